What follows belongs to an exercise in optimizing a design on an open flow for small area and a short achievable clock period; a production flow would make more cautious choices.
At most, simulation tests tie the RTL to the original design; equivalence was not proved.
The runs stand in the order in which they began. Some may have run side by side, so a run need not build on the results above it, and the first need not be the original design.
The series may have gaps, and a smaller design here may also do less where the tests do not look.
Only the layout flow was run in runs 1 to 4, 8, 11, 13, 15, 19, 20, 22, 27 and 28; the RTL was not checked for function there.

==> flow/design.v <==
module fft_complex_compute #(
  parameter DATA_WIDTH = 32
) (
  input  logic clk,
  input  logic [DATA_WIDTH-1:0] x_N,
  input  logic [DATA_WIDTH-1:0] x_M,
  input  logic [DATA_WIDTH-1:0] w_N,
  output logic [DATA_WIDTH-1:0] y_N,
  output logic [DATA_WIDTH-1:0] y_M
);
  localparam H = DATA_WIDTH/2;
  logic signed [H-1:0] reg_x_N_r, reg_x_N_i;
  logic signed [H-1:0] dly_x_N_r, dly_x_N_i;
  logic signed [H-1:0] reg_x_M_r, reg_x_M_i;
  logic signed [H-1:0] reg_w_N_r, reg_w_N_i;
  logic signed [H-1:0] add_y_N_r, add_y_N_i;
  logic signed [H-1:0] add_y_M_r, add_y_M_i;
  logic signed [DATA_WIDTH-1:0] mul_y_N_r, mul_y_N_i;
  logic signed [DATA_WIDTH-1:0] mul_y_M_r, mul_y_M_i;
  always_ff @(posedge clk) begin
    reg_x_N_r <= x_N[DATA_WIDTH-1:H];
    reg_x_N_i <= x_N[H-1:0];
    reg_x_M_r <= x_M[DATA_WIDTH-1:H];
    reg_x_M_i <= x_M[H-1:0];
    reg_w_N_r <= w_N[DATA_WIDTH-1:H];
    reg_w_N_i <= w_N[H-1:0];
  end
  always_ff @(posedge clk) begin
    dly_x_N_r <= reg_x_N_r;
    dly_x_N_i <= reg_x_N_i;
  end
  always_ff @(posedge clk) begin
    mul_y_N_r <= reg_w_N_r*reg_x_M_r;
    mul_y_M_r <= reg_w_N_i*reg_x_M_i;
    mul_y_N_i <= reg_w_N_r*reg_x_M_i;
    mul_y_M_i <= reg_w_N_i*reg_x_M_r;
  end
  always_ff @(posedge clk) begin
    add_y_N_r <= dly_x_N_r + mul_y_N_r[DATA_WIDTH-3:H-2] - mul_y_M_r[DATA_WIDTH-3:H-2];
    add_y_M_r <= dly_x_N_r - mul_y_N_r[DATA_WIDTH-3:H-2] + mul_y_M_r[DATA_WIDTH-3:H-2];
    add_y_N_i <= dly_x_N_i + mul_y_N_i[DATA_WIDTH-3:H-2] + mul_y_M_i[DATA_WIDTH-3:H-2];
    add_y_M_i <= dly_x_N_i - mul_y_N_i[DATA_WIDTH-3:H-2] - mul_y_M_i[DATA_WIDTH-3:H-2];
  end
  assign y_N = {add_y_N_r,add_y_N_i};
  assign y_M = {add_y_M_r,add_y_M_i};
endmodule
==> flow/run.sh <==
#!/bin/bash
# synth_recipe.tcl (not shown) runs the flow's synth.tcl, then flattens the netlist and writes it again
# the make line also repeats each setting of config.mk as NAME=value (left out here)
make -C /OpenROAD-flow-scripts/flow DESIGN_CONFIG=/design/flow/config.mk WORK_HOME=/design/flow/orfs CLKGATE_MAP_FILE= SYNTH_SCRIPT=/design/flow/synth_recipe.tcl finish
==> flow/config.mk <==
export PLATFORM = sky130hd
export DESIGN_NAME = fft_complex_compute
export DESIGN_NICKNAME = fft_complex_compute
export VERILOG_FILES = /design/flow/design.v
export SDC_FILE = /design/flow/constraint.sdc
export NUM_CORES = 4
export LEC_CHECK = 0
export CAP_MARGIN = 20
export CORE_MARGIN = 2
export CORE_UTILIZATION = 40
export SLEW_MARGIN = 20
==> flow/constraint.sdc <==
create_clock -name core_clock -period 8.0 [get_ports {clk}]
set_input_delay 1.6000 -clock core_clock [delete_from_list [all_inputs] [get_ports {clk}]]
set_output_delay 1.6000 -clock core_clock [all_outputs]
set_load 0.01 [all_outputs]
==> results of run 1 <==
[cell usage in the layout (no fill, tap or decap), drive strengths merged, types with 5 or more instances in the layout]
cell and instances:
a2111oi 10, a211oi 5, a21boi 11, a21o 21, a21oi 66, and2 487
and3 16, and4 6, buf 84, clkbuf 46, clkdlybuf4s50 160, dfxtp 255
fa 1049, ha 366, inv 1288, nand2 512, nand2b 35, nand3 17
nand4 12, nor2 125, nor2b 14, nor3 22, o2111ai 8, o211ai 10
o21a 13, o21ai 51, o21bai 5, or3 5, xnor2 135, xor2 30
[final timing paths]
kind | startpoint | end | slack, ns | cells after the start
setup / recovery | reg_x_M_i[1]$_DFF_P_ | mul_y_M_r[29]$_DFF_P_ | 1.0 | 21
hold / removal | reg_x_N_r[14]$_DFF_P_ | dly_x_N_r[14]$_DFF_P_ | 0.32 | 0
setup reg to reg | reg_x_M_i[1]$_DFF_P_ | mul_y_M_r[29]$_DFF_P_ | 1.0 | 21
hold reg to reg | reg_x_N_r[14]$_DFF_P_ | dly_x_N_r[14]$_DFF_P_ | 0.32 | 0
[cell families after synthesis]
| group | share of synthesized area |
|---|---|
| adders and majority gates | 0.562 |
| DFF | 0.112 |
| AOI/OAI and AO/OA | 0.0340 |
| and+or+nand+nor | 0.139 |
| buffers and inverters | 0.122 |
| xor gates and xnor gates | 0.0317 |
| muxes | 0.000220 |
[routing by layer]
layer / up-vias / part of all wire
li1: 14000 / -
met1: 15900 / 0.43
met2: 677 / 0.50
met3: 163 / 0.045
met4: 2 / 0.029
met5: - / 0.00011
[registers in the layout (all words and copies together), names as in the netlist]
register   count
add_y_N_i     16
add_y_N_r     15
mul_y_M_r     16
dly_x_N_i     16
mul_y_N_r     16
reg_w_N_i     16
mul_y_N_i     16
reg_x_N_i     16
add_y_M_r     16
dly_x_N_r     16
mul_y_M_i     16
reg_w_N_r     16
reg_x_M_i     16
reg_x_N_r     16
reg_x_M_r     16
add_y_M_i     16
[critical path, cell delays in order (launching register included)]
cell and delay [ns]:
dfxtp_1 1.02, buf_4 0.38, nand2_1 0.11, fa_1 0.52, fa_1 0.53, fa_1 0.52, inv_1 0.06, fa_1 0.48
fa_1 0.51, inv_1 0.05, fa_1 0.49, inv_1 0.05, ha_1 0.30, and4_1 0.23, a21oi_1 0.18, o211ai_1 0.11
a31o_2 0.30, a21oi_1 0.19, o22ai_1 0.14, o41ai_1 0.41, o21bai_1 0.13, xnor2_1 0.14
[layout make-up]
type                       instances  area (sq um)
clock buffer                      46           990
clock inverter                    17           221
sequential                       255          5110
timing repair buffer             244          2260
inverter                        1283          4820
antenna                            2          5.00
tap                             1500          1880
fill                           10900         62500
multi-input combinational       3078         34900
[per-stage QoR]
stage | instance area, sq um | instances | worst slack, ns | hold WS [ns] | util
floorplan | 45500 | 4809 | 1.94 | 0.310 | -
global placement | 49000 | 6360 | 1.10 | 0.311 | 0.435
detailed placement | 49000 | 6360 | 1.01 | 0.312 | 0.435
CTS | 50200 | 6423 | 0.982 | 0.321 | 0.445
global route | 50200 | 6424 | 0.628 | 0.327 | 0.445
finish | 50200 | 6425 | 0.998 | 0.319 | 0.445
==> impl_metrics.toml, run 1 <==
[logic_synthesis]
ys_ff_latch = 255
yosys_warnings = 1
synth-edff-count = 0
netlist_instances = 4809
syn_area_per_cell_sq_um = 9.47
yosysTopAreaCellShare = 0.461
synth.most_common_cell = "inv_1"
seq_area_frac_synth = 0.112
yosys-top-cells-area = "fa_1 (46%), dfxtp_1 (11%), inv_1 (11%), ha_1 (10%), and2_1 (6.7%)"
synthDistinctLibCells = 64
synth_top_cell_by_area = "fa_1"
ys_async_sr_fraction = 0
synth_ff_type = "dfxtp_1"
syn_area_sq_um = 45500
synth_commonest_cells = "inv_1 (1282), fa_1 (1049), nand2_1 (512)"

[hold_path]
hold_class = "reg2reg"

[cts]
ctsResizeCount = 0
path_clk_slew_ns = 0.05
cts.sink_count = 255
cts_hold_buffers = 0
clkLatencyLatePin_ns = 0.60
root_buffer = "clkbuf_16"
cts_tree = "built"
postCtsSetupRepairBufs = 0
clk_path_buf_depth = 3
cts_max_level = 2
cts_made_buffers = 36

[die]
coreArea_sq_um = 113000
start_util = 0.404
fp.dieW_microns = 341
ios = 161
dieArea_sq_um = 117000
die_h_microns = 341
rows = 123

[status]
status = "finished clean"

[routing]
wl_microns = 114000
drc = 0
viasPerCell = 4.78
drtIter0Drc = 1505
dr.pass1.iters = 5
num_vias = 30700
ant_nets = 0
wire_per_inst_microns = 17.8

[sta]
rsz0062_at_grt = "false"
tns_ns = 0
setup-violations-final = 0
slew_violations = 0
fin_crit_sh = 0.875
hold_violations = 0
worstMarginPinSlew_ns = 1.07
clock.fmax_mhz = 143
period_needed_ns = 7.00
fin_skew_ns = 0.0469
max_slew_margin = 0.285

[global_routing]
grt_max_degree = 33
antenna_found_initial = 7
grt_pass1_vias = 34000
track_usage = 0.206
use_met1 = 0.265
grt_pass1_wl_microns = 187000
use_met2 = 0.363
grt_overflow = 0
grt.busiest_layer = "met2"
gr-usage-met3 = 0.0268

[placement]
hpwl_microns = 93600
gp_congestion = 0.883
portBuffers = 160

[run]
maxCapViolCount = 0

[layout]
area_growth_pct = 10.2
fin_nets = 6410
drive_gt1_frac = 0.0325

[setup_path]
worstPathMaxFanout = 17
cp.required_ns = 8.44
start_kind = "flop"
end_kind = "flop"
path_class = "reg2reg"
arrival_ns = 7.45
Power of run 1 is not shown: default switching activity piles up to over one toggle a cycle in this logic, so the estimate is an artifact.
==> run 2: too many edits to list; what changed since run 1 <==
flow/design.v: 46 -> 2611 lines; modules unchanged: 0
  fft_complex_compute: edited, 46 -> 2603 lines, shown in part
  cbfly_fa: new, 4 lines
  cbfly_ha: new, 4 lines
==> module fft_complex_compute, changes in run 2, first 95 of 2622 lines <==
@@ -10,37 +10,2594 @@
 );
-  localparam H = DATA_WIDTH/2;
-  logic signed [H-1:0] reg_x_N_r, reg_x_N_i;
-  logic signed [H-1:0] dly_x_N_r, dly_x_N_i;
-  logic signed [H-1:0] reg_x_M_r, reg_x_M_i;
-  logic signed [H-1:0] reg_w_N_r, reg_w_N_i;
-  logic signed [H-1:0] add_y_N_r, add_y_N_i;
-  logic signed [H-1:0] add_y_M_r, add_y_M_i;
-  logic signed [DATA_WIDTH-1:0] mul_y_N_r, mul_y_N_i;
-  logic signed [DATA_WIDTH-1:0] mul_y_M_r, mul_y_M_i;
+  logic [15:0] ar, ai, wr, wi;
+  logic [15:0] ar2, ai2;
+  logic [15:0] ynr, yni, ymr, ymi;
+  logic [7:0] br_neg, br_one, br_two;
+  logic [7:0] bi_neg, bi_one, bi_two;
+  logic pp1;
+  logic pp2;
+  logic pp3;
+  logic pp4;
+  logic pp5;
+  logic pp6;
+  logic pp7;
+  logic pp8;
+  logic pp9;
+  logic pp10;
+  logic pp11;
+  logic pp12;
+  logic pp13;
+  logic pp14;
+  logic pp15;
+  logic pp16;
+  logic pp17;
+  logic pp18;
+  logic pp19;
+  logic pp20;
+  logic pp21;
+  logic pp22;
+  logic pp23;
+  logic pp24;
+  logic pp25;
+  logic pp26;
+  logic pp27;
+  logic pp28;
+  logic pp29;
+  logic pp30;
+  logic pp31;
+  logic pp32;
+  logic pp33;
+  logic pp34;
+  logic pp35;
+  logic pp36;
+  logic pp37;
+  logic pp38;
+  logic pp39;
+  logic pp40;
+  logic pp41;
+  logic pp42;
+  logic pp43;
+  logic pp44;
+  logic pp45;
+  logic pp46;
+  logic pp47;
+  logic pp48;
+  logic pp49;
+  logic pp50;
+  logic pp51;
+  logic pp52;
+  logic pp53;
+  logic pp54;
+  logic pp55;
+  logic pp56;
+  logic pp57;
+  logic pp58;
+  logic pp59;
+  logic pp60;
+  logic pp61;
+  logic pp62;
+  logic pp63;
+  logic pp64;
+  logic pp65;
+  logic pp66;
+  logic pp67;
+  logic pp68;
+  logic pp69;
+  logic pp70;
+  logic pp71;
+  logic pp72;
+  logic pp73;
+  logic pp74;
+  logic pp75;
+  logic pp76;
+  logic pp77;
+  logic pp78;
+  logic pp79;
==> module cbfly_fa as of run 2 <==
module cbfly_fa (input logic a, b, c, output logic s, co);
  assign s = a ^ b ^ c;
  assign co = (a & b) | (a & c) | (b & c);
endmodule
==> module cbfly_ha as of run 2 <==
module cbfly_ha (input logic a, b, output logic s, co);
  assign s = a ^ b;
  assign co = a & b;
endmodule
--- a/flow/config.mk
+++ b/flow/config.mk
@@ -7,2 +7,3 @@
 export LEC_CHECK = 0
+export ABC_AREA = 1
 export CAP_MARGIN = 20
@@ -11 +12,3 @@
 export SLEW_MARGIN = 20
+export SYNTH_HIERARCHICAL = 1
+export SYNTH_MINIMUM_KEEP_SIZE = 0
==> run 2 against run 1 <==
  * Still clean
  * Area after synthesis down 33%
  * Via count down 21%
  * Maximum frequency up 30%
  * Die area down 32%
  * Cell count down 33%
  * Wire length down 12%
  * Global-route usage up 5.1 points
  * Clock skew down 0.015 ns
  * Sequential share of layout area up 5.9 points
  * Utilization up 0.48 points
  * Critical path depth down 11
==> impl_metrics.toml, run 2 <==
[logic_synthesis]
synth_top_cell_by_area = "fa_1"
ys_async_sr_fraction = 0
syn_area_sq_um = 30600
ys_ff_latch = 274
netlist_instances = 3250
yosys-top-cells-area = "fa_1 (32%), dfxtp_1 (18%), xor2_1 (16%), o22ai_1 (9.3%), ha_1 (5.2%)"
synth_ff_type = "dfxtp_1"
synth-edff-count = 0
synthDistinctLibCells = 24
seq_area_frac_synth = 0.179
syn_area_per_cell_sq_um = 9.41
synth_commonest_cells = "xor2_1 (549), fa_1 (496), o22ai_1 (457)"
yosysTopAreaCellShare = 0.325
yosys_warnings = 7
synth.most_common_cell = "xor2_1"

[setup_path]
cpMostUsedCell = "fa_1"
slowest_delay_ns = 0.91
cp.required_ns = 8.43
crit_chain = "inv_1 -> o22ai_1 -> xor2_1 -> fa_1 -> fa_1 -> fa_1 -> fa_1 -> fa_1 -> fa_1 -> fa_1"
reg2reg_depth = 10
end_kind = "flop"
path_class = "reg2reg"
slowest_stage = "dfxtp_1"
start_kind = "flop"
worstPathMaxFanout = 18
arrival_ns = 5.81

[die]
ios = 161
rows = 101
die_h_microns = 281
fp.dieW_microns = 281
dieArea_sq_um = 78700
coreArea_sq_um = 75800
start_util = 0.404

[cts]
clkLatencyLatePin_ns = 0.58
cts_hold_buffers = 0
ctsResizeCount = 0
cts_max_level = 2
clk_path_buf_depth = 3
cts_tree = "built"
cts.sink_count = 274
root_buffer = "clkbuf_16"
cts_made_buffers = 35
postCtsSetupRepairBufs = 0
path_clk_slew_ns = 0.06

[routing]
drtIter0Drc = 2385
num_vias = 24200
wl_microns = 101000
wire_per_inst_microns = 23.4
wl_met1_microns = 39800
drc = 0
top_layer = "met4"
ant_nets = 0
dr.pass1.iters = 7
met3WireLength_microns = 11400
route.met2.wl_microns = 44500
viasPerCell = 5.64

[sta]
slew_violations = 0
worstMarginPinSlew_ns = 1.01
clock.fmax_mhz = 186
fin_crit_sh = 0.672
setup-violations-final = 0
tns_ns = 0
rsz0062_at_grt = "false"
max_slew_margin = 0.326
period_needed_ns = 5.38
hold_violations = 0
fin_skew_ns = 0.0314

[global_routing]
grt_max_degree = 36
grt_pass1_vias = 24800
track_usage = 0.257
antenna_found_initial = 1
grt_pass1_wl_microns = 152000
grt_overflow = 0

[layout]
final_common_cell = "xor2_1"
area_growth_pct = 11.6
fin_nets = 4010
layout_common_cells = "xor2_1 (549), fa_1 (496), o22ai_1 (457), nand2_1 (419), inv_1 (363)"
drive_gt1_frac = 0.0567

[hold_path]
holdPathStages = 0
hold_class = "reg2reg"

[placement]
gp_congestion = 0.940
hpwl_microns = 71000
portBuffers = 160

[status]
status = "finished clean"

[run]
maxCapViolCount = 0
[run 2: cell count changes in the layout (fill, tap and decap cells not counted), moves of 21 or more]
cell / previous run / this run
o22ai_1: 1 / 457
xor2_1: 30 / 549
ha_1: 366 / 128
nor2_1: 125 / 76
inv_1: 1282 / 363
xnor2_1: 135 / 11
fa_1: 1049 / 496
nand2_1: 512 / 419
a21o_1: 21 / 0
nand3_1: 17 / 71
nand2b_1: 35 / 0
and2_1: 487 / 0
[run 2: per-module statistics from Yosys, one instance, submodules excluded]
module | cells inside | cell area (sq um) | flops+latches | times used
fft_complex_compute | 2778 | 21400 | 274 | 1
cbfly_fa | 1 | 20.0 | 0 | 432
cbfly_ha | 1 | 12.5 | 0 | 40
[run 2: worst paths after layout]
path | slack, ns | from | end
setup / recovery | 2.62 | wr[0]$_DFF_P_ | dsi[4]$_DFF_P_
hold / removal | 0.32 | ar[1]$_DFF_P_ | ar2[1]$_DFF_P_
setup reg to reg | 2.62 | wr[0]$_DFF_P_ | dsi[4]$_DFF_P_
hold reg to reg | 0.32 | ar[1]$_DFF_P_ | ar2[1]$_DFF_P_
[run 2: kinds of logic after synthesis]
logic type | share of synthesized area
buf+inv | 0.0848
fa+ha+maj | 0.377
xor+xnor | 0.160
simple gates | 0.0790
other cells | 0.000123
compound gates | 0.114
flops | 0.179
mux | 0.00515
[run 2: worst max-delay path: cells and delay by family, from the launching register on]
kind,cells,cell delay (ns)
compound gates,1,0.31
xor+xnor,1,0.24
fa+ha+maj,7,3.18
buf+inv,1,0.58
flops,1,0.91
[run 2: stage by stage]
| step | hold slack [ns] | area [sq um] | setup slack (ns) | instances | utilization |
|---|---|---|---|---|---|
| after floorplan | 0.310 | 30600 | 3.75 | 3263 | - |
| after global placement | 0.311 | 32900 | 2.81 | 4230 | 0.433 |
| after detailed placement | 0.313 | 32900 | 2.71 | 4230 | 0.433 |
| after CTS | 0.323 | 34100 | 2.67 | 4294 | 0.450 |
| after global routing | 0.330 | 34100 | 2.45 | 4295 | 0.450 |
| final | 0.322 | 34100 | 2.62 | 4295 | 0.450 |
[run 2: layer usage]
layer  GRT usage  vias to the layer above
met5           0                        -
met4       0.108                        0
met3      0.0724                      333
met2       0.404                     1535
met1       0.331                    11800
li1            -                    10600
[run 2: area by class of cell]
cell class                 instances  area, sq um
sequential                       274         5500
clock buffer                      46          977
antenna                            1         2.50
clock inverter                    18          300
timing repair buffer             236         2170
inverter                         372         1400
fill                            7312        41700
tap                              978         1220
multi-input combinational       2370        22600
Power of run 2 is not shown: the default activity estimate is doubtful for this run.
==> run 3: changes to the inputs <==
--- a/flow/config.mk
+++ b/flow/config.mk
@@ -11,2 +11,3 @@
 export CORE_UTILIZATION = 40
+export SETUP_SLACK_MARGIN = 3.5
 export SLEW_MARGIN = 20
==> run 3 against run 2 <==
  * Synthesized cell count unchanged
  * Critical path depth is 1 higher
  * Via count grew 0.92%
  * Still clean
  * Highest routed layer unchanged
  * First-iteration DRC count grew 5.9%
  * Hold slack is essentially flat
  * Area after synthesis stayed put
  * Non-clock buffer count rose by 57
  * Maximum frequency up 20%
  * Wire length grew 1.9%
==> impl_metrics.toml, run 3 <==
[sta]
rsz0062_at_grt = "true"
worstMarginPinSlew_ns = 0.784
tns_ns = 0
setup-violations-final = 0
hold_violations = 0
fin_skew_ns = 0.0343
max_slew_margin = 0.472
fin_crit_sh = 0.561
clock.fmax_mhz = 223
period_needed_ns = 4.49
slew_violations = 0

[setup_path]
cp.required_ns = 8.45
path_delay_family = "adder cells"
crit_chain = "inv_1 -> buf_6 -> o22ai_1 -> xor2_1 -> fa_1 -> fa_1 -> fa_1 -> fa_1 -> fa_1 -> fa_1 -> fa_1"
cpMostUsedCell = "fa_1"
slowest_delay_ns = 0.55
path_class = "reg2reg"
r2r_setup_slack_ns = 3.51
slowest_stage = "fa_1"
cp_num_buf_inv = 2
arrival_ns = 4.94
end_kind = "flop"
worstPathMaxFanout = 30
r2r_end = "dsr[4]$_DFF_P_"
reg2reg_depth = 11
start_kind = "flop"
r2r-start = "br_two[3]$_DFF_P_"

[global_routing]
grt_pass1_wl_microns = 155000
grt_max_degree = 36
track_usage = 0.261
grt_overflow = 0
grt_pass1_vias = 25100
antenna_found_initial = 1

[status]
status = "finished clean"

[logic_synthesis]
yosys-top-cells-area = "fa_1 (32%), dfxtp_1 (18%), xor2_1 (16%), o22ai_1 (9.3%), ha_1 (5.2%)"
ys_async_sr_fraction = 0
yosys_warnings = 7
ys_ff_latch = 274
synth-edff-count = 0
syn_area_per_cell_sq_um = 9.41
synth_commonest_cells = "xor2_1 (549), fa_1 (496), o22ai_1 (457)"
synthDistinctLibCells = 24
seq_area_frac_synth = 0.179
syn_area_sq_um = 30600
synth_ff_type = "dfxtp_1"
synth.most_common_cell = "xor2_1"
synth_top_cell_by_area = "fa_1"
yosysTopAreaCellShare = 0.325
netlist_instances = 3250

[routing]
wire_per_inst_microns = 23.6
num_vias = 24400
ant_nets = 0
drc = 0
drtIter0Drc = 2526
viasPerCell = 5.62
wl_microns = 103000
dr.pass1.iters = 6

[cts]
cts_made_buffers = 35
cts_tree = "built"
clkLatencyLatePin_ns = 0.59
clk_path_buf_depth = 3
root_buffer = "clkbuf_16"
cts.sink_count = 274
path_clk_slew_ns = 0.06
cts_max_level = 2

[hold_path]
hp-start = "ar[1]$_DFF_P_"
hold_class = "reg2reg"
holdPathStages = 0
holdPathEnd = "ar2[1]$_DFF_P_"

[run]
maxCapViolCount = 0

[die]
fp.dieW_microns = 281
dieArea_sq_um = 78700
start_util = 0.404
rows = 101
ios = 161
die_h_microns = 281
coreArea_sq_um = 75800

[layout]
final_cell_area_sq_um = 35100
nFillCells = 7221
multiInputGateArea_sq_um = 22600
regArea_sq_um = 5540
final_common_cell = "xor2_1"
fin_nets = 4067
drive_gt1_frac = 0.0907
layout_common_cells = "xor2_1 (548), fa_1 (486), o22ai_1 (450), nand2_1 (419), inv_1 (339)"
area_growth_pct = 14.6

[placement]
gp_congestion = 0.940
placed_area_sq_um = 32900
portBuffers = 160
hpwl_microns = 71000
[run 3: per-module statistics from Yosys (local to each module, per instance)]
module,copies in the design,flip-flops and latches,cells,area [sq um]
cbfly_ha,40,0,1,12.5
cbfly_fa,432,0,1,20.0
fft_complex_compute,1,274,2778,21400
[run 3: how the worst max path moves through the flow]
| stage | cells past startpoint | slack (ns) | to | startpoint |
|---|---|---|---|---|
| after floorplan | 11 | 3.75 | dsr[4]$_DFF_P_ | bi_neg[6]$_DFF_P_ |
| after global placement | 10 | 2.81 | dsi[4]$_DFF_P_ | wr[0]$_DFF_P_ |
| after detailed placement | 10 | 2.71 | dsi[4]$_DFF_P_ | wr[0]$_DFF_P_ |
| after CTS | 11 | 3.50 | dsr[4]$_DFF_P_ | br_two[7]$_DFF_P_ |
| after global routing | 13 | 3.43 | dei[0]$_DFF_P_ | wr[1]$_DFF_P_ |
| final | 11 | 3.51 | dsr[4]$_DFF_P_ | br_two[3]$_DFF_P_ |
[run 3: cell type report]
cell class	count	share of cell area
Multi-Input combinational cell	2370	0.646
Sequential cell	274	0.158
Timing Repair Buffer	293	0.0818
Inverter	372	0.0429
Tap cell	978	0.0349
Clock buffer	46	0.0279
Clock inverter	18	0.00857
Antenna cell	1	0.0000714
[run 3: per-layer routing]
layer,GRT usage,share of wire
met5,0,0
met4,0.128,0.055
met3,0.0828,0.11
met2,0.404,0.44
met1,0.330,0.39
[run 3: per-stage QoR]
step           setup WS (ns)   util  instances  hold WS (ns)
2_1_floorplan           3.75      -       3263         0.310
3_3_place_gp            2.81  0.433       4230         0.311
3_5_place_dp            2.71  0.433       4230         0.313
4_1_cts                 3.50  0.459       4346         0.323
5_1_grt                 3.43  0.462       4352         0.330
6_report                3.51  0.462       4352         0.322
[run 3: cells by family (layout without fill, tap and decap cells)]
family,count (synthesis),count (layout),share of synthesized area
AOI/OAI and AO/OA,557,557,0.114
buffers and inverters,619,729,0.0848
muxes,14,14,0.00515
and+or+nand+nor,601,601,0.0790
xor gates and xnor gates,560,560,0.160
DFF,274,274,0.179
other,1,15,0.000123
adders and majority gates,624,624,0.377
[run 3: repair_timing]
action                     in CTS  in global routing
pin swaps                       0                 10
hold buffers                    0                  0
setup endpoints to repair      37                 14
gates resized for setup        71                 60
setup buffers                  52                  5
[run 3: worst reg2reg max path: cells and delay by family (launching register included)]
family | cells | cell delay (ns)
compound gates | 1 | 0.20
buf+inv | 2 | 0.42
xor+xnor | 1 | 0.19
flops | 1 | 0.33
fa+ha+maj | 7 | 3.21
Power of run 3 is not shown: the default activity estimate is doubtful for this run.
==> run 4: changes to the inputs <==
--- a/flow/config.mk
+++ b/flow/config.mk
@@ -11,3 +11,3 @@
 export CORE_UTILIZATION = 40
-export SETUP_SLACK_MARGIN = 3.5
+export SETUP_SLACK_MARGIN = 4.2
 export SLEW_MARGIN = 20
==> run 4 against run 3 <==
  * Hold slack got worse by 0.0061 ns
  * Utilization rose by 3.9 points
  * Via count rose by 4.3%
  * Sequential share of layout area fell by 1.1 points
  * Sequential cell count did not move
  * Design area rose by 8.4%
  * Global-route usage rose by 1.3 points
  * Die area did not move
  * Clock skew fell by 0.0077 ns
  * Largest cell class unchanged
  * Register-to-register slack improved by 0.13 ns
==> impl_metrics.toml, run 4 <==
[logic_synthesis]
netlist_instances = 3250
synth-edff-count = 0
yosys-top-cells-area = "fa_1 (32%), dfxtp_1 (18%), xor2_1 (16%), o22ai_1 (9.3%), ha_1 (5.2%)"
yosysTopAreaCellShare = 0.325
seq_area_frac_synth = 0.179
yosys_warnings = 7
ys_async_sr_fraction = 0
synth_commonest_cells = "xor2_1 (549), fa_1 (496), o22ai_1 (457)"
syn_area_sq_um = 30600
ys_ff_latch = 274
synthDistinctLibCells = 24
synth.most_common_cell = "xor2_1"
synth_ff_type = "dfxtp_1"
synth_top_cell_by_area = "fa_1"
syn_area_per_cell_sq_um = 9.41

[sta]
worst_slack_ns = 3.64
tns_ns = 0
fin_crit_sh = 0.545
worstMarginPinSlew_ns = 1.25
setup-violations-final = 0
rsz0062_at_grt = "true"
max_slew_margin = 0.158
worst_hold_slack_ns = 0.316
period_needed_ns = 4.36
hold_violations = 0
slew_violations = 0
clock.fmax_mhz = 229
fin_skew_ns = 0.0266

[placement]
portBuffers = 160
gp_congestion = 0.945
hpwl_microns = 69200
detailedPlace.worstSlack_ns = 2.91
dp.cells = 4228

[layout]
stdcell_count = 4398
fin_nets = 4114
drive_gt1_frac = 0.184
layout_common_cells = "xor2_1 (502), nand2_1 (417), o22ai_1 (374), fa_1 (373), inv_1 (321)"
n_antenna_cell = 0
area_growth_pct = 24.2
final_common_cell = "xor2_1"

[die]
fp.dieW_microns = 281
coreArea_sq_um = 75800
ios = 161
dieArea_sq_um = 78700
start_util = 0.404
rows = 101
die_h_microns = 281

[global_routing]
grt_pass1_wl_microns = 161000
grt_max_degree = 36
antenna_found_initial = 1
grt_pass1_vias = 26100
grt_overflow = 0
track_usage = 0.274

[setup_path]
end_kind = "flop"
path_class = "reg2reg"
slowest_stage = "fa_2"
cp_num_buf_inv = 1
cpMostUsedCell = "fa_1"
start_kind = "flop"
crit_chain = "buf_4 -> o21ai_0 -> xor2_1 -> fa_1 -> fa_1 -> fa_2 -> fa_1 -> fa_1 -> fa_2"
slowest_delay_ns = 0.58
cp.required_ns = 8.44
worstPathMaxFanout = 6
path_delay_family = "adder cells"
arrival_ns = 4.80

[routing]
ant_nets = 0
wire_per_inst_microns = 24.8
dr.pass1.iters = 9
viasPerCell = 5.80
num_vias = 25500
drc = 0
drtIter0Drc = 3010
wl_microns = 109000

[cts]
cts_max_level = 2
clk_path_buf_depth = 3
path_clk_slew_ns = 0.06
cts_hold_buffers = 0
cts.sink_count = 274
cts_made_buffers = 35
cts_tree = "built"
root_buffer = "clkbuf_16"
clkLatencyLatePin_ns = 0.59

[hold_path]
hold_class = "reg2reg"

[status]
status = "finished clean"

[run]
maxCapViolCount = 0
==> run 4: cell counts after synthesis <==
Identical to the previous run, type by type.
==> run 4: final timing paths <==
kind / endpoint / slack, ns / start / cells past startpoint
max reg2reg: dsi[4]$_DFF_P_ / 3.64 / wr[15]$_DFF_P_ / 9
min: ai2[11]$_DFF_P_ / 0.32 / ai[11]$_DFF_P_ / 0
max: dsi[4]$_DFF_P_ / 3.64 / wr[15]$_DFF_P_ / 9
min reg2reg: ai2[11]$_DFF_P_ / 0.32 / ai[11]$_DFF_P_ / 0
==> run 4: repair_timing <==
item | CTS | global route
gates cloned | 23 | 5
endpoints found under the setup margin | 58 | 51
resized for setup | 426 | 146
buffers inserted | 65 | 13
pin swaps | 93 | 78
==> run 4: final cells by class <==
type / instances / area [sq um]
fillers: 6843 / 37800
repair buffers: 339 / 4540
clock inverters: 15 / 144
flip-flops and latches: 274 / 5580
repair inverters: 1 / 6.26
multi-input cells: 2370 / 24000
clock buffers: 49 / 1030
inverters: 372 / 1530
well taps: 978 / 1220
==> run 4: cells by family after synthesis <==
kind of cell | share of synthesized area
compound gates | 0.114
simple gates | 0.0790
xor+xnor | 0.160
fa+ha+maj | 0.377
buf+inv | 0.0848
flops | 0.179
mux | 0.00515
other cells | 0.000123
==> run 4: per-module statistics from Yosys, one instance, submodules excluded <==
module,times used,cell area (sq um),flip-flops and latches,cells
cbfly_fa,432,20.0,0,1
cbfly_ha,40,12.5,0,1
fft_complex_compute,1,21400,274,2778
==> run 4: routing by layer <==
| metal | part of all wire | up-vias | global-route usage |
|---|---|---|---|
| met3 | 0.13 | 497 | 0.0938 |
| li1 | - | 10800 | - |
| met4 | 0.070 | 0 | 0.169 |
| met5 | 0 | - | 0 |
| met2 | 0.43 | 1833 | 0.414 |
| met1 | 0.37 | 12400 | 0.337 |
==> run 4: stage by stage <==
step,cell area (sq um),utilization
detailed placement,33100,0.436
floorplan,31100,-
global route,38000,0.501
CTS,37100,0.489
global placement,33100,0.436
finish,38000,0.501
Power of run 4 is not shown: the default activity estimate is doubtful for this run.
## Run 5: large edit since run 4, in outline
flow/design.v: 2611 -> 3423 lines; modules unchanged: 2
  fft_complex_compute: edited, 2603 -> 3415 lines, shown in part
==> module fft_complex_compute, changes in run 5, first 113 of 3974 lines <==
@@ -370,36 +370,36 @@
   logic c355;
-  logic [13:0] rA_ls356;
-  logic [13:0] rA_lc357;
-  logic [14:0] rA_sum358;
-  logic rA_cy359;
-  logic s360;
-  logic c361;
-  logic s362;
-  logic c363;
-  logic s364;
-  logic c365;
-  logic s366;
-  logic c367;
-  logic s368;
-  logic c369;
-  logic s370;
-  logic c371;
-  logic s372;
-  logic c373;
-  logic s374;
-  logic c375;
-  logic s376;
-  logic c377;
-  logic s378;
-  logic c379;
-  logic s380;
-  logic c381;
-  logic s382;
-  logic c383;
-  logic s384;
-  logic c385;
-  logic s386;
-  logic c387;
-  logic s388;
-  logic c389;
+  logic g356;
+  logic p357;
+  logic g358;
+  logic p359;
+  logic g360;
+  logic p361;
+  logic g362;
+  logic p363;
+  logic g364;
+  logic p365;
+  logic g366;
+  logic p367;
+  logic g368;
+  logic p369;
+  logic g370;
+  logic p371;
+  logic g372;
+  logic p373;
+  logic g374;
+  logic g375;
+  logic g376;
+  logic p377;
+  logic g378;
+  logic g379;
+  logic g380;
+  logic g381;
+  logic p382;
+  logic g383;
+  logic g384;
+  logic g385;
+  logic p386;
+  logic g387;
+  logic p388;
+  logic g389;
   logic s390;
@@ -458,318 +458,318 @@
   logic c443;
-  logic [13:0] rB_ls444;
-  logic [13:0] rB_lc445;
-  logic [14:0] rB_sum446;
-  logic rB_cy447;
-  logic ci448;
-  logic ci449;
-  logic ci450;
-  logic ci451;
-  logic ci452;
-  logic ci453;
-  logic ci454;
-  logic s455;
-  logic c456;
-  logic s457;
-  logic c458;
-  logic s459;
-  logic c460;
-  logic s461;
-  logic c462;
-  logic s463;
-  logic c464;
-  logic s465;
-  logic c466;
-  logic s467;
-  logic c468;
-  logic s469;
-  logic c470;
-  logic s471;
-  logic c472;
-  logic s473;
-  logic c474;
-  logic s475;
-  logic c476;
-  logic s477;
-  logic c478;
-  logic s479;
-  logic c480;
-  logic s481;
-  logic c482;
-  logic s483;
--- a/flow/config.mk
+++ b/flow/config.mk
@@ -11,3 +11,3 @@
 export CORE_UTILIZATION = 40
-export SETUP_SLACK_MARGIN = 4.2
+export SETUP_SLACK_MARGIN = 4.0
 export SLEW_MARGIN = 20
==> run 5 against run 4 <==
  * Critical endpoint is now qi_l0g1$_DFF_P_
  * Utilization down 5.4 points
  * Highest routed layer unchanged
  * Critical path depth up 1
  * Cell count up 0.25%
  * Sequential share of layout area up 4.9 points
  * Non-clock buffer count down 106
==> impl_metrics.toml, run 5 <==
[status]
status = "finished clean"

[sta]
rsz0062_at_grt = "true"
fin_crit_sh = 0.492
clock.fmax_mhz = 254
worst_hold_slack_ns = 0.319
slew_violations = 0
fin_skew_ns = 0.0236
hold_violations = 0
setup-violations-final = 0
tns_ns = 0
period_needed_ns = 3.93
max_slew_margin = 0.309
worstMarginPinSlew_ns = 1.03

[logic_synthesis]
synthDistinctLibCells = 31
synth_ff_type = "dfxtp_1"
synth.most_common_cell = "xor2_1"
yosys_warnings = 7
syn_area_sq_um = 31900
syn_area_per_cell_sq_um = 9.69
yosys-top-cells-area = "fa_1 (30%), dfxtp_1 (22%), xor2_1 (15%), o22ai_1 (9.3%), nand2_1 (5.0%)"
ys_ff_latch = 344
yosysTopAreaCellShare = 0.301
synth-edff-count = 0
netlist_instances = 3293
seq_area_frac_synth = 0.216
ys_async_sr_fraction = 0
synth_top_cell_by_area = "fa_1"
synth_commonest_cells = "xor2_1 (544), fa_1 (480), o22ai_1 (476)"

[global_routing]
antenna_found_initial = 2
grt_max_degree = 34
track_usage = 0.249
grt_pass1_wl_microns = 155000
grt_overflow = 0
grt_pass1_vias = 25000

[setup_path]
crit_chain = "clkinvlp_4 -> o22ai_1 -> xor2_1 -> fa_1 -> fa_1 -> fa_1 -> ha_1 -> ha_1 -> nor2_1 -> o21ai_0"
worstPathMaxFanout = 30
r2r-start = "bi_one[3]$_DFF_P_"
r2r_setup_slack_ns = 4.07
start_kind = "flop"
startpoint = "bi_one[3]$_DFF_P_"
cp_num_buf_inv = 1
path_delay_family = "adder cells"
cp.required_ns = 8.46
slowest_stage = "clkinvlp_4"
end_kind = "flop"
path_class = "reg2reg"
arrival_ns = 4.39
slowest_delay_ns = 0.61
cpMostUsedCell = "fa_1"

[die]
start_util = 0.404
rows = 103
die_h_microns = 286
coreArea_sq_um = 79000
fp.dieW_microns = 286
dieArea_sq_um = 82100
ios = 161

[layout]
layout_common_cells = "xor2_1 (544), fa_1 (480), o22ai_1 (476), nand2_1 (422), dfxtp_1 (336)"
drive_gt1_frac = 0.0566
final_common_cell = "xor2_1"
area_growth_pct = 10.6
fin_nets = 4031

[placement]
hpwl_microns = 71900
gp_congestion = 0.954
portBuffers = 160

[hold_path]
hold_class = "reg2reg"
hp-start = "ai[12]$_DFF_P_"

[routing]
viasPerCell = 5.64
wl_microns = 103000
dr.pass1.iters = 6
ant_nets = 0
drc = 0
wire_per_inst_microns = 23.3
drtIter0Drc = 2630
num_vias = 24900

[cts]
cts.sink_count = 344
cts_hold_buffers = 0
cts_max_level = 2
root_buffer = "clkbuf_16"
path_clk_slew_ns = 0.06
clk_path_buf_depth = 3
cts_made_buffers = 42
cts_tree = "built"
clkLatencyLatePin_ns = 0.59

[run]
maxCapViolCount = 0
-- run 5: cell types whose count changed after synthesis, sizes merged, moves of 11 or more --
cell / delta
buf: +58
a21oi: -12
nand3: -11
fa: -16
clkbuf: -62
dfxtp: +70
inv: -45
nor2: +38
-- run 5: cell type report --
cell class | instances | area [sq um]
Antenna cell | 1 | 2.50
Fill cell | 7638 | 43700
Sequential cell | 344 | 6900
Timing Repair inverter | 1 | 7.51
Tap cell | 1050 | 1310
Multi-Input combinational cell | 2378 | 22300
Timing Repair Buffer | 233 | 2160
Clock buffer | 53 | 1120
Clock inverter | 21 | 249
Inverter | 328 | 1260
-- run 5: worst paths after layout --
kind,endpoint,cells past startpoint
max,qi_l0g1$_DFF_P_,10
min,ai2[12]$_DFF_P_,0
max reg2reg,qi_l0g1$_DFF_P_,10
min reg2reg,ai2[12]$_DFF_P_,0
-- run 5: cells by family (layout without fill, tap and decap cells) --
| family | Yosys count | after routing | synth area share |
|---|---|---|---|
| AO/OA/AOI/OAI | 564 | 564 | 0.109 |
| AND/OR/NAND/NOR | 630 | 630 | 0.0791 |
| XOR/XNOR | 564 | 564 | 0.155 |
| multiplexers | 14 | 14 | 0.00494 |
| buffers and inverters | 571 | 636 | 0.0864 |
| flip-flops | 344 | 344 | 0.216 |
| other | 0 | 1 | 0 |
| adder cells (fa/ha/maj) | 606 | 606 | 0.350 |
-- run 5: Yosys stat by module (local to each module, per instance) --
module               flops+latches  cells  area (sq um)  copies in the design
fft_complex_compute            344   2765         21700                     1
cbfly_fa                         0      1          20.0                   476
cbfly_ha                         0      1          12.5                    52
-- run 5: stage by stage --
stage / area (sq um) / worst slack [ns] / instances / util
after detailed placement: 33800 / 3.99 / 4326 / 0.428
after global routing: 35300 / 3.93 / 4408 / 0.447
after global placement: 33800 / 4.03 / 4326 / 0.428
after CTS: 35200 / 4.02 / 4400 / 0.445
final: 35300 / 4.07 / 4409 / 0.447
after floorplan: 31900 / 4.73 / 3293 / -
-- run 5: what timing repair did --
action                                  4_1_cts  5_1_grt
resized for setup                             1        8
endpoints found under the hold margin         0        0
pin swaps                                     0        0
endpoints found under the setup margin        1       58
buffers inserted                              0        5
cloned                                        0        1
-- run 5: routing by layer --
metal | up-vias | GRT usage | routed length (microns)
met1 | 12100 | 0.332 | 41100
met4 | 0 | 0.111 | 5270
met5 | - | 0 | 0
li1 | 10800 | - | -
met3 | 319 | 0.0675 | 12100
met2 | 1624 | 0.377 | 44200
Power of run 5 is left out: the tool's default activity adds up to more than one toggle a clock period on the data nets, which glitch-free logic cannot reach.
==> run 6: changes to the inputs <==
--- a/flow/config.mk
+++ b/flow/config.mk
@@ -11,3 +11,3 @@
 export CORE_UTILIZATION = 40
-export SETUP_SLACK_MARGIN = 4.0
+export SETUP_SLACK_MARGIN = 5.0
 export SLEW_MARGIN = 20
==> run 6 against run 5 <==
  * Still clean
  * Critical path depth rose by 1
  * Synthesized cell count unchanged
  * Area after synthesis did not move
  * Design area rose by 20%
  * Sequential share of layout area decreased by 2.9 points
  * Via count is 12% higher
  * Cell count rose by 4.8%
  * Sequential cell count is the same
  * Maximum frequency up 18%
  * First-iteration DRC count up 54%
  * Count of clock-buffer cells in the layout up 9
  * Clock skew is 0.0029 ns higher
==> impl_metrics.toml, run 6 <==
[status]
status = "finished clean"

[sta]
hold_violations = 0
slew_violations = 0
worst_hold_slack_ns = 0.314
max_slew_margin = 0.207
rsz0062_at_grt = "true"
clock.fmax_mhz = 300
tns_ns = 0
fin_skew_ns = 0.0265
fin_crit_sh = 0.417
setup-violations-final = 0
period_needed_ns = 3.34
worstMarginPinSlew_ns = 1.18

[setup_path]
path_delay_family = "adder cells"
slowest_delay_ns = 0.55
end_kind = "flop"
crit_chain = "inv_6 -> buf_12 -> o22ai_2 -> xor2_1 -> fa_1 -> fa_1 -> fa_1 -> fa_2 -> o221a_2 -> nand2_1 -> nand2_1"
worstPathMaxFanout = 7
start_kind = "flop"
cpMostUsedCell = "fa_1"
path_class = "reg2reg"
slowest_stage = "fa_1"
cp.required_ns = 8.54
arrival_ns = 3.88
cp_num_buf_inv = 2

[logic_synthesis]
yosys-top-cells-area = "fa_1 (30%), dfxtp_1 (22%), xor2_1 (15%), o22ai_1 (9.3%), nand2_1 (5.0%)"
netlist_instances = 3293
synth_top_family_by_area = "adder cells"
synth.most_common_cell = "xor2_1"
syn_area_per_cell_sq_um = 9.69
synth_commonest_cells = "xor2_1 (544), fa_1 (480), o22ai_1 (476)"
ys_async_sr_fraction = 0
yosys_warnings = 7
synth-edff-count = 0
synth-simple-area-share = 0.0791
seq_area_frac_synth = 0.216
synthDistinctLibCells = 31
synth_mux_area_frac = 0.00494
synth_top_cell_by_area = "fa_1"
ys_ff_latch = 344
synthXorXnorAreaFrac = 0.155
synth_compound_area_frac = 0.109
yosysTopAreaCellShare = 0.301
synth_fa_ha_area_frac = 0.350
synth_ff_type = "dfxtp_1"
syn_area_sq_um = 31900

[global_routing]
grt_max_degree = 34
antenna_found_initial = 0
grt_overflow = 0
grt_pass1_wl_microns = 173000
grt_pass1_vias = 27300
track_usage = 0.284

[cts]
cts_tree = "built"
clkLatencyLatePin_ns = 0.60
path_clk_slew_ns = 0.07
clk_path_buf_depth = 3
cts.sink_count = 344
root_buffer = "clkbuf_16"
cts_made_buffers = 42
cts_max_level = 2

[die]
rows = 103
fp.dieW_microns = 286
coreArea_sq_um = 79000
start_util = 0.404
die_h_microns = 286
ios = 161
dieArea_sq_um = 82100

[routing]
drtIter0Drc = 4038
dr.pass1.iters = 13
wire_per_inst_microns = 27.3
num_vias = 27800
ant_nets = 0
wl_microns = 126000
drc = 0
viasPerCell = 6.01

[layout]
n_antenna_cell = 0
final_util = 0.535
fin_nets = 4238
regArea_sq_um = 7040
drive_gt1_frac = 0.297
final_common_cell = "xor2_1"
layout_common_cells = "xor2_1 (486), o22ai_1 (350), fa_1 (336), nand2_1 (332), dfxtp_1 (277)"
area_growth_pct = 32.4
nFillCells = 6619
multiInputGateArea_sq_um = 25400

[placement]
hpwl_microns = 71300
portBuffers = 160
gp_congestion = 0.934

[hold_path]
hold_class = "reg2reg"

[run]
maxCapViolCount = 0
[run 6: cell counts after synthesis]
Identical to the previous run, type by type.
[run 6: layout make-up]
cell class              count  area share
flip-flops and latches    344       0.167
multi-input cells        2378       0.602
clock inverters            16     0.00320
inverters                 328      0.0360
well taps                1050      0.0311
repair inverters            6     0.00116
repair buffers            435       0.130
clock buffers              62      0.0298
[run 6: repair_timing]
item / CTS / global route
hold buffers: 0 / 0
setup buffers: 112 / 53
gates resized for setup: 631 / 496
cloned: 37 / 15
endpoints found under the hold margin: 0 / 0
pin swaps: 127 / 246
endpoints found under the setup margin: 181 / 111
[run 6: logic make-up (layout without fill, tap and decap cells)]
group / Yosys count / after routing
AOI/OAI and AO/OA: 564 / 564
muxes: 14 / 14
DFF: 344 / 344
xor gates and xnor gates: 564 / 564
buffers and inverters: 571 / 847
and+or+nand+nor: 630 / 630
adders and majority gates: 606 / 606
[run 6: modules after synthesis (local to each module, per instance)]
module / times used / flip-flops and latches
cbfly_fa: 476 / 0
cbfly_ha: 52 / 0
fft_complex_compute: 1 / 344
[run 6: worst paths after layout]
path	end	depth (start not counted)	startpoint	slack, ns
setup / recovery	qr_l1g0$_DFF_P_	11	wi[8]$_DFF_P_	4.66
hold / removal	ai2[13]$_DFF_P_	0	ai[13]$_DFF_P_	0.31
setup reg to reg	qr_l1g0$_DFF_P_	11	wi[8]$_DFF_P_	4.66
hold reg to reg	ai2[13]$_DFF_P_	0	ai[13]$_DFF_P_	0.31
[run 6: per-stage QoR]
step	instance area, sq um	setup WS, ns	cells
final	42200	4.66	4619
after global routing	42200	4.63	4619
after CTS	39300	4.77	4551
after detailed placement	34000	4.11	4324
after global placement	34000	4.11	4324
after floorplan	32300	4.94	3293
[run 6: routing by layer]
layer  wire length, microns  up-vias  track usage
met1                  44500    13400        0.345
li1                       -    11200            -
met2                  51400     2385        0.408
met3                  19600      786        0.128
met5                    195        -      0.00698
met4                  10500        6        0.178
Power of run 6 is left out for the same reason.
==> run 7: changes to the inputs <==
--- a/flow/config.mk
+++ b/flow/config.mk
@@ -10,4 +10,5 @@
 export CORE_MARGIN = 2
-export CORE_UTILIZATION = 40
-export SETUP_SLACK_MARGIN = 5.0
+export CORE_UTILIZATION = 60
+export PLACE_DENSITY = 0.7
+export SETUP_SLACK_MARGIN = 4.5
 export SLEW_MARGIN = 20
==> run 7 against run 6 <==
  * Wire length shrank 18%
  * Utilization grew 14 points
  * Register-to-register slack lost 0.19 ns
  * Highest routed layer is now met4
==> impl_metrics.toml, run 7 <==
[status]
status = "finished clean"

[cts]
cts_made_buffers = 38
cts_max_level = 2
path_clk_slew_ns = 0.06
root_buffer = "clkbuf_16"
cts_tree = "built"
cts_hold_buffers = 0
cts.sink_count = 344
clkLatencyLatePin_ns = 0.59
clk_path_buf_depth = 3

[die]
ios = 161
coreArea_sq_um = 52600
die_h_microns = 235
rows = 84
fp.dieW_microns = 235
dieArea_sq_um = 55100
start_util = 0.607

[global_routing]
grt_max_degree = 34
track_usage = 0.369
grt_pass1_wl_microns = 155000
grt_overflow = 0
antenna_found_initial = 0
grt_pass1_vias = 26100

[sta]
clock.fmax_mhz = 283
max_slew_margin = 0.284
hold_violations = 0
setup-violations-final = 0
rsz0062_at_grt = "true"
fin_crit_sh = 0.442
worst_hold_slack_ns = 0.325
fin_skew_ns = 0.0370
worst_slack_ns = 4.47
worstMarginPinSlew_ns = 1.06
slew_violations = 0
tns_ns = 0
period_needed_ns = 3.53

[logic_synthesis]
yosysTopAreaCellShare = 0.301
synth-edff-count = 0
synth_top_family_by_area = "adder cells"
synth-simple-area-share = 0.0791
synthXorXnorAreaFrac = 0.155
synth_commonest_cells = "xor2_1 (544), fa_1 (480), o22ai_1 (476)"
seq_area_frac_synth = 0.216
synthDistinctLibCells = 31
yosys-top-cells-area = "fa_1 (30%), dfxtp_1 (22%), xor2_1 (15%), o22ai_1 (9.3%), nand2_1 (5.0%)"
synth_top_cell_by_area = "fa_1"
ys_ff_latch = 344
syn_area_sq_um = 31900
ys_async_sr_fraction = 0
synth_ff_type = "dfxtp_1"
synth.most_common_cell = "xor2_1"
synth_compound_area_frac = 0.109
synth_fa_ha_area_frac = 0.350
yosys_warnings = 7
netlist_instances = 3293
syn_area_per_cell_sq_um = 9.69
synth_mux_area_frac = 0.00494

[routing]
viasPerCell = 6.25
wl_microns = 103000
wire_per_inst_microns = 25.3
dr.pass1.iters = 6
num_vias = 25400
drtIter0Drc = 2709
drc = 0
ant_nets = 0

[setup_path]
worstPathMaxFanout = 33
r2r-start = "br_neg[5]$_DFF_P_"
slowest_delay_ns = 0.61
slowest_stage = "buf_4"
cp.required_ns = 8.49
arrival_ns = 4.02
path_class = "reg2reg"
cpMostUsedCell = "fa_1"
start_kind = "flop"
crit_chain = "buf_4 -> inv_1 -> xor2_1 -> fa_1 -> fa_1 -> fa_1 -> o221a_2 -> nand2_1 -> nand2_1"
startpoint = "br_neg[5]$_DFF_P_"
end_kind = "flop"

[hold_path]
hold_class = "reg2reg"
hp-start = "ar[4]$_DFF_P_"

[layout]
nFillCells = 4153
multiInputGateArea_sq_um = 22400
regArea_sq_um = 6930
layout_common_cells = "xor2_1 (537), fa_1 (476), o22ai_1 (469), nand2_1 (422), dfxtp_1 (322)"
fin_nets = 4052
drive_gt1_frac = 0.0726
final_common_cell = "xor2_1"
area_growth_pct = 10.8

[placement]
gp_congestion = 1.02
detailedPlace.worstSlack_ns = 3.92
portBuffers = 160
hpwl_microns = 70800

[run]
maxCapViolCount = 0
[run 7: cell counts after synthesis]
No cell type changed its count.
[run 7: path summary, 6_finish.rpt]
kind	depth (start not counted)	end	slack, ns
hold / removal	0	ar2[4]$_DFF_P_	0.32
hold reg to reg	0	ar2[4]$_DFF_P_	0.32
setup reg to reg	9	qr_l0g0$_DFF_P_	4.47
setup / recovery	9	qr_l0g0$_DFF_P_	4.47
[run 7: layer usage]
metal / vias to the layer above / track usage / part of all wire
li1: 10800 / - / -
met2: 1795 / 0.549 / 0.43
met5: - / 0 / 0
met4: 0 / 0.206 / 0.062
met3: 451 / 0.114 / 0.12
met1: 12300 / 0.480 / 0.38
[run 7: per-stage QoR]
stage	util	std cells	area, sq um
4_1_cts	0.667	4060	35100
6_report	0.673	4063	35400
3_5_place_dp	0.635	3967	33400
5_1_grt	0.673	4062	35400
2_1_floorplan	-	3293	31900
3_3_place_gp	0.635	3967	33400
[run 7: modules after synthesis (local to each module, per instance)]
| module | flops+latches | times used | cells inside |
|---|---|---|---|
| cbfly_fa | 0 | 476 | 1 |
| cbfly_ha | 0 | 52 | 1 |
| fft_complex_compute | 344 | 1 | 2765 |
[run 7: cells by family (layout without fill, tap and decap cells)]
| group | count (synthesis) | in the layout |
|---|---|---|
| DFF | 344 | 344 |
| adders and majority gates | 606 | 606 |
| xor gates and xnor gates | 564 | 564 |
| AOI/OAI and AO/OA | 564 | 564 |
| other | 0 | 1 |
| muxes | 14 | 14 |
| and+or+nand+nor | 630 | 630 |
| buffers and inverters | 571 | 652 |
[run 7: worst max-delay path, delay by kind of cell (launching register included)]
family | cells | cell delay, ns
AO/OA/AOI/OAI | 1 | 0.27
flip-flops | 1 | 0.31
XOR/XNOR | 1 | 0.47
adder cells (fa/ha/maj) | 3 | 1.36
AND/OR/NAND/NOR | 2 | 0.10
buffers and inverters | 2 | 0.93
[run 7: final cells by class]
| cell class | count | share of cell area |
|---|---|---|
| inverters | 328 | 0.0366 |
| diodes | 1 | 0.0000707 |
| repair buffers | 257 | 0.0735 |
| well taps | 688 | 0.0243 |
| clock inverters | 16 | 0.00630 |
| flip-flops and latches | 344 | 0.196 |
| clock buffers | 49 | 0.0303 |
| multi-input cells | 2378 | 0.633 |
| repair inverters | 2 | 0.000424 |
[run 7: what timing repair did]
action                                  4_1_cts  5_1_grt
endpoints found under the setup margin       71       40
pin swaps                                     0        8
gates cloned                                  2        0
gates resized for setup                      47       83
buffers inserted                             26        2
Power of run 7 is left out for the same reason.
==> run 8: changes to the inputs <==
--- a/flow/design.v
+++ b/flow/design.v
@@ -13,2 +13,3 @@
   logic [15:0] ynr, yni, ymr, ymi;
+  logic [15:0] ar3, ai3, dr3, di3;
   logic [7:0] br_neg, br_one, br_two;
@@ -1593,6 +1594,6 @@
   logic c1578;
-  logic s1579;
-  logic c1580;
-  logic s1581;
-  logic c1582;
+  logic [15:0] dr_x1579;
+  logic [15:0] dr_y1580;
+  logic lc1581;
+  logic lc1582;
   logic s1583;
@@ -1625,20 +1626,20 @@
   logic c1610;
-  logic [15:0] ynr_x1611;
-  logic [15:0] ynr_y1612;
-  logic na1613;
-  logic na1614;
-  logic na1615;
-  logic na1616;
-  logic na1617;
-  logic na1618;
-  logic na1619;
-  logic na1620;
-  logic na1621;
-  logic na1622;
-  logic na1623;
-  logic na1624;
-  logic na1625;
-  logic na1626;
-  logic na1627;
-  logic na1628;
+  logic s1611;
+  logic c1612;
+  logic s1613;
+  logic c1614;
+  logic s1615;
+  logic c1616;
+  logic s1617;
+  logic c1618;
+  logic s1619;
+  logic c1620;
+  logic s1621;
+  logic c1622;
+  logic s1623;
+  logic c1624;
+  logic s1625;
+  logic c1626;
+  logic s1627;
+  logic c1628;
   logic s1629;
@@ -1661,168 +1662,4 @@
   logic c1646;
-  logic s1647;
-  logic c1648;
-  logic s1649;
-  logic c1650;
-  logic s1651;
-  logic c1652;
-  logic s1653;
-  logic c1654;
-  logic s1655;
-  logic c1656;
-  logic s1657;
-  logic c1658;
-  logic s1659;
-  logic c1660;
-  logic [15:0] ymr_x1661;
-  logic [15:0] ymr_y1662;
-  logic lc1663;
-  logic lc1664;
-  logic s1665;
-  logic c1666;
-  logic s1667;
-  logic c1668;
-  logic s1669;
-  logic c1670;
-  logic s1671;
-  logic c1672;
-  logic s1673;
-  logic c1674;
-  logic s1675;
-  logic c1676;
-  logic s1677;
-  logic c1678;
-  logic s1679;
-  logic c1680;
-  logic s1681;
-  logic c1682;
-  logic s1683;
-  logic c1684;
-  logic s1685;
-  logic c1686;
-  logic s1687;
-  logic c1688;
-  logic s1689;
-  logic c1690;
-  logic s1691;
-  logic c1692;
-  logic s1693;
-  logic c1694;
-  logic s1695;
-  logic c1696;
-  logic s1697;
-  logic c1698;
-  logic s1699;
-  logic c1700;
-  logic s1701;
-  logic c1702;
-  logic s1703;
-  logic c1704;
-  logic s1705;
-  logic c1706;
-  logic s1707;
-  logic c1708;
-  logic s1709;
-  logic c1710;
-  logic s1711;
-  logic c1712;
-  logic s1713;
-  logic c1714;
-  logic s1715;
-  logic c1716;
-  logic s1717;
-  logic c1718;
-  logic s1719;
-  logic c1720;
-  logic s1721;
-  logic c1722;
-  logic s1723;
-  logic c1724;
-  logic s1725;
-  logic c1726;
-  logic s1727;
-  logic c1728;
-  logic s1729;
-  logic c1730;
-  logic s1731;
-  logic c1732;
-  logic s1733;
-  logic c1734;
-  logic s1735;
-  logic c1736;
-  logic s1737;
-  logic c1738;
-  logic s1739;
-  logic c1740;
-  logic s1741;
-  logic c1742;
-  logic s1743;
-  logic c1744;
-  logic s1745;
-  logic c1746;
-  logic s1747;
-  logic c1748;
-  logic s1749;
-  logic c1750;
-  logic s1751;
-  logic c1752;
-  logic s1753;
-  logic c1754;
-  logic s1755;
-  logic c1756;
-  logic s1757;
-  logic c1758;
-  logic s1759;
-  logic c1760;
-  logic [15:0] yni_x1761;
-  logic [15:0] yni_y1762;
-  logic na1763;
-  logic na1764;
-  logic na1765;
-  logic na1766;
-  logic na1767;
-  logic na1768;
-  logic na1769;
-  logic na1770;
-  logic na1771;
-  logic na1772;
-  logic na1773;
-  logic na1774;
-  logic na1775;
-  logic na1776;
-  logic na1777;
-  logic na1778;
-  logic s1779;
-  logic c1780;
-  logic s1781;
-  logic c1782;
-  logic s1783;
-  logic c1784;
-  logic s1785;
-  logic c1786;
-  logic s1787;
-  logic c1788;
-  logic s1789;
-  logic c1790;
-  logic s1791;
-  logic c1792;
-  logic s1793;
-  logic c1794;
-  logic s1795;
-  logic c1796;
-  logic s1797;
-  logic c1798;
-  logic s1799;
-  logic c1800;
-  logic s1801;
-  logic c1802;
-  logic s1803;
-  logic c1804;
-  logic s1805;
-  logic c1806;
-  logic s1807;
-  logic c1808;
-  logic s1809;
-  logic c1810;
-  logic [15:0] ymi_x1811;
-  logic [15:0] ymi_y1812;
+  logic [15:0] di_x1647;
+  logic [15:0] di_y1648;
   wire [16:0] br_x = {x_M[31:16], 1'b0};
@@ -3270,146 +3107,50 @@
   cbfly_fa u_s1577 (.a(qr_h15_3), .b(c1572), .c(s1575), .s(s1577), .co(c1578));
-  cbfly_ha u_s1579 (.a(ar2[0]), .b(s1515), .s(s1579), .co(c1580));
-  cbfly_fa u_s1581 (.a(ar2[1]), .b(c1518), .c(c1580), .s(s1581), .co(c1582));
-  cbfly_fa u_s1583 (.a(ar2[2]), .b(c1522), .c(s1525), .s(s1583), .co(c1584));
-  cbfly_fa u_s1585 (.a(ar2[3]), .b(c1526), .c(s1529), .s(s1585), .co(c1586));
-  cbfly_fa u_s1587 (.a(ar2[4]), .b(c1530), .c(s1533), .s(s1587), .co(c1588));
-  cbfly_fa u_s1589 (.a(ar2[5]), .b(c1534), .c(s1537), .s(s1589), .co(c1590));
-  cbfly_fa u_s1591 (.a(ar2[6]), .b(s1541), .c(c1538), .s(s1591), .co(c1592));
-  cbfly_fa u_s1593 (.a(ar2[7]), .b(c1542), .c(s1545), .s(s1593), .co(c1594));
-  cbfly_fa u_s1595 (.a(ar2[8]), .b(s1549), .c(c1546), .s(s1595), .co(c1596));
-  cbfly_fa u_s1597 (.a(ar2[9]), .b(c1550), .c(s1553), .s(s1597), .co(c1598));
-  cbfly_fa u_s1599 (.a(ar2[10]), .b(c1554), .c(s1557), .s(s1599), .co(c1600));
-  cbfly_fa u_s1601 (.a(ar2[11]), .b(c1558), .c(s1561), .s(s1601), .co(c1602));
-  cbfly_fa u_s1603 (.a(ar2[12]), .b(c1562), .c(s1565), .s(s1603), .co(c1604));
-  cbfly_fa u_s1605 (.a(ar2[13]), .b(c1566), .c(s1569), .s(s1605), .co(c1606));
-  cbfly_fa u_s1607 (.a(ar2[14]), .b(c1570), .c(s1573), .s(s1607), .co(c1608));
-  cbfly_fa u_s1609 (.a(ar2[15]), .b(c1574), .c(s1577), .s(s1609), .co(c1610));
-  assign ynr_x1611 = {c1608, c1606, c1604, c1602, c1600, c1598, c1596, c1594, c1592, c1590, c1588, c1586, c1584, c1582, s1521, s1517};
-  assign ynr_y1612 = {s1609, s1607, s1605, s1603, s1601, s1599, s1597, s1595, s1593, s1591, s1589, s1587, s1585, s1583, s1581, s1579};
-  always_ff @(posedge clk) ynr <= ynr_x1611 + ynr_y1612;
-  assign na1613 = ~ar2[0];
-  assign na1614 = ~ar2[1];
-  assign na1615 = ~ar2[2];
-  assign na1616 = ~ar2[3];
-  assign na1617 = ~ar2[4];
-  assign na1618 = ~ar2[5];
-  assign na1619 = ~ar2[6];
-  assign na1620 = ~ar2[7];
-  assign na1621 = ~ar2[8];
-  assign na1622 = ~ar2[9];
-  assign na1623 = ~ar2[10];
-  assign na1624 = ~ar2[11];
-  assign na1625 = ~ar2[12];
-  assign na1626 = ~ar2[13];
-  assign na1627 = ~ar2[14];
-  assign na1628 = ~ar2[15];
-  cbfly_ha u_s1629 (.a(na1613), .b(s1515), .s(s1629), .co(c1630));
-  cbfly_fa u_s1631 (.a(na1614), .b(c1518), .c(c1630), .s(s1631), .co(c1632));
-  cbfly_fa u_s1633 (.a(na1615), .b(c1522), .c(s1525), .s(s1633), .co(c1634));
-  cbfly_fa u_s1635 (.a(na1616), .b(c1526), .c(s1529), .s(s1635), .co(c1636));
-  cbfly_fa u_s1637 (.a(na1617), .b(c1530), .c(s1533), .s(s1637), .co(c1638));
-  cbfly_fa u_s1639 (.a(na1618), .b(c1534), .c(s1537), .s(s1639), .co(c1640));
-  cbfly_fa u_s1641 (.a(na1619), .b(s1541), .c(c1538), .s(s1641), .co(c1642));
-  cbfly_fa u_s1643 (.a(na1620), .b(c1542), .c(s1545), .s(s1643), .co(c1644));
-  cbfly_fa u_s1645 (.a(na1621), .b(s1549), .c(c1546), .s(s1645), .co(c1646));
-  cbfly_fa u_s1647 (.a(na1622), .b(c1550), .c(s1553), .s(s1647), .co(c1648));
-  cbfly_fa u_s1649 (.a(na1623), .b(c1554), .c(s1557), .s(s1649), .co(c1650));
-  cbfly_fa u_s1651 (.a(na1624), .b(c1558), .c(s1561), .s(s1651), .co(c1652));
-  cbfly_fa u_s1653 (.a(na1625), .b(c1562), .c(s1565), .s(s1653), .co(c1654));
-  cbfly_fa u_s1655 (.a(na1626), .b(c1566), .c(s1569), .s(s1655), .co(c1656));
-  cbfly_fa u_s1657 (.a(na1627), .b(c1570), .c(s1573), .s(s1657), .co(c1658));
-  cbfly_fa u_s1659 (.a(na1628), .b(c1574), .c(s1577), .s(s1659), .co(c1660));
-  assign ymr_x1661 = {c1658, c1656, c1654, c1652, c1650, c1648, c1646, c1644, c1642, c1640, c1638, c1636, c1634, c1632, s1521, s1517};
-  assign ymr_y1662 = {s1659, s1657, s1655, s1653, s1651, s1649, s1647, s1645, s1643, s1641, s1639, s1637, s1635, s1633, s1631, s1629};
-  always_ff @(posedge clk) ymr <= ~(ymr_x1661 + ymr_y1662);
-  assign lc1663 = qi_l0g1 | (qi_l0p1 & qi_l0g0);
-  assign lc1664 = qi_l1g1 | (qi_l1p1 & qi_l1g0);
-  cbfly_fa u_s1665 (.a(qi_h0_0), .b(qi_h0_1), .c(qi_h0_2), .s(s1665), .co(c1666));
-  cbfly_fa u_s1667 (.a(qi_h0_3), .b(lc1663), .c(lc1664), .s(s1667), .co(c1668));
-  cbfly_fa u_s1669 (.a(qi_h1_0), .b(qi_h1_1), .c(qi_h1_2), .s(s1669), .co(c1670));
-  cbfly_fa u_s1671 (.a(qi_h1_3), .b(c1666), .c(s1669), .s(s1671), .co(c1672));
-  cbfly_fa u_s1673 (.a(qi_h2_0), .b(qi_h2_1), .c(qi_h2_2), .s(s1673), .co(c1674));
-  cbfly_fa u_s1675 (.a(qi_h2_3), .b(c1670), .c(s1673), .s(s1675), .co(c1676));
-  cbfly_fa u_s1677 (.a(qi_h3_0), .b(qi_h3_1), .c(qi_h3_2), .s(s1677), .co(c1678));
-  cbfly_fa u_s1679 (.a(qi_h3_3), .b(c1674), .c(s1677), .s(s1679), .co(c1680));
-  cbfly_fa u_s1681 (.a(qi_h4_0), .b(qi_h4_1), .c(qi_h4_2), .s(s1681), .co(c1682));
-  cbfly_fa u_s1683 (.a(qi_h4_3), .b(c1678), .c(s1681), .s(s1683), .co(c1684));
-  cbfly_fa u_s1685 (.a(qi_h5_0), .b(qi_h5_1), .c(qi_h5_2), .s(s1685), .co(c1686));
-  cbfly_fa u_s1687 (.a(qi_h5_3), .b(c1682), .c(s1685), .s(s1687), .co(c1688));
-  cbfly_fa u_s1689 (.a(qi_h6_0), .b(qi_h6_1), .c(qi_h6_2), .s(s1689), .co(c1690));
-  cbfly_ha u_s1691 (.a(c1686), .b(s1689), .s(s1691), .co(c1692));
-  cbfly_fa u_s1693 (.a(qi_h7_0), .b(qi_h7_1), .c(qi_h7_2), .s(s1693), .co(c1694));
-  cbfly_fa u_s1695 (.a(qi_h7_3), .b(c1690), .c(s1693), .s(s1695), .co(c1696));
-  cbfly_fa u_s1697 (.a(qi_h8_0), .b(qi_h8_1), .c(qi_h8_2), .s(s1697), .co(c1698));
-  cbfly_ha u_s1699 (.a(c1694), .b(s1697), .s(s1699), .co(c1700));
-  cbfly_fa u_s1701 (.a(qi_h9_0), .b(qi_h9_1), .c(qi_h9_2), .s(s1701), .co(c1702));
-  cbfly_fa u_s1703 (.a(qi_h9_3), .b(c1698), .c(s1701), .s(s1703), .co(c1704));
-  cbfly_fa u_s1705 (.a(qi_h10_0), .b(qi_h10_1), .c(qi_h10_2), .s(s1705), .co(c1706));
-  cbfly_fa u_s1707 (.a(qi_h10_3), .b(c1702), .c(s1705), .s(s1707), .co(c1708));
-  cbfly_fa u_s1709 (.a(qi_h11_0), .b(qi_h11_1), .c(qi_h11_2), .s(s1709), .co(c1710));
-  cbfly_fa u_s1711 (.a(qi_h11_3), .b(c1706), .c(s1709), .s(s1711), .co(c1712));
-  cbfly_fa u_s1713 (.a(qi_h12_0), .b(qi_h12_1), .c(qi_h12_2), .s(s1713), .co(c1714));
-  cbfly_fa u_s1715 (.a(qi_h12_3), .b(c1710), .c(s1713), .s(s1715), .co(c1716));
-  cbfly_fa u_s1717 (.a(qi_h13_0), .b(qi_h13_1), .c(qi_h13_2), .s(s1717), .co(c1718));
-  cbfly_fa u_s1719 (.a(qi_h13_3), .b(c1714), .c(s1717), .s(s1719), .co(c1720));
-  cbfly_fa u_s1721 (.a(qi_h14_0), .b(qi_h14_1), .c(qi_h14_2), .s(s1721), .co(c1722));
-  cbfly_fa u_s1723 (.a(qi_h14_3), .b(c1718), .c(s1721), .s(s1723), .co(c1724));
-  cbfly_fa u_s1725 (.a(qi_h15_0), .b(qi_h15_1), .c(qi_h15_2), .s(s1725), .co(c1726));
-  cbfly_fa u_s1727 (.a(qi_h15_3), .b(c1722), .c(s1725), .s(s1727), .co(c1728));
-  cbfly_ha u_s1729 (.a(ai2[0]), .b(s1665), .s(s1729), .co(c1730));
-  cbfly_fa u_s1731 (.a(ai2[1]), .b(c1668), .c(c1730), .s(s1731), .co(c1732));
-  cbfly_fa u_s1733 (.a(ai2[2]), .b(c1672), .c(s1675), .s(s1733), .co(c1734));
-  cbfly_fa u_s1735 (.a(ai2[3]), .b(c1676), .c(s1679), .s(s1735), .co(c1736));
-  cbfly_fa u_s1737 (.a(ai2[4]), .b(c1680), .c(s1683), .s(s1737), .co(c1738));
-  cbfly_fa u_s1739 (.a(ai2[5]), .b(c1684), .c(s1687), .s(s1739), .co(c1740));
-  cbfly_fa u_s1741 (.a(ai2[6]), .b(s1691), .c(c1688), .s(s1741), .co(c1742));
-  cbfly_fa u_s1743 (.a(ai2[7]), .b(c1692), .c(s1695), .s(s1743), .co(c1744));
-  cbfly_fa u_s1745 (.a(ai2[8]), .b(s1699), .c(c1696), .s(s1745), .co(c1746));
-  cbfly_fa u_s1747 (.a(ai2[9]), .b(c1700), .c(s1703), .s(s1747), .co(c1748));
-  cbfly_fa u_s1749 (.a(ai2[10]), .b(c1704), .c(s1707), .s(s1749), .co(c1750));
-  cbfly_fa u_s1751 (.a(ai2[11]), .b(c1708), .c(s1711), .s(s1751), .co(c1752));
-  cbfly_fa u_s1753 (.a(ai2[12]), .b(c1712), .c(s1715), .s(s1753), .co(c1754));
-  cbfly_fa u_s1755 (.a(ai2[13]), .b(c1716), .c(s1719), .s(s1755), .co(c1756));
-  cbfly_fa u_s1757 (.a(ai2[14]), .b(c1720), .c(s1723), .s(s1757), .co(c1758));
-  cbfly_fa u_s1759 (.a(ai2[15]), .b(c1724), .c(s1727), .s(s1759), .co(c1760));
-  assign yni_x1761 = {c1758, c1756, c1754, c1752, c1750, c1748, c1746, c1744, c1742, c1740, c1738, c1736, c1734, c1732, s1671, s1667};
-  assign yni_y1762 = {s1759, s1757, s1755, s1753, s1751, s1749, s1747, s1745, s1743, s1741, s1739, s1737, s1735, s1733, s1731, s1729};
-  always_ff @(posedge clk) yni <= yni_x1761 + yni_y1762;
-  assign na1763 = ~ai2[0];
-  assign na1764 = ~ai2[1];
-  assign na1765 = ~ai2[2];
-  assign na1766 = ~ai2[3];
-  assign na1767 = ~ai2[4];
-  assign na1768 = ~ai2[5];
-  assign na1769 = ~ai2[6];
-  assign na1770 = ~ai2[7];
-  assign na1771 = ~ai2[8];
-  assign na1772 = ~ai2[9];
-  assign na1773 = ~ai2[10];
-  assign na1774 = ~ai2[11];
-  assign na1775 = ~ai2[12];
-  assign na1776 = ~ai2[13];
-  assign na1777 = ~ai2[14];
-  assign na1778 = ~ai2[15];
-  cbfly_ha u_s1779 (.a(na1763), .b(s1665), .s(s1779), .co(c1780));
-  cbfly_fa u_s1781 (.a(na1764), .b(c1668), .c(c1780), .s(s1781), .co(c1782));
-  cbfly_fa u_s1783 (.a(na1765), .b(c1672), .c(s1675), .s(s1783), .co(c1784));
-  cbfly_fa u_s1785 (.a(na1766), .b(c1676), .c(s1679), .s(s1785), .co(c1786));
-  cbfly_fa u_s1787 (.a(na1767), .b(c1680), .c(s1683), .s(s1787), .co(c1788));
-  cbfly_fa u_s1789 (.a(na1768), .b(c1684), .c(s1687), .s(s1789), .co(c1790));
-  cbfly_fa u_s1791 (.a(na1769), .b(s1691), .c(c1688), .s(s1791), .co(c1792));
-  cbfly_fa u_s1793 (.a(na1770), .b(c1692), .c(s1695), .s(s1793), .co(c1794));
-  cbfly_fa u_s1795 (.a(na1771), .b(s1699), .c(c1696), .s(s1795), .co(c1796));
-  cbfly_fa u_s1797 (.a(na1772), .b(c1700), .c(s1703), .s(s1797), .co(c1798));
-  cbfly_fa u_s1799 (.a(na1773), .b(c1704), .c(s1707), .s(s1799), .co(c1800));
-  cbfly_fa u_s1801 (.a(na1774), .b(c1708), .c(s1711), .s(s1801), .co(c1802));
-  cbfly_fa u_s1803 (.a(na1775), .b(c1712), .c(s1715), .s(s1803), .co(c1804));
-  cbfly_fa u_s1805 (.a(na1776), .b(c1716), .c(s1719), .s(s1805), .co(c1806));
-  cbfly_fa u_s1807 (.a(na1777), .b(c1720), .c(s1723), .s(s1807), .co(c1808));
-  cbfly_fa u_s1809 (.a(na1778), .b(c1724), .c(s1727), .s(s1809), .co(c1810));
-  assign ymi_x1811 = {c1808, c1806, c1804, c1802, c1800, c1798, c1796, c1794, c1792, c1790, c1788, c1786, c1784, c1782, s1671, s1667};
-  assign ymi_y1812 = {s1809, s1807, s1805, s1803, s1801, s1799, s1797, s1795, s1793, s1791, s1789, s1787, s1785, s1783, s1781, s1779};
-  always_ff @(posedge clk) ymi <= ~(ymi_x1811 + ymi_y1812);
-  assign y_N = {ynr, yni};
-  assign y_M = {ymr, ymi};
+  assign dr_x1579 = {c1574, c1570, c1566, c1562, c1558, c1554, c1550, c1546, c1542, c1538, c1534, c1530, c1526, c1522, c1518, s1515};
+  assign dr_y1580 = {s1577, s1573, s1569, s1565, s1561, s1557, s1553, s1549, s1545, s1541, s1537, s1533, s1529, s1525, s1521, s1517};
+  always_ff @(posedge clk) begin
+    dr3 <= dr_x1579 + dr_y1580;
+    ar3 <= ar2;
+  end
+  assign lc1581 = qi_l0g1 | (qi_l0p1 & qi_l0g0);
+  assign lc1582 = qi_l1g1 | (qi_l1p1 & qi_l1g0);
+  cbfly_fa u_s1583 (.a(qi_h0_0), .b(qi_h0_1), .c(qi_h0_2), .s(s1583), .co(c1584));
+  cbfly_fa u_s1585 (.a(qi_h0_3), .b(lc1581), .c(lc1582), .s(s1585), .co(c1586));
+  cbfly_fa u_s1587 (.a(qi_h1_0), .b(qi_h1_1), .c(qi_h1_2), .s(s1587), .co(c1588));
+  cbfly_fa u_s1589 (.a(qi_h1_3), .b(c1584), .c(s1587), .s(s1589), .co(c1590));
+  cbfly_fa u_s1591 (.a(qi_h2_0), .b(qi_h2_1), .c(qi_h2_2), .s(s1591), .co(c1592));
+  cbfly_fa u_s1593 (.a(qi_h2_3), .b(c1588), .c(s1591), .s(s1593), .co(c1594));
+  cbfly_fa u_s1595 (.a(qi_h3_0), .b(qi_h3_1), .c(qi_h3_2), .s(s1595), .co(c1596));
+  cbfly_fa u_s1597 (.a(qi_h3_3), .b(c1592), .c(s1595), .s(s1597), .co(c1598));
+  cbfly_fa u_s1599 (.a(qi_h4_0), .b(qi_h4_1), .c(qi_h4_2), .s(s1599), .co(c1600));
+  cbfly_fa u_s1601 (.a(qi_h4_3), .b(c1596), .c(s1599), .s(s1601), .co(c1602));
+  cbfly_fa u_s1603 (.a(qi_h5_0), .b(qi_h5_1), .c(qi_h5_2), .s(s1603), .co(c1604));
+  cbfly_fa u_s1605 (.a(qi_h5_3), .b(c1600), .c(s1603), .s(s1605), .co(c1606));
+  cbfly_fa u_s1607 (.a(qi_h6_0), .b(qi_h6_1), .c(qi_h6_2), .s(s1607), .co(c1608));
+  cbfly_ha u_s1609 (.a(c1604), .b(s1607), .s(s1609), .co(c1610));
+  cbfly_fa u_s1611 (.a(qi_h7_0), .b(qi_h7_1), .c(qi_h7_2), .s(s1611), .co(c1612));
+  cbfly_fa u_s1613 (.a(qi_h7_3), .b(c1608), .c(s1611), .s(s1613), .co(c1614));
+  cbfly_fa u_s1615 (.a(qi_h8_0), .b(qi_h8_1), .c(qi_h8_2), .s(s1615), .co(c1616));
+  cbfly_ha u_s1617 (.a(c1612), .b(s1615), .s(s1617), .co(c1618));
+  cbfly_fa u_s1619 (.a(qi_h9_0), .b(qi_h9_1), .c(qi_h9_2), .s(s1619), .co(c1620));
+  cbfly_fa u_s1621 (.a(qi_h9_3), .b(c1616), .c(s1619), .s(s1621), .co(c1622));
+  cbfly_fa u_s1623 (.a(qi_h10_0), .b(qi_h10_1), .c(qi_h10_2), .s(s1623), .co(c1624));
+  cbfly_fa u_s1625 (.a(qi_h10_3), .b(c1620), .c(s1623), .s(s1625), .co(c1626));
+  cbfly_fa u_s1627 (.a(qi_h11_0), .b(qi_h11_1), .c(qi_h11_2), .s(s1627), .co(c1628));
+  cbfly_fa u_s1629 (.a(qi_h11_3), .b(c1624), .c(s1627), .s(s1629), .co(c1630));
+  cbfly_fa u_s1631 (.a(qi_h12_0), .b(qi_h12_1), .c(qi_h12_2), .s(s1631), .co(c1632));
+  cbfly_fa u_s1633 (.a(qi_h12_3), .b(c1628), .c(s1631), .s(s1633), .co(c1634));
+  cbfly_fa u_s1635 (.a(qi_h13_0), .b(qi_h13_1), .c(qi_h13_2), .s(s1635), .co(c1636));
+  cbfly_fa u_s1637 (.a(qi_h13_3), .b(c1632), .c(s1635), .s(s1637), .co(c1638));
+  cbfly_fa u_s1639 (.a(qi_h14_0), .b(qi_h14_1), .c(qi_h14_2), .s(s1639), .co(c1640));
+  cbfly_fa u_s1641 (.a(qi_h14_3), .b(c1636), .c(s1639), .s(s1641), .co(c1642));
+  cbfly_fa u_s1643 (.a(qi_h15_0), .b(qi_h15_1), .c(qi_h15_2), .s(s1643), .co(c1644));
+  cbfly_fa u_s1645 (.a(qi_h15_3), .b(c1640), .c(s1643), .s(s1645), .co(c1646));
+  assign di_x1647 = {c1642, c1638, c1634, c1630, c1626, c1622, c1618, c1614, c1610, c1606, c1602, c1598, c1594, c1590, c1586, s1583};
+  assign di_y1648 = {s1645, s1641, s1637, s1633, s1629, s1625, s1621, s1617, s1613, s1609, s1605, s1601, s1597, s1593, s1589, s1585};
+  always_ff @(posedge clk) begin
+    di3 <= di_x1647 + di_y1648;
+    ai3 <= ai2;
+  end
+  assign y_N = {ar3 + dr3, ai3 + di3};
+  assign y_M = {ar3 - dr3, ai3 - di3};
 endmodule
--- a/flow/config.mk
+++ b/flow/config.mk
@@ -10,4 +10,3 @@
 export CORE_MARGIN = 2
-export CORE_UTILIZATION = 60
-export PLACE_DENSITY = 0.7
+export CORE_UTILIZATION = 40
 export SETUP_SLACK_MARGIN = 4.5
==> run 8 against run 7 <==
  * Design area is 10% higher
  * Sequential share of layout area fell by 1.6 points
  * Clock skew fell by 0.0041 ns
  * Area after synthesis is 0.60% higher
  * Critical path depth rose by 1
  * Cell count grew 18%
  * Hold slack got worse by 0.0068 ns
  * Still clean
  * Maximum frequency shrank 8.3%
  * Synthesized cell count grew 7.7%
  * Register-to-register slack better by 0.07 ns
  * Non-clock buffer count increased by 126
==> impl_metrics.toml, run 8 <==
[status]
status = "finished clean"

[cts]
clk_path_buf_depth = 3
path_clk_slew_ns = 0.06
cts_tree = "built"
clkLatencyLatePin_ns = 0.60
root_buffer = "clkbuf_16"
cts.sink_count = 344
cts_max_level = 2
cts_hold_buffers = 0
cts_made_buffers = 42

[setup_path]
r2r_setup_slack_ns = 4.54
r2r-start = "bi_neg[1]$_DFF_P_"
worstPathMaxFanout = 6
path_class = "reg2out"
arrival_ns = 2.25
r2r_end = "qr_h5_3$_DFF_P_"
cp.required_ns = 6.40
start_kind = "flop"
endpoint = "y_N[10]"
end_kind = "output port"
startpoint = "ai3[6]$_DFF_P_"
reg2reg_depth = 7

[die]
rows = 103
fp.dieW_microns = 287
ios = 161
start_util = 0.405
coreArea_sq_um = 79300
die_h_microns = 287
dieArea_sq_um = 82600

[logic_synthesis]
synth_top_cell_by_area = "fa_1"
synthDistinctLibCells = 37
ys_ff_latch = 344
yosys-top-cells-area = "fa_1 (26%), dfxtp_1 (21%), xor2_1 (16%), o22ai_1 (9.3%), ha_1 (5.9%)"
ys_async_sr_fraction = 0
synth-edff-count = 0
yosys_warnings = 7
netlist_instances = 3547
synth_commonest_cells = "xor2_1 (572), o22ai_1 (476), nand2_1 (467)"
syn_area_per_cell_sq_um = 9.05
seq_area_frac_synth = 0.214
syn_area_sq_um = 32100
yosysTopAreaCellShare = 0.263
synth.most_common_cell = "xor2_1"
synth_ff_type = "dfxtp_1"

[global_routing]
grt_overflow = 0
grt_pass1_vias = 26900
track_usage = 0.256
antenna_found_initial = 0
grt_pass1_wl_microns = 162000
grt_max_degree = 34

[routing]
wire_per_inst_microns = 22.6
viasPerCell = 5.64
wl_microns = 109000
dr.pass1.iters = 6
drc = 0
drtIter0Drc = 2363
ant_nets = 0
num_vias = 27100

[hold_path]
holdPathStages = 0
hold_class = "reg2reg"

[sta]
fin_skew_ns = 0.0329
hold_violations = 0
fin_crit_sh = 0.481
worst_hold_slack_ns = 0.318
clock.fmax_mhz = 260
setup-violations-final = 0
tns_ns = 0
slew_violations = 0
max_slew_margin = 0.411
period_needed_ns = 3.85
worstMarginPinSlew_ns = 0.875
rsz0062_at_grt = "true"

[placement]
portBuffers = 160
hpwl_microns = 73300
gp_congestion = 0.961
placed_area_sq_um = 34400
dp.cells = 4564

[layout]
drive_gt1_frac = 0.223
final_cell_area_sq_um = 39000
layout_common_cells = "xor2_1 (553), o22ai_1 (465), fa_1 (417), nand2_1 (377)"
final_common_cell = "xor2_1"
area_growth_pct = 21.5
fin_nets = 4386
nFillCells = 7332
stdcell_count = 4799

[run]
maxCapViolCount = 0
==> run 8: cell count changes after synthesis, moves of 27 or more <==
cell,delta
clkbuf_1,+163
buf_2,-112
fa_1,-58
nand2_1,+45
inv_1,+41
buf_6,-34
nand3_1,+30
xor2_1,+28
nor2_1,+27
==> run 8: critical path: stages (launching register included) <==
cell     delay, ns
dfxtp_1       0.39
ha_4          0.26
buf_4         0.16
nor2_4        0.11
inv_2         0.09
nor2_4        0.12
nand4_1       0.16
nand3_1       0.13
nand2_1       0.05
nand2_1       0.08
buf_2         0.14
==> run 8: repair_timing <==
item                       4_1_cts  5_1_grt
gates cloned                     4        0
resized for setup              589      318
setup buffers                   94       59
setup endpoints to repair      132      100
hold endpoints to repair         0        0
pin swaps                       95      128
==> run 8: routing by layer <==
metal | global-route usage | vias up | share of wire
met5 | 0 | - | 0
met1 | 0.335 | 13200 | 0.39
met2 | 0.404 | 1567 | 0.45
li1 | - | 11900 | -
met3 | 0.0601 | 364 | 0.10
met4 | 0.110 | 0 | 0.054
==> run 8: logic make-up (layout without fill, tap and decap cells) <==
| family | Yosys count | count (layout) | synth area share |
|---|---|---|---|
| fa+ha+maj | 574 | 574 | 0.322 |
| other cells | 0 | 1 | 0 |
| flops | 344 | 344 | 0.214 |
| mux | 14 | 14 | 0.00491 |
| compound gates | 622 | 622 | 0.119 |
| buf+inv | 636 | 837 | 0.0807 |
| xor+xnor | 578 | 578 | 0.158 |
| simple gates | 779 | 779 | 0.101 |
==> run 8: metrics by stage <==
| stage | util | worst slack (ns) |
|---|---|---|
| 2_1_floorplan | - | 4.73 |
| 3_3_place_gp | 0.434 | 3.92 |
| 3_5_place_dp | 0.434 | 3.79 |
| 6_report | 0.492 | 4.15 |
| 5_1_grt | 0.492 | 4.07 |
| 4_1_cts | 0.474 | 4.14 |
==> run 8: per-module statistics from Yosys, one instance, submodules excluded <==
module               cells inside  flops+latches  copies in the design  area [sq um]
fft_complex_compute          3083            344                     1         23200
cbfly_fa                        1              0                   416          20.0
cbfly_ha                        1              0                    48          12.5
==> run 8: how the worst min path moves through the flow <==
stage | start | endpoint
2_1_floorplan | ai[0]$_DFF_P_ | ai2[0]$_DFF_P_
3_3_place_gp | ar2[1]$_DFF_P_ | ar3[1]$_DFF_P_
3_5_place_dp | ar2[3]$_DFF_P_ | ar3[3]$_DFF_P_
4_1_cts | ar2[0]$_DFF_P_ | ar3[0]$_DFF_P_
5_1_grt | ar2[8]$_DFF_P_ | ar3[8]$_DFF_P_
6_report | ar2[0]$_DFF_P_ | ar3[0]$_DFF_P_
==> run 8: cell type report <==
type	instances	area (sq um)	area share
diodes	1	2.50	0.0000641
clock buffers	55	1160	0.0298
clock inverters	22	236	0.00606
inverters	373	1570	0.0401
multi-input cells	2567	24200	0.621
flip-flops and latches	344	7020	0.180
well taps	1050	1310	0.0337
repair buffers	383	3460	0.0886
repair inverters	4	30.0	0.000770
Power of run 8 is not shown: the default activity estimate is doubtful for this run.
==> run 9: changes to the inputs <==
==> flow/design.v: back to that of run 5 <==
==> run 9 against run 8 <==
  * Still clean
  * Via count is 6.7% lower
  * Critical path depth is 4 lower
  * Cell count is 7.0% lower
  * Sequential cell count stayed put
  * Design area is 7.1% lower
  * Largest cell class unchanged
==> impl_metrics.toml, run 9 <==
[hold_path]
hold_class = "reg2reg"

[die]
die_h_microns = 286
rows = 103
fp.dieW_microns = 286
coreArea_sq_um = 79000
ios = 161
dieArea_sq_um = 82100
start_util = 0.404

[sta]
worst_hold_slack_ns = 0.320
tns_ns = 0
hold_violations = 0
clock.fmax_mhz = 286
setup-violations-final = 0
slew_violations = 0
worst_slack_ns = 4.50
period_needed_ns = 3.50
max_slew_margin = 0.224
rsz0062_at_grt = "true"
worstMarginPinSlew_ns = 1.15
fin_skew_ns = 0.0250
fin_crit_sh = 0.438

[cts]
cts_max_level = 2
path_clk_slew_ns = 0.06
root_buffer = "clkbuf_16"
clkLatencyLatePin_ns = 0.59
clk_path_buf_depth = 3
cts_tree = "built"
cts.sink_count = 344
cts_made_buffers = 42

[routing]
dr.pass1.iters = 6
num_vias = 25200
ant_nets = 0
viasPerCell = 5.66
wire_per_inst_microns = 23.6
drc = 0
wl_microns = 105000
drtIter0Drc = 2916

[layout]
n_antenna_cell = 0
layout_common_cells = "xor2_1 (536), fa_1 (479), o22ai_1 (470), nand2_1 (422), dfxtp_1 (312)"
drive_gt1_frac = 0.0850
final_common_cell = "xor2_1"
area_growth_pct = 13.6
fin_nets = 4084

[setup_path]
cp.required_ns = 8.46
worstPathMaxFanout = 5
path_class = "reg2reg"
start_kind = "flop"
arrival_ns = 3.96
end_kind = "flop"

[global_routing]
grt_overflow = 0
grt_pass1_wl_microns = 158000
antenna_found_initial = 3
track_usage = 0.255
grt_max_degree = 34
grt_pass1_vias = 25500

[logic_synthesis]
synth_commonest_cells = "xor2_1 (544), fa_1 (480), o22ai_1 (476)"
synth-edff-count = 0
yosys_warnings = 7
synth.most_common_cell = "xor2_1"
yosys-top-cells-area = "fa_1 (30%), dfxtp_1 (22%), xor2_1 (15%), o22ai_1 (9.3%), nand2_1 (5.0%)"
yosysTopAreaCellShare = 0.301
synth_ff_type = "dfxtp_1"
seq_area_frac_synth = 0.216
syn_area_per_cell_sq_um = 9.69
ys_ff_latch = 344
netlist_instances = 3293
synth_top_cell_by_area = "fa_1"
ys_async_sr_fraction = 0
synthDistinctLibCells = 31
syn_area_sq_um = 31900

[placement]
portBuffers = 160
detailedPlace.worstSlack_ns = 3.99
hpwl_microns = 71900
gp_congestion = 0.954

[run]
maxCapViolCount = 0

[status]
status = "finished clean"
[run 9: cell types whose count changed after synthesis, sizes merged, moves of 32 or more]
cell / change
clkbuf: -163
nand2: -63
fa: +58
inv: -45
buf: +143
nand3: -32
[run 9: metal layers]
| layer | track usage | part of all wire | routed length, microns | up-vias |
|---|---|---|---|---|
| met5 | 0 | 0.00022 | 23 | - |
| met4 | 0.115 | 0.058 | 6140 | 4 |
| met3 | 0.0766 | 0.13 | 13200 | 407 |
| met2 | 0.384 | 0.42 | 44400 | 1689 |
| met1 | 0.337 | 0.39 | 41300 | 12300 |
| li1 | - | - | - | 10900 |
[run 9: kinds of logic (layout without fill, tap and decap cells)]
logic type / count (synthesis) / in the layout / synth area share
fa+ha+maj: 606 / 606 / 0.350
buf+inv: 571 / 689 / 0.0864
flops: 344 / 344 / 0.216
mux: 14 / 14 / 0.00494
xor+xnor: 564 / 564 / 0.155
simple gates: 630 / 630 / 0.0791
compound gates: 564 / 564 / 0.109
[run 9: Yosys stat by module (local to each module, per instance)]
module	copies in the design	cells inside
cbfly_ha	52	1
fft_complex_compute	1	2765
cbfly_fa	476	1
[run 9: final timing paths]
check	slack [ns]	endpoint	depth (start not counted)	start
max	4.50	qr_h8_2$_DFF_P_	6	bi_one[2]$_DFF_P_
max reg2reg	4.50	qr_h8_2$_DFF_P_	6	bi_one[2]$_DFF_P_
min reg2reg	0.32	ai2[12]$_DFF_P_	0	ai[12]$_DFF_P_
min	0.32	ai2[12]$_DFF_P_	0	ai[12]$_DFF_P_
[run 9: cell type report]
type | count | area (sq um)
fillers | 7535 | 42700
multi-input cells | 2378 | 22400
flip-flops and latches | 344 | 6940
repair buffers | 280 | 2870
inverters | 328 | 1340
well taps | 1050 | 1310
clock buffers | 53 | 1120
clock inverters | 21 | 249
repair inverters | 7 | 52.6
[run 9: what timing repair did]
item | in CTS | in global routing
pin swaps | 0 | 2
hold endpoints to repair | 0 | 0
endpoints found under the setup margin | 73 | 45
gates resized for setup | 59 | 114
hold buffers | 0 | 0
cloned | 7 | 0
buffers inserted | 49 | 5
[run 9: through the flow]
step / utilization / instance area (sq um) / instances
after floorplan: - / 31900 / 3293
after global placement: 0.428 / 33800 / 4326
after detailed placement: 0.428 / 33800 / 4326
after CTS: 0.454 / 35900 / 4456
after global routing: 0.459 / 36300 / 4461
final: 0.459 / 36300 / 4461
[run 9: worst max-delay path, cell delays in order, from the launching register on]
cell     delay [ns]
dfxtp_1        0.35
o21ai_0        0.91
xor2_1         0.23
fa_1           0.56
fa_1           0.44
fa_1           0.46
fa_1           0.44
Power of run 9 is left out: the tool's default activity adds up to more than one toggle a clock period on the data nets, which glitch-free logic cannot reach.
==> run 10: changes to the inputs <==
--- a/flow/config.mk
+++ b/flow/config.mk
@@ -11,2 +11,3 @@
 export CORE_UTILIZATION = 40
+export CTS_BUF_LIST = sky130_fd_sc_hd__clkbuf_8
 export SETUP_SLACK_MARGIN = 4.5
==> run 10 against run 9 <==
  * Clock skew is 0.029 ns higher
  * Hold slack worse by 0.0086 ns
  * Global-route usage is 0.25 points higher
  * Maximum frequency is 0.61% lower
  * Die area stayed put
  * Register-to-register slack worse by 0.02 ns
  * Count of clock-buffer cells in the layout is 27 higher
  * Via count is 0.86% higher
  * Sequential cell count stayed put
  * Sequential share of layout area hardly changed
  * Setup slack worse by 0.021 ns
  * Critical path type unchanged
  * Highest routed layer unchanged
==> impl_metrics.toml, run 10 <==
[status]
status = "finished clean"

[routing]
viasPerCell = 5.65
wire_per_inst_microns = 23.6
wl_microns = 106000
num_vias = 25500
dr.pass1.iters = 8
ant_nets = 0
drc = 0
drtIter0Drc = 2984

[cts]
root_buffer = "clkbuf_8"
path_clk_slew_ns = 0.06
cts_made_buffers = 66
cts.sink_count = 344
cts_tree = "built"
cts_max_level = 3
clk_path_buf_depth = 3
clkLatencyLatePin_ns = 0.71
cts_hold_buffers = 0

[global_routing]
grt_pass1_vias = 25800
grt_overflow = 0
track_usage = 0.257
antenna_found_initial = 4
grt_max_degree = 34
grt_pass1_wl_microns = 159000

[sta]
fin_skew_ns = 0.0536
tns_ns = 0
setup-violations-final = 0
fin_crit_sh = 0.440
period_needed_ns = 3.52
worstMarginPinSlew_ns = 1.06
rsz0062_at_grt = "true"
hold_violations = 0
max_slew_margin = 0.289
slew_violations = 0
clock.fmax_mhz = 284

[setup_path]
reg2reg_depth = 7
r2r_end = "qr_h0_3$_DFF_P_"
start_kind = "flop"
startpoint = "br_neg[7]$_DFF_P_"
arrival_ns = 4.09
end_kind = "flop"
cp.required_ns = 8.57
r2r_setup_slack_ns = 4.48
path_class = "reg2reg"
worstPathMaxFanout = 32
r2r-start = "br_neg[7]$_DFF_P_"
endpoint = "qr_h0_3$_DFF_P_"

[layout]
final_cell_area_sq_um = 36300
area_growth_pct = 13.7
nFillCells = 7539
fin_nets = 4104
drive_gt1_frac = 0.0924
final_common_cell = "xor2_1"
layout_common_cells = "xor2_1 (538), fa_1 (479), o22ai_1 (472), nand2_1 (422), inv_1 (314)"

[die]
start_util = 0.404
rows = 103
dieArea_sq_um = 82100
die_h_microns = 286
coreArea_sq_um = 79000
ios = 161
fp.dieW_microns = 286

[logic_synthesis]
syn_area_per_cell_sq_um = 9.69
seq_area_frac_synth = 0.216
synthDistinctLibCells = 31
synth_top_cell_by_area = "fa_1"
yosys_warnings = 7
netlist_instances = 3293
yosys-top-cells-area = "fa_1 (30%), dfxtp_1 (22%), xor2_1 (15%), o22ai_1 (9.3%), nand2_1 (5.0%)"
yosysTopAreaCellShare = 0.301
ys_ff_latch = 344
ys_async_sr_fraction = 0
synth-edff-count = 0
synth.most_common_cell = "xor2_1"
synth_ff_type = "dfxtp_1"
synth_commonest_cells = "xor2_1 (544), fa_1 (480), o22ai_1 (476)"
syn_area_sq_um = 31900

[placement]
hpwl_microns = 71900
placed_area_sq_um = 33800
gp_congestion = 0.954
portBuffers = 160

[run]
maxCapViolCount = 0

[hold_path]
hold_class = "reg2reg"
[run 10: cell counts after synthesis]
Identical to the previous run, type by type.
[run 10: worst min path at each step]
stage	start	endpoint	slack, ns	cells after the start
after detailed placement	ar[4]$_DFF_P_	ar2[4]$_DFF_P_	0.31	0
after floorplan	ai[0]$_DFF_P_	ai2[0]$_DFF_P_	0.31	0
after global placement	ar[14]$_DFF_P_	ar2[14]$_DFF_P_	0.31	0
after global routing	ai[12]$_DFF_P_	ai2[12]$_DFF_P_	0.30	0
after CTS	ai[12]$_DFF_P_	ai2[12]$_DFF_P_	0.29	0
final	ai[12]$_DFF_P_	ai2[12]$_DFF_P_	0.31	0
[run 10: cells by family after synthesis]
family                   after synthesis  share of synthesized area
AO/OA/AOI/OAI                        564                      0.109
multiplexers                          14                    0.00494
flip-flops                           344                      0.216
AND/OR/NAND/NOR                      630                     0.0791
buffers and inverters                571                     0.0864
adder cells (fa/ha/maj)              606                      0.350
XOR/XNOR                             564                      0.155
[run 10: stage by stage]
step	worst slack [ns]	std cells	hold WS (ns)	util
after global placement	4.03	4326	0.312	0.428
after CTS	4.44	4498	0.289	0.455
after floorplan	4.73	3293	0.310	-
after global routing	4.44	4503	0.298	0.459
final	4.48	4505	0.311	0.460
after detailed placement	3.99	4326	0.313	0.428
[run 10: modules after synthesis, one instance, submodules excluded]
module	cell area, sq um	cells	copies in the design
cbfly_fa	20.0	1	476
cbfly_ha	12.5	1	52
fft_complex_compute	21700	2765	1
[run 10: critical path, stage by stage (launching register included)]
cell and delay [ns]:
dfxtp_2 0.32, buf_6 0.35, inv_1 0.30, xor2_1 0.34
fa_1 0.52, fa_1 0.56, fa_1 0.44, fa_1 0.48
[run 10: area by class of cell]
type                            instances  area [sq um]  share of cell area
Multi-Input combinational cell       2378         22300               0.616
Inverter                              328          1330              0.0367
Timing Repair inverter                  7          52.6             0.00145
Clock buffer                           80          1100              0.0303
Antenna cell                            3          7.51            0.000207
Timing Repair Buffer                  276          2890              0.0796
Tap cell                             1050          1310              0.0362
Clock inverter                         39           323             0.00889
Sequential cell                       344          6940               0.191
[run 10: what timing repair did]
item,4_1_cts,5_1_grt
pin swaps,0,2
setup buffers,46,3
cloned,7,1
resized for setup,59,100
setup endpoints to repair,74,49
[run 10: metal layers]
layer | vias to the layer above | routed length (microns) | GRT usage
met3 | 404 | 13100 | 0.0828
met2 | 1687 | 44700 | 0.380
met1 | 12400 | 42200 | 0.337
li1 | 10900 | - | -
met5 | - | 26 | 0
met4 | 4 | 6150 | 0.130
Power of run 10 is left out for the same reason.
## Run 11: large edit since run 10, in outline
flow/design.v: 3423 -> 3440 lines; modules unchanged: 2
  fft_complex_compute: edited, 3415 -> 3432 lines, shown in part
==> module fft_complex_compute, changes in run 11, first 114 of 2613 lines <==
@@ -13,2 +13,3 @@
   logic [15:0] ynr, yni, ymr, ymi;
+  logic [15:0] ar3, ai3, dr3, di3;
   logic [7:0] br_neg, br_one, br_two;
@@ -403,87 +404,87 @@
   logic p388;
-  logic g389;
-  logic s390;
-  logic c391;
-  logic s392;
-  logic c393;
-  logic s394;
-  logic c395;
-  logic s396;
-  logic c397;
-  logic s398;
-  logic c399;
-  logic s400;
-  logic c401;
-  logic s402;
-  logic c403;
-  logic s404;
-  logic c405;
-  logic s406;
-  logic c407;
-  logic s408;
-  logic c409;
-  logic s410;
-  logic c411;
-  logic s412;
-  logic c413;
-  logic s414;
-  logic c415;
-  logic s416;
-  logic c417;
-  logic s418;
-  logic c419;
-  logic s420;
-  logic c421;
-  logic s422;
-  logic c423;
-  logic s424;
-  logic c425;
-  logic s426;
-  logic c427;
-  logic s428;
-  logic c429;
-  logic s430;
-  logic c431;
-  logic s432;
-  logic c433;
-  logic s434;
-  logic c435;
-  logic s436;
-  logic c437;
-  logic s438;
-  logic c439;
-  logic s440;
-  logic c441;
-  logic s442;
-  logic c443;
-  logic s444;
-  logic c445;
-  logic s446;
-  logic c447;
-  logic s448;
-  logic c449;
-  logic s450;
-  logic c451;
-  logic s452;
-  logic c453;
-  logic s454;
-  logic c455;
-  logic s456;
-  logic c457;
-  logic s458;
-  logic c459;
-  logic s460;
-  logic c461;
-  logic s462;
-  logic c463;
-  logic s464;
-  logic c465;
-  logic s466;
-  logic c467;
-  logic s468;
-  logic c469;
-  logic s470;
-  logic c471;
-  logic s472;
-  logic c473;
+  logic s389;
+  logic c390;
+  logic s391;
+  logic c392;
+  logic s393;
+  logic c394;
+  logic s395;
+  logic c396;
+  logic s397;
+  logic c398;
+  logic s399;
+  logic c400;
+  logic s401;
+  logic c402;
+  logic s403;
+  logic c404;
+  logic s405;
+  logic c406;
+  logic s407;
+  logic c408;
+  logic s409;
+  logic c410;
+  logic s411;
--- a/flow/config.mk
+++ b/flow/config.mk
@@ -11,3 +11,2 @@
 export CORE_UTILIZATION = 40
-export CTS_BUF_LIST = sky130_fd_sc_hd__clkbuf_8
 export SETUP_SLACK_MARGIN = 4.5
==> run 11 against run 10 <==
  * Wire length fell by 2.9%
  * Die area rose by 1.3%
  * First-iteration DRC count fell by 22%
  * Utilization fell by 0.44 points
  * Count of clock-buffer cells in the layout fell by 28
  * Critical endpoint is now qi_l1p1$_DFF_P_
  * Largest cell class unchanged
==> impl_metrics.toml, run 11 <==
[setup_path]
start_kind = "flop"
crit_chain = "clkbuf_8 -> inv_1 -> xor2_1 -> fa_1 -> fa_1 -> fa_1 -> fa_1 -> o21a_1"
slowest_delay_ns = 0.51
worstPathMaxFanout = 33
cpMostUsedCell = "fa_1"
path_class = "reg2reg"
arrival_ns = 4.02
slowest_stage = "fa_1"
cp.required_ns = 8.48
end_kind = "flop"

[placement]
portBuffers = 160
detailedPlace.worstSlack_ns = 4.12
hpwl_microns = 72700
gp_congestion = 0.979

[logic_synthesis]
ys_ff_latch = 352
synth_ff_type = "dfxtp_1"
syn_area_per_cell_sq_um = 9.79
netlist_instances = 3303
syn_area_sq_um = 32300
synth_top_cell_by_area = "fa_1"
synth.most_common_cell = "xor2_1"
seq_area_frac_synth = 0.218
yosysTopAreaCellShare = 0.297
yosys_warnings = 7
synthDistinctLibCells = 34
ys_async_sr_fraction = 0
synth-edff-count = 0
yosys-top-cells-area = "fa_1 (30%), dfxtp_1 (22%), xor2_1 (15%), o22ai_1 (8.5%), ha_1 (4.9%)"
synth_commonest_cells = "xor2_1 (548), fa_1 (480), o22ai_1 (439)"

[die]
ios = 161
rows = 104
start_util = 0.403
coreArea_sq_um = 80300
dieArea_sq_um = 83100
fp.dieW_microns = 288
die_h_microns = 288

[sta]
setup-violations-final = 0
worstMarginPinSlew_ns = 1.01
fin_crit_sh = 0.442
period_needed_ns = 3.54
hold_violations = 0
max_slew_margin = 0.321
tns_ns = 0
worst_slack_ns = 4.46
worst_hold_slack_ns = 0.320
clock.fmax_mhz = 283
rsz0062_at_grt = "true"
slew_violations = 0
fin_skew_ns = 0.0275

[cts]
clkLatencyLatePin_ns = 0.60
cts.sink_count = 352
cts_made_buffers = 43
cts_hold_buffers = 0
path_clk_slew_ns = 0.06
root_buffer = "clkbuf_16"
clk_path_buf_depth = 3
cts_max_level = 2
cts_tree = "built"

[layout]
drive_gt1_frac = 0.0872
n_antenna_cell = 0
regArea_sq_um = 7080
multiInputGateArea_sq_um = 22500
layout_common_cells = "xor2_1 (544), fa_1 (479), o22ai_1 (437), nand2_1 (396), dfxtp_1 (328)"
final_util = 0.455
final_common_cell = "xor2_1"
nFillCells = 7553
area_growth_pct = 13.0
fin_nets = 4075

[routing]
wire_per_inst_microns = 23.1
drc = 0
viasPerCell = 5.55
dr.pass1.iters = 6
wl_microns = 103000
drtIter0Drc = 2328
ant_nets = 0
num_vias = 24800

[run]
maxCapViolCount = 0

[global_routing]
grt_max_degree = 34
grt_overflow = 0
grt_pass1_wl_microns = 156000
grt_pass1_vias = 25300
track_usage = 0.249
antenna_found_initial = 0

[status]
status = "finished clean"

[hold_path]
hold_class = "reg2reg"
[run 11: cell types whose count changed after synthesis, moves of 4 or more]
| cell | change |
|---|---|
| a21oi_1 | +11 |
| dfxtp_1 | +8 |
| inv_1 | +25 |
| nand2_1 | -26 |
| nor2_1 | -18 |
| o21ai_0 | +8 |
| o221a_2 | -4 |
| o22ai_1 | -37 |
| o22ai_2 | +37 |
| xnor2_1 | -4 |
| xor2_1 | +4 |
[run 11: logic make-up after synthesis]
kind of cell / after synthesis / synth area share
adders and majority gates: 606 / 0.346
AOI/OAI and AO/OA: 581 / 0.116
muxes: 14 / 0.00487
DFF: 352 / 0.218
xor gates and xnor gates: 564 / 0.153
and+or+nand+nor: 589 / 0.0737
buffers and inverters: 597 / 0.0887
[run 11: what timing repair did]
item / CTS / global route
setup endpoints to repair: 72 / 37
cloned: 5 / 0
resized for setup: 41 / 90
pin swaps: 0 / 2
buffers inserted: 24 / 7
[run 11: modules after synthesis, one instance, submodules excluded]
module | area, sq um | times used | cells
cbfly_fa | 20.0 | 476 | 1
cbfly_ha | 12.5 | 52 | 1
fft_complex_compute | 22200 | 1 | 2775
[run 11: worst paths after layout]
kind	cells after the start	start	slack, ns	to
setup / recovery	8	br_neg[4]$_DFF_P_	4.46	qi_l1p1$_DFF_P_
hold / removal	0	ar[5]$_DFF_P_	0.32	ar2[5]$_DFF_P_
setup reg to reg	8	br_neg[4]$_DFF_P_	4.46	qi_l1p1$_DFF_P_
hold reg to reg	0	ar[5]$_DFF_P_	0.32	ar2[5]$_DFF_P_
[run 11: layout make-up]
cell class / count / share of cell area
Clock buffer: 52 / 0.0315
Clock inverter: 28 / 0.0111
Inverter: 354 / 0.0388
Multi-Input combinational cell: 2354 / 0.615
Sequential cell: 352 / 0.194
Tap cell: 1060 / 0.0363
Timing Repair Buffer: 262 / 0.0725
Timing Repair inverter: 5 / 0.000959
[run 11: stage by stage]
stage / instance area, sq um / std cells
after floorplan: 32300 / 3303
after global placement: 34300 / 4351
after detailed placement: 34300 / 4351
after CTS: 36200 / 4460
after global routing: 36500 / 4467
final: 36500 / 4467
[run 11: layer usage]
layer / wire, microns / global-route usage / vias up
li1: - / - / 10900
met1: 41500 / 0.328 / 12100
met2: 44500 / 0.375 / 1508
met3: 12100 / 0.0776 / 314
met4: 4890 / 0.111 / 0
met5: 0 / 0 / -
[run 11: worst max-delay path, delay by kind of cell, from the launching register on]
family	cells	cell delay (ns)
DFF	1	0.32
buffers and inverters	2	0.60
xor gates and xnor gates	1	0.43
adders and majority gates	4	1.89
AOI/OAI and AO/OA	1	0.18
Power of run 11 is left out for the same reason.
==> run 12: changes to the inputs <==
==> flow/design.v: back to that of run 5 <==
--- a/flow/config.mk
+++ b/flow/config.mk
@@ -11,3 +11,3 @@
 export CORE_UTILIZATION = 40
-export SETUP_SLACK_MARGIN = 4.5
+export SETUP_SLACK_MARGIN = 4.7
 export SLEW_MARGIN = 20
==> run 12 against run 11 <==
  * Largest cell class unchanged
  * Setup slack gained 0.15 ns
  * Via count is 4.9% higher
  * Critical path type unchanged
  * Sequential share of layout area is 1.3 points lower
  * First-iteration DRC count rose by 51%
  * Wire length rose by 8.8%
  * Count of clock-buffer cells in the layout grew 1
  * Still clean on timing, DRC and antenna
==> impl_metrics.toml, run 12 <==
[status]
status = "finished clean"

[layout]
area_growth_pct = 20.8
layout_common_cells = "xor2_1 (514), fa_1 (450), nand2_1 (422), o22ai_1 (411), dfxtp_1 (301)"
drive_gt1_frac = 0.150
stdcell_count = 4544
final_common_cell = "xor2_1"
fin_nets = 4166
final_util = 0.488
nFillCells = 7259

[setup_path]
slowest_delay_ns = 0.49
r2r_end = "qr_h0_3$_DFF_P_"
endpoint = "qr_h0_3$_DFF_P_"
cpMostUsedCell = "fa_1"
path_class = "reg2reg"
path_delay_family = "adder cells"
startpoint = "bi_two[2]$_DFF_P_"
cp.required_ns = 8.45
worstPathMaxFanout = 30
arrival_ns = 3.84
slowest_stage = "fa_1"
r2r-start = "bi_two[2]$_DFF_P_"
r2r_setup_slack_ns = 4.61
start_kind = "flop"
cp.depth = 10
crit_chain = "inv_1 -> buf_12 -> o22ai_2 -> xor2_1 -> fa_1 -> fa_1 -> fa_1 -> fa_1 -> inv_2 -> fa_1"
end_kind = "flop"
cp_num_buf_inv = 3
reg2reg_depth = 10

[logic_synthesis]
synth-edff-count = 0
seq_area_frac_synth = 0.216
synth_ff_type = "dfxtp_1"
syn_area_sq_um = 31900
yosys-top-cells-area = "fa_1 (30%), dfxtp_1 (22%), xor2_1 (15%), o22ai_1 (9.3%), nand2_1 (5.0%)"
synth.most_common_cell = "xor2_1"
synthDistinctLibCells = 31
ys_async_sr_fraction = 0
syn_area_per_cell_sq_um = 9.69
yosysTopAreaCellShare = 0.301
ys_ff_latch = 344
synth_commonest_cells = "xor2_1 (544), fa_1 (480), o22ai_1 (476)"
netlist_instances = 3293
synth_top_cell_by_area = "fa_1"
yosys_warnings = 7

[global_routing]
grt_overflow = 0
track_usage = 0.262
grt_pass1_wl_microns = 162000
antenna_found_initial = 4
grt_max_degree = 34
grt_pass1_vias = 25800

[sta]
period_needed_ns = 3.39
setup-violations-final = 0
fin_crit_sh = 0.423
max_slew_margin = 0.240
worstMarginPinSlew_ns = 1.13
fin_skew_ns = 0.0221
rsz0062_at_grt = "true"
slew_violations = 0
tns_ns = 0
clock.fmax_mhz = 295
hold_violations = 0

[routing]
dr.pass1.iters = 9
drc = 0
num_vias = 26000
wire_per_inst_microns = 24.7
viasPerCell = 5.73
ant_nets = 0
drtIter0Drc = 3511
wl_microns = 112000

[die]
ios = 161
dieArea_sq_um = 82100
fp.dieW_microns = 286
die_h_microns = 286
coreArea_sq_um = 79000
rows = 103
start_util = 0.404

[run]
maxCapViolCount = 0

[cts]
cts.sink_count = 344
cts_max_level = 2
clk_path_buf_depth = 3
cts_made_buffers = 42
root_buffer = "clkbuf_16"
path_clk_slew_ns = 0.06
cts_tree = "built"
clkLatencyLatePin_ns = 0.59

[placement]
hpwl_microns = 71900
gp_congestion = 0.954
dp.cells = 4326
portBuffers = 160

[hold_path]
hold_class = "reg2reg"
run 12: changes by cell type in the layout (fill, tap and decap cells not counted), moves of 25 or more:
cell     delta
nand2_1    +26
buf_12     +39
buf_4      +57
o22ai_1    -26
xor2_1     -30
xor2_2     +25
fa_1       -29
fa_2       +29
dfxtp_1    -27
inv_1      -46
run 12: how the worst min path moves through the flow:
stage                              start         endpoint  slack (ns)  depth (start not counted)
final                     ai[12]$_DFF_P_  ai2[12]$_DFF_P_        0.32                          0
after global routing      ai[12]$_DFF_P_  ai2[12]$_DFF_P_        0.32                          0
after floorplan            ai[0]$_DFF_P_   ai2[0]$_DFF_P_        0.31                          0
after CTS                 ai[12]$_DFF_P_  ai2[12]$_DFF_P_        0.32                          0
after global placement    ar[14]$_DFF_P_  ar2[14]$_DFF_P_        0.31                          0
after detailed placement   ar[4]$_DFF_P_   ar2[4]$_DFF_P_        0.31                          0
run 12: layout make-up:
type / count / area (sq um) / area share
Multi-Input combinational cell: 2378 / 23200 / 0.602
Sequential cell: 344 / 6990 / 0.181
Timing Repair Buffer: 362 / 4240 / 0.110
Inverter: 328 / 1390 / 0.0361
Tap cell: 1050 / 1310 / 0.0341
Clock buffer: 53 / 1120 / 0.0291
Clock inverter: 21 / 249 / 0.00646
Timing Repair inverter: 7 / 52.6 / 0.00136
Antenna cell: 1 / 2.50 / 0.0000649
run 12: routing by layer:
metal / vias to the layer above / GRT usage / wire length [microns]
li1: 11000 / - / -
met1: 12600 / 0.341 / 42100
met2: 1900 / 0.389 / 46700
met3: 513 / 0.0843 / 15400
met4: 4 / 0.134 / 7950
met5: - / 0 / 27
run 12: worst reg2reg max path, cell delays in order (launching register included):
cell	delay (ns)
dfxtp_1	0.33
inv_1	0.10
buf_12	0.24
o22ai_2	0.16
xor2_1	0.19
fa_1	0.42
fa_1	0.40
fa_1	0.49
fa_1	0.40
inv_2	0.13
fa_1	0.40
run 12: logic make-up (layout without fill, tap and decap cells):
family	after synthesis	after routing	share of synthesized area
AND/OR/NAND/NOR	630	630	0.0791
AO/OA/AOI/OAI	564	564	0.109
flip-flops	344	344	0.216
multiplexers	14	14	0.00494
adder cells (fa/ha/maj)	606	606	0.350
other	0	1	0
XOR/XNOR	564	564	0.155
buffers and inverters	571	771	0.0864
run 12: timing repair:
item / CTS / global route
pin swaps: 21 / 81
setup buffers: 89 / 27
endpoints found under the setup margin: 87 / 48
hold buffers: 0 / 0
cloned: 15 / 12
resized for setup: 236 / 207
run 12: metrics by stage:
stage          hold slack (ns)  cell area (sq um)  setup slack (ns)
2_1_floorplan            0.310              31900              4.73
3_3_place_gp             0.312              33800              4.03
3_5_place_dp             0.313              33800              3.99
4_1_cts                  0.316              37100              4.61
5_1_grt                  0.317              38500              4.57
6_report                 0.321              38600              4.61
run 12: Yosys stat by module (local to each module, per instance):
module | area [sq um] | times used | cells inside
cbfly_fa | 20.0 | 476 | 1
cbfly_ha | 12.5 | 52 | 1
fft_complex_compute | 21700 | 1 | 2765
Power of run 12 is left out for the same reason.
==> run 13: changes to the inputs <==
--- a/flow/design.v
+++ b/flow/design.v
@@ -10,7 +10,10 @@
 );
-  logic [15:0] ar, ai, wr, wi;
+  logic [15:0] ar, ai, wr, wi, wrn, win;
   logic [15:0] ar2, ai2;
   logic [15:0] ynr, yni, ymr, ymi;
+  logic [15:0] ar3, ai3, dr3, di3;
   logic [7:0] br_neg, br_one, br_two;
+  logic [7:0] br_negn, br_onen, br_twon;
   logic [7:0] bi_neg, bi_one, bi_two;
+  logic [7:0] bi_negn, bi_onen, bi_twon;
   logic pp1;
@@ -1828,17 +1831,29 @@
   wire [16:0] br_x = {x_M[31:16], 1'b0};
-  always_ff @(posedge clk) begin
+  logic [7:0] br_neg_d, br_one_d, br_two_d;
+  always_comb begin
     for (int k = 0; k < 8; k++) begin
-      br_neg[k] <= br_x[2*k+2];
-      br_one[k] <= br_x[2*k+1] ^ br_x[2*k];
-      br_two[k] <= (br_x[2*k+2] & ~br_x[2*k+1] & ~br_x[2*k]) |
-                     (~br_x[2*k+2] & br_x[2*k+1] & br_x[2*k]);
+      br_neg_d[k] = br_x[2*k+2];
+      br_one_d[k] = br_x[2*k+1] ^ br_x[2*k];
+      br_two_d[k] = (br_x[2*k+2] & ~br_x[2*k+1] & ~br_x[2*k]) |
+                      (~br_x[2*k+2] & br_x[2*k+1] & br_x[2*k]);
     end
   end
-  wire [16:0] bi_x = {x_M[15:0], 1'b0};
   always_ff @(posedge clk) begin
+    br_neg <= br_neg_d;
+    br_one <= br_one_d;
+    br_two <= br_two_d;
+  end
+  always_ff @(posedge clk) begin
+    br_negn <= ~br_neg_d;
+    br_onen <= ~br_one_d;
+    br_twon <= ~br_two_d;
+  end
+  wire [16:0] bi_x = {x_M[15:0], 1'b0};
+  logic [7:0] bi_neg_d, bi_one_d, bi_two_d;
+  always_comb begin
     for (int k = 0; k < 8; k++) begin
-      bi_neg[k] <= bi_x[2*k+2];
-      bi_one[k] <= bi_x[2*k+1] ^ bi_x[2*k];
-      bi_two[k] <= (bi_x[2*k+2] & ~bi_x[2*k+1] & ~bi_x[2*k]) |
-                     (~bi_x[2*k+2] & bi_x[2*k+1] & bi_x[2*k]);
+      bi_neg_d[k] = bi_x[2*k+2];
+      bi_one_d[k] = bi_x[2*k+1] ^ bi_x[2*k];
+      bi_two_d[k] = (bi_x[2*k+2] & ~bi_x[2*k+1] & ~bi_x[2*k]) |
+                      (~bi_x[2*k+2] & bi_x[2*k+1] & bi_x[2*k]);
     end
@@ -1846,3 +1861,14 @@
   always_ff @(posedge clk) begin
+    bi_neg <= bi_neg_d;
+    bi_one <= bi_one_d;
+    bi_two <= bi_two_d;
+  end
+  always_ff @(posedge clk) begin
+    bi_negn <= ~bi_neg_d;
+    bi_onen <= ~bi_one_d;
+    bi_twon <= ~bi_two_d;
+  end
+  always_ff @(posedge clk) begin
     ar <= x_N[31:16]; ai <= x_N[15:0];
+    wrn <= ~w_N[31:16]; win <= ~w_N[15:0];    
     wr <= w_N[31:16]; wi <= w_N[15:0];
@@ -2408,272 +2434,272 @@
   cbfly_ha u_s758 (.a(pp254), .b(pp269), .s(s758), .co(c759));
-  assign pp760 = (bi_one[0] & wr[0]) ^ bi_neg[0];
-  assign pp761 = ((bi_one[0] & wr[1]) | (bi_two[0] & wr[0])) ^ bi_neg[0];
-  assign pp762 = ((bi_one[0] & wr[2]) | (bi_two[0] & wr[1])) ^ bi_neg[0];
-  assign pp763 = ((bi_one[0] & wr[3]) | (bi_two[0] & wr[2])) ^ bi_neg[0];
-  assign pp764 = ((bi_one[0] & wr[4]) | (bi_two[0] & wr[3])) ^ bi_neg[0];
-  assign pp765 = ((bi_one[0] & wr[5]) | (bi_two[0] & wr[4])) ^ bi_neg[0];
-  assign pp766 = ((bi_one[0] & wr[6]) | (bi_two[0] & wr[5])) ^ bi_neg[0];
-  assign pp767 = ((bi_one[0] & wr[7]) | (bi_two[0] & wr[6])) ^ bi_neg[0];
-  assign pp768 = ((bi_one[0] & wr[8]) | (bi_two[0] & wr[7])) ^ bi_neg[0];
-  assign pp769 = ((bi_one[0] & wr[9]) | (bi_two[0] & wr[8])) ^ bi_neg[0];
-  assign pp770 = ((bi_one[0] & wr[10]) | (bi_two[0] & wr[9])) ^ bi_neg[0];
-  assign pp771 = ((bi_one[0] & wr[11]) | (bi_two[0] & wr[10])) ^ bi_neg[0];
-  assign pp772 = ((bi_one[0] & wr[12]) | (bi_two[0] & wr[11])) ^ bi_neg[0];
-  assign pp773 = ((bi_one[0] & wr[13]) | (bi_two[0] & wr[12])) ^ bi_neg[0];
-  assign pp774 = ((bi_one[0] & wr[14]) | (bi_two[0] & wr[13])) ^ bi_neg[0];
-  assign pp775 = ((bi_one[0] & wr[15]) | (bi_two[0] & wr[14])) ^ bi_neg[0];
-  assign pp776 = ((bi_one[0] | bi_two[0]) & wr[15]) ~^ bi_neg[0];
-  assign pp777 = (bi_one[1] & wr[0]) ^ bi_neg[1];
-  assign pp778 = ((bi_one[1] & wr[1]) | (bi_two[1] & wr[0])) ^ bi_neg[1];
-  assign pp779 = ((bi_one[1] & wr[2]) | (bi_two[1] & wr[1])) ^ bi_neg[1];
-  assign pp780 = ((bi_one[1] & wr[3]) | (bi_two[1] & wr[2])) ^ bi_neg[1];
-  assign pp781 = ((bi_one[1] & wr[4]) | (bi_two[1] & wr[3])) ^ bi_neg[1];
-  assign pp782 = ((bi_one[1] & wr[5]) | (bi_two[1] & wr[4])) ^ bi_neg[1];
-  assign pp783 = ((bi_one[1] & wr[6]) | (bi_two[1] & wr[5])) ^ bi_neg[1];
-  assign pp784 = ((bi_one[1] & wr[7]) | (bi_two[1] & wr[6])) ^ bi_neg[1];
-  assign pp785 = ((bi_one[1] & wr[8]) | (bi_two[1] & wr[7])) ^ bi_neg[1];
-  assign pp786 = ((bi_one[1] & wr[9]) | (bi_two[1] & wr[8])) ^ bi_neg[1];
-  assign pp787 = ((bi_one[1] & wr[10]) | (bi_two[1] & wr[9])) ^ bi_neg[1];
-  assign pp788 = ((bi_one[1] & wr[11]) | (bi_two[1] & wr[10])) ^ bi_neg[1];
-  assign pp789 = ((bi_one[1] & wr[12]) | (bi_two[1] & wr[11])) ^ bi_neg[1];
-  assign pp790 = ((bi_one[1] & wr[13]) | (bi_two[1] & wr[12])) ^ bi_neg[1];
-  assign pp791 = ((bi_one[1] & wr[14]) | (bi_two[1] & wr[13])) ^ bi_neg[1];
-  assign pp792 = ((bi_one[1] & wr[15]) | (bi_two[1] & wr[14])) ^ bi_neg[1];
-  assign pp793 = ((bi_one[1] | bi_two[1]) & wr[15]) ~^ bi_neg[1];
-  assign pp794 = (bi_one[2] & wr[0]) ^ bi_neg[2];
-  assign pp795 = ((bi_one[2] & wr[1]) | (bi_two[2] & wr[0])) ^ bi_neg[2];
-  assign pp796 = ((bi_one[2] & wr[2]) | (bi_two[2] & wr[1])) ^ bi_neg[2];
-  assign pp797 = ((bi_one[2] & wr[3]) | (bi_two[2] & wr[2])) ^ bi_neg[2];
-  assign pp798 = ((bi_one[2] & wr[4]) | (bi_two[2] & wr[3])) ^ bi_neg[2];
-  assign pp799 = ((bi_one[2] & wr[5]) | (bi_two[2] & wr[4])) ^ bi_neg[2];
-  assign pp800 = ((bi_one[2] & wr[6]) | (bi_two[2] & wr[5])) ^ bi_neg[2];
-  assign pp801 = ((bi_one[2] & wr[7]) | (bi_two[2] & wr[6])) ^ bi_neg[2];
-  assign pp802 = ((bi_one[2] & wr[8]) | (bi_two[2] & wr[7])) ^ bi_neg[2];
-  assign pp803 = ((bi_one[2] & wr[9]) | (bi_two[2] & wr[8])) ^ bi_neg[2];
-  assign pp804 = ((bi_one[2] & wr[10]) | (bi_two[2] & wr[9])) ^ bi_neg[2];
-  assign pp805 = ((bi_one[2] & wr[11]) | (bi_two[2] & wr[10])) ^ bi_neg[2];
-  assign pp806 = ((bi_one[2] & wr[12]) | (bi_two[2] & wr[11])) ^ bi_neg[2];
-  assign pp807 = ((bi_one[2] & wr[13]) | (bi_two[2] & wr[12])) ^ bi_neg[2];
-  assign pp808 = ((bi_one[2] & wr[14]) | (bi_two[2] & wr[13])) ^ bi_neg[2];
-  assign pp809 = ((bi_one[2] & wr[15]) | (bi_two[2] & wr[14])) ^ bi_neg[2];
-  assign pp810 = ((bi_one[2] | bi_two[2]) & wr[15]) ~^ bi_neg[2];
-  assign pp811 = (bi_one[3] & wr[0]) ^ bi_neg[3];
-  assign pp812 = ((bi_one[3] & wr[1]) | (bi_two[3] & wr[0])) ^ bi_neg[3];
-  assign pp813 = ((bi_one[3] & wr[2]) | (bi_two[3] & wr[1])) ^ bi_neg[3];
-  assign pp814 = ((bi_one[3] & wr[3]) | (bi_two[3] & wr[2])) ^ bi_neg[3];
-  assign pp815 = ((bi_one[3] & wr[4]) | (bi_two[3] & wr[3])) ^ bi_neg[3];
-  assign pp816 = ((bi_one[3] & wr[5]) | (bi_two[3] & wr[4])) ^ bi_neg[3];
-  assign pp817 = ((bi_one[3] & wr[6]) | (bi_two[3] & wr[5])) ^ bi_neg[3];
-  assign pp818 = ((bi_one[3] & wr[7]) | (bi_two[3] & wr[6])) ^ bi_neg[3];
-  assign pp819 = ((bi_one[3] & wr[8]) | (bi_two[3] & wr[7])) ^ bi_neg[3];
-  assign pp820 = ((bi_one[3] & wr[9]) | (bi_two[3] & wr[8])) ^ bi_neg[3];
-  assign pp821 = ((bi_one[3] & wr[10]) | (bi_two[3] & wr[9])) ^ bi_neg[3];
-  assign pp822 = ((bi_one[3] & wr[11]) | (bi_two[3] & wr[10])) ^ bi_neg[3];
-  assign pp823 = ((bi_one[3] & wr[12]) | (bi_two[3] & wr[11])) ^ bi_neg[3];
-  assign pp824 = ((bi_one[3] & wr[13]) | (bi_two[3] & wr[12])) ^ bi_neg[3];
-  assign pp825 = ((bi_one[3] & wr[14]) | (bi_two[3] & wr[13])) ^ bi_neg[3];
-  assign pp826 = ((bi_one[3] & wr[15]) | (bi_two[3] & wr[14])) ^ bi_neg[3];
-  assign pp827 = ((bi_one[3] | bi_two[3]) & wr[15]) ~^ bi_neg[3];
-  assign pp828 = (bi_one[4] & wr[0]) ^ bi_neg[4];
-  assign pp829 = ((bi_one[4] & wr[1]) | (bi_two[4] & wr[0])) ^ bi_neg[4];
-  assign pp830 = ((bi_one[4] & wr[2]) | (bi_two[4] & wr[1])) ^ bi_neg[4];
-  assign pp831 = ((bi_one[4] & wr[3]) | (bi_two[4] & wr[2])) ^ bi_neg[4];
-  assign pp832 = ((bi_one[4] & wr[4]) | (bi_two[4] & wr[3])) ^ bi_neg[4];
-  assign pp833 = ((bi_one[4] & wr[5]) | (bi_two[4] & wr[4])) ^ bi_neg[4];
-  assign pp834 = ((bi_one[4] & wr[6]) | (bi_two[4] & wr[5])) ^ bi_neg[4];
-  assign pp835 = ((bi_one[4] & wr[7]) | (bi_two[4] & wr[6])) ^ bi_neg[4];
-  assign pp836 = ((bi_one[4] & wr[8]) | (bi_two[4] & wr[7])) ^ bi_neg[4];
-  assign pp837 = ((bi_one[4] & wr[9]) | (bi_two[4] & wr[8])) ^ bi_neg[4];
-  assign pp838 = ((bi_one[4] & wr[10]) | (bi_two[4] & wr[9])) ^ bi_neg[4];
-  assign pp839 = ((bi_one[4] & wr[11]) | (bi_two[4] & wr[10])) ^ bi_neg[4];
-  assign pp840 = ((bi_one[4] & wr[12]) | (bi_two[4] & wr[11])) ^ bi_neg[4];
-  assign pp841 = ((bi_one[4] & wr[13]) | (bi_two[4] & wr[12])) ^ bi_neg[4];
-  assign pp842 = ((bi_one[4] & wr[14]) | (bi_two[4] & wr[13])) ^ bi_neg[4];
-  assign pp843 = ((bi_one[4] & wr[15]) | (bi_two[4] & wr[14])) ^ bi_neg[4];
-  assign pp844 = ((bi_one[4] | bi_two[4]) & wr[15]) ~^ bi_neg[4];
-  assign pp845 = (bi_one[5] & wr[0]) ^ bi_neg[5];
-  assign pp846 = ((bi_one[5] & wr[1]) | (bi_two[5] & wr[0])) ^ bi_neg[5];
-  assign pp847 = ((bi_one[5] & wr[2]) | (bi_two[5] & wr[1])) ^ bi_neg[5];
-  assign pp848 = ((bi_one[5] & wr[3]) | (bi_two[5] & wr[2])) ^ bi_neg[5];
-  assign pp849 = ((bi_one[5] & wr[4]) | (bi_two[5] & wr[3])) ^ bi_neg[5];
-  assign pp850 = ((bi_one[5] & wr[5]) | (bi_two[5] & wr[4])) ^ bi_neg[5];
-  assign pp851 = ((bi_one[5] & wr[6]) | (bi_two[5] & wr[5])) ^ bi_neg[5];
-  assign pp852 = ((bi_one[5] & wr[7]) | (bi_two[5] & wr[6])) ^ bi_neg[5];
-  assign pp853 = ((bi_one[5] & wr[8]) | (bi_two[5] & wr[7])) ^ bi_neg[5];
-  assign pp854 = ((bi_one[5] & wr[9]) | (bi_two[5] & wr[8])) ^ bi_neg[5];
-  assign pp855 = ((bi_one[5] & wr[10]) | (bi_two[5] & wr[9])) ^ bi_neg[5];
-  assign pp856 = ((bi_one[5] & wr[11]) | (bi_two[5] & wr[10])) ^ bi_neg[5];
-  assign pp857 = ((bi_one[5] & wr[12]) | (bi_two[5] & wr[11])) ^ bi_neg[5];
-  assign pp858 = ((bi_one[5] & wr[13]) | (bi_two[5] & wr[12])) ^ bi_neg[5];
-  assign pp859 = ((bi_one[5] & wr[14]) | (bi_two[5] & wr[13])) ^ bi_neg[5];
-  assign pp860 = ((bi_one[5] & wr[15]) | (bi_two[5] & wr[14])) ^ bi_neg[5];
-  assign pp861 = ((bi_one[5] | bi_two[5]) & wr[15]) ~^ bi_neg[5];
-  assign pp862 = (bi_one[6] & wr[0]) ^ bi_neg[6];
-  assign pp863 = ((bi_one[6] & wr[1]) | (bi_two[6] & wr[0])) ^ bi_neg[6];
-  assign pp864 = ((bi_one[6] & wr[2]) | (bi_two[6] & wr[1])) ^ bi_neg[6];
-  assign pp865 = ((bi_one[6] & wr[3]) | (bi_two[6] & wr[2])) ^ bi_neg[6];
-  assign pp866 = ((bi_one[6] & wr[4]) | (bi_two[6] & wr[3])) ^ bi_neg[6];
-  assign pp867 = ((bi_one[6] & wr[5]) | (bi_two[6] & wr[4])) ^ bi_neg[6];
-  assign pp868 = ((bi_one[6] & wr[6]) | (bi_two[6] & wr[5])) ^ bi_neg[6];
-  assign pp869 = ((bi_one[6] & wr[7]) | (bi_two[6] & wr[6])) ^ bi_neg[6];
-  assign pp870 = ((bi_one[6] & wr[8]) | (bi_two[6] & wr[7])) ^ bi_neg[6];
-  assign pp871 = ((bi_one[6] & wr[9]) | (bi_two[6] & wr[8])) ^ bi_neg[6];
-  assign pp872 = ((bi_one[6] & wr[10]) | (bi_two[6] & wr[9])) ^ bi_neg[6];
-  assign pp873 = ((bi_one[6] & wr[11]) | (bi_two[6] & wr[10])) ^ bi_neg[6];
-  assign pp874 = ((bi_one[6] & wr[12]) | (bi_two[6] & wr[11])) ^ bi_neg[6];
-  assign pp875 = ((bi_one[6] & wr[13]) | (bi_two[6] & wr[12])) ^ bi_neg[6];
-  assign pp876 = ((bi_one[6] & wr[14]) | (bi_two[6] & wr[13])) ^ bi_neg[6];
-  assign pp877 = ((bi_one[6] & wr[15]) | (bi_two[6] & wr[14])) ^ bi_neg[6];
-  assign pp878 = ((bi_one[6] | bi_two[6]) & wr[15]) ~^ bi_neg[6];
-  assign pp879 = (bi_one[7] & wr[0]) ^ bi_neg[7];
-  assign pp880 = ((bi_one[7] & wr[1]) | (bi_two[7] & wr[0])) ^ bi_neg[7];
-  assign pp881 = ((bi_one[7] & wr[2]) | (bi_two[7] & wr[1])) ^ bi_neg[7];
-  assign pp882 = ((bi_one[7] & wr[3]) | (bi_two[7] & wr[2])) ^ bi_neg[7];
-  assign pp883 = ((bi_one[7] & wr[4]) | (bi_two[7] & wr[3])) ^ bi_neg[7];
-  assign pp884 = ((bi_one[7] & wr[5]) | (bi_two[7] & wr[4])) ^ bi_neg[7];
-  assign pp885 = ((bi_one[7] & wr[6]) | (bi_two[7] & wr[5])) ^ bi_neg[7];
-  assign pp886 = ((bi_one[7] & wr[7]) | (bi_two[7] & wr[6])) ^ bi_neg[7];
-  assign pp887 = ((bi_one[7] & wr[8]) | (bi_two[7] & wr[7])) ^ bi_neg[7];
-  assign pp888 = ((bi_one[7] & wr[9]) | (bi_two[7] & wr[8])) ^ bi_neg[7];
-  assign pp889 = ((bi_one[7] & wr[10]) | (bi_two[7] & wr[9])) ^ bi_neg[7];
-  assign pp890 = ((bi_one[7] & wr[11]) | (bi_two[7] & wr[10])) ^ bi_neg[7];
-  assign pp891 = ((bi_one[7] & wr[12]) | (bi_two[7] & wr[11])) ^ bi_neg[7];
-  assign pp892 = ((bi_one[7] & wr[13]) | (bi_two[7] & wr[12])) ^ bi_neg[7];
-  assign pp893 = ((bi_one[7] & wr[14]) | (bi_two[7] & wr[13])) ^ bi_neg[7];
-  assign pp894 = ((bi_one[7] & wr[15]) | (bi_two[7] & wr[14])) ^ bi_neg[7];
-  assign pp895 = (br_one[0] & wi[0]) ^ br_neg[0];
-  assign pp896 = ((br_one[0] & wi[1]) | (br_two[0] & wi[0])) ^ br_neg[0];
-  assign pp897 = ((br_one[0] & wi[2]) | (br_two[0] & wi[1])) ^ br_neg[0];
-  assign pp898 = ((br_one[0] & wi[3]) | (br_two[0] & wi[2])) ^ br_neg[0];
-  assign pp899 = ((br_one[0] & wi[4]) | (br_two[0] & wi[3])) ^ br_neg[0];
-  assign pp900 = ((br_one[0] & wi[5]) | (br_two[0] & wi[4])) ^ br_neg[0];
-  assign pp901 = ((br_one[0] & wi[6]) | (br_two[0] & wi[5])) ^ br_neg[0];
-  assign pp902 = ((br_one[0] & wi[7]) | (br_two[0] & wi[6])) ^ br_neg[0];
-  assign pp903 = ((br_one[0] & wi[8]) | (br_two[0] & wi[7])) ^ br_neg[0];
-  assign pp904 = ((br_one[0] & wi[9]) | (br_two[0] & wi[8])) ^ br_neg[0];
-  assign pp905 = ((br_one[0] & wi[10]) | (br_two[0] & wi[9])) ^ br_neg[0];
-  assign pp906 = ((br_one[0] & wi[11]) | (br_two[0] & wi[10])) ^ br_neg[0];
-  assign pp907 = ((br_one[0] & wi[12]) | (br_two[0] & wi[11])) ^ br_neg[0];
-  assign pp908 = ((br_one[0] & wi[13]) | (br_two[0] & wi[12])) ^ br_neg[0];
-  assign pp909 = ((br_one[0] & wi[14]) | (br_two[0] & wi[13])) ^ br_neg[0];
-  assign pp910 = ((br_one[0] & wi[15]) | (br_two[0] & wi[14])) ^ br_neg[0];
-  assign pp911 = ((br_one[0] | br_two[0]) & wi[15]) ~^ br_neg[0];
-  assign pp912 = (br_one[1] & wi[0]) ^ br_neg[1];
-  assign pp913 = ((br_one[1] & wi[1]) | (br_two[1] & wi[0])) ^ br_neg[1];
-  assign pp914 = ((br_one[1] & wi[2]) | (br_two[1] & wi[1])) ^ br_neg[1];
-  assign pp915 = ((br_one[1] & wi[3]) | (br_two[1] & wi[2])) ^ br_neg[1];
-  assign pp916 = ((br_one[1] & wi[4]) | (br_two[1] & wi[3])) ^ br_neg[1];
-  assign pp917 = ((br_one[1] & wi[5]) | (br_two[1] & wi[4])) ^ br_neg[1];
-  assign pp918 = ((br_one[1] & wi[6]) | (br_two[1] & wi[5])) ^ br_neg[1];
-  assign pp919 = ((br_one[1] & wi[7]) | (br_two[1] & wi[6])) ^ br_neg[1];
-  assign pp920 = ((br_one[1] & wi[8]) | (br_two[1] & wi[7])) ^ br_neg[1];
-  assign pp921 = ((br_one[1] & wi[9]) | (br_two[1] & wi[8])) ^ br_neg[1];
-  assign pp922 = ((br_one[1] & wi[10]) | (br_two[1] & wi[9])) ^ br_neg[1];
-  assign pp923 = ((br_one[1] & wi[11]) | (br_two[1] & wi[10])) ^ br_neg[1];
-  assign pp924 = ((br_one[1] & wi[12]) | (br_two[1] & wi[11])) ^ br_neg[1];
-  assign pp925 = ((br_one[1] & wi[13]) | (br_two[1] & wi[12])) ^ br_neg[1];
-  assign pp926 = ((br_one[1] & wi[14]) | (br_two[1] & wi[13])) ^ br_neg[1];
-  assign pp927 = ((br_one[1] & wi[15]) | (br_two[1] & wi[14])) ^ br_neg[1];
-  assign pp928 = ((br_one[1] | br_two[1]) & wi[15]) ~^ br_neg[1];
-  assign pp929 = (br_one[2] & wi[0]) ^ br_neg[2];
-  assign pp930 = ((br_one[2] & wi[1]) | (br_two[2] & wi[0])) ^ br_neg[2];
-  assign pp931 = ((br_one[2] & wi[2]) | (br_two[2] & wi[1])) ^ br_neg[2];
-  assign pp932 = ((br_one[2] & wi[3]) | (br_two[2] & wi[2])) ^ br_neg[2];
-  assign pp933 = ((br_one[2] & wi[4]) | (br_two[2] & wi[3])) ^ br_neg[2];
-  assign pp934 = ((br_one[2] & wi[5]) | (br_two[2] & wi[4])) ^ br_neg[2];
-  assign pp935 = ((br_one[2] & wi[6]) | (br_two[2] & wi[5])) ^ br_neg[2];
-  assign pp936 = ((br_one[2] & wi[7]) | (br_two[2] & wi[6])) ^ br_neg[2];
-  assign pp937 = ((br_one[2] & wi[8]) | (br_two[2] & wi[7])) ^ br_neg[2];
-  assign pp938 = ((br_one[2] & wi[9]) | (br_two[2] & wi[8])) ^ br_neg[2];
-  assign pp939 = ((br_one[2] & wi[10]) | (br_two[2] & wi[9])) ^ br_neg[2];
-  assign pp940 = ((br_one[2] & wi[11]) | (br_two[2] & wi[10])) ^ br_neg[2];
-  assign pp941 = ((br_one[2] & wi[12]) | (br_two[2] & wi[11])) ^ br_neg[2];
-  assign pp942 = ((br_one[2] & wi[13]) | (br_two[2] & wi[12])) ^ br_neg[2];
-  assign pp943 = ((br_one[2] & wi[14]) | (br_two[2] & wi[13])) ^ br_neg[2];
-  assign pp944 = ((br_one[2] & wi[15]) | (br_two[2] & wi[14])) ^ br_neg[2];
-  assign pp945 = ((br_one[2] | br_two[2]) & wi[15]) ~^ br_neg[2];
-  assign pp946 = (br_one[3] & wi[0]) ^ br_neg[3];
-  assign pp947 = ((br_one[3] & wi[1]) | (br_two[3] & wi[0])) ^ br_neg[3];
-  assign pp948 = ((br_one[3] & wi[2]) | (br_two[3] & wi[1])) ^ br_neg[3];
-  assign pp949 = ((br_one[3] & wi[3]) | (br_two[3] & wi[2])) ^ br_neg[3];
-  assign pp950 = ((br_one[3] & wi[4]) | (br_two[3] & wi[3])) ^ br_neg[3];
-  assign pp951 = ((br_one[3] & wi[5]) | (br_two[3] & wi[4])) ^ br_neg[3];
-  assign pp952 = ((br_one[3] & wi[6]) | (br_two[3] & wi[5])) ^ br_neg[3];
-  assign pp953 = ((br_one[3] & wi[7]) | (br_two[3] & wi[6])) ^ br_neg[3];
-  assign pp954 = ((br_one[3] & wi[8]) | (br_two[3] & wi[7])) ^ br_neg[3];
-  assign pp955 = ((br_one[3] & wi[9]) | (br_two[3] & wi[8])) ^ br_neg[3];
-  assign pp956 = ((br_one[3] & wi[10]) | (br_two[3] & wi[9])) ^ br_neg[3];
-  assign pp957 = ((br_one[3] & wi[11]) | (br_two[3] & wi[10])) ^ br_neg[3];
-  assign pp958 = ((br_one[3] & wi[12]) | (br_two[3] & wi[11])) ^ br_neg[3];
-  assign pp959 = ((br_one[3] & wi[13]) | (br_two[3] & wi[12])) ^ br_neg[3];
-  assign pp960 = ((br_one[3] & wi[14]) | (br_two[3] & wi[13])) ^ br_neg[3];
-  assign pp961 = ((br_one[3] & wi[15]) | (br_two[3] & wi[14])) ^ br_neg[3];
-  assign pp962 = ((br_one[3] | br_two[3]) & wi[15]) ~^ br_neg[3];
-  assign pp963 = (br_one[4] & wi[0]) ^ br_neg[4];
-  assign pp964 = ((br_one[4] & wi[1]) | (br_two[4] & wi[0])) ^ br_neg[4];
-  assign pp965 = ((br_one[4] & wi[2]) | (br_two[4] & wi[1])) ^ br_neg[4];
-  assign pp966 = ((br_one[4] & wi[3]) | (br_two[4] & wi[2])) ^ br_neg[4];
-  assign pp967 = ((br_one[4] & wi[4]) | (br_two[4] & wi[3])) ^ br_neg[4];
-  assign pp968 = ((br_one[4] & wi[5]) | (br_two[4] & wi[4])) ^ br_neg[4];
-  assign pp969 = ((br_one[4] & wi[6]) | (br_two[4] & wi[5])) ^ br_neg[4];
-  assign pp970 = ((br_one[4] & wi[7]) | (br_two[4] & wi[6])) ^ br_neg[4];
-  assign pp971 = ((br_one[4] & wi[8]) | (br_two[4] & wi[7])) ^ br_neg[4];
-  assign pp972 = ((br_one[4] & wi[9]) | (br_two[4] & wi[8])) ^ br_neg[4];
-  assign pp973 = ((br_one[4] & wi[10]) | (br_two[4] & wi[9])) ^ br_neg[4];
-  assign pp974 = ((br_one[4] & wi[11]) | (br_two[4] & wi[10])) ^ br_neg[4];
-  assign pp975 = ((br_one[4] & wi[12]) | (br_two[4] & wi[11])) ^ br_neg[4];
-  assign pp976 = ((br_one[4] & wi[13]) | (br_two[4] & wi[12])) ^ br_neg[4];
-  assign pp977 = ((br_one[4] & wi[14]) | (br_two[4] & wi[13])) ^ br_neg[4];
-  assign pp978 = ((br_one[4] & wi[15]) | (br_two[4] & wi[14])) ^ br_neg[4];
-  assign pp979 = ((br_one[4] | br_two[4]) & wi[15]) ~^ br_neg[4];
-  assign pp980 = (br_one[5] & wi[0]) ^ br_neg[5];
-  assign pp981 = ((br_one[5] & wi[1]) | (br_two[5] & wi[0])) ^ br_neg[5];
-  assign pp982 = ((br_one[5] & wi[2]) | (br_two[5] & wi[1])) ^ br_neg[5];
-  assign pp983 = ((br_one[5] & wi[3]) | (br_two[5] & wi[2])) ^ br_neg[5];
-  assign pp984 = ((br_one[5] & wi[4]) | (br_two[5] & wi[3])) ^ br_neg[5];
-  assign pp985 = ((br_one[5] & wi[5]) | (br_two[5] & wi[4])) ^ br_neg[5];
-  assign pp986 = ((br_one[5] & wi[6]) | (br_two[5] & wi[5])) ^ br_neg[5];
-  assign pp987 = ((br_one[5] & wi[7]) | (br_two[5] & wi[6])) ^ br_neg[5];
-  assign pp988 = ((br_one[5] & wi[8]) | (br_two[5] & wi[7])) ^ br_neg[5];
-  assign pp989 = ((br_one[5] & wi[9]) | (br_two[5] & wi[8])) ^ br_neg[5];
-  assign pp990 = ((br_one[5] & wi[10]) | (br_two[5] & wi[9])) ^ br_neg[5];
-  assign pp991 = ((br_one[5] & wi[11]) | (br_two[5] & wi[10])) ^ br_neg[5];
-  assign pp992 = ((br_one[5] & wi[12]) | (br_two[5] & wi[11])) ^ br_neg[5];
-  assign pp993 = ((br_one[5] & wi[13]) | (br_two[5] & wi[12])) ^ br_neg[5];
-  assign pp994 = ((br_one[5] & wi[14]) | (br_two[5] & wi[13])) ^ br_neg[5];
-  assign pp995 = ((br_one[5] & wi[15]) | (br_two[5] & wi[14])) ^ br_neg[5];
-  assign pp996 = ((br_one[5] | br_two[5]) & wi[15]) ~^ br_neg[5];
-  assign pp997 = (br_one[6] & wi[0]) ^ br_neg[6];
-  assign pp998 = ((br_one[6] & wi[1]) | (br_two[6] & wi[0])) ^ br_neg[6];
-  assign pp999 = ((br_one[6] & wi[2]) | (br_two[6] & wi[1])) ^ br_neg[6];
-  assign pp1000 = ((br_one[6] & wi[3]) | (br_two[6] & wi[2])) ^ br_neg[6];
-  assign pp1001 = ((br_one[6] & wi[4]) | (br_two[6] & wi[3])) ^ br_neg[6];
-  assign pp1002 = ((br_one[6] & wi[5]) | (br_two[6] & wi[4])) ^ br_neg[6];
-  assign pp1003 = ((br_one[6] & wi[6]) | (br_two[6] & wi[5])) ^ br_neg[6];
-  assign pp1004 = ((br_one[6] & wi[7]) | (br_two[6] & wi[6])) ^ br_neg[6];
-  assign pp1005 = ((br_one[6] & wi[8]) | (br_two[6] & wi[7])) ^ br_neg[6];
-  assign pp1006 = ((br_one[6] & wi[9]) | (br_two[6] & wi[8])) ^ br_neg[6];
-  assign pp1007 = ((br_one[6] & wi[10]) | (br_two[6] & wi[9])) ^ br_neg[6];
-  assign pp1008 = ((br_one[6] & wi[11]) | (br_two[6] & wi[10])) ^ br_neg[6];
-  assign pp1009 = ((br_one[6] & wi[12]) | (br_two[6] & wi[11])) ^ br_neg[6];
-  assign pp1010 = ((br_one[6] & wi[13]) | (br_two[6] & wi[12])) ^ br_neg[6];
-  assign pp1011 = ((br_one[6] & wi[14]) | (br_two[6] & wi[13])) ^ br_neg[6];
-  assign pp1012 = ((br_one[6] & wi[15]) | (br_two[6] & wi[14])) ^ br_neg[6];
-  assign pp1013 = ((br_one[6] | br_two[6]) & wi[15]) ~^ br_neg[6];
-  assign pp1014 = (br_one[7] & wi[0]) ^ br_neg[7];
-  assign pp1015 = ((br_one[7] & wi[1]) | (br_two[7] & wi[0])) ^ br_neg[7];
-  assign pp1016 = ((br_one[7] & wi[2]) | (br_two[7] & wi[1])) ^ br_neg[7];
-  assign pp1017 = ((br_one[7] & wi[3]) | (br_two[7] & wi[2])) ^ br_neg[7];
-  assign pp1018 = ((br_one[7] & wi[4]) | (br_two[7] & wi[3])) ^ br_neg[7];
-  assign pp1019 = ((br_one[7] & wi[5]) | (br_two[7] & wi[4])) ^ br_neg[7];
-  assign pp1020 = ((br_one[7] & wi[6]) | (br_two[7] & wi[5])) ^ br_neg[7];
-  assign pp1021 = ((br_one[7] & wi[7]) | (br_two[7] & wi[6])) ^ br_neg[7];
-  assign pp1022 = ((br_one[7] & wi[8]) | (br_two[7] & wi[7])) ^ br_neg[7];
-  assign pp1023 = ((br_one[7] & wi[9]) | (br_two[7] & wi[8])) ^ br_neg[7];
-  assign pp1024 = ((br_one[7] & wi[10]) | (br_two[7] & wi[9])) ^ br_neg[7];
-  assign pp1025 = ((br_one[7] & wi[11]) | (br_two[7] & wi[10])) ^ br_neg[7];
-  assign pp1026 = ((br_one[7] & wi[12]) | (br_two[7] & wi[11])) ^ br_neg[7];
-  assign pp1027 = ((br_one[7] & wi[13]) | (br_two[7] & wi[12])) ^ br_neg[7];
-  assign pp1028 = ((br_one[7] & wi[14]) | (br_two[7] & wi[13])) ^ br_neg[7];
-  assign pp1029 = ((br_one[7] & wi[15]) | (br_two[7] & wi[14])) ^ br_neg[7];
+  assign pp760 = ~(bi_onen[0] | wrn[0]) ~^ bi_negn[0];
+  assign pp761 = ~((bi_onen[0] | wrn[1]) & (bi_twon[0] | wrn[0])) ~^ bi_negn[0];
+  assign pp762 = ~((bi_onen[0] | wrn[2]) & (bi_twon[0] | wrn[1])) ~^ bi_negn[0];
+  assign pp763 = ~((bi_onen[0] | wrn[3]) & (bi_twon[0] | wrn[2])) ~^ bi_negn[0];
+  assign pp764 = ~((bi_onen[0] | wrn[4]) & (bi_twon[0] | wrn[3])) ~^ bi_negn[0];
+  assign pp765 = ~((bi_onen[0] | wrn[5]) & (bi_twon[0] | wrn[4])) ~^ bi_negn[0];
+  assign pp766 = ~((bi_onen[0] | wrn[6]) & (bi_twon[0] | wrn[5])) ~^ bi_negn[0];
+  assign pp767 = ~((bi_onen[0] | wrn[7]) & (bi_twon[0] | wrn[6])) ~^ bi_negn[0];
+  assign pp768 = ~((bi_onen[0] | wrn[8]) & (bi_twon[0] | wrn[7])) ~^ bi_negn[0];
+  assign pp769 = ~((bi_onen[0] | wrn[9]) & (bi_twon[0] | wrn[8])) ~^ bi_negn[0];
+  assign pp770 = ~((bi_onen[0] | wrn[10]) & (bi_twon[0] | wrn[9])) ~^ bi_negn[0];
+  assign pp771 = ~((bi_onen[0] | wrn[11]) & (bi_twon[0] | wrn[10])) ~^ bi_negn[0];
+  assign pp772 = ~((bi_onen[0] | wrn[12]) & (bi_twon[0] | wrn[11])) ~^ bi_negn[0];
+  assign pp773 = ~((bi_onen[0] | wrn[13]) & (bi_twon[0] | wrn[12])) ~^ bi_negn[0];
+  assign pp774 = ~((bi_onen[0] | wrn[14]) & (bi_twon[0] | wrn[13])) ~^ bi_negn[0];
+  assign pp775 = ~((bi_onen[0] | wrn[15]) & (bi_twon[0] | wrn[14])) ~^ bi_negn[0];
+  assign pp776 = ~((bi_onen[0] & bi_twon[0]) | wrn[15]) ^ bi_negn[0];
+  assign pp777 = ~(bi_onen[1] | wrn[0]) ~^ bi_negn[1];
+  assign pp778 = ~((bi_onen[1] | wrn[1]) & (bi_twon[1] | wrn[0])) ~^ bi_negn[1];
+  assign pp779 = ~((bi_onen[1] | wrn[2]) & (bi_twon[1] | wrn[1])) ~^ bi_negn[1];
+  assign pp780 = ~((bi_onen[1] | wrn[3]) & (bi_twon[1] | wrn[2])) ~^ bi_negn[1];
+  assign pp781 = ~((bi_onen[1] | wrn[4]) & (bi_twon[1] | wrn[3])) ~^ bi_negn[1];
+  assign pp782 = ~((bi_onen[1] | wrn[5]) & (bi_twon[1] | wrn[4])) ~^ bi_negn[1];
+  assign pp783 = ~((bi_onen[1] | wrn[6]) & (bi_twon[1] | wrn[5])) ~^ bi_negn[1];
+  assign pp784 = ~((bi_onen[1] | wrn[7]) & (bi_twon[1] | wrn[6])) ~^ bi_negn[1];
+  assign pp785 = ~((bi_onen[1] | wrn[8]) & (bi_twon[1] | wrn[7])) ~^ bi_negn[1];
+  assign pp786 = ~((bi_onen[1] | wrn[9]) & (bi_twon[1] | wrn[8])) ~^ bi_negn[1];
+  assign pp787 = ~((bi_onen[1] | wrn[10]) & (bi_twon[1] | wrn[9])) ~^ bi_negn[1];
+  assign pp788 = ~((bi_onen[1] | wrn[11]) & (bi_twon[1] | wrn[10])) ~^ bi_negn[1];
+  assign pp789 = ~((bi_onen[1] | wrn[12]) & (bi_twon[1] | wrn[11])) ~^ bi_negn[1];
+  assign pp790 = ~((bi_onen[1] | wrn[13]) & (bi_twon[1] | wrn[12])) ~^ bi_negn[1];
+  assign pp791 = ~((bi_onen[1] | wrn[14]) & (bi_twon[1] | wrn[13])) ~^ bi_negn[1];
+  assign pp792 = ~((bi_onen[1] | wrn[15]) & (bi_twon[1] | wrn[14])) ~^ bi_negn[1];
+  assign pp793 = ~((bi_onen[1] & bi_twon[1]) | wrn[15]) ^ bi_negn[1];
+  assign pp794 = ~(bi_onen[2] | wrn[0]) ~^ bi_negn[2];
+  assign pp795 = ~((bi_onen[2] | wrn[1]) & (bi_twon[2] | wrn[0])) ~^ bi_negn[2];
+  assign pp796 = ~((bi_onen[2] | wrn[2]) & (bi_twon[2] | wrn[1])) ~^ bi_negn[2];
+  assign pp797 = ~((bi_onen[2] | wrn[3]) & (bi_twon[2] | wrn[2])) ~^ bi_negn[2];
+  assign pp798 = ~((bi_onen[2] | wrn[4]) & (bi_twon[2] | wrn[3])) ~^ bi_negn[2];
+  assign pp799 = ~((bi_onen[2] | wrn[5]) & (bi_twon[2] | wrn[4])) ~^ bi_negn[2];
+  assign pp800 = ~((bi_onen[2] | wrn[6]) & (bi_twon[2] | wrn[5])) ~^ bi_negn[2];
+  assign pp801 = ~((bi_onen[2] | wrn[7]) & (bi_twon[2] | wrn[6])) ~^ bi_negn[2];
+  assign pp802 = ~((bi_onen[2] | wrn[8]) & (bi_twon[2] | wrn[7])) ~^ bi_negn[2];
+  assign pp803 = ~((bi_onen[2] | wrn[9]) & (bi_twon[2] | wrn[8])) ~^ bi_negn[2];
+  assign pp804 = ~((bi_onen[2] | wrn[10]) & (bi_twon[2] | wrn[9])) ~^ bi_negn[2];
+  assign pp805 = ~((bi_onen[2] | wrn[11]) & (bi_twon[2] | wrn[10])) ~^ bi_negn[2];
+  assign pp806 = ~((bi_onen[2] | wrn[12]) & (bi_twon[2] | wrn[11])) ~^ bi_negn[2];
+  assign pp807 = ~((bi_onen[2] | wrn[13]) & (bi_twon[2] | wrn[12])) ~^ bi_negn[2];
+  assign pp808 = ~((bi_onen[2] | wrn[14]) & (bi_twon[2] | wrn[13])) ~^ bi_negn[2];
+  assign pp809 = ~((bi_onen[2] | wrn[15]) & (bi_twon[2] | wrn[14])) ~^ bi_negn[2];
+  assign pp810 = ~((bi_onen[2] & bi_twon[2]) | wrn[15]) ^ bi_negn[2];
+  assign pp811 = ~(bi_onen[3] | wrn[0]) ~^ bi_negn[3];
+  assign pp812 = ~((bi_onen[3] | wrn[1]) & (bi_twon[3] | wrn[0])) ~^ bi_negn[3];
+  assign pp813 = ~((bi_onen[3] | wrn[2]) & (bi_twon[3] | wrn[1])) ~^ bi_negn[3];
+  assign pp814 = ~((bi_onen[3] | wrn[3]) & (bi_twon[3] | wrn[2])) ~^ bi_negn[3];
+  assign pp815 = ~((bi_onen[3] | wrn[4]) & (bi_twon[3] | wrn[3])) ~^ bi_negn[3];
+  assign pp816 = ~((bi_onen[3] | wrn[5]) & (bi_twon[3] | wrn[4])) ~^ bi_negn[3];
+  assign pp817 = ~((bi_onen[3] | wrn[6]) & (bi_twon[3] | wrn[5])) ~^ bi_negn[3];
+  assign pp818 = ~((bi_onen[3] | wrn[7]) & (bi_twon[3] | wrn[6])) ~^ bi_negn[3];
+  assign pp819 = ~((bi_onen[3] | wrn[8]) & (bi_twon[3] | wrn[7])) ~^ bi_negn[3];
+  assign pp820 = ~((bi_onen[3] | wrn[9]) & (bi_twon[3] | wrn[8])) ~^ bi_negn[3];
+  assign pp821 = ~((bi_onen[3] | wrn[10]) & (bi_twon[3] | wrn[9])) ~^ bi_negn[3];
+  assign pp822 = ~((bi_onen[3] | wrn[11]) & (bi_twon[3] | wrn[10])) ~^ bi_negn[3];
+  assign pp823 = ~((bi_onen[3] | wrn[12]) & (bi_twon[3] | wrn[11])) ~^ bi_negn[3];
+  assign pp824 = ~((bi_onen[3] | wrn[13]) & (bi_twon[3] | wrn[12])) ~^ bi_negn[3];
+  assign pp825 = ~((bi_onen[3] | wrn[14]) & (bi_twon[3] | wrn[13])) ~^ bi_negn[3];
+  assign pp826 = ~((bi_onen[3] | wrn[15]) & (bi_twon[3] | wrn[14])) ~^ bi_negn[3];
+  assign pp827 = ~((bi_onen[3] & bi_twon[3]) | wrn[15]) ^ bi_negn[3];
+  assign pp828 = ~(bi_onen[4] | wrn[0]) ~^ bi_negn[4];
+  assign pp829 = ~((bi_onen[4] | wrn[1]) & (bi_twon[4] | wrn[0])) ~^ bi_negn[4];
+  assign pp830 = ~((bi_onen[4] | wrn[2]) & (bi_twon[4] | wrn[1])) ~^ bi_negn[4];
+  assign pp831 = ~((bi_onen[4] | wrn[3]) & (bi_twon[4] | wrn[2])) ~^ bi_negn[4];
+  assign pp832 = ~((bi_onen[4] | wrn[4]) & (bi_twon[4] | wrn[3])) ~^ bi_negn[4];
+  assign pp833 = ~((bi_onen[4] | wrn[5]) & (bi_twon[4] | wrn[4])) ~^ bi_negn[4];
+  assign pp834 = ~((bi_onen[4] | wrn[6]) & (bi_twon[4] | wrn[5])) ~^ bi_negn[4];
+  assign pp835 = ~((bi_onen[4] | wrn[7]) & (bi_twon[4] | wrn[6])) ~^ bi_negn[4];
+  assign pp836 = ~((bi_onen[4] | wrn[8]) & (bi_twon[4] | wrn[7])) ~^ bi_negn[4];
+  assign pp837 = ~((bi_onen[4] | wrn[9]) & (bi_twon[4] | wrn[8])) ~^ bi_negn[4];
+  assign pp838 = ~((bi_onen[4] | wrn[10]) & (bi_twon[4] | wrn[9])) ~^ bi_negn[4];
+  assign pp839 = ~((bi_onen[4] | wrn[11]) & (bi_twon[4] | wrn[10])) ~^ bi_negn[4];
+  assign pp840 = ~((bi_onen[4] | wrn[12]) & (bi_twon[4] | wrn[11])) ~^ bi_negn[4];
+  assign pp841 = ~((bi_onen[4] | wrn[13]) & (bi_twon[4] | wrn[12])) ~^ bi_negn[4];
+  assign pp842 = ~((bi_onen[4] | wrn[14]) & (bi_twon[4] | wrn[13])) ~^ bi_negn[4];
+  assign pp843 = ~((bi_onen[4] | wrn[15]) & (bi_twon[4] | wrn[14])) ~^ bi_negn[4];
+  assign pp844 = ~((bi_onen[4] & bi_twon[4]) | wrn[15]) ^ bi_negn[4];
+  assign pp845 = ~(bi_onen[5] | wrn[0]) ~^ bi_negn[5];
+  assign pp846 = ~((bi_onen[5] | wrn[1]) & (bi_twon[5] | wrn[0])) ~^ bi_negn[5];
+  assign pp847 = ~((bi_onen[5] | wrn[2]) & (bi_twon[5] | wrn[1])) ~^ bi_negn[5];
+  assign pp848 = ~((bi_onen[5] | wrn[3]) & (bi_twon[5] | wrn[2])) ~^ bi_negn[5];
+  assign pp849 = ~((bi_onen[5] | wrn[4]) & (bi_twon[5] | wrn[3])) ~^ bi_negn[5];
+  assign pp850 = ~((bi_onen[5] | wrn[5]) & (bi_twon[5] | wrn[4])) ~^ bi_negn[5];
+  assign pp851 = ~((bi_onen[5] | wrn[6]) & (bi_twon[5] | wrn[5])) ~^ bi_negn[5];
+  assign pp852 = ~((bi_onen[5] | wrn[7]) & (bi_twon[5] | wrn[6])) ~^ bi_negn[5];
+  assign pp853 = ~((bi_onen[5] | wrn[8]) & (bi_twon[5] | wrn[7])) ~^ bi_negn[5];
+  assign pp854 = ~((bi_onen[5] | wrn[9]) & (bi_twon[5] | wrn[8])) ~^ bi_negn[5];
+  assign pp855 = ~((bi_onen[5] | wrn[10]) & (bi_twon[5] | wrn[9])) ~^ bi_negn[5];
+  assign pp856 = ~((bi_onen[5] | wrn[11]) & (bi_twon[5] | wrn[10])) ~^ bi_negn[5];
+  assign pp857 = ~((bi_onen[5] | wrn[12]) & (bi_twon[5] | wrn[11])) ~^ bi_negn[5];
+  assign pp858 = ~((bi_onen[5] | wrn[13]) & (bi_twon[5] | wrn[12])) ~^ bi_negn[5];
+  assign pp859 = ~((bi_onen[5] | wrn[14]) & (bi_twon[5] | wrn[13])) ~^ bi_negn[5];
+  assign pp860 = ~((bi_onen[5] | wrn[15]) & (bi_twon[5] | wrn[14])) ~^ bi_negn[5];
+  assign pp861 = ~((bi_onen[5] & bi_twon[5]) | wrn[15]) ^ bi_negn[5];
+  assign pp862 = ~(bi_onen[6] | wrn[0]) ~^ bi_negn[6];
+  assign pp863 = ~((bi_onen[6] | wrn[1]) & (bi_twon[6] | wrn[0])) ~^ bi_negn[6];
+  assign pp864 = ~((bi_onen[6] | wrn[2]) & (bi_twon[6] | wrn[1])) ~^ bi_negn[6];
+  assign pp865 = ~((bi_onen[6] | wrn[3]) & (bi_twon[6] | wrn[2])) ~^ bi_negn[6];
+  assign pp866 = ~((bi_onen[6] | wrn[4]) & (bi_twon[6] | wrn[3])) ~^ bi_negn[6];
+  assign pp867 = ~((bi_onen[6] | wrn[5]) & (bi_twon[6] | wrn[4])) ~^ bi_negn[6];
+  assign pp868 = ~((bi_onen[6] | wrn[6]) & (bi_twon[6] | wrn[5])) ~^ bi_negn[6];
+  assign pp869 = ~((bi_onen[6] | wrn[7]) & (bi_twon[6] | wrn[6])) ~^ bi_negn[6];
+  assign pp870 = ~((bi_onen[6] | wrn[8]) & (bi_twon[6] | wrn[7])) ~^ bi_negn[6];
+  assign pp871 = ~((bi_onen[6] | wrn[9]) & (bi_twon[6] | wrn[8])) ~^ bi_negn[6];
+  assign pp872 = ~((bi_onen[6] | wrn[10]) & (bi_twon[6] | wrn[9])) ~^ bi_negn[6];
+  assign pp873 = ~((bi_onen[6] | wrn[11]) & (bi_twon[6] | wrn[10])) ~^ bi_negn[6];
+  assign pp874 = ~((bi_onen[6] | wrn[12]) & (bi_twon[6] | wrn[11])) ~^ bi_negn[6];
+  assign pp875 = ~((bi_onen[6] | wrn[13]) & (bi_twon[6] | wrn[12])) ~^ bi_negn[6];
+  assign pp876 = ~((bi_onen[6] | wrn[14]) & (bi_twon[6] | wrn[13])) ~^ bi_negn[6];
+  assign pp877 = ~((bi_onen[6] | wrn[15]) & (bi_twon[6] | wrn[14])) ~^ bi_negn[6];
+  assign pp878 = ~((bi_onen[6] & bi_twon[6]) | wrn[15]) ^ bi_negn[6];
+  assign pp879 = ~(bi_onen[7] | wrn[0]) ~^ bi_negn[7];
+  assign pp880 = ~((bi_onen[7] | wrn[1]) & (bi_twon[7] | wrn[0])) ~^ bi_negn[7];
+  assign pp881 = ~((bi_onen[7] | wrn[2]) & (bi_twon[7] | wrn[1])) ~^ bi_negn[7];
+  assign pp882 = ~((bi_onen[7] | wrn[3]) & (bi_twon[7] | wrn[2])) ~^ bi_negn[7];
+  assign pp883 = ~((bi_onen[7] | wrn[4]) & (bi_twon[7] | wrn[3])) ~^ bi_negn[7];
+  assign pp884 = ~((bi_onen[7] | wrn[5]) & (bi_twon[7] | wrn[4])) ~^ bi_negn[7];
+  assign pp885 = ~((bi_onen[7] | wrn[6]) & (bi_twon[7] | wrn[5])) ~^ bi_negn[7];
+  assign pp886 = ~((bi_onen[7] | wrn[7]) & (bi_twon[7] | wrn[6])) ~^ bi_negn[7];
+  assign pp887 = ~((bi_onen[7] | wrn[8]) & (bi_twon[7] | wrn[7])) ~^ bi_negn[7];
+  assign pp888 = ~((bi_onen[7] | wrn[9]) & (bi_twon[7] | wrn[8])) ~^ bi_negn[7];
+  assign pp889 = ~((bi_onen[7] | wrn[10]) & (bi_twon[7] | wrn[9])) ~^ bi_negn[7];
+  assign pp890 = ~((bi_onen[7] | wrn[11]) & (bi_twon[7] | wrn[10])) ~^ bi_negn[7];
+  assign pp891 = ~((bi_onen[7] | wrn[12]) & (bi_twon[7] | wrn[11])) ~^ bi_negn[7];
+  assign pp892 = ~((bi_onen[7] | wrn[13]) & (bi_twon[7] | wrn[12])) ~^ bi_negn[7];
+  assign pp893 = ~((bi_onen[7] | wrn[14]) & (bi_twon[7] | wrn[13])) ~^ bi_negn[7];
+  assign pp894 = ~((bi_onen[7] | wrn[15]) & (bi_twon[7] | wrn[14])) ~^ bi_negn[7];
+  assign pp895 = ~(br_onen[0] | win[0]) ~^ br_negn[0];
+  assign pp896 = ~((br_onen[0] | win[1]) & (br_twon[0] | win[0])) ~^ br_negn[0];
+  assign pp897 = ~((br_onen[0] | win[2]) & (br_twon[0] | win[1])) ~^ br_negn[0];
+  assign pp898 = ~((br_onen[0] | win[3]) & (br_twon[0] | win[2])) ~^ br_negn[0];
+  assign pp899 = ~((br_onen[0] | win[4]) & (br_twon[0] | win[3])) ~^ br_negn[0];
+  assign pp900 = ~((br_onen[0] | win[5]) & (br_twon[0] | win[4])) ~^ br_negn[0];
+  assign pp901 = ~((br_onen[0] | win[6]) & (br_twon[0] | win[5])) ~^ br_negn[0];
+  assign pp902 = ~((br_onen[0] | win[7]) & (br_twon[0] | win[6])) ~^ br_negn[0];
+  assign pp903 = ~((br_onen[0] | win[8]) & (br_twon[0] | win[7])) ~^ br_negn[0];
+  assign pp904 = ~((br_onen[0] | win[9]) & (br_twon[0] | win[8])) ~^ br_negn[0];
+  assign pp905 = ~((br_onen[0] | win[10]) & (br_twon[0] | win[9])) ~^ br_negn[0];
+  assign pp906 = ~((br_onen[0] | win[11]) & (br_twon[0] | win[10])) ~^ br_negn[0];
+  assign pp907 = ~((br_onen[0] | win[12]) & (br_twon[0] | win[11])) ~^ br_negn[0];
+  assign pp908 = ~((br_onen[0] | win[13]) & (br_twon[0] | win[12])) ~^ br_negn[0];
+  assign pp909 = ~((br_onen[0] | win[14]) & (br_twon[0] | win[13])) ~^ br_negn[0];
+  assign pp910 = ~((br_onen[0] | win[15]) & (br_twon[0] | win[14])) ~^ br_negn[0];
+  assign pp911 = ~((br_onen[0] & br_twon[0]) | win[15]) ^ br_negn[0];
+  assign pp912 = ~(br_onen[1] | win[0]) ~^ br_negn[1];
+  assign pp913 = ~((br_onen[1] | win[1]) & (br_twon[1] | win[0])) ~^ br_negn[1];
+  assign pp914 = ~((br_onen[1] | win[2]) & (br_twon[1] | win[1])) ~^ br_negn[1];
+  assign pp915 = ~((br_onen[1] | win[3]) & (br_twon[1] | win[2])) ~^ br_negn[1];
+  assign pp916 = ~((br_onen[1] | win[4]) & (br_twon[1] | win[3])) ~^ br_negn[1];
+  assign pp917 = ~((br_onen[1] | win[5]) & (br_twon[1] | win[4])) ~^ br_negn[1];
+  assign pp918 = ~((br_onen[1] | win[6]) & (br_twon[1] | win[5])) ~^ br_negn[1];
+  assign pp919 = ~((br_onen[1] | win[7]) & (br_twon[1] | win[6])) ~^ br_negn[1];
+  assign pp920 = ~((br_onen[1] | win[8]) & (br_twon[1] | win[7])) ~^ br_negn[1];
+  assign pp921 = ~((br_onen[1] | win[9]) & (br_twon[1] | win[8])) ~^ br_negn[1];
+  assign pp922 = ~((br_onen[1] | win[10]) & (br_twon[1] | win[9])) ~^ br_negn[1];
+  assign pp923 = ~((br_onen[1] | win[11]) & (br_twon[1] | win[10])) ~^ br_negn[1];
+  assign pp924 = ~((br_onen[1] | win[12]) & (br_twon[1] | win[11])) ~^ br_negn[1];
+  assign pp925 = ~((br_onen[1] | win[13]) & (br_twon[1] | win[12])) ~^ br_negn[1];
+  assign pp926 = ~((br_onen[1] | win[14]) & (br_twon[1] | win[13])) ~^ br_negn[1];
+  assign pp927 = ~((br_onen[1] | win[15]) & (br_twon[1] | win[14])) ~^ br_negn[1];
+  assign pp928 = ~((br_onen[1] & br_twon[1]) | win[15]) ^ br_negn[1];
+  assign pp929 = ~(br_onen[2] | win[0]) ~^ br_negn[2];
+  assign pp930 = ~((br_onen[2] | win[1]) & (br_twon[2] | win[0])) ~^ br_negn[2];
+  assign pp931 = ~((br_onen[2] | win[2]) & (br_twon[2] | win[1])) ~^ br_negn[2];
+  assign pp932 = ~((br_onen[2] | win[3]) & (br_twon[2] | win[2])) ~^ br_negn[2];
+  assign pp933 = ~((br_onen[2] | win[4]) & (br_twon[2] | win[3])) ~^ br_negn[2];
+  assign pp934 = ~((br_onen[2] | win[5]) & (br_twon[2] | win[4])) ~^ br_negn[2];
+  assign pp935 = ~((br_onen[2] | win[6]) & (br_twon[2] | win[5])) ~^ br_negn[2];
+  assign pp936 = ~((br_onen[2] | win[7]) & (br_twon[2] | win[6])) ~^ br_negn[2];
+  assign pp937 = ~((br_onen[2] | win[8]) & (br_twon[2] | win[7])) ~^ br_negn[2];
+  assign pp938 = ~((br_onen[2] | win[9]) & (br_twon[2] | win[8])) ~^ br_negn[2];
+  assign pp939 = ~((br_onen[2] | win[10]) & (br_twon[2] | win[9])) ~^ br_negn[2];
+  assign pp940 = ~((br_onen[2] | win[11]) & (br_twon[2] | win[10])) ~^ br_negn[2];
+  assign pp941 = ~((br_onen[2] | win[12]) & (br_twon[2] | win[11])) ~^ br_negn[2];
+  assign pp942 = ~((br_onen[2] | win[13]) & (br_twon[2] | win[12])) ~^ br_negn[2];
+  assign pp943 = ~((br_onen[2] | win[14]) & (br_twon[2] | win[13])) ~^ br_negn[2];
+  assign pp944 = ~((br_onen[2] | win[15]) & (br_twon[2] | win[14])) ~^ br_negn[2];
+  assign pp945 = ~((br_onen[2] & br_twon[2]) | win[15]) ^ br_negn[2];
+  assign pp946 = ~(br_onen[3] | win[0]) ~^ br_negn[3];
+  assign pp947 = ~((br_onen[3] | win[1]) & (br_twon[3] | win[0])) ~^ br_negn[3];
+  assign pp948 = ~((br_onen[3] | win[2]) & (br_twon[3] | win[1])) ~^ br_negn[3];
+  assign pp949 = ~((br_onen[3] | win[3]) & (br_twon[3] | win[2])) ~^ br_negn[3];
+  assign pp950 = ~((br_onen[3] | win[4]) & (br_twon[3] | win[3])) ~^ br_negn[3];
+  assign pp951 = ~((br_onen[3] | win[5]) & (br_twon[3] | win[4])) ~^ br_negn[3];
+  assign pp952 = ~((br_onen[3] | win[6]) & (br_twon[3] | win[5])) ~^ br_negn[3];
+  assign pp953 = ~((br_onen[3] | win[7]) & (br_twon[3] | win[6])) ~^ br_negn[3];
+  assign pp954 = ~((br_onen[3] | win[8]) & (br_twon[3] | win[7])) ~^ br_negn[3];
+  assign pp955 = ~((br_onen[3] | win[9]) & (br_twon[3] | win[8])) ~^ br_negn[3];
+  assign pp956 = ~((br_onen[3] | win[10]) & (br_twon[3] | win[9])) ~^ br_negn[3];
+  assign pp957 = ~((br_onen[3] | win[11]) & (br_twon[3] | win[10])) ~^ br_negn[3];
+  assign pp958 = ~((br_onen[3] | win[12]) & (br_twon[3] | win[11])) ~^ br_negn[3];
+  assign pp959 = ~((br_onen[3] | win[13]) & (br_twon[3] | win[12])) ~^ br_negn[3];
+  assign pp960 = ~((br_onen[3] | win[14]) & (br_twon[3] | win[13])) ~^ br_negn[3];
+  assign pp961 = ~((br_onen[3] | win[15]) & (br_twon[3] | win[14])) ~^ br_negn[3];
+  assign pp962 = ~((br_onen[3] & br_twon[3]) | win[15]) ^ br_negn[3];
+  assign pp963 = ~(br_onen[4] | win[0]) ~^ br_negn[4];
+  assign pp964 = ~((br_onen[4] | win[1]) & (br_twon[4] | win[0])) ~^ br_negn[4];
+  assign pp965 = ~((br_onen[4] | win[2]) & (br_twon[4] | win[1])) ~^ br_negn[4];
+  assign pp966 = ~((br_onen[4] | win[3]) & (br_twon[4] | win[2])) ~^ br_negn[4];
+  assign pp967 = ~((br_onen[4] | win[4]) & (br_twon[4] | win[3])) ~^ br_negn[4];
+  assign pp968 = ~((br_onen[4] | win[5]) & (br_twon[4] | win[4])) ~^ br_negn[4];
+  assign pp969 = ~((br_onen[4] | win[6]) & (br_twon[4] | win[5])) ~^ br_negn[4];
+  assign pp970 = ~((br_onen[4] | win[7]) & (br_twon[4] | win[6])) ~^ br_negn[4];
+  assign pp971 = ~((br_onen[4] | win[8]) & (br_twon[4] | win[7])) ~^ br_negn[4];
+  assign pp972 = ~((br_onen[4] | win[9]) & (br_twon[4] | win[8])) ~^ br_negn[4];
+  assign pp973 = ~((br_onen[4] | win[10]) & (br_twon[4] | win[9])) ~^ br_negn[4];
+  assign pp974 = ~((br_onen[4] | win[11]) & (br_twon[4] | win[10])) ~^ br_negn[4];
+  assign pp975 = ~((br_onen[4] | win[12]) & (br_twon[4] | win[11])) ~^ br_negn[4];
+  assign pp976 = ~((br_onen[4] | win[13]) & (br_twon[4] | win[12])) ~^ br_negn[4];
+  assign pp977 = ~((br_onen[4] | win[14]) & (br_twon[4] | win[13])) ~^ br_negn[4];
+  assign pp978 = ~((br_onen[4] | win[15]) & (br_twon[4] | win[14])) ~^ br_negn[4];
+  assign pp979 = ~((br_onen[4] & br_twon[4]) | win[15]) ^ br_negn[4];
+  assign pp980 = ~(br_onen[5] | win[0]) ~^ br_negn[5];
+  assign pp981 = ~((br_onen[5] | win[1]) & (br_twon[5] | win[0])) ~^ br_negn[5];
+  assign pp982 = ~((br_onen[5] | win[2]) & (br_twon[5] | win[1])) ~^ br_negn[5];
+  assign pp983 = ~((br_onen[5] | win[3]) & (br_twon[5] | win[2])) ~^ br_negn[5];
+  assign pp984 = ~((br_onen[5] | win[4]) & (br_twon[5] | win[3])) ~^ br_negn[5];
+  assign pp985 = ~((br_onen[5] | win[5]) & (br_twon[5] | win[4])) ~^ br_negn[5];
+  assign pp986 = ~((br_onen[5] | win[6]) & (br_twon[5] | win[5])) ~^ br_negn[5];
+  assign pp987 = ~((br_onen[5] | win[7]) & (br_twon[5] | win[6])) ~^ br_negn[5];
+  assign pp988 = ~((br_onen[5] | win[8]) & (br_twon[5] | win[7])) ~^ br_negn[5];
+  assign pp989 = ~((br_onen[5] | win[9]) & (br_twon[5] | win[8])) ~^ br_negn[5];
+  assign pp990 = ~((br_onen[5] | win[10]) & (br_twon[5] | win[9])) ~^ br_negn[5];
+  assign pp991 = ~((br_onen[5] | win[11]) & (br_twon[5] | win[10])) ~^ br_negn[5];
+  assign pp992 = ~((br_onen[5] | win[12]) & (br_twon[5] | win[11])) ~^ br_negn[5];
+  assign pp993 = ~((br_onen[5] | win[13]) & (br_twon[5] | win[12])) ~^ br_negn[5];
+  assign pp994 = ~((br_onen[5] | win[14]) & (br_twon[5] | win[13])) ~^ br_negn[5];
+  assign pp995 = ~((br_onen[5] | win[15]) & (br_twon[5] | win[14])) ~^ br_negn[5];
+  assign pp996 = ~((br_onen[5] & br_twon[5]) | win[15]) ^ br_negn[5];
+  assign pp997 = ~(br_onen[6] | win[0]) ~^ br_negn[6];
+  assign pp998 = ~((br_onen[6] | win[1]) & (br_twon[6] | win[0])) ~^ br_negn[6];
+  assign pp999 = ~((br_onen[6] | win[2]) & (br_twon[6] | win[1])) ~^ br_negn[6];
+  assign pp1000 = ~((br_onen[6] | win[3]) & (br_twon[6] | win[2])) ~^ br_negn[6];
+  assign pp1001 = ~((br_onen[6] | win[4]) & (br_twon[6] | win[3])) ~^ br_negn[6];
+  assign pp1002 = ~((br_onen[6] | win[5]) & (br_twon[6] | win[4])) ~^ br_negn[6];
+  assign pp1003 = ~((br_onen[6] | win[6]) & (br_twon[6] | win[5])) ~^ br_negn[6];
+  assign pp1004 = ~((br_onen[6] | win[7]) & (br_twon[6] | win[6])) ~^ br_negn[6];
+  assign pp1005 = ~((br_onen[6] | win[8]) & (br_twon[6] | win[7])) ~^ br_negn[6];
+  assign pp1006 = ~((br_onen[6] | win[9]) & (br_twon[6] | win[8])) ~^ br_negn[6];
+  assign pp1007 = ~((br_onen[6] | win[10]) & (br_twon[6] | win[9])) ~^ br_negn[6];
+  assign pp1008 = ~((br_onen[6] | win[11]) & (br_twon[6] | win[10])) ~^ br_negn[6];
+  assign pp1009 = ~((br_onen[6] | win[12]) & (br_twon[6] | win[11])) ~^ br_negn[6];
+  assign pp1010 = ~((br_onen[6] | win[13]) & (br_twon[6] | win[12])) ~^ br_negn[6];
+  assign pp1011 = ~((br_onen[6] | win[14]) & (br_twon[6] | win[13])) ~^ br_negn[6];
+  assign pp1012 = ~((br_onen[6] | win[15]) & (br_twon[6] | win[14])) ~^ br_negn[6];
+  assign pp1013 = ~((br_onen[6] & br_twon[6]) | win[15]) ^ br_negn[6];
+  assign pp1014 = ~(br_onen[7] | win[0]) ~^ br_negn[7];
+  assign pp1015 = ~((br_onen[7] | win[1]) & (br_twon[7] | win[0])) ~^ br_negn[7];
+  assign pp1016 = ~((br_onen[7] | win[2]) & (br_twon[7] | win[1])) ~^ br_negn[7];
+  assign pp1017 = ~((br_onen[7] | win[3]) & (br_twon[7] | win[2])) ~^ br_negn[7];
+  assign pp1018 = ~((br_onen[7] | win[4]) & (br_twon[7] | win[3])) ~^ br_negn[7];
+  assign pp1019 = ~((br_onen[7] | win[5]) & (br_twon[7] | win[4])) ~^ br_negn[7];
+  assign pp1020 = ~((br_onen[7] | win[6]) & (br_twon[7] | win[5])) ~^ br_negn[7];
+  assign pp1021 = ~((br_onen[7] | win[7]) & (br_twon[7] | win[6])) ~^ br_negn[7];
+  assign pp1022 = ~((br_onen[7] | win[8]) & (br_twon[7] | win[7])) ~^ br_negn[7];
+  assign pp1023 = ~((br_onen[7] | win[9]) & (br_twon[7] | win[8])) ~^ br_negn[7];
+  assign pp1024 = ~((br_onen[7] | win[10]) & (br_twon[7] | win[9])) ~^ br_negn[7];
+  assign pp1025 = ~((br_onen[7] | win[11]) & (br_twon[7] | win[10])) ~^ br_negn[7];
+  assign pp1026 = ~((br_onen[7] | win[12]) & (br_twon[7] | win[11])) ~^ br_negn[7];
+  assign pp1027 = ~((br_onen[7] | win[13]) & (br_twon[7] | win[12])) ~^ br_negn[7];
+  assign pp1028 = ~((br_onen[7] | win[14]) & (br_twon[7] | win[13])) ~^ br_negn[7];
+  assign pp1029 = ~((br_onen[7] | win[15]) & (br_twon[7] | win[14])) ~^ br_negn[7];
   cbfly_fa u_s1030 (.a(bi_neg[1]), .b(pp762), .c(pp777), .s(s1030), .co(c1031));
--- a/flow/config.mk
+++ b/flow/config.mk
@@ -11,3 +11,3 @@
 export CORE_UTILIZATION = 40
-export SETUP_SLACK_MARGIN = 4.7
+export SETUP_SLACK_MARGIN = 4.5
 export SLEW_MARGIN = 20
==> run 13 against run 12 <==
  * Critical endpoint unchanged
  * Hold slack got worse by 0.0047 ns
  * Setup slack got worse by 0.12 ns
  * Sequential share of layout area increased by 4.7 points
  * Sequential cell count grew 80
  * Global-route usage shrank 3.4 points
  * Count of clock-buffer cells in the layout grew 6
  * Die area up 2.3%
  * Clock skew up 0.0037 ns
  * Maximum frequency is 3.4% lower
  * Register-to-register slack got worse by 0.12 ns
==> impl_metrics.toml, run 13 <==
[setup_path]
cp.required_ns = 8.49
cp.depth = 8
crit_chain = "inv_1 -> o22ai_1 -> xor2_1 -> fa_1 -> fa_1 -> fa_1 -> fa_1 -> fa_1"
start_kind = "flop"
path_class = "reg2reg"
arrival_ns = 3.99
path_delay_family = "adder cells"
startpoint = "wr[7]$_DFF_P_"
cp_num_buf_inv = 1
end_kind = "flop"
slowest_delay_ns = 0.49
worstPathMaxFanout = 16
r2r-start = "wr[7]$_DFF_P_"
reg2reg_depth = 8
cpMostUsedCell = "fa_1"
slowest_stage = "fa_1"

[sta]
hold_violations = 0
period_needed_ns = 3.51
fin_skew_ns = 0.0258
fin_crit_sh = 0.438
clock.fmax_mhz = 285
max_slew_margin = 0.335
slew_violations = 0
setup-violations-final = 0
rsz0062_at_grt = "true"
worstMarginPinSlew_ns = 0.988
tns_ns = 0

[routing]
wire_per_inst_microns = 22.0
drc = 0
route.met2.wl_microns = 44800
ant_nets = 0
wl_met1_microns = 39700
viasPerCell = 5.45
num_vias = 24000
top_layer = "met5"
drtIter0Drc = 2290
wl_microns = 97200
met3WireLength_microns = 7790
dr.pass1.iters = 5

[die]
rows = 104
fp.dieW_microns = 290
die_h_microns = 290
coreArea_sq_um = 80700
dieArea_sq_um = 84000
start_util = 0.405
ios = 161

[logic_synthesis]
syn_area_per_cell_sq_um = 10.2
synth_ff_type = "dfxtp_1"
yosys_warnings = 7
ys_ff_latch = 424
ys_async_sr_fraction = 0
yosysTopAreaCellShare = 0.294
seq_area_frac_synth = 0.260
syn_area_sq_um = 32700
synth_commonest_cells = "xor2_1 (554), fa_1 (480), o22ai_1 (476)"
synth_top_cell_by_area = "fa_1"
yosys-top-cells-area = "fa_1 (29%), dfxtp_1 (26%), xor2_1 (15%), o22ai_1 (9.1%), ha_1 (4.8%)"
synth.most_common_cell = "xor2_1"
synthDistinctLibCells = 34
netlist_instances = 3215
synth-edff-count = 0

[global_routing]
antenna_found_initial = 0
grt_pass1_vias = 24200
grt_pass1_wl_microns = 147000
grt_overflow = 0
grt_max_degree = 18
track_usage = 0.227

[layout]
n_antenna_cell = 0
regArea_sq_um = 8580
drive_gt1_frac = 0.105
layout_common_cells = "xor2_1 (553), fa_1 (478), o22ai_1 (474), dfxtp_1 (354), inv_1 (250)"
multiInputGateArea_sq_um = 22000
area_growth_pct = 15.0
fin_nets = 4008
nFillCells = 7571
final_common_cell = "xor2_1"

[cts]
clkLatencyLatePin_ns = 0.63
cts_tree = "built"
clk_path_buf_depth = 3
cts.sink_count = 424
root_buffer = "clkbuf_16"
cts_made_buffers = 50
path_clk_slew_ns = 0.07
cts_max_level = 2

[run]
maxCapViolCount = 0

[status]
status = "finished clean"

[hold_path]
hp-start = "ai[10]$_DFF_P_"
holdPathStages = 0
hold_class = "reg2reg"

[placement]
gp_congestion = 0.941
portBuffers = 160
hpwl_microns = 73200
[run 13: kinds of logic (layout without fill, tap and decap cells)]
| logic type | Yosys count | after routing | share of synthesized area |
|---|---|---|---|
| buffers and inverters | 538 | 670 | 0.0688 |
| flip-flops | 424 | 424 | 0.260 |
| AO/OA/AOI/OAI | 664 | 664 | 0.123 |
| XOR/XNOR | 578 | 578 | 0.155 |
| AND/OR/NAND/NOR | 405 | 405 | 0.0505 |
| adder cells (fa/ha/maj) | 606 | 606 | 0.342 |
[run 13: repair_timing]
item / CTS / global route
buffers inserted: 10 / 85
hold endpoints to repair: 0 / 0
gates resized for setup: 32 / 92
pin swaps: 0 / 2
setup endpoints to repair: 38 / 26
gates cloned: 0 / 6
hold buffers: 0 / 0
[run 13: worst register-to-register path: stages (launching register included)]
cell and delay [ns]:
dfxtp_1 0.30, inv_1 0.47, o22ai_1 0.18, xor2_1 0.18
fa_1 0.40, fa_1 0.39, fa_1 0.47, fa_1 0.49
fa_1 0.48
[run 13: area by class of cell]
class	instances	share of cell area
timing repair inverter	6	0.00113
sequential	424	0.228
inverter	310	0.0348
tap	1060	0.0353
clock buffer	59	0.0350
timing repair buffer	260	0.0656
multi-input combinational	2253	0.584
clock inverter	35	0.0154
[run 13: metrics by stage]
step / setup WS (ns) / std cells / util / cell area, sq um / hold WS (ns)
2_1_floorplan: 4.77 / 3215 / - / 32700 / 0.310
3_3_place_gp: 4.29 / 4212 / 0.428 / 34600 / 0.311
3_5_place_dp: 4.20 / 4212 / 0.428 / 34600 / 0.312
4_1_cts: 4.49 / 4316 / 0.453 / 36600 / 0.318
5_1_grt: 4.43 / 4407 / 0.466 / 37600 / 0.328
6_report: 4.49 / 4407 / 0.466 / 37600 / 0.317
[run 13: routing by layer]
metal / vias up / track usage
met5: - / 0
met4: 2 / 0.0990
met3: 241 / 0.0385
met2: 1180 / 0.363
met1: 11800 / 0.305
li1: 10700 / -
[run 13: path summary, 6_finish.rpt]
| path | endpoint | slack (ns) |
|---|---|---|
| setup / recovery | qr_h0_3$_DFF_P_ | 4.49 |
| hold reg to reg | ai2[10]$_DFF_P_ | 0.32 |
| setup reg to reg | qr_h0_3$_DFF_P_ | 4.49 |
| hold / removal | ai2[10]$_DFF_P_ | 0.32 |
[run 13: per-module statistics from Yosys, one instance, submodules excluded]
module               flops+latches  times used  cells  cell area (sq um)
fft_complex_compute            424           1   2687              22500
cbfly_ha                         0          52      1               12.5
cbfly_fa                         0         476      1               20.0
Power of run 13 is left out for the same reason.
--- run 14: outline of the changes from run 13 ---
flow/design.v: 3449 -> 3852 lines; modules unchanged: 2
  fft_complex_compute: edited, 3441 -> 3844 lines, shown in part
==> module fft_complex_compute, changes in run 14, first 96 of 1515 lines <==
@@ -15,5 +15,3 @@
   logic [7:0] br_neg, br_one, br_two;
-  logic [7:0] br_negn, br_onen, br_twon;
   logic [7:0] bi_neg, bi_one, bi_two;
-  logic [7:0] bi_negn, bi_onen, bi_twon;
   logic pp1;
@@ -1630,70 +1628,70 @@
   logic [15:0] ynr_y1612;
-  logic na1613;
-  logic na1614;
-  logic na1615;
-  logic na1616;
-  logic na1617;
-  logic na1618;
-  logic na1619;
-  logic na1620;
-  logic na1621;
-  logic na1622;
-  logic na1623;
-  logic na1624;
-  logic na1625;
-  logic na1626;
-  logic na1627;
-  logic na1628;
-  logic s1629;
-  logic c1630;
-  logic s1631;
-  logic c1632;
-  logic s1633;
-  logic c1634;
-  logic s1635;
-  logic c1636;
-  logic s1637;
-  logic c1638;
-  logic s1639;
-  logic c1640;
-  logic s1641;
-  logic c1642;
-  logic s1643;
-  logic c1644;
-  logic s1645;
-  logic c1646;
-  logic s1647;
-  logic c1648;
-  logic s1649;
-  logic c1650;
-  logic s1651;
-  logic c1652;
-  logic s1653;
-  logic c1654;
-  logic s1655;
-  logic c1656;
-  logic s1657;
-  logic c1658;
-  logic s1659;
-  logic c1660;
-  logic [15:0] ymr_x1661;
-  logic [15:0] ymr_y1662;
-  logic lc1663;
-  logic lc1664;
-  logic s1665;
-  logic c1666;
-  logic s1667;
-  logic c1668;
-  logic s1669;
-  logic c1670;
-  logic s1671;
-  logic c1672;
-  logic s1673;
-  logic c1674;
-  logic s1675;
-  logic c1676;
-  logic s1677;
-  logic c1678;
-  logic s1679;
-  logic c1680;
+  logic [15:0] ynr_g1613;
+  logic [15:0] ynr_p1614;
+  logic ynr_G1615;
+  logic ynr_G1616;
+  logic ynr_P1617;
+  logic ynr_G1618;
+  logic ynr_P1619;
+  logic ynr_G1620;
+  logic ynr_P1621;
+  logic ynr_G1622;
+  logic ynr_P1623;
+  logic ynr_G1624;
+  logic ynr_P1625;
+  logic ynr_G1626;
+  logic ynr_P1627;
+  logic ynr_G1628;
+  logic ynr_P1629;
+  logic ynr_G1630;
+  logic ynr_G1631;
+  logic ynr_G1632;
removed: flow/run.sh
==> flow/flow/run.sh (new file) <==
#!/bin/bash
# The standard layout (standard.sh: ORFS synthesis through finish,
# unchanged), except that the port buffers that global placement inserts on
# every input and output are the platform's smallest buffer (buf_1) rather
# than the one buffer_ports picks by default.  Timing repair still resizes
# them where a path needs it.  The tools' output goes to standard.log.
set -euo pipefail
export BUFFER_PORTS_ARGS="-buffer_cell sky130_fd_sc_hd__buf_1"
bash standard.sh > standard.log 2>&1
==> flow/standard.sh (new file) <==
#!/bin/bash
# synth_recipe.tcl (not shown) runs the flow's synth.tcl, then flattens the netlist and writes it again
# the make line also repeats each setting of config.mk as NAME=value (left out here)
make -C /OpenROAD-flow-scripts/flow DESIGN_CONFIG=/design/flow/config.mk WORK_HOME=/design/flow/orfs CLKGATE_MAP_FILE= SYNTH_SCRIPT=/design/flow/synth_recipe.tcl "${@:-finish}"
==> run 14 against run 13 <==
  * Still clean
  * Register-to-register slack improved by 0.02 ns
  * Setup slack improved by 0.025 ns
  * Critical path depth increased by 3
  * Cell count decreased by 5.1%
  * Die area decreased by 4.2%
  * Hold slack improved by 0.0034 ns
  * First-iteration DRC count increased by 10%
  * Utilization decreased by 2.0 points
  * Non-clock buffer count increased by 7
  * Wire length decreased by 1.1%
  * Design area decreased by 8.2%
  * Highest routed layer unchanged
==> impl_metrics.toml, run 14 <==
[routing]
drc = 0
wire_per_inst_microns = 23.0
drtIter0Drc = 2521
ant_nets = 0
wl_microns = 96100
dr.pass1.iters = 7
num_vias = 23300
viasPerCell = 5.56

[die]
rows = 102
fp.dieW_microns = 284
coreArea_sq_um = 77500
ios = 161
die_h_microns = 284
dieArea_sq_um = 80400
start_util = 0.404

[global_routing]
grt_pass1_vias = 24200
grt_overflow = 0
grt_pass1_wl_microns = 146000
antenna_found_initial = 2
track_usage = 0.237
grt_max_degree = 34

[setup_path]
path_delay_family = "adder cells"
arrival_ns = 3.97
end_kind = "flop"
cp_num_buf_inv = 2
start_kind = "flop"
slowest_stage = "fa_1"
cp.required_ns = 8.49
slowest_delay_ns = 0.56
worstPathMaxFanout = 32
crit_chain = "inv_2 -> buf_6 -> o22ai_2 -> xor2_1 -> fa_1 -> fa_2 -> fa_1 -> ha_1 -> o221a_2 -> nand2_1 -> nand2_1"
path_class = "reg2reg"

[logic_synthesis]
netlist_instances = 3047
synth_ff_type = "dfxtp_1"
yosys_warnings = 7
syn_area_sq_um = 31300
syn_area_per_cell_sq_um = 10.3
synth_commonest_cells = "xor2_1 (544), fa_1 (492), o22ai_1 (431)"
ys_async_sr_fraction = 0
ys_ff_latch = 344
seq_area_frac_synth = 0.220
synth-edff-count = 0
yosys-top-cells-area = "fa_1 (31%), dfxtp_1 (22%), xor2_1 (15%), o22ai_1 (8.6%), ha_1 (4.9%)"
yosysTopAreaCellShare = 0.315
synth_top_cell_by_area = "fa_1"
synthDistinctLibCells = 28
synth.most_common_cell = "xor2_1"

[cts]
cts_max_level = 2
root_buffer = "clkbuf_16"
cts_tree = "built"
clk_path_buf_depth = 3
path_clk_slew_ns = 0.07
cts.sink_count = 344
clkLatencyLatePin_ns = 0.59
cts_made_buffers = 41
cts_hold_buffers = 0

[sta]
fin_skew_ns = 0.0240
clock.fmax_mhz = 287
worstMarginPinSlew_ns = 1.03
setup-violations-final = 0
tns_ns = 0
max_slew_margin = 0.304
period_needed_ns = 3.48
fin_crit_sh = 0.435
rsz0062_at_grt = "true"
worst_hold_slack_ns = 0.320
slew_violations = 0
hold_violations = 0

[layout]
area_growth_pct = 10.3
nFillCells = 7443
regArea_sq_um = 6950
multiInputGateArea_sq_um = 21900
n_antenna_cell = 0
fin_nets = 3827
final_common_cell = "xor2_1"
layout_common_cells = "xor2_1 (538), fa_1 (485), o22ai_1 (425), dfxtp_1 (309), nand2_1 (296)"
drive_gt1_frac = 0.107

[run]
maxCapViolCount = 0

[hold_path]
hold_class = "reg2reg"

[placement]
hpwl_microns = 65500
portBuffers = 160
gp_congestion = 0.921

[status]
status = "finished clean"
[run 14: cell types whose count changed after synthesis, moves of 32 or more]
cell | previous run | this run
buf_6 | 0 | 43
o22ai_1 | 476 | 431
clkbuf_1 | 51 | 10
o22ai_2 | 0 | 45
o21ai_0 | 79 | 36
nand2_1 | 211 | 300
dfxtp_1 | 424 | 344
nor2_1 | 120 | 88
a21oi_1 | 75 | 35
[run 14: per-stage QoR]
| step | cell area (sq um) | setup slack (ns) | std cells | utilization |
|---|---|---|---|---|
| finish | 34500 | 4.52 | 4184 | 0.445 |
| global route | 34500 | 4.47 | 4184 | 0.445 |
| global placement | 32200 | 4.06 | 4074 | 0.416 |
| detailed placement | 32200 | 3.97 | 4074 | 0.416 |
| CTS | 34100 | 4.50 | 4176 | 0.440 |
| floorplan | 31300 | 4.73 | 3047 | - |
[run 14: metal layers]
| metal | part of all wire | GRT usage | vias to the layer above |
|---|---|---|---|
| met5 | 0.00087 | 0.00774 | - |
| met4 | 0.056 | 0.116 | 2 |
| met3 | 0.11 | 0.0655 | 351 |
| met2 | 0.44 | 0.374 | 1495 |
| met1 | 0.38 | 0.299 | 11300 |
| li1 | - | - | 10100 |
[run 14: final cells by class]
cell class / count / share of cell area
clock buffers: 54 / 0.0326
clock inverters: 17 / 0.00725
inverters: 284 / 0.0337
multi-input cells: 2176 / 0.636
flip-flops and latches: 344 / 0.202
well taps: 1040 / 0.0377
repair buffers: 267 / 0.0507
repair inverters: 2 / 0.000435
[run 14: cells by family (layout without fill, tap and decap cells)]
group	after synthesis	after routing	synth area share
adder cells (fa/ha/maj)	614	614	0.364
XOR/XNOR	554	554	0.155
AND/OR/NAND/NOR	434	434	0.0542
AO/OA/AOI/OAI	560	560	0.119
multiplexers	14	14	0.00504
buffers and inverters	527	624	0.0826
flip-flops	344	344	0.220
[run 14: final timing paths]
kind | from | to | slack [ns] | cells past startpoint
max | wi[7]$_DFF_P_ | qi_l1g0$_DFF_P_ | 4.52 | 11
min | ar[5]$_DFF_P_ | ar2[5]$_DFF_P_ | 0.32 | 0
max reg2reg | wi[7]$_DFF_P_ | qi_l1g0$_DFF_P_ | 4.52 | 11
min reg2reg | ar[5]$_DFF_P_ | ar2[5]$_DFF_P_ | 0.32 | 0
[run 14: worst register-to-register path, cell delays in order (launching register included)]
cell     delay [ns]
dfxtp_1        0.30
inv_2          0.05
buf_6          0.36
o22ai_2        0.15
xor2_1         0.17
fa_1           0.56
fa_2           0.50
fa_1           0.49
ha_1           0.42
o221a_2        0.31
nand2_1        0.06
nand2_1        0.04
[run 14: modules after synthesis, one instance, submodules excluded]
module,copies in the design,cells
cbfly_ha,52,1
fft_complex_compute,1,2519
cbfly_fa,476,1
[run 14: repair_timing]
action | CTS | global route
endpoints found under the setup margin | 86 | 30
gates resized for setup | 89 | 98
pin swaps | 0 | 4
gates cloned | 2 | 2
buffers inserted | 29 | 6
Power of run 14 is left out for the same reason.
## Run 15: large edit since run 14, in outline
flow/design.v: 3852 -> 3776 lines; modules unchanged: 2
  fft_complex_compute: edited, 3844 -> 3768 lines, shown in part
==> module fft_complex_compute, changes in run 15, first 117 of 3782 lines <==
@@ -384,7 +384,7 @@
   logic g368;
-  logic p369;
+  logic g369;
   logic g370;
-  logic p371;
+  logic g371;
   logic g372;
-  logic p373;
+  logic g373;
   logic g374;
@@ -392,15 +392,15 @@
   logic g376;
-  logic p377;
-  logic g378;
+  logic g377;
+  logic p378;
   logic g379;
-  logic g380;
+  logic p380;
   logic g381;
-  logic p382;
-  logic g383;
-  logic g384;
-  logic g385;
-  logic p386;
-  logic g387;
-  logic p388;
-  logic g389;
+  logic s382;
+  logic c383;
+  logic s384;
+  logic c385;
+  logic s386;
+  logic c387;
+  logic s388;
+  logic c389;
   logic s390;
@@ -481,16 +481,16 @@
   logic c465;
-  logic s466;
-  logic c467;
-  logic s468;
-  logic c469;
-  logic s470;
-  logic c471;
-  logic s472;
-  logic c473;
-  logic ci474;
-  logic ci475;
-  logic ci476;
-  logic ci477;
-  logic ci478;
-  logic ci479;
+  logic ci466;
+  logic ci467;
+  logic ci468;
+  logic ci469;
+  logic ci470;
+  logic ci471;
+  logic g472;
+  logic p473;
+  logic g474;
+  logic p475;
+  logic g476;
+  logic p477;
+  logic g478;
+  logic p479;
   logic g480;
@@ -500,31 +500,31 @@
   logic g484;
-  logic p485;
+  logic g485;
   logic g486;
-  logic p487;
+  logic g487;
   logic g488;
-  logic p489;
+  logic g489;
   logic g490;
-  logic p491;
+  logic g491;
   logic g492;
-  logic p493;
-  logic g494;
-  logic p495;
-  logic g496;
-  logic p497;
-  logic g498;
-  logic g499;
-  logic g500;
-  logic p501;
-  logic g502;
-  logic g503;
-  logic g504;
-  logic g505;
-  logic p506;
-  logic g507;
-  logic g508;
-  logic g509;
-  logic p510;
-  logic g511;
-  logic p512;
-  logic g513;
+  logic g493;
+  logic p494;
+  logic g495;
+  logic p496;
+  logic g497;
+  logic s498;
+  logic c499;
+  logic s500;
+  logic c501;
+  logic s502;
+  logic c503;
+  logic s504;
+  logic c505;
removed: flow/flow/run.sh
removed: flow/standard.sh
==> flow/run.sh (new file) <==
#!/bin/bash
# synth_recipe.tcl (not shown) runs the flow's synth.tcl, then flattens the netlist and writes it again
# the make line also repeats each setting of config.mk as NAME=value (left out here)
make -C /OpenROAD-flow-scripts/flow DESIGN_CONFIG=/design/flow/config.mk WORK_HOME=/design/flow/orfs CLKGATE_MAP_FILE= SYNTH_SCRIPT=/design/flow/synth_recipe.tcl finish
==> run 15 against run 14 <==
  * Still clean on timing, DRC and antenna
  * Cell count shrank 4.8%
  * Sequential cell count shrank 6
  * Hold slack better by 0.0016 ns
  * Via count rose by 0.10%
  * Setup slack got worse by 0.13 ns
  * Maximum frequency shrank 3.5%
  * Utilization increased by 4.7 points
  * Synthesized cell count shrank 6.9%
  * Count of clock-buffer cells in the layout is 2 lower
==> impl_metrics.toml, run 15 <==
[sta]
clock.fmax_mhz = 277
rsz0062_at_grt = "true"
worstMarginPinSlew_ns = 0.893
slew_violations = 0
period_needed_ns = 3.61
fin_crit_sh = 0.451
setup-violations-final = 0
tns_ns = 0
fin_skew_ns = 0.0480
hold_violations = 0
max_slew_margin = 0.398

[placement]
gp_congestion = 0.981
portBuffers = 160
hpwl_microns = 66500

[global_routing]
use_met2 = 0.413
grt_pass1_vias = 24900
track_usage = 0.263
grt_pass1_wl_microns = 152000
gr-usage-met3 = 0.0764
grt.busiest_layer = "met2"
use_met1 = 0.326
grt_overflow = 0
grt_max_degree = 34
antenna_found_initial = 2

[cts]
cts_hold_buffers = 0
clk_path_buf_depth = 3
cts_made_buffers = 40
root_buffer = "clkbuf_16"
cts.sink_count = 338
path_clk_slew_ns = 0.06
cts_max_level = 2
cts_tree = "built"
clkLatencyLatePin_ns = 0.60

[die]
ios = 161
coreArea_sq_um = 74100
fp.dieW_microns = 277
die_h_microns = 277
dieArea_sq_um = 76700
rows = 100
start_util = 0.403

[layout]
final_common_cell = "xor2_1"
layout_common_cells = "xor2_1 (521), fa_1 (469), o22ai_1 (423), dfxtp_1 (300), inv_1 (181)"
n_antenna_cell = 0
drive_gt1_frac = 0.167
fin_nets = 3686
area_growth_pct = 22.3

[logic_synthesis]
netlist_instances = 2836
ys_async_sr_fraction = 0
yosys-top-cells-area = "fa_1 (34%), dfxtp_1 (23%), xor2_1 (16%), o22ai_1 (10%), ha_1 (4.2%)"
syn_area_per_cell_sq_um = 10.5
synth_mux_area_frac = 0.00529
yosysTopAreaCellShare = 0.339
seq_area_frac_synth = 0.227
synth_fa_ha_area_frac = 0.381
synth_commonest_cells = "xor2_1 (547), fa_1 (505), o22ai_1 (476)"
synth_top_family_by_area = "adder cells"
synth_top_cell_by_area = "fa_1"
synthDistinctLibCells = 37
synth-edff-count = 0
synth_ff_type = "dfxtp_1"
synth.most_common_cell = "xor2_1"
synth_compound_area_frac = 0.121
yosys_warnings = 7
synthXorXnorAreaFrac = 0.167
ys_ff_latch = 338
syn_area_sq_um = 29800
synth-simple-area-share = 0.0355

[setup_path]
end_kind = "flop"
startpoint = "br_one[2]$_DFF_P_"
path_class = "reg2reg"
r2r-start = "br_one[2]$_DFF_P_"
arrival_ns = 4.10
endpoint = "qi_l1g0$_DFF_P_"
reg2reg_depth = 13
r2r_setup_slack_ns = 4.39
worstPathMaxFanout = 7
cpMostUsedCell = "fa_1"
start_kind = "flop"
r2r_end = "qi_l1g0$_DFF_P_"
crit_chain = "clkinvlp_4 -> buf_12 -> o22ai_2 -> xor2_1 -> fa_1 -> fa_1 -> ha_1 -> fa_2 -> fa_1 -> nand2_1 -> nor3_1 -> nand2_1 -> a21oi_1"
path_delay_family = "adder cells"
slowest_stage = "fa_1"
cp.required_ns = 8.49
cp.depth = 13
cp_num_buf_inv = 2
slowest_delay_ns = 0.49

[routing]
drc = 0
wl_microns = 106000
num_vias = 23300
dr.pass1.iters = 7
viasPerCell = 5.85
ant_nets = 0
wire_per_inst_microns = 26.5
drtIter0Drc = 2851

[run]
maxCapViolCount = 0

[hold_path]
hp-start = "ar[2]$_DFF_P_"
hold_class = "reg2reg"

[status]
status = "finished clean"
## run 15: metal layers
metal | up-vias | part of all wire
li1 | 9633 | -
met1 | 11700 | 0.38
met2 | 1536 | 0.44
met3 | 414 | 0.12
met4 | 4 | 0.060
met5 | - | 0.00025
## run 15: kinds of logic after synthesis
kind of cell | count (synthesis)
mux | 14
buf+inv | 474
simple gates | 254
xor+xnor | 569
compound gates | 581
fa+ha+maj | 606
flops | 338
## run 15: worst min-delay path by stage
stage,to,slack (ns),depth (start not counted)
final,ar2[2]$_DFF_P_,0.32,0
after CTS,ar2[1]$_DFF_P_,0.32,0
after global routing,ai2[5]$_DFF_P_,0.33,0
after floorplan,ai2[0]$_DFF_P_,0.31,0
after detailed placement,ar2[14]$_DFF_P_,0.31,0
after global placement,ai2[15]$_DFF_P_,0.31,0
## run 15: through the flow
step	cell area, sq um	util	cells	hold slack (ns)	setup WS (ns)
floorplan	29800	-	2836	0.310	4.55
global placement	32100	0.434	3789	0.313	3.86
detailed placement	32100	0.434	3789	0.312	3.84
CTS	34600	0.467	3917	0.324	4.40
global route	36500	0.492	3982	0.330	4.24
finish	36500	0.492	3982	0.322	4.39
## run 15: Yosys stat by module, one instance, submodules excluded
module | area [sq um] | cells | flip-flops and latches | times used
fft_complex_compute | 19500 | 2308 | 338 | 1
cbfly_ha | 12.5 | 1 | 0 | 35
cbfly_fa | 20.0 | 1 | 0 | 493
## run 15: worst reg2reg max path: stages, from the launching register on
cell        delay (ns)
dfxtp_4           0.36
clkinvlp_4        0.14
buf_12            0.19
o22ai_2           0.17
xor2_1            0.23
fa_1              0.49
fa_1              0.46
ha_1              0.22
fa_2              0.34
fa_1              0.48
nand2_1           0.06
nor3_1            0.18
nand2_1           0.07
a21oi_1           0.13
## run 15: area by class of cell
type | instances | area (sq um)
Sequential cell | 338 | 6870
Inverter | 231 | 1030
Clock inverter | 20 | 238
Timing Repair Buffer | 346 | 3980
Timing Repair inverter | 2 | 15.0
Multi-Input combinational cell | 2024 | 22000
Fill cell | 6640 | 37600
Tap cell | 969 | 1210
Clock buffer | 52 | 1110
## run 15: repair_timing
item,CTS,global route
resized for setup,181,244
cloned,2,15
setup buffers,54,50
pin swaps,11,58
endpoints found under the setup margin,92,47
Power of run 15 is not shown: the default activity estimate is doubtful for this run.
==> run 16: changes to the inputs <==
==> flow/design.v: back to that of run 14 <==
--- a/flow/config.mk
+++ b/flow/config.mk
@@ -11,2 +11,4 @@
 export CORE_UTILIZATION = 40
+export CTS_CLUSTER_DIAMETER = 150
+export CTS_CLUSTER_SIZE = 30
 export SETUP_SLACK_MARGIN = 4.5
==> run 16 against run 15 <==
  * Maximum frequency up 2.9%
  * Wire length down 8.9%
  * Cell count up 3.8%
  * Via count down 0.13%
  * Non-clock buffer count down 81
  * Area after synthesis up 4.9%
  * Still clean
  * Sequential cell count up 6
  * Critical path depth down 2
  * Sequential share of layout area up 1.3 points
  * Count of clock-buffer cells in the layout down 34
==> impl_metrics.toml, run 16 <==
[logic_synthesis]
yosysTopAreaCellShare = 0.315
synthDistinctLibCells = 28
ys_async_sr_fraction = 0
synth_ff_type = "dfxtp_1"
seq_area_frac_synth = 0.220
synth.most_common_cell = "xor2_1"
ys_ff_latch = 344
netlist_instances = 3047
yosys_warnings = 7
syn_area_sq_um = 31300
synth_commonest_cells = "xor2_1 (544), fa_1 (492), o22ai_1 (431)"
yosys-top-cells-area = "fa_1 (31%), dfxtp_1 (22%), xor2_1 (15%), o22ai_1 (8.6%), ha_1 (4.9%)"
synth-edff-count = 0
synth_top_cell_by_area = "fa_1"
syn_area_per_cell_sq_um = 10.3

[routing]
num_vias = 23200
dr.pass1.iters = 8
wl_microns = 96100
drc = 0
ant_nets = 0
wire_per_inst_microns = 23.3
viasPerCell = 5.62
drtIter0Drc = 2677

[setup_path]
cp.required_ns = 8.47
arrival_ns = 3.98
r2r_setup_slack_ns = 4.49
cp_num_buf_inv = 2
worstPathMaxFanout = 30
path_class = "reg2reg"
end_kind = "flop"
path_delay_family = "adder cells"
reg2reg_depth = 11
r2r_end = "qi_l1g0$_DFF_P_"
crit_chain = "inv_1 -> buf_12 -> o22ai_2 -> xor2_1 -> fa_1 -> fa_2 -> fa_2 -> fa_1 -> o221a_2 -> nand2_1 -> nand2_1"
r2r-start = "br_one[1]$_DFF_P_"
slowest_stage = "fa_2"
start_kind = "flop"
slowest_delay_ns = 0.61

[sta]
tns_ns = 0
slew_violations = 0
clock.fmax_mhz = 285
setup-violations-final = 0
rsz0062_at_grt = "true"
hold_violations = 0
period_needed_ns = 3.51
worstMarginPinSlew_ns = 1.15
fin_crit_sh = 0.438
max_slew_margin = 0.227
fin_skew_ns = 0.0307

[placement]
hpwl_microns = 65500
gp_congestion = 0.920
portBuffers = 160

[global_routing]
grt.busiest_layer = "met2"
use_met2 = 0.371
track_usage = 0.236
grt_max_degree = 34
gr-usage-met3 = 0.0567
use_met1 = 0.304
grt_pass1_vias = 23700
grt_overflow = 0
grt_pass1_wl_microns = 145000
antenna_found_initial = 1

[layout]
area_growth_pct = 10.8
drive_gt1_frac = 0.0957
final_common_cell = "xor2_1"
fin_nets = 3801
layout_common_cells = "xor2_1 (536), fa_1 (481), o22ai_1 (428), dfxtp_1 (308), nand2_1 (296)"
n_antenna_cell = 0

[hold_path]
holdPathEnd = "ai2[3]$_DFF_P_"
holdPathStages = 0
hold_class = "reg2reg"
hp-start = "ai[3]$_DFF_P_"

[cts]
path_clk_slew_ns = 0.12
cts_max_level = 1
cts_hold_buffers = 0
clk_path_buf_depth = 3
root_buffer = "clkbuf_16"
clkLatencyLatePin_ns = 0.58
cts_tree = "built"
cts.sink_count = 344
cts_made_buffers = 16

[die]
coreArea_sq_um = 77500
die_h_microns = 284
fp.dieW_microns = 284
ios = 161
rows = 102
start_util = 0.404
dieArea_sq_um = 80400

[status]
status = "finished clean"

[run]
maxCapViolCount = 0
## run 16: changes by cell type after synthesis, sizes merged, moves of 21 or more
cell / delta
buf: +164
clkbuf: -164
ha: +21
inv: +53
nand2: +147
nor2: +37
## run 16: cell type report
type / instances / area, sq um
clock inverter: 4 / 52.6
timing repair inverter: 3 / 22.5
sequential: 344 / 6960
fill: 7386 / 42800
multi-input combinational: 2176 / 22000
inverter: 284 / 1170
timing repair buffer: 265 / 2760
tap: 1040 / 1300
clock buffer: 18 / 429
## run 16: how the worst max path moves through the flow
stage,startpoint,endpoint,slack (ns),depth (start not counted)
floorplan,bi_neg[1]$_DFF_P_,qi_l0g0$_DFF_P_,4.73,10
global placement,bi_neg[3]$_DFF_P_,qr_h0_3$_DFF_P_,4.04,7
detailed placement,bi_neg[3]$_DFF_P_,qr_h0_3$_DFF_P_,4.02,7
CTS,wi[11]$_DFF_P_,qr_h0_3$_DFF_P_,4.44,10
global route,br_one[1]$_DFF_P_,qi_l1g0$_DFF_P_,4.41,11
finish,br_one[1]$_DFF_P_,qi_l1g0$_DFF_P_,4.49,11
## run 16: worst reg2reg max path, delay by kind of cell (launching register included)
kind | cells | cell delay, ns
DFF | 1 | 0.41
xor gates and xnor gates | 1 | 0.19
and+or+nand+nor | 2 | 0.11
buffers and inverters | 2 | 0.26
adders and majority gates | 4 | 1.93
AOI/OAI and AO/OA | 2 | 0.49
## run 16: per-layer routing
layer,routed length [microns],share of wire
met1,37100,0.39
met4,5460,0.057
met2,43100,0.45
met5,11,0.00011
met3,10600,0.11
## run 16: timing repair
action / CTS / global route
pin swaps: 0 / 2
setup endpoints to repair: 81 / 41
buffers inserted: 29 / 5
cloned: 3 / 1
resized for setup: 85 / 122
## run 16: cell families (layout without fill, tap and decap cells)
family,count (synthesis),after routing,share of synthesized area
xor gates and xnor gates,554,554,0.155
and+or+nand+nor,434,434,0.0542
muxes,14,14,0.00504
DFF,344,344,0.220
AOI/OAI and AO/OA,560,560,0.119
adders and majority gates,614,614,0.364
buffers and inverters,527,574,0.0826
## run 16: metrics by stage
step	setup WS, ns	utilization	cells	instance area (sq um)	hold WS [ns]
floorplan	4.73	-	3047	31300	0.310
global placement	4.04	0.429	4074	33200	0.312
detailed placement	4.02	0.429	4074	33200	0.312
CTS	4.44	0.441	4128	34200	0.328
global route	4.41	0.447	4134	34700	0.346
finish	4.49	0.447	4134	34700	0.337
## run 16: Yosys stat by module, one instance, submodules excluded
module	cells inside	copies in the design
cbfly_fa	1	476
cbfly_ha	1	52
fft_complex_compute	2519	1
Power of run 16 is not shown: default switching activity piles up to over one toggle a cycle in this logic, so the estimate is an artifact.
==> run 17: changes to the inputs <==
--- a/flow/config.mk
+++ b/flow/config.mk
@@ -11,4 +11,2 @@
 export CORE_UTILIZATION = 40
-export CTS_CLUSTER_DIAMETER = 150
-export CTS_CLUSTER_SIZE = 30
 export SETUP_SLACK_MARGIN = 4.5
==> run 17 against run 16 <==
  * Wire length rose by 1.9%
  * Via count rose by 1.3%
  * Synthesized cell count did not move
  * Count of clock-buffer cells in the layout rose by 38
  * Area after synthesis did not move
  * Hold slack got worse by 0.015 ns
  * Critical path depth did not move
  * Die area did not move
  * First-iteration DRC count fell by 0.86%
  * Clock skew rose by 0.015 ns
  * Utilization rose by 1.3 points
  * Register-to-register slack improved by 0.03 ns
  * Critical path type unchanged
==> impl_metrics.toml, run 17 <==
[logic_synthesis]
synth_top_cell_by_area = "fa_1"
syn_area_sq_um = 31300
yosysTopAreaCellShare = 0.315
ys_ff_latch = 344
syn_area_per_cell_sq_um = 10.3
yosys-top-cells-area = "fa_1 (31%), dfxtp_1 (22%), xor2_1 (15%), o22ai_1 (8.6%), ha_1 (4.9%)"
seq_area_frac_synth = 0.220
yosys_warnings = 7
netlist_instances = 3047
synth_commonest_cells = "xor2_1 (544), fa_1 (492), o22ai_1 (431)"
ys_async_sr_fraction = 0
synthDistinctLibCells = 28
synth_ff_type = "dfxtp_1"
synth-edff-count = 0
synth.most_common_cell = "xor2_1"

[die]
dieArea_sq_um = 80400
ios = 161
fp.dieW_microns = 284
coreArea_sq_um = 77500
rows = 102
start_util = 0.404
die_h_microns = 284

[sta]
hold_violations = 0
tns_ns = 0
setup-violations-final = 0
clock.fmax_mhz = 288
slew_violations = 0
worstMarginPinSlew_ns = 1.10
max_slew_margin = 0.260
worst_hold_slack_ns = 0.322
rsz0062_at_grt = "true"
fin_skew_ns = 0.0458
period_needed_ns = 3.48
fin_crit_sh = 0.435

[setup_path]
path_class = "reg2reg"
r2r-start = "br_two[1]$_DFF_P_"
startpoint = "br_two[1]$_DFF_P_"
start_kind = "flop"
end_kind = "flop"
arrival_ns = 4.01
worstPathMaxFanout = 30
cp.required_ns = 8.53
reg2reg_depth = 11

[cts]
clk_path_buf_depth = 3
path_clk_slew_ns = 0.07
cts_max_level = 2
cts_tree = "built"
clkLatencyLatePin_ns = 0.62
cts_made_buffers = 42
root_buffer = "clkbuf_16"
cts.sink_count = 344

[hold_path]
holdPathStages = 0
hp-start = "ai[10]$_DFF_P_"
hold_class = "reg2reg"

[placement]
hpwl_microns = 65500
dp.cells = 4074
portBuffers = 160
gp_congestion = 0.920

[global_routing]
grt_pass1_vias = 24100
antenna_found_initial = 3
grt_max_degree = 34
grt_pass1_wl_microns = 147000
track_usage = 0.240
grt_overflow = 0

[layout]
area_growth_pct = 14.1
fin_nets = 3832
final_common_cell = "xor2_1"
regArea_sq_um = 6950
nFillCells = 7270
final_util = 0.461
drive_gt1_frac = 0.110
stdcell_count = 4195
layout_common_cells = "xor2_1 (537), fa_1 (482), o22ai_1 (427), dfxtp_1 (312), nand2_1 (296)"
multiInputGateArea_sq_um = 22000

[run]
maxCapViolCount = 0

[status]
status = "finished clean"

[routing]
num_vias = 23600
wire_per_inst_microns = 23.3
drc = 0
viasPerCell = 5.61
ant_nets = 0
wl_microns = 97900
dr.pass1.iters = 7
drtIter0Drc = 2654
==> run 17: cell types whose count changed in the layout (fill, tap and decap cells not counted), sizes merged, moves of 2 or more <==
cell	delta
clkinvlp	+2
clkbuf	+40
buf	+3
bufinv	+4
clkinv	+12
==> run 17: kinds of logic (layout without fill, tap and decap cells) <==
kind of cell,after synthesis,in the layout,share of synthesized area
adder cells (fa/ha/maj),614,614,0.364
AO/OA/AOI/OAI,560,560,0.119
XOR/XNOR,554,554,0.155
buffers and inverters,527,634,0.0826
AND/OR/NAND/NOR,434,434,0.0542
flip-flops,344,344,0.220
multiplexers,14,14,0.00504
other,0,1,0
==> run 17: routing by layer <==
layer  global-route usage  share of wire  vias up
li1                     -              -    10100
met1                0.302           0.38    11500
met2                0.373           0.44     1537
met3               0.0681           0.11      416
met4                0.126          0.062        6
met5                    0         0.0016        -
==> run 17: metrics by stage <==
stage	cell area [sq um]	worst slack, ns
3_3_place_gp	33200	4.04
3_5_place_dp	33200	4.02
4_1_cts	35200	4.44
6_report	35700	4.52
5_1_grt	35700	4.47
2_1_floorplan	31300	4.73
==> run 17: cell type report <==
type / instances / share of cell area
Antenna cell: 1 / 0.0000701
Timing Repair inverter: 3 / 0.000631
Tap cell: 1040 / 0.0365
Sequential cell: 344 / 0.195
Clock inverter: 21 / 0.00754
Timing Repair Buffer: 270 / 0.0789
Inverter: 284 / 0.0329
Clock buffer: 56 / 0.0332
Multi-Input combinational cell: 2176 / 0.616
==> run 17: per-module statistics from Yosys, one instance, submodules excluded <==
| module | cell area [sq um] | flip-flops and latches | cells inside |
|---|---|---|---|
| fft_complex_compute | 21100 | 344 | 2519 |
| cbfly_ha | 12.5 | 0 | 1 |
| cbfly_fa | 20.0 | 0 | 1 |
==> run 17: final timing paths <==
path	end	slack, ns
worst min-delay path	ai2[10]$_DFF_P_	0.32
worst max register to register	qi_l1g0$_DFF_P_	4.52
worst min register to register	ai2[10]$_DFF_P_	0.32
worst max-delay path	qi_l1g0$_DFF_P_	4.52
==> run 17: what timing repair did <==
action / CTS / global route
endpoints found under the setup margin: 82 / 48
resized for setup: 87 / 110
pin swaps: 0 / 7
gates cloned: 3 / 2
setup buffers: 30 / 8
hold buffers: 0 / 0
==> run 17: critical path, stage by stage (launching register included) <==
cell	delay, ns
dfxtp_2	0.39
inv_1	0.09
buf_12	0.18
o22ai_2	0.14
xor2_1	0.21
fa_1	0.47
fa_2	0.63
fa_2	0.47
fa_2	0.53
o221a_2	0.16
nand2_1	0.05
nand2_1	0.05
Power of run 17 is left out for the same reason.
==> run 18: changes to the inputs <==
==> flow/flow/run.sh (new file) <==
#!/bin/bash
# The standard layout (standard.sh: ORFS synthesis through finish,
# unchanged), except that the port buffers that global placement inserts on
# every input and output are the platform's smallest buffer (buf_1) rather
# than the one buffer_ports picks by default.  Timing repair still resizes
# them where a path needs it.  The tools' output goes to standard.log.
set -euo pipefail
export BUFFER_PORTS_ARGS="-buffer_cell sky130_fd_sc_hd__buf_1"
bash standard.sh > standard.log 2>&1
==> flow/standard.sh (new file) <==
#!/bin/bash
# synth_recipe.tcl (not shown) runs the flow's synth.tcl, then flattens the netlist and writes it again
# the make line also repeats each setting of config.mk as NAME=value (left out here)
make -C /OpenROAD-flow-scripts/flow DESIGN_CONFIG=/design/flow/config.mk WORK_HOME=/design/flow/orfs CLKGATE_MAP_FILE= SYNTH_SCRIPT=/design/flow/synth_recipe.tcl "${@:-finish}"
--- a/flow/config.mk
+++ b/flow/config.mk
@@ -11,2 +11,4 @@
 export CORE_UTILIZATION = 40
+export CTS_CLUSTER_DIAMETER = 120
+export CTS_CLUSTER_SIZE = 20
 export SETUP_SLACK_MARGIN = 4.5
removed: flow/run.sh
==> run 18 against run 17 <==
  * Critical path depth is 1 lower
  * Non-clock buffer count is 11 lower
  * Count of clock-buffer cells in the layout shrank 33
  * Utilization decreased by 2.5 points
  * Wire length decreased by 2.8%
  * Cell count fell by 1.4%
  * Setup slack improved by 0.018 ns
  * Die area did not move
  * Clock skew shrank 0.023 ns
  * Design area down 5.4%
  * First-iteration DRC count decreased by 14%
  * Maximum frequency increased by 0.52%
==> impl_metrics.toml, run 18 <==
[setup_path]
r2r-start = "bi_two[2]$_DFF_P_"
worstPathMaxFanout = 27
end_kind = "flop"
cp.required_ns = 8.50
arrival_ns = 3.96
start_kind = "flop"
path_class = "reg2reg"
startpoint = "bi_two[2]$_DFF_P_"

[layout]
layout_common_cells = "xor2_1 (538), fa_1 (484), o22ai_1 (427), dfxtp_1 (308), nand2_1 (296)"
area_growth_pct = 7.93
final_common_cell = "xor2_1"
multiInputGateArea_sq_um = 22000
drive_gt1_frac = 0.0959
fin_nets = 3801
nFillCells = 7493
regArea_sq_um = 6950
stdcell_count = 4136
n_antenna_cell = 0

[logic_synthesis]
ys_ff_latch = 344
netlist_instances = 3047
synth.most_common_cell = "xor2_1"
synth-edff-count = 0
yosysTopAreaCellShare = 0.315
synth_top_cell_by_area = "fa_1"
synth_commonest_cells = "xor2_1 (544), fa_1 (492), o22ai_1 (431)"
syn_area_sq_um = 31300
synth_ff_type = "dfxtp_1"
seq_area_frac_synth = 0.220
ys_async_sr_fraction = 0
yosys-top-cells-area = "fa_1 (31%), dfxtp_1 (22%), xor2_1 (15%), o22ai_1 (8.6%), ha_1 (4.9%)"
synthDistinctLibCells = 28
syn_area_per_cell_sq_um = 10.3
yosys_warnings = 7

[routing]
drtIter0Drc = 2291
wire_per_inst_microns = 23.0
drc = 0
viasPerCell = 5.56
dr.pass1.iters = 8
ant_nets = 0
num_vias = 23000
wl_microns = 95200

[sta]
tns_ns = 0
max_slew_margin = 0.316
hold_violations = 0
period_needed_ns = 3.46
fin_crit_sh = 0.433
fin_skew_ns = 0.0231
setup-violations-final = 0
clock.fmax_mhz = 289
worstMarginPinSlew_ns = 1.02
slew_violations = 0
rsz0062_at_grt = "true"

[hold_path]
hp-start = "ar[5]$_DFF_P_"
hold_class = "reg2reg"

[cts]
cts_made_buffers = 23
cts_tree = "built"
cts_hold_buffers = 0
path_clk_slew_ns = 0.10
root_buffer = "clkbuf_16"
clkLatencyLatePin_ns = 0.61
clk_path_buf_depth = 3
cts.sink_count = 344
cts_max_level = 1

[die]
start_util = 0.404
dieArea_sq_um = 80400
rows = 102
ios = 161
fp.dieW_microns = 284
coreArea_sq_um = 77500
die_h_microns = 284

[global_routing]
antenna_found_initial = 1
grt_overflow = 0
grt_pass1_wl_microns = 145000
grt_pass1_vias = 24000
grt_max_degree = 34
track_usage = 0.236

[placement]
portBuffers = 160
gp_congestion = 0.921
dp.cells = 4074
hpwl_microns = 65500

[status]
status = "finished clean"

[run]
maxCapViolCount = 0
==> run 18: layer usage <==
| layer | vias up | share of wire | global-route usage |
|---|---|---|---|
| li1 | 9984 | - | - |
| met1 | 11300 | 0.39 | 0.300 |
| met2 | 1369 | 0.44 | 0.371 |
| met3 | 354 | 0.11 | 0.0641 |
| met4 | 0 | 0.059 | 0.118 |
| met5 | - | 0 | 0.00119 |
==> run 18: repair_timing <==
item,4_1_cts,5_1_grt
setup endpoints to repair,84,36
pin swaps,0,3
setup buffers,26,3
gates cloned,2,0
resized for setup,86,104
==> run 18: cell type report <==
type                            count  share of cell area
Clock buffer                       23              0.0170
Clock inverter                      8             0.00345
Inverter                          284              0.0343
Multi-Input combinational cell   2176               0.650
Sequential cell                   344               0.206
Tap cell                         1040              0.0385
Timing Repair Buffer              259              0.0499
Timing Repair inverter              2            0.000445
==> run 18: final timing paths <==
check | cells past startpoint | to | slack, ns
setup / recovery | 10 | qr_h0_3$_DFF_P_ | 4.54
setup reg to reg | 10 | qr_h0_3$_DFF_P_ | 4.54
hold reg to reg | 0 | ar2[5]$_DFF_P_ | 0.33
hold / removal | 0 | ar2[5]$_DFF_P_ | 0.33
==> run 18: through the flow <==
stage | cell area, sq um | setup WS (ns) | util | hold WS (ns)
2_1_floorplan | 31300 | 4.73 | - | 0.310
3_3_place_gp | 32200 | 4.06 | 0.416 | 0.310
3_5_place_dp | 32200 | 3.97 | 0.416 | 0.313
4_1_cts | 33400 | 4.50 | 0.431 | 0.332
5_1_grt | 33800 | 4.47 | 0.436 | 0.334
6_report | 33800 | 4.54 | 0.436 | 0.329
==> run 18: cells by family after synthesis <==
logic type	Yosys count	share of synthesized area
AOI/OAI and AO/OA	560	0.119
xor gates and xnor gates	554	0.155
adders and majority gates	614	0.364
buffers and inverters	527	0.0826
DFF	344	0.220
muxes	14	0.00504
and+or+nand+nor	434	0.0542
==> run 18: critical path, stage by stage, from the launching register on <==
cell	delay [ns]
dfxtp_2	0.35
inv_1	0.17
buf_12	0.23
o22ai_1	0.12
xor2_1	0.18
fa_1	0.39
fa_1	0.46
fa_1	0.50
fa_1	0.40
inv_1	0.13
fa_1	0.42
==> run 18: modules after synthesis (local to each module, per instance) <==
module	area [sq um]	flops+latches	times used
cbfly_fa	20.0	0	476
cbfly_ha	12.5	0	52
fft_complex_compute	21100	344	1
Power of run 18 is left out for the same reason.
--- run 19: outline of the changes from run 18 ---
flow/design.v: 3852 -> 3776 lines; modules unchanged: 2
  fft_complex_compute: edited, 3844 -> 3768 lines, shown in part
==> module fft_complex_compute, changes in run 19, first 111 of 2914 lines <==
@@ -775,28 +775,28 @@
   logic c759;
-  logic pp760;
-  logic pp761;
-  logic pp762;
-  logic pp763;
-  logic pp764;
-  logic pp765;
-  logic pp766;
-  logic pp767;
-  logic pp768;
-  logic pp769;
-  logic pp770;
-  logic pp771;
-  logic pp772;
-  logic pp773;
-  logic pp774;
-  logic pp775;
-  logic pp776;
-  logic pp777;
-  logic pp778;
-  logic pp779;
-  logic pp780;
-  logic pp781;
-  logic pp782;
-  logic pp783;
-  logic pp784;
-  logic pp785;
+  logic s760;
+  logic c761;
+  logic s762;
+  logic c763;
+  logic s764;
+  logic c765;
+  logic s766;
+  logic c767;
+  logic s768;
+  logic c769;
+  logic s770;
+  logic c771;
+  logic s772;
+  logic c773;
+  logic s774;
+  logic c775;
+  logic s776;
+  logic c777;
+  logic s778;
+  logic c779;
+  logic s780;
+  logic c781;
+  logic s782;
+  logic c783;
+  logic s784;
+  logic c785;
   logic pp786;
@@ -1045,28 +1045,28 @@
   logic pp1029;
-  logic s1030;
-  logic c1031;
-  logic s1032;
-  logic c1033;
-  logic s1034;
-  logic c1035;
-  logic s1036;
-  logic c1037;
-  logic s1038;
-  logic c1039;
-  logic s1040;
-  logic c1041;
-  logic s1042;
-  logic c1043;
-  logic s1044;
-  logic c1045;
-  logic s1046;
-  logic c1047;
-  logic s1048;
-  logic c1049;
-  logic s1050;
-  logic c1051;
-  logic s1052;
-  logic c1053;
-  logic s1054;
-  logic c1055;
+  logic pp1030;
+  logic pp1031;
+  logic pp1032;
+  logic pp1033;
+  logic pp1034;
+  logic pp1035;
+  logic pp1036;
+  logic pp1037;
+  logic pp1038;
+  logic pp1039;
+  logic pp1040;
+  logic pp1041;
+  logic pp1042;
+  logic pp1043;
+  logic pp1044;
+  logic pp1045;
+  logic pp1046;
+  logic pp1047;
+  logic pp1048;
+  logic pp1049;
+  logic pp1050;
+  logic pp1051;
+  logic pp1052;
+  logic pp1053;
+  logic pp1054;
+  logic pp1055;
   logic s1056;
@@ -1129,62 +1129,62 @@
--- a/flow/config.mk
+++ b/flow/config.mk
@@ -11,4 +11,2 @@
 export CORE_UTILIZATION = 40
-export CTS_CLUSTER_DIAMETER = 120
-export CTS_CLUSTER_SIZE = 20
 export SETUP_SLACK_MARGIN = 4.5
==> run 19 against run 18 <==
  * Area after synthesis shrank 2.4%
  * Synthesized cell count shrank 1.2%
  * Critical path depth shrank 1
  * Critical path type unchanged
  * Hold slack lost 0.0073 ns
  * Wire length grew 6.5%
  * Count of clock-buffer cells in the layout grew 25
  * Clock skew grew 0.015 ns
  * Non-clock buffer count grew 61
  * Still clean on timing, DRC and antenna
  * Cell count shrank 0.12%
  * Register-to-register slack lost 0.14 ns
==> impl_metrics.toml, run 19 <==
[cts]
root_buffer = "clkbuf_16"
cts_hold_buffers = 0
cts_max_level = 2
cts.sink_count = 306
cts_made_buffers = 38
cts_tree = "built"
clkLatencyLatePin_ns = 0.59
path_clk_slew_ns = 0.06
clk_path_buf_depth = 3

[sta]
fin_crit_sh = 0.450
hold_violations = 0
fin_skew_ns = 0.0377
clock.fmax_mhz = 278
worst_hold_slack_ns = 0.322
tns_ns = 0
period_needed_ns = 3.60
max_slew_margin = 0.404
rsz0062_at_grt = "true"
worstMarginPinSlew_ns = 0.884
slew_violations = 0
setup-violations-final = 0
worst_slack_ns = 4.40

[global_routing]
grt_overflow = 0
grt_pass1_wl_microns = 149000
grt_max_degree = 34
grt_pass1_vias = 24300
antenna_found_initial = 0
track_usage = 0.251

[die]
ios = 161
rows = 101
coreArea_sq_um = 75700
die_h_microns = 280
fp.dieW_microns = 280
dieArea_sq_um = 78500
start_util = 0.403

[placement]
gp_congestion = 0.933
portBuffers = 160
detailedPlace.worstSlack_ns = 3.54
hpwl_microns = 65800

[routing]
met3WireLength_microns = 13400
dr.pass1.iters = 8
ant_nets = 0
viasPerCell = 5.75
wl_met1_microns = 37100
wl_microns = 101000
top_layer = "met4"
wire_per_inst_microns = 24.5
drc = 0
route.met2.wl_microns = 44000
num_vias = 23800
drtIter0Drc = 2575

[setup_path]
path_class = "reg2reg"
slowest_delay_ns = 0.60
start_kind = "flop"
worstPathMaxFanout = 28
end_kind = "flop"
crit_chain = "inv_1 -> buf_12 -> o22ai_2 -> xor2_1 -> fa_1 -> fa_2 -> fa_1 -> fa_1 -> fa_1"
cpMostUsedCell = "fa_1"
slowest_stage = "fa_1"
cp.required_ns = 8.43
arrival_ns = 4.03

[logic_synthesis]
seq_area_frac_synth = 0.201
netlist_instances = 3009
synth_top_cell_by_area = "fa_1"
syn_area_sq_um = 30500
synth_ff_type = "dfxtp_1"
ys_async_sr_fraction = 0
synthDistinctLibCells = 28
yosys_warnings = 7
synth_commonest_cells = "xor2_1 (544), fa_1 (492), o22ai_1 (431)"
ys_ff_latch = 306
yosys-top-cells-area = "fa_1 (32%), dfxtp_1 (20%), xor2_1 (16%), o22ai_1 (8.8%), ha_1 (5.0%)"
synth.most_common_cell = "xor2_1"
yosysTopAreaCellShare = 0.323
syn_area_per_cell_sq_um = 10.1
synth-edff-count = 0

[layout]
layout_common_cells = "xor2_1 (513), fa_1 (426), o22ai_1 (359), nand2_1 (295), dfxtp_1 (260)"
n_antenna_cell = 0
drive_gt1_frac = 0.179
nFillCells = 6917
fin_nets = 3839
area_growth_pct = 17.1
final_common_cell = "xor2_1"

[run]
maxCapViolCount = 0

[status]
status = "finished clean"

[hold_path]
hold_class = "reg2reg"
-- run 19: cell count changes in the layout (fill, tap and decap cells not counted), moves of 23 or more --
cell       change
o22ai_2       +62
xor2_1        -25
xor2_2        +25
clkbuf_16     +23
dfxtp_1       -48
fa_1          -58
buf_12        +43
o22ai_1       -68
fa_2          +58
-- run 19: per-layer routing --
metal,vias up,GRT usage
met5,-,0
met4,0,0.140
met3,475,0.0811
met2,1725,0.387
met1,11500,0.311
li1,10000,-
-- run 19: per-module statistics from Yosys, one instance, submodules excluded --
| module | cells inside | times used |
|---|---|---|
| cbfly_ha | 1 | 52 |
| fft_complex_compute | 2481 | 1 |
| cbfly_fa | 1 | 476 |
-- run 19: path summary, 6_finish.rpt --
| kind | startpoint | to | slack (ns) | depth (start not counted) |
|---|---|---|---|---|
| worst min register to register | ai[5]$_DFF_P_ | ai2[5]$_DFF_P_ | 0.32 | 0 |
| worst max-delay path | br_one[4]$_DFF_P_ | qr_h3_1$_DFF_P_ | 4.40 | 9 |
| worst max register to register | br_one[4]$_DFF_P_ | qr_h3_1$_DFF_P_ | 4.40 | 9 |
| worst min-delay path | ai[5]$_DFF_P_ | ai2[5]$_DFF_P_ | 0.32 | 0 |
-- run 19: kinds of logic (layout without fill, tap and decap cells) --
group	count (synthesis)	in the layout	synth area share
fa+ha+maj	614	614	0.373
compound gates	560	560	0.122
xor+xnor	554	554	0.159
buf+inv	527	671	0.0847
simple gates	434	434	0.0555
flops	306	306	0.201
mux	14	14	0.00517
-- run 19: metrics by stage --
step,utilization,std cells,cell area [sq um]
floorplan,-,3009,30500
global placement,0.414,3970,31300
detailed placement,0.414,3970,31300
CTS,0.456,4093,34500
global route,0.472,4131,35700
finish,0.472,4131,35700
-- run 19: what timing repair did --
item / in CTS / in global routing
gates resized for setup: 350 / 174
buffers inserted: 44 / 30
pin swaps: 31 / 79
gates cloned: 14 / 8
setup endpoints to repair: 80 / 54
-- run 19: critical path, delay by kind of cell, from the launching register on --
family                     cells  cell delay [ns]
DFF                            1             0.38
xor gates and xnor gates       1             0.17
AOI/OAI and AO/OA              1             0.12
buffers and inverters          2             0.38
adders and majority gates      5             2.42
-- run 19: area by class of cell --
class / instances / area (sq um) / area share
Multi-Input combinational cell: 2176 / 22700 / 0.636
Timing Repair inverter: 2 / 15.0 / 0.000420
Timing Repair Buffer: 320 / 3040 / 0.0851
Clock buffer: 48 / 1020 / 0.0285
Tap cell: 978 / 1220 / 0.0342
Clock inverter: 17 / 186 / 0.00522
Sequential cell: 306 / 6250 / 0.175
Inverter: 284 / 1270 / 0.0357
Power of run 19 is not shown: the default activity estimate is doubtful for this run.
--- run 20: outline of the changes from run 19 ---
flow/design.v: 3776 -> 3820 lines; modules unchanged: 2
  fft_complex_compute: edited, 3768 -> 3812 lines, shown in part
==> module fft_complex_compute, changes in run 20, first 111 of 3541 lines <==
@@ -775,28 +775,28 @@
   logic c759;
-  logic s760;
-  logic c761;
-  logic s762;
-  logic c763;
-  logic s764;
-  logic c765;
-  logic s766;
-  logic c767;
-  logic s768;
-  logic c769;
-  logic s770;
-  logic c771;
-  logic s772;
-  logic c773;
-  logic s774;
-  logic c775;
-  logic s776;
-  logic c777;
-  logic s778;
-  logic c779;
-  logic s780;
-  logic c781;
-  logic s782;
-  logic c783;
-  logic s784;
-  logic c785;
+  logic pp760;
+  logic pp761;
+  logic pp762;
+  logic pp763;
+  logic pp764;
+  logic pp765;
+  logic pp766;
+  logic pp767;
+  logic pp768;
+  logic pp769;
+  logic pp770;
+  logic pp771;
+  logic pp772;
+  logic pp773;
+  logic pp774;
+  logic pp775;
+  logic pp776;
+  logic pp777;
+  logic pp778;
+  logic pp779;
+  logic pp780;
+  logic pp781;
+  logic pp782;
+  logic pp783;
+  logic pp784;
+  logic pp785;
   logic pp786;
@@ -1045,28 +1045,28 @@
   logic pp1029;
-  logic pp1030;
-  logic pp1031;
-  logic pp1032;
-  logic pp1033;
-  logic pp1034;
-  logic pp1035;
-  logic pp1036;
-  logic pp1037;
-  logic pp1038;
-  logic pp1039;
-  logic pp1040;
-  logic pp1041;
-  logic pp1042;
-  logic pp1043;
-  logic pp1044;
-  logic pp1045;
-  logic pp1046;
-  logic pp1047;
-  logic pp1048;
-  logic pp1049;
-  logic pp1050;
-  logic pp1051;
-  logic pp1052;
-  logic pp1053;
-  logic pp1054;
-  logic pp1055;
+  logic s1030;
+  logic c1031;
+  logic s1032;
+  logic c1033;
+  logic s1034;
+  logic c1035;
+  logic s1036;
+  logic c1037;
+  logic s1038;
+  logic c1039;
+  logic s1040;
+  logic c1041;
+  logic s1042;
+  logic c1043;
+  logic s1044;
+  logic c1045;
+  logic s1046;
+  logic c1047;
+  logic s1048;
+  logic c1049;
+  logic s1050;
+  logic c1051;
+  logic s1052;
+  logic c1053;
+  logic s1054;
+  logic c1055;
   logic s1056;
@@ -1129,62 +1129,62 @@
==> run 20 against run 19 <==
  * Count of clock-buffer cells in the layout up 5
  * Wire length down 3.8%
  * Maximum frequency up 4.0%
  * Global-route usage down 0.84 points
  * Sequential cell count up 36
  * Critical path depth down 2
  * Via count about the same
  * Design area down 3.5%
  * Largest cell class unchanged
  * Hold slack better by 0.0019 ns
  * Die area up 1.2%
  * Cell count up 2.7%
==> impl_metrics.toml, run 20 <==
[sta]
fin_skew_ns = 0.0375
fin_crit_sh = 0.433
worst_hold_slack_ns = 0.324
setup-violations-final = 0
worstMarginPinSlew_ns = 0.974
max_slew_margin = 0.344
worst_slack_ns = 4.54
period_needed_ns = 3.46
hold_violations = 0
tns_ns = 0
clock.fmax_mhz = 289
slew_violations = 0
rsz0062_at_grt = "true"

[routing]
viasPerCell = 5.60
num_vias = 23800
wl_microns = 97500
drc = 0
dr.pass1.iters = 8
ant_nets = 0
drtIter0Drc = 2473
wire_per_inst_microns = 23.0

[die]
start_util = 0.405
fp.dieW_microns = 282
die_h_microns = 282
coreArea_sq_um = 76200
dieArea_sq_um = 79500
rows = 101
ios = 161

[placement]
detailedPlace.worstSlack_ns = 4.07
portBuffers = 160
hpwl_microns = 65900
gp_congestion = 0.943

[setup_path]
startpoint = "bi_neg[5]$_DFF_P_"
path_class = "reg2reg"
r2r-start = "bi_neg[5]$_DFF_P_"
cp.required_ns = 8.47
worstPathMaxFanout = 20
end_kind = "flop"
r2r_setup_slack_ns = 4.54
reg2reg_depth = 7
start_kind = "flop"
arrival_ns = 3.93
r2r_end = "qr_h2_2$_DFF_P_"

[logic_synthesis]
seq_area_frac_synth = 0.222
ys_ff_latch = 342
netlist_instances = 3105
yosys_warnings = 7
yosysTopAreaCellShare = 0.298
synthDistinctLibCells = 30
ys_async_sr_fraction = 0
synth_ff_type = "dfxtp_1"
synth_top_cell_by_area = "fa_1"
syn_area_per_cell_sq_um = 9.95
synth-edff-count = 0
yosys-top-cells-area = "fa_1 (30%), dfxtp_1 (22%), xor2_1 (15%), o22ai_1 (9.0%), ha_1 (4.8%)"
syn_area_sq_um = 30900
synth.most_common_cell = "xor2_1"
synth_commonest_cells = "xor2_1 (543), fa_1 (460), o22ai_1 (444)"

[global_routing]
antenna_found_initial = 1
track_usage = 0.243
grt_pass1_vias = 24300
grt_pass1_wl_microns = 146000
grt_overflow = 0
grt_max_degree = 34

[layout]
area_growth_pct = 11.6
n_antenna_cell = 0
multiInputGateArea_sq_um = 21700
fin_nets = 3856
final_util = 0.452
regArea_sq_um = 6910
layout_common_cells = "xor2_1 (537), fa_1 (446), o22ai_1 (433), nand2_1 (344), dfxtp_1 (308)"
final_common_cell = "xor2_1"
drive_gt1_frac = 0.110
nFillCells = 7220

[run]
maxCapViolCount = 0

[cts]
clkLatencyLatePin_ns = 0.61
cts_hold_buffers = 0
root_buffer = "clkbuf_16"
cts_max_level = 2
cts.sink_count = 342
cts_tree = "built"
cts_made_buffers = 44
clk_path_buf_depth = 3
path_clk_slew_ns = 0.06

[status]
status = "finished clean"

[hold_path]
hp-start = "ai[8]$_DFF_P_"
hold_class = "reg2reg"
holdPathEnd = "ai2[8]$_DFF_P_"
holdPathStages = 0
-- run 20: cell types whose count changed after synthesis, moves of 6 or more --
cell / delta
o22ai_1: +13
fa_1: -32
a21oi_1: +15
o22ai_2: -13
nor2_1: +24
dfxtp_1: +36
nand2_1: +48
o21a_1: +6
-- run 20: cell families (layout without fill, tap and decap cells) --
family,after synthesis,count (layout),share of synthesized area
mux,14,14,0.00510
flops,342,342,0.222
buf+inv,526,634,0.0845
compound gates,586,586,0.123
fa+ha+maj,578,578,0.346
simple gates,508,508,0.0639
xor+xnor,551,551,0.156
-- run 20: per-stage QoR --
| step | cell area, sq um | std cells |
|---|---|---|
| 2_1_floorplan | 30900 | 3105 |
| 3_3_place_gp | 31800 | 4123 |
| 3_5_place_dp | 31800 | 4123 |
| 4_1_cts | 33800 | 4224 |
| 5_1_grt | 34500 | 4243 |
| 6_report | 34500 | 4243 |
-- run 20: per-module statistics from Yosys (local to each module, per instance) --
module / copies in the design / cells inside / cell area (sq um)
cbfly_fa: 448 / 1 / 20.0
cbfly_ha: 48 / 1 / 12.5
fft_complex_compute: 1 / 2609 / 21300
-- run 20: cell type report --
type                            instances  area share
Timing Repair Buffer                  273      0.0546
Tap cell                             1030      0.0374
Inverter                              281      0.0328
Sequential cell                       342       0.200
Clock inverter                         25      0.0101
Timing Repair inverter                  2    0.000435
Clock buffer                           53      0.0347
Multi-Input combinational cell       2237       0.630
-- run 20: critical path, stage by stage (launching register included) --
cell	delay, ns
dfxtp_1	0.31
buf_4	0.38
inv_2	0.39
xor2_1	0.30
fa_1	0.55
fa_1	0.54
fa_1	0.40
fa_1	0.45
-- run 20: timing repair --
action | CTS | global route
gates cloned | 2 | 4
gates resized for setup | 85 | 137
buffers inserted | 21 | 15
hold endpoints to repair | 0 | 0
pin swaps | 1 | 12
setup endpoints to repair | 79 | 54
-- run 20: layer usage --
layer  GRT usage  vias up  share of wire  wire, microns
li1            -    10300              -              -
met1       0.310    11600           0.39          37600
met2       0.379     1492           0.44          43100
met3      0.0689      349           0.12          11400
met5           0        -        0.00012             12
met4       0.116        2          0.056           5440
-- run 20: how the worst max path moves through the flow --
stage | end | cells after the start
after global routing | qi_l1g1$_DFF_P_ | 11
after floorplan | ymr[9]$_DFF_P_ | 12
final | qr_h2_2$_DFF_P_ | 7
after CTS | qr_h0_3$_DFF_P_ | 10
after global placement | qr_h0_3$_DFF_P_ | 7
after detailed placement | qr_h0_3$_DFF_P_ | 7
Power of run 20 is left out: the tool's default activity adds up to more than one toggle a clock period on the data nets, which glitch-free logic cannot reach.
==> run 21: changes to the inputs <==
==> flow/design.v: back to that of run 14 <==
--- a/flow/config.mk
+++ b/flow/config.mk
@@ -11,3 +11,5 @@
 export CORE_UTILIZATION = 40
-export SETUP_SLACK_MARGIN = 4.5
+export CTS_CLUSTER_DIAMETER = 120
+export CTS_CLUSTER_SIZE = 20
+export SETUP_SLACK_MARGIN = 4.6
 export SLEW_MARGIN = 20
==> run 21 against run 20 <==
  * Highest routed layer unchanged
  * Critical path depth grew 2
  * Synthesized cell count down 1.9%
  * Setup slack worse by 0.11 ns
  * Die area rose by 1.2%
  * Count of clock-buffer cells in the layout fell by 30
  * Maximum frequency fell by 3.1%
  * Wire length down 0.58%
  * Sequential cell count up 2
  * Hold slack improved by 0.0060 ns
  * Still clean on timing, DRC and antenna
==> impl_metrics.toml, run 21 <==
[layout]
fin_nets = 3819
nFillCells = 7422
regArea_sq_um = 6970
stdcell_count = 4154
final_common_cell = "xor2_1"
final_cell_area_sq_um = 34400
n_antenna_cell = 0
layout_common_cells = "xor2_1 (535), fa_1 (478), o22ai_1 (417), dfxtp_1 (304), nand2_1 (294)"
multiInputGateArea_sq_um = 22100
drive_gt1_frac = 0.112
area_growth_pct = 10.0

[global_routing]
grt_pass1_vias = 24100
antenna_found_initial = 1
grt_max_degree = 34
track_usage = 0.236
grt_pass1_wl_microns = 145000
grt_overflow = 0

[die]
rows = 102
start_util = 0.404
ios = 161
die_h_microns = 284
coreArea_sq_um = 77500
fp.dieW_microns = 284
dieArea_sq_um = 80400

[sta]
period_needed_ns = 3.57
fin_crit_sh = 0.447
rsz0062_at_grt = "true"
hold_violations = 0
setup-violations-final = 0
clock.fmax_mhz = 280
fin_skew_ns = 0.0286
worst_slack_ns = 4.43
slew_violations = 0
tns_ns = 0
max_slew_margin = 0.262
worstMarginPinSlew_ns = 1.10

[setup_path]
arrival_ns = 4.09
slowest_delay_ns = 0.64
cp.required_ns = 8.52
slowest_stage = "xor2_1"
path_delay_family = "adder cells"
cp_num_buf_inv = 2
cpMostUsedCell = "fa_1"
end_kind = "flop"
start_kind = "flop"
path_class = "reg2reg"
crit_chain = "buf_6 -> inv_1 -> xor2_1 -> fa_1 -> fa_1 -> fa_1 -> o221a_2 -> nand2_1 -> nand2_1"
worstPathMaxFanout = 33

[routing]
drc = 0
viasPerCell = 5.61
num_vias = 23300
wl_microns = 97000
wire_per_inst_microns = 23.3
drtIter0Drc = 2505
dr.pass1.iters = 10
ant_nets = 0

[cts]
cts_tree = "built"
cts_max_level = 1
cts_made_buffers = 23
cts_hold_buffers = 0
clkLatencyLatePin_ns = 0.61
root_buffer = "clkbuf_16"
clk_path_buf_depth = 3
path_clk_slew_ns = 0.10
cts.sink_count = 344

[placement]
gp_congestion = 0.921
portBuffers = 160
detailedPlace.worstSlack_ns = 3.97
dp.cells = 4074
placed_area_sq_um = 32200
hpwl_microns = 65500

[hold_path]
hold_class = "reg2reg"

[logic_synthesis]
synth_ff_type = "dfxtp_1"
synthDistinctLibCells = 28
netlist_instances = 3047
synth_commonest_cells = "xor2_1 (544), fa_1 (492), o22ai_1 (431)"
synth_top_cell_by_area = "fa_1"
ys_ff_latch = 344
yosysTopAreaCellShare = 0.315
ys_async_sr_fraction = 0
syn_area_sq_um = 31300
syn_area_per_cell_sq_um = 10.3
yosys-top-cells-area = "fa_1 (31%), dfxtp_1 (22%), xor2_1 (15%), o22ai_1 (8.6%), ha_1 (4.9%)"
yosys_warnings = 7
seq_area_frac_synth = 0.220
synth-edff-count = 0
synth.most_common_cell = "xor2_1"

[run]
maxCapViolCount = 0

[status]
status = "finished clean"
## run 21: cell types whose count changed after synthesis, moves of 3 or more
| cell | previous run | this run |
|---|---|---|
| nand3_1 | 39 | 36 |
| fa_1 | 460 | 492 |
| nor2_1 | 112 | 88 |
| ha_1 | 118 | 122 |
| nand2_1 | 348 | 300 |
| a21oi_1 | 50 | 35 |
| buf_6 | 47 | 43 |
| o21a_1 | 9 | 3 |
| o22ai_1 | 444 | 431 |
| o22ai_2 | 32 | 45 |
| buf_2 | 169 | 173 |
## run 21: area by class of cell
cell class / count / area share
repair inverters: 2 / 0.000436
clock buffers: 23 / 0.0167
flip-flops and latches: 344 / 0.203
well taps: 1040 / 0.0378
multi-input cells: 2176 / 0.642
inverters: 284 / 0.0347
repair buffers: 277 / 0.0624
clock inverters: 8 / 0.00338
## run 21: logic make-up after synthesis
family	Yosys count	share of synthesized area
adder cells (fa/ha/maj)	614	0.364
XOR/XNOR	554	0.155
multiplexers	14	0.00504
AND/OR/NAND/NOR	434	0.0542
AO/OA/AOI/OAI	560	0.119
buffers and inverters	527	0.0826
flip-flops	344	0.220
## run 21: per-module statistics from Yosys (local to each module, per instance)
module	cell area [sq um]	times used	flops+latches	cells
fft_complex_compute	21100	1	344	2519
cbfly_fa	20.0	476	0	1
cbfly_ha	12.5	52	0	1
## run 21: metal layers
layer,GRT usage,share of wire
met1,0.301,0.39
met2,0.372,0.44
met3,0.0579,0.11
met4,0.120,0.058
met5,0.00476,0.00058
## run 21: timing repair
action,4_1_cts,5_1_grt
gates cloned,2,6
resized for setup,148,159
endpoints found under the setup margin,95,41
buffers inserted,27,14
pin swaps,4,16
## run 21: worst paths after layout
| check | end | start | slack [ns] | cells after the start |
|---|---|---|---|---|
| max reg2reg | qr_l0g0$_DFF_P_ | br_neg[5]$_DFF_P_ | 4.43 | 9 |
| min reg2reg | ar2[6]$_DFF_P_ | ar[6]$_DFF_P_ | 0.33 | 0 |
| max | qr_l0g0$_DFF_P_ | br_neg[5]$_DFF_P_ | 4.43 | 9 |
| min | ar2[6]$_DFF_P_ | ar[6]$_DFF_P_ | 0.33 | 0 |
## run 21: stage by stage
stage,hold slack [ns],utilization
after floorplan,0.310,-
after global placement,0.310,0.416
after detailed placement,0.313,0.416
after CTS,0.332,0.434
after global routing,0.334,0.444
final,0.330,0.444
Power of run 21 is left out for the same reason.
==> run 22: changes to the inputs <==
==> flow/design.v: back to that of run 20 <==
--- a/flow/config.mk
+++ b/flow/config.mk
@@ -13,3 +13,3 @@
 export CTS_CLUSTER_SIZE = 20
-export SETUP_SLACK_MARGIN = 4.6
+export SETUP_SLACK_MARGIN = 4.5
 export SLEW_MARGIN = 20
==> run 22 against run 21 <==
  * Still clean on timing, DRC and antenna
  * Hold slack worse by 0.0011 ns
  * Critical path depth is 1 higher
  * Design area is 1.8% lower
  * Highest routed layer unchanged
==> impl_metrics.toml, run 22 <==
[logic_synthesis]
ys_async_sr_fraction = 0
syn_area_per_cell_sq_um = 9.95
yosys_warnings = 7
seq_area_frac_synth = 0.222
synth_top_cell_by_area = "fa_1"
synth.most_common_cell = "xor2_1"
ys_ff_latch = 342
netlist_instances = 3105
synth_commonest_cells = "xor2_1 (543), fa_1 (460), o22ai_1 (444)"
yosys-top-cells-area = "fa_1 (30%), dfxtp_1 (22%), xor2_1 (15%), o22ai_1 (9.0%), ha_1 (4.8%)"
syn_area_sq_um = 30900
yosysTopAreaCellShare = 0.298
synthDistinctLibCells = 30
synth-edff-count = 0
synth_ff_type = "dfxtp_1"

[routing]
drc = 0
wire_per_inst_microns = 23.3
wl_microns = 97800
dr.pass1.iters = 8
drtIter0Drc = 2218
viasPerCell = 5.62
ant_nets = 0
num_vias = 23600

[setup_path]
slowest_stage = "fa_2"
path_class = "reg2reg"
worstPathMaxFanout = 28
end_kind = "flop"
slowest_delay_ns = 0.62
cp_num_buf_inv = 1
path_delay_family = "adder cells"
r2r_setup_slack_ns = 4.49
crit_chain = "inv_6 -> o22ai_1 -> xor2_1 -> fa_1 -> fa_2 -> fa_2 -> fa_2 -> o221a_2 -> nand2_1 -> nand2_1"
cpMostUsedCell = "fa_2"
arrival_ns = 4.03
start_kind = "flop"
cp.required_ns = 8.52

[sta]
worstMarginPinSlew_ns = 1.13
period_needed_ns = 3.51
tns_ns = 0
fin_skew_ns = 0.0353
hold_violations = 0
setup-violations-final = 0
slew_violations = 0
fin_crit_sh = 0.439
rsz0062_at_grt = "true"
worst_hold_slack_ns = 0.329
clock.fmax_mhz = 285
max_slew_margin = 0.241

[cts]
clkLatencyLatePin_ns = 0.59
path_clk_slew_ns = 0.09
clk_path_buf_depth = 3
root_buffer = "clkbuf_16"
cts.sink_count = 342
cts_tree = "built"
cts_max_level = 1
cts_hold_buffers = 0
cts_made_buffers = 23

[global_routing]
track_usage = 0.239
grt_overflow = 0
grt_pass1_vias = 24000
grt_max_degree = 34
antenna_found_initial = 2
grt_pass1_wl_microns = 144000

[layout]
regArea_sq_um = 6920
multiInputGateArea_sq_um = 21800
fin_nets = 3839
nFillCells = 7288
final_common_cell = "xor2_1"
layout_common_cells = "xor2_1 (535), fa_1 (445), o22ai_1 (427), nand2_1 (344), dfxtp_1 (307)"
drive_gt1_frac = 0.103
area_growth_pct = 9.34

[die]
die_h_microns = 282
start_util = 0.405
fp.dieW_microns = 282
rows = 101
dieArea_sq_um = 79500
coreArea_sq_um = 76200
ios = 161

[hold_path]
hold_class = "reg2reg"

[status]
status = "finished clean"

[placement]
hpwl_microns = 65900
portBuffers = 160
gp_congestion = 0.943

[run]
maxCapViolCount = 0
==> run 22: cell types whose count changed after synthesis, moves of 3 or more <==
cell	previous run	this run
nand2_1	300	348
fa_1	492	460
nor2_1	88	112
a21oi_1	35	50
o22ai_1	431	444
o22ai_2	45	32
o21a_1	3	9
buf_2	173	169
buf_6	43	47
ha_1	122	118
nand3_1	36	39
==> run 22: modules after synthesis (local to each module, per instance) <==
module	flip-flops and latches	area, sq um	cells inside	copies in the design
fft_complex_compute	342	21300	2609	1
cbfly_fa	0	20.0	1	448
cbfly_ha	0	12.5	1	48
==> run 22: final timing paths <==
path	startpoint	endpoint	cells past startpoint
worst min register to register	ai[9]$_DFF_P_	ai2[9]$_DFF_P_	0
worst min-delay path	ai[9]$_DFF_P_	ai2[9]$_DFF_P_	0
worst max register to register	br_two[0]$_DFF_P_	qi_l1g0$_DFF_P_	10
worst max-delay path	br_two[0]$_DFF_P_	qi_l1g0$_DFF_P_	10
==> run 22: worst register-to-register path: stages (launching register included) <==
cell and delay (ns):
dfxtp_2 0.37, inv_6 0.27, o22ai_1 0.19, xor2_1 0.22
fa_1 0.48, fa_2 0.62, fa_2 0.47, fa_2 0.55
o221a_2 0.18, nand2_1 0.05, nand2_1 0.04
==> run 22: repair_timing <==
item | CTS | global route
setup buffers | 22 | 16
endpoints found under the setup margin | 77 | 55
gates cloned | 2 | 6
pin swaps | 1 | 15
gates resized for setup | 85 | 165
==> run 22: metal layers <==
layer | track usage | share of wire | vias up
met5 | 0 | 0.00025 | -
met4 | 0.109 | 0.058 | 4
met3 | 0.0631 | 0.11 | 364
met2 | 0.378 | 0.44 | 1547
met1 | 0.307 | 0.38 | 11500
li1 | - | - | 10200
==> run 22: per-stage QoR <==
stage | std cells | instance area [sq um] | setup WS [ns] | util
floorplan | 3105 | 30900 | 4.71 | -
global placement | 4123 | 31800 | 4.05 | 0.417
detailed placement | 4123 | 31800 | 4.07 | 0.417
CTS | 4178 | 32900 | 4.45 | 0.432
global route | 4200 | 33800 | 4.45 | 0.443
finish | 4201 | 33800 | 4.49 | 0.443
==> run 22: logic make-up (layout without fill, tap and decap cells) <==
kind of cell             count (synthesis)  count (layout)  share of synthesized area
AO/OA/AOI/OAI                          586             586                      0.123
adder cells (fa/ha/maj)                578             578                      0.346
XOR/XNOR                               551             551                      0.156
buffers and inverters                  526             591                     0.0845
AND/OR/NAND/NOR                        508             508                     0.0639
flip-flops                             342             342                      0.222
multiplexers                            14              14                    0.00510
other                                    0               1                          0
==> run 22: layout make-up <==
cell class | instances | share of cell area
Clock buffer | 23 | 0.0170
Sequential cell | 342 | 0.205
Inverter | 281 | 0.0336
Timing Repair Buffer | 277 | 0.0587
Antenna cell | 1 | 0.0000741
Multi-Input combinational cell | 2237 | 0.644
Tap cell | 1030 | 0.0381
Clock inverter | 8 | 0.00318
Timing Repair inverter | 2 | 0.000444
Power of run 22 is left out for the same reason.
==> run 23: changes to the inputs <==
==> flow/design.v: back to that of run 14 <==
--- a/flow/config.mk
+++ b/flow/config.mk
@@ -10,3 +10,3 @@
 export CORE_MARGIN = 2
-export CORE_UTILIZATION = 40
+export CORE_UTILIZATION = 55
 export CTS_CLUSTER_DIAMETER = 120
==> run 23 against run 22 <==
  * Cell count fell by 8.5%
  * Maximum frequency up 0.33%
  * Area after synthesis increased by 1.2%
  * Register-to-register slack about the same
  * Design area decreased by 0.94%
  * Critical path type unchanged
  * Critical endpoint is now qr_l0g0$_DFF_P_
  * Largest cell class unchanged
==> impl_metrics.toml, run 23 <==
[status]
status = "finished clean"

[global_routing]
track_usage = 0.335
antenna_found_initial = 3
grt_pass1_vias = 25500
grt_pass1_wl_microns = 150000
grt_overflow = 0
grt_max_degree = 34

[cts]
cts_made_buffers = 21
clkLatencyLatePin_ns = 0.59
clk_path_buf_depth = 3
cts_tree = "built"
root_buffer = "clkbuf_16"
cts_max_level = 1
cts.sink_count = 344
path_clk_slew_ns = 0.09
cts_hold_buffers = 0

[placement]
gp_congestion = 0.972
hpwl_microns = 66100
portBuffers = 160

[routing]
top_layer = "met5"
wl_microns = 99400
drc = 0
drtIter0Drc = 2344
met3WireLength_microns = 10700
viasPerCell = 6.17
dr.pass1.iters = 7
route.met2.wl_microns = 45400
wl_met1_microns = 37400
ant_nets = 0
wire_per_inst_microns = 25.9
num_vias = 23700

[hold_path]
holdPathEnd = "ai2[7]$_DFF_P_"
holdPathStages = 0
hold_class = "reg2reg"
hp-start = "ai[7]$_DFF_P_"

[die]
ios = 161
dieArea_sq_um = 58800
die_h_microns = 242
fp.dieW_microns = 242
start_util = 0.556
coreArea_sq_um = 56300
rows = 87

[logic_synthesis]
synth.most_common_cell = "xor2_1"
synth_fa_ha_area_frac = 0.364
synthDistinctLibCells = 28
ys_ff_latch = 344
ys_async_sr_fraction = 0
yosys_warnings = 7
synth_commonest_cells = "xor2_1 (544), fa_1 (492), o22ai_1 (431)"
synth_ff_type = "dfxtp_1"
synthXorXnorAreaFrac = 0.155
synth_top_cell_by_area = "fa_1"
yosys-top-cells-area = "fa_1 (31%), dfxtp_1 (22%), xor2_1 (15%), o22ai_1 (8.6%), ha_1 (4.9%)"
netlist_instances = 3047
synth-edff-count = 0
syn_area_sq_um = 31300
synth_top_family_by_area = "adder cells"
syn_area_per_cell_sq_um = 10.3
synth_compound_area_frac = 0.119
synth-simple-area-share = 0.0542
synth_mux_area_frac = 0.00504
yosysTopAreaCellShare = 0.315
seq_area_frac_synth = 0.220

[layout]
final_util = 0.595
layout_common_cells = "xor2_1 (532), fa_1 (480), o22ai_1 (414), dfxtp_1 (317), nand2_1 (296)"
drive_gt1_frac = 0.0966
fin_nets = 3794
area_growth_pct = 7.01
nFillCells = 4890
final_common_cell = "xor2_1"

[setup_path]
arrival_ns = 4.03
r2r-start = "br_neg[5]$_DFF_P_"
crit_chain = "buf_4 -> inv_1 -> xor2_1 -> fa_1 -> fa_1 -> fa_2 -> o221a_2 -> nand2_1 -> nand2_1"
cp.required_ns = 8.53
start_kind = "flop"
slowest_delay_ns = 0.56
r2r_end = "qr_l0g0$_DFF_P_"
slowest_stage = "buf_4"
startpoint = "br_neg[5]$_DFF_P_"
worstPathMaxFanout = 33
reg2reg_depth = 9
r2r_setup_slack_ns = 4.50
path_class = "reg2reg"
end_kind = "flop"

[sta]
max_slew_margin = 0.347
period_needed_ns = 3.50
hold_violations = 0
clock.fmax_mhz = 286
setup-violations-final = 0
slew_violations = 0
rsz0062_at_grt = "true"
fin_skew_ns = 0.0392
fin_crit_sh = 0.437
worstMarginPinSlew_ns = 0.969
tns_ns = 0

[run]
maxCapViolCount = 0
-- run 23: worst max-delay path, delay by kind of cell (launching register included) --
kind | cells | cell delay, ns
xor gates and xnor gates | 1 | 0.43
DFF | 1 | 0.32
and+or+nand+nor | 2 | 0.11
buffers and inverters | 2 | 0.89
AOI/OAI and AO/OA | 1 | 0.16
adders and majority gates | 3 | 1.53
-- run 23: timing repair --
item	CTS	global route
gates cloned	0	2
buffers inserted	14	10
resized for setup	70	155
pin swaps	0	20
endpoints found under the setup margin	74	51
endpoints found under the hold margin	0	0
-- run 23: cell families after synthesis --
kind of cell / Yosys count
AOI/OAI and AO/OA: 560
xor gates and xnor gates: 554
adders and majority gates: 614
buffers and inverters: 527
DFF: 344
muxes: 14
and+or+nand+nor: 434
-- run 23: per-layer routing --
layer  track usage  vias to the layer above
met5             0                        -
met4         0.200                        2
met3        0.0811                      381
met2         0.528                     1525
met1         0.419                    11800
li1              -                     9973
-- run 23: cell type report --
cell class	instances	area, sq um	share of cell area
multi-input cells	2176	22100	0.661
clock inverters	4	52.6	0.00157
inverters	284	1170	0.0348
repair buffers	256	1720	0.0515
well taps	756	946	0.0283
flip-flops and latches	344	6940	0.207
diodes	1	2.50	0.0000748
clock buffers	22	529	0.0158
-- run 23: through the flow --
step           hold WS, ns  cell area, sq um  setup slack (ns)  std cells
3_3_place_gp         0.312             31800              4.06       3790
2_1_floorplan        0.310             31300              4.73       3047
5_1_grt              0.335             33500              4.47       3842
6_report             0.329             33500              4.50       3843
3_5_place_dp         0.312             31800              4.06       3790
4_1_cts              0.332             32800              4.47       3830
-- run 23: how the worst max path moves through the flow --
stage / end / slack, ns / cells after the start
3_5_place_dp: qr_h0_3$_DFF_P_ / 4.06 / 7
6_report: qr_l0g0$_DFF_P_ / 4.50 / 9
5_1_grt: ynr[8]$_DFF_P_ / 4.47 / 11
4_1_cts: qr_h0_3$_DFF_P_ / 4.47 / 10
3_3_place_gp: qr_h0_3$_DFF_P_ / 4.06 / 7
2_1_floorplan: qi_l0g0$_DFF_P_ / 4.73 / 10
-- run 23: per-module statistics from Yosys (local to each module, per instance) --
module / times used / cell area [sq um] / flops+latches
fft_complex_compute: 1 / 21100 / 344
cbfly_fa: 476 / 20.0 / 0
cbfly_ha: 52 / 12.5 / 0
Power of run 23 is left out for the same reason.
==> run 24: changes to the inputs <==
--- a/flow/config.mk
+++ b/flow/config.mk
@@ -10,6 +10,6 @@
 export CORE_MARGIN = 2
-export CORE_UTILIZATION = 55
+export CORE_UTILIZATION = 40
 export CTS_CLUSTER_DIAMETER = 120
 export CTS_CLUSTER_SIZE = 20
-export SETUP_SLACK_MARGIN = 4.5
+export SETUP_SLACK_MARGIN = 4.4
 export SLEW_MARGIN = 20
==> run 24 against run 23 <==
  * Setup slack got worse by 0.061 ns
  * Area after synthesis is the same
  * Critical endpoint is now qr_h0_3$_DFF_P_
  * Utilization decreased by 16 points
  * Maximum frequency decreased by 1.7%
  * Global-route usage is 9.9 points lower
  * Via count fell by 2.6%
  * Design area fell by 0.10%
  * Clock skew is 0.012 ns lower
  * Die area grew 37%
  * Non-clock buffer count up 2
  * Highest routed layer unchanged
==> impl_metrics.toml, run 24 <==
[logic_synthesis]
syn_area_sq_um = 31300
synth_commonest_cells = "xor2_1 (544), fa_1 (492), o22ai_1 (431)"
seq_area_frac_synth = 0.220
synth_top_cell_by_area = "fa_1"
yosys-top-cells-area = "fa_1 (31%), dfxtp_1 (22%), xor2_1 (15%), o22ai_1 (8.6%), ha_1 (4.9%)"
yosysTopAreaCellShare = 0.315
netlist_instances = 3047
synthDistinctLibCells = 28
ys_ff_latch = 344
synth_ff_type = "dfxtp_1"
synth.most_common_cell = "xor2_1"
syn_area_per_cell_sq_um = 10.3
ys_async_sr_fraction = 0
yosys_warnings = 7
synth-edff-count = 0

[setup_path]
arrival_ns = 4.05
worstPathMaxFanout = 32
path_class = "reg2reg"
cp.required_ns = 8.50
end_kind = "flop"
start_kind = "flop"

[cts]
cts.sink_count = 344
cts_hold_buffers = 0
cts_made_buffers = 23
cts_max_level = 1
clk_path_buf_depth = 3
cts_tree = "built"
root_buffer = "clkbuf_16"
path_clk_slew_ns = 0.10
clkLatencyLatePin_ns = 0.61

[die]
die_h_microns = 284
dieArea_sq_um = 80400
rows = 102
ios = 161
start_util = 0.404
fp.dieW_microns = 284
coreArea_sq_um = 77500

[global_routing]
grt_overflow = 0
grt_pass1_vias = 24000
grt_pass1_wl_microns = 145000
antenna_found_initial = 1
grt_max_degree = 34
track_usage = 0.236

[layout]
area_growth_pct = 6.90
nFillCells = 7530
multiInputGateArea_sq_um = 21800
layout_common_cells = "xor2_1 (542), fa_1 (490), o22ai_1 (431), dfxtp_1 (317), nand2_1 (297)"
final_common_cell = "xor2_1"
fin_nets = 3800
drive_gt1_frac = 0.0863
regArea_sq_um = 6930
n_antenna_cell = 0

[sta]
fin_skew_ns = 0.0267
fin_crit_sh = 0.445
period_needed_ns = 3.56
hold_violations = 0
clock.fmax_mhz = 281
worstMarginPinSlew_ns = 1.05
max_slew_margin = 0.296
rsz0062_at_grt = "true"
setup-violations-final = 0
worst_hold_slack_ns = 0.329
tns_ns = 0
slew_violations = 0

[status]
status = "finished clean"

[routing]
dr.pass1.iters = 6
wl_microns = 95400
drc = 0
wire_per_inst_microns = 23.1
ant_nets = 0
drtIter0Drc = 2281
num_vias = 23100
viasPerCell = 5.59

[placement]
portBuffers = 160
hpwl_microns = 65500
gp_congestion = 0.921

[hold_path]
hold_class = "reg2reg"

[run]
maxCapViolCount = 0
[run 24: cell types whose count changed in the layout (fill, tap and decap cells not counted), sizes merged]
cell      previous run  this run
clkinvlp            10        12
inv                269       272
buf                252       258
clkinv               8         9
diode                1         0
clkbuf              26        23
[run 24: per-layer routing]
| layer | global-route usage | share of wire |
|---|---|---|
| met5 | 0.00952 | 0.0012 |
| met4 | 0.109 | 0.054 |
| met3 | 0.0645 | 0.11 |
| met2 | 0.372 | 0.45 |
| met1 | 0.299 | 0.38 |
[run 24: cells by family (layout without fill, tap and decap cells)]
| group | count (synthesis) | count (layout) | synth area share |
|---|---|---|---|
| DFF | 344 | 344 | 0.220 |
| adders and majority gates | 614 | 614 | 0.364 |
| xor gates and xnor gates | 554 | 554 | 0.155 |
| buffers and inverters | 527 | 575 | 0.0826 |
| muxes | 14 | 14 | 0.00504 |
| AOI/OAI and AO/OA | 560 | 560 | 0.119 |
| and+or+nand+nor | 434 | 434 | 0.0542 |
[run 24: repair_timing]
action,CTS,global route
setup endpoints to repair,75,47
resized for setup,37,66
gates cloned,2,0
buffers inserted,17,11
[run 24: worst max-delay path: stages, from the launching register on]
cell and delay [ns]:
dfxtp_1 0.30, inv_1 0.04, buf_4 0.41, o22ai_2 0.14
xor2_1 0.19, fa_1 0.46, fa_1 0.46, fa_1 0.49
fa_1 0.40, inv_1 0.12, fa_1 0.42
[run 24: modules after synthesis, one instance, submodules excluded]
module	copies in the design	flops+latches
fft_complex_compute	1	344
cbfly_ha	52	0
cbfly_fa	476	0
[run 24: cell type report]
cell class | instances | area share
clock inverter | 8 | 0.00348
tap | 1040 | 0.0389
sequential | 344 | 0.207
timing repair inverter | 2 | 0.000449
inverter | 284 | 0.0341
clock buffer | 23 | 0.0172
timing repair buffer | 258 | 0.0455
multi-input combinational | 2176 | 0.653
[run 24: worst paths after layout]
| path | start | end | slack [ns] | cells past startpoint |
|---|---|---|---|---|
| setup / recovery | wi[11]$_DFF_P_ | qr_h0_3$_DFF_P_ | 4.44 | 10 |
| hold / removal | ar[5]$_DFF_P_ | ar2[5]$_DFF_P_ | 0.33 | 0 |
| setup reg to reg | wi[11]$_DFF_P_ | qr_h0_3$_DFF_P_ | 4.44 | 10 |
| hold reg to reg | ar[5]$_DFF_P_ | ar2[5]$_DFF_P_ | 0.33 | 0 |
[run 24: metrics by stage]
step	instance area, sq um	cells	util	setup WS, ns
2_1_floorplan	31300	3047	-	4.73
3_3_place_gp	32200	4074	0.416	4.06
3_5_place_dp	32200	4074	0.416	3.97
4_1_cts	33200	4124	0.428	4.40
5_1_grt	33400	4135	0.432	4.30
6_report	33400	4135	0.432	4.44
Power of run 24 is left out for the same reason.
==> run 25: changes to the inputs <==
--- a/flow/config.mk
+++ b/flow/config.mk
@@ -13,3 +13,3 @@
 export CTS_CLUSTER_SIZE = 20
-export SETUP_SLACK_MARGIN = 4.4
+export SETUP_SLACK_MARGIN = 4.5
 export SLEW_MARGIN = 20
@@ -17 +17,2 @@
 export SYNTH_MINIMUM_KEEP_SIZE = 0
+export TNS_END_PERCENT = 25
==> run 25 against run 24 <==
  * Maximum frequency rose by 1.6%
  * Hold slack about the same
  * Die area is the same
  * Critical endpoint unchanged
  * First-iteration DRC count shrank 2.6%
  * Critical path depth unchanged
  * Still clean on timing, DRC and antenna
  * Sequential cell count did not move
  * Wire length hardly changed
  * Count of clock-buffer cells in the layout unchanged
  * Highest routed layer is now met4
  * Utilization grew 0.38 points
==> impl_metrics.toml, run 25 <==
[status]
status = "finished clean"

[routing]
top_layer = "met4"
wl_met1_microns = 37100
viasPerCell = 5.59
met3WireLength_microns = 10500
route.met2.wl_microns = 42600
dr.pass1.iters = 9
drc = 0
drtIter0Drc = 2222
wl_microns = 95500
ant_nets = 0
wire_per_inst_microns = 23.1
num_vias = 23100

[cts]
clk_path_buf_depth = 3
path_clk_slew_ns = 0.10
cts_max_level = 1
cts_hold_buffers = 0
clkLatencyLatePin_ns = 0.60
cts_made_buffers = 23
cts_tree = "built"
cts.sink_count = 344
root_buffer = "clkbuf_16"

[setup_path]
slowest_stage = "fa_1"
path_class = "reg2reg"
r2r_setup_slack_ns = 4.50
end_kind = "flop"
arrival_ns = 3.99
worstPathMaxFanout = 22
slowest_delay_ns = 0.49
startpoint = "bi_two[1]$_DFF_P_"
cp_num_buf_inv = 3
cp.required_ns = 8.49
r2r-start = "bi_two[1]$_DFF_P_"
crit_chain = "inv_2 -> buf_12 -> o22ai_1 -> xor2_1 -> fa_1 -> fa_1 -> fa_1 -> fa_1 -> inv_1 -> fa_1"
start_kind = "flop"
cpMostUsedCell = "fa_1"
path_delay_family = "adder cells"

[layout]
area_growth_pct = 7.84
fin_nets = 3803
layout_common_cells = "xor2_1 (540), fa_1 (487), o22ai_1 (427), dfxtp_1 (309), nand2_1 (296)"
final_common_cell = "xor2_1"
drive_gt1_frac = 0.0936
nFillCells = 7503
regArea_sq_um = 6950
stdcell_count = 4138
multiInputGateArea_sq_um = 21900
n_antenna_cell = 0

[logic_synthesis]
synth_top_cell_by_area = "fa_1"
syn_area_per_cell_sq_um = 10.3
synth-edff-count = 0
synth.most_common_cell = "xor2_1"
syn_area_sq_um = 31300
ys_async_sr_fraction = 0
yosysTopAreaCellShare = 0.315
synth_commonest_cells = "xor2_1 (544), fa_1 (492), o22ai_1 (431)"
netlist_instances = 3047
ys_ff_latch = 344
yosys-top-cells-area = "fa_1 (31%), dfxtp_1 (22%), xor2_1 (15%), o22ai_1 (8.6%), ha_1 (4.9%)"
seq_area_frac_synth = 0.220
synth_ff_type = "dfxtp_1"
synthDistinctLibCells = 28
yosys_warnings = 7

[sta]
max_slew_margin = 0.330
fin_skew_ns = 0.0238
slew_violations = 0
period_needed_ns = 3.50
worstMarginPinSlew_ns = 0.995
rsz0062_at_grt = "true"
clock.fmax_mhz = 286
hold_violations = 0
setup-violations-final = 0
tns_ns = 0
fin_crit_sh = 0.438

[hold_path]
hp-start = "ar[2]$_DFF_P_"
hold_class = "reg2reg"

[global_routing]
grt_pass1_wl_microns = 145000
grt_max_degree = 34
grt_overflow = 0
antenna_found_initial = 1
grt_pass1_vias = 24000
track_usage = 0.236

[placement]
hpwl_microns = 65500
portBuffers = 160
gp_congestion = 0.921
dp.cells = 4074

[die]
dieArea_sq_um = 80400
coreArea_sq_um = 77500
start_util = 0.404
die_h_microns = 284
fp.dieW_microns = 284
ios = 161
rows = 102

[run]
maxCapViolCount = 0
[run 25: worst paths after layout]
path / endpoint / cells after the start
hold / removal: ar2[2]$_DFF_P_ / 0
hold reg to reg: ar2[2]$_DFF_P_ / 0
setup / recovery: qr_h0_3$_DFF_P_ / 10
setup reg to reg: qr_h0_3$_DFF_P_ / 10
[run 25: worst reg2reg max path: cells and delay by family (launching register included)]
| family | cells | cell delay, ns |
|---|---|---|
| AO/OA/AOI/OAI | 1 | 0.14 |
| flip-flops | 1 | 0.35 |
| buffers and inverters | 3 | 0.55 |
| XOR/XNOR | 1 | 0.18 |
| adder cells (fa/ha/maj) | 5 | 2.20 |
[run 25: final cells by class]
| class | instances | area share |
|---|---|---|
| multi-input combinational | 2176 | 0.649 |
| sequential | 344 | 0.206 |
| clock buffer | 23 | 0.0171 |
| inverter | 284 | 0.0342 |
| timing repair inverter | 2 | 0.000445 |
| tap | 1040 | 0.0386 |
| timing repair buffer | 261 | 0.0509 |
| clock inverter | 8 | 0.00345 |
[run 25: through the flow]
| stage | utilization | setup slack, ns | cell area [sq um] | hold slack (ns) |
|---|---|---|---|---|
| global placement | 0.416 | 4.06 | 32200 | 0.310 |
| global route | 0.435 | 4.45 | 33700 | 0.334 |
| floorplan | - | 4.73 | 31300 | 0.310 |
| finish | 0.435 | 4.50 | 33700 | 0.329 |
| CTS | 0.430 | 4.45 | 33300 | 0.332 |
| detailed placement | 0.416 | 3.97 | 32200 | 0.313 |
[run 25: cells by family after synthesis]
family          count (synthesis)  synth area share
compound gates                560             0.119
flops                         344             0.220
buf+inv                       527            0.0826
mux                            14           0.00504
xor+xnor                      554             0.155
fa+ha+maj                     614             0.364
simple gates                  434            0.0542
[run 25: metal layers]
metal,up-vias,track usage
li1,10000,-
met4,0,0.112
met3,359,0.0597
met5,-,0
met1,11300,0.302
met2,1453,0.372
[run 25: modules after synthesis (local to each module, per instance)]
module,copies in the design,cells,cell area (sq um),flops+latches
cbfly_ha,52,1,12.5,0
cbfly_fa,476,1,20.0,0
fft_complex_compute,1,2519,21100,344
[run 25: timing repair]
action | in CTS | in global routing
endpoints found under the setup margin | 84 | 36
pin swaps | 0 | 4
resized for setup | 61 | 116
buffers inserted | 26 | 4
gates cloned | 2 | 1
Power of run 25 is left out for the same reason.
==> run 26: changes to the inputs <==
--- a/flow/config.mk
+++ b/flow/config.mk
@@ -17,2 +17,2 @@
 export SYNTH_MINIMUM_KEEP_SIZE = 0
-export TNS_END_PERCENT = 25
+export TNS_END_PERCENT = 5
==> run 26 against run 25 <==
  * Design area is 0.84% lower
  * Via count hardly changed
  * Critical path depth is 1 lower
  * Count of clock-buffer cells in the layout stayed put
  * Hold slack hardly changed
  * Wire length is 0.51% lower
  * Still clean on timing, DRC and antenna
  * Non-clock buffer count is 4 lower
  * Die area stayed put
==> impl_metrics.toml, run 26 <==
[status]
status = "finished clean"

[placement]
hpwl_microns = 65500
portBuffers = 160
gp_congestion = 0.921

[layout]
fin_nets = 3799
drive_gt1_frac = 0.0856
final_common_cell = "xor2_1"
n_antenna_cell = 0
area_growth_pct = 6.93
layout_common_cells = "xor2_1 (542), fa_1 (490), o22ai_1 (431), dfxtp_1 (317), nand2_1 (298)"

[global_routing]
grt_overflow = 0
use_met1 = 0.303
grt_pass1_wl_microns = 145000
grt.busiest_layer = "met2"
grt_pass1_vias = 24000
antenna_found_initial = 1
gr-usage-met3 = 0.0585
grt_max_degree = 34
use_met2 = 0.372
track_usage = 0.235

[cts]
root_buffer = "clkbuf_16"
cts_max_level = 1
clk_path_buf_depth = 3
cts.sink_count = 344
cts_hold_buffers = 0
path_clk_slew_ns = 0.09
clkLatencyLatePin_ns = 0.61
cts_made_buffers = 23
cts_tree = "built"

[sta]
max_slew_margin = 0.351
worstMarginPinSlew_ns = 0.963
setup-violations-final = 0
tns_ns = 0
period_needed_ns = 3.61
hold_violations = 0
slew_violations = 0
rsz0062_at_grt = "true"
fin_crit_sh = 0.452
clock.fmax_mhz = 277
fin_skew_ns = 0.0263

[routing]
wire_per_inst_microns = 23.0
wl_microns = 95000
num_vias = 23100
viasPerCell = 5.59
dr.pass1.iters = 7
drtIter0Drc = 2295
ant_nets = 0
drc = 0

[die]
ios = 161
fp.dieW_microns = 284
coreArea_sq_um = 77500
die_h_microns = 284
start_util = 0.404
rows = 102
dieArea_sq_um = 80400

[logic_synthesis]
ys_ff_latch = 344
yosys_warnings = 7
synth_commonest_cells = "xor2_1 (544), fa_1 (492), o22ai_1 (431)"
synth.most_common_cell = "xor2_1"
seq_area_frac_synth = 0.220
syn_area_sq_um = 31300
yosysTopAreaCellShare = 0.315
synth-edff-count = 0
syn_area_per_cell_sq_um = 10.3
yosys-top-cells-area = "fa_1 (31%), dfxtp_1 (22%), xor2_1 (15%), o22ai_1 (8.6%), ha_1 (4.9%)"
synthDistinctLibCells = 28
synth_top_cell_by_area = "fa_1"
ys_async_sr_fraction = 0
netlist_instances = 3047
synth_ff_type = "dfxtp_1"

[setup_path]
worstPathMaxFanout = 32
end_kind = "flop"
arrival_ns = 4.10
start_kind = "flop"
path_class = "reg2reg"
cp.required_ns = 8.49

[run]
maxCapViolCount = 0

[hold_path]
hold_class = "reg2reg"
==> run 26: cell count changes in the layout (fill, tap and decap cells not counted), sizes merged <==
cell      before  now
clkinvlp      12   11
inv          272  273
clkbuf        27   23
==> run 26: routing by layer <==
layer / vias up / routed length, microns
met5: - / 56
met1: 11300 / 36900
met3: 360 / 10600
met4: 2 / 5450
met2: 1448 / 42000
li1: 9993 / -
==> run 26: logic make-up after synthesis <==
family | Yosys count | synth area share
compound gates | 560 | 0.119
xor+xnor | 554 | 0.155
fa+ha+maj | 614 | 0.364
buf+inv | 527 | 0.0826
flops | 344 | 0.220
mux | 14 | 0.00504
simple gates | 434 | 0.0542
==> run 26: Yosys stat by module (local to each module, per instance) <==
module	cells inside	area [sq um]	flip-flops and latches
cbfly_ha	1	12.5	0
cbfly_fa	1	20.0	0
fft_complex_compute	2519	21100	344
==> run 26: final timing paths <==
kind | start | endpoint | slack (ns) | cells after the start
min | ar[2]$_DFF_P_ | ar2[2]$_DFF_P_ | 0.33 | 0
max | wr[6]$_DFF_P_ | qi_h0_3$_DFF_P_ | 4.39 | 9
min reg2reg | ar[2]$_DFF_P_ | ar2[2]$_DFF_P_ | 0.33 | 0
max reg2reg | wr[6]$_DFF_P_ | qi_h0_3$_DFF_P_ | 4.39 | 9
==> run 26: final cells by class <==
class / instances / area, sq um
timing repair inverter: 2 / 15.0
multi-input combinational: 2176 / 21800
inverter: 284 / 1140
clock buffer: 23 / 576
timing repair buffer: 257 / 1530
sequential: 344 / 6940
clock inverter: 8 / 116
tap: 1040 / 1300
fill: 7532 / 44000
==> run 26: repair_timing <==
action	4_1_cts	5_1_grt
hold endpoints to repair	0	0
cloned	2	0
setup endpoints to repair	84	59
gates resized for setup	55	54
setup buffers	22	5
==> run 26: critical path, cell delays in order (launching register included) <==
cell     delay, ns
dfxtp_1       0.32
inv_1         0.05
buf_4         0.44
o22ai_1       0.16
xor2_1        0.18
fa_1          0.41
fa_1          0.45
fa_1          0.47
fa_1          0.51
fa_1          0.50
==> run 26: per-stage QoR <==
| step | instance area (sq um) | hold WS, ns | cells | util | worst slack (ns) |
|---|---|---|---|---|---|
| floorplan | 31300 | 0.310 | 3047 | - | 4.73 |
| global placement | 32200 | 0.310 | 4074 | 0.416 | 4.06 |
| detailed placement | 32200 | 0.313 | 4074 | 0.416 | 3.97 |
| CTS | 33300 | 0.332 | 4129 | 0.430 | 4.45 |
| global route | 33400 | 0.334 | 4134 | 0.432 | 4.37 |
| finish | 33400 | 0.329 | 4134 | 0.432 | 4.39 |
Power of run 26 is left out for the same reason.
## Run 27: large edit since run 26, in outline
flow/design.v: 3852 -> 3836 lines; modules unchanged: 2
  fft_complex_compute: edited, 3844 -> 3828 lines, shown in part
==> module fft_complex_compute, changes in run 27, first 119 of 2876 lines <==
@@ -405,87 +405,87 @@
   logic g389;
-  logic s390;
-  logic c391;
-  logic s392;
-  logic c393;
-  logic s394;
-  logic c395;
-  logic s396;
-  logic c397;
-  logic s398;
-  logic c399;
-  logic s400;
-  logic c401;
-  logic s402;
-  logic c403;
-  logic s404;
-  logic c405;
-  logic s406;
-  logic c407;
-  logic s408;
-  logic c409;
-  logic s410;
-  logic c411;
-  logic s412;
-  logic c413;
-  logic s414;
-  logic c415;
-  logic s416;
-  logic c417;
-  logic s418;
-  logic c419;
-  logic s420;
-  logic c421;
-  logic s422;
-  logic c423;
-  logic s424;
-  logic c425;
-  logic s426;
-  logic c427;
-  logic s428;
-  logic c429;
-  logic s430;
-  logic c431;
-  logic s432;
-  logic c433;
-  logic s434;
-  logic c435;
-  logic s436;
-  logic c437;
-  logic s438;
-  logic c439;
-  logic s440;
-  logic c441;
-  logic s442;
-  logic c443;
-  logic s444;
-  logic c445;
-  logic s446;
-  logic c447;
-  logic s448;
-  logic c449;
-  logic s450;
-  logic c451;
-  logic s452;
-  logic c453;
-  logic s454;
-  logic c455;
-  logic s456;
-  logic c457;
-  logic s458;
-  logic c459;
-  logic s460;
-  logic c461;
-  logic s462;
-  logic c463;
-  logic s464;
-  logic c465;
-  logic s466;
-  logic c467;
-  logic s468;
-  logic c469;
-  logic s470;
-  logic c471;
-  logic s472;
-  logic c473;
-  logic ci474;
+  logic g390;
+  logic s391;
+  logic c392;
+  logic s393;
+  logic c394;
+  logic s395;
+  logic c396;
+  logic s397;
+  logic c398;
+  logic s399;
+  logic c400;
+  logic s401;
+  logic c402;
+  logic s403;
+  logic c404;
+  logic s405;
+  logic c406;
+  logic s407;
+  logic c408;
+  logic s409;
+  logic c410;
+  logic s411;
+  logic c412;
+  logic s413;
+  logic c414;
+  logic s415;
+  logic c416;
+  logic s417;
+  logic c418;
+  logic s419;
+  logic c420;
+  logic s421;
--- a/flow/config.mk
+++ b/flow/config.mk
@@ -17,2 +17 @@
 export SYNTH_MINIMUM_KEEP_SIZE = 0
-export TNS_END_PERCENT = 5
==> run 27 against run 26 <==
  * Design area is 1.8% higher
  * Global-route usage increased by 0.85 points
  * Critical path type unchanged
  * Register-to-register slack improved by 0.07 ns
==> impl_metrics.toml, run 27 <==
[logic_synthesis]
synth_commonest_cells = "xor2_1 (546), fa_1 (492), o22ai_1 (474)"
synth-simple-area-share = 0.0476
synth_compound_area_frac = 0.118
syn_area_per_cell_sq_um = 10.4
synth_mux_area_frac = 0.00515
synth_top_cell_by_area = "fa_1"
yosys_warnings = 7
synth_ff_type = "dfxtp_1"
synthXorXnorAreaFrac = 0.160
synth-edff-count = 0
yosys-top-cells-area = "fa_1 (32%), dfxtp_1 (22%), xor2_1 (16%), o22ai_1 (9.7%), ha_1 (4.8%)"
ys_ff_latch = 336
seq_area_frac_synth = 0.220
synth_top_family_by_area = "adder cells"
synth_fa_ha_area_frac = 0.370
synthDistinctLibCells = 35
synth.most_common_cell = "xor2_1"
yosysTopAreaCellShare = 0.322
syn_area_sq_um = 30600
netlist_instances = 2950
ys_async_sr_fraction = 0

[global_routing]
use_met1 = 0.309
grt_max_degree = 34
grt.busiest_layer = "met2"
gr-usage-met3 = 0.0683
track_usage = 0.244
grt_pass1_wl_microns = 145000
antenna_found_initial = 1
use_met2 = 0.381
grt_pass1_vias = 23700
grt_overflow = 0

[die]
start_util = 0.404
coreArea_sq_um = 75800
ios = 161
fp.dieW_microns = 281
rows = 101
die_h_microns = 281
dieArea_sq_um = 78800

[sta]
slew_violations = 0
max_slew_margin = 0.278
fin_skew_ns = 0.0201
setup-violations-final = 0
tns_ns = 0
clock.fmax_mhz = 282
rsz0062_at_grt = "true"
worstMarginPinSlew_ns = 1.07
fin_crit_sh = 0.443
hold_violations = 0
period_needed_ns = 3.54

[layout]
fin_nets = 3735
nFillCells = 7132
area_growth_pct = 11.2
stdcell_count = 4015
final_common_cell = "xor2_1"
layout_common_cells = "xor2_1 (539), fa_1 (479), o22ai_1 (449), dfxtp_1 (300), nand2_1 (214)"
drive_gt1_frac = 0.112

[setup_path]
path_delay_family = "adder cells"
path_class = "reg2reg"
cp.required_ns = 8.50
start_kind = "flop"
cp_num_buf_inv = 2
end_kind = "flop"
crit_chain = "buf_6 -> inv_1 -> xor2_2 -> fa_1 -> fa_1 -> ha_1 -> ha_1 -> nor2_2 -> nor3_1 -> a21oi_1 -> nand2_1"
slowest_delay_ns = 0.52
slowest_stage = "fa_1"
arrival_ns = 4.04
worstPathMaxFanout = 33

[routing]
wire_per_inst_microns = 24.0
num_vias = 23100
drtIter0Drc = 2422
wl_microns = 96400
ant_nets = 0
drc = 0
viasPerCell = 5.75
dr.pass1.iters = 5

[placement]
portBuffers = 160
gp_congestion = 0.957
dp.cells = 3917
hpwl_microns = 64700

[cts]
path_clk_slew_ns = 0.09
clk_path_buf_depth = 3
cts_tree = "built"
root_buffer = "clkbuf_16"
cts_made_buffers = 25
clkLatencyLatePin_ns = 0.61
cts_max_level = 1
cts.sink_count = 336
cts_hold_buffers = 0

[status]
status = "finished clean"

[run]
maxCapViolCount = 0

[hold_path]
hold_class = "reg2reg"
run 27: changes by cell type after synthesis, sizes merged, moves of 6 or more:
cell / before / now
a21o: 3 / 12
inv: 282 / 250
nor2: 88 / 82
nand3b: 0 / 8
a21oi: 35 / 44
dfxtp: 344 / 336
nand2: 303 / 221
run 27: cells by family (layout without fill, tap and decap cells):
family                   Yosys count  in the layout
adder cells (fa/ha/maj)          610            610
AND/OR/NAND/NOR                  354            354
other                              0              1
XOR/XNOR                         560            560
multiplexers                      14             14
buffers and inverters            495            581
flip-flops                       336            336
AO/OA/AOI/OAI                    581            581
run 27: final timing paths:
path	start	depth (start not counted)	slack, ns	end
setup / recovery	br_neg[6]$_DFF_P_	11	4.46	qr_l0g0$_DFF_P_
hold / removal	ai[5]$_DFF_P_	0	0.32	ai2[5]$_DFF_P_
setup reg to reg	br_neg[6]$_DFF_P_	11	4.46	qr_l0g0$_DFF_P_
hold reg to reg	ai[5]$_DFF_P_	0	0.32	ai2[5]$_DFF_P_
run 27: what timing repair did:
action                     4_1_cts  5_1_grt
cloned                           7        3
setup buffers                   37       15
gates resized for setup        179      113
setup endpoints to repair       70       27
pin swaps                        4       17
run 27: layout make-up:
cell class / instances / area [sq um] / share of cell area
Antenna cell: 1 / 2.50 / 0.0000735
Clock buffer: 26 / 629 / 0.0185
Clock inverter: 9 / 166 / 0.00489
Inverter: 252 / 1050 / 0.0310
Multi-Input combinational cell: 2119 / 21800 / 0.641
Sequential cell: 336 / 6820 / 0.200
Tap cell: 978 / 1220 / 0.0359
Timing Repair Buffer: 291 / 2310 / 0.0678
Timing Repair inverter: 3 / 22.5 / 0.000661
run 27: per-module statistics from Yosys (local to each module, per instance):
module,cells,copies in the design,area (sq um),flip-flops and latches
fft_complex_compute,2422,1,20400,336
cbfly_ha,1,48,12.5,0
cbfly_fa,1,480,20.0,0
run 27: layer usage:
metal / wire (microns) / part of all wire
met1: 36500 / 0.38
met2: 42500 / 0.44
met3: 11900 / 0.12
met4: 5550 / 0.058
met5: 0 / 0
run 27: metrics by stage:
step	instance area, sq um	util	setup WS, ns	hold WS [ns]
finish	34100	0.449	4.46	0.323
global route	34100	0.449	4.39	0.327
floorplan	30600	-	4.64	0.310
global placement	31500	0.416	4.02	0.312
detailed placement	31500	0.416	3.99	0.312
CTS	33300	0.440	4.49	0.327
Power of run 27 is left out for the same reason.
==> run 28: too many edits to list; what changed since run 27 <==
flow/design.v: 3836 -> 3892 lines; modules unchanged: 2
  fft_complex_compute: edited, 3828 -> 3884 lines, shown in part
==> module fft_complex_compute, changes in run 28, first 119 of 3640 lines <==
@@ -405,87 +405,87 @@
   logic g389;
-  logic g390;
-  logic s391;
-  logic c392;
-  logic s393;
-  logic c394;
-  logic s395;
-  logic c396;
-  logic s397;
-  logic c398;
-  logic s399;
-  logic c400;
-  logic s401;
-  logic c402;
-  logic s403;
-  logic c404;
-  logic s405;
-  logic c406;
-  logic s407;
-  logic c408;
-  logic s409;
-  logic c410;
-  logic s411;
-  logic c412;
-  logic s413;
-  logic c414;
-  logic s415;
-  logic c416;
-  logic s417;
-  logic c418;
-  logic s419;
-  logic c420;
-  logic s421;
-  logic c422;
-  logic s423;
-  logic c424;
-  logic s425;
-  logic c426;
-  logic s427;
-  logic c428;
-  logic s429;
-  logic c430;
-  logic s431;
-  logic c432;
-  logic s433;
-  logic c434;
-  logic s435;
-  logic c436;
-  logic s437;
-  logic c438;
-  logic s439;
-  logic c440;
-  logic s441;
-  logic c442;
-  logic s443;
-  logic c444;
-  logic s445;
-  logic c446;
-  logic s447;
-  logic c448;
-  logic s449;
-  logic c450;
-  logic s451;
-  logic c452;
-  logic s453;
-  logic c454;
-  logic s455;
-  logic c456;
-  logic s457;
-  logic c458;
-  logic s459;
-  logic c460;
-  logic s461;
-  logic c462;
-  logic s463;
-  logic c464;
-  logic s465;
-  logic c466;
-  logic s467;
-  logic c468;
-  logic s469;
-  logic c470;
-  logic s471;
-  logic c472;
-  logic s473;
-  logic c474;
+  logic s390;
+  logic c391;
+  logic s392;
+  logic c393;
+  logic s394;
+  logic c395;
+  logic s396;
+  logic c397;
+  logic s398;
+  logic c399;
+  logic s400;
+  logic c401;
+  logic s402;
+  logic c403;
+  logic s404;
+  logic c405;
+  logic s406;
+  logic c407;
+  logic s408;
+  logic c409;
+  logic s410;
+  logic c411;
+  logic s412;
+  logic c413;
+  logic s414;
+  logic c415;
+  logic s416;
+  logic c417;
+  logic s418;
+  logic c419;
+  logic s420;
+  logic c421;
==> run 28 against run 27 <==
  * Still clean
  * Utilization decreased by 0.41 points
  * Area after synthesis is 3.5% higher
  * Design area up 2.9%
==> impl_metrics.toml, run 28 <==
[logic_synthesis]
synth_top_cell_by_area = "fa_1"
yosysTopAreaCellShare = 0.311
synthDistinctLibCells = 28
synth-edff-count = 0
ys_ff_latch = 364
yosys-top-cells-area = "fa_1 (31%), dfxtp_1 (23%), xor2_1 (15%), o22ai_1 (8.5%), ha_1 (4.8%)"
syn_area_per_cell_sq_um = 10.3
synth.most_common_cell = "xor2_1"
synthXorXnorAreaFrac = 0.153
netlist_instances = 3067
synth_commonest_cells = "xor2_1 (544), fa_1 (492), o22ai_1 (431)"
synth_top_family_by_area = "adder cells"
synth_mux_area_frac = 0.00498
synth_compound_area_frac = 0.118
ys_async_sr_fraction = 0
syn_area_sq_um = 31700
synth_fa_ha_area_frac = 0.359
synth_ff_type = "dfxtp_1"
synth-simple-area-share = 0.0535
yosys_warnings = 7
seq_area_frac_synth = 0.230

[sta]
setup-violations-final = 0
worst_hold_slack_ns = 0.329
hold_violations = 0
max_slew_margin = 0.289
fin_crit_sh = 0.453
clock.fmax_mhz = 276
fin_skew_ns = 0.0416
rsz0062_at_grt = "true"
tns_ns = 0
period_needed_ns = 3.62
worstMarginPinSlew_ns = 1.06
slew_violations = 0

[cts]
cts_made_buffers = 25
cts_tree = "built"
clkLatencyLatePin_ns = 0.60
cts_hold_buffers = 0
cts.sink_count = 364
clk_path_buf_depth = 3
path_clk_slew_ns = 0.10
cts_max_level = 1
root_buffer = "clkbuf_16"

[routing]
dr.pass1.iters = 5
drc = 0
ant_nets = 0
num_vias = 23300
wire_per_inst_microns = 23.3
wl_microns = 97300
drtIter0Drc = 2224
viasPerCell = 5.57

[placement]
portBuffers = 160
dp.cells = 4107
gp_congestion = 0.921
hpwl_microns = 66600

[global_routing]
grt.busiest_layer = "met2"
use_met1 = 0.301
use_met2 = 0.368
track_usage = 0.235
gr-usage-met3 = 0.0639
grt_pass1_vias = 24200
antenna_found_initial = 2
grt_overflow = 0
grt_pass1_wl_microns = 146000
grt_max_degree = 34

[layout]
stdcell_count = 4180
area_growth_pct = 10.6
fin_nets = 3832
layout_common_cells = "xor2_1 (538), fa_1 (468), o22ai_1 (416), dfxtp_1 (324), inv_1 (244)"
nFillCells = 7449
final_common_cell = "xor2_1"
drive_gt1_frac = 0.138

[setup_path]
end_kind = "flop"
r2r_setup_slack_ns = 4.38
path_class = "reg2reg"
worstPathMaxFanout = 3
cp.required_ns = 8.49
arrival_ns = 4.12
start_kind = "flop"
reg2reg_depth = 12

[status]
status = "finished clean"

[die]
fp.dieW_microns = 285
dieArea_sq_um = 81500
rows = 103
ios = 161
start_util = 0.402
die_h_microns = 285
coreArea_sq_um = 78700

[run]
maxCapViolCount = 0

[hold_path]
holdPathStages = 0
hold_class = "reg2reg"
[run 28: kinds of logic (layout without fill, tap and decap cells)]
kind of cell	after synthesis	in the layout
XOR/XNOR	554	554
flip-flops	364	364
other	0	3
multiplexers	14	14
adder cells (fa/ha/maj)	614	614
buffers and inverters	527	587
AO/OA/AOI/OAI	560	560
AND/OR/NAND/NOR	434	434
[run 28: through the flow]
stage          worst slack [ns]  cell area, sq um   util
2_1_floorplan              4.50             31700      -
3_3_place_gp               3.80             32600  0.415
3_5_place_dp               3.76             32600  0.415
4_1_cts                    4.31             34000  0.432
5_1_grt                    4.27             35000  0.445
6_report                   4.38             35000  0.445
[run 28: repair_timing]
| item | CTS | global route |
|---|---|---|
| setup endpoints to repair | 75 | 66 |
| buffers inserted | 25 | 11 |
| pin swaps | 33 | 67 |
| gates resized for setup | 122 | 247 |
| gates cloned | 0 | 1 |
[run 28: critical path, cell delays in order, from the launching register on]
cell     delay (ns)
dfxtp_4        0.40
fa_2           0.45
fa_2           0.37
fa_2           0.61
fa_1           0.46
ha_4           0.32
nand3_2        0.10
nand2_4        0.10
nand2_4        0.06
nand2_4        0.08
inv_2          0.04
fa_2           0.52
inv_2          0.03
[run 28: cell type report]
cell class                      count  area (sq um)  share of cell area
Clock inverter                      7          83.8             0.00239
Antenna cell                        3          7.51            0.000214
Timing Repair Buffer              270          1820              0.0520
Sequential cell                   364          7360               0.210
Clock buffer                       26           639              0.0182
Tap cell                         1050          1310              0.0375
Inverter                          284          1140              0.0326
Multi-Input combinational cell   2176         22700               0.647
[run 28: worst paths after layout]
kind | from | endpoint
setup / recovery | qr_h2_2$_DFF_P_ | ynr[8]$_DFF_P_
hold reg to reg | ar[11]$_DFF_P_ | ar2[11]$_DFF_P_
setup reg to reg | qr_h2_2$_DFF_P_ | ynr[8]$_DFF_P_
hold / removal | ar[11]$_DFF_P_ | ar2[11]$_DFF_P_
[run 28: metal layers]
metal,wire [microns],part of all wire,up-vias
met1,37300,0.38,11500
met2,44100,0.45,1394
met5,149,0.0015,-
li1,-,-,10100
met3,10500,0.11,316
met4,5320,0.055,2
[run 28: modules after synthesis, one instance, submodules excluded]
| module | cells inside | times used |
|---|---|---|
| cbfly_fa | 1 | 476 |
| cbfly_ha | 1 | 52 |
| fft_complex_compute | 2539 | 1 |
Power of run 28 is left out for the same reason.
==> run 29: changes to the inputs <==
==> flow/design.v: back to that of run 14 <==
--- a/flow/config.mk
+++ b/flow/config.mk
@@ -13,2 +13,3 @@
 export CTS_CLUSTER_SIZE = 20
+export GPL_ROUTABILITY_DRIVEN = 0
 export SETUP_SLACK_MARGIN = 4.5
==> run 29 against run 28 <==
  * Sequential cell count fell by 20
  * Wire length fell by 2.1%
  * Area after synthesis fell by 1.3%
  * Register-to-register slack improved by 0.16 ns
  * Global-route usage rose by 0.096 points
  * Design area fell by 3.7%
  * Count of clock-buffer cells in the layout fell by 3
==> impl_metrics.toml, run 29 <==
[cts]
root_buffer = "clkbuf_16"
path_clk_slew_ns = 0.10
cts_max_level = 1
cts_made_buffers = 23
cts_tree = "built"
cts.sink_count = 344
clkLatencyLatePin_ns = 0.61
cts_hold_buffers = 0
clk_path_buf_depth = 3

[layout]
final_common_cell = "xor2_1"
n_antenna_cell = 0
layout_common_cells = "xor2_1 (538), fa_1 (484), o22ai_1 (427), dfxtp_1 (308), nand2_1 (296)"
nFillCells = 7493
fin_nets = 3801
drive_gt1_frac = 0.0959
area_growth_pct = 7.93
final_util = 0.436

[logic_synthesis]
synthDistinctLibCells = 28
synth_commonest_cells = "xor2_1 (544), fa_1 (492), o22ai_1 (431)"
ys_ff_latch = 344
yosysTopAreaCellShare = 0.315
synth_ff_type = "dfxtp_1"
synth_fa_ha_area_frac = 0.364
synth_mux_area_frac = 0.00504
syn_area_per_cell_sq_um = 10.3
netlist_instances = 3047
yosys-top-cells-area = "fa_1 (31%), dfxtp_1 (22%), xor2_1 (15%), o22ai_1 (8.6%), ha_1 (4.9%)"
synth.most_common_cell = "xor2_1"
synth_top_family_by_area = "adder cells"
ys_async_sr_fraction = 0
synthXorXnorAreaFrac = 0.155
syn_area_sq_um = 31300
yosys_warnings = 7
synth_compound_area_frac = 0.119
synth_top_cell_by_area = "fa_1"
seq_area_frac_synth = 0.220
synth-simple-area-share = 0.0542
synth-edff-count = 0

[die]
ios = 161
start_util = 0.404
fp.dieW_microns = 284
die_h_microns = 284
rows = 102
dieArea_sq_um = 80400
coreArea_sq_um = 77500

[hold_path]
holdPathEnd = "ar2[5]$_DFF_P_"
hp-start = "ar[5]$_DFF_P_"
hold_class = "reg2reg"
holdPathStages = 0

[sta]
tns_ns = 0
worstMarginPinSlew_ns = 1.02
rsz0062_at_grt = "true"
fin_crit_sh = 0.433
setup-violations-final = 0
max_slew_margin = 0.316
hold_violations = 0
fin_skew_ns = 0.0231
period_needed_ns = 3.46
clock.fmax_mhz = 289
slew_violations = 0
worst_hold_slack_ns = 0.329

[global_routing]
grt_pass1_wl_microns = 145000
grt_max_degree = 34
antenna_found_initial = 1
track_usage = 0.236
grt_overflow = 0
grt_pass1_vias = 24000

[setup_path]
end_kind = "flop"
r2r_setup_slack_ns = 4.54
reg2reg_depth = 10
slowest_stage = "fa_1"
path_class = "reg2reg"
crit_chain = "inv_1 -> buf_12 -> o22ai_1 -> xor2_1 -> fa_1 -> fa_1 -> fa_1 -> fa_1 -> inv_1 -> fa_1"
slowest_delay_ns = 0.50
arrival_ns = 3.96
r2r_end = "qr_h0_3$_DFF_P_"
worstPathMaxFanout = 27
cp.required_ns = 8.50
cpMostUsedCell = "fa_1"
start_kind = "flop"
r2r-start = "bi_two[2]$_DFF_P_"

[routing]
ant_nets = 0
drc = 0
viasPerCell = 5.56
dr.pass1.iters = 8
num_vias = 23000
wire_per_inst_microns = 23.0
drtIter0Drc = 2291
wl_microns = 95200

[placement]
portBuffers = 160
hpwl_microns = 65500

[run]
maxCapViolCount = 0

[status]
status = "finished clean"
[run 29: through the flow]
step	instances	worst slack [ns]	instance area (sq um)
after floorplan	3047	4.73	31300
after global placement	4074	4.06	32200
after detailed placement	4074	3.97	32200
after CTS	4133	4.50	33400
after global routing	4136	4.47	33800
final	4136	4.54	33800
[run 29: per-module statistics from Yosys (local to each module, per instance)]
module | cells inside | area (sq um) | flops+latches
fft_complex_compute | 2519 | 21100 | 344
cbfly_ha | 1 | 12.5 | 0
cbfly_fa | 1 | 20.0 | 0
[run 29: worst max path at each step]
| stage | start | to | slack [ns] | cells past startpoint |
|---|---|---|---|---|
| detailed placement | wi[15]$_DFF_P_ | qr_h6_2$_DFF_P_ | 3.97 | 7 |
| finish | bi_two[2]$_DFF_P_ | qr_h0_3$_DFF_P_ | 4.54 | 10 |
| global route | bi_one[3]$_DFF_P_ | qr_l1g0$_DFF_P_ | 4.47 | 12 |
| CTS | qi_l0g0$_DFF_P_ | yni[8]$_DFF_P_ | 4.50 | 13 |
| global placement | bi_neg[3]$_DFF_P_ | qr_h0_3$_DFF_P_ | 4.06 | 7 |
| floorplan | bi_neg[1]$_DFF_P_ | qi_l0g0$_DFF_P_ | 4.73 | 10 |
[run 29: critical path: cells and delay by family, from the launching register on]
kind	cells	cell delay [ns]
AOI/OAI and AO/OA	1	0.12
xor gates and xnor gates	1	0.18
DFF	1	0.35
buffers and inverters	3	0.53
adders and majority gates	5	2.17
[run 29: layout make-up]
cell class	count	area, sq um	area share
multi-input cells	2176	22000	0.650
flip-flops and latches	344	6950	0.206
repair buffers	259	1690	0.0499
well taps	1040	1300	0.0385
inverters	284	1160	0.0343
clock buffers	23	576	0.0170
clock inverters	8	116	0.00345
repair inverters	2	15.0	0.000445
[run 29: cell families after synthesis]
kind of cell / Yosys count
xor gates and xnor gates: 554
buffers and inverters: 527
and+or+nand+nor: 434
AOI/OAI and AO/OA: 560
muxes: 14
DFF: 344
adders and majority gates: 614
[run 29: repair_timing]
item | CTS | global route
buffers inserted | 26 | 3
gates resized for setup | 86 | 104
endpoints found under the setup margin | 84 | 36
cloned | 2 | 0
pin swaps | 0 | 3
[run 29: routing by layer]
metal / vias to the layer above / GRT usage / share of wire
li1: 9984 / - / -
met1: 11300 / 0.300 / 0.39
met2: 1369 / 0.371 / 0.44
met3: 354 / 0.0641 / 0.11
met4: 0 / 0.118 / 0.059
met5: - / 0.00119 / 0
Power of run 29 is left out for the same reason.
==> run 30: changes to the inputs <==
--- a/flow/config.mk
+++ b/flow/config.mk
@@ -13,3 +13,3 @@
 export CTS_CLUSTER_SIZE = 20
-export GPL_ROUTABILITY_DRIVEN = 0
+export PLACE_DENSITY = 0.75
 export SETUP_SLACK_MARGIN = 4.5
==> run 30 against run 29 <==
  * Still clean
  * Maximum frequency decreased by 3.0%
  * Critical path depth decreased by 3
  * First-iteration DRC count increased by 47%
  * Wire length increased by 1.3%
  * Design area increased by 0.94%
  * Cell count increased by 0.75%
  * Sequential share of layout area decreased by 0.22 points
  * Sequential cell count unchanged
  * Clock skew increased by 0.026 ns
  * Count of clock-buffer cells in the layout increased by 1
  * Utilization increased by 0.41 points
  * Highest routed layer is now met5
==> impl_metrics.toml, run 30 <==
[logic_synthesis]
synth_compound_area_frac = 0.119
seq_area_frac_synth = 0.220
synth_commonest_cells = "xor2_1 (544), fa_1 (492), o22ai_1 (431)"
yosys-top-cells-area = "fa_1 (31%), dfxtp_1 (22%), xor2_1 (15%), o22ai_1 (8.6%), ha_1 (4.9%)"
synth-edff-count = 0
synth_mux_area_frac = 0.00504
syn_area_sq_um = 31300
synth_ff_type = "dfxtp_1"
synth.most_common_cell = "xor2_1"
ys_async_sr_fraction = 0
synth-simple-area-share = 0.0542
yosysTopAreaCellShare = 0.315
ys_ff_latch = 344
synthDistinctLibCells = 28
netlist_instances = 3047
synth_fa_ha_area_frac = 0.364
synth_top_family_by_area = "adder cells"
yosys_warnings = 7
syn_area_per_cell_sq_um = 10.3
synthXorXnorAreaFrac = 0.155
synth_top_cell_by_area = "fa_1"

[routing]
num_vias = 24200
wl_microns = 96500
wire_per_inst_microns = 23.2
dr.pass1.iters = 10
viasPerCell = 5.80
drtIter0Drc = 3375
drc = 0
ant_nets = 0

[setup_path]
cp.required_ns = 8.48
reg2reg_depth = 7
cpMostUsedCell = "fa_1"
start_kind = "flop"
slowest_delay_ns = 0.54
r2r_end = "qr_h0_3$_DFF_P_"
slowest_stage = "fa_1"
r2r-start = "br_neg[7]$_DFF_P_"
arrival_ns = 4.04
crit_chain = "buf_6 -> inv_1 -> xor2_2 -> fa_1 -> fa_1 -> fa_1 -> fa_1"
end_kind = "flop"
cp_num_buf_inv = 2
path_class = "reg2reg"
worstPathMaxFanout = 32
r2r_setup_slack_ns = 4.43
path_delay_family = "adder cells"

[run]
maxCapViolCount = 0

[die]
die_h_microns = 284
dieArea_sq_um = 80400
start_util = 0.404
fp.dieW_microns = 284
coreArea_sq_um = 77500
ios = 161
rows = 102

[hold_path]
holdPathStages = 0
hp-start = "ar[11]$_DFF_P_"
holdPathEnd = "ar2[11]$_DFF_P_"
hold_class = "reg2reg"

[global_routing]
grt_pass1_vias = 25400
antenna_found_initial = 2
grt_pass1_wl_microns = 146000
track_usage = 0.235
grt_overflow = 0
grt_max_degree = 34

[layout]
layout_common_cells = "xor2_1 (537), fa_1 (482), o22ai_1 (421), dfxtp_1 (311), nand2_1 (296)"
drive_gt1_frac = 0.106
regArea_sq_um = 6940
nFillCells = 7240
final_common_cell = "xor2_1"
stdcell_count = 4167
fin_nets = 3829
area_growth_pct = 8.95
multiInputGateArea_sq_um = 22000

[cts]
cts_tree = "built"
path_clk_slew_ns = 0.09
clk_path_buf_depth = 3
clkLatencyLatePin_ns = 0.62
cts_max_level = 1
cts.sink_count = 344
root_buffer = "clkbuf_16"
cts_made_buffers = 23

[sta]
period_needed_ns = 3.57
worst_slack_ns = 4.43
fin_skew_ns = 0.0491
worst_hold_slack_ns = 0.330
slew_violations = 0
setup-violations-final = 0
tns_ns = 0
clock.fmax_mhz = 280
worstMarginPinSlew_ns = 1.21
max_slew_margin = 0.187
fin_crit_sh = 0.446
hold_violations = 0
rsz0062_at_grt = "true"

[placement]
hpwl_microns = 64200
portBuffers = 160
gp_congestion = 0.983
dp.cells = 4073
detailedPlace.worstSlack_ns = 4.08

[status]
status = "finished clean"
run 30: area by class of cell:
| cell class | count | area share |
|---|---|---|
| multi-input combinational | 2176 | 0.645 |
| sequential | 344 | 0.204 |
| timing repair buffer | 282 | 0.0567 |
| tap | 1040 | 0.0382 |
| inverter | 284 | 0.0345 |
| clock buffer | 24 | 0.0173 |
| clock inverter | 8 | 0.00279 |
| timing repair inverter | 7 | 0.00154 |
| antenna | 2 | 0.000147 |
run 30: worst reg2reg max path: stages (launching register included):
cell and delay (ns):
dfxtp_2 0.33, buf_6 0.38, inv_1 0.26, xor2_2 0.47, fa_1 0.52, fa_1 0.54
fa_1 0.45, fa_1 0.48
run 30: worst max path at each step:
stage / startpoint / to / slack [ns] / depth (start not counted)
after floorplan: bi_neg[1]$_DFF_P_ / qi_l0g0$_DFF_P_ / 4.73 / 10
after global placement: bi_neg[3]$_DFF_P_ / qr_h0_3$_DFF_P_ / 4.14 / 7
after detailed placement: bi_neg[3]$_DFF_P_ / qr_h0_3$_DFF_P_ / 4.08 / 7
after CTS: br_one[4]$_DFF_P_ / qr_l0g1$_DFF_P_ / 4.46 / 11
after global routing: br_one[4]$_DFF_P_ / qr_l0g1$_DFF_P_ / 4.43 / 11
final: br_neg[7]$_DFF_P_ / qr_h0_3$_DFF_P_ / 4.43 / 7
run 30: per-module statistics from Yosys, one instance, submodules excluded:
module               cell area [sq um]  flops+latches  cells
cbfly_ha                          12.5              0      1
cbfly_fa                          20.0              0      1
fft_complex_compute              21100            344   2519
run 30: cells by family after synthesis:
kind of cell / Yosys count
AND/OR/NAND/NOR: 434
multiplexers: 14
buffers and inverters: 527
AO/OA/AOI/OAI: 560
XOR/XNOR: 554
adder cells (fa/ha/maj): 614
flip-flops: 344
run 30: per-layer routing:
| metal | vias up | wire length [microns] | track usage |
|---|---|---|---|
| met1 | 11500 | 33600 | 0.280 |
| met4 | 6 | 6920 | 0.137 |
| met3 | 558 | 14800 | 0.0974 |
| li1 | 10100 | - | - |
| met2 | 2029 | 41000 | 0.354 |
| met5 | - | 192 | 0.00536 |
run 30: timing repair:
item / 4_1_cts / 5_1_grt
buffers inserted: 38 / 13
resized for setup: 65 / 154
endpoints found under the setup margin: 76 / 53
pin swaps: 0 / 6
hold buffers: 0 / 0
gates cloned: 7 / 2
run 30: per-stage QoR:
step / area (sq um) / utilization
6_report: 34100 / 0.440
3_5_place_dp: 32200 / 0.416
5_1_grt: 34100 / 0.440
2_1_floorplan: 31300 / -
4_1_cts: 33400 / 0.432
3_3_place_gp: 32200 / 0.416
Power of run 30 is left out for the same reason.

[re-timing with driven ports]
The results above use ideal ports. As a check the final layouts listed here were re-extracted and re-timed, cells and wires unchanged.
Step 1 sets driving cells, clkbuf_16 on the clock port and buf_2 on the other inputs (assumed; they add their load-dependent delay and slew).
Step 2 also shifts input and output timing later by t, the mid clock arrival at the registers, as if the neighbouring blocks saw the same clock.
Slacks: ideal / step 1 / step 2; pairs: ideal / step 1.
run	t (ns)	setup slack, ns	worst hold slack (ns)	pins driven straight from the clock port
run 1	0.651	0.998 / 0.998 / 0.998	0.319 / 0.319 / 0.319	1
run 2	0.629	2.620 / 2.620 / 2.620	0.322 / 0.322 / 0.322	1
run 3	0.639	3.513 / 3.513 / 3.513	0.322 / 0.322 / 0.322	1
run 4	0.639	3.639 / 3.639 / 3.639	0.316 / 0.316 / 0.316	1
run 5	0.643	4.066 / 4.066 / 4.066	0.319 / 0.319 / 0.319	1
run 6	0.650	4.662 / 4.662 / 4.662	0.314 / 0.314 / 0.314	1
run 7	0.637	4.467 / 4.467 / 4.467	0.325 / 0.325 / 0.325	1
run 8	0.643	4.149 / 4.086 / 4.542	0.318 / 0.318 / 0.318	1
run 9	0.647	4.499 / 4.499 / 4.499	0.320 / 0.320 / 0.320	1
run 10	0.747	4.478 / 4.478 / 4.478	0.311 / 0.311 / 0.311	1
run 11	0.649	4.465 / 4.465 / 4.465	0.320 / 0.320 / 0.320	1
run 12	0.643	4.615 / 4.615 / 4.615	0.321 / 0.321 / 0.321	1
run 13	0.685	4.494 / 4.494 / 4.494	0.317 / 0.317 / 0.317	1
run 14	0.649	4.519 / 4.519 / 4.519	0.320 / 0.320 / 0.320	1
run 15	0.639	4.393 / 4.393 / 4.393	0.322 / 0.322 / 0.322	1
run 16	0.634	4.493 / 4.493 / 4.493	0.337 / 0.337 / 0.337	1
run 17	0.663	4.522 / 4.522 / 4.522	0.322 / 0.322 / 0.322	1
run 18	0.673	4.540 / 4.540 / 4.540	0.329 / 0.329 / 0.329	1
run 19	0.643	4.400 / 4.400 / 4.400	0.322 / 0.322 / 0.322	1
run 20	0.658	4.537 / 4.537 / 4.537	0.324 / 0.324 / 0.324	1
run 21	0.667	4.425 / 4.425 / 4.425	0.330 / 0.330 / 0.330	1
run 22	0.637	4.492 / 4.492 / 4.492	0.329 / 0.329 / 0.329	1
run 23	0.633	4.503 / 4.503 / 4.503	0.329 / 0.329 / 0.329	1
run 24	0.665	4.442 / 4.442 / 4.442	0.329 / 0.329 / 0.329	1
run 25	0.661	4.498 / 4.498 / 4.498	0.329 / 0.329 / 0.329	1
run 26	0.667	4.388 / 4.388 / 4.388	0.329 / 0.329 / 0.329	1
run 27	0.667	4.457 / 4.457 / 4.457	0.323 / 0.323 / 0.323	1
run 28	0.649	4.376 / 4.376 / 4.376	0.329 / 0.329 / 0.329	1
run 29	0.673	4.540 / 4.540 / 4.540	0.329 / 0.329 / 0.329	1
run 30	0.663	4.433 / 4.433 / 4.433	0.330 / 0.330 / 0.330	1
After both steps setup and hold are still met in every run listed.
